Background: an optimization exercise with open tools, aiming at small area and a short achievable clock period. Do not read the settings as production practice. RTL that was checked went through simulation tests only; none was proved equivalent to the original. The runs stand in the order in which they began. Some may have run side by side, so a run need not build on the results above it, and the first need not be the original design. Not every run is shown, and edits may drop behaviour that the tests do not exercise. Function not checked in runs 2, 3, 6 to 8, 10 to 12, 22 and 24: the RTL went through the layout flow alone. No activity file was given, so power comes from the tool's default toggle rates.

==> design.v <==
module full_adder_1bit (A, B, Cin, S, Cout);
    input A, B, Cin;
    output S, Cout;
    wire D;
    assign D = A ^ B;
    assign S = Cin ^ D;
    assign Cout = (Cin & D) | (A & B);
endmodule
module addsub_4bit (Sum, Ovfl, A, B, sub);
	input [3:0] A, B;
	input sub;
	output [3:0] Sum;
	output Ovfl;
    wire c1, c2, c3, c4;
	full_adder_1bit FA1( .A(A[0]), .B(B[0] ^ sub), .Cin(sub), .S(Sum[0]), .Cout(c1));
	full_adder_1bit FA2( .A(A[1]), .B(B[1] ^ sub), .Cin(c1), .S(Sum[1]), .Cout(c2));
	full_adder_1bit FA3( .A(A[2]), .B(B[2] ^ sub), .Cin(c2), .S(Sum[2]), .Cout(c3));
	full_adder_1bit FA4( .A(A[3]), .B(B[3] ^ sub), .Cin(c3), .S(Sum[3]), .Cout(c4));
    assign Ovfl = c4 ^ c3;
endmodule
module CLA_4bit(
    input [3:0] A,   
    input [3:0] B,   
    input Cin,       
    output [3:0] Sum,   
    output Cout,       
    output Ovfl
);
    wire [3:0] G;  
    wire [3:0] P;  
    wire [4:0] C;  
    assign G = A & B;  
    assign P = A ^ B;  
    assign C[0] = Cin;  
    assign C[1] = G[0] | (P[0] & C[0]);
    assign C[2] = G[1] | (P[1] & C[1]);
    assign C[3] = G[2] | (P[2] & C[2]);
    assign C[4] = G[3] | (P[3] & C[3]);
    assign Sum = P ^ C[3:0];  
    assign Cout = C[4];  
    assign Ovfl = C[4] ^ C[3]; 
endmodule
module CLA_16bit(
    input [15:0] A,   
    input [15:0] B,   
    input Cin,        
    output [15:0] Sum,   
    output Cout,        
    output Ovfl
);
wire C1, C2, C3;
CLA_4bit CLA1(
    .A(A[3:0]),
    .B(B[3:0]),
    .Cin(Cin),
    .Sum(Sum[3:0]),
    .Cout(C1),
    .Ovfl()
);
CLA_4bit CLA2(
    .A(A[7:4]),
    .B(B[7:4]),
    .Cin(C1),
    .Sum(Sum[7:4]),
    .Cout(C2),
    .Ovfl() 
);
CLA_4bit CLA3(
    .A(A[11:8]),
    .B(B[11:8]),
    .Cin(C2),
    .Sum(Sum[11:8]),
    .Cout(C3),
    .Ovfl() 
);
CLA_4bit CLA4(
    .A(A[15:12]),
    .B(B[15:12]),
    .Cin(C3),
    .Sum(Sum[15:12]),
    .Cout(Cout),
    .Ovfl(Ovfl)
);
endmodule
module PSA_16bit(Sum, Error, A, B);
    input [15:0] A, B;
    output [15:0] Sum;
    output Error;
    wire O1, O2, O3, O4;
    wire [15:0] checkSum;
    addsub_4bit A1( .A(A[15:12]), .B(B[15:12]), .Sum(checkSum[15:12]), .Ovfl(O1), .sub(1'b0));
    addsub_4bit A2( .A(A[11:8]), .B(B[11:8]), .Sum(checkSum[11:8]), .Ovfl(O2), .sub(1'b0));
    addsub_4bit A3( .A(A[7:4]), .B(B[7:4]), .Sum(checkSum[7:4]), .Ovfl(O3), .sub(1'b0));
    addsub_4bit A4( .A(A[3:0]), .B(B[3:0]), .Sum(checkSum[3:0]), .Ovfl(O4), .sub(1'b0));
    assign Sum[3:0] = (O4 & ~(A[3] ^ B[3])) ? (A[3] ? 4'h1 : 4'h7 ) : checkSum[3:0]; 
    assign Sum[7:4] = (O3 & ~(A[7] ^ B[7])) ? (A[7] ? 4'h1 : 4'h7 ) : checkSum[7:4]; 
    assign Sum[11:8] = (O4 & ~(A[11] ^ B[11])) ? (A[11] ? 4'h1 : 4'h7 ) : checkSum[11:8]; 
    assign Sum[15:12] = (O4 & ~(A[15] ^ B[15])) ? (A[15] ? 4'h1 : 4'h7 ) : checkSum[15:12]; 
    assign Error = O1 | O2 | O3 | O4;
endmodule
module ALU (rd, rs, rt, Opcode, flag_out, flags_in);
    input [15:0] rs, rt;
    input [3:0] Opcode;
    input [2:0] flags_in; 
    output reg [15:0] rd;
    output reg [2:0] flag_out; 
    wire [15:0] Sum;
    wire Ovfl;
    wire [15:0] A_complemented;
    wire [15:0] B_complemented;
    wire [15:0] Sum_intermediate;
    wire [15:0] Cin_intermediate;
    wire Cout;
    assign A_complemented = rs;
    assign B_complemented = Opcode[0] ? ~rt : rt; 
    CLA_16bit CLAADDSUB(.Sum(Sum_intermediate), .A(rs), .B(B_complemented), .Cin(Opcode[0]), .Cout(Cout), .Ovfl(Ovfl));
    assign Sum = (Ovfl & ~(A_complemented[15] ^ B_complemented[15])) ? (A_complemented[15] ? 16'h100 : 16'h7FFF ) : Sum_intermediate; 
    wire [11:0] sum1, sum2;   
    wire [15:0] final_sum;   
    wire [3:0] lower_sum1, upper_sum1, lower_sum2, upper_sum2;
    wire [3:0] lower_final_sum, upper_final_sum, final_upper;
    wire carry1, carry2, carry_out1, carry_out2, final_carry, final_carry2, final_carry3;
    CLA_4bit add_upper_rs_rt(.A(rs[3:0]), .B(rt[3:0]), .Cin(1'b0), .Sum(lower_sum1), .Cout(carry_out1));
    CLA_4bit add_lower_rs_rt(.A(rs[7:4]), .B(rt[7:4]), .Cin(carry_out1), .Sum(lower_sum2), .Cout(carry1));
    CLA_4bit add_upper_rs_rt_2(.A(rs[11:8]), .B(rt[11:8]), .Cin(1'b0), .Sum(upper_sum1), .Cout(carry_out2));
    CLA_4bit add_lower_rs_rt_2(.A(rs[15:12]), .B(rt[15:12]), .Cin(carry_out2), .Sum(upper_sum2), .Cout(carry2));
    assign sum1 = {{3{carry1}}, carry1, lower_sum2, lower_sum1};
    assign sum2 = {{3{carry2}}, carry2, upper_sum2, upper_sum1};
    CLA_4bit add_final_lower(.A(sum1[3:0]), .B(sum2[3:0]), .Cin(1'b0), .Sum(lower_final_sum), .Cout(final_carry));
    CLA_4bit add_final_upper2(.A(sum1[7:4]), .B(sum2[7:4]), .Cin(final_carry), .Sum(upper_final_sum), .Cout(final_carry2));
    CLA_4bit add_final_upper3(.A(sum1[11:8]), .B(sum2[11:8]), .Cin(final_carry2), .Sum(final_upper), .Cout(final_carry3)); 
    assign final_sum = {{4{final_carry3}}, final_upper, upper_final_sum, lower_final_sum};
    wire [15:0] ror_data1, ror_data2, ror_data3, ror_data4;
    assign ror_data1 = rt[0] ? {rs[0], rs[15:1]} : rs;
    assign ror_data2 = rt[1] ? {ror_data1[1:0], ror_data1[15:2]} : ror_data1;
    assign ror_data3 = rt[2] ? {ror_data2[3:0], ror_data2[15:4]} : ror_data2;
    assign ror_data4 = rt[3] ? {ror_data3[7:0], ror_data3[15:8]} : ror_data3;
  wire [15:0] Sum_PADDSB; 
  PSA_16bit PSA(.A(rs), .B(rt), .Sum(Sum_PADDSB), .Error( ));
    wire [15:0] Shift_Out;
    wire [15:0] a, b, c, d;
    assign a = rt[0] ? ( Opcode[0] ? { rs[15], rs[15:1] } : { rs[14:0] , 1'b0 } ) : rs;
    assign b = rt[1] ? ( Opcode[0] ? { {2{a[15]}} , a[15:2] } : { a[13:0] , {2{1'b0}} } ) : a;
    assign c = rt[2] ? ( Opcode[0] ? { {4{b[15]}} , b[15:4] } : { b[11:0] , {4{1'b0}} } ) : b;
    assign d = rt[3] ? ( Opcode[0] ? { {8{c[15]}} , c[15:8] } : { c[7:0] , {8{1'b0}} } ) : c;
    assign Shift_Out = d;
    wire [15:0] temp_addr; 
    wire [15:0] Sum_intermediate_mem;
    wire [16:0] Cout_intermediate_mem;
    assign temp_addr = rs & 16'hFFFE; 
CLA_16bit CLAMEM(.Sum(Sum_intermediate_mem), .A(temp_addr), .B(rt), .Cin(1'b0), .Cout( )); 
    always@(*)begin
        case(Opcode)
            4'b0000: begin  
		    rd = Sum;
    		    flag_out[2] = Sum[15];
    		    flag_out[1] = Ovfl; 
    		    flag_out[0] = Sum == 0 ? 1'b1 : 1'b0; 
	    end 
            4'b0001: begin  
		    rd = Sum;
    		    flag_out[2] = Sum[15];
    		    flag_out[1] = Ovfl; 
    		    flag_out[0] = Sum == 0 ? 1'b1 : 1'b0; 
	    end 
            4'b0010: begin  
		    rd = rs ^ rt; 
		    flag_out = (rd == 0) ? {flags_in[2:1], 1'b1} : flags_in; 
	    end 
            4'b0011: begin  
		    rd = final_sum;
		    flag_out = flags_in;
	    end 
            4'b0100: begin  
		    rd = Shift_Out; 
		    flag_out = (rd == 0) ? {flags_in[2:1], 1'b1} : flags_in; 
	    end 
            4'b0101: begin  
		    rd = Shift_Out; 
		    flag_out = (rd == 0) ? {flags_in[2:1], 1'b1} : flags_in; 
	    end 
            4'b0110: begin  
		    rd = ror_data4; 
		    flag_out = (rd == 0) ? {flags_in[2:1], 1'b1} : flags_in; 
	    end 
            4'b0111: begin  
		    rd = Sum_PADDSB; 
			flag_out = flags_in;
	    end 
            4'b1000: begin  
		    rd = Sum_intermediate_mem;
			flag_out = flags_in;
	    end 
            4'b1001: begin  
		    rd = Sum_intermediate_mem;
			flag_out = flags_in;
	    end 
            default: begin  
 			rd = rs;
		   flag_out = flags_in;
	    end
        endcase
    end
endmodule
module dff (q, d, wen, clk, rst);
    output         q;  
    input          d;  
    input 	   wen;  
    input          clk;  
    input          rst;  
    reg            state;
    assign q = state;
    always @(posedge clk) begin
      state <= rst ? 1'b0 : (wen ? d : state);
    end
endmodule
module BitCell(clk, rst, D, WriteEnable, ReadEnable1, ReadEnable2, Bitline1, Bitline2);
    input clk, rst, D, WriteEnable, ReadEnable1, ReadEnable2;
    output Bitline1, Bitline2;
    wire Read;
    dff DFF(.q(Read), .d(D), .wen(WriteEnable), .clk(clk), .rst(rst));
    assign Bitline1 = ReadEnable1 & Read;
    assign Bitline2 = ReadEnable2 & Read;
endmodule
module Register( clk, rst, D, WriteReg, ReadEnable1, ReadEnable2, Bitline1, Bitline2);
    input clk, rst, ReadEnable1, ReadEnable2, WriteReg;
    input [15:0] D;
    output [15:0] Bitline1, Bitline2;
    BitCell B[15:0] (.clk(clk), .rst(rst), .D(D), .WriteEnable(WriteReg), .ReadEnable1(ReadEnable1), .ReadEnable2(ReadEnable2), .Bitline1(Bitline1), .Bitline2(Bitline2));
endmodule
module ReadDecoder_4_16( RegId, Wordline);
    input [3:0] RegId;
    output [15:0] Wordline;
    assign Wordline[0]  = ~RegId[3] & ~RegId[2] & ~RegId[1] & ~RegId[0];
    assign Wordline[1]  = ~RegId[3] & ~RegId[2] & ~RegId[1] &  RegId[0];
    assign Wordline[2]  = ~RegId[3] & ~RegId[2] &  RegId[1] & ~RegId[0];
    assign Wordline[3]  = ~RegId[3] & ~RegId[2] &  RegId[1] &  RegId[0];
    assign Wordline[4]  = ~RegId[3] &  RegId[2] & ~RegId[1] & ~RegId[0];
    assign Wordline[5]  = ~RegId[3] &  RegId[2] & ~RegId[1] &  RegId[0];
    assign Wordline[6]  = ~RegId[3] &  RegId[2] &  RegId[1] & ~RegId[0];
    assign Wordline[7]  = ~RegId[3] &  RegId[2] &  RegId[1] &  RegId[0];
    assign Wordline[8]  =  RegId[3] & ~RegId[2] & ~RegId[1] & ~RegId[0];
    assign Wordline[9]  =  RegId[3] & ~RegId[2] & ~RegId[1] &  RegId[0];
    assign Wordline[10] =  RegId[3] & ~RegId[2] &  RegId[1] & ~RegId[0];
    assign Wordline[11] =  RegId[3] & ~RegId[2] &  RegId[1] &  RegId[0];
    assign Wordline[12] =  RegId[3] &  RegId[2] & ~RegId[1] & ~RegId[0];
    assign Wordline[13] =  RegId[3] &  RegId[2] & ~RegId[1] &  RegId[0];
    assign Wordline[14] =  RegId[3] &  RegId[2] &  RegId[1] & ~RegId[0];
    assign Wordline[15] =  RegId[3] &  RegId[2] &  RegId[1] &  RegId[0];   
endmodule
module WriteDecoder_4_16(RegId, WriteReg, Wordline);
    input [3:0] RegId;
    output [15:0] Wordline;
    input WriteReg;
    assign Wordline[0]  = (WriteReg) ? (~RegId[3] & ~RegId[2] & ~RegId[1] & ~RegId[0]) : 1'b0;
    assign Wordline[1]  = (WriteReg) ? (~RegId[3] & ~RegId[2] & ~RegId[1] &  RegId[0]) : 1'b0;
    assign Wordline[2]  = (WriteReg) ? (~RegId[3] & ~RegId[2] &  RegId[1] & ~RegId[0]) : 1'b0;
    assign Wordline[3]  = (WriteReg) ? (~RegId[3] & ~RegId[2] &  RegId[1] &  RegId[0]) : 1'b0;
    assign Wordline[4]  = (WriteReg) ? (~RegId[3] &  RegId[2] & ~RegId[1] & ~RegId[0]) : 1'b0;
    assign Wordline[5]  = (WriteReg) ? (~RegId[3] &  RegId[2] & ~RegId[1] &  RegId[0]) : 1'b0;
    assign Wordline[6]  = (WriteReg) ? (~RegId[3] &  RegId[2] &  RegId[1] & ~RegId[0]) : 1'b0;
    assign Wordline[7]  = (WriteReg) ? (~RegId[3] &  RegId[2] &  RegId[1] &  RegId[0]) : 1'b0;
    assign Wordline[8]  = (WriteReg) ? ( RegId[3] & ~RegId[2] & ~RegId[1] & ~RegId[0]) : 1'b0;
    assign Wordline[9]  = (WriteReg) ? ( RegId[3] & ~RegId[2] & ~RegId[1] &  RegId[0]) : 1'b0;
    assign Wordline[10] = (WriteReg) ? ( RegId[3] & ~RegId[2] &  RegId[1] & ~RegId[0]) : 1'b0;
    assign Wordline[11] = (WriteReg) ? ( RegId[3] & ~RegId[2] &  RegId[1] &  RegId[0]) : 1'b0;
    assign Wordline[12] = (WriteReg) ? ( RegId[3] &  RegId[2] & ~RegId[1] & ~RegId[0]) : 1'b0;
    assign Wordline[13] = (WriteReg) ? ( RegId[3] &  RegId[2] & ~RegId[1] &  RegId[0]) : 1'b0;
    assign Wordline[14] = (WriteReg) ? ( RegId[3] &  RegId[2] &  RegId[1] & ~RegId[0]) : 1'b0;
    assign Wordline[15] = (WriteReg) ? ( RegId[3] &  RegId[2] &  RegId[1] &  RegId[0]) : 1'b0;
endmodule
module RegisterFile( clk, rst, SrcReg1, SrcReg2, DstReg, WriteReg, DstData, SrcData1, SrcData2);
    input clk, rst, WriteReg;
    input [3:0] SrcReg1, SrcReg2, DstReg;
    input [15:0] DstData;
    output [15:0] SrcData1, SrcData2;
    wire [15:0] ReadEnable1, ReadEnable2, WriteEnable;
    reg [15:0] bypass1, bypass2;
    wire [255:0] bitlines1, bitlines2;
    integer i;
    ReadDecoder_4_16 RD1( .RegId(SrcReg1), .Wordline(ReadEnable1));
    ReadDecoder_4_16 RD2( .RegId(SrcReg2), .Wordline(ReadEnable2));
    WriteDecoder_4_16 WD( .RegId(DstReg), .WriteReg(WriteReg), .Wordline(WriteEnable));
    Register R[15:0] (.clk(clk), .rst(rst), .D(DstData), .ReadEnable1(ReadEnable1), .ReadEnable2(ReadEnable2), .WriteReg(WriteEnable), .Bitline1(bitlines1), .Bitline2(bitlines2));
    always @(*) begin
        bypass1 = 16'h0000;
        bypass2 = 16'h0000;
        for (i = 0; i < 16; i = i + 1) begin
            bypass1 = bypass1 | bitlines1[16*i +: 16];
            bypass2 = bypass2 | bitlines2[16*i +: 16];
        end
    end
    assign SrcData1 = bypass1;
    assign SrcData2 = bypass2;
endmodule
module Control( opcode, rf_write, dm_write, memtoreg, lb, alu_src, branch );
	input [3:0] opcode;
	output reg rf_write, dm_write, memtoreg;
	output reg [1:0] lb, alu_src;
	output reg [2:0] branch;
	always @(*) begin
        case(opcode)
            4'b0000: begin rf_write = 1; dm_write = 0; memtoreg = 0; lb = 2'b00; alu_src = 2'b00; branch = 3'b000; end
            4'b0001: begin rf_write = 1; dm_write = 0; memtoreg = 0; lb = 2'b00; alu_src = 2'b00; branch = 3'b000; end
            4'b0010: begin rf_write = 1; dm_write = 0; memtoreg = 0; lb = 2'b00; alu_src = 2'b00; branch = 3'b000; end
            4'b0011: begin rf_write = 1; dm_write = 0; memtoreg = 0; lb = 2'b00; alu_src = 2'b00; branch = 3'b000; end
            4'b0100: begin rf_write = 1; dm_write = 0; memtoreg = 0; lb = 2'b00; alu_src = 2'b01; branch = 3'b000; end
            4'b0101: begin rf_write = 1; dm_write = 0; memtoreg = 0; lb = 2'b00; alu_src = 2'b01; branch = 3'b000; end
            4'b0110: begin rf_write = 1; dm_write = 0; memtoreg = 0; lb = 2'b00; alu_src = 2'b01; branch = 3'b000; end
            4'b0111: begin rf_write = 1; dm_write = 0; memtoreg = 0; lb = 2'b00; alu_src = 2'b00; branch = 3'b000; end
            4'b1000: begin rf_write = 1; dm_write = 0; memtoreg = 1; lb = 2'b00; alu_src = 2'b10; branch = 3'b000; end
            4'b1001: begin rf_write = 0; dm_write = 1; memtoreg = 0; lb = 2'b00; alu_src = 2'b10; branch = 3'b000; end
            4'b1010: begin rf_write = 1; dm_write = 0; memtoreg = 0; lb = 2'b01; alu_src = 2'b00; branch = 3'b000; end 
            4'b1011: begin rf_write = 1; dm_write = 0; memtoreg = 0; lb = 2'b11; alu_src = 2'b00; branch = 3'b000; end 
            4'b1100: begin rf_write = 0; dm_write = 0; memtoreg = 0; lb = 2'b00; alu_src = 2'b00; branch = 3'b001; end
            4'b1101: begin rf_write = 0; dm_write = 0; memtoreg = 0; lb = 2'b00; alu_src = 2'b00; branch = 3'b010; end 
            4'b1110: begin rf_write = 1; dm_write = 0; memtoreg = 0; lb = 2'b00; alu_src = 2'b00; branch = 3'b011; end 
            4'b1111: begin rf_write = 0; dm_write = 0; memtoreg = 0; lb = 2'b00; alu_src = 2'b00; branch = 3'b100; end        
            default: begin rf_write = 1; dm_write = 0; memtoreg = 0; lb = 2'b00; alu_src = 2'b00; branch = 3'b000; end
        endcase
    end
endmodule
module PC_control( C, F, I, PC_in, PC_out, Control_PC, PC_jump, took);
    input [2:0] C;  
    input [2:0] F;  
    input [8:0] I;  
    input [15:0] PC_in;  
    output [15:0] PC_out;  
    input [2:0] Control_PC;  
    input [15:0] PC_jump;  
    output took;
    wire Error1, Error2;
    reg flag;
    wire [15:0] PC_next, PC_branch, inc, branch_inc;
    reg [15:0] PC_new;
    assign inc = 2'b10;
    assign branch_inc = { {7{I[8]}}, I} << 1;
    assign PC_out = PC_new;
    wire [15:0] Cout;
    wire [15:0] Cout2;
    full_adder_1bit FA1[15:0]( .A(PC_in), .B(inc), .Cin({Cout[14:0],1'b0}), .S(PC_next), .Cout(Cout));
    full_adder_1bit FA2[15:0]( .A(PC_next), .B(branch_inc), .Cin({Cout2[14:0],1'b0}), .S(PC_branch), .Cout(Cout2));
    always @(*) begin
        case(C)
            3'b000: flag = (~F[0]) ? 1'b1 : 1'b0;
            3'b001: flag = (F[0]) ? 1'b1 : 1'b0;
            3'b010: flag = (~F[0] & ~F[2]) ? 1'b1 : 1'b0;
            3'b011: flag = (F[2]) ? 1'b1 : 1'b0;
            3'b100: flag = (F[0] | (~F[0] & ~F[2])) ? 1'b1 : 1'b0;
            3'b101: flag = (F[2] | F[0]) ? 1'b1 : 1'b0;
            3'b110: flag = (F[1]) ? 1'b1 : 1'b0;
            3'b111: flag = 1'b1;
            default: flag = 1'b0;
        endcase
    end
    always @(*) begin
        case(Control_PC)
	    3'b000: PC_new = PC_next;
            3'b001: PC_new = flag ? PC_branch : PC_next;
	    3'b010: PC_new = flag ? PC_jump : PC_next;
	    3'b011: PC_new = PC_next;
	    3'b100: PC_new = PC_in;
            default: PC_new = PC_next;
        endcase
    end
    assign took = (Control_PC == 3'b001 || Control_PC == 3'b010) & flag;
endmodule
module PC_Register(clk, rst, D, Q, wen);
    input clk, rst, wen;
    input [15:0] D;
    output [15:0] Q;
    wire [15:0] D2;
    dff DFF1[15:0](.q(Q), .d(D), .wen(wen), .clk(clk), .rst(rst));
endmodule
module Flag_Register(clk, rst, D, Q);
    input clk, rst;
    input [2:0] D;
    output [2:0] Q;
    dff N(.q(Q[2]), .d(D[2]), .wen(1'b1), .clk(clk), .rst(rst));
    dff V(.q(Q[1]), .d(D[1]), .wen(1'b1), .clk(clk), .rst(rst));
    dff Z(.q(Q[0]), .d(D[0]), .wen(1'b1), .clk(clk), .rst(rst));
endmodule
module cpu( clk, rst_n, hlt, pc, imem_data, dmem_addr, dmem_wdata, dmem_we, dmem_rdata);
    input clk, rst_n;
    output hlt;
    output [15:0] pc;
    input [15:0] imem_data;
    output [15:0] dmem_addr, dmem_wdata;
    output dmem_we;
    input [15:0] dmem_rdata;
    wire [15:0] inst;
    wire [15:0] holder1;
    wire [15:0] dm_data_out;
    wire dm_write; 
    wire [3:0] rf_read_reg1, rf_read_reg2, rf_write_reg;
    wire [15:0] rf_data_in, rf_data_out1, rf_data_out2, lb_input;
    wire rf_write;
    wire [2:0] flags, flags_r;
    wire [15:0] pc_new, pc_out;
    wire memtoreg;
    wire [1:0] alu_src,lb;
    wire [2:0] branch;
    wire [15:0] alu_result;
    wire [15:0] alu_input;
    wire dm_read;
    wire rst;
    assign rst = !rst_n;
    assign dm_read = (inst[15:12] == 4'b1000);
    PC_Register PC(.clk(clk), .rst(rst), .D(pc_out), .Q(pc), .wen(1'b1));
    assign inst = imem_data;
    Control CM( .opcode(inst[15:12]), .rf_write(rf_write), .dm_write(dm_write), .memtoreg(memtoreg), .lb(lb), .alu_src(alu_src),. branch(branch) );
    assign rf_read_reg1 = lb[0] ? inst[11:8] : inst[7:4] ;
    assign rf_read_reg2 = dm_write ? inst[11:8] :inst[3:0];
    assign rf_write_reg = inst[11:8];
    RegisterFile RF( .clk(clk), .rst(rst), .SrcReg1(rf_read_reg1), .SrcReg2(rf_read_reg2), .DstReg(rf_write_reg), 
	.WriteReg(rf_write), .DstData(rf_data_in), .SrcData1(rf_data_out1), .SrcData2(rf_data_out2));
    assign alu_input = alu_src[0] ? { {12{1'b0}}, inst[3:0] } :  
	(alu_src[1]) ? { {12{inst[3]}}, inst[3:0] } << 1 : rf_data_out2;
    ALU lu (.Opcode(inst[15:12]), .rs(rf_data_out1), .rt(alu_input), .flag_out(flags), .rd(alu_result), .flags_in(flags_r));
    Flag_Register FG(.clk(clk), .rst(rst), .D(flags), .Q(flags_r));
    assign dmem_addr = alu_result;
    assign dmem_wdata = rf_data_out2;
    assign dmem_we = dm_write & ~rst;
    assign dm_data_out = dm_write ? 16'h0000 : dmem_rdata;
    assign lb_input = lb[1] ? ((rf_data_out1 & 16'h00FF) | inst[7:0] << 8)  : ((rf_data_out1 & 16'hFF00) | inst[7:0] );
    assign rf_data_in = memtoreg ? dm_data_out : lb[0] ? lb_input : (branch[1] & branch[0]) ? pc_out : alu_result;
    PC_control PCC(.C(inst[11:9]), .F(flags), .I(inst[8:0]), .PC_in(pc), .PC_out(pc_out), .Control_PC(branch), .PC_jump(rf_data_out1));
    assign hlt = branch[2];
endmodule
==> run.sh <==
#!/bin/bash
# synth_recipe.tcl (not shown) runs the flow's synth.tcl, then flattens the netlist and writes it again
# the make line also repeats each setting of config.mk as NAME=value (left out here)
make -C /OpenROAD-flow-scripts/flow DESIGN_CONFIG=/design/flow/config.mk WORK_HOME=/design/flow/orfs CLKGATE_MAP_FILE= SYNTH_SCRIPT=/design/flow/synth_recipe.tcl finish
==> config.mk <==
export PLATFORM = sky130hd
export DESIGN_NAME = cpu
export DESIGN_NICKNAME = cpu
export VERILOG_FILES = /design/flow/design.v
export SDC_FILE = /design/flow/constraint.sdc
export NUM_CORES = 4
export LEC_CHECK = 0
export CAP_MARGIN = 20
export CORE_MARGIN = 2
export CORE_UTILIZATION = 40
export PLACE_DENSITY = 0.6
export SLEW_MARGIN = 20
==> constraint.sdc <==
create_clock -name core_clock -period 22.0 [get_ports {clk}]
set_input_delay 4.4000 -clock core_clock [delete_from_list [all_inputs] [get_ports {clk}]]
set_output_delay 4.4000 -clock core_clock [all_outputs]
set_load 0.01 [all_outputs]
==> impl_metrics.env, run 1 <==
export IMPL_core_mm2=0.0578
export IMPL_r2r_end="RF.R[4].B[10].DFF.state"
export IMPL_synth_top_cell_by_area="dfxtp_1"
export IMPL_crit_top_cell="fa_1"
export IMPL_synth_avg_cell_area_um2=7.83
export IMPL_max_freq_mhz=46.6
export IMPL_cp_slowest_stage_delay_ps=940
export IMPL_hold_depth=2
export IMPL_detail_route_antenna_nets=0
export IMPL_crit_buf_inv=5
export IMPL_viasPerCell=7.20
export IMPL_critPathKind="in -> out"
export IMPL_synth_edf_count=0
export IMPL_synthMostInstantiatedCell="dfxtp_1"
export IMPL_totalWireLength_mm=137
export IMPL_irDropWorstVdd_uv=67.1
export IMPL_status="timing/DRC/antenna clean"
export IMPL_power_share_clock_pct=34.2
export IMPL_holdBufCountCts=0
export IMPL_slowest_stage="mux2i_2"
export IMPL_vias=27000
export IMPL_dp_hpwl_mm=101
export IMPL_clkLatencyLatePin_ps=620
export IMPL_synth_top_flop_cell="dfxtp_1"
export IMPL_finalNetCount=3102
export IMPL_ys_seq_elements=275
export IMPL_die_h_um=246
export IMPL_initialDrtViolationCount=3814
export IMPL_cp_max_fo=17
export IMPL_clockBufferDepth=3
export IMPL_port_buffers=83
export IMPL_synth_cells=2989
export IMPL_chipWidth_um=246
export IMPL_slew_headroom_pct=18.3
export IMPL_r2r_slack_ps=10010
export IMPL_power_total_uw=1570
export IMPL_p_comb_share_pct=32.0
export IMPL_grt_max_degree=76
export IMPL_io_pins=84
export IMPL_power_share_switching_pct=38.2
export IMPL_grt_pass1_wl_mm=191
export IMPL_crit_arrival_ps=17070
export IMPL_crit_path_end_kind="output pin"
export IMPL_cp_required_ps=17600
export IMPL_synth_cell_area_mm2=0.0234
export IMPL_h_tree_depth=1
export IMPL_worstHoldPathType="reg -> reg"
export IMPL_ys_top_cells_by_count="275 x dfxtp_1, 258 x nor2_1, 224 x o21ai_0"
export IMPL_area_growth_pct=11.9
export IMPL_grt_overflow_total=0
export IMPL_grt_setup_unrepaired="no"
export IMPL_start_util_pct=40.5
export IMPL_synth_area_leaders="dfxtp_1 24%, fa_1 6.3%, mux2i_1 6.2%"
export IMPL_netlist_area_leader_share_pct=23.5
export IMPL_hold_end="FG.V.state"
export IMPL_hold_viol_final=0
export IMPL_cts_tree="done"
export IMPL_switchingPower_uw=601
export IMPL_power_density_mw_per_mm2=60.1
export IMPL_cts_sinks=275
export IMPL_track_usage_pct=43.9
export IMPL_fillCellCount=5811
export IMPL_grt_pass1_vias=25300
export IMPL_r2r_start="RF.R[7].B[1].DFF.state"
export IMPL_wl_per_cell_um=36.4
export IMPL_die_area_mm2=0.0604
export IMPL_yosysSeqAreaShare_pct=23.5
export IMPL_syn_nets=3133
export IMPL_setup_violations=0
export IMPL_setup_tns_ps=0
export IMPL_clk_pin_slew_ps=70
export IMPL_place_congestion=1.06
export IMPL_synthArstFlopShare_pct=0
export IMPL_cts_buffers_inserted=29
export IMPL_worstSetupStartpointType="input port"
export IMPL_antenna_found_initial=3
export IMPL_period_minus_slack_ps=21470
export IMPL_drv_slew=0
export IMPL_worstRegToRegCells=37
export IMPL_clock_skew_ps=16.1
export IMPL_cp_top_family="adder cells"
export IMPL_finalCritPeriodShare_pct=97.6
export IMPL_std_cell_rows=88
export IMPL_p_int_uw=971
export IMPL_p_leak_uw=0.00974
export IMPL_synth_cell_types=101
export IMPL_synth_warnings=5
export IMPL_hp_start="FG.V.state"
export IMPL_drt_pass1_iter_count=12
export IMPL_drc=0
export IMPL_max_cap_violations=0
export IMPL_drive_above_1_share_pct=12.0
export IMPL_worstMarginPinSlew_ps=1220
export IMPL_seq_power_share_pct=33.8
export IMPL_cts_root_buf="clkbuf_16"
layer usage:
metal  vias to the layer above  wire, um  track usage [%]  part of all wire, %
met4                         2     13500             35.3                  9.9
li1                      11300         -                -                    -
met2                      2122     58400             67.0                   43
met1                     12900     49600             52.1                   36
met5                         -        13                0               0.0095
met3                       642     15100             11.4                   11
sequential cells by signal, summed over array words and instances (netlist names):
register          cells
FG.Z.state            1
PC.DFF1.state        16
FG.V.state            1
RF.R.B.DFF.state    256
FG.N.state            1
worst max path at each step:
stage                               end     startpoint  cells after the start  slack [ps]
after floorplan            dmem_addr[7]  imem_data[13]                     41        3550
after global placement    dmem_addr[10]  imem_data[13]                     36         690
after detailed placement  dmem_addr[10]  imem_data[13]                     36         630
after CTS                 dmem_addr[10]  imem_data[13]                     36         630
after global routing       dmem_addr[7]  imem_data[13]                     36         230
final                     dmem_addr[10]  imem_data[13]                     36         530
power by group through the flow:
stage | logic (uW) | registers, uW | clock network (uW)
final | 503 | 531 | 538
after CTS | 481 | 530 | 540
after global placement | 480 | 541 | 0
after floorplan | 280 | 533 | 0
after global routing | 518 | 532 | 560
after detailed placement | 480 | 541 | 0
area by class of cell:
type | instances | area [um2] | share of cell area (%)
antenna | 4 | 10.0 | 0.0382
clock buffer | 37 | 796 | 3.04
clock inverter | 16 | 220 | 0.841
inverter | 78 | 295 | 1.13
multi-input combinational | 2333 | 16400 | 62.6
sequential | 275 | 5510 | 21.0
tap | 765 | 957 | 3.66
timing repair buffer | 241 | 1990 | 7.62
repair_timing:
action	CTS	global route
endpoints found under the setup margin	0	1
gates resized for setup	0	1
endpoints found under the hold margin	0	0
buffers inserted	0	0
placed cells by master (no fill, tap or decap), types with 14 or more instances in the layout:
cell type / synthesis / layout
nor4_1: 23 / 23
mux2i_1: 145 / 136
clkbuf_16: 0 / 29
a221oi_1: 26 / 25
o21ai_0: 224 / 220
nor2b_1: 15 / 14
nor2_1: 258 / 244
a32oi_1: 16 / 16
or3_1: 15 / 15
a211oi_1: 102 / 102
a31oi_1: 73 / 72
clkdlybuf4s50_1: 0 / 73
a21oi_1: 186 / 186
nand3_1: 116 / 116
a22oi_1: 128 / 128
nand3b_1: 24 / 24
nand2b_1: 31 / 31
nor3_1: 84 / 75
buf_4: 30 / 157
o22ai_1: 22 / 22
ha_1: 36 / 36
a222oi_1: 32 / 32
nand4_1: 43 / 43
xnor2_1: 14 / 14
o21a_1: 25 / 25
inv_1: 69 / 68
o31ai_1: 18 / 17
nand4b_1: 19 / 19
fa_1: 74 / 74
nor4bb_1: 16 / 16
mux2_2: 36 / 36
and3_1: 46 / 46
o211ai_1: 30 / 30
nand2_1: 196 / 196
dfxtp_1: 275 / 275
worst reg2reg max path, delay by kind of cell, from the launching register on:
kind                       cells  cell delay [ps]
muxes                          1              130
AOI/OAI and AO/OA             10             2980
adders and majority gates     15             5830
and+or+nand+nor                8             2120
xor gates and xnor gates       1              160
buffers and inverters          2              120
DFF                            1              480
logic make-up after synthesis:
family,after synthesis,share of synthesized area (%)
xor+xnor,18,0.674
flops,275,23.5
mux,191,8.66
simple gates,962,21.2
fa+ha+maj,110,8.26
compound gates,1052,30.5
buf+inv,381,7.19
through the flow:
| step | std cells | hold WS, ps | util, % | cell area (um2) | worst slack [ps] |
|---|---|---|---|---|---|
| 4_1_cts | 3745 | 487 | 45.2 | 26100 | 629 |
| 5_1_grt | 3745 | 512 | 45.3 | 26200 | 233 |
| 3_5_place_dp | 3692 | 470 | 43.5 | 25100 | 630 |
| 2_1_floorplan | 2989 | 446 | - | 23400 | 3550 |
| 6_report | 3749 | 484 | 45.3 | 26200 | 531 |
| 3_3_place_gp | 3692 | 465 | 43.5 | 25100 | 691 |
==> run 2, diff against run 1 <==
==> design.v (replaced) <==
module cpu( clk, rst_n, hlt, pc, imem_data, dmem_addr, dmem_wdata, dmem_we, dmem_rdata);
    input clk, rst_n;
    output hlt;
    output [15:0] pc;
    input [15:0] imem_data;
    output [15:0] dmem_addr, dmem_wdata;
    output dmem_we;
    input [15:0] dmem_rdata;
    wire [15:0] inst = imem_data;
    wire [3:0] op = inst[15:12];
    wire rst = ~rst_n;
    wire op_add  = (op == 4'h0);
    wire op_sub  = (op == 4'h1);
    wire op_xor  = (op == 4'h2);
    wire op_red  = (op == 4'h3);
    wire op_sll  = (op == 4'h4);
    wire op_sra  = (op == 4'h5);
    wire op_ror  = (op == 4'h6);
    wire op_padd = (op == 4'h7);
    wire op_lw   = (op == 4'h8);
    wire op_sw   = (op == 4'h9);
    wire op_llb  = (op == 4'hA);
    wire op_lhb  = (op == 4'hB);
    wire op_b    = (op == 4'hC);
    wire op_br   = (op == 4'hD);
    wire op_pcs  = (op == 4'hE);
    wire op_hlt  = (op == 4'hF);
    wire op_mem  = op_lw | op_sw;
    wire op_sh   = op_sll | op_sra | op_ror;
    reg [15:0] pc_r;
    reg [2:0] flags_r;    
    reg [255:0] rf;
    wire [3:0] rr1 = (op_llb | op_lhb) ? inst[11:8] : inst[7:4];
    wire [3:0] rr2 = op_sw ? inst[11:8] : inst[3:0];
    reg [15:0] rs, rtr;
    integer i;
    always @(*) begin
        rs = 16'h0000;
        rtr = 16'h0000;
        for (i = 0; i < 16; i = i + 1) begin
            rs  = rs  | (rf[16*i +: 16] & {16{rr1 == i}});
            rtr = rtr | (rf[16*i +: 16] & {16{rr2 == i}});
        end
    end
    wire [15:0] imm_mem = {{11{inst[3]}}, inst[3:0], 1'b0};
    wire [15:0] rt = op_sh ? {12'h000, inst[3:0]} : op_mem ? imm_mem : rtr;
    wire sub = op_sub;
    wire [15:0] A = op_mem ? {rs[15:1], 1'b0} : rs;
    wire [15:0] B = sub ? ~rt : rt;
    wire k4  = ~op_padd;
    wire k8  = ~(op_padd | op_red);
    wire k12 = ~op_padd;
    wire [18:0] xa = {A[15:12], k12, A[11:8], k8, A[7:4], k4, A[3:0]};
    wire [18:0] xb = {B[15:12], 1'b0, B[11:8], 1'b0, B[7:4], 1'b0, B[3:0]};
    wire [19:0] xs = xa + xb + {18'b0, sub};
    wire [15:0] S = {xs[18:15], xs[13:10], xs[8:5], xs[3:0]};
    wire ovf = (A[15] == B[15]) & (S[15] != A[15]);
    wire [15:0] addsat = ovf ? (A[15] ? 16'h0100 : 16'h7FFF) : S;
    wire ov0 = (A[3] == B[3]) & (S[3] != A[3]);
    wire ov1 = (A[7] == B[7]) & (S[7] != A[7]);
    wire [15:0] padd;
    assign padd[3:0]   = (ov0 & ~(A[3]  ^ B[3]))  ? (A[3]  ? 4'h1 : 4'h7) : S[3:0];
    assign padd[7:4]   = (ov1 & ~(A[7]  ^ B[7]))  ? (A[7]  ? 4'h1 : 4'h7) : S[7:4];
    assign padd[11:8]  = (ov0 & ~(A[11] ^ B[11])) ? (A[11] ? 4'h1 : 4'h7) : S[11:8];
    assign padd[15:12] = (ov0 & ~(A[15] ^ B[15])) ? (A[15] ? 4'h1 : 4'h7) : S[15:12];
    wire c1 = xs[9];
    wire c2 = xs[19];
    wire [12:0] redsum = {1'b0, {4{c1}}, S[7:0]} + {1'b0, {4{c2}}, S[15:8]};
    wire [15:0] red = {{4{redsum[12]}}, redsum[11:0]};
    wire [3:0] n = inst[3:0];
    wire [3:0] rot = op_sll ? (4'd0 - n) : n;
    wire [31:0] rr = {rs, rs} >> rot;
    reg [15:0] sh;
    integer j;
    always @(*) begin
        for (j = 0; j < 16; j = j + 1) begin
            if (op_sll && (j < n))
                sh[j] = 1'b0;
            else if (op_sra && (j > 15 - n))
                sh[j] = rs[15];
            else
                sh[j] = rr[j];
        end
    end
    reg [15:0] rd;
    always @(*) begin
        case (op)
            4'h0, 4'h1: rd = addsat;
            4'h2: rd = rs ^ rtr;
            4'h3: rd = red;
            4'h4, 4'h5, 4'h6: rd = sh;
            4'h7: rd = padd;
            4'h8, 4'h9: rd = S;
            default: rd = rs;
        endcase
    end
    reg [2:0] flags;
    always @(*) begin
        if (op_add | op_sub)
            flags = {~ovf & S[15], ovf, ~ovf & (S == 16'h0000)};
        else if (op_xor | op_sh)
            flags = {flags_r[2:1], flags_r[0] | (rd == 16'h0000)};
        else
            flags = flags_r;
    end
    wire [15:0] pc_next = {pc_r[15:1] + 15'd1, pc_r[0]};
    wire [15:0] pc_br = {pc_r[15:1] + {{6{inst[8]}}, inst[8:0]} + 15'd1, pc_r[0]};
    wire fN = flags_r[2], fV = flags_r[1], fZ = flags_r[0];
    reg cond;
    always @(*) begin
        case (inst[11:9])
            3'b000: cond = ~fZ;
            3'b001: cond = fZ;
            3'b010: cond = ~fZ & ~fN;
            3'b011: cond = fN;
            3'b100: cond = fZ | ~fN;
            3'b101: cond = fN | fZ;
            3'b110: cond = fV;
            default: cond = 1'b1;
        endcase
    end
    wire [15:0] pc_new = (op_b & cond) ? pc_br :
                         (op_br & cond) ? rs :
                         op_hlt ? pc_r : pc_next;
    wire rf_we = ~(op_sw | op_b | op_br | op_hlt);
    wire [15:0] wdata = op_lw ? dmem_rdata :
                        op_llb ? {rs[15:8], inst[7:0]} :
                        op_lhb ? {inst[7:0], rs[7:0]} :
                        op_pcs ? pc_next : rd;
    integer k;
    always @(posedge clk) begin
        pc_r <= rst ? 16'h0000 : pc_new;
        flags_r <= rst ? 3'b000 : flags;
        for (k = 0; k < 16; k = k + 1)
            if (rst)
                rf[16*k +: 16] <= 16'h0000;
            else if (rf_we && inst[11:8] == k)
                rf[16*k +: 16] <= wdata;
    end
    assign pc = pc_r;
    assign hlt = op_hlt;
    assign dmem_addr = rd;
    assign dmem_wdata = rtr;
    assign dmem_we = op_sw & rst_n;
endmodule
==> impl_metrics.env, run 2 <==
export IMPL_initialDrtViolationCount=4493
export IMPL_synth_edf_count=0
export IMPL_die_area_mm2=0.0585
export IMPL_grt_pass1_vias=24600
export IMPL_worstMarginPinSlew_ps=1350
export IMPL_worstHoldPathType="reg -> reg"
export IMPL_status="timing/DRC/antenna clean"
export IMPL_synthArstFlopShare_pct=0
export IMPL_cts_repair_resized=0
export IMPL_grt_pass1_wl_mm=190
export IMPL_place_area_mm2=0.0241
export IMPL_grt_overflow_total=0
export IMPL_drt_pass1_iter_count=9
export IMPL_netlist_area_leader_share_pct=24.3
export IMPL_cp_max_fo=58
export IMPL_reg_top3="rf: 256 flops, pc_r: 16 flops, flags_r: 3 flops"
export IMPL_multi_input_area_mm2=0.0158
export IMPL_holdBufCountCts=0
export IMPL_cts_root_buf="clkbuf_16"
export IMPL_critPathKind="in -> out"
export IMPL_start_util_pct=40.3
export IMPL_clk_pin_slew_ps=70
export IMPL_viasPerCell=7.25
export IMPL_ys_seq_elements=275
export IMPL_synth_warnings=1
export IMPL_std_cell_rows=87
export IMPL_finalNetCount=3000
export IMPL_cp_top_family="compound AO/OA/AOI/OAI gates"
export IMPL_place_congestion=1.12
export IMPL_synth_top_flop_cell="dfxtp_1"
export IMPL_io_pins=84
export IMPL_cts_sinks=275
export IMPL_crit_top_cell="o21ai_0"
export IMPL_h_tree_depth=2
export IMPL_worstSetupStartpointType="input port"
export IMPL_dp_hpwl_mm=99.8
export IMPL_max_freq_mhz=54.0
export IMPL_fillCellCount=5652
export IMPL_layout_commonest_cell="dfxtp_1"
export IMPL_vias=26800
export IMPL_setup_tns_ps=0
export IMPL_cts_tree="done"
export IMPL_clock_skew_ps=35.8
export IMPL_yosysSeqAreaShare_pct=24.3
export IMPL_cp_required_ps=17600
export IMPL_crit_path_end_kind="output pin"
export IMPL_antenna_found_initial=9
export IMPL_clkLatencyLatePin_ps=570
export IMPL_drive_above_1_share_pct=10.8
export IMPL_setup_violations=0
export IMPL_synth_cells=2957
export IMPL_synth_avg_cell_area_um2=7.66
export IMPL_totalWireLength_mm=138
export IMPL_final_area_mm2=0.0252
export IMPL_grt_setup_unrepaired="no"
export IMPL_drc=0
export IMPL_core_mm2=0.0562
export IMPL_hold_viol_final=0
export IMPL_irDropWorstVdd_uv=74.8
export IMPL_regMostFlops="rf"
export IMPL_area_growth_pct=11.5
export IMPL_max_cap_violations=0
export IMPL_grt_max_degree=108
export IMPL_crit_buf_inv=5
export IMPL_wl_per_cell_um=37.2
export IMPL_cts_buffers_inserted=34
export IMPL_detail_route_antenna_nets=0
export IMPL_crit_arrival_ps=14130
export IMPL_cp_slowest_stage_delay_ps=920
export IMPL_track_usage_pct=45.0
export IMPL_most_common_layout_cells="275 x dfxtp_1, 259 x o21ai_0, 211 x nand2_1"
export IMPL_slew_headroom_pct=10.1
export IMPL_die_h_um=242
export IMPL_period_minus_slack_ps=18530
export IMPL_synth_top_cell_by_area="dfxtp_1"
export IMPL_clockBufferDepth=3
export IMPL_syn_nets=3037
export IMPL_power_density_mw_per_mm2=61.6
export IMPL_synth_cell_area_mm2=0.0226
export IMPL_post_cts_repair_setup_buffers=0
export IMPL_synth_cell_types=113
export IMPL_largest_reg_flops=256
export IMPL_slowest_stage="and3b_4"
export IMPL_ys_top_cells_by_count="275 x dfxtp_1, 259 x o21ai_0, 219 x nor2_1"
export IMPL_finalCritPeriodShare_pct=84.2
export IMPL_area_sequential_mm2=0.00551
export IMPL_synth_area_leaders="dfxtp_1 24%, o21ai_0 5.7%, mux2i_1 5.0%"
export IMPL_synthMostInstantiatedCell="dfxtp_1"
export IMPL_p_leak_uw=0.00959
export IMPL_power_total_uw=1550
export IMPL_timing_hold_ws_ps=495
export IMPL_drv_slew=0
export IMPL_chipWidth_um=242
export IMPL_port_buffers=83
[run 2: final cells by class]
class | count | area share (%)
tap | 756 | 3.75
clock buffer | 44 | 3.76
multi-input combinational | 2350 | 62.5
sequential | 275 | 21.8
antenna | 3 | 0.0297
timing repair buffer | 187 | 6.21
clock inverter | 13 | 0.852
inverter | 72 | 1.07
[run 2: cell families after synthesis]
group                      after synthesis  share of synthesized area (%)
adders and majority gates               46                           2.64
muxes                                  163                           7.98
DFF                                    275                           24.3
and+or+nand+nor                       1041                           24.7
AOI/OAI and AO/OA                     1030                           31.1
buffers and inverters                  332                           6.59
xor gates and xnor gates                70                           2.71
[run 2: metal layers]
metal,vias to the layer above,wire (um),global-route usage [%],share of wire [%]
met5,-,51,0,0.037
met4,6,13500,35.7,9.8
met3,658,16000,12.6,12
met2,2170,58300,68.4,42
met1,12900,49800,53.4,36
li1,11100,-,-,-
[run 2: per-stage QoR]
step | setup WS, ps | cells | utilization, %
finish | 3470 | 3700 | 45.0
global route | 3310 | 3697 | 44.9
CTS | 4010 | 3697 | 44.9
detailed placement | 4040 | 3640 | 42.9
global placement | 4100 | 3640 | 42.8
floorplan | 6860 | 2957 | -
[run 2: worst paths after layout]
| path | startpoint | to | slack, ps | depth (start not counted) |
|---|---|---|---|---|
| worst min register to register | rf[68] | rf[68] | 490 | 2 |
| worst min-delay path | rf[68] | rf[68] | 490 | 2 |
| worst max-delay path | imem_data[13] | dmem_addr[9] | 3470 | 27 |
| worst max register to register | rf[86] | rf[61] | 13870 | 29 |
[run 2: worst min-delay path, stage by stage, from the launching register on]
cell	delay, ps
dfxtp_1	330
nand3_1	70
o21ai_1	50
[run 2: report_power, final]
group	internal (uW)	leakage, uW	total [uW]	switching (uW)
combinational	124	0.00681	423	298
clock	354	0.000560	601	246
sequential	512	0.00223	531	19.4
==> run 3, diff against run 2 <==
--- a/design.v
+++ b/design.v
@@ -132,10 +132,8 @@
         pc_r <= rst ? 16'h0000 : pc_new;
         flags_r <= rst ? 3'b000 : flags;
         for (k = 0; k < 16; k = k + 1)
-            if (rst)
-                rf[16*k +: 16] <= 16'h0000;
-            else if (rf_we && inst[11:8] == k)
-                rf[16*k +: 16] <= wdata;
+            if (rst | (rf_we && inst[11:8] == k))
+                rf[16*k +: 16] <= wdata & {16{rst_n}};
     end
     assign pc = pc_r;
     assign hlt = op_hlt;
--- a/config.mk
+++ b/config.mk
@@ -5,6 +5,7 @@
 export SDC_FILE = /design/flow/constraint.sdc
 export NUM_CORES = 4
 export LEC_CHECK = 0
+export ABC_AREA = 1
 export CAP_MARGIN = 20
 export CORE_MARGIN = 2
 export CORE_UTILIZATION = 40
==> impl_metrics.env, run 3 <==
export IMPL_most_common_layout_cells="606 x nand2_1, 368 x nand3_1, 268 x inv_1"
export IMPL_setup_violations=0
export IMPL_detail_route_antenna_nets=0
export IMPL_synth_avg_cell_area_um2=7.57
export IMPL_hold_viol_final=0
export IMPL_r2r_start="rf[54]"
export IMPL_status="timing/DRC/antenna clean"
export IMPL_syn_nets=2610
export IMPL_synthArstFlopShare_pct=0
export IMPL_netlist_area_leader_share_pct=40.1
export IMPL_die_area_mm2=0.0496
export IMPL_synth_cells=2530
export IMPL_drv_slew=0
export IMPL_worstHoldPathType="reg -> reg"
export IMPL_hp_start="flags_r[2]"
export IMPL_clkLatencyLatePin_ps=590
export IMPL_r2r_slack_ps=14630
export IMPL_grt_overflow_total=0
export IMPL_regMostFlops="rf"
export IMPL_critPathKind="in -> out"
export IMPL_crit_top_cell="nand2_1"
export IMPL_synth_cell_types=52
export IMPL_track_usage_pct=36.0
export IMPL_clockBufferDepth=3
export IMPL_cts_buffers_inserted=31
export IMPL_place_area_mm2=0.0207
export IMPL_synth_warnings=1
export IMPL_dp_hpwl_mm=65.4
export IMPL_drive_above_1_share_pct=7.60
export IMPL_finalNetCount=2673
export IMPL_post_place_ws_ps=4290
export IMPL_grt_setup_unrepaired="no"
export IMPL_power_total_uw=2180
export IMPL_synth_area_leaders="edfxtp_1 40%, nand2_1 12%, nand3_1 9.6%"
export IMPL_synth_top_cell_by_area="edfxtp_1"
export IMPL_chipWidth_um=223
export IMPL_grt_pass1_wl_mm=130
export IMPL_holdBufCountCts=0
export IMPL_drt_pass1_iter_count=6
export IMPL_period_minus_slack_ps=18060
export IMPL_synthMostInstantiatedCell="nand2_1"
export IMPL_cts_sinks=275
export IMPL_area_growth_pct=14.0
export IMPL_post_cts_repair_setup_buffers=0
export IMPL_drc=0
export IMPL_crit_path_end_kind="output pin"
export IMPL_slowest_stage="clkdlybuf4s50_1"
export IMPL_crit_arrival_ps=13660
export IMPL_max_cap_violations=0
export IMPL_wl_per_cell_um=28.0
export IMPL_grt_pass1_vias=18700
export IMPL_initialDrtViolationCount=2531
export IMPL_place_congestion=1.00
export IMPL_crit_buf_inv=11
export IMPL_die_h_um=223
export IMPL_finalCritPeriodShare_pct=82.1
export IMPL_synth_top_flop_cell="edfxtp_1"
export IMPL_final_area_mm2=0.0218
export IMPL_start_util_pct=40.3
export IMPL_h_tree_depth=1
export IMPL_std_cell_rows=80
export IMPL_cp_top_family="simple AND/OR/NAND/NOR gates"
export IMPL_irDropWorstVdd_uv=65.3
export IMPL_cp_max_fo=12
export IMPL_totalWireLength_mm=90.5
export IMPL_cts_root_buf="clkbuf_16"
export IMPL_synth_edf_count=256
export IMPL_synth_cell_area_mm2=0.0192
export IMPL_port_buffers=83
export IMPL_cp_required_ps=17600
export IMPL_io_pins=84
export IMPL_grt_max_degree=57
export IMPL_crit_start="imem_data[15]"
export IMPL_slew_headroom_pct=25.2
export IMPL_worstMarginPinSlew_ps=1120
export IMPL_yosysSeqAreaShare_pct=42.1
export IMPL_p_leak_uw=0.00938
export IMPL_ys_top_cells_by_count="606 x nand2_1, 369 x nand3_1, 268 x inv_1"
export IMPL_worstSetupStartpointType="input port"
export IMPL_cp_slowest_stage_delay_ps=890
export IMPL_antenna_found_initial=0
export IMPL_worst_slack_ps=3940
export IMPL_n_antenna_cell=0
export IMPL_largest_reg_flops=256
export IMPL_layout_commonest_cell="nand2_1"
export IMPL_clock_skew_ps=32.4
export IMPL_vias=19600
export IMPL_power_density_mw_per_mm2=99.8
export IMPL_ys_seq_elements=275
export IMPL_max_freq_mhz=55.4
export IMPL_setup_tns_ps=0
export IMPL_cts_repair_resized=0
export IMPL_viasPerCell=6.06
export IMPL_timing_hold_ws_ps=518
export IMPL_cts_tree="done"
export IMPL_core_mm2=0.0475
export IMPL_reg_top3="rf: 256 flops, pc_r: 16 flops, flags_r: 3 flops"
export IMPL_clk_pin_slew_ps=60
[run 3: cell types whose count changed after synthesis, moves of 44 or more]
cell	previous run	this run
mux2i_1	112	0
nand2_1	211	606
a22oi_1	101	0
o21ai_0	259	201
a21oi_1	191	108
nand2b_1	52	0
a211oi_1	61	8
edfxtp_1	0	256
and3_1	69	0
buf_2	78	34
clkbuf_1	145	34
inv_1	68	268
dfxtp_1	275	19
nand3_1	181	369
[run 3: path summary, 6_finish.rpt]
path / to / cells after the start
max: dmem_addr[14] / 47
min: flags_r[2] / 2
max reg2reg: rf[62] / 40
min reg2reg: flags_r[2] / 2
[run 3: tightest hold or removal path, stage by stage (launching register included)]
cell and delay [ps]:
dfxtp_1 330, a21oi_1 70, nor2_1 80
[run 3: cell families (layout without fill, tap and decap cells)]
kind of cell	count (synthesis)	after routing	share of synthesized area [%]
AOI/OAI and AO/OA	464	464	13.8
xor gates and xnor gates	39	39	1.78
adders and majority gates	46	46	3.12
buffers and inverters	381	468	8.43
DFF	275	275	42.1
and+or+nand+nor	1325	1325	30.7
[run 3: area by class of cell]
class / count / area, um2
Clock buffer: 32 / 779
Tap cell: 615 / 769
Sequential cell: 275 / 8070
Inverter: 290 / 1090
Timing Repair Buffer: 121 / 1110
Multi-Input combinational cell: 1874 / 9670
Clock inverter: 25 / 344
Fill cell: 4819 / 25700
[run 3: where the power goes]
| group | switching [uW] | internal, uW |
|---|---|---|
| combinational | 641 | 246 |
| clock | 223 | 352 |
| sequential | 43.3 | 674 |
[run 3: layer usage]
| metal | GRT usage, % | vias to the layer above | share of wire [%] |
|---|---|---|---|
| li1 | - | 8796 | - |
| met1 | 44.1 | 9305 | 38 |
| met2 | 58.5 | 1207 | 46 |
| met3 | 6.74 | 287 | 9.1 |
| met4 | 22.8 | 0 | 7.3 |
| met5 | 0 | - | 0 |
[run 3: metrics by stage]
| stage | util, % | cells |
|---|---|---|
| floorplan | - | 2530 |
| global placement | 43.5 | 3175 |
| detailed placement | 43.5 | 3175 |
| CTS | 45.9 | 3232 |
| global route | 45.9 | 3232 |
| finish | 45.9 | 3232 |
==> run 4, diff against run 3 <==
==> design.v (replaced) <==
module cpu( clk, rst_n, hlt, pc, imem_data, dmem_addr, dmem_wdata, dmem_we, dmem_rdata);
    input clk, rst_n;
    output hlt;
    output [15:0] pc;
    input [15:0] imem_data;
    output [15:0] dmem_addr, dmem_wdata;
    output dmem_we;
    input [15:0] dmem_rdata;
    wire [15:0] inst = imem_data;
    wire [3:0] op = inst[15:12];
    wire rst = ~rst_n;
    wire op_add  = (op == 4'h0);
    wire op_sub  = (op == 4'h1);
    wire op_xor  = (op == 4'h2);
    wire op_red  = (op == 4'h3);
    wire op_sll  = (op == 4'h4);
    wire op_sra  = (op == 4'h5);
    wire op_ror  = (op == 4'h6);
    wire op_padd = (op == 4'h7);
    wire op_lw   = (op == 4'h8);
    wire op_sw   = (op == 4'h9);
    wire op_llb  = (op == 4'hA);
    wire op_lhb  = (op == 4'hB);
    wire op_b    = (op == 4'hC);
    wire op_br   = (op == 4'hD);
    wire op_pcs  = (op == 4'hE);
    wire op_hlt  = (op == 4'hF);
    wire op_mem  = op_lw | op_sw;
    wire op_sh   = op_sll | op_sra | op_ror;
    reg [15:0] pc_r;
    reg [2:0] flags_r;    
    reg [255:0] rf;
    wire [3:0] rr1 = (op_llb | op_lhb) ? inst[11:8] : inst[7:4];
    wire [3:0] rr2 = op_sw ? inst[11:8] : inst[3:0];
    wire [15:0] rs, rtr;
    wire [15:0] sel1, sel2;
    genvar d;
    generate for (d = 0; d < 16; d = d + 1) begin : dec
        assign sel1[d] = (rr1 == d);
        assign sel2[d] = (rr2 == d);
    end endgenerate
    rdport RP1 (.rf(rf), .sel(sel1), .q(rs));
    rdport RP2 (.rf(rf), .sel(sel2), .q(rtr));
    wire [15:0] rd;
    wire [2:0] flags;
    alu ALU0 (.inst(inst), .rs(rs), .rtr(rtr), .flags_r(flags_r), .rd(rd), .flags(flags));
    wire [15:0] ci, cb;
    wire [14:0] pn, pb;
    assign ci[0] = 1'b1;
    assign cb[0] = 1'b1;
    genvar g;
    generate for (g = 0; g < 15; g = g + 1) begin : pcadd
        wire bb = inst[g < 9 ? g : 8];
        assign pn[g] = pc_r[g+1] ^ ci[g];
        assign ci[g+1] = pc_r[g+1] & ci[g];
        assign pb[g] = pc_r[g+1] ^ bb ^ cb[g];
        assign cb[g+1] = (pc_r[g+1] & bb) | (pc_r[g+1] & cb[g]) | (bb & cb[g]);
    end endgenerate
    wire [15:0] pc_next = {pn, pc_r[0]};
    wire [15:0] pc_br = {pb, pc_r[0]};
    wire fN = flags_r[2], fV = flags_r[1], fZ = flags_r[0];
    reg cond;
    always @(*) begin
        case (inst[11:9])
            3'b000: cond = ~fZ;
            3'b001: cond = fZ;
            3'b010: cond = ~fZ & ~fN;
            3'b011: cond = fN;
            3'b100: cond = fZ | ~fN;
            3'b101: cond = fN | fZ;
            3'b110: cond = fV;
            default: cond = 1'b1;
        endcase
    end
    wire [15:0] pc_new = (op_b & cond) ? pc_br :
                         (op_br & cond) ? rs :
                         op_hlt ? pc_r : pc_next;
    wire rf_we = ~(op_sw | op_b | op_br | op_hlt);
    wire [15:0] wdata = op_lw ? dmem_rdata :
                        op_llb ? {rs[15:8], inst[7:0]} :
                        op_lhb ? {inst[7:0], rs[7:0]} :
                        op_pcs ? pc_next : rd;
    integer k;
    always @(posedge clk) begin
        pc_r <= rst ? 16'h0000 : pc_new;
        flags_r <= rst ? 3'b000 : flags;
        for (k = 0; k < 16; k = k + 1)
            if (rst | (rf_we && inst[11:8] == k))
                rf[16*k +: 16] <= wdata & {16{rst_n}};
    end
    assign pc = pc_r;
    assign hlt = op_hlt;
    assign dmem_addr = rd;
    assign dmem_wdata = rtr;
    assign dmem_we = op_sw & rst_n;
endmodule
module rdport(rf, sel, q);
    input [255:0] rf;
    input [15:0] sel;
    output reg [15:0] q;
    integer i;
    always @(*) begin
        q = 16'h0000;
        for (i = 0; i < 16; i = i + 1)
            q = q | (rf[16*i +: 16] & {16{sel[i]}});
    end
endmodule
module alu(inst, rs, rtr, flags_r, rd, flags);
    input [15:0] inst, rs, rtr;
    input [2:0] flags_r;
    output reg [15:0] rd;
    output reg [2:0] flags;
    wire [3:0] op = inst[15:12];
    wire op_add  = (op == 4'h0);
    wire op_sub  = (op == 4'h1);
    wire op_xor  = (op == 4'h2);
    wire op_red  = (op == 4'h3);
    wire op_sll  = (op == 4'h4);
    wire op_sra  = (op == 4'h5);
    wire op_ror  = (op == 4'h6);
    wire op_padd = (op == 4'h7);
    wire op_lw   = (op == 4'h8);
    wire op_sw   = (op == 4'h9);
    wire op_mem  = op_lw | op_sw;
    wire op_sh   = op_sll | op_sra | op_ror;
    wire sub = op_sub;
    wire [15:0] A = op_mem ? {rs[15:1], 1'b0} : rs;
    wire [15:0] Bsrc = op_mem ? {{11{inst[3]}}, inst[3:0], 1'b0} : rtr;
    wire [15:0] B = sub ? ~Bsrc : Bsrc;
    wire [15:0] S = A + B + {15'b0, sub};
    wire ovf = (A[15] == B[15]) & (S[15] != A[15]);
    wire [15:0] addsat = ovf ? (A[15] ? 16'h0100 : 16'h7FFF) : S;
    wire [3:0] n0 = rs[3:0] + rtr[3:0];
    wire [3:0] n1 = rs[7:4] + rtr[7:4];
    wire [3:0] n2 = rs[11:8] + rtr[11:8];
    wire [3:0] n3 = rs[15:12] + rtr[15:12];
    wire ov0 = (rs[3] == rtr[3]) & (n0[3] != rs[3]);
    wire ov1 = (rs[7] == rtr[7]) & (n1[3] != rs[7]);
    wire [15:0] padd;
    assign padd[3:0]   = ov0 ? (rs[3] ? 4'h1 : 4'h7) : n0;
    assign padd[7:4]   = ov1 ? (rs[7] ? 4'h1 : 4'h7) : n1;
    assign padd[11:8]  = (ov0 & ~(rs[11] ^ rtr[11])) ? (rs[11] ? 4'h1 : 4'h7) : n2;
    assign padd[15:12] = (ov0 & ~(rs[15] ^ rtr[15])) ? (rs[15] ? 4'h1 : 4'h7) : n3;
    wire [9:0] X = {2'b0, rs[7:0]} + {2'b0, rtr[7:0]} + {2'b0, rs[15:8]} + {2'b0, rtr[15:8]};
    wire [8:0] lo9 = {1'b0, rs[7:0]} + {1'b0, rtr[7:0]};
    wire [8:0] hi9 = {1'b0, rs[15:8]} + {1'b0, rtr[15:8]};
    wire c1 = lo9[8];
    wire c2 = hi9[8];
    wire kk = X[8] ^ c1 ^ c2;
    wire [4:0] T = {4'b0, kk} + (c1 ? 5'd15 : 5'd0) + (c2 ? 5'd15 : 5'd0);
    wire [15:0] red = {{4{T[4]}}, T[3:0], X[7:0]};
    wire [3:0] n = inst[3:0];
    wire [3:0] rot = op_sll ? (4'd0 - n) : n;
    wire [31:0] rr = {rs, rs} >> rot;
    reg [15:0] sh;
    integer j;
    always @(*) begin
        for (j = 0; j < 16; j = j + 1) begin
            if (op_sll && (j < n))
                sh[j] = 1'b0;
            else if (op_sra && (j > 15 - n))
                sh[j] = rs[15];
            else
                sh[j] = rr[j];
        end
    end
    always @(*) begin
        case (op)
            4'h0, 4'h1: rd = addsat;
            4'h2: rd = rs ^ rtr;
            4'h3: rd = red;
            4'h4, 4'h5, 4'h6: rd = sh;
            4'h7: rd = padd;
            4'h8, 4'h9: rd = S;
            default: rd = rs;
        endcase
    end
    always @(*) begin
        if (op_add | op_sub)
            flags = {~ovf & S[15], ovf, ~ovf & (S == 16'h0000)};
        else if (op_xor | op_sh)
            flags = {flags_r[2:1], flags_r[0] | (rd == 16'h0000)};
        else
            flags = flags_r;
    end
endmodule
--- a/config.mk
+++ b/config.mk
@@ -11,3 +11,4 @@
 export CORE_UTILIZATION = 40
 export PLACE_DENSITY = 0.6
 export SLEW_MARGIN = 20
+export SYNTH_HIERARCHICAL = 1
==> impl_metrics.env, run 4 <==
export IMPL_status="timing/DRC/antenna clean"
export IMPL_setup_violations=0
export IMPL_regMostFlops="rf"
export IMPL_hp_start="pc_r[0]"
export IMPL_initialDrtViolationCount=1986
export IMPL_hold_viol_final=0
export IMPL_place_area_mm2=0.0220
export IMPL_worstMarginPinSlew_ps=1120
export IMPL_synth_edf_count=256
export IMPL_r2r_end="pc_r[15]"
export IMPL_drive_above_1_share_pct=9.41
export IMPL_viasPerCell=5.35
export IMPL_drt_pass1_iter_count=5
export IMPL_power_total_uw=2070
export IMPL_synth_top_cell_by_area="edfxtp_1"
export IMPL_period_minus_slack_ps=16320
export IMPL_grt_max_degree=53
export IMPL_irDropWorstVdd_uv=67.6
export IMPL_most_common_layout_cells="1134 x nand2_1, 411 x inv_1, 256 x edfxtp_1"
export IMPL_ys_seq_elements=275
export IMPL_max_cap_violations=0
export IMPL_timing_hold_ws_ps=549
export IMPL_final_cell_count_no_fill=3635
export IMPL_reg_top3="rf: 256 flops, pc_r: 16 flops, flags_r: 3 flops"
export IMPL_cts_root_buf="clkbuf_16"
export IMPL_synthMostInstantiatedCell="nand2_1"
export IMPL_grt_overflow_total=0
export IMPL_power_density_mw_per_mm2=89.6
export IMPL_place_congestion=1.01
export IMPL_p_leak_uw=0.0110
export IMPL_grt_pass1_wl_mm=114
export IMPL_worstSetupStartpointType="input port"
export IMPL_largest_reg_flops=256
export IMPL_drv_slew=0
export IMPL_grt_setup_unrepaired="no"
export IMPL_final_area_mm2=0.0231
export IMPL_port_buffers=83
export IMPL_synth_cell_area_mm2=0.0208
export IMPL_detail_route_antenna_nets=0
export IMPL_max_freq_mhz=61.3
export IMPL_layout_commonest_cell="nand2_1"
export IMPL_hold_depth=2
export IMPL_netlist_area_leader_share_pct=37.0
export IMPL_finalCritPeriodShare_pct=74.2
export IMPL_clk_pin_slew_ps=70
export IMPL_cts_tree="done"
export IMPL_worstRegToRegCells=22
export IMPL_cp_max_fo=22
export IMPL_h_tree_depth=1
export IMPL_synth_top_flop_cell="edfxtp_1"
export IMPL_chipWidth_um=232
export IMPL_place_inst=3583
export IMPL_synth_cells=2867
export IMPL_synth_warnings=9
export IMPL_ys_top_cells_by_count="1134 x nand2_1, 411 x inv_1, 256 x edfxtp_1"
export IMPL_holdBufCountCts=0
export IMPL_core_mm2=0.0513
export IMPL_grt_pass1_vias=18600
export IMPL_clock_skew_ps=26.7
export IMPL_hold_end="pc_r[0]"
export IMPL_slowest_stage="nor2_1"
export IMPL_synth_area_leaders="edfxtp_1 37%, nand2_1 20%, inv_1 7.4%"
export IMPL_synth_avg_cell_area_um2=7.24
export IMPL_cp_required_ps=17600
export IMPL_vias=19500
export IMPL_critPathKind="in -> out"
export IMPL_slew_headroom_pct=25.2
export IMPL_yosysSeqAreaShare_pct=38.8
export IMPL_track_usage_pct=28.5
export IMPL_crit_top_cell="nand2_1"
export IMPL_cts_repair_resized=0
export IMPL_antenna_found_initial=1
export IMPL_synthArstFlopShare_pct=0
export IMPL_die_h_um=232
export IMPL_crit_path_end_kind="output pin"
export IMPL_totalWireLength_mm=77.0
export IMPL_setup_tns_ps=0
export IMPL_post_cts_repair_setup_buffers=0
export IMPL_io_pins=84
export IMPL_syn_nets=2992
export IMPL_clkLatencyLatePin_ps=570
export IMPL_std_cell_rows=83
export IMPL_synth_cell_types=56
export IMPL_worstHoldPathType="reg -> reg"
export IMPL_fillCellCount=5121
export IMPL_drc=0
export IMPL_r2r_slack_ps=15510
export IMPL_area_growth_pct=11.0
export IMPL_crit_arrival_ps=11920
export IMPL_cts_sinks=275
export IMPL_r2r_start="pc_r[1]"
export IMPL_start_util_pct=40.5
export IMPL_clockBufferDepth=3
export IMPL_wl_per_cell_um=21.2
export IMPL_finalNetCount=3058
export IMPL_cp_slowest_stage_delay_ps=870
export IMPL_dp_hpwl_mm=57.3
export IMPL_die_area_mm2=0.0538
export IMPL_cts_buffers_inserted=28
==> run 4: final cells by class <==
type	instances	area (um2)	area share (%)
clock buffers	30	729	3.16
multi-input cells	2055	10200	44.3
flip-flops and latches	275	8070	35.0
diodes	1	2.50	0.0109
clock inverters	21	258	1.12
well taps	680	851	3.69
repair buffers	149	1330	5.79
inverters	424	1600	6.93
==> run 4: how the worst max path moves through the flow <==
stage                        from             to  cells after the start
floorplan           imem_data[15]  dmem_addr[14]                     34
finish              imem_data[15]   dmem_addr[3]                     29
global placement    imem_data[15]  dmem_addr[14]                     31
CTS                 imem_data[15]  dmem_addr[14]                     31
detailed placement  imem_data[15]  dmem_addr[14]                     31
global route        imem_data[15]   dmem_addr[7]                     33
==> run 4: critical path, delay by kind of cell <==
| family | cells | cell delay, ps |
|---|---|---|
| AOI/OAI and AO/OA | 5 | 1200 |
| xor gates and xnor gates | 1 | 260 |
| adders and majority gates | 4 | 1380 |
| buffers and inverters | 8 | 1560 |
| and+or+nand+nor | 11 | 3100 |
==> run 4: report_power, final <==
group          internal [uW]  switching (uW)  total, uW
Sequential               667            41.9        709
Combinational            259             586        845
Clock                    301             212        513
==> run 4: cell families after synthesis <==
family / Yosys count / synth area share (%)
compound gates: 256 / 6.81
xor+xnor: 28 / 1.18
fa+ha+maj: 91 / 6.71
buf+inv: 537 / 12.2
flops: 275 / 38.8
simple gates: 1680 / 34.2
==> run 4: metrics by stage <==
step	worst slack, ps	utilization, %
6_report	5680	44.9
5_1_grt	5140	44.9
3_3_place_gp	6000	42.9
3_5_place_dp	5820	43.0
4_1_cts	5820	44.9
2_1_floorplan	8920	-
==> run 4: routing by layer <==
layer	vias to the layer above	track usage (%)	routed length, um
met5	-	0	0
li1	9156	-	-
met2	837	49.4	37200
met4	0	16.3	4880
met1	9248	34.0	29200
met3	209	3.73	5690
==> run 4: Yosys stat by module (local to each module, per instance) <==
module / cells / flops+latches / area, um2
alu: 925 / 0 / 4970
cpu: 758 / 275 / 10600
rdport: 592 / 0 / 2620
==> run 5, diff against run 4 <==
--- a/config.mk
+++ b/config.mk
@@ -10,5 +10,6 @@
 export CORE_MARGIN = 2
 export CORE_UTILIZATION = 40
 export PLACE_DENSITY = 0.6
+export SETUP_SLACK_MARGIN = 5
 export SLEW_MARGIN = 20
 export SYNTH_HIERARCHICAL = 1
==> impl_metrics.env, run 5 <==
export IMPL_finish_utilization_pct=44.9
export IMPL_clockBufferDepth=3
export IMPL_synth_area_leaders="edfxtp_1 37%, nand2_1 20%, inv_1 7.4%"
export IMPL_drv_slew=0
export IMPL_die_area_mm2=0.0538
export IMPL_cp_slowest_stage_delay_ps=870
export IMPL_synth_edf_count=256
export IMPL_cts_repair_resized=0
export IMPL_antenna_found_initial=1
export IMPL_slew_headroom_pct=25.2
export IMPL_place_area_mm2=0.0220
export IMPL_track_usage_pct=28.5
export IMPL_hold_end="pc_r[0]"
export IMPL_ys_top_cells_by_count="1134 x nand2_1, 411 x inv_1, 256 x edfxtp_1"
export IMPL_synth_cell_area_mm2=0.0208
export IMPL_initialDrtViolationCount=1986
export IMPL_regMostFlops="rf"
export IMPL_max_cap_violations=0
export IMPL_grt_setup_unrepaired="no"
export IMPL_critPathKind="in -> out"
export IMPL_io_pins=84
export IMPL_crit_path_end_kind="output pin"
export IMPL_wl_per_cell_um=21.2
export IMPL_grt_max_degree=53
export IMPL_synth_warnings=9
export IMPL_cts_sinks=275
export IMPL_place_congestion=1.01
export IMPL_clock_skew_ps=26.7
export IMPL_power_density_mw_per_mm2=89.6
export IMPL_drc=0
export IMPL_hold_viol_final=0
export IMPL_cts_tree="done"
export IMPL_syn_nets=2992
export IMPL_yosysSeqAreaShare_pct=38.8
export IMPL_largest_reg_flops=256
export IMPL_hold_depth=2
export IMPL_final_cell_count_no_fill=3635
export IMPL_slowest_stage="nor2_1"
export IMPL_ys_seq_elements=275
export IMPL_clkLatencyLatePin_ps=570
export IMPL_netlist_area_leader_share_pct=37.0
export IMPL_met1_usage_pct=34.0
export IMPL_irDropWorstVdd_uv=67.6
export IMPL_most_common_layout_cells="1134 x nand2_1, 411 x inv_1, 256 x edfxtp_1"
export IMPL_finalCritPeriodShare_pct=74.2
export IMPL_worstHoldPathType="reg -> reg"
export IMPL_synth_cell_types=56
export IMPL_final_area_mm2=0.0231
export IMPL_holdBufCountCts=0
export IMPL_hp_start="pc_r[0]"
export IMPL_max_freq_mhz=61.3
export IMPL_status="timing/DRC/antenna clean"
export IMPL_dp_hpwl_mm=57.3
export IMPL_std_cell_rows=83
export IMPL_grtUsageMet2_pct=49.4
export IMPL_grt_pass1_wl_mm=114
export IMPL_area_growth_pct=11.0
export IMPL_grt_overflow_total=0
export IMPL_drt_pass1_iter_count=5
export IMPL_setup_violations=0
export IMPL_top_usage_layer="met2"
export IMPL_start_util_pct=40.5
export IMPL_r2r_start="pc_r[1]"
export IMPL_crit_arrival_ps=11920
export IMPL_core_mm2=0.0513
export IMPL_synthMostInstantiatedCell="nand2_1"
export IMPL_synth_top_flop_cell="edfxtp_1"
export IMPL_port_buffers=83
export IMPL_grt_met3_usage_pct=3.73
export IMPL_synth_cells=2867
export IMPL_worstRegToRegCells=22
export IMPL_finalNetCount=3058
export IMPL_synth_top_cell_by_area="edfxtp_1"
export IMPL_cts_buffers_inserted=28
export IMPL_h_tree_depth=1
export IMPL_p_leak_uw=0.0110
export IMPL_post_cts_repair_setup_buffers=0
export IMPL_reg_top3="rf: 256 flops, pc_r: 16 flops, flags_r: 3 flops"
export IMPL_layout_commonest_cell="nand2_1"
export IMPL_r2r_end="pc_r[15]"
export IMPL_drive_above_1_share_pct=9.41
export IMPL_crit_top_cell="nand2_1"
export IMPL_detail_route_antenna_nets=0
export IMPL_chipWidth_um=232
export IMPL_r2r_slack_ps=15510
export IMPL_period_minus_slack_ps=16320
export IMPL_totalWireLength_mm=77.0
export IMPL_clk_pin_slew_ps=70
export IMPL_viasPerCell=5.35
export IMPL_die_h_um=232
export IMPL_synth_avg_cell_area_um2=7.24
export IMPL_setup_tns_ps=0
export IMPL_worstSetupStartpointType="input port"
export IMPL_synthArstFlopShare_pct=0
export IMPL_place_inst=3583
export IMPL_cp_max_fo=22
export IMPL_worstMarginPinSlew_ps=1120
export IMPL_vias=19500
export IMPL_cts_root_buf="clkbuf_16"
export IMPL_cp_required_ps=17600
export IMPL_grt_pass1_vias=18600
==> run 5: routing by layer <==
layer | up-vias | wire length (um)
met1 | 9248 | 29200
li1 | 9156 | -
met5 | - | 0
met2 | 837 | 37200
met4 | 0 | 4880
met3 | 209 | 5690
==> run 5: kinds of logic (layout without fill, tap and decap cells) <==
group           after synthesis  after routing  share of synthesized area (%)
simple gates               1680           1680                           34.2
buf+inv                     537            624                           12.2
flops                       275            275                           38.8
compound gates              256            256                           6.81
fa+ha+maj                    91             91                           6.71
xor+xnor                     28             28                           1.18
other cells                   0              1                              0
==> run 5: worst max-delay path: cells and delay by family <==
kind | cells | cell delay [ps]
and+or+nand+nor | 11 | 3100
buffers and inverters | 8 | 1560
adders and majority gates | 4 | 1380
AOI/OAI and AO/OA | 5 | 1200
xor gates and xnor gates | 1 | 260
==> run 5: how the worst max path moves through the flow <==
stage                     slack [ps]            end           from
after floorplan                 8920  dmem_addr[14]  imem_data[15]
after global placement          6000  dmem_addr[14]  imem_data[15]
after detailed placement        5820  dmem_addr[14]  imem_data[15]
after CTS                       5820  dmem_addr[14]  imem_data[15]
after global routing            5140   dmem_addr[7]  imem_data[15]
final                           5680   dmem_addr[3]  imem_data[15]
==> run 5: cell type report <==
class	count	area, um2
sequential	275	8070
fill	5121	28200
multi-input combinational	2055	10200
inverter	424	1600
antenna	1	2.50
clock inverter	21	258
timing repair buffer	149	1330
tap	680	851
clock buffer	30	729
==> run 5: modules after synthesis, one instance, submodules excluded <==
| module | cells | times used | flip-flops and latches |
|---|---|---|---|
| cpu | 758 | 1 | 275 |
| alu | 925 | 1 | 0 |
| rdport | 592 | 2 | 0 |
==> run 5: per-stage QoR <==
step / power (uW) / hold slack (ps) / setup WS [ps]
final: 2070 / 549 / 5680
after global placement: 1530 / 533 / 6000
after CTS: 2060 / 545 / 5820
after floorplan: 1220 / 488 / 8920
after detailed placement: 1540 / 535 / 5820
after global routing: 2180 / 561 / 5140
==> run 5: power by group <==
group / total (uW) / internal (uW) / switching (uW) / leakage [uW]
Sequential: 709 / 667 / 41.9 / 0.00278
Clock: 513 / 301 / 212 / 0.000490
Combinational: 845 / 259 / 586 / 0.00770
==> run 6, diff against run 5 <==
--- a/design.v
+++ b/design.v
@@ -127,43 +127,39 @@
     wire [15:0] A = op_mem ? {rs[15:1], 1'b0} : rs;
     wire [15:0] Bsrc = op_mem ? {{11{inst[3]}}, inst[3:0], 1'b0} : rtr;
     wire [15:0] B = sub ? ~Bsrc : Bsrc;
-    wire [15:0] S = A + B + {15'b0, sub};
+    wire k4  = ~op_padd;
+    wire k8  = ~(op_padd | op_red);
+    wire k12 = ~op_padd;
+    wire [18:0] xa = {A[15:12], k12, A[11:8], k8, A[7:4], k4, A[3:0]};
+    wire [18:0] xb = {B[15:12], 1'b0, B[11:8], 1'b0, B[7:4], 1'b0, B[3:0]};
+    wire [19:0] xs = xa + xb + {18'b0, sub};
+    wire [15:0] S = {xs[18:15], xs[13:10], xs[8:5], xs[3:0]};
     wire ovf = (A[15] == B[15]) & (S[15] != A[15]);
     wire [15:0] addsat = ovf ? (A[15] ? 16'h0100 : 16'h7FFF) : S;
-    wire [3:0] n0 = rs[3:0] + rtr[3:0];
-    wire [3:0] n1 = rs[7:4] + rtr[7:4];
-    wire [3:0] n2 = rs[11:8] + rtr[11:8];
-    wire [3:0] n3 = rs[15:12] + rtr[15:12];
-    wire ov0 = (rs[3] == rtr[3]) & (n0[3] != rs[3]);
-    wire ov1 = (rs[7] == rtr[7]) & (n1[3] != rs[7]);
+    wire ov0 = (A[3] == B[3]) & (S[3] != A[3]);
+    wire ov1 = (A[7] == B[7]) & (S[7] != A[7]);
     wire [15:0] padd;
-    assign padd[3:0]   = ov0 ? (rs[3] ? 4'h1 : 4'h7) : n0;
-    assign padd[7:4]   = ov1 ? (rs[7] ? 4'h1 : 4'h7) : n1;
-    assign padd[11:8]  = (ov0 & ~(rs[11] ^ rtr[11])) ? (rs[11] ? 4'h1 : 4'h7) : n2;
-    assign padd[15:12] = (ov0 & ~(rs[15] ^ rtr[15])) ? (rs[15] ? 4'h1 : 4'h7) : n3;
-    wire [9:0] X = {2'b0, rs[7:0]} + {2'b0, rtr[7:0]} + {2'b0, rs[15:8]} + {2'b0, rtr[15:8]};
-    wire [8:0] lo9 = {1'b0, rs[7:0]} + {1'b0, rtr[7:0]};
-    wire [8:0] hi9 = {1'b0, rs[15:8]} + {1'b0, rtr[15:8]};
-    wire c1 = lo9[8];
-    wire c2 = hi9[8];
-    wire kk = X[8] ^ c1 ^ c2;
+    assign padd[3:0]   = ov0 ? (A[3] ? 4'h1 : 4'h7) : S[3:0];
+    assign padd[7:4]   = ov1 ? (A[7] ? 4'h1 : 4'h7) : S[7:4];
+    assign padd[11:8]  = (ov0 & ~(A[11] ^ B[11])) ? (A[11] ? 4'h1 : 4'h7) : S[11:8];
+    assign padd[15:12] = (ov0 & ~(A[15] ^ B[15])) ? (A[15] ? 4'h1 : 4'h7) : S[15:12];
+    wire c1 = xs[9];
+    wire c2 = xs[19];
+    wire [8:0] ab = {1'b0, S[7:0]} + {1'b0, S[15:8]};
+    wire kk = ab[8];
     wire [4:0] T = {4'b0, kk} + (c1 ? 5'd15 : 5'd0) + (c2 ? 5'd15 : 5'd0);
-    wire [15:0] red = {{4{T[4]}}, T[3:0], X[7:0]};
+    wire [15:0] red = {{4{T[4]}}, T[3:0], ab[7:0]};
     wire [3:0] n = inst[3:0];
-    wire [3:0] rot = op_sll ? (4'd0 - n) : n;
-    wire [31:0] rr = {rs, rs} >> rot;
-    reg [15:0] sh;
-    integer j;
-    always @(*) begin
-        for (j = 0; j < 16; j = j + 1) begin
-            if (op_sll && (j < n))
-                sh[j] = 1'b0;
-            else if (op_sra && (j > 15 - n))
-                sh[j] = rs[15];
-            else
-                sh[j] = rr[j];
-        end
-    end
+    wire [3:0] r = op_sll ? (4'd0 - n) : n;
+    wire [15:0] s1 = r[0] ? {rs[0],   rs[15:1]} : rs;
+    wire [15:0] s2 = r[1] ? {s1[1:0], s1[15:2]} : s1;
+    wire [15:0] s3 = r[2] ? {s2[3:0], s2[15:4]} : s2;
+    wire [15:0] s4 = r[3] ? {s3[7:0], s3[15:8]} : s3;
+    wire [15:0] lowm = ~(16'hFFFF << n);
+    wire [15:0] him  = ~(16'hFFFF >> n);
+    wire [15:0] kill = ({16{op_sll}} & lowm) | ({16{op_sra}} & him);
+    wire [15:0] fill = {16{op_sra & rs[15]}} & him;
+    wire [15:0] sh = (s4 & ~kill) | fill;
     always @(*) begin
         case (op)
             4'h0, 4'h1: rd = addsat;
--- a/config.mk
+++ b/config.mk
@@ -5,7 +5,6 @@
 export SDC_FILE = /design/flow/constraint.sdc
 export NUM_CORES = 4
 export LEC_CHECK = 0
-export ABC_AREA = 1
 export CAP_MARGIN = 20
 export CORE_MARGIN = 2
 export CORE_UTILIZATION = 40
==> impl_metrics.env, run 6 <==
export IMPL_synth_edf_count=256
export IMPL_finalNetCount=1909
export IMPL_most_common_layout_cells="256 x edfxtp_1, 143 x a22o_1, 134 x nor2_1"
export IMPL_p_int_uw=1310
export IMPL_totalWireLength_mm=78.7
export IMPL_drive_above_1_share_pct=18.8
export IMPL_grt_pass1_vias=15800
export IMPL_period_minus_slack_ps=16780
export IMPL_ys_seq_elements=275
export IMPL_seq_power_share_pct=33.3
export IMPL_irDropWorstVdd_uv=84.1
export IMPL_slowest_stage="o41ai_1"
export IMPL_synth_cell_area_mm2=0.0184
export IMPL_initialDrtViolationCount=2382
export IMPL_place_congestion=1.01
export IMPL_syn_nets=1828
export IMPL_setup_violations=0
export IMPL_crit_top_cell="buf_4"
export IMPL_netlist_area_leader_share_pct=41.8
export IMPL_ys_top_cells_by_count="256 x edfxtp_1, 143 x a22o_1, 136 x nor2_1"
export IMPL_crit_path_end_kind="output pin"
export IMPL_finalCritPeriodShare_pct=76.3
export IMPL_cts_tree="done"
export IMPL_holdBufCountCts=0
export IMPL_detail_route_antenna_nets=0
export IMPL_grt_overflow_total=0
export IMPL_cts_root_buf="clkbuf_16"
export IMPL_crit_buf_inv=8
export IMPL_synth_top_cell_by_area="edfxtp_1"
export IMPL_h_tree_depth=1
export IMPL_synth_top_flop_cell="edfxtp_1"
export IMPL_chipWidth_um=219
export IMPL_power_total_uw=2160
export IMPL_synthArstFlopShare_pct=0
export IMPL_synth_cell_types=84
export IMPL_viasPerCell=7.06
export IMPL_worstSetupStartpointType="input port"
export IMPL_synth_warnings=9
export IMPL_clockBufferDepth=3
export IMPL_p_comb_share_pct=44.8
export IMPL_finish_utilization_pct=48.2
export IMPL_crit_arrival_ps=12380
export IMPL_synth_area_leaders="edfxtp_1 42%, a22o_1 6.8%, a221oi_1 6.3%"
export IMPL_synth_avg_cell_area_um2=10.6
export IMPL_drv_slew=0
export IMPL_clock_skew_ps=12.3
export IMPL_cts_buffers_inserted=26
export IMPL_area_growth_pct=18.8
export IMPL_die_h_um=219
export IMPL_grt_setup_unrepaired="yes"
export IMPL_power_share_clock_pct=21.9
export IMPL_setup_tns_ps=0
export IMPL_largest_reg_flops=256
export IMPL_yosysSeqAreaShare_pct=43.8
export IMPL_die_area_mm2=0.0478
export IMPL_post_place_ws_ps=2860
export IMPL_clk_pin_slew_ps=70
export IMPL_port_buffers=83
export IMPL_power_density_mw_per_mm2=98.9
export IMPL_synthMostInstantiatedCell="edfxtp_1"
export IMPL_worstHoldPathType="reg -> reg"
export IMPL_io_pins=84
export IMPL_antenna_found_initial=1
export IMPL_synth_cells=1733
export IMPL_switchingPower_uw=851
export IMPL_track_usage_pct=32.0
export IMPL_dp_hpwl_mm=53.4
export IMPL_std_cell_rows=78
export IMPL_cp_max_fo=16
export IMPL_cp_required_ps=17600
export IMPL_reg_top3="rf: 256 flops, pc_r: 16 flops, flags_r: 3 flops"
export IMPL_cp_top_family="compound AO/OA/AOI/OAI gates"
export IMPL_worst_slack_ps=5220
export IMPL_worstMarginPinSlew_ps=1150
export IMPL_drt_pass1_iter_count=6
export IMPL_cp_slowest_stage_delay_ps=510
export IMPL_max_freq_mhz=59.6
export IMPL_clkLatencyLatePin_ps=560
export IMPL_grt_max_degree=50
export IMPL_regMostFlops="rf"
export IMPL_drc=0
export IMPL_max_cap_violations=0
export IMPL_vias=17200
export IMPL_start_util_pct=40.6
export IMPL_power_share_switching_pct=39.3
export IMPL_critPathKind="in -> out"
export IMPL_slew_headroom_pct=23.6
export IMPL_layout_commonest_cell="edfxtp_1"
export IMPL_grt_pass1_wl_mm=112
export IMPL_cts_sinks=275
export IMPL_core_mm2=0.0454
export IMPL_status="timing/DRC/antenna clean"
export IMPL_wl_per_cell_um=32.3
export IMPL_hold_viol_final=0
export IMPL_p_leak_uw=0.00792
==> run 6: changes by cell type after synthesis, sizes merged, moves of 30 or more <==
cell | before | now
nand2 | 1252 | 113
mux2i | 0 | 39
xnor2 | 6 | 36
clkbuf | 33 | 89
inv | 421 | 31
nor2 | 181 | 137
a22o | 1 | 143
a221oi | 2 | 135
o21ai | 129 | 83
nand3 | 176 | 22
==> run 6: layout make-up <==
class	instances	area, um2
fillers	4181	23500
multi-input cells	1263	10100
flip-flops and latches	275	8070
repair buffers	213	1940
well taps	600	751
clock buffers	28	658
clock inverters	19	230
inverters	35	131
diodes	1	2.50
==> run 6: tightest hold or removal path, delay by kind of cell (launching register included) <==
| kind | cells | cell delay (ps) |
|---|---|---|
| flops | 1 | 390 |
| mux | 1 | 150 |
| simple gates | 1 | 50 |
==> run 6: final timing paths <==
path	end	depth (start not counted)	slack, ps	from
worst min register to register	pc_r[0]	2	630	pc_r[0]
worst max register to register	rf[140]	32	13530	rf[82]
worst min-delay path	pc_r[0]	2	630	pc_r[0]
worst max-delay path	dmem_addr[10]	33	5220	imem_data[15]
==> run 6: what timing repair did <==
item | in CTS | in global routing
resized for setup | 110 | 55
setup endpoints to repair | 14 | 8
setup buffers | 34 | 14
gates cloned | 4 | 2
pin swaps | 26 | 20
==> run 6: cells by family (layout without fill, tap and decap cells) <==
group	after synthesis	in the layout	share of synthesized area, %
AOI/OAI and AO/OA	637	637	26.4
and+or+nand+nor	433	435	11.5
DFF	275	275	43.8
buffers and inverters	197	295	5.59
muxes	75	75	5.20
adders and majority gates	61	61	4.96
xor gates and xnor gates	55	55	2.62
other	0	1	0
==> run 6: power groups by stage <==
stage	sequential, uW	clock (uW)	combinational (uW)
6_report	722	473	969
5_1_grt	727	498	1020
4_1_cts	718	477	898
3_5_place_dp	726	0	842
3_3_place_gp	722	0	840
2_1_floorplan	712	0	521
==> run 6: layer usage <==
metal	up-vias	wire (um)	global-route usage (%)
met4	0	4300	14.1
met5	-	0	0
li1	7134	-	-
met3	225	8480	5.97
met1	8652	30900	43.1
met2	1184	35000	50.1
==> run 6: per-stage QoR <==
stage | hold WS, ps | instance area, um2 | std cells
4_1_cts | 614 | 21500 | 2415
6_report | 632 | 21900 | 2434
3_3_place_gp | 588 | 19700 | 2330
5_1_grt | 623 | 21900 | 2433
3_5_place_dp | 625 | 19800 | 2330
2_1_floorplan | 519 | 18400 | 1733
==> run 6: modules after synthesis (local to each module, per instance) <==
module  copies in the design  cells
cpu                        1    661
alu                        1    720
rdport                     2    176
==> run 7, diff against run 6 <==
==> flow/run.sh (new file) <==
#!/bin/bash
# Standard layout, with repair_timing aiming for extra setup slack.
set -euo pipefail
export SETUP_SLACK_MARGIN=9
bash standard.sh > standard.log 2>&1
==> standard.sh (new file) <==
#!/bin/bash
# synth_recipe.tcl (not shown) runs the flow's synth.tcl, then flattens the netlist and writes it again
# the make line also repeats each setting of config.mk as NAME=value (left out here)
make -C /OpenROAD-flow-scripts/flow DESIGN_CONFIG=/design/flow/config.mk WORK_HOME=/design/flow/orfs CLKGATE_MAP_FILE= SYNTH_SCRIPT=/design/flow/synth_recipe.tcl "${@:-finish}"
--- a/config.mk
+++ b/config.mk
@@ -9,6 +9,5 @@
 export CORE_MARGIN = 2
 export CORE_UTILIZATION = 40
 export PLACE_DENSITY = 0.6
-export SETUP_SLACK_MARGIN = 5
 export SLEW_MARGIN = 20
 export SYNTH_HIERARCHICAL = 1
removed: run.sh
==> impl_metrics.env, run 7 <==
export IMPL_port_buffers=83
export IMPL_reg_top3="rf: 256 flops, pc_r: 16 flops, flags_r: 3 flops"
export IMPL_clk_pin_slew_ps=70
export IMPL_cp_slowest_stage_delay_ps=550
export IMPL_holdBufCountCts=0
export IMPL_viasPerCell=6.91
export IMPL_grt_overflow_total=0
export IMPL_setup_tns_ps=0
export IMPL_cts_tree="done"
export IMPL_hold_end="pc_r[0]"
export IMPL_start_util_pct=40.6
export IMPL_place_inst=2341
export IMPL_crit_arrival_ps=11980
export IMPL_synth_warnings=9
export IMPL_hold_depth=2
export IMPL_most_common_layout_cells="256 x edfxtp_1, 185 x buf_4, 143 x a22o_1"
export IMPL_r2r_end="rf[252]"
export IMPL_worstRegToRegCells=37
export IMPL_h_tree_depth=1
export IMPL_power_density_mw_per_mm2=103
export IMPL_clock_skew_ps=12.7
export IMPL_synth_top_cell_by_area="edfxtp_1"
export IMPL_status="timing/DRC/antenna clean"
export IMPL_io_pins=84
export IMPL_crit_buf_inv=6
export IMPL_irDropWorstVdd_uv=89.1
export IMPL_initialDrtViolationCount=2364
export IMPL_synth_edf_count=256
export IMPL_drv_slew=0
export IMPL_synthArstFlopShare_pct=0
export IMPL_n_antenna_cell=0
export IMPL_drc=0
export IMPL_chipWidth_um=219
export IMPL_synthMostInstantiatedCell="edfxtp_1"
export IMPL_r2r_slack_ps=14010
export IMPL_finalCritPeriodShare_pct=74.5
export IMPL_wl_per_cell_um=32.0
export IMPL_syn_nets=1828
export IMPL_area_growth_pct=25.6
export IMPL_layout_commonest_cell="edfxtp_1"
export IMPL_critPathKind="in -> out"
export IMPL_max_cap_violations=0
export IMPL_worstHoldPathType="reg -> reg"
export IMPL_cp_top_family="compound AO/OA/AOI/OAI gates"
export IMPL_synth_cell_types=84
export IMPL_core_mm2=0.0454
export IMPL_antenna_found_initial=0
export IMPL_regMostFlops="rf"
export IMPL_totalWireLength_mm=80.7
export IMPL_synth_avg_cell_area_um2=10.6
export IMPL_clkLatencyLatePin_ps=580
export IMPL_place_congestion=1.04
export IMPL_clockBufferDepth=3
export IMPL_cts_sinks=275
export IMPL_drt_pass1_iter_count=6
export IMPL_synth_cell_area_mm2=0.0184
export IMPL_finalNetCount=1992
export IMPL_track_usage_pct=32.8
export IMPL_ys_top_cells_by_count="256 x edfxtp_1, 143 x a22o_1, 136 x nor2_1"
export IMPL_cp_max_fo=16
export IMPL_r2r_start="rf[86]"
export IMPL_hold_viol_final=0
export IMPL_grt_pass1_wl_mm=114
export IMPL_largest_reg_flops=256
export IMPL_crit_top_cell="fa_2"
export IMPL_worstSetupStartpointType="input port"
export IMPL_worstMarginPinSlew_ps=1180
export IMPL_std_cell_rows=78
export IMPL_netlist_area_leader_share_pct=41.8
export IMPL_yosysSeqAreaShare_pct=43.8
export IMPL_ys_seq_elements=275
export IMPL_slowest_stage="fa_2"
export IMPL_synth_top_flop_cell="edfxtp_1"
export IMPL_detail_route_antenna_nets=0
export IMPL_p_leak_uw=0.00844
export IMPL_grt_max_degree=43
export IMPL_grt_setup_unrepaired="yes"
export IMPL_slew_headroom_pct=21.4
export IMPL_cts_buffers_inserted=28
export IMPL_die_area_mm2=0.0478
export IMPL_die_h_um=219
export IMPL_cp_required_ps=17600
export IMPL_synth_cells=1733
export IMPL_drive_above_1_share_pct=26.3
export IMPL_period_minus_slack_ps=16380
export IMPL_vias=17400
export IMPL_grt_pass1_vias=16500
export IMPL_crit_path_end_kind="output pin"
export IMPL_synth_area_leaders="edfxtp_1 42%, a22o_1 6.8%, a221oi_1 6.3%"
export IMPL_final_cell_count_no_fill=2519
export IMPL_crit_cells=38
export IMPL_dp_hpwl_mm=54.2
export IMPL_setup_violations=0
export IMPL_max_freq_mhz=61.0
export IMPL_hp_start="pc_r[0]"
export IMPL_cts_root_buf="clkbuf_16"
==> run 7: cell types whose count changed in the layout (fill, tap and decap cells not counted), moves of 11 or more <==
| cell | before | now |
|---|---|---|
| buf_4 | 118 | 185 |
| clkdlybuf4s50_1 | 66 | 55 |
| a221oi_1 | 95 | 84 |
| buf_6 | 5 | 20 |
| buf_2 | 3 | 16 |
| a221oi_4 | 2 | 14 |
==> run 7: how the worst max path moves through the flow <==
stage	startpoint	endpoint	slack, ps
global route	imem_data[14]	dmem_addr[10]	5390
global placement	imem_data[15]	dmem_addr[12]	3040
finish	imem_data[10]	dmem_addr[10]	5620
floorplan	imem_data[15]	dmem_addr[10]	6650
CTS	imem_data[14]	dmem_addr[10]	5720
detailed placement	imem_data[15]	dmem_addr[12]	2910
==> run 7: what timing repair did <==
action / CTS / global route
pin swaps: 82 / 58
resized for setup: 218 / 71
gates cloned: 8 / 0
setup endpoints to repair: 145 / 44
setup buffers: 93 / 25
==> run 7: per-layer routing <==
layer / track usage (%) / part of all wire [%] / routed length, um / vias up
met2: 52.7 / 46 / 36900 / 1179
met3: 5.86 / 9.9 / 7990 / 274
met1: 42.2 / 38 / 30400 / 8663
met5: 1.25 / 0.095 / 77 / -
met4: 17.1 / 6.6 / 5320 / 2
li1: - / - / - / 7297
==> run 7: layout make-up <==
| type | count | area [um2] |
|---|---|---|
| fillers | 4097 | 22300 |
| well taps | 600 | 751 |
| clock buffers | 35 | 727 |
| multi-input cells | 1264 | 10800 |
| clock inverters | 17 | 144 |
| inverters | 35 | 131 |
| repair buffers | 293 | 2520 |
| flip-flops and latches | 275 | 8070 |
==> run 7: power breakdown <==
part	internal [uW]	switching (uW)	total [uW]	leakage (uW)
sequential	674	51.2	725	0.00278
combinational	502	704	1210	0.00523
clock	249	210	459	0.000428
==> run 7: cells by family after synthesis <==
| group | synth area share, % |
|---|---|
| compound gates | 26.4 |
| simple gates | 11.5 |
| flops | 43.8 |
| buf+inv | 5.59 |
| mux | 5.20 |
| fa+ha+maj | 4.96 |
| xor+xnor | 2.62 |
==> run 7: through the flow <==
step | setup WS [ps] | cell area [um2] | utilization (%) | power (uW) | hold WS (ps)
after floorplan | 6650 | 18800 | - | 1260 | 519
after global placement | 3040 | 20100 | 44.3 | 1610 | 563
after detailed placement | 2910 | 20100 | 44.3 | 1610 | 580
after CTS | 5720 | 22600 | 49.8 | 2230 | 592
after global routing | 5390 | 23100 | 51.0 | 2470 | 600
final | 5620 | 23100 | 51.0 | 2390 | 586
==> run 7: modules after synthesis (local to each module, per instance) <==
module,flops+latches,cells inside
alu,0,720
cpu,275,661
rdport,0,176
==> run 7: worst min-delay path: stages (launching register included) <==
cell and delay [ps]:
dfxtp_1 350, mux2i_1 140, nor2_1 50
==> run 8, diff against run 7 <==
==> run.sh (new file) <==
#!/bin/bash
# synth_recipe.tcl (not shown) runs the flow's synth.tcl, then flattens the netlist and writes it again
# the make line also repeats each setting of config.mk as NAME=value (left out here)
make -C /OpenROAD-flow-scripts/flow DESIGN_CONFIG=/design/flow/config.mk WORK_HOME=/design/flow/orfs CLKGATE_MAP_FILE= SYNTH_SCRIPT=/design/flow/synth_recipe.tcl finish
--- a/config.mk
+++ b/config.mk
@@ -8,6 +8,8 @@
 export CAP_MARGIN = 20
 export CORE_MARGIN = 2
 export CORE_UTILIZATION = 40
+export CTS_BUF_LIST = sky130_fd_sc_hd__clkbuf_4 sky130_fd_sc_hd__clkbuf_8
 export PLACE_DENSITY = 0.6
+export SETUP_SLACK_MARGIN = 5
 export SLEW_MARGIN = 20
 export SYNTH_HIERARCHICAL = 1
removed: flow/run.sh
removed: standard.sh
==> impl_metrics.env, run 8 <==
export IMPL_totalWireLength_mm=78.5
export IMPL_cp_required_ps=17600
export IMPL_cp_slowest_stage_delay_ps=750
export IMPL_drc=0
export IMPL_worst_slack_ps=5100
export IMPL_synth_avg_cell_area_um2=10.6
export IMPL_place_area_mm2=0.0198
export IMPL_seq_power_share_pct=34.2
export IMPL_grt_overflow_total=0
export IMPL_fillCellCount=4238
export IMPL_hold_viol_final=0
export IMPL_drv_slew=0
export IMPL_wl_per_cell_um=31.8
export IMPL_ys_seq_elements=275
export IMPL_p_int_uw=1260
export IMPL_power_share_switching_pct=40.4
export IMPL_slowest_stage="a221oi_1"
export IMPL_largest_reg_flops=256
export IMPL_final_area_mm2=0.0218
export IMPL_clock_skew_ps=33.1
export IMPL_drt_pass1_iter_count=6
export IMPL_grt_pass1_wl_mm=112
export IMPL_track_usage_pct=32.1
export IMPL_power_share_clock_pct=20.2
export IMPL_setup_tns_ps=0
export IMPL_synth_cell_types=84
export IMPL_start_util_pct=40.6
export IMPL_hold_end="pc_r[0]"
export IMPL_slew_headroom_pct=24.2
export IMPL_worstSetupStartpointType="input port"
export IMPL_post_place_ws_ps=2860
export IMPL_clk_pin_slew_ps=60
export IMPL_crit_path_end_kind="output pin"
export IMPL_viasPerCell=6.91
export IMPL_critPathKind="in -> out"
export IMPL_worstHoldPathType="reg -> reg"
export IMPL_grt_setup_unrepaired="yes"
export IMPL_r2r_start="rf[76]"
export IMPL_synth_top_cell_by_area="edfxtp_1"
export IMPL_port_buffers=83
export IMPL_most_common_layout_cells="256 x edfxtp_1, 143 x a22o_1, 135 x nor2_1"
export IMPL_regMostFlops="rf"
export IMPL_detail_route_antenna_nets=0
export IMPL_synth_cells=1733
export IMPL_irDropWorstVdd_uv=83.9
export IMPL_yosysSeqAreaShare_pct=43.8
export IMPL_status="timing/DRC/antenna clean"
export IMPL_antenna_found_initial=1
export IMPL_grt_max_degree=50
export IMPL_synth_cell_area_mm2=0.0184
export IMPL_cts_buffers_inserted=42
export IMPL_cts_sinks=275
export IMPL_finalCritPeriodShare_pct=76.8
export IMPL_synth_edf_count=256
export IMPL_chipWidth_um=219
export IMPL_std_cell_rows=78
export IMPL_final_cell_count_no_fill=2466
export IMPL_vias=17000
export IMPL_r2r_end="rf[108]"
export IMPL_crit_arrival_ps=12500
export IMPL_io_pins=84
export IMPL_cts_tree="done"
export IMPL_place_congestion=1.01
export IMPL_setup_violations=0
export IMPL_die_h_um=219
export IMPL_die_area_mm2=0.0478
export IMPL_synth_warnings=9
export IMPL_cp_max_fo=16
export IMPL_finalNetCount=1926
export IMPL_h_tree_depth=2
export IMPL_finish_utilization_pct=48.0
export IMPL_place_inst=2330
export IMPL_area_growth_pct=18.3
export IMPL_hp_start="pc_r[0]"
export IMPL_layout_commonest_cell="edfxtp_1"
export IMPL_syn_nets=1828
export IMPL_power_density_mw_per_mm2=96.9
export IMPL_grt_pass1_vias=16000
export IMPL_p_leak_uw=0.00793
export IMPL_max_freq_mhz=59.2
export IMPL_switchingPower_uw=852
export IMPL_period_minus_slack_ps=16900
export IMPL_synth_top_flop_cell="edfxtp_1"
export IMPL_synthMostInstantiatedCell="edfxtp_1"
export IMPL_clockBufferDepth=3
export IMPL_ys_top_cells_by_count="256 x edfxtp_1, 143 x a22o_1, 136 x nor2_1"
export IMPL_clkLatencyLatePin_ps=590
export IMPL_drive_above_1_share_pct=19.8
export IMPL_max_cap_violations=0
export IMPL_cts_root_buf="clkbuf_8"
export IMPL_netlist_area_leader_share_pct=41.8
export IMPL_synth_area_leaders="edfxtp_1 42%, a22o_1 6.8%, a221oi_1 6.3%"
export IMPL_worstRegToRegCells=28
export IMPL_reg_top3="rf: 256 flops, pc_r: 16 flops, flags_r: 3 flops"
export IMPL_worstMarginPinSlew_ps=1140
export IMPL_holdBufCountCts=0
export IMPL_p_comb_share_pct=45.6
export IMPL_hold_depth=2
export IMPL_core_mm2=0.0454
export IMPL_r2r_slack_ps=13410
export IMPL_dp_hpwl_mm=53.4
export IMPL_synthArstFlopShare_pct=0
export IMPL_initialDrtViolationCount=2559
[run 8: cell counts after synthesis]
No cell type changed its count.
[run 8: logic make-up after synthesis]
kind of cell	after synthesis	share of synthesized area, %
compound gates	637	26.4
xor+xnor	55	2.62
fa+ha+maj	61	4.96
buf+inv	197	5.59
flops	275	43.8
mux	75	5.20
simple gates	433	11.5
[run 8: per-module statistics from Yosys (local to each module, per instance)]
| module | times used | cells | area, um2 |
|---|---|---|---|
| cpu | 1 | 661 | 10600 |
| alu | 1 | 720 | 4890 |
| rdport | 2 | 176 | 1480 |
[run 8: final cells by class]
cell class | count | area, um2 | area share (%)
Antenna cell | 2 | 5.00 | 0.0230
Clock inverter | 18 | 118 | 0.540
Inverter | 35 | 131 | 0.603
Timing Repair Buffer | 214 | 1930 | 8.85
Multi-Input combinational cell | 1263 | 10100 | 46.2
Sequential cell | 275 | 8070 | 37.0
Tap cell | 600 | 751 | 3.45
Clock buffer | 59 | 712 | 3.27
[run 8: critical path: cells and delay by family]
family	cells	cell delay, ps
XOR/XNOR	1	100
buffers and inverters	5	960
AND/OR/NAND/NOR	9	2060
multiplexers	1	230
AO/OA/AOI/OAI	10	2720
adder cells (fa/ha/maj)	5	1990
[run 8: worst max-delay path by stage]
stage	from	end	slack [ps]
after global routing	imem_data[15]	dmem_addr[10]	4810
after floorplan	imem_data[15]	dmem_addr[12]	5710
after detailed placement	imem_data[15]	dmem_addr[12]	2860
after CTS	imem_data[15]	dmem_addr[10]	5000
after global placement	imem_data[15]	dmem_addr[12]	3050
final	imem_data[15]	dmem_addr[10]	5100
[run 8: power groups by stage]
stage | Sequential (uW) | Combinational, uW | Clock (uW)
finish | 722 | 962 | 427
global route | 727 | 1010 | 453
CTS | 718 | 902 | 430
detailed placement | 726 | 842 | 0
global placement | 722 | 840 | 0
floorplan | 712 | 521 | 0
[run 8: timing repair]
item                                    4_1_cts  5_1_grt
pin swaps                                    30       16
cloned                                        4        1
buffers inserted                             36       14
resized for setup                           110       49
endpoints found under the setup margin       14        8
[run 8: metrics by stage]
step           power (uW)  hold slack, ps
2_1_floorplan        1230             519
3_3_place_gp         1560             588
3_5_place_dp         1570             625
4_1_cts              2050             614
5_1_grt              2190             624
6_report             2110             631
[run 8: per-layer routing]
metal  share of wire, %  wire (um)  GRT usage, %
met1                 39      30500          42.9
met4                5.0       3900          13.4
met3                 11       8330          7.06
met2                 46      35700          50.4
met5                  0          0             0
==> run 9, diff against run 8 <==
==> design.v: back to that of run 4 <==
==> flow/run.sh (new file) <==
#!/bin/bash
# Standard layout; the port buffers are buf_4 cells.
set -euo pipefail
export BUFFER_PORTS_ARGS="-buffer_cell sky130_fd_sc_hd__buf_4"
bash standard.sh > standard.log 2>&1
==> standard.sh (new file) <==
#!/bin/bash
# synth_recipe.tcl (not shown) runs the flow's synth.tcl, then flattens the netlist and writes it again
# the make line also repeats each setting of config.mk as NAME=value (left out here)
make -C /OpenROAD-flow-scripts/flow DESIGN_CONFIG=/design/flow/config.mk WORK_HOME=/design/flow/orfs CLKGATE_MAP_FILE= SYNTH_SCRIPT=/design/flow/synth_recipe.tcl "${@:-finish}"
--- a/config.mk
+++ b/config.mk
@@ -8,7 +8,6 @@
 export CAP_MARGIN = 20
 export CORE_MARGIN = 2
 export CORE_UTILIZATION = 40
-export CTS_BUF_LIST = sky130_fd_sc_hd__clkbuf_4 sky130_fd_sc_hd__clkbuf_8
 export PLACE_DENSITY = 0.6
 export SETUP_SLACK_MARGIN = 5
 export SLEW_MARGIN = 20
removed: run.sh
==> impl_metrics.env, run 9 <==
export IMPL_synth_cells=1801
export IMPL_clockBufferDepth=3
export IMPL_synth_cell_types=91
export IMPL_final_area_mm2=0.0211
export IMPL_crit_arrival_ps=12070
export IMPL_grt_overflow_total=0
export IMPL_layout_commonest_cell="edfxtp_1"
export IMPL_ys_seq_elements=275
export IMPL_clkLatencyLatePin_ps=570
export IMPL_synthMostInstantiatedCell="edfxtp_1"
export IMPL_grt_met3_usage_pct=4.65
export IMPL_worstMarginPinSlew_ps=1150
export IMPL_worstHoldPathType="reg -> reg"
export IMPL_crit_start="imem_data[15]"
export IMPL_setup_tns_ps=0
export IMPL_detail_route_antenna_nets=0
export IMPL_period_minus_slack_ps=16470
export IMPL_grt_pass1_vias=16100
export IMPL_netlist_area_leader_share_pct=40.5
export IMPL_drt_pass1_iter_count=19
export IMPL_std_cell_rows=79
export IMPL_synth_area_leaders="edfxtp_1 41%, a22o_1 6.7%, a221oi_1 6.2%"
export IMPL_cts_buffers_inserted=27
export IMPL_area_growth_pct=11.1
export IMPL_dp_hpwl_mm=56.6
export IMPL_die_h_um=222
export IMPL_place_area_mm2=0.0202
export IMPL_die_area_mm2=0.0492
export IMPL_synth_cell_area_mm2=0.0190
export IMPL_vias=17000
export IMPL_worstSetupStartpointType="input port"
export IMPL_grt_pass1_wl_mm=113
export IMPL_finalCritPeriodShare_pct=74.8
export IMPL_met1_usage_pct=40.5
export IMPL_largest_reg_flops=256
export IMPL_p_leak_uw=0.00783
export IMPL_port_buffers=83
export IMPL_status="timing/DRC/antenna clean"
export IMPL_grt_max_degree=48
export IMPL_place_congestion=1.02
export IMPL_worstRegToRegCells=19
export IMPL_totalWireLength_mm=78.4
export IMPL_h_tree_depth=1
export IMPL_hold_viol_final=0
export IMPL_finish_utilization_pct=45.2
export IMPL_power_density_mw_per_mm2=99.2
export IMPL_grtUsageMet2_pct=50.8
export IMPL_top_usage_layer="met2"
export IMPL_synth_top_cell_by_area="edfxtp_1"
export IMPL_critPathKind="in -> out"
export IMPL_antenna_found_initial=2
export IMPL_r2r_slack_ps=14700
export IMPL_hold_depth=2
export IMPL_max_cap_violations=0
export IMPL_clock_skew_ps=16.9
export IMPL_holdBufCountCts=0
export IMPL_drv_slew=0
export IMPL_chipWidth_um=222
export IMPL_finalNetCount=1966
export IMPL_clk_pin_slew_ps=70
export IMPL_slew_headroom_pct=23.2
export IMPL_irDropWorstVdd_uv=68.1
export IMPL_syn_nets=1926
export IMPL_cts_sinks=275
export IMPL_most_common_layout_cells="256 x edfxtp_1, 161 x buf_4, 145 x a22o_1"
export IMPL_synth_edf_count=256
export IMPL_regMostFlops="rf"
export IMPL_cp_max_fo=38
export IMPL_r2r_start="rf[87]"
export IMPL_synth_top_flop_cell="edfxtp_1"
export IMPL_synthArstFlopShare_pct=0
export IMPL_drc=0
export IMPL_post_place_ws_ps=5470
export IMPL_max_freq_mhz=60.7
export IMPL_core_mm2=0.0467
export IMPL_initialDrtViolationCount=2182
export IMPL_wl_per_cell_um=31.8
export IMPL_crit_end="dmem_addr[9]"
export IMPL_crit_path_end_kind="output pin"
export IMPL_track_usage_pct=30.9
export IMPL_drive_above_1_share_pct=14.7
export IMPL_hp_start="pc_r[0]"
export IMPL_grt_setup_unrepaired="no"
export IMPL_start_util_pct=40.6
export IMPL_cp_required_ps=17600
export IMPL_viasPerCell=6.90
export IMPL_cts_root_buf="clkbuf_16"
export IMPL_ys_top_cells_by_count="256 x edfxtp_1, 145 x a22o_1, 137 x nor2_1"
export IMPL_r2r_end="rf[31]"
export IMPL_worst_slack_ps=5530
export IMPL_reg_top3="rf: 256 flops, pc_r: 16 flops, flags_r: 3 flops"
export IMPL_synth_avg_cell_area_um2=10.5
export IMPL_yosysSeqAreaShare_pct=42.6
export IMPL_synth_warnings=9
export IMPL_cts_tree="done"
export IMPL_setup_violations=0
export IMPL_io_pins=84
## run 9: changes by cell type after synthesis, moves of 9 or more
cell,change
fa_1,+14
xnor2_1,-11
clkbuf_1,-13
nor3_1,+13
inv_1,+29
ha_1,+16
mux2i_1,-9
## run 9: power by group
group | total, uW | switching [uW] | internal, uW
Combinational | 912 | 604 | 307
Sequential | 711 | 42.6 | 669
Clock | 467 | 205 | 262
Total | 2090 | 852 | 1240
## run 9: how the worst min path moves through the flow
stage / endpoint / slack, ps
after floorplan: flags_r[1] / 520
after global placement: pc_r[0] / 570
after detailed placement: pc_r[0] / 570
after CTS: pc_r[0] / 580
after global routing: pc_r[0] / 580
final: pc_r[0] / 590
## run 9: worst max-delay path, stage by stage
cell and delay [ps]:
buf_4 420, nand2_1 130, or2_2 500, a31oi_1 460, nor2_1 110, buf_4 230, a22o_1 220, a221oi_1 270
nand4_1 780, inv_1 660, fa_1 510, fa_1 510, inv_1 40, ha_1 310, o21a_1 110, nor2_1 140
mux2_2 380, o311ai_0 350, o2111ai_1 230, nand2b_1 230, a2111oi_0 340, a32oi_1 380, buf_4 290
## run 9: modules after synthesis, one instance, submodules excluded
module	copies in the design	cells inside
alu	1	790
cpu	1	659
rdport	2	176
## run 9: metal layers
layer / vias up / share of wire, %
met5: - / 0.017
met4: 2 / 4.8
met3: 217 / 10
met2: 1083 / 47
met1: 8430 / 39
li1: 7303 / -
## run 9: kinds of logic after synthesis
kind of cell	after synthesis	share of synthesized area, %
xor+xnor	40	1.85
compound gates	667	26.7
flops	275	42.6
simple gates	458	12.0
fa+ha+maj	91	7.35
mux	57	3.68
buf+inv	213	5.86
## run 9: timing repair
item,in CTS,in global routing
resized for setup,0,1
setup endpoints to repair,0,1
buffers inserted,0,0
## run 9: area by class of cell
cell class | count | area (um2)
inverters | 62 | 233
repair buffers | 162 | 1210
diodes | 1 | 2.50
fillers | 4453 | 25600
flip-flops and latches | 275 | 8070
clock inverters | 17 | 181
well taps | 607 | 759
multi-input cells | 1313 | 9920
clock buffers | 31 | 691
## run 9: per-stage QoR
step	std cells	power [uW]	hold slack, ps
after floorplan	1801	1240	520
after global placement	2418	1600	572
after detailed placement	2419	1610	573
after CTS	2467	2070	579
after global routing	2467	2170	584
final	2468	2090	585
==> run 10, diff against run 9 <==
--- a/design.v
+++ b/design.v
@@ -30,14 +30,13 @@
     reg [15:0] pc_r;
     reg [2:0] flags_r;    
     reg [255:0] rf;
-    wire [3:0] rr1 = (op_llb | op_lhb) ? inst[11:8] : inst[7:4];
-    wire [3:0] rr2 = op_sw ? inst[11:8] : inst[3:0];
+    wire m2 = op_sw | op_llb | op_lhb;
     wire [15:0] rs, rtr;
     wire [15:0] sel1, sel2;
     genvar d;
     generate for (d = 0; d < 16; d = d + 1) begin : dec
-        assign sel1[d] = (rr1 == d);
-        assign sel2[d] = (rr2 == d);
+        assign sel1[d] = (inst[7:4] == d);
+        assign sel2[d] = m2 ? (inst[11:8] == d) : (inst[3:0] == d);
     end endgenerate
     rdport RP1 (.rf(rf), .sel(sel1), .q(rs));
     rdport RP2 (.rf(rf), .sel(sel2), .q(rtr));
@@ -77,8 +76,8 @@
                          op_hlt ? pc_r : pc_next;
     wire rf_we = ~(op_sw | op_b | op_br | op_hlt);
     wire [15:0] wdata = op_lw ? dmem_rdata :
-                        op_llb ? {rs[15:8], inst[7:0]} :
-                        op_lhb ? {inst[7:0], rs[7:0]} :
+                        op_llb ? {rtr[15:8], inst[7:0]} :
+                        op_lhb ? {inst[7:0], rtr[7:0]} :
                         op_pcs ? pc_next : rd;
     integer k;
     always @(posedge clk) begin
@@ -127,43 +126,39 @@
     wire [15:0] A = op_mem ? {rs[15:1], 1'b0} : rs;
     wire [15:0] Bsrc = op_mem ? {{11{inst[3]}}, inst[3:0], 1'b0} : rtr;
     wire [15:0] B = sub ? ~Bsrc : Bsrc;
-    wire [15:0] S = A + B + {15'b0, sub};
+    wire k4  = ~op_padd;
+    wire k8  = ~(op_padd | op_red);
+    wire k12 = ~op_padd;
+    wire [18:0] xa = {A[15:12], k12, A[11:8], k8, A[7:4], k4, A[3:0]};
+    wire [18:0] xb = {B[15:12], 1'b0, B[11:8], 1'b0, B[7:4], 1'b0, B[3:0]};
+    wire [19:0] xs = xa + xb + {18'b0, sub};
+    wire [15:0] S = {xs[18:15], xs[13:10], xs[8:5], xs[3:0]};
     wire ovf = (A[15] == B[15]) & (S[15] != A[15]);
     wire [15:0] addsat = ovf ? (A[15] ? 16'h0100 : 16'h7FFF) : S;
-    wire [3:0] n0 = rs[3:0] + rtr[3:0];
-    wire [3:0] n1 = rs[7:4] + rtr[7:4];
-    wire [3:0] n2 = rs[11:8] + rtr[11:8];
-    wire [3:0] n3 = rs[15:12] + rtr[15:12];
-    wire ov0 = (rs[3] == rtr[3]) & (n0[3] != rs[3]);
-    wire ov1 = (rs[7] == rtr[7]) & (n1[3] != rs[7]);
+    wire ov0 = (A[3] == B[3]) & (S[3] != A[3]);
+    wire ov1 = (A[7] == B[7]) & (S[7] != A[7]);
     wire [15:0] padd;
-    assign padd[3:0]   = ov0 ? (rs[3] ? 4'h1 : 4'h7) : n0;
-    assign padd[7:4]   = ov1 ? (rs[7] ? 4'h1 : 4'h7) : n1;
-    assign padd[11:8]  = (ov0 & ~(rs[11] ^ rtr[11])) ? (rs[11] ? 4'h1 : 4'h7) : n2;
-    assign padd[15:12] = (ov0 & ~(rs[15] ^ rtr[15])) ? (rs[15] ? 4'h1 : 4'h7) : n3;
-    wire [9:0] X = {2'b0, rs[7:0]} + {2'b0, rtr[7:0]} + {2'b0, rs[15:8]} + {2'b0, rtr[15:8]};
-    wire [8:0] lo9 = {1'b0, rs[7:0]} + {1'b0, rtr[7:0]};
-    wire [8:0] hi9 = {1'b0, rs[15:8]} + {1'b0, rtr[15:8]};
-    wire c1 = lo9[8];
-    wire c2 = hi9[8];
-    wire kk = X[8] ^ c1 ^ c2;
+    assign padd[3:0]   = ov0 ? (A[3] ? 4'h1 : 4'h7) : S[3:0];
+    assign padd[7:4]   = ov1 ? (A[7] ? 4'h1 : 4'h7) : S[7:4];
+    assign padd[11:8]  = (ov0 & ~(A[11] ^ B[11])) ? (A[11] ? 4'h1 : 4'h7) : S[11:8];
+    assign padd[15:12] = (ov0 & ~(A[15] ^ B[15])) ? (A[15] ? 4'h1 : 4'h7) : S[15:12];
+    wire c1 = xs[9];
+    wire c2 = xs[19];
+    wire [8:0] ab = {1'b0, S[7:0]} + {1'b0, S[15:8]};
+    wire kk = ab[8];
     wire [4:0] T = {4'b0, kk} + (c1 ? 5'd15 : 5'd0) + (c2 ? 5'd15 : 5'd0);
-    wire [15:0] red = {{4{T[4]}}, T[3:0], X[7:0]};
+    wire [15:0] red = {{4{T[4]}}, T[3:0], ab[7:0]};
     wire [3:0] n = inst[3:0];
-    wire [3:0] rot = op_sll ? (4'd0 - n) : n;
-    wire [31:0] rr = {rs, rs} >> rot;
-    reg [15:0] sh;
-    integer j;
-    always @(*) begin
-        for (j = 0; j < 16; j = j + 1) begin
-            if (op_sll && (j < n))
-                sh[j] = 1'b0;
-            else if (op_sra && (j > 15 - n))
-                sh[j] = rs[15];
-            else
-                sh[j] = rr[j];
-        end
-    end
+    wire [3:0] r = op_sll ? (4'd0 - n) : n;
+    wire [15:0] s1 = r[0] ? {rs[0],   rs[15:1]} : rs;
+    wire [15:0] s2 = r[1] ? {s1[1:0], s1[15:2]} : s1;
+    wire [15:0] s3 = r[2] ? {s2[3:0], s2[15:4]} : s2;
+    wire [15:0] s4 = r[3] ? {s3[7:0], s3[15:8]} : s3;
+    wire [15:0] lowm = ~(16'hFFFF << n);
+    wire [15:0] him  = ~(16'hFFFF >> n);
+    wire [15:0] kill = ({16{op_sll}} & lowm) | ({16{op_sra}} & him);
+    wire [15:0] fill = {16{op_sra & rs[15]}} & him;
+    wire [15:0] sh = (s4 & ~kill) | fill;
     always @(*) begin
         case (op)
             4'h0, 4'h1: rd = addsat;
@@ -172,6 +167,7 @@
             4'h4, 4'h5, 4'h6: rd = sh;
             4'h7: rd = padd;
             4'h8, 4'h9: rd = S;
+            4'hA, 4'hB: rd = rtr;
             default: rd = rs;
         endcase
     end
==> run.sh (new file) <==
#!/bin/bash
# synth_recipe.tcl (not shown) runs the flow's synth.tcl, then flattens the netlist and writes it again
# the make line also repeats each setting of config.mk as NAME=value (left out here)
make -C /OpenROAD-flow-scripts/flow DESIGN_CONFIG=/design/flow/config.mk WORK_HOME=/design/flow/orfs CLKGATE_MAP_FILE= SYNTH_SCRIPT=/design/flow/synth_recipe.tcl finish
==> config.mk (replaced) <==
export PLATFORM = sky130hd
export DESIGN_NAME = cpu
export DESIGN_NICKNAME = cpu
export VERILOG_FILES = /design/flow/design.v
export SDC_FILE = /design/flow/constraint.sdc
export NUM_CORES = 4
export LEC_CHECK = 0
export CAP_MARGIN = 0
export CORE_MARGIN = 2
export CORE_UTILIZATION = 65
export CTS_BUF_LIST = sky130_fd_sc_hd__clkbuf_8
export PLACE_DENSITY = 0.75
export SETUP_SLACK_MARGIN = 5
export SLEW_MARGIN = 0
export SYNTH_HIERARCHICAL = 1
removed: flow/run.sh
removed: standard.sh
==> impl_metrics.env, run 10 <==
export IMPL_status="timing/DRC/antenna clean"
export IMPL_grt_setup_unrepaired="no"
export IMPL_cts_sinks=275
export IMPL_synthArstFlopShare_pct=0
export IMPL_netlist_area_leader_share_pct=41.7
export IMPL_grt_pass1_vias=16600
export IMPL_yosys_area_share_simple_pct=11.4
export IMPL_synthXorXnorAreaFrac_pct=1.97
export IMPL_drt_pass1_iter_count=10
export IMPL_layout_commonest_cell="edfxtp_1"
export IMPL_clockBufferDepth=3
export IMPL_wl_per_cell_um=33.5
export IMPL_p_leak_uw=0.00781
export IMPL_power_density_mw_per_mm2=92.8
export IMPL_synth_avg_cell_area_um2=10.8
export IMPL_vias=17800
export IMPL_crit_arrival_ps=12300
export IMPL_ys_top_cells_by_count="256 x edfxtp_1, 142 x a22o_1, 135 x a221oi_1"
export IMPL_synth_fa_ha_area_share_pct=4.67
export IMPL_core_mm2=0.0279
export IMPL_slowest_stage="dlygate4sd2_1"
export IMPL_clk_pin_slew_ps=60
export IMPL_ys_seq_elements=275
export IMPL_viasPerCell=8.06
export IMPL_cp_required_ps=17600
export IMPL_largest_reg_flops=256
export IMPL_worst_slack_ps=5300
export IMPL_synthMostInstantiatedCell="edfxtp_1"
export IMPL_finalNetCount=1889
export IMPL_synth_top_cell_by_area="edfxtp_1"
export IMPL_setup_tns_ps=0
export IMPL_period_minus_slack_ps=16700
export IMPL_synth_cell_area_mm2=0.0184
export IMPL_cp_slowest_stage_delay_ps=720
export IMPL_syn_nets=1804
export IMPL_hold_viol_final=0
export IMPL_area_growth_pct=12.8
export IMPL_synth_cell_types=102
export IMPL_setup_violations=0
export IMPL_post_place_ws_ps=4470
export IMPL_clkLatencyLatePin_ps=590
export IMPL_cts_tree="done"
export IMPL_most_common_layout_cells="256 x edfxtp_1, 142 x a22o_1, 131 x a221oi_1"
export IMPL_grt_overflow_total=0
export IMPL_max_cap_violations=0
export IMPL_io_pins=84
export IMPL_max_freq_mhz=59.9
export IMPL_yosysSeqAreaShare_pct=43.8
export IMPL_drv_slew=0
export IMPL_std_cell_rows=61
export IMPL_synth_cells=1713
export IMPL_critPathKind="in -> out"
export IMPL_holdBufCountCts=0
export IMPL_cts_root_buf="clkbuf_8"
export IMPL_chipWidth_um=172
export IMPL_final_cell_count_no_fill=2209
export IMPL_h_tree_depth=2
export IMPL_start_util_pct=66.1
export IMPL_crit_path_end_kind="output pin"
export IMPL_drc=0
export IMPL_worstMarginPinSlew_ps=1370
export IMPL_final_area_mm2=0.0208
export IMPL_place_inst=2104
export IMPL_die_h_um=172
export IMPL_detail_route_antenna_nets=0
export IMPL_place_congestion=1.05
export IMPL_synth_warnings=9
export IMPL_drive_above_1_share_pct=15.3
export IMPL_worstSetupStartpointType="input port"
export IMPL_initialDrtViolationCount=3283
export IMPL_worstHoldPathType="reg -> reg"
export IMPL_synthMuxAreaShare_pct=5.51
export IMPL_slew_headroom_pct=8.45
export IMPL_synth_top_flop_cell="edfxtp_1"
export IMPL_place_area_mm2=0.0197
export IMPL_grt_pass1_wl_mm=108
export IMPL_synth_edf_count=256
export IMPL_cts_buffers_inserted=42
export IMPL_clock_skew_ps=40.5
export IMPL_synth_top_family_by_area="compound AO/OA/AOI/OAI gates"
export IMPL_die_area_mm2=0.0297
export IMPL_regMostFlops="rf"
export IMPL_crit_top_cell="nand2b_1"
export IMPL_track_usage_pct=49.9
export IMPL_cp_max_fo=16
export IMPL_dp_hpwl_mm=49.8
export IMPL_reg_top3="rf: 256 flops, pc_r: 16 flops, flags_r: 3 flops"
export IMPL_finalCritPeriodShare_pct=75.9
export IMPL_irDropWorstVdd_uv=87.1
export IMPL_synth_area_leaders="edfxtp_1 42%, a22o_1 6.8%, a221oi_1 6.4%"
export IMPL_finish_utilization_pct=74.6
export IMPL_totalWireLength_mm=74.0
export IMPL_synth_compound_area_share_pct=26.9
export IMPL_grt_max_degree=55
export IMPL_port_buffers=83
export IMPL_antenna_found_initial=5
==> run 10: changes by cell type after synthesis, moves of 9 or more <==
cell,previous run,this run
ha_1,57,40
inv_1,60,31
clkbuf_1,76,103
fa_1,34,17
nand2_1,109,70
a211oi_1,13,25
mux2_2,18,8
o31ai_1,8,18
a311o_1,13,0
nand3_1,22,38
a31oi_1,21,12
nor2_1,137,115
mux2i_1,30,53
nor3_1,33,21
==> run 10: worst max-delay path: cells and delay by family <==
family,cells,cell delay [ps]
muxes,1,570
AOI/OAI and AO/OA,12,2340
adders and majority gates,4,1280
and+or+nand+nor,9,1990
buffers and inverters,3,1430
xor gates and xnor gates,1,260
==> run 10: per-module statistics from Yosys (local to each module, per instance) <==
module,area (um2),cells,copies in the design,flip-flops and latches
rdport,1480,176,2,0
cpu,10700,658,1,275
alu,4740,703,1,0
==> run 10: area by class of cell <==
| class | count | area [um2] |
|---|---|---|
| Antenna cell | 2 | 5.00 |
| Multi-Input combinational cell | 1237 | 9530 |
| Sequential cell | 275 | 8070 |
| Inverter | 32 | 120 |
| Clock buffer | 43 | 592 |
| Fill cell | 1886 | 7070 |
| Timing Repair Buffer | 210 | 1840 |
| Clock inverter | 32 | 156 |
| Tap cell | 378 | 473 |
==> run 10: repair_timing <==
action,4_1_cts,5_1_grt
buffers inserted,8,19
endpoints found under the setup margin,8,9
pin swaps,6,14
resized for setup,7,30
cloned,0,1
==> run 10: path summary, 6_finish.rpt <==
path	from	endpoint	slack [ps]	depth (start not counted)
setup reg to reg	rf[0]	rf[8]	14080	30
setup / recovery	imem_data[5]	dmem_addr[8]	5300	30
hold / removal	flags_r[1]	flags_r[1]	560	2
hold reg to reg	flags_r[1]	flags_r[1]	560	2
==> run 10: report_power, final <==
part | internal [uW] | switching [uW]
logic | 295 | 509
clock network | 185 | 211
registers | 677 | 52.3
total | 1160 | 772
==> run 10: kinds of logic after synthesis <==
logic type                 after synthesis
AOI/OAI and AO/OA                      653
xor gates and xnor gates                39
adders and majority gates               59
buffers and inverters                  201
DFF                                    275
muxes                                   82
and+or+nand+nor                        404
==> run 10: metal layers <==
metal	wire length [um]	GRT usage, %
met1	23900	60.1
met2	31700	73.9
met3	11200	17.9
met4	7160	36.5
met5	46	0
==> run 10: stage by stage <==
step	hold WS, ps	power, uW
final	557	1930
after global routing	581	1980
after CTS	554	1860
after detailed placement	538	1460
after global placement	539	1440
after floorplan	522	1170
==> run 11, diff against run 10 <==
==> config.mk (replaced) <==
export PLATFORM = sky130hd
export DESIGN_NAME = cpu
export DESIGN_NICKNAME = cpu
export VERILOG_FILES = /design/flow/design.v
export SDC_FILE = /design/flow/constraint.sdc
export NUM_CORES = 4
export LEC_CHECK = 0
export CAP_MARGIN = 50
export CORE_MARGIN = 2
export CORE_UTILIZATION = 40
export PLACE_DENSITY = 0.6
export SETUP_SLACK_MARGIN = 5
export SLEW_MARGIN = 70
export SYNTH_HIERARCHICAL = 1
==> impl_metrics.env, run 11 <==
export IMPL_status="timing/DRC/antenna clean"
export IMPL_synth_area_leaders="edfxtp_1 42%, a22o_1 6.8%, a221oi_1 6.4%"
export IMPL_synth_edf_count=256
export IMPL_place_area_mm2=0.0212
export IMPL_grt_overflow_total=0
export IMPL_finalCritPeriodShare_pct=75.9
export IMPL_synth_top_cell_by_area="edfxtp_1"
export IMPL_drv_slew=0
export IMPL_power_share_clock_pct=22.8
export IMPL_std_cell_rows=78
export IMPL_wl_per_cell_um=30.7
export IMPL_synth_cell_types=102
export IMPL_p_leak_uw=0.00840
export IMPL_drc=0
export IMPL_die_area_mm2=0.0478
export IMPL_worstMarginPinSlew_ps=488
export IMPL_chipWidth_um=219
export IMPL_cp_slowest_stage_delay_ps=530
export IMPL_worst_slack_ps=5300
export IMPL_synthMostInstantiatedCell="edfxtp_1"
export IMPL_crit_end="dmem_addr[9]"
export IMPL_r2r_start="rf[82]"
export IMPL_start_util_pct=40.6
export IMPL_seq_power_share_pct=34.8
export IMPL_r2r_slack_ps=14300
export IMPL_finalNetCount=1965
export IMPL_irDropWorstVdd_uv=84.4
export IMPL_crit_start="imem_data[2]"
export IMPL_cp_required_ps=17600
export IMPL_ys_top_cells_by_count="256 x edfxtp_1, 142 x a22o_1, 135 x a221oi_1"
export IMPL_final_area_mm2=0.0226
export IMPL_io_pins=84
export IMPL_initialDrtViolationCount=2107
export IMPL_post_place_ws_ps=4050
export IMPL_holdBufCountCts=0
export IMPL_setup_tns_ps=0
export IMPL_drive_above_1_share_pct=23.0
export IMPL_slowest_stage="or4_1"
export IMPL_clk_pin_slew_ps=70
export IMPL_area_growth_pct=22.6
export IMPL_core_mm2=0.0454
export IMPL_clock_skew_ps=19.5
export IMPL_cts_buffers_inserted=27
export IMPL_p_int_uw=1280
export IMPL_power_share_switching_pct=38.1
export IMPL_synth_avg_cell_area_um2=10.8
export IMPL_cts_sinks=275
export IMPL_place_congestion=0.991
export IMPL_cp_max_fo=40
export IMPL_slew_headroom_pct=67.5
export IMPL_power_total_uw=2070
export IMPL_yosysSeqAreaShare_pct=43.8
export IMPL_netlist_area_leader_share_pct=41.7
export IMPL_hp_start="flags_r[1]"
export IMPL_synth_warnings=9
export IMPL_grt_pass1_vias=15900
export IMPL_cts_tree="done"
export IMPL_worstRegToRegCells=32
export IMPL_worstSetupStartpointType="input port"
export IMPL_period_minus_slack_ps=16700
export IMPL_switchingPower_uw=791
export IMPL_drt_pass1_iter_count=5
export IMPL_grt_setup_unrepaired="no"
export IMPL_synth_cell_area_mm2=0.0184
export IMPL_worstHoldPathType="reg -> reg"
export IMPL_track_usage_pct=31.4
export IMPL_max_freq_mhz=59.9
export IMPL_clkLatencyLatePin_ps=560
export IMPL_h_tree_depth=1
export IMPL_largest_reg_flops=256
export IMPL_detail_route_antenna_nets=0
export IMPL_layout_commonest_cell="edfxtp_1"
export IMPL_setup_violations=0
export IMPL_critPathKind="in -> out"
export IMPL_syn_nets=1804
export IMPL_crit_arrival_ps=12300
export IMPL_crit_path_end_kind="output pin"
export IMPL_vias=17000
export IMPL_synthArstFlopShare_pct=0
export IMPL_p_comb_share_pct=42.4
export IMPL_cts_root_buf="clkbuf_16"
export IMPL_clockBufferDepth=3
export IMPL_dp_hpwl_mm=57.4
export IMPL_viasPerCell=6.81
export IMPL_finish_utilization_pct=49.7
export IMPL_antenna_found_initial=3
export IMPL_most_common_layout_cells="256 x edfxtp_1, 142 x a22o_1, 120 x buf_4"
export IMPL_max_cap_violations=0
export IMPL_ys_seq_elements=275
export IMPL_synth_top_flop_cell="edfxtp_1"
export IMPL_port_buffers=83
export IMPL_hold_viol_final=0
export IMPL_reg_top3="rf: 256 flops, pc_r: 16 flops, flags_r: 3 flops"
export IMPL_r2r_end="rf[120]"
export IMPL_die_h_um=219
export IMPL_grt_pass1_wl_mm=110
export IMPL_regMostFlops="rf"
export IMPL_power_density_mw_per_mm2=91.9
export IMPL_totalWireLength_mm=76.7
export IMPL_grt_max_degree=42
export IMPL_synth_cells=1713
==> run 11: per-module statistics from Yosys (local to each module, per instance) <==
module | cells | area [um2] | flops+latches
alu | 703 | 4740 | 0
cpu | 658 | 10700 | 275
rdport | 176 | 1480 | 0
==> run 11: stage by stage <==
stage,std cells,hold WS (ps)
after floorplan,1713,522
after global placement,2298,556
after detailed placement,2420,559
after CTS,2474,575
after global routing,2493,616
final,2495,582
==> run 11: repair_timing <==
action,CTS,global route
endpoints found under the setup margin,11,9
gates resized for setup,14,28
setup buffers,6,6
pin swaps,5,6
gates cloned,0,1
==> run 11: logic make-up after synthesis <==
logic type | Yosys count | synth area share [%]
simple gates | 404 | 11.4
fa+ha+maj | 59 | 4.67
buf+inv | 201 | 5.72
xor+xnor | 39 | 1.97
compound gates | 653 | 26.9
flops | 275 | 43.8
mux | 82 | 5.51
==> run 11: layout make-up <==
class                           count  area (um2)
Clock buffer                       33         698
Antenna cell                        2        5.00
Timing Repair Buffer              301        2420
Multi-Input combinational cell   1237       10300
Sequential cell                   275        8070
Tap cell                          600         751
Inverter                           32         121
Clock inverter                     15         188
Fill cell                        4090       22800
==> run 11: critical path, delay by kind of cell <==
family | cells | cell delay (ps)
AND/OR/NAND/NOR | 10 | 2310
buffers and inverters | 7 | 2030
AO/OA/AOI/OAI | 11 | 1800
adder cells (fa/ha/maj) | 5 | 1450
XOR/XNOR | 1 | 250
==> run 11: layer usage <==
metal,vias up,routed length (um),GRT usage (%)
li1,7252,-,-
met1,8466,30300,42.2
met2,1089,35300,50.9
met3,188,7840,5.40
met4,0,3210,11.7
met5,-,0,0
==> run 11: worst min path at each step <==
| stage | end | slack [ps] | cells past startpoint |
|---|---|---|---|
| floorplan | flags_r[1] | 520 | 2 |
| global placement | flags_r[1] | 560 | 2 |
| detailed placement | flags_r[1] | 560 | 2 |
| CTS | flags_r[1] | 580 | 2 |
| global route | flags_r[1] | 620 | 2 |
| finish | flags_r[1] | 580 | 2 |
==> run 11: power by group through the flow <==
stage          sequential [uW]  combinational (uW)  clock [uW]
3_3_place_gp               725                 761           0
2_1_floorplan              716                 457           0
5_1_grt                    728                 919         497
4_1_cts                    719                 836         478
3_5_place_dp               730                 820           0
6_report                   722                 879         474
==> run 12, diff against run 11 <==
--- a/design.v
+++ b/design.v
@@ -126,28 +126,28 @@
     wire [15:0] A = op_mem ? {rs[15:1], 1'b0} : rs;
     wire [15:0] Bsrc = op_mem ? {{11{inst[3]}}, inst[3:0], 1'b0} : rtr;
     wire [15:0] B = sub ? ~Bsrc : Bsrc;
-    wire k4  = ~op_padd;
-    wire k8  = ~(op_padd | op_red);
-    wire k12 = ~op_padd;
-    wire [18:0] xa = {A[15:12], k12, A[11:8], k8, A[7:4], k4, A[3:0]};
-    wire [18:0] xb = {B[15:12], 1'b0, B[11:8], 1'b0, B[7:4], 1'b0, B[3:0]};
-    wire [19:0] xs = xa + xb + {18'b0, sub};
-    wire [15:0] S = {xs[18:15], xs[13:10], xs[8:5], xs[3:0]};
+    wire [15:0] S = A + B + {15'b0, sub};
     wire ovf = (A[15] == B[15]) & (S[15] != A[15]);
     wire [15:0] addsat = ovf ? (A[15] ? 16'h0100 : 16'h7FFF) : S;
-    wire ov0 = (A[3] == B[3]) & (S[3] != A[3]);
-    wire ov1 = (A[7] == B[7]) & (S[7] != A[7]);
+    wire [3:0] n0 = rs[3:0] + rtr[3:0];
+    wire [3:0] n1 = rs[7:4] + rtr[7:4];
+    wire [3:0] n2 = rs[11:8] + rtr[11:8];
+    wire [3:0] n3 = rs[15:12] + rtr[15:12];
+    wire ov0 = (rs[3] == rtr[3]) & (n0[3] != rs[3]);
+    wire ov1 = (rs[7] == rtr[7]) & (n1[3] != rs[7]);
     wire [15:0] padd;
-    assign padd[3:0]   = ov0 ? (A[3] ? 4'h1 : 4'h7) : S[3:0];
-    assign padd[7:4]   = ov1 ? (A[7] ? 4'h1 : 4'h7) : S[7:4];
-    assign padd[11:8]  = (ov0 & ~(A[11] ^ B[11])) ? (A[11] ? 4'h1 : 4'h7) : S[11:8];
-    assign padd[15:12] = (ov0 & ~(A[15] ^ B[15])) ? (A[15] ? 4'h1 : 4'h7) : S[15:12];
-    wire c1 = xs[9];
-    wire c2 = xs[19];
-    wire [8:0] ab = {1'b0, S[7:0]} + {1'b0, S[15:8]};
-    wire kk = ab[8];
+    assign padd[3:0]   = ov0 ? (rs[3] ? 4'h1 : 4'h7) : n0;
+    assign padd[7:4]   = ov1 ? (rs[7] ? 4'h1 : 4'h7) : n1;
+    assign padd[11:8]  = (ov0 & ~(rs[11] ^ rtr[11])) ? (rs[11] ? 4'h1 : 4'h7) : n2;
+    assign padd[15:12] = (ov0 & ~(rs[15] ^ rtr[15])) ? (rs[15] ? 4'h1 : 4'h7) : n3;
+    wire [9:0] X = {2'b0, rs[7:0]} + {2'b0, rtr[7:0]} + {2'b0, rs[15:8]} + {2'b0, rtr[15:8]};
+    wire [8:0] lo9 = {1'b0, rs[7:0]} + {1'b0, rtr[7:0]};
+    wire [8:0] hi9 = {1'b0, rs[15:8]} + {1'b0, rtr[15:8]};
+    wire c1 = lo9[8];
+    wire c2 = hi9[8];
+    wire kk = X[8] ^ c1 ^ c2;
     wire [4:0] T = {4'b0, kk} + (c1 ? 5'd15 : 5'd0) + (c2 ? 5'd15 : 5'd0);
-    wire [15:0] red = {{4{T[4]}}, T[3:0], ab[7:0]};
+    wire [15:0] red = {{4{T[4]}}, T[3:0], X[7:0]};
     wire [3:0] n = inst[3:0];
     wire [3:0] r = op_sll ? (4'd0 - n) : n;
     wire [15:0] s1 = r[0] ? {rs[0],   rs[15:1]} : rs;
--- a/config.mk
+++ b/config.mk
@@ -5,10 +5,10 @@
 export SDC_FILE = /design/flow/constraint.sdc
 export NUM_CORES = 4
 export LEC_CHECK = 0
-export CAP_MARGIN = 50
+export CAP_MARGIN = 20
 export CORE_MARGIN = 2
 export CORE_UTILIZATION = 40
 export PLACE_DENSITY = 0.6
 export SETUP_SLACK_MARGIN = 5
-export SLEW_MARGIN = 70
+export SLEW_MARGIN = 20
 export SYNTH_HIERARCHICAL = 1
==> impl_metrics.env, run 12 <==
export IMPL_status="timing/DRC/antenna clean"
export IMPL_area_growth_pct=13.1
export IMPL_synthMostInstantiatedCell="edfxtp_1"
export IMPL_syn_nets=1951
export IMPL_max_freq_mhz=60.9
export IMPL_ys_top_cells_by_count="256 x edfxtp_1, 143 x a22o_1, 131 x a221oi_1"
export IMPL_port_buffers=83
export IMPL_worstMarginPinSlew_ps=947
export IMPL_clockBufferDepth=3
export IMPL_clk_pin_slew_ps=60
export IMPL_synth_area_leaders="edfxtp_1 40%, a22o_1 6.5%, a221oi_1 5.9%"
export IMPL_chipWidth_um=224
export IMPL_synth_avg_cell_area_um2=10.6
export IMPL_layout_commonest_cell="edfxtp_1"
export IMPL_period_minus_slack_ps=16420
export IMPL_grt_met3_usage_pct=6.05
export IMPL_track_usage_pct=31.9
export IMPL_place_congestion=1.00
export IMPL_max_cap_violations=0
export IMPL_die_area_mm2=0.0501
export IMPL_io_pins=84
export IMPL_n_antenna_cell=0
export IMPL_drv_slew=0
export IMPL_post_cts_repair_setup_buffers=0
export IMPL_synth_top_flop_cell="edfxtp_1"
export IMPL_yosysSeqAreaShare_pct=41.8
export IMPL_regMostFlops="rf"
export IMPL_synthArstFlopShare_pct=0
export IMPL_power_density_mw_per_mm2=90.5
export IMPL_critPathKind="in -> out"
export IMPL_grt_pass1_vias=16800
export IMPL_setup_violations=0
export IMPL_met1_usage_pct=42.1
export IMPL_grt_max_degree=55
export IMPL_start_util_pct=40.5
export IMPL_finalCritPeriodShare_pct=74.6
export IMPL_top_usage_layer="met2"
export IMPL_p_leak_uw=0.00804
export IMPL_netlist_area_leader_share_pct=39.8
export IMPL_cts_root_buf="clkbuf_16"
export IMPL_irDropWorstVdd_uv=82.9
export IMPL_totalWireLength_mm=80.9
export IMPL_grtUsageMet2_pct=51.3
export IMPL_drive_above_1_share_pct=13.4
export IMPL_dp_hpwl_mm=56.7
export IMPL_core_mm2=0.0477
export IMPL_fillCellCount=4433
export IMPL_grt_pass1_wl_mm=118
export IMPL_grt_setup_unrepaired="no"
export IMPL_ys_seq_elements=275
export IMPL_finish_utilization_pct=45.8
export IMPL_clkLatencyLatePin_ps=570
export IMPL_cp_max_fo=32
export IMPL_cts_tree="done"
export IMPL_cp_required_ps=17600
export IMPL_drt_pass1_iter_count=6
export IMPL_synth_warnings=9
export IMPL_synth_edf_count=256
export IMPL_crit_path_end_kind="output pin"
export IMPL_viasPerCell=6.95
export IMPL_h_tree_depth=1
export IMPL_cts_repair_resized=0
export IMPL_vias=17400
export IMPL_setup_tns_ps=0
export IMPL_largest_reg_flops=256
export IMPL_synth_cell_types=98
export IMPL_holdBufCountCts=0
export IMPL_initialDrtViolationCount=2463
export IMPL_synth_cells=1827
export IMPL_wl_per_cell_um=32.3
export IMPL_antenna_found_initial=1
export IMPL_clock_skew_ps=19.3
export IMPL_cts_buffers_inserted=27
export IMPL_synth_top_cell_by_area="edfxtp_1"
export IMPL_finalNetCount=1996
export IMPL_most_common_layout_cells="256 x edfxtp_1, 143 x a22o_1, 131 x a221oi_1"
export IMPL_grt_overflow_total=0
export IMPL_reg_top3="rf: 256 flops, pc_r: 16 flops, flags_r: 3 flops"
export IMPL_slew_headroom_pct=35.2
export IMPL_std_cell_rows=80
export IMPL_cts_sinks=275
export IMPL_worstSetupStartpointType="input port"
export IMPL_drc=0
export IMPL_crit_arrival_ps=12020
export IMPL_worstHoldPathType="reg -> reg"
export IMPL_synth_cell_area_mm2=0.0193
export IMPL_die_h_um=224
export IMPL_detail_route_antenna_nets=0
export IMPL_hold_viol_final=0
## run 12: changes by cell type after synthesis, moves of 10 or more
cell and change:
inv_1 +34, a21oi_1 +22, nor3_1 +22, fa_1 +17
ha_1 +16, nand2_1 +10
## run 12: final timing paths
check / cells after the start / end / from / slack (ps)
max: 22 / dmem_addr[11] / imem_data[15] / 5580
min reg2reg: 2 / flags_r[1] / flags_r[1] / 590
min: 2 / flags_r[1] / flags_r[1] / 590
max reg2reg: 21 / rf[183] / rf[17] / 14560
## run 12: report_power, final
group / internal [uW] / switching, uW / total [uW]
logic: 288 / 523 / 810
clock network: 254 / 214 / 467
registers: 663 / 37.6 / 700
total: 1200 / 774 / 1980
## run 12: final cells by class
cell class	count	area (um2)	area share, %
inverters	65	244	1.12
repair buffers	183	1560	7.12
well taps	615	769	3.52
multi-input cells	1320	10300	47.3
clock buffers	30	687	3.14
flip-flops and latches	275	8070	36.9
clock inverters	20	196	0.899
## run 12: logic make-up after synthesis
kind of cell / share of synthesized area [%]
adder cells (fa/ha/maj): 7.15
AO/OA/AOI/OAI: 27.0
AND/OR/NAND/NOR: 11.0
buffers and inverters: 6.04
multiplexers: 5.28
flip-flops: 41.8
XOR/XNOR: 1.72
## run 12: per-module statistics from Yosys (local to each module, per instance)
module / cells inside / cell area, um2
rdport: 176 / 1480
cpu: 658 / 10700
alu: 817 / 5640
## run 12: per-layer routing
layer | vias up | share of wire (%)
met5 | - | 0
met4 | 0 | 4.8
met3 | 188 | 10
met2 | 1072 | 46
met1 | 8742 | 39
li1 | 7423 | -
## run 12: worst max-delay path, stage by stage
cell and delay, ps:
clkdlybuf4s50_1 450, buf_4 370, nor2b_1 310, o21ai_2 100, buf_4 270, nand3_1 140
o41ai_2 80, buf_4 250, a22o_1 230, a221oi_1 290, nand4_1 690, a21oi_1 390
xnor2_1 90, ha_1 430, nand2_1 150, nor4_1 510, or3b_2 500, a2bb2oi_2 190
nor3_1 650, nor3_1 170, a31oi_1 640, clkdlybuf4s50_1 670
## run 12: metrics by stage
stage	instance area (um2)	hold WS [ps]	instances	worst slack [ps]	total power (uW)
6_report	21900	587	2508	5580	1980
5_1_grt	21900	610	2508	5160	2060
2_1_floorplan	19300	523	1827	8350	1180
4_1_cts	21800	585	2508	5730	1960
3_3_place_gp	20900	553	2457	5840	1480
3_5_place_dp	21000	569	2458	5740	1490
==> run 13, diff against run 12 <==
--- a/design.v
+++ b/design.v
@@ -126,7 +126,11 @@
     wire [15:0] A = op_mem ? {rs[15:1], 1'b0} : rs;
     wire [15:0] Bsrc = op_mem ? {{11{inst[3]}}, inst[3:0], 1'b0} : rtr;
     wire [15:0] B = sub ? ~Bsrc : Bsrc;
-    wire [15:0] S = A + B + {15'b0, sub};
+    wire k8 = ~op_red;
+    wire [16:0] xa = {A[15:8], k8, A[7:0]};
+    wire [16:0] xb = {B[15:8], 1'b0, B[7:0]};
+    wire [17:0] xs = xa + xb + {16'b0, sub};
+    wire [15:0] S = {xs[16:9], xs[7:0]};
     wire ovf = (A[15] == B[15]) & (S[15] != A[15]);
     wire [15:0] addsat = ovf ? (A[15] ? 16'h0100 : 16'h7FFF) : S;
     wire [3:0] n0 = rs[3:0] + rtr[3:0];
@@ -140,14 +144,12 @@
     assign padd[7:4]   = ov1 ? (rs[7] ? 4'h1 : 4'h7) : n1;
     assign padd[11:8]  = (ov0 & ~(rs[11] ^ rtr[11])) ? (rs[11] ? 4'h1 : 4'h7) : n2;
     assign padd[15:12] = (ov0 & ~(rs[15] ^ rtr[15])) ? (rs[15] ? 4'h1 : 4'h7) : n3;
-    wire [9:0] X = {2'b0, rs[7:0]} + {2'b0, rtr[7:0]} + {2'b0, rs[15:8]} + {2'b0, rtr[15:8]};
-    wire [8:0] lo9 = {1'b0, rs[7:0]} + {1'b0, rtr[7:0]};
-    wire [8:0] hi9 = {1'b0, rs[15:8]} + {1'b0, rtr[15:8]};
-    wire c1 = lo9[8];
-    wire c2 = hi9[8];
-    wire kk = X[8] ^ c1 ^ c2;
+    wire c1 = xs[8];
+    wire c2 = xs[17];
+    wire [8:0] ab = {1'b0, S[7:0]} + {1'b0, S[15:8]};
+    wire kk = ab[8];
     wire [4:0] T = {4'b0, kk} + (c1 ? 5'd15 : 5'd0) + (c2 ? 5'd15 : 5'd0);
-    wire [15:0] red = {{4{T[4]}}, T[3:0], X[7:0]};
+    wire [15:0] red = {{4{T[4]}}, T[3:0], ab[7:0]};
     wire [3:0] n = inst[3:0];
     wire [3:0] r = op_sll ? (4'd0 - n) : n;
     wire [15:0] s1 = r[0] ? {rs[0],   rs[15:1]} : rs;
==> impl_metrics.env, run 13 <==
export IMPL_status="timing/DRC/antenna clean"
export IMPL_std_cell_rows=79
export IMPL_wl_per_cell_um=31.9
export IMPL_r2r_end="rf[13]"
export IMPL_detail_route_antenna_nets=0
export IMPL_final_area_mm2=0.0215
export IMPL_yosysSeqAreaShare_pct=42.9
export IMPL_crit_end="dmem_addr[8]"
export IMPL_worstRegToRegCells=31
export IMPL_drc=0
export IMPL_cp_required_ps=17600
export IMPL_clk_pin_slew_ps=70
export IMPL_setup_tns_ps=0
export IMPL_synth_top_cell_by_area="edfxtp_1"
export IMPL_chipWidth_um=221
export IMPL_synth_top_flop_cell="edfxtp_1"
export IMPL_io_pins=84
export IMPL_h_tree_depth=1
export IMPL_regMostFlops="rf"
export IMPL_n_antenna_cell=0
export IMPL_hold_viol_final=0
export IMPL_synth_cells=1763
export IMPL_cts_buffers_inserted=27
export IMPL_setup_violations=0
export IMPL_clockBufferDepth=3
export IMPL_place_inst=2356
export IMPL_core_mm2=0.0465
export IMPL_largest_reg_flops=256
export IMPL_finalCritPeriodShare_pct=75.4
export IMPL_netlist_area_leader_share_pct=40.9
export IMPL_hold_depth=2
export IMPL_die_h_um=221
export IMPL_vias=17000
export IMPL_most_common_layout_cells="256 x edfxtp_1, 147 x a22o_1, 126 x a221oi_1"
export IMPL_reg_top3="rf: 256 flops, pc_r: 16 flops, flags_r: 3 flops"
export IMPL_synthArstFlopShare_pct=0
export IMPL_crit_arrival_ps=12180
export IMPL_max_cap_violations=0
export IMPL_irDropWorstVdd_uv=72.6
export IMPL_grt_pass1_vias=15500
export IMPL_ys_seq_elements=275
export IMPL_final_cell_count_no_fill=2438
export IMPL_synth_cell_area_mm2=0.0188
export IMPL_drv_slew=0
export IMPL_clkLatencyLatePin_ps=570
export IMPL_slew_headroom_pct=22.3
export IMPL_synth_edf_count=256
export IMPL_layout_commonest_cell="edfxtp_1"
export IMPL_antenna_found_initial=1
export IMPL_drive_above_1_share_pct=14.7
export IMPL_grt_setup_unrepaired="no"
export IMPL_area_growth_pct=14.6
export IMPL_initialDrtViolationCount=2575
export IMPL_viasPerCell=6.96
export IMPL_synthMostInstantiatedCell="edfxtp_1"
export IMPL_synth_warnings=9
export IMPL_ys_top_cells_by_count="256 x edfxtp_1, 147 x a22o_1, 131 x a221oi_1"
export IMPL_fillCellCount=4299
export IMPL_cts_root_buf="clkbuf_16"
export IMPL_grt_pass1_wl_mm=110
export IMPL_start_util_pct=40.4
export IMPL_port_buffers=83
export IMPL_synth_compound_area_share_pct=27.3
export IMPL_synth_avg_cell_area_um2=10.7
export IMPL_synth_top_family_by_area="compound AO/OA/AOI/OAI gates"
export IMPL_grt_overflow_total=0
export IMPL_die_area_mm2=0.0487
export IMPL_drt_pass1_iter_count=6
export IMPL_yosys_area_share_simple_pct=11.0
export IMPL_cts_tree="done"
export IMPL_synthMuxAreaShare_pct=5.18
export IMPL_crit_path_end_kind="output pin"
export IMPL_slowest_stage="clkdlybuf4s50_1"
export IMPL_power_density_mw_per_mm2=91.9
export IMPL_place_congestion=1.04
export IMPL_synthXorXnorAreaFrac_pct=1.91
export IMPL_worst_slack_ps=5420
export IMPL_worstMarginPinSlew_ps=1170
export IMPL_synth_fa_ha_area_share_pct=5.77
export IMPL_p_leak_uw=0.00789
export IMPL_worstHoldPathType="reg -> reg"
export IMPL_max_freq_mhz=60.3
export IMPL_post_place_ws_ps=4370
export IMPL_place_area_mm2=0.0202
export IMPL_totalWireLength_mm=77.8
export IMPL_cp_slowest_stage_delay_ps=730
export IMPL_clock_skew_ps=14.3
export IMPL_holdBufCountCts=0
export IMPL_crit_start="imem_data[11]"
export IMPL_finalNetCount=1919
export IMPL_synth_cell_types=94
export IMPL_cts_sinks=275
export IMPL_cp_max_fo=16
export IMPL_r2r_slack_ps=14120
export IMPL_worstSetupStartpointType="input port"
export IMPL_synth_area_leaders="edfxtp_1 41%, a22o_1 6.9%, a221oi_1 6.1%"
export IMPL_syn_nets=1871
export IMPL_critPathKind="in -> out"
export IMPL_period_minus_slack_ps=16580
export IMPL_grt_max_degree=55
export IMPL_track_usage_pct=31.3
export IMPL_r2r_start="rf[82]"
export IMPL_dp_hpwl_mm=53.1
run 13: cell count changes after synthesis, moves of 7 or more:
cell      before  now
inv_1         65   39
o21ai_0       97   81
nand3_1       32   18
fa_1          34   21
nor3_1        43   30
nand2_1       80   70
and2_1        10   18
nor2_1       108  116
o221ai_1       9    1
mux2i_1       48   55
run 13: cell type report:
type	count	area [um2]	area share, %
Multi-Input combinational cell	1274	9990	46.4
Sequential cell	275	8070	37.5
Timing Repair Buffer	192	1670	7.77
Tap cell	607	759	3.53
Clock buffer	32	694	3.23
Clock inverter	17	180	0.837
Inverter	41	154	0.715
run 13: critical path: cells and delay by family:
family,cells,cell delay (ps)
AO/OA/AOI/OAI,14,3030
AND/OR/NAND/NOR,6,1220
XOR/XNOR,2,300
buffers and inverters,5,1760
adder cells (fa/ha/maj),4,1400
run 13: worst min path at each step:
stage            endpoint  slack [ps]  startpoint
6_report       flags_r[1]         580  flags_r[1]
5_1_grt        flags_r[1]         620  flags_r[1]
4_1_cts        flags_r[1]         580  flags_r[1]
3_5_place_dp   flags_r[1]         570  flags_r[1]
3_3_place_gp   flags_r[1]         550  flags_r[1]
2_1_floorplan  flags_r[1]         520  flags_r[1]
run 13: layer usage:
layer | part of all wire [%] | GRT usage (%) | wire length [um]
met2 | 44 | 48.6 | 34600
met4 | 5.0 | 14.0 | 3930
met3 | 11 | 7.13 | 8780
met1 | 39 | 41.6 | 30500
met5 | 0 | 0 | 0
run 13: cell families after synthesis:
group | count (synthesis)
AO/OA/AOI/OAI | 680
XOR/XNOR | 41
adder cells (fa/ha/maj) | 74
buffers and inverters | 214
flip-flops | 275
multiplexers | 82
AND/OR/NAND/NOR | 397
run 13: report_power, final:
part,switching [uW],internal (uW)
Combinational,512,291
Sequential,39.1,666
Clock,206,262
run 13: timing repair:
item,4_1_cts,5_1_grt
buffers inserted,17,15
setup endpoints to repair,8,9
hold endpoints to repair,0,0
pin swaps,11,9
cloned,0,1
resized for setup,3,20
run 13: modules after synthesis, one instance, submodules excluded:
module / area (um2) / cells inside / copies in the design
rdport: 1480 / 176 / 2
alu: 5100 / 753 / 1
cpu: 10700 / 658 / 1
run 13: stage by stage:
stage / hold slack [ps] / utilization, % / power (uW)
after floorplan: 523 / - / 1160
after global placement: 552 / 43.4 / 1450
after detailed placement: 565 / 43.5 / 1460
after CTS: 582 / 45.7 / 1940
after global routing: 618 / 46.3 / 2040
final: 584 / 46.3 / 1980
==> run 14, diff against run 13 <==
==> design.v: back to that of run 4 <==
==> impl_metrics.env, run 14 <==
export IMPL_totalWireLength_mm=78.4
export IMPL_yosysSeqAreaShare_pct=42.6
export IMPL_switchingPower_uw=857
export IMPL_initialDrtViolationCount=2420
export IMPL_place_congestion=1.04
export IMPL_drc=0
export IMPL_hold_viol_final=0
export IMPL_fillCellCount=4360
export IMPL_setup_tns_ps=0
export IMPL_crit_buf_inv=7
export IMPL_synth_top_cell_by_area="edfxtp_1"
export IMPL_cts_sinks=275
export IMPL_grt_setup_unrepaired="no"
export IMPL_viasPerCell=6.89
export IMPL_start_util_pct=40.6
export IMPL_grt_max_degree=52
export IMPL_cts_tree="done"
export IMPL_drive_above_1_share_pct=11.8
export IMPL_worstSetupStartpointType="input port"
export IMPL_period_minus_slack_ps=16610
export IMPL_max_cap_violations=0
export IMPL_power_share_switching_pct=40.8
export IMPL_crit_arrival_ps=12210
export IMPL_synth_top_flop_cell="edfxtp_1"
export IMPL_vias=17100
export IMPL_clockBufferDepth=3
export IMPL_critPathKind="in -> out"
export IMPL_wl_per_cell_um=31.6
export IMPL_p_comb_share_pct=43.6
export IMPL_chipWidth_um=222
export IMPL_synth_area_leaders="edfxtp_1 41%, a22o_1 6.7%, a221oi_1 6.2%"
export IMPL_die_area_mm2=0.0492
export IMPL_holdBufCountCts=0
export IMPL_track_usage_pct=31.0
export IMPL_reg_top3="rf: 256 flops, pc_r: 16 flops, flags_r: 3 flops"
export IMPL_p_int_uw=1240
export IMPL_worstMarginPinSlew_ps=1130
export IMPL_clk_pin_slew_ps=70
export IMPL_cts_buffers_inserted=27
export IMPL_dp_hpwl_mm=56.1
export IMPL_synth_cell_area_mm2=0.0190
export IMPL_ys_top_cells_by_count="256 x edfxtp_1, 145 x a22o_1, 137 x nor2_1"
export IMPL_synth_warnings=9
export IMPL_crit_path_end_kind="output pin"
export IMPL_cp_top_family="buffers and inverters"
export IMPL_synth_cell_types=91
export IMPL_slowest_stage="clkdlybuf4s50_1"
export IMPL_crit_top_cell="buf_4"
export IMPL_synth_cells=1801
export IMPL_most_common_layout_cells="256 x edfxtp_1, 145 x a22o_1, 137 x nor2_1"
export IMPL_power_density_mw_per_mm2=97.8
export IMPL_setup_violations=0
export IMPL_finalNetCount=1979
export IMPL_grt_pass1_vias=16400
export IMPL_cp_slowest_stage_delay_ps=590
export IMPL_netlist_area_leader_share_pct=40.5
export IMPL_irDropWorstVdd_uv=86.2
export IMPL_largest_reg_flops=256
export IMPL_port_buffers=83
export IMPL_cp_required_ps=17600
export IMPL_slew_headroom_pct=24.7
export IMPL_syn_nets=1926
export IMPL_h_tree_depth=1
export IMPL_synthMostInstantiatedCell="edfxtp_1"
export IMPL_core_mm2=0.0467
export IMPL_synth_avg_cell_area_um2=10.5
export IMPL_cp_max_fo=31
export IMPL_status="timing/DRC/antenna clean"
export IMPL_std_cell_rows=79
export IMPL_ys_seq_elements=275
export IMPL_area_growth_pct=13.2
export IMPL_drt_pass1_iter_count=17
export IMPL_cts_root_buf="clkbuf_16"
export IMPL_finalCritPeriodShare_pct=75.5
export IMPL_clkLatencyLatePin_ps=590
export IMPL_seq_power_share_pct=33.8
export IMPL_drv_slew=0
export IMPL_p_leak_uw=0.00781
export IMPL_n_antenna_cell=0
export IMPL_antenna_found_initial=0
export IMPL_detail_route_antenna_nets=0
export IMPL_worstHoldPathType="reg -> reg"
export IMPL_synth_edf_count=256
export IMPL_clock_skew_ps=28.6
export IMPL_power_share_clock_pct=22.6
export IMPL_finish_utilization_pct=46.0
export IMPL_grt_overflow_total=0
export IMPL_max_freq_mhz=60.2
export IMPL_layout_commonest_cell="edfxtp_1"
export IMPL_grt_pass1_wl_mm=113
export IMPL_io_pins=84
export IMPL_synthArstFlopShare_pct=0
export IMPL_regMostFlops="rf"
export IMPL_die_h_um=222
-- run 14: metal layers --
metal / global-route usage, % / part of all wire [%] / vias up
li1: - / - / 7334
met5: 0 / 0 / -
met1: 40.2 / 39 / 8456
met3: 4.98 / 9.9 / 209
met2: 50.8 / 47 / 1101
met4: 14.5 / 4.9 / 0
-- run 14: repair_timing --
item                       CTS  global route
gates resized for setup      0            12
setup buffers                1             2
pin swaps                    1             1
setup endpoints to repair    1             2
-- run 14: logic make-up (layout without fill, tap and decap cells) --
logic type	after synthesis	count (layout)	share of synthesized area, %
AOI/OAI and AO/OA	667	667	26.7
and+or+nand+nor	458	458	12.0
DFF	275	275	42.6
buffers and inverters	213	287	5.86
adders and majority gates	91	91	7.35
muxes	57	57	3.68
xor gates and xnor gates	40	40	1.85
-- run 14: worst reg2reg max path, delay by kind of cell (launching register included) --
kind,cells,cell delay (ps)
flops,1,390
fa+ha+maj,3,1150
buf+inv,3,730
simple gates,5,1080
compound gates,8,2730
mux,1,390
-- run 14: modules after synthesis, one instance, submodules excluded --
module	area (um2)	cells	times used	flops+latches
alu	5460	790	1	0
rdport	1480	176	2	0
cpu	10600	659	1	275
-- run 14: metrics by stage --
stage	instances	worst slack [ps]	power [uW]	hold WS, ps	cell area (um2)
detailed placement	2428	4820	1610	555	20400
floorplan	1801	7490	1240	520	19000
finish	2482	5390	2100	568	21500
CTS	2479	5230	2080	568	21400
global placement	2426	4910	1600	560	20400
global route	2482	5010	2190	586	21500
-- run 14: final timing paths --
| kind | from | to | slack [ps] | depth (start not counted) |
|---|---|---|---|---|
| setup / recovery | imem_data[13] | dmem_addr[9] | 5390 | 25 |
| hold / removal | pc_r[0] | pc_r[0] | 570 | 2 |
| hold reg to reg | pc_r[0] | pc_r[0] | 570 | 2 |
| setup reg to reg | rf[93] | rf[63] | 15230 | 20 |
-- run 14: layout make-up --
type | count | area [um2] | area share (%)
clock buffers | 27 | 676 | 3.15
clock inverters | 23 | 234 | 1.09
inverters | 62 | 236 | 1.10
multi-input cells | 1313 | 9960 | 46.4
flip-flops and latches | 275 | 8070 | 37.6
well taps | 607 | 759 | 3.54
repair buffers | 175 | 1520 | 7.08
-- run 14: power groups by stage --
stage | Sequential (uW) | Combinational [uW] | Clock, uW
floorplan | 706 | 532 | 0
global placement | 714 | 885 | 0
detailed placement | 718 | 890 | 0
CTS | 707 | 895 | 480
global route | 715 | 975 | 501
finish | 709 | 916 | 474
==> run 15, diff against run 14 <==
==> design.v: back to that of run 13 <==
--- a/config.mk
+++ b/config.mk
@@ -8,6 +8,8 @@
 export CAP_MARGIN = 20
 export CORE_MARGIN = 2
 export CORE_UTILIZATION = 40
+export CTS_CLUSTER_DIAMETER = 100
+export CTS_CLUSTER_SIZE = 30
 export PLACE_DENSITY = 0.6
 export SETUP_SLACK_MARGIN = 5
 export SLEW_MARGIN = 20
==> impl_metrics.env, run 15 <==
export IMPL_hp_start="flags_r[1]"
export IMPL_clkLatencyLatePin_ps=520
export IMPL_clockBufferDepth=3
export IMPL_synth_top_flop_cell="edfxtp_1"
export IMPL_holdBufCountCts=0
export IMPL_initialDrtViolationCount=2589
export IMPL_place_congestion=1.04
export IMPL_regMostFlops="rf"
export IMPL_drt_pass1_iter_count=6
export IMPL_p_leak_uw=0.00767
export IMPL_crit_buf_inv=5
export IMPL_slowest_stage="clkdlybuf4s50_1"
export IMPL_wl_per_cell_um=32.1
export IMPL_r2r_end="rf[173]"
export IMPL_antenna_found_initial=3
export IMPL_crit_arrival_ps=12180
export IMPL_core_mm2=0.0465
export IMPL_synth_warnings=9
export IMPL_worstSetupStartpointType="input port"
export IMPL_cts_sinks=275
export IMPL_reg_top3="rf: 256 flops, pc_r: 16 flops, flags_r: 3 flops"
export IMPL_drv_slew=0
export IMPL_hold_viol_final=0
export IMPL_synthArstFlopShare_pct=0
export IMPL_netlist_area_leader_share_pct=40.9
export IMPL_finalCritPeriodShare_pct=75.3
export IMPL_synthMostInstantiatedCell="edfxtp_1"
export IMPL_drc=0
export IMPL_grt_overflow_total=0
export IMPL_synth_edf_count=256
export IMPL_area_sequential_mm2=0.00807
export IMPL_die_h_um=221
export IMPL_synth_cell_area_mm2=0.0188
export IMPL_start_util_pct=40.4
export IMPL_synth_cell_types=94
export IMPL_period_minus_slack_ps=16580
export IMPL_power_density_mw_per_mm2=85.0
export IMPL_grt_pass1_wl_mm=109
export IMPL_ys_seq_elements=275
export IMPL_r2r_start="rf[82]"
export IMPL_cts_buffers_inserted=13
export IMPL_r2r_slack_ps=14030
export IMPL_hold_end="flags_r[1]"
export IMPL_die_area_mm2=0.0487
export IMPL_area_growth_pct=12.0
export IMPL_synth_top_cell_by_area="edfxtp_1"
export IMPL_port_buffers=83
export IMPL_power_total_uw=1790
export IMPL_cts_tree="done"
export IMPL_crit_path_end_kind="output pin"
export IMPL_multi_input_area_mm2=0.00998
export IMPL_finalNetCount=1909
export IMPL_slew_headroom_pct=23.0
export IMPL_status="timing/DRC/antenna clean"
export IMPL_synth_area_leaders="edfxtp_1 41%, a22o_1 6.9%, a221oi_1 6.1%"
export IMPL_largest_reg_flops=256
export IMPL_max_freq_mhz=60.3
export IMPL_ys_top_cells_by_count="256 x edfxtp_1, 147 x a22o_1, 131 x a221oi_1"
export IMPL_clk_pin_slew_ps=110
export IMPL_cts_root_buf="clkbuf_16"
export IMPL_cp_required_ps=17600
export IMPL_drive_above_1_share_pct=13.9
export IMPL_most_common_layout_cells="256 x edfxtp_1, 147 x a22o_1, 126 x a221oi_1"
export IMPL_std_cell_rows=79
export IMPL_clock_skew_ps=22.0
export IMPL_chipWidth_um=221
export IMPL_setup_violations=0
export IMPL_hold_depth=2
export IMPL_viasPerCell=7.02
export IMPL_cp_top_family="compound AO/OA/AOI/OAI gates"
export IMPL_worstHoldPathType="reg -> reg"
export IMPL_io_pins=84
export IMPL_synth_avg_cell_area_um2=10.7
export IMPL_syn_nets=1871
export IMPL_detail_route_antenna_nets=0
export IMPL_post_place_ws_ps=4370
export IMPL_synth_cells=1763
export IMPL_dp_hpwl_mm=53.1
export IMPL_worstRegToRegCells=31
export IMPL_grt_max_degree=55
export IMPL_worstMarginPinSlew_ps=1150
export IMPL_setup_tns_ps=0
export IMPL_track_usage_pct=31.0
export IMPL_layout_commonest_cell="edfxtp_1"
export IMPL_vias=16900
export IMPL_worst_slack_ps=5420
export IMPL_cp_slowest_stage_delay_ps=720
export IMPL_irDropWorstVdd_uv=67.1
export IMPL_grt_setup_unrepaired="no"
export IMPL_h_tree_depth=1
export IMPL_yosysSeqAreaShare_pct=42.9
export IMPL_max_cap_violations=0
export IMPL_critPathKind="in -> out"
export IMPL_grt_pass1_vias=15300
export IMPL_totalWireLength_mm=77.4
export IMPL_cp_max_fo=16
export IMPL_fillCellCount=4339
-- run 15: changes by cell type in the layout (fill, tap and decap cells not counted), sizes merged, moves of 13 or more --
cell / previous run / this run
mux2i: 31 / 56
nor2: 138 / 116
buf: 94 / 117
nand2: 110 / 70
inv: 62 / 43
a311o: 13 / 0
fa: 34 / 21
clkinv: 15 / 1
a211oi: 14 / 27
a21oi: 92 / 120
-- run 15: report_power, final --
group	total, uW	internal (uW)	switching (uW)
Combinational	805	293	512
Clock	281	113	168
Sequential	704	665	39.0
Total	1790	1070	719
-- run 15: logic make-up (layout without fill, tap and decap cells) --
| kind of cell | Yosys count | count (layout) | synth area share [%] |
|---|---|---|---|
| AO/OA/AOI/OAI | 680 | 680 | 27.3 |
| XOR/XNOR | 41 | 41 | 1.91 |
| adder cells (fa/ha/maj) | 74 | 74 | 5.77 |
| buffers and inverters | 214 | 254 | 5.93 |
| flip-flops | 275 | 275 | 42.9 |
| multiplexers | 82 | 82 | 5.18 |
| other | 0 | 1 | 0 |
| AND/OR/NAND/NOR | 397 | 397 | 11.0 |
-- run 15: per-module statistics from Yosys (local to each module, per instance) --
module  flops+latches  cells inside  area, um2
rdport              0           176       1480
alu                 0           753       5100
cpu               275           658      10700
-- run 15: worst min-delay path, stage by stage (launching register included) --
cell	delay, ps
dfxtp_1	360
a21o_1	110
and2_1	110
-- run 15: final cells by class --
cell class	count	share of cell area, %
clock buffer	14	1.56
sequential	275	38.3
tap	607	3.61
clock inverter	3	0.178
multi-input combinational	1274	47.4
antenna	1	0.0119
inverter	41	0.731
timing repair buffer	196	8.12
-- run 15: per-stage QoR --
step / std cells / hold WS, ps / utilization (%) / instance area, um2
2_1_floorplan: 1763 / 523 / - / 18800
5_1_grt: 2410 / 630 / 45.3 / 21000
3_3_place_gp: 2356 / 552 / 43.4 / 20200
6_report: 2411 / 597 / 45.3 / 21000
3_5_place_dp: 2356 / 565 / 43.5 / 20200
4_1_cts: 2388 / 594 / 44.6 / 20700
-- run 15: layer usage --
layer	routed length, um	vias to the layer above	track usage [%]	share of wire (%)
met5	8	-	0	0.010
met4	3780	2	14.3	4.9
met3	8770	197	6.45	11
met2	34600	1185	48.0	45
met1	30300	8391	41.7	39
li1	-	7139	-	-
-- run 15: repair_timing --
item | CTS | global route
setup endpoints to repair | 8 | 9
buffers inserted | 15 | 18
pin swaps | 10 | 10
hold endpoints to repair | 0 | 0
gates cloned | 0 | 1
resized for setup | 3 | 20
-- run 15: how the worst max path moves through the flow --
stage	end	from	slack, ps	cells past startpoint
2_1_floorplan	dmem_addr[8]	imem_data[14]	7020	32
3_3_place_gp	dmem_addr[15]	imem_data[15]	4380	37
3_5_place_dp	dmem_addr[15]	imem_data[15]	4370	37
4_1_cts	dmem_addr[15]	imem_data[7]	5000	31
5_1_grt	dmem_addr[8]	imem_data[11]	5020	31
6_report	dmem_addr[8]	imem_data[11]	5420	31
==> run 16, diff against run 15 <==
--- a/config.mk
+++ b/config.mk
@@ -8,8 +8,8 @@
 export CAP_MARGIN = 20
 export CORE_MARGIN = 2
 export CORE_UTILIZATION = 40
-export CTS_CLUSTER_DIAMETER = 100
-export CTS_CLUSTER_SIZE = 30
+export CTS_CLUSTER_DIAMETER = 80
+export CTS_CLUSTER_SIZE = 22
 export PLACE_DENSITY = 0.6
 export SETUP_SLACK_MARGIN = 5
 export SLEW_MARGIN = 20
==> impl_metrics.env, run 16 <==
export IMPL_finalNetCount=1909
export IMPL_die_area_mm2=0.0487
export IMPL_synth_avg_cell_area_um2=10.7
export IMPL_grt_overflow_total=0
export IMPL_clockBufferDepth=3
export IMPL_reg_top3="rf: 256 flops, pc_r: 16 flops, flags_r: 3 flops"
export IMPL_synthMostInstantiatedCell="edfxtp_1"
export IMPL_largest_reg_flops=256
export IMPL_worstSetupStartpointType="input port"
export IMPL_max_cap_violations=0
export IMPL_cp_required_ps=17600
export IMPL_drc=0
export IMPL_place_congestion=1.04
export IMPL_drt_pass1_iter_count=6
export IMPL_yosysSeqAreaShare_pct=42.9
export IMPL_p_leak_uw=0.00771
export IMPL_crit_arrival_ps=12190
export IMPL_cp_slowest_stage_delay_ps=730
export IMPL_synth_top_flop_cell="edfxtp_1"
export IMPL_final_area_mm2=0.0211
export IMPL_place_area_mm2=0.0202
export IMPL_setup_violations=0
export IMPL_synth_warnings=9
export IMPL_initialDrtViolationCount=2561
export IMPL_irDropWorstVdd_uv=78.5
export IMPL_cts_buffers_inserted=17
export IMPL_antenna_found_initial=1
export IMPL_die_h_um=221
export IMPL_detail_route_antenna_nets=0
export IMPL_cp_max_fo=16
export IMPL_power_total_uw=1830
export IMPL_ys_seq_elements=275
export IMPL_drv_slew=0
export IMPL_clock_skew_ps=26.9
export IMPL_ys_top_cells_by_count="256 x edfxtp_1, 147 x a22o_1, 131 x a221oi_1"
export IMPL_clk_pin_slew_ps=80
export IMPL_synth_edf_count=256
export IMPL_vias=16800
export IMPL_worstRegToRegCells=31
export IMPL_grt_setup_unrepaired="no"
export IMPL_chipWidth_um=221
export IMPL_synth_cell_area_mm2=0.0188
export IMPL_area_growth_pct=12.5
export IMPL_finalCritPeriodShare_pct=75.4
export IMPL_drive_above_1_share_pct=14.0
export IMPL_crit_buf_inv=5
export IMPL_cp_top_family="compound AO/OA/AOI/OAI gates"
export IMPL_period_minus_slack_ps=16590
export IMPL_grt_pass1_vias=15400
export IMPL_post_place_ws_ps=4370
export IMPL_cts_tree="done"
export IMPL_totalWireLength_mm=76.9
export IMPL_r2r_start="rf[83]"
export IMPL_power_density_mw_per_mm2=86.5
export IMPL_r2r_slack_ps=14080
export IMPL_hp_start="flags_r[1]"
export IMPL_worstHoldPathType="reg -> reg"
export IMPL_synth_cells=1763
export IMPL_critPathKind="in -> out"
export IMPL_setup_tns_ps=0
export IMPL_cts_root_buf="clkbuf_16"
export IMPL_synthArstFlopShare_pct=0
export IMPL_viasPerCell=6.95
export IMPL_dp_hpwl_mm=53.1
export IMPL_core_mm2=0.0465
export IMPL_slowest_stage="clkdlybuf4s50_1"
export IMPL_hold_end="flags_r[1]"
export IMPL_io_pins=84
export IMPL_crit_path_end_kind="output pin"
export IMPL_clkLatencyLatePin_ps=510
export IMPL_netlist_area_leader_share_pct=40.9
export IMPL_port_buffers=83
export IMPL_synth_cell_types=94
export IMPL_grt_max_degree=55
export IMPL_track_usage_pct=31.0
export IMPL_r2r_end="rf[157]"
export IMPL_std_cell_rows=79
export IMPL_synth_top_cell_by_area="edfxtp_1"
export IMPL_most_common_layout_cells="256 x edfxtp_1, 147 x a22o_1, 126 x a221oi_1"
export IMPL_max_freq_mhz=60.3
export IMPL_hold_viol_final=0
export IMPL_slew_headroom_pct=24.2
export IMPL_regMostFlops="rf"
export IMPL_syn_nets=1871
export IMPL_hold_depth=2
export IMPL_status="timing/DRC/antenna clean"
export IMPL_h_tree_depth=1
export IMPL_n_antenna_cell=0
export IMPL_holdBufCountCts=0
export IMPL_worst_slack_ps=5410
export IMPL_worstMarginPinSlew_ps=1140
export IMPL_start_util_pct=40.4
export IMPL_cts_sinks=275
export IMPL_synth_area_leaders="edfxtp_1 41%, a22o_1 6.9%, a221oi_1 6.1%"
export IMPL_grt_pass1_wl_mm=109
export IMPL_wl_per_cell_um=31.9
export IMPL_layout_commonest_cell="edfxtp_1"
## run 16: final cells by class
type,count,area (um2)
clock buffer,21,450
clock inverter,2,36.3
fill,4323,25300
inverter,41,154
multi-input combinational,1274,9990
sequential,275,8070
tap,607,759
timing repair buffer,192,1670
## run 16: power breakdown
group	leakage, uW	internal (uW)	switching (uW)
logic	0.00468	291	510
clock network	0.000237	148	175
registers	0.00279	665	38.5
## run 16: timing repair
item                       in CTS  in global routing
setup buffers                  17                 15
pin swaps                      11                  9
hold endpoints to repair        0                  0
setup endpoints to repair       8                  9
gates resized for setup         3                 20
gates cloned                    0                  1
## run 16: how the worst max path moves through the flow
stage	from	end	cells after the start
5_1_grt	imem_data[11]	dmem_addr[8]	31
6_report	imem_data[11]	dmem_addr[8]	31
2_1_floorplan	imem_data[14]	dmem_addr[8]	32
3_5_place_dp	imem_data[15]	dmem_addr[15]	37
4_1_cts	imem_data[7]	dmem_addr[15]	31
3_3_place_gp	imem_data[15]	dmem_addr[15]	37
## run 16: kinds of logic after synthesis
group                    synth area share (%)
AO/OA/AOI/OAI                            27.3
AND/OR/NAND/NOR                          11.0
flip-flops                               42.9
buffers and inverters                    5.93
multiplexers                             5.18
adder cells (fa/ha/maj)                  5.77
XOR/XNOR                                 1.91
## run 16: through the flow
step,hold WS [ps],util [%],std cells
finish,589,45.5,2412
CTS,587,44.9,2396
global route,623,45.5,2412
floorplan,523,-,1763
global placement,552,43.4,2356
detailed placement,565,43.5,2356
## run 16: metal layers
| layer | wire, um | GRT usage [%] | vias to the layer above | part of all wire [%] |
|---|---|---|---|---|
| li1 | - | - | 7135 | - |
| met2 | 33900 | 48.0 | 1122 | 44 |
| met5 | 0 | 0 | - | 0 |
| met4 | 4530 | 14.4 | 0 | 5.9 |
| met1 | 30100 | 41.5 | 8268 | 39 |
| met3 | 8460 | 6.58 | 234 | 11 |
## run 16: modules after synthesis (local to each module, per instance)
module	cells inside	copies in the design	cell area (um2)	flip-flops and latches
cpu	658	1	10700	275
alu	753	1	5100	0
rdport	176	2	1480	0
## run 16: worst min-delay path: cells and delay by family, from the launching register on
family | cells | cell delay [ps]
DFF | 1 | 350
AOI/OAI and AO/OA | 1 | 110
and+or+nand+nor | 1 | 110
==> run 17, diff against run 16 <==
--- a/config.mk
+++ b/config.mk
@@ -7,10 +7,10 @@
 export LEC_CHECK = 0
 export CAP_MARGIN = 20
 export CORE_MARGIN = 2
-export CORE_UTILIZATION = 40
+export CORE_UTILIZATION = 55
 export CTS_CLUSTER_DIAMETER = 80
 export CTS_CLUSTER_SIZE = 22
-export PLACE_DENSITY = 0.6
+export PLACE_DENSITY = 0.7
 export SETUP_SLACK_MARGIN = 5
 export SLEW_MARGIN = 20
 export SYNTH_HIERARCHICAL = 1
==> impl_metrics.env, run 17 <==
export IMPL_critPathKind="in -> out"
export IMPL_power_density_mw_per_mm2=85.7
export IMPL_max_freq_mhz=59.7
export IMPL_viasPerCell=7.44
export IMPL_switchingPower_uw=693
export IMPL_synth_top_family_by_area="compound AO/OA/AOI/OAI gates"
export IMPL_fillCellCount=2775
export IMPL_clkLatencyLatePin_ps=510
export IMPL_synth_cell_types=94
export IMPL_setup_tns_ps=0
export IMPL_p_comb_share_pct=43.3
export IMPL_finalNetCount=1908
export IMPL_place_congestion=1.01
export IMPL_vias=16800
export IMPL_totalWireLength_mm=71.9
export IMPL_cp_top_family="simple AND/OR/NAND/NOR gates"
export IMPL_synthXorXnorAreaFrac_pct=1.91
export IMPL_seq_power_share_pct=39.3
export IMPL_worstMarginPinSlew_ps=1160
export IMPL_antenna_found_initial=0
export IMPL_drc=0
export IMPL_cts_sinks=275
export IMPL_p_leak_uw=0.00768
export IMPL_cp_max_fo=37
export IMPL_clk_pin_slew_ps=90
export IMPL_worstSetupStartpointType="input port"
export IMPL_cts_tree="done"
export IMPL_synthArstFlopShare_pct=0
export IMPL_crit_buf_inv=6
export IMPL_synth_fa_ha_area_share_pct=5.77
export IMPL_setup_violations=0
export IMPL_synthMostInstantiatedCell="edfxtp_1"
export IMPL_initialDrtViolationCount=2544
export IMPL_synth_top_flop_cell="edfxtp_1"
export IMPL_irDropWorstVdd_uv=86.4
export IMPL_syn_nets=1871
export IMPL_finalCritPeriodShare_pct=76.2
export IMPL_std_cell_rows=67
export IMPL_die_area_mm2=0.0356
export IMPL_cp_slowest_stage_delay_ps=810
export IMPL_netlist_area_leader_share_pct=40.9
export IMPL_crit_arrival_ps=12360
export IMPL_ys_seq_elements=275
export IMPL_r2r_start="rf[90]"
export IMPL_synth_compound_area_share_pct=27.3
export IMPL_area_growth_pct=11.0
export IMPL_cts_buffers_inserted=17
export IMPL_power_share_clock_pct=17.4
export IMPL_dp_hpwl_mm=50.2
export IMPL_largest_reg_flops=256
export IMPL_hold_viol_final=0
export IMPL_track_usage_pct=39.4
export IMPL_r2r_slack_ps=14180
export IMPL_io_pins=84
export IMPL_port_buffers=83
export IMPL_die_h_um=189
export IMPL_reg_top3="rf: 256 flops, pc_r: 16 flops, flags_r: 3 flops"
export IMPL_timing_hold_ws_ps=614
export IMPL_core_mm2=0.0336
export IMPL_synth_warnings=9
export IMPL_start_util_pct=55.9
export IMPL_holdBufCountCts=0
export IMPL_clock_skew_ps=21.8
export IMPL_worstRegToRegCells=25
export IMPL_status="timing/DRC/antenna clean"
export IMPL_n_antenna_cell=0
export IMPL_crit_top_cell="nand4_1"
export IMPL_yosys_area_share_simple_pct=11.0
export IMPL_p_int_uw=1090
export IMPL_chipWidth_um=189
export IMPL_grt_setup_unrepaired="no"
export IMPL_detail_route_antenna_nets=0
export IMPL_drv_slew=0
export IMPL_synth_edf_count=256
export IMPL_drt_pass1_iter_count=6
export IMPL_cts_root_buf="clkbuf_16"
export IMPL_grt_overflow_total=0
export IMPL_power_share_switching_pct=38.8
export IMPL_synth_cell_area_mm2=0.0188
export IMPL_slowest_stage="nand4_1"
export IMPL_drive_above_1_share_pct=13.4
export IMPL_synthMuxAreaShare_pct=5.18
export IMPL_synth_area_leaders="edfxtp_1 41%, a22o_1 6.9%, a221oi_1 6.1%"
export IMPL_synth_avg_cell_area_um2=10.7
export IMPL_max_cap_violations=0
export IMPL_r2r_end="rf[170]"
export IMPL_clockBufferDepth=3
export IMPL_worstHoldPathType="reg -> reg"
export IMPL_crit_path_end_kind="output pin"
export IMPL_period_minus_slack_ps=16760
export IMPL_grt_pass1_vias=15700
export IMPL_yosysSeqAreaShare_pct=42.9
export IMPL_synth_top_cell_by_area="edfxtp_1"
export IMPL_grt_max_degree=55
export IMPL_cp_required_ps=17600
export IMPL_ys_top_cells_by_count="256 x edfxtp_1, 147 x a22o_1, 131 x a221oi_1"
export IMPL_crit_cells=27
export IMPL_synth_cells=1763
export IMPL_wl_per_cell_um=31.9
export IMPL_layout_commonest_cell="edfxtp_1"
export IMPL_crit_end="dmem_addr[8]"
export IMPL_crit_start="imem_data[14]"
export IMPL_most_common_layout_cells="256 x edfxtp_1, 147 x a22o_1, 128 x a221oi_1"
export IMPL_grt_pass1_wl_mm=104
export IMPL_h_tree_depth=1
export IMPL_regMostFlops="rf"
export IMPL_slew_headroom_pct=22.2
[run 17: cell counts after synthesis]
No cell type changed its count.
[run 17: logic make-up after synthesis]
kind of cell / Yosys count
AO/OA/AOI/OAI: 680
AND/OR/NAND/NOR: 397
flip-flops: 275
buffers and inverters: 214
multiplexers: 82
adder cells (fa/ha/maj): 74
XOR/XNOR: 41
[run 17: per-module statistics from Yosys, one instance, submodules excluded]
module | area (um2) | cells
rdport | 1480 | 176
alu | 5100 | 753
cpu | 10700 | 658
[run 17: cell type report]
class                           instances  area, um2  share of cell area (%)
Tap cell                              448        561                    2.69
Sequential cell                       275       8070                    38.7
Clock buffer                           17        425                    2.04
Timing Repair Buffer                  191       1680                    8.05
Inverter                               41        154                   0.738
Clock inverter                          5       41.3                   0.198
Multi-Input combinational cell       1274       9920                    47.6
[run 17: through the flow]
step	utilization (%)	setup slack (ps)	std cells	power [uW]	instance area, um2
final	62.0	5240	2251	1790	20900
after global routing	62.0	5010	2251	1860	20900
after CTS	61.5	5010	2240	1750	20700
after detailed placement	59.7	4430	2208	1440	20100
after global placement	59.6	4490	2207	1430	20000
after floorplan	-	7020	1763	1160	18800
[run 17: repair_timing]
action	4_1_cts	5_1_grt
gates cloned	0	1
buffers inserted	10	10
resized for setup	9	14
pin swaps	7	8
endpoints found under the setup margin	8	8
[run 17: routing by layer]
| metal | share of wire, % | track usage, % | vias to the layer above | wire length, um |
|---|---|---|---|---|
| met1 | 37 | 50.5 | 8197 | 26800 |
| met5 | 0 | 0 | - | 0 |
| met4 | 6.7 | 22.2 | 0 | 4810 |
| li1 | - | - | 7138 | - |
| met2 | 46 | 64.2 | 1162 | 33200 |
| met3 | 9.7 | 5.72 | 258 | 6990 |
[run 17: worst min-delay path, delay by kind of cell, from the launching register on]
family | cells | cell delay (ps)
muxes | 1 | 150
DFF | 1 | 370
and+or+nand+nor | 1 | 60
[run 17: power by group through the flow]
| stage | clock, uW | combinational [uW] | sequential [uW] |
|---|---|---|---|
| finish | 311 | 774 | 703 |
| detailed placement | 0 | 723 | 712 |
| floorplan | 0 | 456 | 703 |
| CTS | 312 | 736 | 701 |
| global placement | 0 | 717 | 709 |
| global route | 329 | 817 | 709 |
[run 17: how the worst min path moves through the flow]
stage / cells after the start / startpoint / end
after global placement: 2 / pc_r[0] / pc_r[0]
final: 2 / pc_r[0] / pc_r[0]
after global routing: 2 / pc_r[0] / pc_r[0]
after CTS: 2 / pc_r[0] / pc_r[0]
after floorplan: 2 / flags_r[1] / flags_r[1]
after detailed placement: 2 / pc_r[0] / pc_r[0]
==> run 18, diff against run 17 <==
==> flow/run.sh (new file) <==
#!/bin/bash
# The standard layout (standard.sh), with buf_2 cells as the port buffers.
# make's output goes to standard.log; ORFS keeps each step's log under orfs/logs/.
set -euo pipefail
export BUFFER_PORTS_ARGS="-buffer_cell sky130_fd_sc_hd__buf_2"
bash standard.sh > standard.log 2>&1
==> standard.sh (new file) <==
#!/bin/bash
# synth_recipe.tcl (not shown) runs the flow's synth.tcl, then flattens the netlist and writes it again
# the make line also repeats each setting of config.mk as NAME=value (left out here)
make -C /OpenROAD-flow-scripts/flow DESIGN_CONFIG=/design/flow/config.mk WORK_HOME=/design/flow/orfs CLKGATE_MAP_FILE= SYNTH_SCRIPT=/design/flow/synth_recipe.tcl "${@:-finish}"
--- a/config.mk
+++ b/config.mk
@@ -7,10 +7,10 @@
 export LEC_CHECK = 0
 export CAP_MARGIN = 20
 export CORE_MARGIN = 2
-export CORE_UTILIZATION = 55
+export CORE_UTILIZATION = 40
 export CTS_CLUSTER_DIAMETER = 80
 export CTS_CLUSTER_SIZE = 22
-export PLACE_DENSITY = 0.7
+export PLACE_DENSITY = 0.6
 export SETUP_SLACK_MARGIN = 5
 export SLEW_MARGIN = 20
 export SYNTH_HIERARCHICAL = 1
removed: run.sh
==> impl_metrics.env, run 18 <==
export IMPL_synthXorXnorAreaFrac_pct=1.91
export IMPL_synthArstFlopShare_pct=0
export IMPL_worstHoldPathType="reg -> reg"
export IMPL_cp_required_ps=17600
export IMPL_irDropWorstVdd_uv=61.7
export IMPL_reg_top3="rf: 256 flops, pc_r: 16 flops, flags_r: 3 flops"
export IMPL_slew_headroom_pct=20.0
export IMPL_clkLatencyLatePin_ps=520
export IMPL_chipWidth_um=221
export IMPL_finalNetCount=1885
export IMPL_grt_pass1_vias=15100
export IMPL_post_place_ws_ps=4960
export IMPL_synth_top_cell_by_area="edfxtp_1"
export IMPL_worst_slack_ps=5420
export IMPL_detail_route_antenna_nets=0
export IMPL_synthMostInstantiatedCell="edfxtp_1"
export IMPL_fillCellCount=4396
export IMPL_setup_tns_ps=0
export IMPL_std_cell_rows=79
export IMPL_worstSetupStartpointType="input port"
export IMPL_regMostFlops="rf"
export IMPL_synth_top_flop_cell="edfxtp_1"
export IMPL_synth_area_leaders="edfxtp_1 41%, a22o_1 6.9%, a221oi_1 6.1%"
export IMPL_grt_pass1_wl_mm=106
export IMPL_drv_slew=0
export IMPL_drt_pass1_iter_count=5
export IMPL_wl_per_cell_um=31.4
export IMPL_cts_sinks=275
export IMPL_synth_cells=1763
export IMPL_io_pins=84
export IMPL_place_congestion=1.08
export IMPL_die_h_um=221
export IMPL_yosys_area_share_simple_pct=11.0
export IMPL_drive_above_1_share_pct=16.6
export IMPL_initialDrtViolationCount=2167
export IMPL_hold_viol_final=0
export IMPL_period_minus_slack_ps=16580
export IMPL_crit_arrival_ps=12180
export IMPL_crit_path_end_kind="output pin"
export IMPL_synth_avg_cell_area_um2=10.7
export IMPL_worstMarginPinSlew_ps=1200
export IMPL_final_area_mm2=0.0204
export IMPL_place_area_mm2=0.0198
export IMPL_power_density_mw_per_mm2=87.4
export IMPL_critPathKind="in -> out"
export IMPL_synth_cell_types=94
export IMPL_n_antenna_cell=0
export IMPL_synth_top_family_by_area="compound AO/OA/AOI/OAI gates"
export IMPL_cp_max_fo=38
export IMPL_grt_met3_usage_pct=5.13
export IMPL_place_inst=2352
export IMPL_yosysSeqAreaShare_pct=42.9
export IMPL_max_cap_violations=0
export IMPL_core_mm2=0.0465
export IMPL_max_freq_mhz=60.3
export IMPL_slowest_stage="a221oi_1"
export IMPL_grt_max_degree=55
export IMPL_clk_pin_slew_ps=90
export IMPL_clockBufferDepth=3
export IMPL_finalCritPeriodShare_pct=75.3
export IMPL_setup_violations=0
export IMPL_grt_setup_unrepaired="no"
export IMPL_start_util_pct=40.4
export IMPL_track_usage_pct=30.1
export IMPL_ys_top_cells_by_count="256 x edfxtp_1, 147 x a22o_1, 131 x a221oi_1"
export IMPL_clock_skew_ps=15.0
export IMPL_synth_fa_ha_area_share_pct=5.77
export IMPL_cts_buffers_inserted=16
export IMPL_synth_cell_area_mm2=0.0188
export IMPL_top_usage_layer="met2"
export IMPL_synthMuxAreaShare_pct=5.18
export IMPL_final_cell_count_no_fill=2394
export IMPL_viasPerCell=6.93
export IMPL_status="timing/DRC/antenna clean"
export IMPL_ys_seq_elements=275
export IMPL_cp_slowest_stage_delay_ps=670
export IMPL_netlist_area_leader_share_pct=40.9
export IMPL_cts_tree="done"
export IMPL_p_leak_uw=0.00757
export IMPL_largest_reg_flops=256
export IMPL_port_buffers=83
export IMPL_grt_overflow_total=0
export IMPL_totalWireLength_mm=75.1
export IMPL_area_growth_pct=8.63
export IMPL_dp_hpwl_mm=53.9
export IMPL_cts_root_buf="clkbuf_16"
export IMPL_synth_warnings=9
export IMPL_h_tree_depth=1
export IMPL_synth_edf_count=256
export IMPL_grtUsageMet2_pct=46.8
export IMPL_layout_commonest_cell="edfxtp_1"
export IMPL_met1_usage_pct=40.6
export IMPL_vias=16600
export IMPL_antenna_found_initial=3
export IMPL_synth_compound_area_share_pct=27.3
export IMPL_syn_nets=1871
export IMPL_drc=0
export IMPL_holdBufCountCts=0
export IMPL_most_common_layout_cells="256 x edfxtp_1, 147 x a22o_1, 128 x a221oi_1"
export IMPL_die_area_mm2=0.0487
[run 18: cell counts after synthesis]
No cell type changed its count.
[run 18: Yosys stat by module, one instance, submodules excluded]
module  flip-flops and latches  cells inside  area, um2
alu                          0           753       5100
cpu                        275           658      10700
rdport                       0           176       1480
[run 18: logic make-up (layout without fill, tap and decap cells)]
kind of cell	Yosys count	count (layout)
compound gates	680	680
xor+xnor	41	41
fa+ha+maj	74	74
buf+inv	214	238
flops	275	275
mux	82	82
simple gates	397	397
[run 18: area by class of cell]
cell class / count / area [um2] / area share [%]
inverter: 41 / 154 / 0.754
sequential: 275 / 8070 / 39.5
clock inverter: 2 / 38.8 / 0.190
multi-input combinational: 1274 / 9860 / 48.3
clock buffer: 26 / 459 / 2.25
tap: 607 / 759 / 3.72
timing repair buffer: 169 / 1070 / 5.22
[run 18: per-layer routing]
metal  wire [um]  share of wire, %
met5          13             0.017
met4        4140               5.5
met3        7340               9.8
met2       33600                45
met1       30100                40
[run 18: path summary, 6_finish.rpt]
path | start | endpoint | slack (ps) | cells past startpoint
max | imem_data[15] | dmem_addr[15] | 5420 | 33
min | flags_r[1] | flags_r[1] | 580 | 2
max reg2reg | rf[5] | rf[77] | 13110 | 29
min reg2reg | flags_r[1] | flags_r[1] | 580 | 2
[run 18: worst max-delay path, delay by kind of cell]
kind / cells / cell delay (ps)
AOI/OAI and AO/OA: 18 / 3600
xor gates and xnor gates: 2 / 490
adders and majority gates: 3 / 1180
buffers and inverters: 6 / 1200
and+or+nand+nor: 4 / 1250
[run 18: stage by stage]
step,power (uW),utilization (%),hold slack [ps]
CTS,1760,43.7,576
finish,1780,43.9,582
detailed placement,1430,42.6,552
global route,1850,43.9,608
floorplan,1160,-,523
global placement,1430,42.6,546
[run 18: power breakdown]
group          internal [uW]  switching, uW
Combinational            257            498
Clock                    157            168
Sequential               665           39.2
[run 18: what timing repair did]
| action | 4_1_cts | 5_1_grt |
|---|---|---|
| endpoints found under the setup margin | 3 | 8 |
| buffers inserted | 1 | 13 |
| pin swaps | 3 | 5 |
| gates resized for setup | 0 | 6 |
==> run 19, diff against run 18 <==
==> flow/run.sh (replaced) <==
#!/bin/bash
# The standard layout (standard.sh) with two changes:
#  - synthesis maps the alu module with ABC's area script (abc_area.script) and the other
#    modules with the speed script, as the standard synthesis does; everything else in the
#    synthesis (ORFS synth.tcl, synth_recipe.tcl's flatten and renames) is unchanged;
#  - the port buffers are buf_2 cells.
# make's output goes to standard.log; ORFS keeps each step's log under orfs/logs/.
set -euo pipefail
W=$(pwd)
sed 's|^  log_cmd abc {\*}\$abc_args$|  set abc_area_args [lreplace $abc_args 1 1 $::env(SCRIPTS_DIR)/abc_area.script]\n  log_cmd abc {*}$abc_area_args alu\n  log_cmd abc {*}$abc_args rdport cpu|' \
  "$FLOW_HOME/scripts/synth.tcl" > "$W/flow_synth.tcl"
grep -q 'abc_area_args' "$W/flow_synth.tcl"
sed "s|source \$::env(SCRIPTS_DIR)/synth.tcl|source $W/flow_synth.tcl|" "$W/synth_recipe.tcl" > "$W/flow_synth_recipe.tcl"
grep -q "source $W/flow_synth.tcl" "$W/flow_synth_recipe.tcl"
sed "s|SYNTH_SCRIPT=[^ ]*|SYNTH_SCRIPT=$W/flow_synth_recipe.tcl|" "$W/standard.sh" > "$W/standard_mix.sh"
grep -q "SYNTH_SCRIPT=$W/flow_synth_recipe.tcl" "$W/standard_mix.sh"
export BUFFER_PORTS_ARGS="-buffer_cell sky130_fd_sc_hd__buf_2"
bash "$W/standard_mix.sh" > standard.log 2>&1
==> impl_metrics.env, run 19 <==
export IMPL_h_tree_depth=1
export IMPL_synth_cell_types=69
export IMPL_status="timing/DRC/antenna clean"
export IMPL_cts_repair_resized=0
export IMPL_synth_warnings=9
export IMPL_post_place_ws_ps=5900
export IMPL_slew_headroom_pct=28.3
export IMPL_most_common_layout_cells="290 x nand2_1, 256 x edfxtp_1, 144 x nand3_1"
export IMPL_slowest_stage="nand4_1"
export IMPL_synth_top_cell_by_area="edfxtp_1"
export IMPL_io_pins=84
export IMPL_reg_top3="rf: 256 flops, pc_r: 16 flops, flags_r: 3 flops"
export IMPL_initialDrtViolationCount=1773
export IMPL_period_minus_slack_ps=16330
export IMPL_drive_above_1_share_pct=13.3
export IMPL_area_sequential_mm2=0.00807
export IMPL_cts_tree="done"
export IMPL_clockBufferDepth=3
export IMPL_power_density_mw_per_mm2=86.2
export IMPL_netlist_area_leader_share_pct=42.1
export IMPL_clk_pin_slew_ps=90
export IMPL_synth_cells=1901
export IMPL_max_freq_mhz=61.2
export IMPL_grt_met3_usage_pct=4.45
export IMPL_largest_reg_flops=256
export IMPL_grt_overflow_total=0
export IMPL_holdBufCountCts=0
export IMPL_clock_skew_ps=29.2
export IMPL_area_growth_pct=8.40
export IMPL_detail_route_antenna_nets=0
export IMPL_yosysSeqAreaShare_pct=44.1
export IMPL_fillCellCount=4449
export IMPL_std_cell_rows=78
export IMPL_antenna_found_initial=0
export IMPL_cp_slowest_stage_delay_ps=560
export IMPL_dp_hpwl_mm=52.1
export IMPL_drc=0
export IMPL_totalWireLength_mm=70.8
export IMPL_irDropWorstVdd_uv=65.4
export IMPL_drt_pass1_iter_count=6
export IMPL_syn_nets=2009
export IMPL_timing_hold_ws_ps=587
export IMPL_cts_sinks=275
export IMPL_die_area_mm2=0.0474
export IMPL_worstMarginPinSlew_ps=1070
export IMPL_grtUsageMet2_pct=47.1
export IMPL_place_congestion=0.977
export IMPL_finish_utilization_pct=43.7
export IMPL_hold_viol_final=0
export IMPL_grt_pass1_vias=15400
export IMPL_layout_commonest_cell="nand2_1"
export IMPL_synth_area_leaders="edfxtp_1 42%, a22o_1 6.8%, a221oi_1 6.3%"
export IMPL_synth_edf_count=256
export IMPL_cp_required_ps=17600
export IMPL_met1_usage_pct=39.8
export IMPL_p_leak_uw=0.00812
export IMPL_track_usage_pct=29.2
export IMPL_die_h_um=218
export IMPL_cts_root_buf="clkbuf_16"
export IMPL_crit_path_end_kind="output pin"
export IMPL_core_mm2=0.0453
export IMPL_final_area_mm2=0.0198
export IMPL_clkLatencyLatePin_ps=520
export IMPL_synth_top_flop_cell="edfxtp_1"
export IMPL_grt_max_degree=55
export IMPL_ys_top_cells_by_count="290 x nand2_1, 256 x edfxtp_1, 144 x nand3_1"
export IMPL_wl_per_cell_um=27.8
export IMPL_max_cap_violations=0
export IMPL_finalCritPeriodShare_pct=74.2
export IMPL_viasPerCell=6.44
export IMPL_finalNetCount=2045
export IMPL_grt_setup_unrepaired="no"
export IMPL_worstHoldPathType="reg -> reg"
export IMPL_multi_input_area_mm2=0.00909
export IMPL_synth_cell_area_mm2=0.0183
export IMPL_port_buffers=83
export IMPL_synth_avg_cell_area_um2=9.61
export IMPL_worstSetupStartpointType="input port"
export IMPL_crit_arrival_ps=11930
export IMPL_synthArstFlopShare_pct=0
export IMPL_place_area_mm2=0.0193
export IMPL_drv_slew=0
export IMPL_setup_tns_ps=0
export IMPL_critPathKind="in -> out"
export IMPL_cts_buffers_inserted=16
export IMPL_grt_pass1_wl_mm=103
export IMPL_regMostFlops="rf"
export IMPL_start_util_pct=40.4
export IMPL_cp_max_fo=32
export IMPL_ys_seq_elements=275
export IMPL_chipWidth_um=218
export IMPL_post_cts_repair_setup_buffers=0
export IMPL_synthMostInstantiatedCell="nand2_1"
export IMPL_worst_slack_ps=5670
export IMPL_setup_violations=0
export IMPL_vias=16400
export IMPL_crit_top_cell="inv_1"
export IMPL_top_usage_layer="met2"
-- run 19: metrics by stage --
| stage | total power (uW) | instances |
|---|---|---|
| after floorplan | 1120 | 1901 |
| after global placement | 1370 | 2519 |
| after detailed placement | 1380 | 2519 |
| after CTS | 1690 | 2541 |
| after global routing | 1790 | 2541 |
| final | 1710 | 2542 |
-- run 19: logic make-up (layout without fill, tap and decap cells) --
family / Yosys count / count (layout) / share of synthesized area (%)
compound gates: 541 / 541 / 22.2
buf+inv: 268 / 308 / 7.23
mux: 34 / 34 / 2.15
flops: 275 / 275 / 44.1
fa+ha+maj: 74 / 74 / 5.93
simple gates: 677 / 677 / 16.8
other cells: 0 / 1 / 0
xor+xnor: 32 / 32 / 1.53
-- run 19: area by class of cell --
class	instances	share of cell area, %
tap	600	3.79
timing repair buffer	149	4.60
clock buffer	20	2.20
clock inverter	2	0.196
inverter	137	2.61
antenna	1	0.0126
multi-input combinational	1358	45.9
sequential	275	40.7
-- run 19: metal layers --
metal,wire length (um),up-vias
li1,-,7231
met1,29400,8157
met2,32700,835
met3,6020,138
met4,2640,0
met5,0,-
-- run 19: worst max-delay path, delay by kind of cell --
family          cells  cell delay (ps)
xor+xnor            2              470
simple gates        8             1620
compound gates     13             2850
fa+ha+maj           4             1250
buf+inv             8             1270
-- run 19: power by group --
| group | total [uW] | leakage, uW | switching [uW] | internal, uW |
|---|---|---|---|---|
| Combinational | 687 | 0.00510 | 478 | 209 |
| Sequential | 700 | 0.00279 | 37.0 | 663 |
| Clock | 321 | 0.000232 | 168 | 153 |
| Total | 1710 | 0.00812 | 683 | 1020 |
-- run 19: worst paths after layout --
path / startpoint / to / slack (ps) / cells past startpoint
setup / recovery: imem_data[15] / dmem_addr[11] / 5670 / 35
hold / removal: pc_r[0] / pc_r[0] / 590 / 2
setup reg to reg: rf[66] / rf[120] / 14290 / 31
hold reg to reg: pc_r[0] / pc_r[0] / 590 / 2
-- run 19: Yosys stat by module, one instance, submodules excluded --
| module | copies in the design | cells inside | area [um2] | flops+latches |
|---|---|---|---|---|
| cpu | 1 | 658 | 10700 | 275 |
| rdport | 2 | 176 | 1480 | 0 |
| alu | 1 | 891 | 4590 | 0 |
==> run 20, diff against run 19 <==
==> flow/run.sh (replaced) <==
#!/bin/bash
# The standard layout (standard.sh) with two changes:
#  - synthesis is ORFS's synth.tcl and synth_recipe.tcl unchanged except for the one ABC call,
#    which maps each module with its own ABC script: alu with $W/flow/abc_area2.script, rdport with $S/abc_speed.script,
#    cpu with $W/flow/abc_area2.script (scripts named flow/... are in this folder, the others are ORFS's);
#  - the port buffers are buf_2 cells.
# make's output goes to standard.log; ORFS keeps each step's log under orfs/logs/.
set -euo pipefail
W=$(pwd)
S=$FLOW_HOME/scripts
ALU=$W/flow/abc_area2.script; RDP=$S/abc_speed.script; CPU=$W/flow/abc_area2.script
sed 's|^  log_cmd abc {\*}\$abc_args$|  log_cmd abc {*}[lreplace $abc_args 1 1 '"$ALU"'] alu\n  log_cmd abc {*}[lreplace $abc_args 1 1 '"$RDP"'] rdport\n  log_cmd abc {*}[lreplace $abc_args 1 1 '"$CPU"'] cpu|' \
  "$S/synth.tcl" > "$W/flow_synth.tcl"
grep -q "lreplace .abc_args 1 1 $CPU. cpu" "$W/flow_synth.tcl"
sed "s|source \$::env(SCRIPTS_DIR)/synth.tcl|source $W/flow_synth.tcl|" "$W/synth_recipe.tcl" > "$W/flow_synth_recipe.tcl"
grep -q "source $W/flow_synth.tcl" "$W/flow_synth_recipe.tcl"
sed "s|SYNTH_SCRIPT=[^ ]*|SYNTH_SCRIPT=$W/flow_synth_recipe.tcl|" "$W/standard.sh" > "$W/standard_mix.sh"
grep -q "SYNTH_SCRIPT=$W/flow_synth_recipe.tcl" "$W/standard_mix.sh"
export BUFFER_PORTS_ARGS="-buffer_cell sky130_fd_sc_hd__buf_2"
bash "$W/standard_mix.sh" > standard.log 2>&1
==> flow/abc_area2.script (new file) <==
strash
&get -n
&dch -f
&nf -R 1000
&put
topo
stime -c
buffer -c
upsize -c
dnsize -c
==> impl_metrics.env, run 20 <==
export IMPL_status="timing/DRC/antenna clean"
export IMPL_crit_buf_inv=4
export IMPL_drv_slew=0
export IMPL_netlist_area_leader_share_pct=44.3
export IMPL_area_growth_pct=9.04
export IMPL_largest_reg_flops=256
export IMPL_cp_required_ps=17600
export IMPL_wl_per_cell_um=29.7
export IMPL_cts_buffers_inserted=20
export IMPL_viasPerCell=6.61
export IMPL_drive_above_1_share_pct=14.9
export IMPL_worstHoldPathType="reg -> reg"
export IMPL_syn_nets=1724
export IMPL_drt_pass1_iter_count=6
export IMPL_start_util_pct=40.4
export IMPL_ys_top_cells_by_count="256 x edfxtp_1, 134 x a221oi_1, 131 x a21oi_1"
export IMPL_slowest_stage="a221oi_1"
export IMPL_ys_seq_elements=275
export IMPL_crit_top_cell="a21oi_1"
export IMPL_p_leak_uw=0.00707
export IMPL_cts_sinks=275
export IMPL_cts_repair_resized=0
export IMPL_die_h_um=212
export IMPL_std_cell_rows=76
export IMPL_initialDrtViolationCount=1789
export IMPL_crit_path_end_kind="output pin"
export IMPL_grt_pass1_wl_mm=95.5
export IMPL_antenna_found_initial=1
export IMPL_grt_pass1_vias=14000
export IMPL_setup_violations=0
export IMPL_grt_overflow_total=0
export IMPL_worstSetupStartpointType="input port"
export IMPL_crit_arrival_ps=11880
export IMPL_detail_route_antenna_nets=0
export IMPL_setup_tns_ps=0
export IMPL_totalWireLength_mm=66.7
export IMPL_drc=0
export IMPL_synthArstFlopShare_pct=0
export IMPL_most_common_layout_cells="256 x edfxtp_1, 134 x a221oi_1, 131 x a21oi_1"
export IMPL_h_tree_depth=1
export IMPL_yosysSeqAreaShare_pct=46.4
export IMPL_holdBufCountCts=0
export IMPL_hold_viol_final=0
export IMPL_slew_headroom_pct=21.7
export IMPL_irDropWorstVdd_uv=65.1
export IMPL_chipWidth_um=212
export IMPL_regMostFlops="rf"
export IMPL_finalCritPeriodShare_pct=74.0
export IMPL_vias=14800
export IMPL_power_density_mw_per_mm2=103
export IMPL_cts_root_buf="clkbuf_16"
export IMPL_synth_cell_area_mm2=0.0174
export IMPL_clock_skew_ps=28.4
export IMPL_cp_top_family="compound AO/OA/AOI/OAI gates"
export IMPL_finalNetCount=1755
export IMPL_place_area_mm2=0.0183
export IMPL_clockBufferDepth=3
export IMPL_max_freq_mhz=61.4
export IMPL_clk_pin_slew_ps=70
export IMPL_synth_top_flop_cell="edfxtp_1"
export IMPL_synth_warnings=9
export IMPL_synth_cell_types=75
export IMPL_layout_commonest_cell="edfxtp_1"
export IMPL_core_mm2=0.0430
export IMPL_place_congestion=1.05
export IMPL_synth_area_leaders="edfxtp_1 44%, a221oi_1 6.8%, a22o_1 6.5%"
export IMPL_fillCellCount=4141
export IMPL_grt_setup_unrepaired="no"
export IMPL_synth_cells=1616
export IMPL_track_usage_pct=29.1
export IMPL_port_buffers=83
export IMPL_cts_tree="done"
export IMPL_reg_top3="rf: 256 flops, pc_r: 16 flops, flags_r: 3 flops"
export IMPL_dp_hpwl_mm=47.9
export IMPL_final_area_mm2=0.0189
export IMPL_clkLatencyLatePin_ps=550
export IMPL_finish_utilization_pct=44.1
export IMPL_synth_top_cell_by_area="edfxtp_1"
export IMPL_die_area_mm2=0.0451
export IMPL_period_minus_slack_ps=16280
export IMPL_max_cap_violations=0
export IMPL_cp_max_fo=32
export IMPL_cp_slowest_stage_delay_ps=590
export IMPL_synth_edf_count=256
export IMPL_synth_avg_cell_area_um2=10.7
export IMPL_io_pins=84
export IMPL_worstMarginPinSlew_ps=1170
export IMPL_post_cts_repair_setup_buffers=0
export IMPL_synthMostInstantiatedCell="edfxtp_1"
export IMPL_grt_max_degree=53
export IMPL_critPathKind="in -> out"
==> run 20: cell count changes in the layout (fill, tap and decap cells not counted), moves of 16 or more <==
cell | previous run | this run
o22ai_1 | 12 | 29
a21oi_1 | 63 | 131
mux2i_1 | 19 | 42
inv_1 | 129 | 30
nand3_1 | 144 | 32
o21ai_0 | 88 | 67
nand2_1 | 290 | 122
xnor2_1 | 5 | 21
nor2_1 | 121 | 100
==> run 20: metrics by stage <==
| step | total power, uW | worst slack, ps | cells | hold WS [ps] |
|---|---|---|---|---|
| finish | 1950 | 5720 | 2245 | 601 |
| detailed placement | 1540 | 6020 | 2210 | 576 |
| global route | 2040 | 5220 | 2244 | 603 |
| floorplan | 1250 | 7410 | 1616 | 517 |
| global placement | 1540 | 6010 | 2210 | 586 |
| CTS | 1940 | 5960 | 2244 | 589 |
==> run 20: worst paths after layout <==
kind	from	endpoint	slack, ps	depth (start not counted)
min	pc_r[0]	pc_r[0]	600	2
max reg2reg	rf[83]	rf[123]	13820	26
max	imem_data[14]	dmem_addr[9]	5720	33
min reg2reg	pc_r[0]	pc_r[0]	600	2
==> run 20: Yosys stat by module (local to each module, per instance) <==
module	cells inside	flip-flops and latches
alu	610	0
rdport	176	0
cpu	654	275
==> run 20: metal layers <==
layer  up-vias  global-route usage, %  share of wire [%]
li1       6473                      -                  -
met1      7342                   38.0                 40
met2       831                   46.8                 46
met3       182                   5.92                9.3
met4         2                   12.8                4.8
met5         -                      0              0.013
==> run 20: area by class of cell <==
type	instances	area [um2]	share of cell area [%]
flip-flops and latches	275	8070	42.6
inverters	30	113	0.595
well taps	585	732	3.86
clock inverters	6	108	0.568
multi-input cells	1164	8400	44.4
diodes	1	2.50	0.0132
repair buffers	156	963	5.09
clock buffers	28	552	2.91
==> run 20: kinds of logic after synthesis <==
group | after synthesis | share of synthesized area, %
AO/OA/AOI/OAI | 620 | 26.0
XOR/XNOR | 52 | 2.67
adder cells (fa/ha/maj) | 75 | 6.30
buffers and inverters | 177 | 5.88
flip-flops | 275 | 46.4
multiplexers | 44 | 2.68
AND/OR/NAND/NOR | 373 | 10.1
==> run 20: power breakdown <==
group | leakage (uW) | internal (uW) | total (uW) | switching, uW
combinational | 0.00397 | 276 | 834 | 558
clock | 0.000320 | 188 | 395 | 207
sequential | 0.00278 | 681 | 725 | 44.0
total | 0.00707 | 1150 | 1950 | 809
==> run 20: worst min-delay path: stages (launching register included) <==
cell	delay, ps
dfxtp_1	360
mux2i_1	140
nor2b_1	50
==> run 21, diff against run 20 <==
--- a/flow/run.sh
+++ b/flow/run.sh
@@ -1,14 +1,14 @@
 #!/bin/bash
 # The standard layout (standard.sh) with two changes:
 #  - synthesis is ORFS's synth.tcl and synth_recipe.tcl unchanged except for the one ABC call,
-#    which maps each module with its own ABC script: alu with $W/flow/abc_area2.script, rdport with $S/abc_speed.script,
-#    cpu with $W/flow/abc_area2.script (scripts named flow/... are in this folder, the others are ORFS's);
+#    which maps each module with its own ABC script: alu with $W/flow/abc_map.script, rdport with $S/abc_speed.script,
+#    cpu with $W/flow/abc_map.script (scripts named flow/... are in this folder, the others are ORFS's);
 #  - the port buffers are buf_2 cells.
 # make's output goes to standard.log; ORFS keeps each step's log under orfs/logs/.
 set -euo pipefail
 W=$(pwd)
 S=$FLOW_HOME/scripts
-ALU=$W/flow/abc_area2.script; RDP=$S/abc_speed.script; CPU=$W/flow/abc_area2.script
+ALU=$W/flow/abc_map.script; RDP=$S/abc_speed.script; CPU=$W/flow/abc_map.script
 sed 's|^  log_cmd abc {\*}\$abc_args$|  log_cmd abc {*}[lreplace $abc_args 1 1 '"$ALU"'] alu\n  log_cmd abc {*}[lreplace $abc_args 1 1 '"$RDP"'] rdport\n  log_cmd abc {*}[lreplace $abc_args 1 1 '"$CPU"'] cpu|' \
   "$S/synth.tcl" > "$W/flow_synth.tcl"
 grep -q "lreplace .abc_args 1 1 $CPU. cpu" "$W/flow_synth.tcl"
==> flow/abc_map.script (new file) <==
strash
&get -n
&dch -f
&nf -R 1000
&put
topo
stime -c
removed: flow/abc_area2.script
==> impl_metrics.env, run 21 <==
export IMPL_cts_tree="done"
export IMPL_reg_top3="rf: 256 flops, pc_r: 16 flops, flags_r: 3 flops"
export IMPL_std_cell_rows=75
export IMPL_grt_setup_unrepaired="no"
export IMPL_critPathKind="in -> out"
export IMPL_io_pins=84
export IMPL_cts_repair_resized=0
export IMPL_crit_start="imem_data[14]"
export IMPL_drc=0
export IMPL_slew_headroom_pct=23.9
export IMPL_yosysSeqAreaShare_pct=47.9
export IMPL_most_common_layout_cells="256 x edfxtp_1, 136 x a221oi_1, 135 x a21oi_1"
export IMPL_worstMarginPinSlew_ps=1140
export IMPL_cts_sinks=275
export IMPL_worstSetupStartpointType="input port"
export IMPL_synth_avg_cell_area_um2=11.0
export IMPL_port_buffers=83
export IMPL_grt_max_degree=53
export IMPL_layout_commonest_cell="edfxtp_1"
export IMPL_crit_top_cell="a21oi_1"
export IMPL_power_density_mw_per_mm2=99.2
export IMPL_timing_hold_ws_ps=590
export IMPL_period_minus_slack_ps=16640
export IMPL_cts_root_buf="clkbuf_16"
export IMPL_grt_overflow_total=0
export IMPL_cp_slowest_stage_delay_ps=550
export IMPL_ys_top_cells_by_count="256 x edfxtp_1, 136 x a221oi_1, 135 x a21oi_1"
export IMPL_die_area_mm2=0.0437
export IMPL_worstHoldPathType="reg -> reg"
export IMPL_drv_slew=0
export IMPL_r2r_start="rf[83]"
export IMPL_crit_arrival_ps=12240
export IMPL_cts_buffers_inserted=17
export IMPL_start_util_pct=40.3
export IMPL_crit_path_end_kind="output pin"
export IMPL_r2r_end="rf[217]"
export IMPL_ys_seq_elements=275
export IMPL_core_mm2=0.0418
export IMPL_regMostFlops="rf"
export IMPL_grt_pass1_wl_mm=93.6
export IMPL_antenna_found_initial=0
export IMPL_holdBufCountCts=0
export IMPL_synth_area_leaders="edfxtp_1 46%, a221oi_1 7.1%, a22o_1 6.7%"
export IMPL_vias=14700
export IMPL_chipWidth_um=209
export IMPL_max_freq_mhz=60.1
export IMPL_detail_route_antenna_nets=0
export IMPL_h_tree_depth=1
export IMPL_finalNetCount=1745
export IMPL_finalCritPeriodShare_pct=75.6
export IMPL_clockBufferDepth=3
export IMPL_irDropWorstVdd_uv=70.9
export IMPL_clkLatencyLatePin_ps=520
export IMPL_synth_cell_area_mm2=0.0168
export IMPL_netlist_area_leader_share_pct=45.7
export IMPL_synth_top_family_by_area="compound AO/OA/AOI/OAI gates"
export IMPL_setup_violations=0
export IMPL_clock_skew_ps=21.9
export IMPL_synthXorXnorAreaFrac_pct=2.71
export IMPL_max_cap_violations=0
export IMPL_clk_pin_slew_ps=90
export IMPL_status="timing/DRC/antenna clean"
export IMPL_cp_max_fo=32
export IMPL_synth_warnings=9
export IMPL_drive_above_1_share_pct=12.1
export IMPL_wl_per_cell_um=29.1
export IMPL_synth_edf_count=256
export IMPL_slowest_stage="a22oi_1"
export IMPL_drt_pass1_iter_count=6
export IMPL_totalWireLength_mm=63.5
export IMPL_syn_nets=1641
export IMPL_synth_cells=1533
export IMPL_largest_reg_flops=256
export IMPL_grt_pass1_vias=14000
export IMPL_synthArstFlopShare_pct=0
export IMPL_place_congestion=0.982
export IMPL_track_usage_pct=28.6
export IMPL_viasPerCell=6.73
export IMPL_synth_compound_area_share_pct=26.5
export IMPL_synth_fa_ha_area_share_pct=6.50
export IMPL_n_antenna_cell=0
export IMPL_dp_hpwl_mm=46.1
export IMPL_setup_tns_ps=0
export IMPL_synthMuxAreaShare_pct=2.62
export IMPL_p_leak_uw=0.00679
export IMPL_r2r_slack_ps=13570
export IMPL_cp_required_ps=17600
export IMPL_hold_viol_final=0
export IMPL_initialDrtViolationCount=1876
export IMPL_yosys_area_share_simple_pct=10.2
export IMPL_area_growth_pct=10.3
export IMPL_crit_end="dmem_addr[9]"
export IMPL_synth_top_flop_cell="edfxtp_1"
export IMPL_synth_cell_types=57
export IMPL_die_h_um=209
export IMPL_synth_top_cell_by_area="edfxtp_1"
export IMPL_synthMostInstantiatedCell="edfxtp_1"
export IMPL_worstRegToRegCells=26
## run 21: routing by layer
layer / share of wire [%] / global-route usage [%] / wire (um)
met5: 0 / 0 / 0
met4: 3.5 / 9.83 / 2250
met3: 8.7 / 4.84 / 5550
met2: 47 / 46.7 / 29700
met1: 41 / 38.6 / 26000
## run 21: area by class of cell
cell class / instances / area (um2)
clock buffer: 21 / 440
sequential: 275 / 8070
inverter: 30 / 113
tap: 539 / 674
timing repair buffer: 149 / 918
fill: 3908 / 23200
clock inverter: 5 / 51.3
multi-input combinational: 1164 / 8300
## run 21: worst min path at each step
stage                    start         end  slack [ps]  cells past startpoint
finish                 pc_r[0]     pc_r[0]         590                      2
global route           pc_r[0]     pc_r[0]         640                      2
CTS                    pc_r[0]     pc_r[0]         590                      2
detailed placement  flags_r[1]  flags_r[1]         570                      3
global placement    flags_r[1]  flags_r[1]         570                      3
floorplan           flags_r[1]  flags_r[1]         520                      3
## run 21: worst max-delay path: cells and delay by family
family	cells	cell delay (ps)
xor+xnor	2	540
simple gates	10	1830
fa+ha+maj	3	1150
compound gates	15	3370
buf+inv	4	930
## run 21: kinds of logic (layout without fill, tap and decap cells)
kind of cell    after synthesis  count (layout)
compound gates              620             620
xor+xnor                     52              52
fa+ha+maj                    75              75
buf+inv                      94             205
flops                       275             275
mux                          44              44
simple gates                373             373
## run 21: report_power, final
| part | switching, uW | leakage, uW | internal, uW |
|---|---|---|---|
| logic | 519 | 0.00377 | 270 |
| clock network | 179 | 0.000232 | 147 |
| registers | 44.7 | 0.00278 | 682 |
| total | 742 | 0.00679 | 1100 |
## run 21: timing repair
item / in CTS / in global routing
buffers inserted: 0 / 8
endpoints found under the hold margin: 0 / 0
endpoints found under the setup margin: 0 / 6
## run 21: Yosys stat by module, one instance, submodules excluded
module,times used,area [um2]
rdport,2,1480
alu,1,3610
cpu,1,10300
## run 21: per-stage QoR
| step | total power (uW) | utilization, % | cell area, um2 | instances | setup WS [ps] |
|---|---|---|---|---|---|
| 2_1_floorplan | 1230 | - | 16800 | 1533 | 6720 |
| 3_3_place_gp | 1490 | 43.0 | 18000 | 2147 | 5420 |
| 3_5_place_dp | 1490 | 43.1 | 18000 | 2149 | 5370 |
| 4_1_cts | 1820 | 44.3 | 18500 | 2175 | 5340 |
| 5_1_grt | 1940 | 44.5 | 18600 | 2183 | 5040 |
| 6_report | 1840 | 44.5 | 18600 | 2183 | 5360 |
==> run 22, diff against run 21 <==
--- a/design.v
+++ b/design.v
@@ -126,26 +126,24 @@
     wire [15:0] A = op_mem ? {rs[15:1], 1'b0} : rs;
     wire [15:0] Bsrc = op_mem ? {{11{inst[3]}}, inst[3:0], 1'b0} : rtr;
     wire [15:0] B = sub ? ~Bsrc : Bsrc;
-    wire k8 = ~op_red;
-    wire [16:0] xa = {A[15:8], k8, A[7:0]};
-    wire [16:0] xb = {B[15:8], 1'b0, B[7:0]};
-    wire [17:0] xs = xa + xb + {16'b0, sub};
-    wire [15:0] S = {xs[16:9], xs[7:0]};
+    wire k4  = ~op_padd;
+    wire k8  = ~(op_padd | op_red);
+    wire k12 = ~op_padd;
+    wire [18:0] xa = {A[15:12], k12, A[11:8], k8, A[7:4], k4, A[3:0]};
+    wire [18:0] xb = {B[15:12], 1'b0, B[11:8], 1'b0, B[7:4], 1'b0, B[3:0]};
+    wire [19:0] xs = xa + xb + {18'b0, sub};
+    wire [15:0] S = {xs[18:15], xs[13:10], xs[8:5], xs[3:0]};
     wire ovf = (A[15] == B[15]) & (S[15] != A[15]);
     wire [15:0] addsat = ovf ? (A[15] ? 16'h0100 : 16'h7FFF) : S;
-    wire [3:0] n0 = rs[3:0] + rtr[3:0];
-    wire [3:0] n1 = rs[7:4] + rtr[7:4];
-    wire [3:0] n2 = rs[11:8] + rtr[11:8];
-    wire [3:0] n3 = rs[15:12] + rtr[15:12];
-    wire ov0 = (rs[3] == rtr[3]) & (n0[3] != rs[3]);
-    wire ov1 = (rs[7] == rtr[7]) & (n1[3] != rs[7]);
+    wire ov0 = (A[3] == B[3]) & (S[3] != A[3]);
+    wire ov1 = (A[7] == B[7]) & (S[7] != A[7]);
     wire [15:0] padd;
-    assign padd[3:0]   = ov0 ? (rs[3] ? 4'h1 : 4'h7) : n0;
-    assign padd[7:4]   = ov1 ? (rs[7] ? 4'h1 : 4'h7) : n1;
-    assign padd[11:8]  = (ov0 & ~(rs[11] ^ rtr[11])) ? (rs[11] ? 4'h1 : 4'h7) : n2;
-    assign padd[15:12] = (ov0 & ~(rs[15] ^ rtr[15])) ? (rs[15] ? 4'h1 : 4'h7) : n3;
-    wire c1 = xs[8];
-    wire c2 = xs[17];
+    assign padd[3:0]   = ov0 ? (A[3] ? 4'h1 : 4'h7) : S[3:0];
+    assign padd[7:4]   = ov1 ? (A[7] ? 4'h1 : 4'h7) : S[7:4];
+    assign padd[11:8]  = (ov0 & ~(A[11] ^ B[11])) ? (A[11] ? 4'h1 : 4'h7) : S[11:8];
+    assign padd[15:12] = (ov0 & ~(A[15] ^ B[15])) ? (A[15] ? 4'h1 : 4'h7) : S[15:12];
+    wire c1 = xs[9];
+    wire c2 = xs[19];
     wire [8:0] ab = {1'b0, S[7:0]} + {1'b0, S[15:8]};
     wire kk = ab[8];
     wire [4:0] T = {4'b0, kk} + (c1 ? 5'd15 : 5'd0) + (c2 ? 5'd15 : 5'd0);
--- a/flow/run.sh
+++ b/flow/run.sh
@@ -1,14 +1,14 @@
 #!/bin/bash
 # The standard layout (standard.sh) with two changes:
 #  - synthesis is ORFS's synth.tcl and synth_recipe.tcl unchanged except for the one ABC call,
-#    which maps each module with its own ABC script: alu with $W/flow/abc_map.script, rdport with $S/abc_speed.script,
-#    cpu with $W/flow/abc_map.script (scripts named flow/... are in this folder, the others are ORFS's);
+#    which maps each module with its own ABC script: alu with $W/flow/abc_area2.script, rdport with $S/abc_speed.script,
+#    cpu with $W/flow/abc_area2.script (scripts named flow/... are in this folder, the others are ORFS's);
 #  - the port buffers are buf_2 cells.
 # make's output goes to standard.log; ORFS keeps each step's log under orfs/logs/.
 set -euo pipefail
 W=$(pwd)
 S=$FLOW_HOME/scripts
-ALU=$W/flow/abc_map.script; RDP=$S/abc_speed.script; CPU=$W/flow/abc_map.script
+ALU=$W/flow/abc_area2.script; RDP=$S/abc_speed.script; CPU=$W/flow/abc_area2.script
 sed 's|^  log_cmd abc {\*}\$abc_args$|  log_cmd abc {*}[lreplace $abc_args 1 1 '"$ALU"'] alu\n  log_cmd abc {*}[lreplace $abc_args 1 1 '"$RDP"'] rdport\n  log_cmd abc {*}[lreplace $abc_args 1 1 '"$CPU"'] cpu|' \
   "$S/synth.tcl" > "$W/flow_synth.tcl"
 grep -q "lreplace .abc_args 1 1 $CPU. cpu" "$W/flow_synth.tcl"
==> flow/abc_area2.script (new file) <==
strash
&get -n
&dch -f
&nf -R 1000
&put
topo
stime -c
buffer -c
upsize -c
dnsize -c
removed: flow/abc_map.script
==> impl_metrics.env, run 22 <==
export IMPL_clock_skew_ps=23.5
export IMPL_wl_per_cell_um=29.2
export IMPL_r2r_start="rf[64]"
export IMPL_synth_cell_area_mm2=0.0171
export IMPL_finalNetCount=1729
export IMPL_detail_route_antenna_nets=0
export IMPL_worstRegToRegCells=31
export IMPL_drt_pass1_iter_count=6
export IMPL_crit_start="imem_data[13]"
export IMPL_power_density_mw_per_mm2=104
export IMPL_worstSetupStartpointType="input port"
export IMPL_critPathKind="in -> out"
export IMPL_cp_required_ps=17600
export IMPL_synth_edf_count=256
export IMPL_synth_top_cell_by_area="edfxtp_1"
export IMPL_r2r_slack_ps=14090
export IMPL_ys_top_cells_by_count="256 x edfxtp_1, 137 x a221oi_1, 136 x a21oi_1"
export IMPL_worstHoldPathType="reg -> reg"
export IMPL_holdBufCountCts=0
export IMPL_place_congestion=1.04
export IMPL_period_minus_slack_ps=16480
export IMPL_power_share_clock_pct=18.6
export IMPL_std_cell_rows=75
export IMPL_synth_cell_types=80
export IMPL_grt_pass1_vias=13700
export IMPL_worstMarginPinSlew_ps=1100
export IMPL_max_freq_mhz=60.7
export IMPL_viasPerCell=6.74
export IMPL_hold_viol_final=0
export IMPL_multi_input_area_mm2=0.00821
export IMPL_place_area_mm2=0.0180
export IMPL_r2r_end="flags_r[0]"
export IMPL_slowest_stage="fa_1"
export IMPL_drive_above_1_share_pct=15.2
export IMPL_p_int_uw=1140
export IMPL_synth_warnings=9
export IMPL_yosysSeqAreaShare_pct=47.1
export IMPL_power_share_switching_pct=41.1
export IMPL_max_cap_violations=0
export IMPL_timing_hold_ws_ps=616
export IMPL_crit_arrival_ps=12080
export IMPL_crit_end="dmem_addr[15]"
export IMPL_clkLatencyLatePin_ps=530
export IMPL_seq_power_share_pct=37.8
export IMPL_setup_violations=0
export IMPL_io_pins=84
export IMPL_die_area_mm2=0.0445
export IMPL_synth_area_leaders="edfxtp_1 45%, a221oi_1 7.0%, a22o_1 6.5%"
export IMPL_finalCritPeriodShare_pct=74.9
export IMPL_clockBufferDepth=3
export IMPL_slew_headroom_pct=27.0
export IMPL_synth_top_flop_cell="edfxtp_1"
export IMPL_antenna_found_initial=0
export IMPL_grt_setup_unrepaired="no"
export IMPL_chipWidth_um=211
export IMPL_clk_pin_slew_ps=90
export IMPL_core_mm2=0.0421
export IMPL_setup_tns_ps=0
export IMPL_port_buffers=83
export IMPL_cts_root_buf="clkbuf_16"
export IMPL_die_h_um=211
export IMPL_p_comb_share_pct=43.6
export IMPL_cts_sinks=275
export IMPL_synthMostInstantiatedCell="edfxtp_1"
export IMPL_cp_max_fo=32
export IMPL_power_total_uw=1940
export IMPL_grt_pass1_wl_mm=92.9
export IMPL_irDropWorstVdd_uv=75.9
export IMPL_regMostFlops="rf"
export IMPL_grt_overflow_total=0
export IMPL_cts_tree="done"
export IMPL_initialDrtViolationCount=1878
export IMPL_start_util_pct=40.6
export IMPL_reg_top3="rf: 256 flops, pc_r: 16 flops, flags_r: 3 flops"
export IMPL_track_usage_pct=28.2
export IMPL_status="timing/DRC/antenna clean"
export IMPL_vias=14700
export IMPL_synthArstFlopShare_pct=0
export IMPL_layout_commonest_cell="edfxtp_1"
export IMPL_largest_reg_flops=256
export IMPL_crit_path_end_kind="output pin"
export IMPL_h_tree_depth=1
export IMPL_synth_avg_cell_area_um2=10.7
export IMPL_drc=0
export IMPL_totalWireLength_mm=63.8
export IMPL_syn_nets=1692
export IMPL_p_leak_uw=0.00697
export IMPL_switchingPower_uw=798
export IMPL_grt_max_degree=53
export IMPL_ys_seq_elements=275
export IMPL_cts_buffers_inserted=18
export IMPL_cp_slowest_stage_delay_ps=460
export IMPL_netlist_area_leader_share_pct=44.9
export IMPL_most_common_layout_cells="256 x edfxtp_1, 137 x a221oi_1, 136 x a21oi_1"
export IMPL_drv_slew=0
export IMPL_fillCellCount=4027
export IMPL_dp_hpwl_mm=46.3
export IMPL_synth_cells=1601
export IMPL_area_sequential_mm2=0.00807
export IMPL_final_area_mm2=0.0186
export IMPL_area_growth_pct=8.79
run 22: worst min path at each step:
stage	to	startpoint	depth (start not counted)	slack (ps)
after detailed placement	pc_r[0]	pc_r[0]	2	600
after global placement	pc_r[0]	pc_r[0]	2	590
final	pc_r[12]	pc_r[12]	2	620
after CTS	pc_r[0]	pc_r[0]	2	610
after global routing	pc_r[0]	pc_r[0]	2	650
after floorplan	pc_r[0]	pc_r[0]	2	550
run 22: repair_timing:
| item | in CTS | in global routing |
|---|---|---|
| endpoints found under the setup margin | 0 | 4 |
| gates resized for setup | 0 | 1 |
| buffers inserted | 0 | 4 |
run 22: cells by family after synthesis:
| group | count (synthesis) | synth area share [%] |
|---|---|---|
| AOI/OAI and AO/OA | 628 | 26.5 |
| and+or+nand+nor | 369 | 10.1 |
| DFF | 275 | 47.1 |
| buffers and inverters | 170 | 5.66 |
| adders and majority gates | 58 | 4.97 |
| xor gates and xnor gates | 55 | 2.90 |
| muxes | 46 | 2.73 |
run 22: power by group through the flow:
stage,Clock (uW),Combinational [uW],Sequential [uW]
2_1_floorplan,0,530,732
3_3_place_gp,0,831,741
3_5_place_dp,0,822,744
4_1_cts,363,826,732
5_1_grt,384,912,743
6_report,361,847,735
run 22: critical path, delay by kind of cell:
kind                     cells  cell delay, ps
AO/OA/AOI/OAI               17            3250
XOR/XNOR                     1             420
AND/OR/NAND/NOR              7            1320
buffers and inverters        6            1170
adder cells (fa/ha/maj)      4            1470
run 22: per-layer routing:
layer  GRT usage, %  vias up  share of wire, %  wire [um]
li1               -     6429                 -          -
met1           39.5     7312                42      26600
met2           44.8      827                45      29000
met3           3.88      152               8.7       5520
met4           10.4        0               4.2       2690
met5              0        -                 0          0
run 22: area by class of cell:
class,count,share of cell area [%]
tap,539,3.62
clock inverter,7,0.537
clock buffer,19,2.55
antenna,1,0.0134
inverter,27,0.544
sequential,275,43.3
timing repair buffer,160,5.35
multi-input combinational,1156,44.1
run 22: Yosys stat by module, one instance, submodules excluded:
| module | cells | flip-flops and latches | cell area [um2] |
|---|---|---|---|
| rdport | 176 | 0 | 1480 |
| cpu | 654 | 275 | 10500 |
| alu | 595 | 0 | 3650 |
run 22: stage by stage:
step                      setup slack, ps  std cells  util (%)
after global routing                 5020       2183      44.2
after floorplan                      6990       1601         -
after global placement               5610       2153      42.7
final                                5520       2184      44.2
after CTS                            5460       2179      44.1
after detailed placement             5480       2153      42.7
==> run 23, diff against run 22 <==
--- a/design.v
+++ b/design.v
@@ -126,24 +126,26 @@
     wire [15:0] A = op_mem ? {rs[15:1], 1'b0} : rs;
     wire [15:0] Bsrc = op_mem ? {{11{inst[3]}}, inst[3:0], 1'b0} : rtr;
     wire [15:0] B = sub ? ~Bsrc : Bsrc;
-    wire k4  = ~op_padd;
-    wire k8  = ~(op_padd | op_red);
-    wire k12 = ~op_padd;
-    wire [18:0] xa = {A[15:12], k12, A[11:8], k8, A[7:4], k4, A[3:0]};
-    wire [18:0] xb = {B[15:12], 1'b0, B[11:8], 1'b0, B[7:4], 1'b0, B[3:0]};
-    wire [19:0] xs = xa + xb + {18'b0, sub};
-    wire [15:0] S = {xs[18:15], xs[13:10], xs[8:5], xs[3:0]};
+    wire k8 = ~op_red;
+    wire [16:0] xa = {A[15:8], k8, A[7:0]};
+    wire [16:0] xb = {B[15:8], 1'b0, B[7:0]};
+    wire [17:0] xs = xa + xb + {16'b0, sub};
+    wire [15:0] S = {xs[16:9], xs[7:0]};
     wire ovf = (A[15] == B[15]) & (S[15] != A[15]);
     wire [15:0] addsat = ovf ? (A[15] ? 16'h0100 : 16'h7FFF) : S;
-    wire ov0 = (A[3] == B[3]) & (S[3] != A[3]);
-    wire ov1 = (A[7] == B[7]) & (S[7] != A[7]);
+    wire [3:0] n0 = rs[3:0] + rtr[3:0];
+    wire [3:0] n1 = rs[7:4] + rtr[7:4];
+    wire [3:0] n2 = rs[11:8] + rtr[11:8];
+    wire [3:0] n3 = rs[15:12] + rtr[15:12];
+    wire ov0 = (rs[3] == rtr[3]) & (n0[3] != rs[3]);
+    wire ov1 = (rs[7] == rtr[7]) & (n1[3] != rs[7]);
     wire [15:0] padd;
-    assign padd[3:0]   = ov0 ? (A[3] ? 4'h1 : 4'h7) : S[3:0];
-    assign padd[7:4]   = ov1 ? (A[7] ? 4'h1 : 4'h7) : S[7:4];
-    assign padd[11:8]  = (ov0 & ~(A[11] ^ B[11])) ? (A[11] ? 4'h1 : 4'h7) : S[11:8];
-    assign padd[15:12] = (ov0 & ~(A[15] ^ B[15])) ? (A[15] ? 4'h1 : 4'h7) : S[15:12];
-    wire c1 = xs[9];
-    wire c2 = xs[19];
+    assign padd[3:0]   = ov0 ? (rs[3] ? 4'h1 : 4'h7) : n0;
+    assign padd[7:4]   = ov1 ? (rs[7] ? 4'h1 : 4'h7) : n1;
+    assign padd[11:8]  = (ov0 & ~(rs[11] ^ rtr[11])) ? (rs[11] ? 4'h1 : 4'h7) : n2;
+    assign padd[15:12] = (ov0 & ~(rs[15] ^ rtr[15])) ? (rs[15] ? 4'h1 : 4'h7) : n3;
+    wire c1 = xs[8];
+    wire c2 = xs[17];
     wire [8:0] ab = {1'b0, S[7:0]} + {1'b0, S[15:8]};
     wire kk = ab[8];
     wire [4:0] T = {4'b0, kk} + (c1 ? 5'd15 : 5'd0) + (c2 ? 5'd15 : 5'd0);
--- a/flow/run.sh
+++ b/flow/run.sh
@@ -3,7 +3,8 @@
 #  - synthesis is ORFS's synth.tcl and synth_recipe.tcl unchanged except for the one ABC call,
 #    which maps each module with its own ABC script: alu with $W/flow/abc_area2.script, rdport with $S/abc_speed.script,
 #    cpu with $W/flow/abc_area2.script (scripts named flow/... are in this folder, the others are ORFS's);
-#  - the port buffers are buf_2 cells.
+#  - the port buffers are buf_2 cells;
+#  - repair_timing aims for 9 ns of setup slack (SETUP_SLACK_MARGIN=9).
 # make's output goes to standard.log; ORFS keeps each step's log under orfs/logs/.
 set -euo pipefail
 W=$(pwd)
@@ -16,5 +17,6 @@
 grep -q "source $W/flow_synth.tcl" "$W/flow_synth_recipe.tcl"
 sed "s|SYNTH_SCRIPT=[^ ]*|SYNTH_SCRIPT=$W/flow_synth_recipe.tcl|" "$W/standard.sh" > "$W/standard_mix.sh"
 grep -q "SYNTH_SCRIPT=$W/flow_synth_recipe.tcl" "$W/standard_mix.sh"
+export SETUP_SLACK_MARGIN=9
 export BUFFER_PORTS_ARGS="-buffer_cell sky130_fd_sc_hd__buf_2"
 bash "$W/standard_mix.sh" > standard.log 2>&1
--- a/config.mk
+++ b/config.mk
@@ -11,6 +11,5 @@
 export CTS_CLUSTER_DIAMETER = 80
 export CTS_CLUSTER_SIZE = 22
 export PLACE_DENSITY = 0.6
-export SETUP_SLACK_MARGIN = 5
 export SLEW_MARGIN = 20
 export SYNTH_HIERARCHICAL = 1
==> impl_metrics.env, run 23 <==
export IMPL_multi_input_area_mm2=0.00952
export IMPL_dp_hpwl_mm=48.4
export IMPL_period_minus_slack_ps=14810
export IMPL_drv_slew=0
export IMPL_syn_nets=1724
export IMPL_die_h_um=212
export IMPL_finalCritPeriodShare_pct=67.3
export IMPL_timing_hold_ws_ps=611
export IMPL_cts_sinks=275
export IMPL_synth_compound_area_share_pct=26.0
export IMPL_clock_skew_ps=24.8
export IMPL_cp_required_ps=17600
export IMPL_io_pins=84
export IMPL_synthXorXnorAreaFrac_pct=2.67
export IMPL_clk_pin_slew_ps=70
export IMPL_reg_top3="rf: 256 flops, pc_r: 16 flops, flags_r: 3 flops"
export IMPL_fillCellCount=3949
export IMPL_area_growth_pct=22.3
export IMPL_holdBufCountCts=0
export IMPL_r2r_slack_ps=14900
export IMPL_die_area_mm2=0.0451
export IMPL_antenna_found_initial=0
export IMPL_drc=0
export IMPL_crit_top_cell="a21oi_2"
export IMPL_place_congestion=0.988
export IMPL_grt_pass1_vias=14600
export IMPL_totalWireLength_mm=73.2
export IMPL_initialDrtViolationCount=1796
export IMPL_clockBufferDepth=3
export IMPL_p_leak_uw=0.00804
export IMPL_synth_area_leaders="edfxtp_1 44%, a221oi_1 6.8%, a22o_1 6.5%"
export IMPL_n_antenna_cell=0
export IMPL_worstSetupStartpointType="input port"
export IMPL_cp_slowest_stage_delay_ps=520
export IMPL_crit_arrival_ps=10410
export IMPL_grt_pass1_wl_mm=104
export IMPL_wl_met3_mm=6.87
export IMPL_setup_tns_ps=0
export IMPL_viasPerCell=6.65
export IMPL_drt_pass1_iter_count=5
export IMPL_finalNetCount=1874
export IMPL_chipWidth_um=212
export IMPL_clkLatencyLatePin_ps=540
export IMPL_hold_viol_final=0
export IMPL_synthMostInstantiatedCell="edfxtp_1"
export IMPL_ys_top_cells_by_count="256 x edfxtp_1, 134 x a221oi_1, 131 x a21oi_1"
export IMPL_grt_max_degree=53
export IMPL_cts_buffers_inserted=21
export IMPL_cts_tree="done"
export IMPL_crit_buf_inv=4
export IMPL_cp_max_fo=16
export IMPL_slowest_stage="ha_1"
export IMPL_synth_cells=1616
export IMPL_drive_above_1_share_pct=29.5
export IMPL_synth_top_flop_cell="edfxtp_1"
export IMPL_slew_headroom_pct=27.0
export IMPL_synth_avg_cell_area_um2=10.7
export IMPL_synth_top_family_by_area="compound AO/OA/AOI/OAI gates"
export IMPL_top_layer="met4"
export IMPL_start_util_pct=40.4
export IMPL_synth_cell_area_mm2=0.0174
export IMPL_regMostFlops="rf"
export IMPL_max_cap_violations=0
export IMPL_wl_per_cell_um=31.0
export IMPL_critPathKind="in -> out"
export IMPL_port_buffers=83
export IMPL_power_density_mw_per_mm2=107
export IMPL_largest_reg_flops=256
export IMPL_netlist_area_leader_share_pct=44.3
export IMPL_synth_warnings=9
export IMPL_grt_setup_unrepaired="yes"
export IMPL_layout_commonest_cell="edfxtp_1"
export IMPL_core_mm2=0.0430
export IMPL_yosysSeqAreaShare_pct=46.4
export IMPL_ys_seq_elements=275
export IMPL_worstHoldPathType="reg -> reg"
export IMPL_std_cell_rows=76
export IMPL_synth_fa_ha_area_share_pct=6.30
export IMPL_synth_edf_count=256
export IMPL_vias=15700
export IMPL_detail_route_antenna_nets=0
export IMPL_wl_met1_mm=29.0
export IMPL_synth_cell_types=75
export IMPL_synth_top_cell_by_area="edfxtp_1"
export IMPL_max_freq_mhz=67.5
export IMPL_synthMuxAreaShare_pct=2.68
export IMPL_dr_wl_met2_mm=33.8
export IMPL_synthArstFlopShare_pct=0
export IMPL_cts_root_buf="clkbuf_16"
export IMPL_track_usage_pct=31.9
export IMPL_status="timing/DRC/antenna clean"
export IMPL_worstMarginPinSlew_ps=1090
export IMPL_grt_overflow_total=0
export IMPL_yosys_area_share_simple_pct=10.1
export IMPL_most_common_layout_cells="256 x edfxtp_1, 154 x buf_4, 128 x a22o_1"
export IMPL_cp_top_family="compound AO/OA/AOI/OAI gates"
export IMPL_irDropWorstVdd_uv=67.4
export IMPL_setup_violations=0
export IMPL_area_sequential_mm2=0.00807
export IMPL_crit_path_end_kind="output pin"
export IMPL_h_tree_depth=1
==> run 23: changes by cell type after synthesis, sizes merged, moves of 7 or more <==
cell / previous run / this run
o21ai: 108 / 93
ha: 40 / 53
o22ai: 18 / 29
nand3: 25 / 33
xor2: 39 / 31
buf: 66 / 73
==> run 23: layout make-up <==
cell class                 instances  area share [%]
multi-input combinational       1166            44.8
sequential                       275            38.0
timing repair buffer             272            10.1
tap                              585            3.44
clock buffer                      21            2.47
clock inverter                    10           0.642
inverter                          30           0.530
==> run 23: modules after synthesis (local to each module, per instance) <==
| module | flip-flops and latches | cells | cell area [um2] | copies in the design |
|---|---|---|---|---|
| alu | 0 | 610 | 3900 | 1 |
| cpu | 275 | 654 | 10500 | 1 |
| rdport | 0 | 176 | 1480 | 2 |
==> run 23: kinds of logic (layout without fill, tap and decap cells) <==
logic type,after synthesis,after routing
mux,44,44
flops,275,275
xor+xnor,52,52
buf+inv,177,333
fa+ha+maj,75,75
compound gates,620,620
simple gates,373,375
==> run 23: power breakdown <==
part | internal (uW) | switching (uW) | total, uW | leakage [uW]
registers | 682 | 49.5 | 731 | 0.00278
clock network | 186 | 209 | 395 | 0.000326
logic | 468 | 690 | 1160 | 0.00493
total | 1340 | 948 | 2280 | 0.00804
==> run 23: repair_timing <==
item | in CTS | in global routing
setup buffers | 93 | 24
pin swaps | 80 | 58
hold endpoints to repair | 0 | 0
cloned | 6 | 0
setup endpoints to repair | 16 | 16
gates resized for setup | 164 | 52
==> run 23: worst register-to-register path, delay by kind of cell, from the launching register on <==
family / cells / cell delay, ps
XOR/XNOR: 1 / 190
AO/OA/AOI/OAI: 15 / 3350
adder cells (fa/ha/maj): 3 / 1300
flip-flops: 1 / 390
AND/OR/NAND/NOR: 5 / 1080
buffers and inverters: 4 / 450
==> run 23: worst paths after layout <==
path / start / endpoint / depth (start not counted)
setup / recovery: imem_data[4] / dmem_addr[8] / 26
hold / removal: pc_r[14] / pc_r[14] / 2
setup reg to reg: rf[21] / rf[159] / 28
hold reg to reg: pc_r[14] / pc_r[14] / 2
==> run 23: metal layers <==
layer  up-vias  global-route usage (%)
li1       6704                       -
met1      7853                    42.1
met2       934                    52.0
met3       189                    5.94
met4         0                    12.7
met5         -                       0
==> run 23: metrics by stage <==
stage / util [%] / area (um2) / power (uW) / setup WS, ps / cells
after global placement: 42.9 / 18400 / 1590 / 5710 / 2205
after global routing: 49.4 / 21200 / 2370 / 6950 / 2359
after CTS: 48.3 / 20800 / 2190 / 7340 / 2335
after detailed placement: 43.0 / 18500 / 1590 / 5760 / 2205
final: 49.4 / 21200 / 2280 / 7190 / 2359
after floorplan: - / 17600 / 1290 / 7950 / 1616
==> run 24, diff against run 23 <==
--- a/design.v
+++ b/design.v
@@ -126,26 +126,26 @@
     wire [15:0] A = op_mem ? {rs[15:1], 1'b0} : rs;
     wire [15:0] Bsrc = op_mem ? {{11{inst[3]}}, inst[3:0], 1'b0} : rtr;
     wire [15:0] B = sub ? ~Bsrc : Bsrc;
-    wire k8 = ~op_red;
-    wire [16:0] xa = {A[15:8], k8, A[7:0]};
-    wire [16:0] xb = {B[15:8], 1'b0, B[7:0]};
-    wire [17:0] xs = xa + xb + {16'b0, sub};
-    wire [15:0] S = {xs[16:9], xs[7:0]};
+    wire k4  = ~op_padd;
+    wire k8  = ~(op_padd | op_red);
+    wire k12 = ~op_padd;
+    wire [18:0] xa = {A[15:12], k12, A[11:8], k8, A[7:4], k4, A[3:0]};
+    wire [18:0] xb = {B[15:12], 1'b0, B[11:8], 1'b0, B[7:4], 1'b0, B[3:0]};
+    wire [19:0] xs = xa + xb + {18'b0, sub};
+    wire [18:0] px = xa ^ xb;
+    wire [15:0] S = {xs[18:15], xs[13:10], xs[8:5], xs[3:0]};
     wire ovf = (A[15] == B[15]) & (S[15] != A[15]);
-    wire [15:0] addsat = ovf ? (A[15] ? 16'h0100 : 16'h7FFF) : S;
-    wire [3:0] n0 = rs[3:0] + rtr[3:0];
-    wire [3:0] n1 = rs[7:4] + rtr[7:4];
-    wire [3:0] n2 = rs[11:8] + rtr[11:8];
-    wire [3:0] n3 = rs[15:12] + rtr[15:12];
-    wire ov0 = (rs[3] == rtr[3]) & (n0[3] != rs[3]);
-    wire ov1 = (rs[7] == rtr[7]) & (n1[3] != rs[7]);
+    wire sat = ovf & (op_add | op_sub);
+    wire [15:0] addsat = sat ? (A[15] ? 16'h0100 : 16'h7FFF) : S;
+    wire ov0 = (A[3] == B[3]) & (S[3] != A[3]);
+    wire ov1 = (A[7] == B[7]) & (S[7] != A[7]);
     wire [15:0] padd;
-    assign padd[3:0]   = ov0 ? (rs[3] ? 4'h1 : 4'h7) : n0;
-    assign padd[7:4]   = ov1 ? (rs[7] ? 4'h1 : 4'h7) : n1;
-    assign padd[11:8]  = (ov0 & ~(rs[11] ^ rtr[11])) ? (rs[11] ? 4'h1 : 4'h7) : n2;
-    assign padd[15:12] = (ov0 & ~(rs[15] ^ rtr[15])) ? (rs[15] ? 4'h1 : 4'h7) : n3;
-    wire c1 = xs[8];
-    wire c2 = xs[17];
+    assign padd[3:0]   = ov0 ? (A[3] ? 4'h1 : 4'h7) : S[3:0];
+    assign padd[7:4]   = ov1 ? (A[7] ? 4'h1 : 4'h7) : S[7:4];
+    assign padd[11:8]  = (ov0 & ~(A[11] ^ B[11])) ? (A[11] ? 4'h1 : 4'h7) : S[11:8];
+    assign padd[15:12] = (ov0 & ~(A[15] ^ B[15])) ? (A[15] ? 4'h1 : 4'h7) : S[15:12];
+    wire c1 = xs[9];
+    wire c2 = xs[19];
     wire [8:0] ab = {1'b0, S[7:0]} + {1'b0, S[15:8]};
     wire kk = ab[8];
     wire [4:0] T = {4'b0, kk} + (c1 ? 5'd15 : 5'd0) + (c2 ? 5'd15 : 5'd0);
@@ -163,19 +163,17 @@
     wire [15:0] sh = (s4 & ~kill) | fill;
     always @(*) begin
         case (op)
-            4'h0, 4'h1: rd = addsat;
-            4'h2: rd = rs ^ rtr;
+            4'h0, 4'h1, 4'h8, 4'h9: rd = addsat;
+            4'h2: rd = {px[18:15], px[13:10], px[8:5], px[3:0]};
             4'h3: rd = red;
             4'h4, 4'h5, 4'h6: rd = sh;
             4'h7: rd = padd;
-            4'h8, 4'h9: rd = S;
-            4'hA, 4'hB: rd = rtr;
-            default: rd = rs;
+            default: rd = op[3:1] == 3'b101 ? rtr : rs;
         endcase
     end
     always @(*) begin
         if (op_add | op_sub)
-            flags = {~ovf & S[15], ovf, ~ovf & (S == 16'h0000)};
+            flags = {rd[15], ovf, rd == 16'h0000};
         else if (op_xor | op_sh)
             flags = {flags_r[2:1], flags_r[0] | (rd == 16'h0000)};
         else
--- a/flow/run.sh
+++ b/flow/run.sh
@@ -4,7 +4,7 @@
 #    which maps each module with its own ABC script: alu with $W/flow/abc_area2.script, rdport with $S/abc_speed.script,
 #    cpu with $W/flow/abc_area2.script (scripts named flow/... are in this folder, the others are ORFS's);
 #  - the port buffers are buf_2 cells;
-#  - repair_timing aims for 9 ns of setup slack (SETUP_SLACK_MARGIN=9).
+#  - repair_timing aims for 7 ns of setup slack (SETUP_SLACK_MARGIN=7).
 # make's output goes to standard.log; ORFS keeps each step's log under orfs/logs/.
 set -euo pipefail
 W=$(pwd)
@@ -17,6 +17,6 @@
 grep -q "source $W/flow_synth.tcl" "$W/flow_synth_recipe.tcl"
 sed "s|SYNTH_SCRIPT=[^ ]*|SYNTH_SCRIPT=$W/flow_synth_recipe.tcl|" "$W/standard.sh" > "$W/standard_mix.sh"
 grep -q "SYNTH_SCRIPT=$W/flow_synth_recipe.tcl" "$W/standard_mix.sh"
-export SETUP_SLACK_MARGIN=9
+export SETUP_SLACK_MARGIN=7
 export BUFFER_PORTS_ARGS="-buffer_cell sky130_fd_sc_hd__buf_2"
 bash "$W/standard_mix.sh" > standard.log 2>&1
==> impl_metrics.env, run 24 <==
export IMPL_status="timing/DRC/antenna clean"
export IMPL_yosysSeqAreaShare_pct=47.4
export IMPL_setup_tns_ps=0
export IMPL_power_share_switching_pct=41.0
export IMPL_io_pins=84
export IMPL_finalCritPeriodShare_pct=68.7
export IMPL_place_congestion=0.976
export IMPL_period_minus_slack_ps=15120
export IMPL_syn_nets=1650
export IMPL_grt_pass1_vias=13800
export IMPL_most_common_layout_cells="256 x edfxtp_1, 161 x buf_4, 128 x a22o_1"
export IMPL_largest_reg_flops=256
export IMPL_synth_cells=1555
export IMPL_slowest_stage="fa_2"
export IMPL_crit_top_cell="fa_2"
export IMPL_std_cell_rows=75
export IMPL_r2r_slack_ps=14560
export IMPL_worstHoldPathType="reg -> reg"
export IMPL_cts_sinks=275
export IMPL_clockBufferDepth=3
export IMPL_r2r_end="rf[15]"
export IMPL_seq_power_share_pct=34.5
export IMPL_area_growth_pct=19.0
export IMPL_fillCellCount=3811
export IMPL_finalNetCount=1792
export IMPL_max_cap_violations=0
export IMPL_max_freq_mhz=66.1
export IMPL_track_usage_pct=28.8
export IMPL_power_share_clock_pct=16.1
export IMPL_cp_top_family="compound AO/OA/AOI/OAI gates"
export IMPL_synth_warnings=9
export IMPL_synthMostInstantiatedCell="edfxtp_1"
export IMPL_p_int_uw=1290
export IMPL_synth_avg_cell_area_um2=10.9
export IMPL_synth_cell_types=81
export IMPL_netlist_area_leader_share_pct=45.2
export IMPL_cts_root_buf="clkbuf_16"
export IMPL_drt_pass1_iter_count=6
export IMPL_power_total_uw=2180
export IMPL_place_inst=2097
export IMPL_p_leak_uw=0.00758
export IMPL_wl_per_cell_um=29.8
export IMPL_synth_area_leaders="edfxtp_1 45%, a221oi_1 6.8%, a22o_1 6.6%"
export IMPL_final_area_mm2=0.0203
export IMPL_synth_cell_area_mm2=0.0170
export IMPL_hold_viol_final=0
export IMPL_reg_top3="rf: 256 flops, pc_r: 16 flops, flags_r: 3 flops"
export IMPL_cp_required_ps=17600
export IMPL_drc=0
export IMPL_clk_pin_slew_ps=80
export IMPL_hold_depth=2
export IMPL_start_util_pct=40.6
export IMPL_clkLatencyLatePin_ps=530
export IMPL_holdBufCountCts=0
export IMPL_grt_setup_unrepaired="yes"
export IMPL_synth_top_cell_by_area="edfxtp_1"
export IMPL_grt_overflow_total=0
export IMPL_synthArstFlopShare_pct=0
export IMPL_layout_commonest_cell="edfxtp_1"
export IMPL_hold_end="flags_r[1]"
export IMPL_ys_top_cells_by_count="256 x edfxtp_1, 132 x a221oi_1, 128 x a22o_1"
export IMPL_port_buffers=83
export IMPL_place_area_mm2=0.0178
export IMPL_cp_max_fo=10
export IMPL_worstSetupStartpointType="input port"
export IMPL_crit_path_end_kind="output pin"
export IMPL_die_h_um=210
export IMPL_synth_edf_count=256
export IMPL_switchingPower_uw=894
export IMPL_dp_hpwl_mm=46.5
export IMPL_crit_buf_inv=8
export IMPL_chipWidth_um=210
export IMPL_core_mm2=0.0419
export IMPL_clock_skew_ps=23.2
export IMPL_irDropWorstVdd_uv=52.0
export IMPL_critPathKind="in -> out"
export IMPL_slew_headroom_pct=23.5
export IMPL_totalWireLength_mm=67.0
export IMPL_vias=15100
export IMPL_drv_slew=0
export IMPL_viasPerCell=6.72
export IMPL_grt_max_degree=53
export IMPL_drive_above_1_share_pct=27.8
export IMPL_hp_start="flags_r[1]"
export IMPL_setup_violations=0
export IMPL_cts_tree="done"
export IMPL_worstRegToRegCells=28
export IMPL_cts_buffers_inserted=18
export IMPL_worstMarginPinSlew_ps=1140
export IMPL_ys_seq_elements=275
export IMPL_detail_route_antenna_nets=0
export IMPL_antenna_found_initial=3
export IMPL_die_area_mm2=0.0442
export IMPL_synth_top_flop_cell="edfxtp_1"
export IMPL_h_tree_depth=1
export IMPL_regMostFlops="rf"
export IMPL_r2r_start="rf[68]"
export IMPL_power_density_mw_per_mm2=108
export IMPL_cp_slowest_stage_delay_ps=380
export IMPL_grt_pass1_wl_mm=94.0
export IMPL_p_comb_share_pct=49.4
export IMPL_crit_arrival_ps=10720
export IMPL_initialDrtViolationCount=1933
export IMPL_final_cell_count_no_fill=2247
run 24: changes by cell type in the layout (fill, tap and decap cells not counted), sizes merged, moves of 8 or more:
| cell | previous run | this run |
|---|---|---|
| inv | 36 | 22 |
| nand2 | 124 | 111 |
| o221ai | 2 | 14 |
| ha | 53 | 42 |
| a21oi | 135 | 125 |
| nand4 | 42 | 52 |
| nor2 | 108 | 99 |
| o22ai | 29 | 37 |
run 24: per-layer routing:
layer	vias up	GRT usage (%)	wire length, um
li1	6523	-	-
met1	7377	38.0	26000
met2	989	46.1	30800
met3	205	5.50	6860
met4	0	12.7	3350
met5	-	0	0
run 24: how the worst max path moves through the flow:
stage,startpoint,to,slack [ps],cells after the start
2_1_floorplan,imem_data[12],dmem_addr[15],7140,33
3_3_place_gp,imem_data[13],dmem_addr[9],5620,34
3_5_place_dp,imem_data[13],dmem_addr[9],5540,34
4_1_cts,imem_data[14],dmem_addr[15],7010,35
5_1_grt,imem_data[12],dmem_addr[9],6710,36
6_report,imem_data[14],dmem_addr[15],6880,34
run 24: power groups by stage:
stage	Sequential (uW)	Clock (uW)	Combinational, uW
CTS	747	353	929
detailed placement	756	0	829
global placement	753	0	839
finish	753	351	1080
floorplan	741	0	536
global route	761	373	1140
run 24: logic make-up after synthesis:
kind of cell / Yosys count / share of synthesized area [%]
AO/OA/AOI/OAI: 601 / 25.8
AND/OR/NAND/NOR: 355 / 10.3
flip-flops: 275 / 47.4
buffers and inverters: 164 / 5.65
adder cells (fa/ha/maj): 62 / 5.38
multiplexers: 51 / 3.07
XOR/XNOR: 47 / 2.46
run 24: modules after synthesis, one instance, submodules excluded:
module / flops+latches / times used / area [um2] / cells
cpu: 275 / 1 / 10500 / 654
alu: 0 / 1 / 3550 / 549
rdport: 0 / 2 / 1480 / 176
run 24: worst min-delay path, stage by stage (launching register included):
cell     delay, ps
dfxtp_1        340
a21o_1         110
and2_1         110
run 24: per-stage QoR:
step                utilization, %  worst slack (ps)  hold slack, ps
finish                        48.3              6880             577
global route                  48.3              6710             605
CTS                           45.6              7010             572
detailed placement            42.5              5540             551
global placement              42.5              5620             555
floorplan                        -              7140             520
run 24: layout make-up:
| cell class | instances | area (um2) | share of cell area, % |
|---|---|---|---|
| timing repair buffer | 268 | 2050 | 10.1 |
| tap | 539 | 674 | 3.33 |
| multi-input combinational | 1116 | 8830 | 43.6 |
| sequential | 275 | 8070 | 39.8 |
| clock inverter | 6 | 63.8 | 0.315 |
| antenna | 2 | 5.00 | 0.0247 |
| inverter | 18 | 70.1 | 0.346 |
| clock buffer | 23 | 490 | 2.42 |
run 24: repair_timing:
item | 4_1_cts | 5_1_grt
resized for setup | 80 | 107
cloned | 1 | 5
endpoints found under the setup margin | 12 | 10
buffers inserted | 42 | 71
endpoints found under the hold margin | 0 | 0
pin swaps | 29 | 38
==> run 25, diff against run 24 <==
==> design.v: back to that of run 13 <==
==> impl_metrics.env, run 25 <==
export IMPL_core_mm2=0.0430
export IMPL_cts_buffers_inserted=20
export IMPL_worstHoldPathType="reg -> reg"
export IMPL_critPathKind="in -> out"
export IMPL_clock_skew_ps=28.0
export IMPL_crit_arrival_ps=10490
export IMPL_largest_reg_flops=256
export IMPL_cts_root_buf="clkbuf_16"
export IMPL_worstMarginPinSlew_ps=1140
export IMPL_irDropWorstVdd_uv=65.2
export IMPL_syn_nets=1724
export IMPL_port_buffers=83
export IMPL_drive_above_1_share_pct=23.5
export IMPL_regMostFlops="rf"
export IMPL_worstRegToRegCells=32
export IMPL_io_pins=84
export IMPL_vias=15300
export IMPL_wl_per_cell_um=29.9
export IMPL_detail_route_antenna_nets=0
export IMPL_period_minus_slack_ps=14890
export IMPL_h_tree_depth=1
export IMPL_drv_slew=0
export IMPL_std_cell_rows=76
export IMPL_initialDrtViolationCount=2168
export IMPL_grt_pass1_wl_mm=96.9
export IMPL_dp_hpwl_mm=47.9
export IMPL_most_common_layout_cells="256 x edfxtp_1, 129 x buf_4, 128 x a22o_1"
export IMPL_clk_pin_slew_ps=70
export IMPL_finalCritPeriodShare_pct=67.7
export IMPL_area_growth_pct=16.6
export IMPL_crit_end="dmem_addr[8]"
export IMPL_start_util_pct=40.4
export IMPL_synthMostInstantiatedCell="edfxtp_1"
export IMPL_clockBufferDepth=3
export IMPL_grt_setup_unrepaired="yes"
export IMPL_fillCellCount=4022
export IMPL_synth_top_flop_cell="edfxtp_1"
export IMPL_viasPerCell=6.61
export IMPL_drc=0
export IMPL_hold_viol_final=0
export IMPL_p_leak_uw=0.00759
export IMPL_layout_commonest_cell="edfxtp_1"
export IMPL_cp_slowest_stage_delay_ps=490
export IMPL_crit_path_end_kind="output pin"
export IMPL_totalWireLength_mm=69.3
export IMPL_synth_warnings=9
export IMPL_track_usage_pct=29.6
export IMPL_max_cap_violations=0
export IMPL_grt_pass1_vias=14100
export IMPL_synth_edf_count=256
export IMPL_slowest_stage="fa_1"
export IMPL_cp_required_ps=17600
export IMPL_ys_top_cells_by_count="256 x edfxtp_1, 134 x a221oi_1, 131 x a21oi_1"
export IMPL_yosysSeqAreaShare_pct=46.4
export IMPL_r2r_slack_ps=15040
export IMPL_synth_cell_area_mm2=0.0174
export IMPL_power_total_uw=2170
export IMPL_wl_met3_mm=6.42
export IMPL_synth_cells=1616
export IMPL_netlist_area_leader_share_pct=44.3
export IMPL_cts_sinks=275
export IMPL_synth_area_leaders="edfxtp_1 44%, a221oi_1 6.8%, a22o_1 6.5%"
export IMPL_power_density_mw_per_mm2=107
export IMPL_dr_wl_met2_mm=32.0
export IMPL_r2r_end="flags_r[0]"
export IMPL_reg_top3="rf: 256 flops, pc_r: 16 flops, flags_r: 3 flops"
export IMPL_die_h_um=212
export IMPL_status="timing/DRC/antenna clean"
export IMPL_synth_top_cell_by_area="edfxtp_1"
export IMPL_r2r_start="rf[17]"
export IMPL_cts_tree="done"
export IMPL_crit_top_cell="a21oi_1"
export IMPL_holdBufCountCts=0
export IMPL_ys_seq_elements=275
export IMPL_finalNetCount=1827
export IMPL_die_area_mm2=0.0451
export IMPL_clkLatencyLatePin_ps=550
export IMPL_max_freq_mhz=67.2
export IMPL_drt_pass1_iter_count=5
export IMPL_top_layer="met4"
export IMPL_wl_met1_mm=27.3
export IMPL_worstSetupStartpointType="input port"
export IMPL_place_congestion=1.05
export IMPL_slew_headroom_pct=23.5
export IMPL_setup_tns_ps=0
export IMPL_grt_overflow_total=0
export IMPL_synthArstFlopShare_pct=0
export IMPL_antenna_found_initial=0
export IMPL_chipWidth_um=212
export IMPL_synth_avg_cell_area_um2=10.7
export IMPL_crit_start="imem_data[14]"
export IMPL_grt_max_degree=53
export IMPL_synth_cell_types=75
export IMPL_setup_violations=0
export IMPL_cp_max_fo=16
[run 25: changes by cell type after synthesis, moves of 7 or more]
cell	before	now
a211oi_1	15	22
a21oi_1	123	131
ha_1	42	53
inv_1	17	30
mux2_2	7	0
nand2_1	108	122
nand3_1	23	32
nand4_1	52	42
nor2_1	96	104
o221ai_1	14	2
o22ai_1	37	29
xnor2_1	14	21
[run 25: report_power, final]
group          switching (uW)  total [uW]  leakage (uW)  internal [uW]
sequential               47.6         729       0.00278            681
combinational             642        1050       0.00449            408
clock                     207         395      0.000320            188
total                     896        2170       0.00759           1280
[run 25: cell type report]
| type | instances | area [um2] | share of cell area, % |
|---|---|---|---|
| Inverter | 30 | 113 | 0.556 |
| Tap cell | 585 | 732 | 3.61 |
| Clock inverter | 6 | 108 | 0.531 |
| Multi-Input combinational cell | 1164 | 9010 | 44.5 |
| Antenna cell | 1 | 2.50 | 0.0124 |
| Clock buffer | 28 | 552 | 2.72 |
| Timing Repair Buffer | 228 | 1670 | 8.26 |
| Sequential cell | 275 | 8070 | 39.8 |
[run 25: cells by family (layout without fill, tap and decap cells)]
logic type	count (synthesis)	count (layout)	share of synthesized area [%]
fa+ha+maj	75	75	6.30
compound gates	620	620	26.0
flops	275	275	46.4
buf+inv	177	292	5.88
xor+xnor	52	52	2.67
mux	44	44	2.68
other cells	0	1	0
simple gates	373	373	10.1
[run 25: what timing repair did]
action                                  in CTS  in global routing
endpoints found under the setup margin      15                 13
endpoints found under the hold margin        0                  0
cloned                                       0                  5
gates resized for setup                     37                116
buffers inserted                            36                 30
pin swaps                                   23                 41
[run 25: metrics by stage]
step | setup slack (ps) | instances | hold slack, ps | instance area, um2 | util (%)
2_1_floorplan | 7410 | 1616 | 517 | 17400 | -
3_3_place_gp | 6010 | 2210 | 586 | 18300 | 42.5
3_5_place_dp | 6020 | 2210 | 576 | 18300 | 42.5
4_1_cts | 7000 | 2280 | 589 | 19400 | 45.1
5_1_grt | 6830 | 2316 | 600 | 20300 | 47.1
6_report | 7110 | 2317 | 597 | 20300 | 47.1
[run 25: routing by layer]
metal  track usage, %  up-vias
li1                 -     6620
met1             39.2     7608
met2             47.7      891
met3             5.21      191
met4             12.7        0
met5                0        -
[run 25: modules after synthesis, one instance, submodules excluded]
module | copies in the design | cell area (um2) | cells inside
cpu | 1 | 10500 | 654
alu | 1 | 3900 | 610
rdport | 2 | 1480 | 176
[run 25: critical path, delay by kind of cell]
kind | cells | cell delay, ps
xor gates and xnor gates | 2 | 440
AOI/OAI and AO/OA | 13 | 1960
and+or+nand+nor | 12 | 1790
buffers and inverters | 4 | 750
adders and majority gates | 3 | 1120
[run 25: worst min path at each step]
stage          cells after the start  startpoint  slack [ps]          to
2_1_floorplan                      3  flags_r[1]         520  flags_r[1]
3_3_place_gp                       2     pc_r[0]         590     pc_r[0]
3_5_place_dp                       2     pc_r[0]         580     pc_r[0]
4_1_cts                            2     pc_r[0]         590     pc_r[0]
5_1_grt                            2     pc_r[0]         600     pc_r[0]
6_report                           2     pc_r[0]         600     pc_r[0]
==> run 26, diff against run 25 <==
--- a/design.v
+++ b/design.v
@@ -126,13 +126,11 @@
     wire [15:0] A = op_mem ? {rs[15:1], 1'b0} : rs;
     wire [15:0] Bsrc = op_mem ? {{11{inst[3]}}, inst[3:0], 1'b0} : rtr;
     wire [15:0] B = sub ? ~Bsrc : Bsrc;
-    wire k8 = ~op_red;
-    wire [16:0] xa = {A[15:8], k8, A[7:0]};
-    wire [16:0] xb = {B[15:8], 1'b0, B[7:0]};
-    wire [17:0] xs = xa + xb + {16'b0, sub};
-    wire [15:0] S = {xs[16:9], xs[7:0]};
+    wire [15:0] S = A + B + {15'b0, sub};
+    wire [15:0] px = A ^ B;
     wire ovf = (A[15] == B[15]) & (S[15] != A[15]);
-    wire [15:0] addsat = ovf ? (A[15] ? 16'h0100 : 16'h7FFF) : S;
+    wire sat = ovf & (op_add | op_sub);
+    wire [15:0] addsat = sat ? (A[15] ? 16'h0100 : 16'h7FFF) : S;
     wire [3:0] n0 = rs[3:0] + rtr[3:0];
     wire [3:0] n1 = rs[7:4] + rtr[7:4];
     wire [3:0] n2 = rs[11:8] + rtr[11:8];
@@ -144,12 +142,14 @@
     assign padd[7:4]   = ov1 ? (rs[7] ? 4'h1 : 4'h7) : n1;
     assign padd[11:8]  = (ov0 & ~(rs[11] ^ rtr[11])) ? (rs[11] ? 4'h1 : 4'h7) : n2;
     assign padd[15:12] = (ov0 & ~(rs[15] ^ rtr[15])) ? (rs[15] ? 4'h1 : 4'h7) : n3;
-    wire c1 = xs[8];
-    wire c2 = xs[17];
-    wire [8:0] ab = {1'b0, S[7:0]} + {1'b0, S[15:8]};
-    wire kk = ab[8];
+    wire [9:0] X = {2'b0, rs[7:0]} + {2'b0, rtr[7:0]} + {2'b0, rs[15:8]} + {2'b0, rtr[15:8]};
+    wire [8:0] lo9 = {1'b0, rs[7:0]} + {1'b0, rtr[7:0]};
+    wire [8:0] hi9 = {1'b0, rs[15:8]} + {1'b0, rtr[15:8]};
+    wire c1 = lo9[8];
+    wire c2 = hi9[8];
+    wire kk = X[8] ^ c1 ^ c2;
     wire [4:0] T = {4'b0, kk} + (c1 ? 5'd15 : 5'd0) + (c2 ? 5'd15 : 5'd0);
-    wire [15:0] red = {{4{T[4]}}, T[3:0], ab[7:0]};
+    wire [15:0] red = {{4{T[4]}}, T[3:0], X[7:0]};
     wire [3:0] n = inst[3:0];
     wire [3:0] r = op_sll ? (4'd0 - n) : n;
     wire [15:0] s1 = r[0] ? {rs[0],   rs[15:1]} : rs;
@@ -163,19 +163,17 @@
     wire [15:0] sh = (s4 & ~kill) | fill;
     always @(*) begin
         case (op)
-            4'h0, 4'h1: rd = addsat;
-            4'h2: rd = rs ^ rtr;
+            4'h0, 4'h1, 4'h8, 4'h9: rd = addsat;
+            4'h2: rd = px;
             4'h3: rd = red;
             4'h4, 4'h5, 4'h6: rd = sh;
             4'h7: rd = padd;
-            4'h8, 4'h9: rd = S;
-            4'hA, 4'hB: rd = rtr;
-            default: rd = rs;
+            default: rd = op[3:1] == 3'b101 ? rtr : rs;
         endcase
     end
     always @(*) begin
         if (op_add | op_sub)
-            flags = {~ovf & S[15], ovf, ~ovf & (S == 16'h0000)};
+            flags = {rd[15], ovf, rd == 16'h0000};
         else if (op_xor | op_sh)
             flags = {flags_r[2:1], flags_r[0] | (rd == 16'h0000)};
         else
==> impl_metrics.env, run 26 <==
export IMPL_status="timing/DRC/antenna clean"
export IMPL_ys_top_cells_by_count="256 x edfxtp_1, 137 x a21oi_1, 129 x a221oi_1"
export IMPL_start_util_pct=40.8
export IMPL_place_area_mm2=0.0186
export IMPL_synth_avg_cell_area_um2=10.7
export IMPL_setup_violations=0
export IMPL_synth_top_cell_by_area="edfxtp_1"
export IMPL_initialDrtViolationCount=1944
export IMPL_slew_headroom_pct=25.7
export IMPL_h_tree_depth=1
export IMPL_yosysSeqAreaShare_pct=45.7
export IMPL_finalNetCount=1836
export IMPL_die_area_mm2=0.0458
export IMPL_crit_cells=20
export IMPL_place_inst=2248
export IMPL_vias=15100
export IMPL_worstHoldPathType="reg -> reg"
export IMPL_port_buffers=83
export IMPL_holdBufCountCts=0
export IMPL_largest_reg_flops=256
export IMPL_layout_commonest_cell="edfxtp_1"
export IMPL_drive_above_1_share_pct=16.1
export IMPL_synth_cells=1644
export IMPL_setup_tns_ps=0
export IMPL_grt_max_degree=53
export IMPL_track_usage_pct=28.5
export IMPL_slowest_stage="nand4_1"
export IMPL_clock_skew_ps=14.8
export IMPL_hold_viol_final=0
export IMPL_netlist_area_leader_share_pct=43.6
export IMPL_cp_required_ps=17600
export IMPL_std_cell_rows=76
export IMPL_grt_pass1_wl_mm=97.0
export IMPL_n_antenna_cell=0
export IMPL_worstMarginPinSlew_ps=1110
export IMPL_clockBufferDepth=3
export IMPL_drt_pass1_iter_count=6
export IMPL_chipWidth_um=214
export IMPL_drv_slew=0
export IMPL_irDropWorstVdd_uv=50.3
export IMPL_syn_nets=1769
export IMPL_crit_top_cell="a21oi_1"
export IMPL_grt_overflow_total=0
export IMPL_final_area_mm2=0.0194
export IMPL_cp_max_fo=16
export IMPL_die_h_um=214
export IMPL_cts_sinks=275
export IMPL_crit_path_end_kind="output pin"
export IMPL_period_minus_slack_ps=14980
export IMPL_synthMostInstantiatedCell="edfxtp_1"
export IMPL_cp_slowest_stage_delay_ps=850
export IMPL_finalCritPeriodShare_pct=68.1
export IMPL_r2r_end="rf[12]"
export IMPL_viasPerCell=6.59
export IMPL_detail_route_antenna_nets=0
export IMPL_crit_start="imem_data[7]"
export IMPL_synth_warnings=9
export IMPL_r2r_start="rf[95]"
export IMPL_path_cells="buf_2 > nand2b_1 > nor2_1 > buf_4 > a22o_1 > a221oi_1 > nand4_1 > inv_1 > fa_1 > fa_1 > inv_1 > ha_1 > a21oi_1 > xnor2_1 > a21oi_1 > o21a_1 > a21oi_1 > and3_1 > o211ai_1 > buf_2"
export IMPL_timing_hold_ws_ps=610
export IMPL_core_mm2=0.0433
export IMPL_grt_pass1_vias=14000
export IMPL_cts_tree="done"
export IMPL_synth_area_leaders="edfxtp_1 44%, a221oi_1 6.4%, a22o_1 6.4%"
export IMPL_synthArstFlopShare_pct=0
export IMPL_grt_setup_unrepaired="no"
export IMPL_critPathKind="in -> out"
export IMPL_power_density_mw_per_mm2=105
export IMPL_wl_per_cell_um=29.6
export IMPL_cp_top_family="compound AO/OA/AOI/OAI gates"
export IMPL_area_growth_pct=9.73
export IMPL_p_leak_uw=0.00738
export IMPL_worstRegToRegCells=18
export IMPL_synth_cell_types=72
export IMPL_reg_top3="rf: 256 flops, pc_r: 16 flops, flags_r: 3 flops"
export IMPL_regMostFlops="rf"
export IMPL_synth_top_flop_cell="edfxtp_1"
export IMPL_max_freq_mhz=66.8
export IMPL_crit_arrival_ps=10580
export IMPL_dp_hpwl_mm=48.4
export IMPL_crit_end="dmem_addr[12]"
export IMPL_final_cell_count_no_fill=2299
export IMPL_antenna_found_initial=0
export IMPL_crit_buf_inv=5
export IMPL_worstSetupStartpointType="input port"
export IMPL_cts_buffers_inserted=17
export IMPL_synth_edf_count=256
export IMPL_ys_seq_elements=275
export IMPL_clk_pin_slew_ps=90
export IMPL_max_cap_violations=0
export IMPL_cts_root_buf="clkbuf_16"
export IMPL_synth_cell_area_mm2=0.0176
export IMPL_most_common_layout_cells="256 x edfxtp_1, 137 x a21oi_1, 128 x a22o_1"
export IMPL_clkLatencyLatePin_ps=510
export IMPL_totalWireLength_mm=68.0
export IMPL_r2r_slack_ps=15300
export IMPL_io_pins=84
export IMPL_place_congestion=1.04
export IMPL_drc=0
run 26: worst min path at each step:
| stage | start | to | slack [ps] | cells after the start |
|---|---|---|---|---|
| after floorplan | flags_r[1] | flags_r[1] | 520 | 2 |
| after global placement | pc_r[0] | pc_r[0] | 580 | 2 |
| after detailed placement | pc_r[0] | pc_r[0] | 580 | 2 |
| after CTS | pc_r[0] | pc_r[0] | 600 | 2 |
| after global routing | pc_r[0] | pc_r[0] | 640 | 2 |
| final | pc_r[0] | pc_r[0] | 610 | 2 |
run 26: worst reg2reg max path, stage by stage, from the launching register on:
cell and delay, ps:
edfxtp_1 390, a22o_1 240, a221oi_1 490, nand4_1 850, inv_1 660, fa_1 530, fa_1 520, inv_1 50
ha_1 310, a21oi_1 170, xnor2_1 150, a21oi_1 140, o21a_1 350, a21oi_1 120, and3_1 210, o211ai_1 270
mux2i_1 170, a211oi_1 290, o221a_2 520
run 26: cell type report:
class / instances / area, um2
fill: 4064 / 23900
timing repair buffer: 187 / 1200
sequential: 275 / 8070
clock buffer: 17 / 425
multi-input combinational: 1175 / 8690
tap: 585 / 732
clock inverter: 5 / 46.3
inverter: 55 / 206
run 26: modules after synthesis (local to each module, per instance):
module | flip-flops and latches | cell area [um2]
alu | 0 | 4180
rdport | 0 | 1480
cpu | 275 | 10500
run 26: through the flow:
step / total power [uW] / utilization [%] / worst slack [ps]
after floorplan: 1330 / - / 8480
after detailed placement: 1670 / 43.1 / 6930
final: 2030 / 44.8 / 7020
after CTS: 1990 / 44.2 / 7010
after global placement: 1670 / 43.0 / 6840
after global routing: 2120 / 44.8 / 6990
run 26: layer usage:
metal	routed length (um)	share of wire (%)	up-vias	track usage, %
met5	0	0	-	0
met4	2920	4.3	0	11.4
met3	6570	9.7	139	3.36
met2	30900	45	930	45.3
met1	27600	41	7496	39.8
li1	-	-	6577	-
run 26: where the power goes:
| part | switching (uW) | total, uW | internal (uW) | leakage, uW |
|---|---|---|---|---|
| Sequential | 50.3 | 747 | 696 | 0.00279 |
| Combinational | 625 | 966 | 340 | 0.00437 |
| Clock | 175 | 318 | 143 | 0.000231 |
run 26: cells by family after synthesis:
logic type      after synthesis  synth area share (%)
xor+xnor                     53                  2.72
compound gates              624                  25.3
fa+ha+maj                    92                  7.95
flops                       275                  45.7
simple gates                354                  9.37
mux                          52                  2.96
buf+inv                     194                  5.98
run 26: timing repair:
action                     4_1_cts  5_1_grt
buffers inserted                 2       27
cloned                           0        0
setup endpoints to repair        3        9
gates resized for setup          1        6
pin swaps                        2       11
==> run 27, diff against run 26 <==
--- a/flow/run.sh
+++ b/flow/run.sh
@@ -4,7 +4,7 @@
 #    which maps each module with its own ABC script: alu with $W/flow/abc_area2.script, rdport with $S/abc_speed.script,
 #    cpu with $W/flow/abc_area2.script (scripts named flow/... are in this folder, the others are ORFS's);
 #  - the port buffers are buf_2 cells;
-#  - repair_timing aims for 7 ns of setup slack (SETUP_SLACK_MARGIN=7).
+#  - repair_timing aims for 9 ns of setup slack (SETUP_SLACK_MARGIN=9).
 # make's output goes to standard.log; ORFS keeps each step's log under orfs/logs/.
 set -euo pipefail
 W=$(pwd)
@@ -17,6 +17,6 @@
 grep -q "source $W/flow_synth.tcl" "$W/flow_synth_recipe.tcl"
 sed "s|SYNTH_SCRIPT=[^ ]*|SYNTH_SCRIPT=$W/flow_synth_recipe.tcl|" "$W/standard.sh" > "$W/standard_mix.sh"
 grep -q "SYNTH_SCRIPT=$W/flow_synth_recipe.tcl" "$W/standard_mix.sh"
-export SETUP_SLACK_MARGIN=7
+export SETUP_SLACK_MARGIN=9
 export BUFFER_PORTS_ARGS="-buffer_cell sky130_fd_sc_hd__buf_2"
 bash "$W/standard_mix.sh" > standard.log 2>&1
==> impl_metrics.env, run 27 <==
export IMPL_worstMarginPinSlew_ps=1110
export IMPL_area_sequential_mm2=0.00807
export IMPL_h_tree_depth=1
export IMPL_p_leak_uw=0.00833
export IMPL_r2r_slack_ps=15460
export IMPL_finalCritPeriodShare_pct=62.1
export IMPL_synth_area_leaders="edfxtp_1 44%, a221oi_1 6.4%, a22o_1 6.4%"
export IMPL_worstHoldPathType="reg -> reg"
export IMPL_grt_pass1_vias=15000
export IMPL_cts_sinks=275
export IMPL_grt_pass1_wl_mm=105
export IMPL_area_growth_pct=23.0
export IMPL_dp_hpwl_mm=49.2
export IMPL_viasPerCell=6.57
export IMPL_crit_start="imem_data[14]"
export IMPL_clock_skew_ps=25.6
export IMPL_finalNetCount=1951
export IMPL_place_congestion=1.02
export IMPL_initialDrtViolationCount=2136
export IMPL_place_area_mm2=0.0188
export IMPL_status="timing/DRC/antenna clean"
export IMPL_grt_met3_usage_pct=5.29
export IMPL_top_usage_layer="met2"
export IMPL_wl_per_cell_um=30.2
export IMPL_crit_path_end_kind="output pin"
export IMPL_multi_input_area_mm2=0.00976
export IMPL_grtUsageMet2_pct=49.5
export IMPL_crit_arrival_ps=9250
export IMPL_synth_cell_area_mm2=0.0176
export IMPL_layout_commonest_cell="edfxtp_1"
export IMPL_cp_max_fo=12
export IMPL_synth_avg_cell_area_um2=10.7
export IMPL_max_cap_violations=0
export IMPL_track_usage_pct=30.8
export IMPL_core_mm2=0.0433
export IMPL_clkLatencyLatePin_ps=530
export IMPL_hp_start="pc_r[12]"
export IMPL_synth_top_cell_by_area="edfxtp_1"
export IMPL_yosysSeqAreaShare_pct=45.7
export IMPL_fillCellCount=3904
export IMPL_cts_tree="done"
export IMPL_max_freq_mhz=73.2
export IMPL_chipWidth_um=214
export IMPL_reg_top3="rf: 256 flops, pc_r: 16 flops, flags_r: 3 flops"
export IMPL_regMostFlops="rf"
export IMPL_io_pins=84
export IMPL_r2r_start="pc_r[1]"
export IMPL_cts_buffers_inserted=18
export IMPL_synthArstFlopShare_pct=0
export IMPL_ys_seq_elements=275
export IMPL_syn_nets=1769
export IMPL_synth_cell_types=72
export IMPL_critPathKind="in -> out"
export IMPL_totalWireLength_mm=73.1
export IMPL_detail_route_antenna_nets=0
export IMPL_cts_root_buf="clkbuf_16"
export IMPL_drv_slew=0
export IMPL_power_density_mw_per_mm2=110
export IMPL_drc=0
export IMPL_grt_overflow_total=0
export IMPL_most_common_layout_cells="256 x edfxtp_1, 178 x buf_4, 126 x a22o_1"
export IMPL_netlist_area_leader_share_pct=43.6
export IMPL_synth_top_flop_cell="edfxtp_1"
export IMPL_period_minus_slack_ps=13650
export IMPL_std_cell_rows=76
export IMPL_clockBufferDepth=3
export IMPL_port_buffers=83
export IMPL_synth_cells=1644
export IMPL_largest_reg_flops=256
export IMPL_irDropWorstVdd_uv=75.9
export IMPL_synth_edf_count=256
export IMPL_vias=15900
export IMPL_worstSetupStartpointType="input port"
export IMPL_synthMostInstantiatedCell="edfxtp_1"
export IMPL_die_h_um=214
export IMPL_final_area_mm2=0.0217
export IMPL_setup_violations=0
export IMPL_grt_max_degree=53
export IMPL_setup_tns_ps=0
export IMPL_grt_setup_unrepaired="yes"
export IMPL_drive_above_1_share_pct=29.6
export IMPL_holdBufCountCts=0
export IMPL_hold_viol_final=0
export IMPL_ys_top_cells_by_count="256 x edfxtp_1, 137 x a21oi_1, 129 x a221oi_1"
export IMPL_slew_headroom_pct=25.7
export IMPL_clk_pin_slew_ps=80
export IMPL_antenna_found_initial=1
export IMPL_die_area_mm2=0.0458
export IMPL_start_util_pct=40.8
export IMPL_cp_required_ps=17600
export IMPL_met1_usage_pct=41.8
export IMPL_drt_pass1_iter_count=6
export IMPL_synth_warnings=9
## run 27: worst max-delay path, stage by stage
cell	delay [ps]
buf_12	110
nand2b_4	200
nor2_4	70
buf_6	140
a21oi_4	140
a21oi_4	50
buf_6	150
buf_4	140
a22o_1	230
a221oi_2	270
nand4_1	130
buf_4	180
inv_1	60
fa_1	430
fa_1	510
inv_1	40
ha_1	350
nand2_2	80
a21oi_2	170
a21o_1	140
a21oi_2	60
xnor2_2	210
a21oi_2	60
o21a_4	250
a21oi_2	110
and3_4	210
o221ai_4	110
buf_2	200
## run 27: timing repair
action,in CTS,in global routing
gates resized for setup,177,102
cloned,4,1
buffers inserted,104,32
setup endpoints to repair,16,16
pin swaps,66,44
## run 27: kinds of logic after synthesis
| family | synth area share, % |
|---|---|
| XOR/XNOR | 2.72 |
| multiplexers | 2.96 |
| flip-flops | 45.7 |
| AND/OR/NAND/NOR | 9.37 |
| adder cells (fa/ha/maj) | 7.95 |
| AO/OA/AOI/OAI | 25.3 |
| buffers and inverters | 5.98 |
## run 27: final timing paths
kind / to / cells past startpoint
max: dmem_addr[13] / 28
min: pc_r[12] / 2
max reg2reg: pc_r[15] / 21
min reg2reg: pc_r[12] / 2
## run 27: metal layers
layer,vias up,part of all wire (%)
li1,6820,-
met1,7965,40
met2,917,46
met3,181,9.6
met4,2,4.8
met5,-,0.021
## run 27: where the power goes
part	switching (uW)	total, uW	leakage, uW	internal, uW
logic	749	1290	0.00528	543
clock network	189	350	0.000266	162
registers	59.4	756	0.00279	697
total	997	2400	0.00833	1400
## run 27: layout make-up
type                       instances  share of cell area [%]
multi-input combinational       1177                    45.0
sequential                       275                    37.2
timing repair buffer             299                    11.0
tap                              585                    3.37
clock buffer                      20                    2.21
inverter                          55                    1.03
clock inverter                     5                   0.294
antenna                            1                  0.0115
## run 27: through the flow
step | hold WS, ps | setup slack [ps] | std cells | power, uW | utilization (%)
finish | 612 | 8350 | 2417 | 2400 | 50.2
global route | 657 | 8230 | 2416 | 2500 | 50.2
CTS | 612 | 8340 | 2383 | 2270 | 48.4
detailed placement | 599 | 7070 | 2250 | 1700 | 43.3
global placement | 593 | 7060 | 2250 | 1700 | 43.3
floorplan | 519 | 8990 | 1644 | 1360 | -
## run 27: modules after synthesis, one instance, submodules excluded
| module | flip-flops and latches | cells |
|---|---|---|
| cpu | 275 | 654 |
| alu | 0 | 638 |
| rdport | 0 | 176 |
==> run 28, diff against run 27 <==
--- a/flow/run.sh
+++ b/flow/run.sh
@@ -4,7 +4,7 @@
 #    which maps each module with its own ABC script: alu with $W/flow/abc_area2.script, rdport with $S/abc_speed.script,
 #    cpu with $W/flow/abc_area2.script (scripts named flow/... are in this folder, the others are ORFS's);
 #  - the port buffers are buf_2 cells;
-#  - repair_timing aims for 9 ns of setup slack (SETUP_SLACK_MARGIN=9).
+#  - repair_timing aims for 8 ns of setup slack (SETUP_SLACK_MARGIN=8).
 # make's output goes to standard.log; ORFS keeps each step's log under orfs/logs/.
 set -euo pipefail
 W=$(pwd)
@@ -17,6 +17,6 @@
 grep -q "source $W/flow_synth.tcl" "$W/flow_synth_recipe.tcl"
 sed "s|SYNTH_SCRIPT=[^ ]*|SYNTH_SCRIPT=$W/flow_synth_recipe.tcl|" "$W/standard.sh" > "$W/standard_mix.sh"
 grep -q "SYNTH_SCRIPT=$W/flow_synth_recipe.tcl" "$W/standard_mix.sh"
-export SETUP_SLACK_MARGIN=9
+export SETUP_SLACK_MARGIN=8
 export BUFFER_PORTS_ARGS="-buffer_cell sky130_fd_sc_hd__buf_2"
 bash "$W/standard_mix.sh" > standard.log 2>&1
==> impl_metrics.env, run 28 <==
export IMPL_status="timing/DRC/antenna clean"
export IMPL_vias=15400
export IMPL_top_layer="met4"
export IMPL_synthArstFlopShare_pct=0
export IMPL_drive_above_1_share_pct=21.0
export IMPL_synth_cell_types=72
export IMPL_grt_overflow_total=0
export IMPL_fillCellCount=4013
export IMPL_holdBufCountCts=0
export IMPL_chipWidth_um=214
export IMPL_most_common_layout_cells="256 x edfxtp_1, 133 x buf_4, 130 x a21oi_1"
export IMPL_initialDrtViolationCount=2042
export IMPL_irDropWorstVdd_uv=56.4
export IMPL_io_pins=84
export IMPL_cp_required_ps=17600
export IMPL_finalCritPeriodShare_pct=63.3
export IMPL_regMostFlops="rf"
export IMPL_viasPerCell=6.60
export IMPL_grt_max_degree=53
export IMPL_layout_commonest_cell="edfxtp_1"
export IMPL_detail_route_antenna_nets=0
export IMPL_place_congestion=1.04
export IMPL_hold_viol_final=0
export IMPL_synthMostInstantiatedCell="edfxtp_1"
export IMPL_place_inst=2248
export IMPL_finish_utilization_pct=46.6
export IMPL_dr_wl_met2_mm=31.5
export IMPL_die_h_um=214
export IMPL_crit_start="imem_data[0]"
export IMPL_grt_pass1_wl_mm=98.9
export IMPL_wl_met1_mm=27.8
export IMPL_period_minus_slack_ps=13920
export IMPL_worstMarginPinSlew_ps=1140
export IMPL_synth_edf_count=256
export IMPL_p_leak_uw=0.00771
export IMPL_max_freq_mhz=71.8
export IMPL_setup_tns_ps=0
export IMPL_track_usage_pct=29.1
export IMPL_n_antenna_cell=0
export IMPL_synth_cells=1644
export IMPL_ys_seq_elements=275
export IMPL_hold_depth=2
export IMPL_drt_pass1_iter_count=5
export IMPL_area_growth_pct=14.3
export IMPL_dp_hpwl_mm=48.4
export IMPL_ys_top_cells_by_count="256 x edfxtp_1, 137 x a21oi_1, 129 x a221oi_1"
export IMPL_worstRegToRegCells=21
export IMPL_core_mm2=0.0433
export IMPL_synth_top_flop_cell="edfxtp_1"
export IMPL_cts_root_buf="clkbuf_16"
export IMPL_cts_tree="done"
export IMPL_netlist_area_leader_share_pct=43.6
export IMPL_wl_per_cell_um=29.9
export IMPL_synth_cell_area_mm2=0.0176
export IMPL_synth_top_cell_by_area="edfxtp_1"
export IMPL_cts_sinks=275
export IMPL_hp_start="pc_r[0]"
export IMPL_h_tree_depth=1
export IMPL_r2r_start="pc_r[1]"
export IMPL_finalNetCount=1874
export IMPL_slew_headroom_pct=24.0
export IMPL_clockBufferDepth=3
export IMPL_wl_met3_mm=6.96
export IMPL_worstHoldPathType="reg -> reg"
export IMPL_antenna_found_initial=0
export IMPL_die_area_mm2=0.0458
export IMPL_drc=0
export IMPL_synth_area_leaders="edfxtp_1 44%, a221oi_1 6.4%, a22o_1 6.4%"
export IMPL_critPathKind="in -> out"
export IMPL_cp_max_fo=35
export IMPL_crit_arrival_ps=9520
export IMPL_power_density_mw_per_mm2=106
export IMPL_grt_pass1_vias=14300
export IMPL_synth_avg_cell_area_um2=10.7
export IMPL_final_cell_count_no_fill=2337
export IMPL_std_cell_rows=76
export IMPL_clock_skew_ps=18.2
export IMPL_clk_pin_slew_ps=90
export IMPL_grt_setup_unrepaired="no"
export IMPL_max_cap_violations=0
export IMPL_yosysSeqAreaShare_pct=45.7
export IMPL_port_buffers=83
export IMPL_cts_buffers_inserted=17
export IMPL_drv_slew=0
export IMPL_worstSetupStartpointType="input port"
export IMPL_clkLatencyLatePin_ps=520
export IMPL_largest_reg_flops=256
export IMPL_crit_path_end_kind="output pin"
export IMPL_reg_top3="rf: 256 flops, pc_r: 16 flops, flags_r: 3 flops"
export IMPL_setup_violations=0
export IMPL_syn_nets=1769
export IMPL_totalWireLength_mm=69.9
export IMPL_start_util_pct=40.8
export IMPL_synth_warnings=9
-- run 28: cell counts after synthesis --
Identical to the previous run, type by type.
-- run 28: repair_timing --
item,in CTS,in global routing
gates resized for setup,46,63
buffers inserted,38,27
pin swaps,21,19
endpoints found under the setup margin,16,16
cloned,1,1
endpoints found under the hold margin,0,0
-- run 28: path summary, 6_finish.rpt --
path	slack (ps)	endpoint
worst max-delay path	8080	dmem_addr[12]
worst min-delay path	600	pc_r[0]
worst max register to register	15510	pc_r[15]
worst min register to register	600	pc_r[0]
-- run 28: modules after synthesis, one instance, submodules excluded --
module	cells inside	flops+latches	times used	area [um2]
cpu	654	275	1	10500
rdport	176	0	2	1480
alu	638	0	1	4180
-- run 28: cell families after synthesis --
group,synth area share [%]
AO/OA/AOI/OAI,25.3
AND/OR/NAND/NOR,9.37
flip-flops,45.7
buffers and inverters,5.98
adder cells (fa/ha/maj),7.95
XOR/XNOR,2.72
multiplexers,2.96
-- run 28: metrics by stage --
stage / setup WS [ps] / hold WS (ps) / cell area, um2 / total power (uW)
floorplan: 8480 / 519 / 17600 / 1330
global placement: 6840 / 580 / 18600 / 1670
detailed placement: 6930 / 585 / 18600 / 1670
CTS: 8000 / 597 / 19600 / 2050
global route: 7960 / 641 / 20200 / 2230
finish: 8080 / 604 / 20200 / 2140
-- run 28: power breakdown --
part | total, uW | switching [uW] | leakage (uW) | internal [uW]
registers | 750 | 53.5 | 0.00279 | 697
logic | 1070 | 669 | 0.00469 | 406
clock network | 317 | 174 | 0.000231 | 143
-- run 28: layout make-up --
cell class / instances / area, um2 / area share, %
Clock buffer: 17 / 425 / 2.11
Clock inverter: 5 / 46.3 / 0.230
Inverter: 55 / 214 / 1.06
Multi-Input combinational cell: 1175 / 9030 / 44.8
Sequential cell: 275 / 8070 / 40.0
Tap cell: 585 / 732 / 3.63
Timing Repair Buffer: 225 / 1650 / 8.17
-- run 28: layer usage --
metal	vias to the layer above	track usage [%]
met1	7667	40.2
met4	0	12.9
met3	170	4.09
met5	-	0
li1	6655	-
met2	942	45.6
-- run 28: critical path, cell delays in order --
cell	delay (ps)
buf_2	120
buf_12	170
inv_1	110
nor2_2	80
a21oi_1	170
a21oi_1	50
buf_4	230
a22o_1	240
a221oi_1	290
nand4_1	240
buf_4	210
inv_1	60
fa_1	450
fa_1	520
inv_1	40
ha_1	330
nor2_1	210
a21oi_4	50
a21o_1	170
a21oi_2	160
xnor2_2	160
a21oi_1	70
o21a_2	310
a21oi_2	160
and3_1	170
o211ai_1	130
buf_2	180
==> run 29, diff against run 28 <==
--- a/flow/run.sh
+++ b/flow/run.sh
@@ -4,7 +4,8 @@
 #    which maps each module with its own ABC script: alu with $W/flow/abc_area2.script, rdport with $S/abc_speed.script,
 #    cpu with $W/flow/abc_area2.script (scripts named flow/... are in this folder, the others are ORFS's);
 #  - the port buffers are buf_2 cells;
-#  - repair_timing aims for 8 ns of setup slack (SETUP_SLACK_MARGIN=8).
+#  - repair_timing aims for 8 ns of setup slack (SETUP_SLACK_MARGIN=8);
+#  - no ADDER_MAP_FILE: ABC maps the adders along with the rest of the logic.
 # make's output goes to standard.log; ORFS keeps each step's log under orfs/logs/.
 set -euo pipefail
 W=$(pwd)
@@ -18,5 +19,6 @@
 sed "s|SYNTH_SCRIPT=[^ ]*|SYNTH_SCRIPT=$W/flow_synth_recipe.tcl|" "$W/standard.sh" > "$W/standard_mix.sh"
 grep -q "SYNTH_SCRIPT=$W/flow_synth_recipe.tcl" "$W/standard_mix.sh"
 export SETUP_SLACK_MARGIN=8
+export ADDER_MAP_FILE=
 export BUFFER_PORTS_ARGS="-buffer_cell sky130_fd_sc_hd__buf_2"
 bash "$W/standard_mix.sh" > standard.log 2>&1
==> impl_metrics.env, run 29 <==
export IMPL_die_h_um=215
export IMPL_cts_root_buf="clkbuf_16"
export IMPL_slowest_stage="or4_1"
export IMPL_grt_overflow_total=0
export IMPL_chipWidth_um=215
export IMPL_synthArstFlopShare_pct=0
export IMPL_reg_top3="rf: 256 flops, pc_r: 16 flops, flags_r: 3 flops"
export IMPL_std_cell_rows=77
export IMPL_syn_nets=1787
export IMPL_layout_commonest_cell="edfxtp_1"
export IMPL_final_cell_count_no_fill=2397
export IMPL_period_minus_slack_ps=13750
export IMPL_worstHoldPathType="reg -> reg"
export IMPL_antenna_found_initial=4
export IMPL_die_area_mm2=0.0461
export IMPL_p_leak_uw=0.00702
export IMPL_setup_violations=0
export IMPL_cts_buffers_inserted=17
export IMPL_detail_route_antenna_nets=0
export IMPL_hold_viol_final=0
export IMPL_finish_utilization_pct=44.8
export IMPL_synthMostInstantiatedCell="edfxtp_1"
export IMPL_slew_headroom_pct=24.2
export IMPL_netlist_area_leader_share_pct=43.3
export IMPL_path_cells="buf_2 > nand2b_1 > nor2_1 > buf_4 > a22o_1 > a221oi_1 > nand4_1 > buf_4 > maj3_1 > xnor2_1 > xnor2_1 > xnor2_2 > o21ai_1 > a31o_2 > a41oi_2 > xnor2_2 > o21ai_0 > a21oi_1 > or4_1 > buf_2"
export IMPL_synth_avg_cell_area_um2=10.1
export IMPL_holdBufCountCts=0
export IMPL_crit_path_end_kind="output pin"
export IMPL_max_cap_violations=0
export IMPL_place_congestion=1.01
export IMPL_dp_hpwl_mm=46.6
export IMPL_ys_seq_elements=275
export IMPL_cp_top_family="compound AO/OA/AOI/OAI gates"
export IMPL_grt_max_degree=53
export IMPL_area_sequential_mm2=0.00807
export IMPL_worstSetupStartpointType="input port"
export IMPL_drc=0
export IMPL_viasPerCell=6.54
export IMPL_drt_pass1_iter_count=6
export IMPL_max_freq_mhz=72.7
export IMPL_synth_top_cell_by_area="edfxtp_1"
export IMPL_synth_edf_count=256
export IMPL_worstMarginPinSlew_ps=1140
export IMPL_irDropWorstVdd_uv=71.1
export IMPL_cp_max_fo=16
export IMPL_cp_required_ps=17600
export IMPL_track_usage_pct=28.3
export IMPL_most_common_layout_cells="256 x edfxtp_1, 144 x nand2_1, 133 x a21oi_1"
export IMPL_grt_pass1_wl_mm=98.2
export IMPL_clock_skew_ps=18.8
export IMPL_synth_cell_types=74
export IMPL_largest_reg_flops=256
export IMPL_drv_slew=0
export IMPL_synth_cells=1753
export IMPL_wl_per_cell_um=28.1
export IMPL_place_inst=2328
export IMPL_drive_above_1_share_pct=19.3
export IMPL_status="timing/DRC/antenna clean"
export IMPL_synth_area_leaders="edfxtp_1 43%, a221oi_1 6.8%, a22o_1 6.4%"
export IMPL_vias=15700
export IMPL_ys_top_cells_by_count="256 x edfxtp_1, 145 x nand2_1, 137 x a221oi_1, 137 x o21ai_0, 134 x a21oi_1"
export IMPL_core_mm2=0.0440
export IMPL_grt_setup_unrepaired="yes"
export IMPL_totalWireLength_mm=67.4
export IMPL_cp_slowest_stage_delay_ps=600
export IMPL_start_util_pct=40.3
export IMPL_cts_sinks=275
export IMPL_h_tree_depth=1
export IMPL_synth_cell_area_mm2=0.0178
export IMPL_initialDrtViolationCount=2075
export IMPL_setup_tns_ps=0
export IMPL_clk_pin_slew_ps=90
export IMPL_cts_tree="done"
export IMPL_multi_input_area_mm2=0.00909
export IMPL_area_growth_pct=11.2
export IMPL_power_density_mw_per_mm2=104
export IMPL_critPathKind="in -> out"
export IMPL_clockBufferDepth=3
export IMPL_synth_top_flop_cell="edfxtp_1"
export IMPL_finalNetCount=1836
export IMPL_port_buffers=83
export IMPL_synth_warnings=9
export IMPL_io_pins=84
export IMPL_regMostFlops="rf"
export IMPL_clkLatencyLatePin_ps=520
export IMPL_finalCritPeriodShare_pct=62.5
export IMPL_crit_arrival_ps=9350
export IMPL_crit_buf_inv=4
export IMPL_grt_pass1_vias=14800
export IMPL_yosysSeqAreaShare_pct=45.4
export IMPL_fillCellCount=4213
-- run 29: modules after synthesis (local to each module, per instance) --
module	flops+latches	times used	cell area (um2)
alu	0	1	4290
cpu	275	1	10500
rdport	0	2	1480
-- run 29: worst register-to-register path, cell delays in order (launching register included) --
cell and delay [ps]:
edfxtp_1 410, a22o_1 240, a221oi_1 520, nand4_1 190, buf_4 280, maj3_1 430
xnor2_1 160, xnor2_1 310, xnor2_2 200, o21ai_1 140, a31o_2 270, a41oi_2 200
xnor2_2 130, o21ai_0 90, a21oi_1 140, or4_1 600, a21oi_1 300, o21ai_0 210
a221oi_1 520, nor2_2 290
-- run 29: stage by stage --
step	hold WS [ps]	power, uW	cell area, um2	setup slack, ps
after CTS	573	1990	19300	8020
after floorplan	526	1380	17800	8720
after global placement	569	1640	18600	6950
final	595	2060	19700	8250
after detailed placement	561	1660	18600	6940
after global routing	633	2160	19700	7990
-- run 29: cell type report --
type,instances,area share [%]
Clock buffer,17,2.16
Multi-Input combinational cell,1299,46.1
Clock inverter,4,0.209
Timing Repair Buffer,198,6.73
Sequential cell,275,40.9
Tap cell,592,3.75
Antenna cell,1,0.0127
Inverter,11,0.209
-- run 29: cell families after synthesis --
family,Yosys count,synth area share (%)
AOI/OAI and AO/OA,671,26.9
and+or+nand+nor,432,11.6
DFF,275,45.4
buffers and inverters,180,5.55
xor gates and xnor gates,139,7.20
muxes,33,1.93
adders and majority gates,23,1.35
-- run 29: power by group --
part	switching [uW]	internal [uW]
combinational	624	369
clock	176	143
sequential	51.6	695
total	852	1210
-- run 29: path summary, 6_finish.rpt --
kind	startpoint	end	slack, ps	cells past startpoint
setup reg to reg	rf[92]	rf[108]	16050	19
hold reg to reg	pc_r[0]	pc_r[0]	590	2
setup / recovery	imem_data[5]	dmem_addr[12]	8250	20
hold / removal	pc_r[0]	pc_r[0]	590	2
-- run 29: repair_timing --
action | in CTS | in global routing
pin swaps | 16 | 9
resized for setup | 4 | 39
cloned | 1 | 0
endpoints found under the setup margin | 16 | 16
hold endpoints to repair | 0 | 0
buffers inserted | 28 | 18
-- run 29: layer usage --
metal,part of all wire [%],vias to the layer above,global-route usage [%]
met2,46,849,45.4
met3,9.4,184,5.19
met4,5.0,4,13.0
li1,-,6944,-
met1,40,7703,37.1
met5,0.039,-,0
==> run 30, diff against run 29 <==
--- a/flow/run.sh
+++ b/flow/run.sh
@@ -4,8 +4,7 @@
 #    which maps each module with its own ABC script: alu with $W/flow/abc_area2.script, rdport with $S/abc_speed.script,
 #    cpu with $W/flow/abc_area2.script (scripts named flow/... are in this folder, the others are ORFS's);
 #  - the port buffers are buf_2 cells;
-#  - repair_timing aims for 8 ns of setup slack (SETUP_SLACK_MARGIN=8);
-#  - no ADDER_MAP_FILE: ABC maps the adders along with the rest of the logic.
+#  - repair_timing aims for 8 ns of setup slack (SETUP_SLACK_MARGIN=8).
 # make's output goes to standard.log; ORFS keeps each step's log under orfs/logs/.
 set -euo pipefail
 W=$(pwd)
@@ -19,6 +18,5 @@
 sed "s|SYNTH_SCRIPT=[^ ]*|SYNTH_SCRIPT=$W/flow_synth_recipe.tcl|" "$W/standard.sh" > "$W/standard_mix.sh"
 grep -q "SYNTH_SCRIPT=$W/flow_synth_recipe.tcl" "$W/standard_mix.sh"
 export SETUP_SLACK_MARGIN=8
-export ADDER_MAP_FILE=
 export BUFFER_PORTS_ARGS="-buffer_cell sky130_fd_sc_hd__buf_2"
 bash "$W/standard_mix.sh" > standard.log 2>&1
--- a/config.mk
+++ b/config.mk
@@ -7,9 +7,9 @@
 export LEC_CHECK = 0
 export CAP_MARGIN = 20
 export CORE_MARGIN = 2
-export CORE_UTILIZATION = 40
+export CORE_UTILIZATION = 55
 export CTS_CLUSTER_DIAMETER = 80
 export CTS_CLUSTER_SIZE = 22
-export PLACE_DENSITY = 0.6
+export PLACE_DENSITY = 0.7
 export SLEW_MARGIN = 20
 export SYNTH_HIERARCHICAL = 1
==> impl_metrics.env, run 30 <==
export IMPL_status="timing/DRC/antenna clean"
export IMPL_synthArstFlopShare_pct=0
export IMPL_clkLatencyLatePin_ps=550
export IMPL_worst_slack_ps=8020
export IMPL_yosysSeqAreaShare_pct=45.7
export IMPL_crit_arrival_ps=9580
export IMPL_std_cell_rows=65
export IMPL_ys_top_cells_by_count="256 x edfxtp_1, 137 x a21oi_1, 129 x a221oi_1"
export IMPL_clockBufferDepth=3
export IMPL_critPathKind="in -> out"
export IMPL_reg_top3="rf: 256 flops, pc_r: 16 flops, flags_r: 3 flops"
export IMPL_worstRegToRegCells=21
export IMPL_grt_overflow_total=0
export IMPL_clk_pin_slew_ps=70
export IMPL_fillCellCount=2583
export IMPL_syn_nets=1769
export IMPL_largest_reg_flops=256
export IMPL_track_usage_pct=39.5
export IMPL_grtUsageMet2_pct=61.2
export IMPL_most_common_layout_cells="256 x edfxtp_1, 131 x a21oi_1, 128 x a22o_1"
export IMPL_setup_violations=0
export IMPL_antenna_found_initial=1
export IMPL_finalCritPeriodShare_pct=63.6
export IMPL_drc=0
export IMPL_netlist_area_leader_share_pct=43.6
export IMPL_holdBufCountCts=0
export IMPL_p_int_uw=1250
export IMPL_crit_end="dmem_addr[15]"
export IMPL_seq_power_share_pct=34.6
export IMPL_worstHoldPathType="reg -> reg"
export IMPL_chipWidth_um=183
export IMPL_synth_top_cell_by_area="edfxtp_1"
export IMPL_grt_setup_unrepaired="yes"
export IMPL_cp_max_fo=18
export IMPL_synth_edf_count=256
export IMPL_ys_seq_elements=275
export IMPL_drive_above_1_share_pct=19.2
export IMPL_r2r_slack_ps=15440
export IMPL_cp_required_ps=17600
export IMPL_grt_pass1_wl_mm=96.4
export IMPL_grt_pass1_vias=14600
export IMPL_period_minus_slack_ps=13980
export IMPL_power_share_switching_pct=42.2
export IMPL_timing_hold_ws_ps=584
export IMPL_die_area_mm2=0.0335
export IMPL_final_cell_count_no_fill=2143
export IMPL_r2r_end="pc_r[15]"
export IMPL_cts_sinks=275
export IMPL_place_inst=2063
export IMPL_synth_cell_types=72
export IMPL_initialDrtViolationCount=2188
export IMPL_synth_top_flop_cell="edfxtp_1"
export IMPL_die_h_um=183
export IMPL_wl_per_cell_um=31.6
export IMPL_hold_viol_final=0
export IMPL_worstSetupStartpointType="input port"
export IMPL_cts_tree="done"
export IMPL_finalNetCount=1861
export IMPL_port_buffers=83
export IMPL_vias=15800
export IMPL_place_congestion=1.12
export IMPL_detail_route_antenna_nets=0
export IMPL_synth_cells=1644
export IMPL_h_tree_depth=1
export IMPL_finish_utilization_pct=62.6
export IMPL_slew_headroom_pct=32.5
export IMPL_switchingPower_uw=915
export IMPL_dp_hpwl_mm=45.7
export IMPL_start_util_pct=55.9
export IMPL_regMostFlops="rf"
export IMPL_cts_buffers_inserted=19
export IMPL_grt_max_degree=53
export IMPL_drt_pass1_iter_count=8
export IMPL_post_place_ws_ps=6750
export IMPL_grt_met3_usage_pct=9.51
export IMPL_crit_start="imem_data[14]"
export IMPL_irDropWorstVdd_uv=73.3
export IMPL_layout_commonest_cell="edfxtp_1"
export IMPL_synth_cell_area_mm2=0.0176
export IMPL_setup_tns_ps=0
export IMPL_r2r_start="pc_r[1]"
export IMPL_max_freq_mhz=71.5
export IMPL_power_density_mw_per_mm2=110
export IMPL_viasPerCell=7.38
export IMPL_worstMarginPinSlew_ps=1010
export IMPL_area_growth_pct=12.0
export IMPL_totalWireLength_mm=67.7
export IMPL_top_usage_layer="met2"
export IMPL_cts_root_buf="clkbuf_16"
export IMPL_p_leak_uw=0.00765
export IMPL_synth_warnings=9
export IMPL_io_pins=84
export IMPL_p_comb_share_pct=48.6
export IMPL_power_share_clock_pct=16.8
export IMPL_synth_avg_cell_area_um2=10.7
export IMPL_clock_skew_ps=44.5
export IMPL_drv_slew=0
export IMPL_synth_area_leaders="edfxtp_1 44%, a221oi_1 6.4%, a22o_1 6.4%"
export IMPL_max_cap_violations=0
export IMPL_core_mm2=0.0316
export IMPL_synthMostInstantiatedCell="edfxtp_1"
export IMPL_crit_path_end_kind="output pin"
export IMPL_met1_usage_pct=51.4
==> run 30: Yosys stat by module, one instance, submodules excluded <==
module | times used | cell area, um2 | cells | flip-flops and latches
alu | 1 | 4180 | 638 | 0
cpu | 1 | 10500 | 654 | 275
rdport | 2 | 1480 | 176 | 0
==> run 30: cells by family after synthesis <==
| family | synth area share [%] |
|---|---|
| AOI/OAI and AO/OA | 25.3 |
| and+or+nand+nor | 9.37 |
| DFF | 45.7 |
| buffers and inverters | 5.98 |
| adders and majority gates | 7.95 |
| xor gates and xnor gates | 2.72 |
| muxes | 2.96 |
==> run 30: layer usage <==
layer | up-vias | routed length (um)
li1 | 6626 | -
met3 | 297 | 8780
met2 | 1305 | 30000
met1 | 7577 | 24400
met5 | - | 13
met4 | 2 | 4520
==> run 30: worst max-delay path, stage by stage <==
cell and delay (ps):
buf_6 150, nand2b_4 170, nor2_4 180, buf_12 180, a21oi_1 130, buf_6 200
a22o_1 230, a221oi_2 290, nand4_1 290, inv_2 130, fa_1 440, fa_2 560
inv_1 50, ha_1 190, a21oi_1 190, nand2_1 100, nand2_2 110, a21oi_2 70
a21o_1 210, a21oi_2 170, xnor2_2 150, a21oi_1 70, o21a_2 240, nor3_2 290
inv_1 170, buf_2 170
==> run 30: worst min path at each step <==
stage | start | to | slack (ps) | cells after the start
after global placement | pc_r[0] | pc_r[0] | 560 | 2
final | pc_r[0] | pc_r[0] | 580 | 2
after CTS | pc_r[0] | pc_r[0] | 570 | 2
after detailed placement | pc_r[0] | pc_r[0] | 570 | 2
after floorplan | flags_r[1] | flags_r[1] | 520 | 2
after global routing | pc_r[0] | pc_r[0] | 630 | 2
==> run 30: final cells by class <==
type,count,area (um2),share of cell area [%]
multi-input combinational,1175,8860,44.9
sequential,275,8070,40.8
timing repair buffer,210,1530,7.74
tap,402,503,2.55
clock buffer,20,500,2.53
inverter,55,206,1.04
clock inverter,5,85.1,0.431
antenna,1,2.50,0.0127
==> run 30: per-stage QoR <==
step | power [uW] | instance area (um2)
6_report | 2170 | 19800
5_1_grt | 2250 | 19800
4_1_cts | 2080 | 19400
3_5_place_dp | 1660 | 18400
3_3_place_gp | 1660 | 18300
2_1_floorplan | 1330 | 17600
==> run 30: power by group through the flow <==
stage | clock network [uW] | logic, uW | registers (uW)
after floorplan | 0 | 586 | 741
after global placement | 0 | 905 | 751
after detailed placement | 0 | 908 | 755
after CTS | 366 | 970 | 744
after global routing | 384 | 1110 | 756
final | 365 | 1050 | 749
==> run 30: timing repair <==
item	CTS	global route
endpoints found under the setup margin	16	16
cloned	0	1
gates resized for setup	34	45
pin swaps	21	8
setup buffers	42	11
==> run 31, diff against run 30 <==
--- a/flow/run.sh
+++ b/flow/run.sh
@@ -1,10 +1,11 @@
 #!/bin/bash
-# The standard layout (standard.sh) with two changes:
+# The standard layout (standard.sh) with these changes:
 #  - synthesis is ORFS's synth.tcl and synth_recipe.tcl unchanged except for the one ABC call,
 #    which maps each module with its own ABC script: alu with $W/flow/abc_area2.script, rdport with $S/abc_speed.script,
 #    cpu with $W/flow/abc_area2.script (scripts named flow/... are in this folder, the others are ORFS's);
 #  - the port buffers are buf_2 cells;
-#  - repair_timing aims for 8 ns of setup slack (SETUP_SLACK_MARGIN=8).
+#  - repair_timing aims for 8 ns of setup slack (SETUP_SLACK_MARGIN=8);
+#  - no ADDER_MAP_FILE: ABC maps the adders along with the rest of the logic.
 # make's output goes to standard.log; ORFS keeps each step's log under orfs/logs/.
 set -euo pipefail
 W=$(pwd)
@@ -18,5 +19,6 @@
 sed "s|SYNTH_SCRIPT=[^ ]*|SYNTH_SCRIPT=$W/flow_synth_recipe.tcl|" "$W/standard.sh" > "$W/standard_mix.sh"
 grep -q "SYNTH_SCRIPT=$W/flow_synth_recipe.tcl" "$W/standard_mix.sh"
 export SETUP_SLACK_MARGIN=8
+export ADDER_MAP_FILE=
 export BUFFER_PORTS_ARGS="-buffer_cell sky130_fd_sc_hd__buf_2"
 bash "$W/standard_mix.sh" > standard.log 2>&1
--- a/config.mk
+++ b/config.mk
@@ -7,9 +7,9 @@
 export LEC_CHECK = 0
 export CAP_MARGIN = 20
 export CORE_MARGIN = 2
-export CORE_UTILIZATION = 55
+export CORE_UTILIZATION = 40
 export CTS_CLUSTER_DIAMETER = 80
 export CTS_CLUSTER_SIZE = 22
-export PLACE_DENSITY = 0.7
+export PLACE_DENSITY = 0.6
 export SLEW_MARGIN = 20
 export SYNTH_HIERARCHICAL = 1
==> impl_metrics.env, run 31 <==
export IMPL_period_minus_slack_ps=13750
export IMPL_clk_pin_slew_ps=90
export IMPL_clock_skew_ps=18.8
export IMPL_totalWireLength_mm=67.4
export IMPL_worstMarginPinSlew_ps=1140
export IMPL_std_cell_rows=77
export IMPL_worstRegToRegCells=19
export IMPL_ys_top_cells_by_count="256 x edfxtp_1, 145 x nand2_1, 137 x a221oi_1, 137 x o21ai_0, 134 x a21oi_1"
export IMPL_r2r_slack_ps=16050
export IMPL_irDropWorstVdd_uv=71.1
export IMPL_core_mm2=0.0440
export IMPL_clkLatencyLatePin_ps=520
export IMPL_synthMostInstantiatedCell="edfxtp_1"
export IMPL_reg_top3="rf: 256 flops, pc_r: 16 flops, flags_r: 3 flops"
export IMPL_setup_violations=0
export IMPL_drive_above_1_share_pct=19.3
export IMPL_detail_route_antenna_nets=0
export IMPL_worstSetupStartpointType="input port"
export IMPL_area_growth_pct=11.2
export IMPL_hp_start="pc_r[0]"
export IMPL_drt_pass1_iter_count=6
export IMPL_status="timing/DRC/antenna clean"
export IMPL_initialDrtViolationCount=2075
export IMPL_synth_cell_area_mm2=0.0178
export IMPL_hold_viol_final=0
export IMPL_netlist_area_leader_share_pct=43.3
export IMPL_drc=0
export IMPL_dp_hpwl_mm=46.6
export IMPL_crit_path_end_kind="output pin"
export IMPL_synth_edf_count=256
export IMPL_setup_tns_ps=0
export IMPL_clockBufferDepth=3
export IMPL_cts_tree="done"
export IMPL_regMostFlops="rf"
export IMPL_finalCritPeriodShare_pct=62.5
export IMPL_r2r_end="rf[108]"
export IMPL_max_freq_mhz=72.7
export IMPL_cts_buffers_inserted=17
export IMPL_grt_setup_unrepaired="yes"
export IMPL_hold_depth=2
export IMPL_max_cap_violations=0
export IMPL_final_area_mm2=0.0197
export IMPL_synth_top_flop_cell="edfxtp_1"
export IMPL_grt_overflow_total=0
export IMPL_grt_pass1_wl_mm=98.2
export IMPL_synthArstFlopShare_pct=0
export IMPL_place_area_mm2=0.0186
export IMPL_die_h_um=215
export IMPL_synth_top_cell_by_area="edfxtp_1"
export IMPL_finish_utilization_pct=44.8
export IMPL_cp_required_ps=17600
export IMPL_wl_per_cell_um=28.1
export IMPL_cts_sinks=275
export IMPL_viasPerCell=6.54
export IMPL_chipWidth_um=215
export IMPL_ys_seq_elements=275
export IMPL_cp_max_fo=16
export IMPL_drv_slew=0
export IMPL_crit_arrival_ps=9350
export IMPL_synth_warnings=9
export IMPL_timing_hold_ws_ps=595
export IMPL_io_pins=84
export IMPL_cts_root_buf="clkbuf_16"
export IMPL_synth_cell_types=74
export IMPL_hold_end="pc_r[0]"
export IMPL_synth_area_leaders="edfxtp_1 43%, a221oi_1 6.8%, a22o_1 6.4%"
export IMPL_start_util_pct=40.3
export IMPL_grt_pass1_vias=14800
export IMPL_slew_headroom_pct=24.2
export IMPL_place_congestion=1.01
export IMPL_port_buffers=83
export IMPL_largest_reg_flops=256
export IMPL_worstHoldPathType="reg -> reg"
export IMPL_p_leak_uw=0.00702
export IMPL_power_density_mw_per_mm2=104
export IMPL_syn_nets=1787
export IMPL_finalNetCount=1836
export IMPL_die_area_mm2=0.0461
export IMPL_h_tree_depth=1
export IMPL_grt_max_degree=53
export IMPL_critPathKind="in -> out"
export IMPL_antenna_found_initial=4
export IMPL_most_common_layout_cells="256 x edfxtp_1, 144 x nand2_1, 133 x a21oi_1"
export IMPL_track_usage_pct=28.3
export IMPL_yosysSeqAreaShare_pct=45.4
export IMPL_layout_commonest_cell="edfxtp_1"
export IMPL_synth_avg_cell_area_um2=10.1
export IMPL_vias=15700
export IMPL_synth_cells=1753
export IMPL_r2r_start="rf[92]"
run 31: worst max-delay path by stage:
stage,from,to,slack [ps],depth (start not counted)
after CTS,imem_data[12],dmem_addr[2],8020,23
after floorplan,imem_data[8],dmem_addr[2],8720,24
final,imem_data[5],dmem_addr[12],8250,20
after detailed placement,imem_data[13],dmem_addr[2],6940,21
after global placement,imem_data[15],dmem_addr[2],6950,21
after global routing,imem_data[14],dmem_addr[2],7990,25
run 31: cell families after synthesis:
group | synth area share [%]
muxes | 1.93
buffers and inverters | 5.55
AOI/OAI and AO/OA | 26.9
DFF | 45.4
adders and majority gates | 1.35
and+or+nand+nor | 11.6
xor gates and xnor gates | 7.20
run 31: power breakdown:
group | internal (uW) | total [uW] | switching (uW)
Sequential | 695 | 747 | 51.6
Clock | 143 | 319 | 176
Combinational | 369 | 993 | 624
Total | 1210 | 2060 | 852
run 31: final cells by class:
type,count,area (um2)
clock inverter,4,41.3
timing repair buffer,198,1330
inverter,11,41.3
antenna,1,2.50
fill,4213,24300
clock buffer,17,425
multi-input combinational,1299,9090
tap,592,741
sequential,275,8070
run 31: timing repair:
item | in CTS | in global routing
hold buffers | 0 | 0
endpoints found under the setup margin | 16 | 16
endpoints found under the hold margin | 0 | 0
gates cloned | 1 | 0
buffers inserted | 28 | 18
pin swaps | 16 | 9
resized for setup | 4 | 39
run 31: worst max-delay path: stages:
cell and delay (ps):
buf_2 290, nand2b_1 300, nor2_1 90, buf_4 210, a22o_1 220, a221oi_1 520, nand4_1 190, buf_4 280
maj3_1 420, xnor2_1 160, xnor2_1 310, xnor2_2 200, o21ai_1 140, a31o_2 270, a41oi_2 200, xnor2_2 130
o21ai_0 90, a21oi_1 140, or4_1 600, buf_2 170
run 31: modules after synthesis, one instance, submodules excluded:
module  flip-flops and latches  cell area, um2  cells  times used
rdport                       0            1480    176           2
alu                          0            4290    684           1
cpu                        275           10500    717           1
run 31: routing by layer:
layer / up-vias / GRT usage, % / part of all wire [%] / wire length, um
met5: - / 0 / 0.039 / 26
met4: 4 / 13.0 / 5.0 / 3360
met3: 184 / 5.19 / 9.4 / 6340
met2: 849 / 45.4 / 46 / 31000
met1: 7703 / 37.1 / 40 / 26600
li1: 6944 / - / - / -
run 31: metrics by stage:
stage	cells	power (uW)	setup WS, ps
after floorplan	1753	1380	8720
after global placement	2328	1640	6950
after global routing	2396	2160	7990
after detailed placement	2328	1660	6940
after CTS	2378	1990	8020
final	2397	2060	8250
==> run 32, diff against run 31 <==
--- a/flow/run.sh
+++ b/flow/run.sh
@@ -4,7 +4,7 @@
 #    which maps each module with its own ABC script: alu with $W/flow/abc_area2.script, rdport with $S/abc_speed.script,
 #    cpu with $W/flow/abc_area2.script (scripts named flow/... are in this folder, the others are ORFS's);
 #  - the port buffers are buf_2 cells;
-#  - repair_timing aims for 8 ns of setup slack (SETUP_SLACK_MARGIN=8);
+#  - repair_timing aims for 8.5 ns of setup slack (SETUP_SLACK_MARGIN=8.5);
 #  - no ADDER_MAP_FILE: ABC maps the adders along with the rest of the logic.
 # make's output goes to standard.log; ORFS keeps each step's log under orfs/logs/.
 set -euo pipefail
@@ -18,7 +18,7 @@
 grep -q "source $W/flow_synth.tcl" "$W/flow_synth_recipe.tcl"
 sed "s|SYNTH_SCRIPT=[^ ]*|SYNTH_SCRIPT=$W/flow_synth_recipe.tcl|" "$W/standard.sh" > "$W/standard_mix.sh"
 grep -q "SYNTH_SCRIPT=$W/flow_synth_recipe.tcl" "$W/standard_mix.sh"
-export SETUP_SLACK_MARGIN=8
+export SETUP_SLACK_MARGIN=8.5
 export ADDER_MAP_FILE=
 export BUFFER_PORTS_ARGS="-buffer_cell sky130_fd_sc_hd__buf_2"
 bash "$W/standard_mix.sh" > standard.log 2>&1
==> impl_metrics.env, run 32 <==
export IMPL_synth_area_leaders="edfxtp_1 43%, a221oi_1 6.8%, a22o_1 6.4%"
export IMPL_crit_path_end_kind="output pin"
export IMPL_grt_setup_unrepaired="yes"
export IMPL_max_cap_violations=0
export IMPL_clkLatencyLatePin_ps=520
export IMPL_h_tree_depth=1
export IMPL_cp_max_fo=17
export IMPL_finalNetCount=1868
export IMPL_place_area_mm2=0.0186
export IMPL_grt_overflow_total=0
export IMPL_setup_tns_ps=0
export IMPL_clockBufferDepth=3
export IMPL_max_freq_mhz=74.5
export IMPL_finalCritPeriodShare_pct=61.1
export IMPL_ys_top_cells_by_count="256 x edfxtp_1, 145 x nand2_1, 137 x a221oi_1, 137 x o21ai_0, 134 x a21oi_1"
export IMPL_clk_pin_slew_ps=90
export IMPL_slew_headroom_pct=26.0
export IMPL_setup_violations=0
export IMPL_worstMarginPinSlew_ps=1100
export IMPL_grt_pass1_wl_mm=98.6
export IMPL_synth_warnings=9
export IMPL_totalWireLength_mm=68.8
export IMPL_synth_edf_count=256
export IMPL_port_buffers=83
export IMPL_yosysSeqAreaShare_pct=45.4
export IMPL_critPathKind="in -> out"
export IMPL_cts_tree="done"
export IMPL_dp_hpwl_mm=46.6
export IMPL_drv_slew=0
export IMPL_worstHoldPathType="reg -> reg"
export IMPL_cts_sinks=275
export IMPL_area_growth_pct=15.7
export IMPL_wl_per_cell_um=28.3
export IMPL_clock_skew_ps=16.4
export IMPL_vias=15900
export IMPL_drt_pass1_iter_count=6
export IMPL_reg_top3="rf: 256 flops, pc_r: 16 flops, flags_r: 3 flops"
export IMPL_detail_route_antenna_nets=0
export IMPL_power_density_mw_per_mm2=106
export IMPL_fillCellCount=4135
export IMPL_most_common_layout_cells="256 x edfxtp_1, 143 x nand2_1, 135 x buf_4"
export IMPL_largest_reg_flops=256
export IMPL_synth_top_cell_by_area="edfxtp_1"
export IMPL_chipWidth_um=215
export IMPL_worstSetupStartpointType="input port"
export IMPL_die_area_mm2=0.0461
export IMPL_start_util_pct=40.3
export IMPL_die_h_um=215
export IMPL_io_pins=84
export IMPL_viasPerCell=6.55
export IMPL_track_usage_pct=28.4
export IMPL_core_mm2=0.0440
export IMPL_ys_seq_elements=275
export IMPL_antenna_found_initial=4
export IMPL_synth_avg_cell_area_um2=10.1
export IMPL_drive_above_1_share_pct=24.2
export IMPL_synth_cell_area_mm2=0.0178
export IMPL_syn_nets=1787
export IMPL_regMostFlops="rf"
export IMPL_p_leak_uw=0.00734
export IMPL_grt_max_degree=53
export IMPL_cp_required_ps=17600
export IMPL_final_area_mm2=0.0205
export IMPL_cts_buffers_inserted=17
export IMPL_synth_cell_types=74
export IMPL_crit_arrival_ps=9030
export IMPL_grt_pass1_vias=14900
export IMPL_irDropWorstVdd_uv=59.4
export IMPL_synthArstFlopShare_pct=0
export IMPL_drc=0
export IMPL_hold_viol_final=0
export IMPL_place_congestion=1.01
export IMPL_status="timing/DRC/antenna clean"
export IMPL_cts_root_buf="clkbuf_16"
export IMPL_synth_cells=1753
export IMPL_period_minus_slack_ps=13430
export IMPL_std_cell_rows=77
export IMPL_initialDrtViolationCount=2191
export IMPL_synthMostInstantiatedCell="edfxtp_1"
export IMPL_layout_commonest_cell="edfxtp_1"
export IMPL_synth_top_flop_cell="edfxtp_1"
export IMPL_netlist_area_leader_share_pct=43.3
## run 32: final timing paths
kind / from / end / slack, ps / cells after the start
hold / removal: pc_r[0] / pc_r[0] / 590 / 2
setup reg to reg: rf[90] / rf[76] / 16420 / 22
hold reg to reg: pc_r[0] / pc_r[0] / 590 / 2
setup / recovery: imem_data[12] / dmem_addr[12] / 8570 / 22
## run 32: layout make-up
| type | instances | area, um2 | area share (%) |
|---|---|---|---|
| diodes | 1 | 2.50 | 0.0122 |
| clock buffers | 17 | 425 | 2.07 |
| clock inverters | 4 | 41.3 | 0.201 |
| inverters | 11 | 41.3 | 0.201 |
| multi-input cells | 1301 | 9560 | 46.6 |
| flip-flops and latches | 275 | 8070 | 39.3 |
| well taps | 592 | 741 | 3.61 |
| repair buffers | 228 | 1650 | 8.05 |
## run 32: kinds of logic after synthesis
group                    share of synthesized area [%]
AO/OA/AOI/OAI                                     26.9
AND/OR/NAND/NOR                                   11.6
flip-flops                                        45.4
buffers and inverters                             5.55
XOR/XNOR                                          7.20
multiplexers                                      1.93
adder cells (fa/ha/maj)                           1.35
## run 32: stage by stage
stage	util [%]	hold WS (ps)	std cells	worst slack, ps	power [uW]
2_1_floorplan	-	526	1753	8720	1380
3_3_place_gp	42.3	569	2328	6950	1640
3_5_place_dp	42.3	561	2328	6940	1660
4_1_cts	44.8	573	2398	8490	2040
5_1_grt	46.6	633	2428	8400	2270
6_report	46.6	586	2429	8570	2170
## run 32: timing repair
action | 4_1_cts | 5_1_grt
pin swaps | 24 | 30
cloned | 1 | 4
gates resized for setup | 48 | 103
hold buffers | 0 | 0
setup endpoints to repair | 16 | 16
setup buffers | 48 | 26
## run 32: modules after synthesis (local to each module, per instance)
module  area [um2]  cells  times used  flops+latches
rdport        1480    176           2              0
cpu          10500    717           1            275
alu           4290    684           1              0
## run 32: report_power, final
group	internal, uW	switching [uW]	leakage, uW
Combinational	438	659	0.00433
Sequential	695	55.8	0.00279
Clock	143	178	0.000226
## run 32: critical path, cell delays in order
cell and delay, ps:
buf_4 180, nor2_4 270, nor2_4 110, a41oi_2 180, a21oi_2 110, buf_6 190
a22o_1 210, a221oi_2 320, nand4_1 180, buf_6 170, mux2i_1 150, xor2_1 320
xor2_2 150, nand3_2 110, o211ai_4 120, maj3_2 370, a221oi_2 330, o211ai_1 140
xnor2_1 200, a21oi_1 110, or4_4 540, buf_2 160
## run 32: per-layer routing
metal / wire length (um) / up-vias / GRT usage (%)
li1: - / 7005 / -
met1: 27000 / 7854 / 37.2
met2: 31500 / 854 / 45.7
met3: 6630 / 196 / 5.30
met4: 3620 / 4 / 13.2
met5: 27 / - / 0
==> run 33, diff against run 32 <==
--- a/flow/run.sh
+++ b/flow/run.sh
@@ -4,7 +4,7 @@
 #    which maps each module with its own ABC script: alu with $W/flow/abc_area2.script, rdport with $S/abc_speed.script,
 #    cpu with $W/flow/abc_area2.script (scripts named flow/... are in this folder, the others are ORFS's);
 #  - the port buffers are buf_2 cells;
-#  - repair_timing aims for 8.5 ns of setup slack (SETUP_SLACK_MARGIN=8.5);
+#  - repair_timing aims for 7.5 ns of setup slack (SETUP_SLACK_MARGIN=7.5);
 #  - no ADDER_MAP_FILE: ABC maps the adders along with the rest of the logic.
 # make's output goes to standard.log; ORFS keeps each step's log under orfs/logs/.
 set -euo pipefail
@@ -18,7 +18,7 @@
 grep -q "source $W/flow_synth.tcl" "$W/flow_synth_recipe.tcl"
 sed "s|SYNTH_SCRIPT=[^ ]*|SYNTH_SCRIPT=$W/flow_synth_recipe.tcl|" "$W/standard.sh" > "$W/standard_mix.sh"
 grep -q "SYNTH_SCRIPT=$W/flow_synth_recipe.tcl" "$W/standard_mix.sh"
-export SETUP_SLACK_MARGIN=8.5
+export SETUP_SLACK_MARGIN=7.5
 export ADDER_MAP_FILE=
 export BUFFER_PORTS_ARGS="-buffer_cell sky130_fd_sc_hd__buf_2"
 bash "$W/standard_mix.sh" > standard.log 2>&1
==> impl_metrics.env, run 33 <==
export IMPL_ys_top_cells_by_count="256 x edfxtp_1, 145 x nand2_1, 137 x a221oi_1, 137 x o21ai_0, 134 x a21oi_1"
export IMPL_drt_pass1_iter_count=6
export IMPL_regMostFlops="rf"
export IMPL_worstSetupStartpointType="input port"
export IMPL_place_congestion=1.01
export IMPL_irDropWorstVdd_uv=65.4
export IMPL_most_common_layout_cells="256 x edfxtp_1, 144 x nand2_1, 135 x a221oi_1"
export IMPL_cts_root_buf="clkbuf_16"
export IMPL_grt_setup_unrepaired="no"
export IMPL_clk_pin_slew_ps=90
export IMPL_totalWireLength_mm=67.4
export IMPL_cts_sinks=275
export IMPL_h_tree_depth=1
export IMPL_area_growth_pct=9.51
export IMPL_clockBufferDepth=3
export IMPL_cp_slowest_stage_delay_ps=500
export IMPL_hold_viol_final=0
export IMPL_n_antenna_cell=0
export IMPL_power_density_mw_per_mm2=104
export IMPL_netlist_area_leader_share_pct=43.3
export IMPL_cts_buffers_inserted=17
export IMPL_synth_top_cell_by_area="edfxtp_1"
export IMPL_largest_reg_flops=256
export IMPL_drive_above_1_share_pct=17.3
export IMPL_detail_route_antenna_nets=0
export IMPL_crit_top_cell="a21oi_1"
export IMPL_crit_buf_inv=4
export IMPL_cp_max_fo=18
export IMPL_synthArstFlopShare_pct=0
export IMPL_synth_edf_count=256
export IMPL_crit_path_end_kind="output pin"
export IMPL_die_h_um=215
export IMPL_grt_pass1_vias=14700
export IMPL_crit_arrival_ps=9760
export IMPL_core_mm2=0.0440
export IMPL_status="timing/DRC/antenna clean"
export IMPL_period_minus_slack_ps=14160
export IMPL_grt_overflow_total=0
export IMPL_cts_tree="done"
export IMPL_finalCritPeriodShare_pct=64.4
export IMPL_worstHoldPathType="reg -> reg"
export IMPL_slowest_stage="a221oi_1"
export IMPL_max_freq_mhz=70.6
export IMPL_worstMarginPinSlew_ps=1170
export IMPL_synth_cell_types=74
export IMPL_yosysSeqAreaShare_pct=45.4
export IMPL_setup_violations=0
export IMPL_reg_top3="rf: 256 flops, pc_r: 16 flops, flags_r: 3 flops"
export IMPL_cp_required_ps=17600
export IMPL_synth_cells=1753
export IMPL_antenna_found_initial=2
export IMPL_slew_headroom_pct=22.2
export IMPL_synth_warnings=9
export IMPL_synth_area_leaders="edfxtp_1 43%, a221oi_1 6.8%, a22o_1 6.4%"
export IMPL_synthMostInstantiatedCell="edfxtp_1"
export IMPL_timing_hold_ws_ps=575
export IMPL_die_area_mm2=0.0461
export IMPL_dp_hpwl_mm=46.6
export IMPL_grt_max_degree=53
export IMPL_track_usage_pct=28.3
export IMPL_io_pins=84
export IMPL_start_util_pct=40.3
export IMPL_initialDrtViolationCount=2307
export IMPL_wl_per_cell_um=28.2
export IMPL_vias=15700
export IMPL_path_cells="buf_2 > nor2_2 > nor2_2 > a41oi_1 > a21oi_1 > buf_4 > a22o_1 > a221oi_1 > nand4_1 > buf_4 > maj3_1 > xnor2_1 > xor2_1 > a21oi_1 > nor2_1 > a21oi_1 > o21bai_1 > a41oi_1 > xnor2_1 > o21ai_0 > a21oi_1 > nand3b_1 > buf_2"
export IMPL_clkLatencyLatePin_ps=520
export IMPL_drc=0
export IMPL_viasPerCell=6.59
export IMPL_synth_cell_area_mm2=0.0178
export IMPL_port_buffers=83
export IMPL_layout_commonest_cell="edfxtp_1"
export IMPL_std_cell_rows=77
export IMPL_setup_tns_ps=0
export IMPL_ys_seq_elements=275
export IMPL_p_leak_uw=0.00690
export IMPL_chipWidth_um=215
export IMPL_syn_nets=1787
export IMPL_cp_top_family="compound AO/OA/AOI/OAI gates"
export IMPL_grt_pass1_wl_mm=98.2
export IMPL_synth_avg_cell_area_um2=10.1
export IMPL_max_cap_violations=0
export IMPL_clock_skew_ps=17.0
export IMPL_synth_top_flop_cell="edfxtp_1"
export IMPL_drv_slew=0
export IMPL_critPathKind="in -> out"
export IMPL_holdBufCountCts=0
export IMPL_finalNetCount=1826
run 33: path summary, 6_finish.rpt:
kind	start	to	slack, ps	cells past startpoint
hold / removal	pc_r[0]	pc_r[0]	580	2
setup reg to reg	rf[82]	rf[76]	15870	19
setup / recovery	imem_data[13]	dmem_addr[15]	7840	23
hold reg to reg	pc_r[0]	pc_r[0]	580	2
run 33: cell families after synthesis:
logic type	share of synthesized area, %
adders and majority gates	1.35
DFF	45.4
AOI/OAI and AO/OA	26.9
buffers and inverters	5.55
xor gates and xnor gates	7.20
and+or+nand+nor	11.6
muxes	1.93
run 33: layout make-up:
cell class / instances / area [um2]
Fill cell: 4245 / 24600
Timing Repair Buffer: 188 / 1220
Tap cell: 592 / 741
Clock inverter: 4 / 41.3
Multi-Input combinational cell: 1299 / 8900
Sequential cell: 275 / 8070
Clock buffer: 17 / 425
Inverter: 11 / 41.3
run 33: worst min-delay path: stages, from the launching register on:
cell and delay (ps):
dfxtp_1 360, a21oi_1 130, nor2_1 50
run 33: repair_timing:
item                       CTS  global route
setup endpoints to repair   16            16
buffers inserted            10            25
cloned                       1             0
pin swaps                    6            11
gates resized for setup      1             6
run 33: per-module statistics from Yosys, one instance, submodules excluded:
module	flops+latches	area [um2]
cpu	275	10500
alu	0	4290
rdport	0	1480
run 33: stage by stage:
step | utilization [%] | cells | setup slack (ps) | cell area (um2) | power [uW]
final | 44.2 | 2386 | 7840 | 19400 | 2020
after global routing | 44.2 | 2386 | 7480 | 19400 | 2120
after CTS | 43.6 | 2360 | 7500 | 19200 | 1980
after detailed placement | 42.3 | 2328 | 6940 | 18600 | 1660
after global placement | 42.3 | 2328 | 6950 | 18600 | 1640
after floorplan | - | 1753 | 8720 | 17800 | 1380
run 33: where the power goes:
part,switching [uW],internal (uW),total [uW]
clock network,177,143,320
logic,605,348,953
registers,49.6,695,744
run 33: routing by layer:
layer	GRT usage [%]	wire length [um]
met3	4.91	6850
met5	0	27
met2	45.7	31000
met1	37.2	26300
met4	12.5	3180
==> run 34, diff against run 33 <==
==> flow/run.sh (replaced) <==
#!/bin/bash
# The standard layout (standard.sh) with these changes:
#  - synthesis is ORFS's synth.tcl and synth_recipe.tcl unchanged except for the one ABC call,
#    which maps each module with its own ABC script: alu with $W/flow/abc_area2.script, rdport with $W/flow/abc_map.script,
#    cpu with $W/flow/abc_area2.script (scripts named flow/... are in this folder, the others are ORFS's);
#  - the port buffers are buf_2 cells;
#  - repair_timing aims for 8 ns of setup slack (SETUP_SLACK_MARGIN=8);
#  - no ADDER_MAP_FILE: ABC maps the adders along with the rest of the logic.
# make's output goes to standard.log; ORFS keeps each step's log under orfs/logs/.
set -euo pipefail
W=$(pwd)
S=$FLOW_HOME/scripts
ALU=$W/flow/abc_area2.script; RDP=$W/flow/abc_map.script; CPU=$W/flow/abc_area2.script
sed 's|^  log_cmd abc {\*}\$abc_args$|  log_cmd abc {*}[lreplace $abc_args 1 1 '"$ALU"'] alu\n  log_cmd abc {*}[lreplace $abc_args 1 1 '"$RDP"'] rdport\n  log_cmd abc {*}[lreplace $abc_args 1 1 '"$CPU"'] cpu|' \
  "$S/synth.tcl" > "$W/flow_synth.tcl"
grep -q "lreplace .abc_args 1 1 $CPU. cpu" "$W/flow_synth.tcl"
sed "s|source \$::env(SCRIPTS_DIR)/synth.tcl|source $W/flow_synth.tcl|" "$W/synth_recipe.tcl" > "$W/flow_synth_recipe.tcl"
grep -q "source $W/flow_synth.tcl" "$W/flow_synth_recipe.tcl"
sed "s|SYNTH_SCRIPT=[^ ]*|SYNTH_SCRIPT=$W/flow_synth_recipe.tcl|" "$W/standard.sh" > "$W/standard_mix.sh"
grep -q "SYNTH_SCRIPT=$W/flow_synth_recipe.tcl" "$W/standard_mix.sh"
export SETUP_SLACK_MARGIN=8
export ADDER_MAP_FILE=
export BUFFER_PORTS_ARGS="-buffer_cell sky130_fd_sc_hd__buf_2"
bash "$W/standard_mix.sh" > standard.log 2>&1
==> flow/abc_map.script (new file) <==
strash
&get -n
&dch -f
&nf -R 1000
&put
topo
stime -c
==> impl_metrics.env, run 34 <==
export IMPL_status="timing/DRC/antenna clean"
export IMPL_r2r_end="rf[203]"
export IMPL_h_tree_depth=1
export IMPL_synth_avg_cell_area_um2=10.0
export IMPL_grt_overflow_total=0
export IMPL_vias=16300
export IMPL_ys_top_cells_by_count="256 x edfxtp_1, 241 x nand2_1, 164 x a221o_1"
export IMPL_worstHoldPathType="reg -> reg"
export IMPL_worstMarginPinSlew_ps=1120
export IMPL_grt_setup_unrepaired="yes"
export IMPL_synth_top_flop_cell="edfxtp_1"
export IMPL_finalCritPeriodShare_pct=65.2
export IMPL_synth_area_leaders="edfxtp_1 44%, a221o_1 9.5%, nand2_1 5.2%"
export IMPL_holdBufCountCts=0
export IMPL_crit_arrival_ps=9950
export IMPL_hold_depth=2
export IMPL_grt_pass1_vias=15400
export IMPL_drc=0
export IMPL_cp_max_fo=16
export IMPL_port_buffers=83
export IMPL_regMostFlops="rf"
export IMPL_drv_slew=0
export IMPL_cp_required_ps=17600
export IMPL_std_cell_rows=76
export IMPL_synthArstFlopShare_pct=0
export IMPL_synth_cells=1721
export IMPL_antenna_found_initial=3
export IMPL_worstRegToRegCells=60
export IMPL_die_h_um=212
export IMPL_synth_cell_types=73
export IMPL_synth_top_cell_by_area="edfxtp_1"
export IMPL_clkLatencyLatePin_ps=570
export IMPL_period_minus_slack_ps=14350
export IMPL_r2r_slack_ps=12410
export IMPL_setup_tns_ps=0
export IMPL_clk_pin_slew_ps=70
export IMPL_dp_hpwl_mm=44.5
export IMPL_layout_commonest_cell="edfxtp_1"
export IMPL_viasPerCell=6.43
export IMPL_grt_pass1_wl_mm=97.8
export IMPL_track_usage_pct=29.1
export IMPL_cts_tree="done"
export IMPL_power_density_mw_per_mm2=114
export IMPL_syn_nets=1755
export IMPL_synth_edf_count=256
export IMPL_yosysSeqAreaShare_pct=46.7
export IMPL_synth_warnings=9
export IMPL_r2r_start="rf[2]"
export IMPL_hold_viol_final=0
export IMPL_cts_root_buf="clkbuf_16"
export IMPL_p_leak_uw=0.00807
export IMPL_synth_cell_area_mm2=0.0173
export IMPL_worstSetupStartpointType="input port"
export IMPL_slew_headroom_pct=24.7
export IMPL_grt_max_degree=52
export IMPL_cts_sinks=275
export IMPL_critPathKind="in -> out"
export IMPL_clockBufferDepth=3
export IMPL_fillCellCount=3885
export IMPL_largest_reg_flops=256
export IMPL_synthMostInstantiatedCell="edfxtp_1"
export IMPL_start_util_pct=40.3
export IMPL_core_mm2=0.0429
export IMPL_chipWidth_um=212
export IMPL_most_common_layout_cells="256 x edfxtp_1, 226 x nand2_1, 176 x buf_4"
export IMPL_drt_pass1_iter_count=9
export IMPL_ys_seq_elements=275
export IMPL_finish_utilization_pct=50.6
export IMPL_initialDrtViolationCount=1920
export IMPL_irDropWorstVdd_uv=81.8
export IMPL_cts_buffers_inserted=20
export IMPL_max_freq_mhz=69.7
export IMPL_setup_violations=0
export IMPL_finalNetCount=1974
export IMPL_hp_start="pc_r[0]"
export IMPL_crit_path_end_kind="output pin"
export IMPL_totalWireLength_mm=67.8
export IMPL_drive_above_1_share_pct=29.1
export IMPL_clock_skew_ps=38.9
export IMPL_area_growth_pct=25.6
export IMPL_io_pins=84
export IMPL_max_cap_violations=0
export IMPL_place_congestion=1.05
export IMPL_die_area_mm2=0.0449
export IMPL_reg_top3="rf: 256 flops, pc_r: 16 flops, flags_r: 3 flops"
export IMPL_netlist_area_leader_share_pct=44.5
export IMPL_wl_per_cell_um=26.7
export IMPL_detail_route_antenna_nets=0
export IMPL_hold_end="pc_r[0]"
==> run 34: changes by cell type in the layout (fill, tap and decap cells not counted), moves of 25 or more <==
cell      previous run  this run
nand2_1            144       226
a22o_1             129         1
a222oi_1             0        32
a21oi_1            133       108
buf_6                1        43
buf_4              103       176
a221oi_1           135         9
a221o_1              4       140
==> run 34: modules after synthesis, one instance, submodules excluded <==
module  flops+latches  times used  cell area [um2]  cells inside
cpu               275           1            10500           717
rdport              0           2             1240           160
alu                 0           1             4290           684
==> run 34: cell type report <==
type / count / area (um2) / area share (%)
Antenna cell: 1 / 2.50 / 0.0115
Clock buffer: 20 / 500 / 2.31
Clock inverter: 11 / 148 / 0.680
Inverter: 11 / 41.3 / 0.190
Multi-Input combinational cell: 1334 / 9800 / 45.1
Sequential cell: 275 / 8070 / 37.2
Tap cell: 585 / 732 / 3.37
Timing Repair Buffer: 298 / 2420 / 11.1
==> run 34: worst max-delay path, cell delays in order <==
cell and delay (ps):
buf_12 100, nand2b_4 150, nor2_4 250, clkbuf_16 240
a21oi_4 170, a222oi_1 400, nand4_1 190, a221o_1 300
a221o_1 280, a221o_1 280, a221o_1 290, a221o_1 260
buf_4 220, o21ai_2 200, xor2_2 250, xor2_2 130
nand2_2 140, nor3_4 70, a2111oi_4 350, buf_6 190
xnor2_4 150, nand2_4 140, buf_6 220, buf_6 110
a21oi_2 140, nor3_2 70, nand2_2 110, buf_6 120
==> run 34: where the power goes <==
group,total (uW),internal [uW],switching (uW)
Clock,386,178,208
Sequential,742,694,48.1
Combinational,1350,601,752
Total,2480,1470,1010
==> run 34: logic make-up (layout without fill, tap and decap cells) <==
logic type	after synthesis	after routing	share of synthesized area, %
xor gates and xnor gates	139	139	7.39
muxes	33	33	1.98
DFF	275	275	46.7
and+or+nand+nor	528	530	14.0
adders and majority gates	23	23	1.38
buffers and inverters	116	340	2.83
other	0	1	0
AOI/OAI and AO/OA	607	609	25.7
==> run 34: through the flow <==
step,setup WS [ps],total power (uW),instances,hold WS [ps],area [um2]
final,7650,2480,2535,589,21700
after global routing,7470,2590,2534,601,21700
after CTS,7760,2290,2502,558,20800
after detailed placement,6550,1670,2348,541,18500
after global placement,6710,1650,2347,563,18500
after floorplan,8010,1390,1721,526,17300
==> run 34: metal layers <==
metal	wire length (um)	global-route usage, %	vias up
li1	-	-	7201
met1	26700	37.5	7968
met2	31000	46.8	891
met3	5940	5.36	229
met4	4090	15.3	4
met5	27	0	-
==> run 34: worst max path at each step <==
stage	from	to	cells past startpoint
floorplan	imem_data[8]	dmem_addr[2]	26
global placement	imem_data[13]	dmem_addr[2]	25
detailed placement	imem_data[13]	dmem_addr[2]	25
CTS	imem_data[13]	dmem_addr[12]	27
global route	imem_data[14]	dmem_addr[10]	30
finish	imem_data[14]	dmem_addr[10]	28
==> run 34: timing repair <==
action	CTS	global route
pin swaps	67	87
gates cloned	6	1
resized for setup	165	122
endpoints found under the setup margin	16	33
buffers inserted	117	31
==> run 35, diff against run 34 <==
--- a/design.v
+++ b/design.v
@@ -131,10 +131,14 @@
     wire ovf = (A[15] == B[15]) & (S[15] != A[15]);
     wire sat = ovf & (op_add | op_sub);
     wire [15:0] addsat = sat ? (A[15] ? 16'h0100 : 16'h7FFF) : S;
-    wire [3:0] n0 = rs[3:0] + rtr[3:0];
-    wire [3:0] n1 = rs[7:4] + rtr[7:4];
-    wire [3:0] n2 = rs[11:8] + rtr[11:8];
-    wire [3:0] n3 = rs[15:12] + rtr[15:12];
+    wire [4:0] m0 = {1'b0, rs[3:0]} + {1'b0, rtr[3:0]};
+    wire [4:0] m1 = {1'b0, rs[7:4]} + {1'b0, rtr[7:4]};
+    wire [4:0] m2n = {1'b0, rs[11:8]} + {1'b0, rtr[11:8]};
+    wire [4:0] m3 = {1'b0, rs[15:12]} + {1'b0, rtr[15:12]};
+    wire [3:0] n0 = m0[3:0];
+    wire [3:0] n1 = m1[3:0];
+    wire [3:0] n2 = m2n[3:0];
+    wire [3:0] n3 = m3[3:0];
     wire ov0 = (rs[3] == rtr[3]) & (n0[3] != rs[3]);
     wire ov1 = (rs[7] == rtr[7]) & (n1[3] != rs[7]);
     wire [15:0] padd;
@@ -143,10 +147,8 @@
     assign padd[11:8]  = (ov0 & ~(rs[11] ^ rtr[11])) ? (rs[11] ? 4'h1 : 4'h7) : n2;
     assign padd[15:12] = (ov0 & ~(rs[15] ^ rtr[15])) ? (rs[15] ? 4'h1 : 4'h7) : n3;
     wire [9:0] X = {2'b0, rs[7:0]} + {2'b0, rtr[7:0]} + {2'b0, rs[15:8]} + {2'b0, rtr[15:8]};
-    wire [8:0] lo9 = {1'b0, rs[7:0]} + {1'b0, rtr[7:0]};
-    wire [8:0] hi9 = {1'b0, rs[15:8]} + {1'b0, rtr[15:8]};
-    wire c1 = lo9[8];
-    wire c2 = hi9[8];
+    wire c1 = m1[4] | ((m1[3:0] == 4'hF) & m0[4]);
+    wire c2 = m3[4] | ((m3[3:0] == 4'hF) & m2n[4]);
     wire kk = X[8] ^ c1 ^ c2;
     wire [4:0] T = {4'b0, kk} + (c1 ? 5'd15 : 5'd0) + (c2 ? 5'd15 : 5'd0);
     wire [15:0] red = {{4{T[4]}}, T[3:0], X[7:0]};
--- a/flow/run.sh
+++ b/flow/run.sh
@@ -1,7 +1,7 @@
 #!/bin/bash
 # The standard layout (standard.sh) with these changes:
 #  - synthesis is ORFS's synth.tcl and synth_recipe.tcl unchanged except for the one ABC call,
-#    which maps each module with its own ABC script: alu with $W/flow/abc_area2.script, rdport with $W/flow/abc_map.script,
+#    which maps each module with its own ABC script: alu with $W/flow/abc_area2.script, rdport with $S/abc_speed.script,
 #    cpu with $W/flow/abc_area2.script (scripts named flow/... are in this folder, the others are ORFS's);
 #  - the port buffers are buf_2 cells;
 #  - repair_timing aims for 8 ns of setup slack (SETUP_SLACK_MARGIN=8);
@@ -10,7 +10,7 @@
 set -euo pipefail
 W=$(pwd)
 S=$FLOW_HOME/scripts
-ALU=$W/flow/abc_area2.script; RDP=$W/flow/abc_map.script; CPU=$W/flow/abc_area2.script
+ALU=$W/flow/abc_area2.script; RDP=$S/abc_speed.script; CPU=$W/flow/abc_area2.script
 sed 's|^  log_cmd abc {\*}\$abc_args$|  log_cmd abc {*}[lreplace $abc_args 1 1 '"$ALU"'] alu\n  log_cmd abc {*}[lreplace $abc_args 1 1 '"$RDP"'] rdport\n  log_cmd abc {*}[lreplace $abc_args 1 1 '"$CPU"'] cpu|' \
   "$S/synth.tcl" > "$W/flow_synth.tcl"
 grep -q "lreplace .abc_args 1 1 $CPU. cpu" "$W/flow_synth.tcl"
removed: flow/abc_map.script
==> impl_metrics.env, run 35 <==
export IMPL_status="timing/DRC/antenna clean"
export IMPL_grt_max_degree=46
export IMPL_setup_tns_ps=0
export IMPL_start_util_pct=40.3
export IMPL_synthMostInstantiatedCell="edfxtp_1"
export IMPL_cts_sinks=275
export IMPL_r2r_end="rf[111]"
export IMPL_io_pins=84
export IMPL_period_minus_slack_ps=13740
export IMPL_reg_top3="rf: 256 flops, pc_r: 16 flops, flags_r: 3 flops"
export IMPL_cts_root_buf="clkbuf_16"
export IMPL_p_comb_share_pct=47.2
export IMPL_h_tree_depth=1
export IMPL_track_usage_pct=27.4
export IMPL_synth_edf_count=256
export IMPL_finalCritPeriodShare_pct=62.4
export IMPL_vias=15700
export IMPL_r2r_slack_ps=16120
export IMPL_viasPerCell=6.57
export IMPL_worstSetupStartpointType="input port"
export IMPL_n_antenna_cell=0
export IMPL_worst_slack_ps=8260
export IMPL_regMostFlops="rf"
export IMPL_crit_arrival_ps=9340
export IMPL_switchingPower_uw=857
export IMPL_die_h_um=214
export IMPL_slowest_stage="a221oi_1"
export IMPL_clockBufferDepth=3
export IMPL_synth_top_flop_cell="edfxtp_1"
export IMPL_drive_above_1_share_pct=18.1
export IMPL_clk_pin_slew_ps=90
export IMPL_final_area_mm2=0.0196
export IMPL_max_freq_mhz=72.8
export IMPL_cp_required_ps=17600
export IMPL_totalWireLength_mm=65.6
export IMPL_worstMarginPinSlew_ps=1040
export IMPL_synthArstFlopShare_pct=0
export IMPL_p_leak_uw=0.00689
export IMPL_synth_cells=1744
export IMPL_path_cells="buf_2 > nand2b_1 > nor2_1 > buf_4 > a22o_1 > a221oi_1 > nand4_1 > buf_4 > xnor2_1 > xnor2_1 > xor2_1 > xnor2_1 > and3_1 > nor2_1 > a211oi_1 > nor2_2 > a311oi_2 > xnor2_1 > buf_4 > o21ai_0 > a21oi_2 > a211oi_1 > nand3_2 > buf_2"
export IMPL_crit_buf_inv=5
export IMPL_irDropWorstVdd_uv=68.7
export IMPL_clkLatencyLatePin_ps=520
export IMPL_cts_tree="done"
export IMPL_place_inst=2314
export IMPL_drc=0
export IMPL_cp_slowest_stage_delay_ps=450
export IMPL_p_int_uw=1220
export IMPL_cp_top_family="compound AO/OA/AOI/OAI gates"
export IMPL_hold_depth=2
export IMPL_power_share_switching_pct=41.3
export IMPL_ys_seq_elements=275
export IMPL_grt_overflow_total=0
export IMPL_layout_commonest_cell="edfxtp_1"
export IMPL_crit_path_end_kind="output pin"
export IMPL_cts_buffers_inserted=18
export IMPL_cp_max_fo=16
export IMPL_place_congestion=0.959
export IMPL_power_total_uw=2070
export IMPL_wl_per_cell_um=27.5
export IMPL_crit_top_cell="xnor2_1"
export IMPL_max_cap_violations=0
export IMPL_drv_slew=0
export IMPL_area_growth_pct=11.0
export IMPL_r2r_start="rf[90]"
export IMPL_setup_violations=0
export IMPL_multi_input_area_mm2=0.00896
export IMPL_largest_reg_flops=256
export IMPL_detail_route_antenna_nets=0
export IMPL_std_cell_rows=77
export IMPL_synth_warnings=9
export IMPL_crit_end="dmem_addr[15]"
export IMPL_synth_area_leaders="edfxtp_1 43%, a221oi_1 6.7%, a22o_1 6.4%"
export IMPL_crit_cells=24
export IMPL_drt_pass1_iter_count=6
export IMPL_synth_avg_cell_area_um2=10.1
export IMPL_syn_nets=1778
export IMPL_finalNetCount=1819
export IMPL_synth_cell_area_mm2=0.0177
export IMPL_synth_cell_types=82
export IMPL_power_density_mw_per_mm2=106
export IMPL_initialDrtViolationCount=2143
export IMPL_critPathKind="in -> out"
export IMPL_holdBufCountCts=0
export IMPL_worstRegToRegCells=23
export IMPL_dp_hpwl_mm=46.3
export IMPL_antenna_found_initial=1
export IMPL_worstHoldPathType="reg -> reg"
export IMPL_crit_start="imem_data[7]"
export IMPL_fillCellCount=4201
export IMPL_ys_top_cells_by_count="256 x edfxtp_1, 139 x o21ai_0, 135 x a221oi_1, 135 x nor2_1, 129 x a22o_1"
export IMPL_netlist_area_leader_share_pct=43.5
export IMPL_slew_headroom_pct=30.6
export IMPL_area_sequential_mm2=0.00807
export IMPL_chipWidth_um=214
export IMPL_grt_setup_unrepaired="no"
export IMPL_port_buffers=83
export IMPL_place_area_mm2=0.0185
export IMPL_grt_pass1_wl_mm=95.7
export IMPL_post_place_ws_ps=7360
export IMPL_die_area_mm2=0.0459
export IMPL_grt_pass1_vias=14500
export IMPL_yosysSeqAreaShare_pct=45.6
export IMPL_power_share_clock_pct=16.9
export IMPL_most_common_layout_cells="256 x edfxtp_1, 129 x a22o_1, 127 x a221oi_1"
export IMPL_synth_top_cell_by_area="edfxtp_1"
export IMPL_final_cell_count_no_fill=2385
export IMPL_core_mm2=0.0439
export IMPL_clock_skew_ps=24.1
export IMPL_hold_viol_final=0
export IMPL_seq_power_share_pct=35.9
[run 35: cell types whose count changed after synthesis, sizes merged, moves of 29 or more]
cell / previous run / this run
a221o: 164 / 1
a22o: 1 / 129
a221oi: 11 / 137
nand2: 243 / 129
buf: 26 / 65
a222oi: 32 / 0
clkbuf: 79 / 108
[run 35: how the worst min path moves through the flow]
stage,start,to
floorplan,flags_r[1],flags_r[1]
global placement,pc_r[0],pc_r[0]
detailed placement,pc_r[0],pc_r[0]
CTS,pc_r[0],pc_r[0]
global route,pc_r[0],pc_r[0]
finish,pc_r[0],pc_r[0]
[run 35: metrics by stage]
step	util [%]	hold slack (ps)
3_5_place_dp	42.2	530
5_1_grt	44.7	565
3_3_place_gp	42.2	530
2_1_floorplan	-	529
6_report	44.7	559
4_1_cts	44.1	553
[run 35: metal layers]
layer | vias up | routed length [um] | global-route usage, %
met5 | - | 0 | 0
met4 | 0 | 3010 | 10.9
met3 | 172 | 5950 | 4.18
met2 | 867 | 30700 | 45.2
met1 | 7718 | 25900 | 36.3
li1 | 6904 | - | -
[run 35: cell families (layout without fill, tap and decap cells)]
logic type / Yosys count / count (layout) / synth area share [%]
buffers and inverters: 181 / 230 / 5.47
XOR/XNOR: 137 / 137 / 7.08
adder cells (fa/ha/maj): 24 / 24 / 1.40
AND/OR/NAND/NOR: 423 / 423 / 11.5
AO/OA/AOI/OAI: 679 / 679 / 27.5
flip-flops: 275 / 275 / 45.6
multiplexers: 25 / 25 / 1.45
[run 35: area by class of cell]
class,instances,area share (%)
Multi-Input combinational cell,1288,45.6
Sequential cell,275,41.1
Timing Repair Buffer,194,6.57
Tap cell,592,3.77
Clock buffer,23,2.50
Clock inverter,5,0.344
Inverter,8,0.153
[run 35: repair_timing]
item | CTS | global route
gates resized for setup | 3 | 24
setup buffers | 35 | 7
endpoints found under the setup margin | 16 | 16
pin swaps | 18 | 7
[run 35: power groups by stage]
stage               registers (uW)  clock network (uW)  logic (uW)
finish                         745                 350         980
global route                   754                 371        1050
CTS                            742                 354         915
detailed placement             754                   0         883
global placement               749                   0         880
floorplan                      738                   0         624
[run 35: Yosys stat by module (local to each module, per instance)]
module	cells	flip-flops and latches	area [um2]	times used
rdport	176	0	1480	2
alu	675	0	4230	1
cpu	717	275	10500	1
[run 35: worst register-to-register path: cells and delay by family (launching register included)]
kind,cells,cell delay (ps)
AO/OA/AOI/OAI,10,2180
flip-flops,1,420
buffers and inverters,2,420
XOR/XNOR,5,960
AND/OR/NAND/NOR,6,1540

## separate check: timing with driven ports
Ports are ideal in the flow. The routed layouts listed here were re-timed in OpenROAD.
Step 1 (the two cells are an assumption about what drives the block):
set clk [get_ports {clk}]
set_driving_cell -lib_cell sky130_fd_sc_hd__clkbuf_16 $clk
set_driving_cell -lib_cell sky130_fd_sc_hd__buf_2 [delete_from_list [all_inputs] $clk]
Step 2 times the ports against the registers' clock, not the clock port: input delays grow and output delays shrink by t, the midpoint of the rising clock arrivals with the driver on.
a / b / c = no drivers / after step 1 / after step 2; a / b = the first two.
run	t (ns)	setup WS [ns]	worst hold slack (ns)	worst slew at a driven data input, ns	pins driven straight from the clock port
run 1	0.667	0.531 / 0.509 / 0.509	0.484 / 0.484 / 0.484	0.12	1
run 2	0.614	3.469 / 3.437 / 3.437	0.495 / 0.495 / 0.495	0.08	1
run 3	0.624	3.943 / 3.856 / 3.856	0.518 / 0.518 / 0.518	0.11	1
run 4	0.615	5.678 / 5.655 / 5.655	0.549 / 0.549 / 0.549	0.08	1
run 5	0.615	5.678 / 5.655 / 5.655	0.549 / 0.549 / 0.549	0.08	1
run 6	0.604	5.221 / 5.198 / 5.198	0.632 / 0.632 / 0.632	0.05	1
run 7	0.625	5.616 / 5.560 / 5.560	0.586 / 0.586 / 0.586	0.08	1
run 8	0.615	5.099 / 5.075 / 5.075	0.631 / 0.631 / 0.631	0.05	1
run 9	0.617	5.533 / 5.500 / 5.500	0.585 / 0.585 / 0.585	0.04	1
run 10	0.625	5.301 / 5.285 / 5.285	0.557 / 0.557 / 0.557	0.07	1
run 11	0.595	5.303 / 5.277 / 5.277	0.582 / 0.582 / 0.582	0.06	1
run 12	0.617	5.577 / 5.549 / 5.549	0.587 / 0.587 / 0.587	0.06	1
run 13	0.619	5.416 / 5.391 / 5.391	0.584 / 0.584 / 0.584	0.05	1
run 14	0.624	5.394 / 5.367 / 5.367	0.568 / 0.568 / 0.568	0.05	1
run 15	0.560	5.424 / 5.399 / 5.399	0.597 / 0.597 / 0.597	0.05	1
run 16	0.553	5.410 / 5.385 / 5.385	0.589 / 0.589 / 0.589	0.05	1
run 17	0.551	5.238 / 5.214 / 5.214	0.614 / 0.614 / 0.614	0.05	1
run 18	0.556	5.425 / 5.397 / 5.397	0.582 / 0.582 / 0.582	0.06	1
run 19	0.552	5.668 / 5.614 / 5.614	0.587 / 0.587 / 0.587	0.08	1
run 20	0.587	5.720 / 5.661 / 5.661	0.601 / 0.601 / 0.601	0.11	1
run 21	0.554	5.359 / 5.311 / 5.311	0.590 / 0.590 / 0.590	0.09	1
run 22	0.570	5.516 / 5.492 / 5.492	0.616 / 0.616 / 0.616	0.06	1
run 23	0.587	7.188 / 7.090 / 7.090	0.611 / 0.611 / 0.611	0.09	1
run 24	0.573	6.877 / 6.826 / 6.826	0.577 / 0.577 / 0.577	0.15	1
run 25	0.587	7.109 / 7.070 / 7.070	0.597 / 0.597 / 0.597	0.11	1
run 26	0.559	7.022 / 6.999 / 6.999	0.610 / 0.610 / 0.610	0.07	1
run 27	0.569	8.345 / 8.259 / 8.259	0.612 / 0.612 / 0.612	0.14	1
run 28	0.559	8.076 / 8.007 / 8.007	0.604 / 0.604 / 0.604	0.09	1
run 29	0.556	8.249 / 8.211 / 8.211	0.595 / 0.595 / 0.595	0.04	1
run 30	0.573	8.017 / 7.983 / 7.983	0.584 / 0.584 / 0.584	0.05	1
run 31	0.556	8.249 / 8.211 / 8.211	0.595 / 0.595 / 0.595	0.04	1
run 32	0.558	8.568 / 8.530 / 8.530	0.586 / 0.586 / 0.586	0.05	1
run 33	0.557	7.841 / 7.808 / 7.808	0.575 / 0.575 / 0.575	0.05	1
run 34	0.601	7.653 / 7.599 / 7.502	0.589 / 0.589 / 0.589	0.07	1
run 35	0.566	8.263 / 8.243 / 8.243	0.559 / 0.559 / 0.559	0.04	1
After both steps every run listed still meets setup and hold. The setup slack of run 34, which loses most, moves by -0.054 ns with the drivers and by -0.151 ns with both steps.
